What follows belongs to an exercise in optimizing a design on an open flow for small area; a production flow would make more cautious choices. Where RTL was checked, it was by simulation tests only, not by an equivalence proof against the original. Order is by start time. A run may have started before the one above it ended, and the first run may already hold edits. Not every run is shown, and edits may drop behaviour that the tests do not exercise. Only the layout flow was run in runs 3 to 7, 9 to 11, 15, 19, 41 and 43; the RTL was not checked for function there. No driver is modelled on the clock port, so clocking that relies on it looks cheaper here than on a real chip. Power is estimated from default activity; no workload was simulated.

--- flow/run.sh ---
#!/bin/bash
# synth_recipe.tcl (not shown) runs the flow's synth.tcl, then flattens the netlist and writes it again
# the make line also repeats each setting of config.mk as NAME=value (left out here)
make -C /OpenROAD-flow-scripts/flow DESIGN_CONFIG=/design/flow/config.mk WORK_HOME=/design/flow/orfs CLKGATE_MAP_FILE= SYNTH_SCRIPT=/design/flow/synth_recipe.tcl finish
--- flow/design.v ---
module controller (
    input logic clk,
    input logic reset,
    output logic load_sreg,
    output logic transmit_pixel,
    output logic [5:0] pixel,
    output logic [4:0] frame
);
    localparam TRANSMIT_FRAME       = 1'b0;
    localparam IDLE                 = 1'b1;
    localparam [2:0] READ_CH_VALS   = 3'b001;
    localparam [2:0] LOAD_SREG      = 3'b010;
    localparam [2:0] TRANSMIT_PIXEL = 3'b100;
    localparam [8:0] TRANSMIT_CYCLES    = 9'd360;        
    localparam [22:0] IDLE_CYCLES       = 23'd2400;
    logic state;
    logic next_state;
    logic [2:0] transmit_phase;
    logic [2:0] next_transmit_phase;
    logic [5:0] pixel_counter;
    logic [4:0] frame_counter;
    logic [8:0] transmit_counter;
    logic [22:0] idle_counter;
    logic transmit_pixel_done;
    logic idle_done;
    assign transmit_pixel_done = (transmit_counter == TRANSMIT_CYCLES - 1);
    assign idle_done = (idle_counter == IDLE_CYCLES - 1);
    always_ff @(posedge clk) begin
        if (reset) begin
            state <= TRANSMIT_FRAME;
            transmit_phase <= READ_CH_VALS;
        end
        else begin
            state <= next_state;
            transmit_phase <= next_transmit_phase;
        end
    end
    always_comb begin
        next_state = state;
        case (state)
            TRANSMIT_FRAME:
                if ((pixel_counter == 6'd63) && (transmit_pixel_done))
                    next_state = IDLE;
                else
                    next_state = TRANSMIT_FRAME;
            IDLE:
                if (idle_done)
                    next_state = TRANSMIT_FRAME;
                else
                    next_state = IDLE;
        endcase
    end
    always_comb begin
        next_transmit_phase = READ_CH_VALS;
        if (state == TRANSMIT_FRAME) begin
            case (transmit_phase)
                READ_CH_VALS:
                    next_transmit_phase = LOAD_SREG;
                LOAD_SREG:
                    next_transmit_phase = TRANSMIT_PIXEL;
                TRANSMIT_PIXEL:
                    next_transmit_phase = transmit_pixel_done ? READ_CH_VALS : TRANSMIT_PIXEL;
                default: ;
            endcase
        end
    end
    always_ff @(posedge clk) begin
        if (reset) begin
            pixel_counter <= 6'd0;
        end
        else if ((state == TRANSMIT_FRAME) && transmit_pixel_done) begin
            pixel_counter <= pixel_counter + 1;
        end
    end
    always_ff @(posedge clk) begin
        if (reset) begin
            frame_counter <= 5'd0;
        end
        else if (idle_done) begin
            frame_counter <= frame_counter + 1;
        end
    end
    always_ff @(posedge clk) begin
        if (reset) begin
            transmit_counter <= 9'd0;
        end
        else if (transmit_phase == TRANSMIT_PIXEL) begin
            transmit_counter <= transmit_counter + 1;
        end
        else begin
            transmit_counter <= 9'd0;
        end
    end
    always_ff @(posedge clk) begin
        if (reset) begin
            idle_counter <= 23'd0;
        end
        else if (state == IDLE) begin
            idle_counter <= idle_counter + 1;
        end
        else begin
            idle_counter <= 23'd0;
        end
    end
    assign pixel = pixel_counter;
    assign frame = frame_counter;
    assign load_sreg = (transmit_phase == LOAD_SREG);
    assign transmit_pixel = (transmit_phase == TRANSMIT_PIXEL);
endmodule
module ws2812b(
    input logic clk,
    input logic reset,
    input logic serial_in,
    input logic transmit,
    output logic ws2812b_out,
    output logic shift
);
    localparam IDLE = 1'b0;
    localparam TRANSMITTING = 1'b1;
    localparam T0_CYCLE_COUNT = 4'd5;
    localparam T1_CYCLE_COUNT = 4'd10;
    localparam MAX_CYCLE_COUNT = 4'd15;
    logic state;
    logic [3:0] cycle_count;
    logic bit_being_sent;
    always_ff @(posedge clk) begin
        if (reset) begin
            state <= IDLE;
            cycle_count <= 4'd0;
            bit_being_sent <= 1'b0;
        end
        else begin
            case (state)
                IDLE:
                    if (transmit == 1'b1) begin
                        state <= TRANSMITTING;
                        cycle_count <= 4'd0;
                        bit_being_sent <= serial_in;
                    end
                TRANSMITTING:
                    if (transmit == 1'b0) begin
                        state <= IDLE;
                    end
                    else if (cycle_count == MAX_CYCLE_COUNT - 1) begin
                        cycle_count <= 4'd0;
                        bit_being_sent <= serial_in;
                    end
                    else begin
                        cycle_count <= cycle_count + 1;
                    end
                default:
                    state <= IDLE;
            endcase
        end
    end
    always_comb begin
        if (state == TRANSMITTING)
            if (bit_being_sent == 1'b0)
                ws2812b_out = (cycle_count < T0_CYCLE_COUNT);
            else
                ws2812b_out = (cycle_count < T1_CYCLE_COUNT);
        else
            ws2812b_out = 1'b0;
    end
    assign shift = (state == TRANSMITTING) && (cycle_count == 4'd0);
endmodule
module rules (
    input logic clk,
    input logic reset,
    input logic step,            
    input logic [127:0] initial_pattern,
    output logic [127:0] grid    
);
    logic [127:0] next_grid;
    always_ff @(posedge clk) begin
        if (reset) begin
            grid <= initial_pattern;
        end
        else if (step) begin
            grid <= next_grid;
        end
    end
    function automatic int neighbors(input int row, input int col, input logic [127:0] g);
        int living;
        int r, c, nr, nc, idx;
        living = 0;
            for (nr = -1; nr <= 1; nr++) begin  
                for (nc = -1; nc <= 1; nc++) begin  
                    if (!(nr == 0 && nc == 0)) begin  
                        r = (row + nr + 8) % 8;  
                        c = (col + nc + 8) % 8;  
                        idx = r * 8 + c;  
                        if (g[2*idx +: 2] == 2'b11) living++;  
                    end
                end
            end
        neighbors =  living;  
    endfunction
generate;
    genvar ir, ic;
    for (ir=0; ir<8; ir++) begin  
        for (ic=0; ic<8; ic++) begin  
            localparam int index = ir * 8 + ic;  
            int living_neighbors;
            always_comb begin
                living_neighbors = neighbors(ir, ic, grid); 
                if (grid[2*index +: 2] == 2'b11) begin  
                    if (living_neighbors == 2 || living_neighbors==3) begin
                        next_grid[2*index +: 2] = 2'b11;
                    end
                    else begin
                        next_grid[2*index +: 2] = 2'b01;
                    end
                end
                else if (grid[2*index +: 2] == 2'b01) begin  
                    if (living_neighbors == 3) begin
                        next_grid[2*index +: 2] = 2'b11;
                    end
                    else begin
                        next_grid[2*index +: 2] = 2'b10;
                    end
                end
                else if (grid[2*index +: 2] == 2'b10) begin  
                    if (living_neighbors == 3) begin
                        next_grid[2*index +: 2] = 2'b11;
                    end
                    else begin
                        next_grid[2*index +: 2] = 2'b00;
                    end
                end
                else  begin  
                    if (living_neighbors == 3) begin
                        next_grid[2*index +: 2] = 2'b11;
                    end
                    else begin
                        next_grid[2*index +: 2] = 2'b00;
                    end
                end
            end
        end
    end
endgenerate
endmodule
module top(
    input logic         clk,
    input logic         SW,          
    input logic [63:0]  pattern,     
    output logic        _48b         
);
    logic [127:0] grid;
    logic [127:0] initial_pattern;
    logic step_game;
    logic reset;
    logic [23:0] shift_reg;
    logic shift;
    logic ws2812b_out;
    logic [5:0] pixel;
    logic load_sreg;
    logic transmit_pixel;
    logic [4:0] frame;
    logic [4:0] last_frame;
    localparam [23:0] OFF     = 24'h000000;
    localparam [23:0] RED     = 24'h00FF00;
    localparam [23:0] GREEN   = 24'hFF0000;
    localparam [23:0] BLUE    = 24'h0000FF;
    genvar gi;
    generate
        for (gi = 0; gi < 64; gi++) begin : g_init
            assign initial_pattern[2*gi +: 2] = pattern[gi] ? 2'b11 : 2'b00;
        end
    endgenerate
    assign reset = ~SW;
    rules u3 (
        .clk(clk),
        .reset(reset),
        .step(step_game),
        .initial_pattern(initial_pattern),
        .grid(grid)  
    );
    ws2812b u4 (
        .clk            (clk),
        .reset          (reset),
        .serial_in      (shift_reg[23]),
        .transmit       (transmit_pixel),
        .ws2812b_out    (ws2812b_out),
        .shift          (shift)
    );
    controller u5 (
        .clk            (clk),
        .reset          (reset),
        .load_sreg      (load_sreg),
        .transmit_pixel (transmit_pixel),
        .pixel          (pixel),
        .frame          (frame)
    );
    always_ff @(posedge clk) begin
        if (reset)
            last_frame <= 5'd0;
        else
            last_frame <= frame;
    end
    assign step_game = (frame != last_frame);  
    always_ff @(posedge clk) begin
        if (reset) begin
            shift_reg <= OFF;
        end
        else if (load_sreg) begin
            if (grid[2*pixel +: 2] == 2'b11) begin  
                shift_reg <= GREEN;
            end
            else if (grid[2*pixel +: 2] == 2'b01) begin  
                shift_reg <= BLUE;
            end
            else if (grid[2*pixel +: 2] == 2'b10) begin  
                shift_reg <= RED;
            end
            else begin  
                shift_reg <= OFF;
            end
        end
        else if (shift) begin
            shift_reg <= { shift_reg[22:0], 1'b0 };
        end
    end
    assign _48b = ws2812b_out;
endmodule
--- flow/constraint.sdc ---
create_clock -name core_clock -period 10.0 [get_ports {clk}]
set_input_delay 2.0000 -clock core_clock [delete_from_list [all_inputs] [get_ports {clk}]]
set_output_delay 2.0000 -clock core_clock [all_outputs]
set_load 0.01 [all_outputs]
--- flow/config.mk ---
export PLATFORM = sky130hd
export DESIGN_NAME = top
export DESIGN_NICKNAME = top
export VERILOG_FILES = /design/flow/design.v
export SDC_FILE = /design/flow/constraint.sdc
export NUM_CORES = 4
export LEC_CHECK = 0
export CAP_MARGIN = 20
export CORE_MARGIN = 2
export CORE_UTILIZATION = 40
export SLEW_MARGIN = 20
==> impl_metrics.csv, run 1 <==
group,metric,value,unit
status,status,"timing/DRC/antenna clean",
clock_network,cts-hold-fix-buffers,0,
synth,ys_top_cells_by_count,"nand2_1 (543), xnor2_1 (490), nor2_1 (398), ha_1 (388), nand3_1 (310)",
worst_setup_path,critPathLaunch,"u3.grid[84]",
clock_network,cts_sinks,210,
grt,grt_use_total,26.04,%
synth,syn_nets,5802,
synth,yosysMostFrequentCell,"nand2_1",
worst_setup_path,crit_arrival,6.71,ns
placed_design,hpwl,104200,microns
timing,finClkSkew,0.02641,ns
worst_setup_path,worstSetupPathType,"flip-flop to flip-flop",
die,ioPinCount,67,
clock_network,post-cts-setup-buffers,0,
synth,yosysTopAreaCell,"ha_1",
synth,synth_top_cells_by_area,"ha_1 (11%), xnor2_1 (10%), edfxtp_1 (9.1%)",
die,num_rows,119,
min_path,min_from,"u5.idle_counter[0]",
synth,synth_cells,5348,
synth,synthDistinctLibCells,116,
die,core_region_area,105000,sq um
synth,ys_seq_area_share,12.98,%
finish,largest_reg_flops,128,
grt,grt_pass1_wl,221900,microns
timing,rsz0062_at_grt,"false",
synth,synth_edf_count,128,
timing,setup_viol,0,
finish,area_growth_syn_to_layout,6.398,%
grt,antenna_found_initial,1,
clock_network,clockBufferDepth,3,
die,initial_utilization,40.26,%
timing,drv_slew,0,
worst_setup_path,critical_path.max_stage_delay,0.60,ns
worst_setup_path,crit_slowest_cell,"ha_1",
die,die_y,329.0,microns
synth,synthArstFlopShare,0,%
synth,yosys.area.top_type_share,11.49,%
detailed_routing,drc,0,
timing,slew_headroom,31.22,%
detailed_routing,ant_nets,0,
clock_network,clock_latency,0.60,ns
worst_setup_path,r2r_slack,3.59,ns
worst_setup_path,reg2reg_from,"u3.grid[84]",
clock_network,htree_levels,2,
finish,antenna_cells,0,
clock_network,cts_tree,"yes",
min_path,min_to,"u5.idle_counter[0]",
synth,avgSynthCellArea,7.902,sq um
grt,grt_max_degree,79,
detailed_routing,wl,145300,microns
detailed_routing,drt_iter0_drc,3835,
clock_network,cts-root-buf,"clkbuf_16",
detailed_routing,firstDrtPassIters,8,
die,die_area,108300,sq um
worst_setup_path,critPathLaunchType,"flip-flop",
timing,fin_crit_sh,64.07,%
synth,ys_warn_count,4,
placed_design,port_buffers,66,
synth,synth_area,42260,sq um
worst_setup_path,reg2reg_depth,29,
detailed_routing,routedWlPerCell,21.99,microns
grt,grt_pass1_vias,37840,
synth,ys_ff_latch,210,
timing,hold_viol_final,0,
clock_network,cts_resized,0,
finish,drive_gt1_share,7.246,%
detailed_routing,vias_per_cell,6.152,
min_path,min_path_type,"flip-flop to flip-flop",
worst_setup_path,rr_endpoint,"u3.grid[102]",
worst_setup_path,critPathMostFrequentCell,"ha_1",
synth,synth_flop_cell,"edfxtp_1",
die,die_x,329.0,microns
worst_setup_path,crit_path_end_kind,"flip-flop",
clock_network,path_clk_slew,0.06,ns
placed_design,place_congestion,0.9096,
grt,grt_overflow,0,
timing,worstMarginPinSlew,1.031,ns
clock_network,cts_inserted_buffers,35,
timing,max_freq,156.1,MHz
worst_setup_path,crit_fanout,20,
timing,fin_tns_setup,0,ns
worst_setup_path,cp.required,10.30,ns
run,cap_violations,0,
timing,finalCriticalPeriod,6.407,ns
finish,nNetsFinal,5647,
min_path,worst_hold_path.num_cells,1,
detailed_routing,vias,40650,
[layer usage]
layer / vias to the layer above / global-route usage [%] / wire length, microns / share of wire (%)
li1: 19320 / - / - / -
met1: 19460 / 34.91 / 63330 / 44
met2: 1551 / 42.97 / 65450 / 45
met3: 322 / 2.806 / 10590 / 7.3
met4: 0 / 9.897 / 5950 / 4.1
met5: - / 0 / 0 / 0
[how the worst max path moves through the flow]
stage                   endpoint  slack [ns]
finish              u3.grid[102]        3.59
global route        u3.grid[102]        3.09
CTS                 u3.grid[102]        3.65
detailed placement  u3.grid[102]        3.69
global placement    u3.grid[102]        3.73
floorplan             u3.grid[0]        2.55
[critical path, delay by kind of cell, from the launching register on]
family	cells	cell delay, ns
compound gates	8	1.45
xor+xnor	1	0.22
fa+ha+maj	6	1.97
buf+inv	4	0.98
flops	1	0.52
simple gates	10	0.98
[layout by cell type, fill, tap and decap left out, types with 31 or more instances in the layout]
cell             Yosys  final
nand3_1            310    309
xnor2_1            490    490
a211oi_1            42     42
inv_1              260    260
nand2_1            543    543
and4_1              43     43
o21ai_0            184    184
o31ai_1             58     58
a21oi_1            184    184
a311oi_1            34     34
clkdlybuf4s50_1      0     65
mux2i_1             64     64
nand2b_1            31     31
a31oi_1            132    132
mux2_2              42     42
nor3_1              88     88
mux4_2              41     41
and2_1              87     87
o22ai_1             53     53
nor2_1             398    398
clkbuf_16            0     37
edfxtp_1           128    128
buf_4               25    107
xor2_1             166    166
xnor3_1            105    105
o211ai_1            53     53
nand4_1            117    117
and3_1             115    115
ha_1               388    388
nand3b_1            63     63
dfxtp_1             82     80
[through the flow]
stage | hold WS (ns) | instances | setup slack [ns] | utilization (%) | cell area, sq um
after floorplan | 0.4175 | 5348 | 2.551 | - | 42260
after global placement | 0.4335 | 6547 | 3.727 | 41.77 | 43850
after detailed placement | 0.4413 | 6547 | 3.693 | 41.77 | 43850
after CTS | 0.4503 | 6608 | 3.653 | 42.83 | 44950
after global routing | 0.4659 | 6608 | 3.091 | 42.83 | 44960
final | 0.4508 | 6608 | 3.593 | 42.83 | 44960
[area by class of cell]
type | count | area (sq um)
Fill cell | 10580 | 60010
Multi-Input combinational cell | 4464 | 33980
Timing Repair Buffer | 173 | 1469
Sequential cell | 210 | 5490
Inverter | 309 | 1176
Tap cell | 1391 | 1740
Clock inverter | 17 | 133.9
Clock buffer | 44 | 972.2
[logic make-up (layout without fill, tap and decap cells)]
| logic type | after synthesis | in the layout | share of synthesized area (%) |
|---|---|---|---|
| simple gates | 1996 | 1996 | 23.98 |
| compound gates | 1123 | 1123 | 18.54 |
| xor+xnor | 806 | 806 | 21.43 |
| buf+inv | 674 | 543 | 6.653 |
| fa+ha+maj | 391 | 391 | 11.56 |
| flops | 210 | 210 | 12.98 |
| mux | 148 | 148 | 4.856 |
Power of run 1 is left out: the tool's default activity adds up to more than one toggle a clock period on the data nets, which glitch-free logic cannot reach.
==> run 2, diff against run 1 <==
==> flow/design.v (replaced) <==
module top(
    input  logic        clk,
    input  logic        SW,          
    input  logic [63:0] pattern,     
    output logic        _48b         
);
    logic reset;
    assign reset = ~SW;
    logic [63:0] ra, ry;             
    logic [5:0]  q;                  
    logic        fresh;
    logic        inpass;             
    logic [15:1] L;                  
    logic [7:0]  R0;                 
    function automatic logic alive(input logic a, input logic y, input logic f);
        alive = a & (y | f);
    endfunction
    logic h_alive;                   
    logic t1, t7, t8, t9, t15;       
    assign h_alive = alive(ra[0],  ry[0],  fresh);
    assign t1      = alive(ra[1],  ry[1],  fresh);
    assign t7      = alive(ra[7],  ry[7],  fresh);
    assign t8      = alive(ra[8],  ry[8],  fresh);
    assign t9      = alive(ra[9],  ry[9],  fresh);
    assign t15     = alive(ra[15], ry[15], fresh);
    logic c0, c7, r0, r7;
    assign c0 = (q[2:0] == 3'd0);
    assign c7 = (q[2:0] == 3'd7);
    assign r0 = (q[5:3] == 3'd0);
    assign r7 = (q[5:3] == 3'd7);
    logic nul, nu, nur, nl, nr, ndl, nd, ndr;
    assign nul = c0 ? L[1]  : L[9];
    assign nu  = L[8];
    assign nur = c7 ? L[15] : L[7];
    assign nl  = c0 ? t7    : L[1];
    assign nr  = c7 ? L[7]  : t1;
    assign ndl = r7 ? R0[0] : (c0 ? t15 : t7);
    assign nd  = r7 ? R0[7] : t8;
    assign ndr = r7 ? R0[6] : (c7 ? t1 : t9);
    logic [3:0] n;
    assign n = nul + nu + nur + nl + nr + ndl + nd + ndr;
    logic h_dead1, h_dead2, new_alive, new_a, new_y;
    assign h_dead1   = ~ra[0] & ry[0] & ~fresh;
    assign h_dead2   = ra[0] & ~ry[0] & ~fresh;
    assign new_alive = (n[3:1] == 3'b001) & (n[0] | h_alive);
    assign new_a     = new_alive | h_dead1;
    assign new_y     = new_alive | h_alive;
    always_ff @(posedge clk) begin
        ra <= reset ? pattern : {inpass ? new_a : ra[0], ra[63:1]};
        ry <= {inpass ? new_y : ry[0], ry[63:1]};
        L  <= {L[14:1], h_alive};
        R0 <= {R0[6:0], (inpass & r0) ? h_alive : R0[7]};
        if (reset) q <= 6'd0; else q <= q + 6'd1;
    end
    logic [2:0] m5;
    logic [1:0] s3;
    logic [4:0] w;
    logic [5:0] p;
    logic       idle;
    logic       N, CB;
    logic we, last_win, idle_end, enter_gap, enter_idle, p_zero;
    assign we         = (s3 == 2'd2) & (m5 == 3'd4);
    assign last_win   = ~idle & (w == 5'd23);
    assign idle_end   = idle & (w == 5'd31) & (p == 6'd4);
    assign enter_idle = we & last_win & (p == 6'd63);
    assign enter_gap  = we & ((last_win & (p != 6'd63)) | idle_end);
    assign p_zero     = (p == 6'd0);
    always_ff @(posedge clk) begin
        if (reset) begin
            m5 <= 3'd4; s3 <= 2'd2; w <= 5'd31; p <= 6'd4; idle <= 1'b1;
        end else begin
            m5 <= enter_gap ? 3'd3 : (m5 == 3'd4) ? 3'd0 : m5 + 3'd1;
            if (m5 == 3'd4 && !enter_gap) s3 <= (s3 == 2'd2) ? 2'd0 : s3 + 2'd1;
            if (we) w <= enter_gap ? 5'd31 : enter_idle ? 5'd0 : w + 5'd1;
            if (we && idle_end) p <= 6'd0;
            else if (we && (last_win || (idle && w == 5'd31))) p <= p + 6'd1;
            if (enter_idle) idle <= 1'b1;
            else if (we && idle_end) idle <= 1'b0;
        end
    end
    always_ff @(posedge clk) begin
        if (reset) begin
            inpass <= 1'b0; fresh <= 1'b1;
        end else begin
            if (q == 6'd63) inpass <= idle & p_zero & (w[4:2] == 3'b001);
            if (inpass && q == 6'd63) fresh <= 1'b0;
        end
    end
    logic n_in;
    always_comb begin
        if (idle) n_in = h_alive;
        else case (w[4:3])
            2'd0: n_in = h_dead2;                      
            2'd1: n_in = h_dead1;                       
            2'd2: n_in = t1;                          
            default: n_in = h_alive;
        endcase
    end
    always_ff @(posedge clk) begin
        if (reset) N <= pattern[0];
        else if (q == p && (!idle || p_zero)) N <= n_in;
        if (we && w[2:0] == 3'd7) CB <= N;
    end
    assign _48b = ~idle & ((s3 == 2'd0) | ((s3 == 2'd1) & CB));
endmodule
==> run 2 against run 1 <==
Non-clock buffer count is 106 lower; flip-flop and latch count shrank 32; clock skew fell by 0.020 ns.
==> impl_metrics.csv, run 2 <==
group,metric,value,unit
status,status,"timing/DRC/antenna clean",
clock_network,htree_levels,4,
finish,drive_gt1_share,18.88,%
timing,fin_crit_sh,40.80,%
worst_setup_path,reg2reg_depth,16,
synth,ys_seq_area_share,63.01,%
worst_setup_path,crit_path_end_kind,"flip-flop",
finish,most-common-layout-cells,"dfxtp_1 (176), mux2_2 (65), clkdlybuf4s50_1 (65)",
clock_network,post-cts-setup-buffers,0,
placed_design,port_buffers,66,
finish,area_growth_syn_to_layout,24.33,%
detailed_routing,wl,9653,microns
synth,synth_xor_area_share,1.232,%
finish,antenna_cells,0,
timing,rsz0062_at_grt,"false",
worst_setup_path,cp.required,10.29,ns
synth,synth_top_cells_by_area,"dfxtp_1 (62%), mux2_2 (13%), ha_1 (2.9%)",
clock_network,clockBufferDepth,2,
die,die_area,15190,sq um
clock_network,path_clk_slew,0.07,ns
synth,yosysMostFrequentCell,"dfxtp_1",
detailed_routing,drt_iter0_drc,197,
detailed_routing,routedWlPerCell,13.50,microns
worst_setup_path,critPathLaunchType,"flip-flop",
timing,drv_slew,0,
synth,yosys.area_share.adder,4.268,%
synth,ys_warn_count,1,
run,cap_violations,0,
grt,grt_use_total,14.21,%
synth,synth_flop_cell,"dfxtp_1",
placed_design,place_congestion,0.7905,
synth,yosys.area_share.simple,9.109,%
detailed_routing,vias,3436,
timing,max_freq,245.1,MHz
grt,grt_max_degree,48,
worst_setup_path,crit_fanout,6,
min_path,min_path_type,"flip-flop to flip-flop",
finish,final_common_cell,"dfxtp_1",
timing,worstMarginPinSlew,0.5774,ns
grt,grt_pass1_wl,16420,microns
clock_network,cts_inserted_buffers,17,
detailed_routing,ant_nets,0,
synth,synth_area,5687,sq um
timing,hold_viol_final,0,
clock_network,cts_resized,0,
finish,fillers,1242,
grt,grt_overflow,0,
die,die_y,123.2,microns
synth,ys_ff_latch,178,
clock_network,clock_latency,0.42,ns
synth,synthArstFlopShare,0,%
die,num_rows,43,
grt,grt_pass1_vias,3450,
synth,synth_edf_count,2,
timing,fin_tns_setup,0,ns
placed_design,hpwl,6634,microns
clock_network,cts-root-buf,"clkbuf_16",
timing,finClkSkew,0.006241,ns
finish,nNetsFinal,605,
die,ioPinCount,67,
grt,antenna_found_initial,0,
synth,ys_top_cells_by_count,"dfxtp_1 (176), mux2_2 (65), nand2_1 (19), o21ai_0 (19), inv_1 (15)",
synth,synth_top_family_by_area,"multiplexers",
synth,synth_cells,453,
die,initial_utilization,40.97,%
synth,yosys.area.top_type_share,61.96,%
synth,synth_compound_area_share,6.535,%
detailed_routing,drc,0,
power_and_ir_drop,powerDensity,247.5,nW/um^2
synth,yosysTopAreaCell,"dfxtp_1",
synth,avgSynthCellArea,12.55,sq um
timing,setup_viol,0,
timing,slew_headroom,61.10,%
power_and_ir_drop,leakagePower,2.777,nW
min_path,worst_hold_path.num_cells,0,
worst_setup_path,r2r_slack,5.92,ns
detailed_routing,firstDrtPassIters,4,
detailed_routing,vias_per_cell,4.806,
die,core_region_area,13880,sq um
finish,post-route-util,50.94,%
clock_network,cts_tree,"yes",
synth,syn_nets,536,
synth,synthDistinctLibCells,49,
clock_network,cts-hold-fix-buffers,0,
synth,synthMuxAreaShare,13.58,%
clock_network,cts_sinks,178,
die,die_x,123.2,microns
worst_setup_path,crit_arrival,4.37,ns
worst_setup_path,worstSetupPathType,"flip-flop to flip-flop",
timing,finalCriticalPeriod,4.080,ns
power_and_ir_drop,ir_drop,0.1053,mV
## run 2: power by group
| group | internal [mW] | total (mW) | switching [mW] | leakage, nW |
|---|---|---|---|---|
| Clock | 0.354 | 0.628 | 0.274 | 0.273 |
| Combinational | 0.148 | 0.311 | 0.164 | 1.03 |
| Sequential | 0.769 | 0.811 | 0.0416 | 1.47 |
| Total | 1.27 | 1.75 | 0.479 | 2.78 |
## run 2: per-layer routing
| metal | routed length (microns) | up-vias | share of wire (%) | track usage, % |
|---|---|---|---|---|
| li1 | - | 1717 | - | - |
| met1 | 4537 | 1615 | 47 | 18.27 |
| met2 | 4338 | 89 | 45 | 21.05 |
| met3 | 594 | 15 | 6.2 | 5.351 |
| met4 | 182 | 0 | 1.9 | 6.818 |
| met5 | 0 | - | 0 | 0 |
## run 2: area by class of cell
class                      instances  area [sq um]  area share [%]
tap                              180         225.2           3.185
clock inverter                    13         122.6           1.734
inverter                          15         56.30          0.7963
sequential                       178          3583           50.68
multi-input combinational        243          1974           27.92
timing repair buffer              67         665.6           9.414
clock buffer                      19         442.9           6.264
## run 2: final timing paths
| check | start | to |
|---|---|---|
| worst max-delay path | q[0] | ra[63] |
| worst min-delay path | R0[4] | R0[5] |
| worst max register to register | q[0] | ra[63] |
| worst min register to register | R0[4] | R0[5] |
## run 2: worst max-delay path: stages (launching register included)
cell	delay, ns
dfxtp_1	0.42
inv_1	0.08
ha_1	0.20
nand2b_1	0.20
mux2i_1	0.14
fa_1	0.52
inv_1	0.06
fa_1	0.52
inv_1	0.05
fa_1	0.53
inv_1	0.04
ha_1	0.22
fa_1	0.51
nand4bb_1	0.15
nand2_1	0.06
o221ai_1	0.15
nand3_1	0.10
## run 2: through the flow
stage / hold slack, ns / setup slack, ns / total power, mW / instance area, sq um / cells
6_report: 0.3226 / 5.920 / 1.750 / 7071 / 715
3_5_place_dp: 0.3121 / 5.945 / 1.138 / 6505 / 683
2_1_floorplan: 0.3096 / 6.233 / 1.050 / 5687 / 453
5_1_grt: 0.3306 / 5.597 / 1.851 / 7071 / 715
4_1_cts: 0.3268 / 5.916 / 1.773 / 7071 / 715
3_3_place_gp: 0.3105 / 6.128 / 1.123 / 6505 / 683
## run 2: cell families (layout without fill, tap and decap cells)
| kind of cell | count (synthesis) | after routing |
|---|---|---|
| AOI/OAI and AO/OA | 60 | 60 |
| xor gates and xnor gates | 8 | 8 |
| adders and majority gates | 17 | 17 |
| buffers and inverters | 32 | 114 |
| DFF | 178 | 178 |
| muxes | 69 | 69 |
| and+or+nand+nor | 89 | 89 |
==> run 3, diff against run 2 <==
--- a/flow/design.v
+++ b/flow/design.v
@@ -9,19 +9,28 @@
     logic [63:0] ra, ry;             
     logic [5:0]  q;                  
+    logic        pol;
     logic        fresh;
     logic        inpass;             
-    logic [15:1] L;                  
+    logic [9:1]  L;                  
+    logic        E;                  
     logic [7:0]  R0;                 
-    function automatic logic alive(input logic a, input logic y, input logic f);
-        alive = a & (y | f);
-    endfunction
+    assign pol = ~q[0];
+    logic ld;
+    assign ld = reset & fresh;
+    logic a0, a1, a7, a8, a9, a15;
+    assign a0  = ra[0]  ^ pol;
+    assign a1  = ra[1]  ^ pol;
+    assign a7  = ra[7]  ^ pol;
+    assign a8  = ra[8]  ^ pol;
+    assign a9  = ra[9]  ^ pol;
+    assign a15 = ra[15] ^ pol;
     logic h_alive;                   
     logic t1, t7, t8, t9, t15;       
-    assign h_alive = alive(ra[0],  ry[0],  fresh);
-    assign t1      = alive(ra[1],  ry[1],  fresh);
-    assign t7      = alive(ra[7],  ry[7],  fresh);
-    assign t8      = alive(ra[8],  ry[8],  fresh);
-    assign t9      = alive(ra[9],  ry[9],  fresh);
-    assign t15     = alive(ra[15], ry[15], fresh);
+    assign h_alive = a0  & (ry[0]  | fresh);
+    assign t1      = a1  & (ry[1]  | fresh);
+    assign t7      = a7  & (ry[7]  | fresh);
+    assign t8      = a8  & (ry[8]  | fresh);
+    assign t9      = a9  & (ry[9]  | fresh);
+    assign t15     = a15 & (ry[15] | fresh);
     logic c0, c7, r0, r7;
     assign c0 = (q[2:0] == 3'd0);
@@ -32,5 +41,5 @@
     assign nul = c0 ? L[1]  : L[9];
     assign nu  = L[8];
-    assign nur = c7 ? L[15] : L[7];
+    assign nur = c7 ? E     : L[7];
     assign nl  = c0 ? t7    : L[1];
     assign nr  = c7 ? L[7]  : t1;
@@ -41,13 +50,16 @@
     assign n = nul + nu + nur + nl + nr + ndl + nd + ndr;
     logic h_dead1, h_dead2, new_alive, new_a, new_y;
-    assign h_dead1   = ~ra[0] & ry[0] & ~fresh;
-    assign h_dead2   = ra[0] & ~ry[0] & ~fresh;
+    assign h_dead1   = ~a0 & ry[0] & ~fresh;
+    assign h_dead2   = a0 & ~ry[0] & ~fresh;
     assign new_alive = (n[3:1] == 3'b001) & (n[0] | h_alive);
     assign new_a     = new_alive | h_dead1;
     assign new_y     = new_alive | h_alive;
     always_ff @(posedge clk) begin
-        ra <= reset ? pattern : {inpass ? new_a : ra[0], ra[63:1]};
+        for (int k = 0; k < 63; k++)
+            ra[k] <= ~((ld | ra[k+1]) & (SW | pattern[k]));
+        ra[63] <= ~((ld | (inpass ? new_a ^ pol : ra[0])) & (SW | pattern[63]));
         ry <= {inpass ? new_y : ry[0], ry[63:1]};
-        L  <= {L[14:1], h_alive};
+        L  <= {L[8:1], h_alive};
+        if (c0) E <= L[8];
         R0 <= {R0[6:0], (inpass & r0) ? h_alive : R0[7]};
         if (reset) q <= 6'd0; else q <= q + 6'd1;
@@ -91,7 +103,7 @@
         if (idle) n_in = h_alive;
         else case (w[4:3])
-            2'd0: n_in = h_dead2;                      
-            2'd1: n_in = h_dead1;                       
-            2'd2: n_in = t1;                          
+            2'd0: n_in = h_dead2;        
+            2'd1: n_in = h_dead1;        
+            2'd2: n_in = t1;             
             default: n_in = h_alive;
         endcase
--- a/flow/config.mk
+++ b/flow/config.mk
@@ -9,3 +9,4 @@
 export CORE_MARGIN = 2
 export CORE_UTILIZATION = 40
+export CTS_BUF_LIST = sky130_fd_sc_hd__clkbuf_8
 export SLEW_MARGIN = 20
==> run 3 against run 2 <==
Final cell count shrank 0.84%; highest routed layer unchanged; register-to-register slack worse by 1.0 ns; global-route usage grew 0.51 points; fmax is 20% lower; first-iteration DRC count fell by 47%; still clean; wire length about the same; clock skew increased by 0.0043 ns; count of clock-buffer cells in the layout is 2 lower; via count decreased by 0.47%; design area down 8.2%.
==> impl_metrics.csv, run 3 <==
group,metric,value,unit
status,status,"timing/DRC/antenna clean",
clock_network,htree_levels,4,
synth,synth_xor_area_share,2.810,%
clock_network,clockBufferDepth,2,
worst_setup_path,crit_slowest_cell,"dfxtp_1",
worst_setup_path,reg2reg_depth,17,
power_and_ir_drop,ir_drop,0.1049,mV
worst_setup_path,critPathLaunchType,"flip-flop",
synth,ys_ff_latch,173,
detailed_routing,vias,3420,
timing,setup_viol,0,
power_and_ir_drop,leakagePower,2.536,nW
clock_network,cts-hold-fix-buffers,0,
placed_design,place_congestion,0.8322,
grt,grt_use_total,14.72,%
synth,synth_top_cells_by_area,"dfxtp_1 (64%), o22ai_1 (7.6%), ha_1 (3.1%)",
synth,synth_top_family_by_area,"compound AO/OA/AOI/OAI gates",
clock_network,cts_inserted_buffers,17,
synth,synth_area,5299,sq um
synth,synth_cells,455,
finish,nNetsFinal,603,
synth,yosys.area.top_type_share,64.23,%
timing,worst_slack,4.889,ns
die,ioPinCount,67,
timing,fin_crit_sh,51.11,%
clock_network,path_clk_slew,0.10,ns
finish,most-common-layout-cells,"dfxtp_1 (170), clkdlybuf4s50_1 (65), o22ai_1 (64)",
detailed_routing,ant_nets,0,
grt,grt_pass1_wl,16400,microns
die,die_x,119.1,microns
power_and_ir_drop,power,1.524,mW
finish,seq_area,3493,sq um
clock_network,cts-root-buf,"clkbuf_8",
timing,finClkSkew,0.01051,ns
finish,antenna_cells,0,
timing,hold_viol_final,0,
finish,final_area,6491,sq um
finish,fillers,1202,
finish,final_common_cell,"dfxtp_1",
placed_design,hpwl,6461,microns
worst_setup_path,cp_top_family,"adder cells",
worst_setup_path,crit_path_end_kind,"flip-flop",
grt,grt_pass1_vias,3430,
placed_design,port_buffers,66,
die,die_area,14180,sq um
timing,rsz0062_at_grt,"false",
finish,multi_input_area,1648,sq um
detailed_routing,drt_iter0_drc,105,
synth,yosys.area_share.simple,8.076,%
worst_setup_path,crit_chain,"inv_1 > ha_1 > nand2b_1 > mux2i_1 > fa_1 > inv_1 > fa_1 > inv_1 > fa_1 > inv_1 > ha_1 > fa_1 > and2_1 > a32o_1 > o31ai_1 > a21oi_1 > o32a_1",
synth,ys_warn_count,1,
timing,finalCriticalPeriod,5.111,ns
worst_setup_path,worstSetupPathType,"flip-flop to flip-flop",
timing,slew_headroom,41.54,%
synth,syn_nets,538,
clock_network,clock_latency,0.44,ns
synth,avgSynthCellArea,11.65,sq um
detailed_routing,routedWlPerCell,13.61,microns
worst_setup_path,crit_arrival,5.45,ns
worst_setup_path,critical_path.max_stage_delay,0.72,ns
synth,yosys.area_share.adder,4.581,%
clock_network,post-cts-setup-buffers,0,
synth,synthMuxAreaShare,1.558,%
worst_setup_path,cp.required,10.34,ns
placed_design,preCtsSetupSlack,4.907,ns
synth,synth_edf_count,3,
grt,antenna_found_initial,0,
die,die_y,119.1,microns
synth,synth_compound_area_share,13.93,%
synth,synthDistinctLibCells,50,
die,initial_utilization,40.50,%
synth,yosysMostFrequentCell,"dfxtp_1",
synth,synth_flop_cell,"dfxtp_1",
worst_setup_path,cp_num_buf_inv,4,
clock_network,cts_tree,"yes",
detailed_routing,drc,0,
power_and_ir_drop,powerDensity,234.7,nW/um^2
grt,grt_overflow,0,
min_path,min_path_type,"flip-flop to flip-flop",
synth,synthArstFlopShare,0,%
placed_design,placed_area,6103,sq um
grt,grt_max_degree,79,
synth,ys_seq_area_share,65.93,%
timing,fin_tns_setup,0,ns
synth,ys_top_cells_by_count,"dfxtp_1 (170), o22ai_1 (64), nor2_1 (24), inv_1 (19), clkbuf_1 (18)",
timing,fin_hold_ws,0.3280,ns
timing,max_freq,195.6,MHz
die,num_rows,42,
clock_network,cts_sinks,173,
detailed_routing,wl,9649,microns
finish,drive_gt1_share,8.443,%
min_path,worst_hold_path.num_cells,0,
synth,yosysTopAreaCell,"dfxtp_1",
worst_setup_path,crit_fanout,13,
die,core_region_area,13090,sq um
timing,drv_slew,0,
worst_setup_path,worst-path-stages,17,
worst_setup_path,r2r_slack,4.89,ns
detailed_routing,firstDrtPassIters,4,
detailed_routing,vias_per_cell,4.824,
run,cap_violations,0,
clock_network,cts_resized,0,
finish,area_growth_syn_to_layout,22.50,%
timing,worstMarginPinSlew,0.8731,ns
-- run 3: cell types whose count changed after synthesis, sizes merged, moves of 4 or more --
cell    previous run  this run
xnor2              6        10
clkbuf            14        18
xor2               2         7
inv               15        19
dfxtp            176       170
o22ai              1        64
nor2               8        25
o21ai             20        11
nand4              7         2
nor3b              5         1
mux2              65         2
nor2b              6         2
-- run 3: final cells by class --
class	instances	share of cell area, %
Inverter	19	1.099
Clock inverter	15	2.371
Sequential cell	173	53.82
Timing Repair Buffer	68	10.33
Clock buffer	17	3.604
Multi-Input combinational cell	241	25.39
Tap cell	176	3.392
-- run 3: worst paths after layout --
| path | start | endpoint |
|---|---|---|
| worst max-delay path | q[0] | ra[63] |
| worst max register to register | q[0] | ra[63] |
| worst min-delay path | ry[21] | ry[20] |
| worst min register to register | ry[21] | ry[20] |
-- run 3: stage by stage --
step,cells,utilization [%]
finish,709,49.61
global route,709,49.61
CTS,709,49.61
detailed placement,677,46.64
global placement,677,46.64
floorplan,455,-
-- run 3: cell families (layout without fill, tap and decap cells) --
logic type,count (synthesis),after routing
AO/OA/AOI/OAI,115,115
XOR/XNOR,17,17
adder cells (fa/ha/maj),17,17
buffers and inverters,41,119
flip-flops,173,173
multiplexers,8,8
AND/OR/NAND/NOR,84,84
-- run 3: power breakdown --
part | internal [mW] | switching [mW]
sequential | 0.743 | 0.0335
combinational | 0.135 | 0.156
clock | 0.185 | 0.271
-- run 3: routing by layer --
metal	vias to the layer above	part of all wire, %	GRT usage (%)
met5	-	0	0
met3	10	4.8	5.508
met2	66	46	22.63
met1	1590	48	19.04
li1	1754	-	-
met4	0	1.2	5.134
==> run 4, diff against run 3 <==
==> flow/flow/run.sh (new file) <==
#!/bin/bash
# Standard layout, with the port buffers made of the smallest buffer cell.
set -euo pipefail
export BUFFER_PORTS_ARGS="-buffer_cell sky130_fd_sc_hd__buf_1"
bash standard.sh > standard.log 2>&1
==> flow/standard.sh (new file) <==
#!/bin/bash
# synth_recipe.tcl (not shown) runs the flow's synth.tcl, then flattens the netlist and writes it again
# the make line also repeats each setting of config.mk as NAME=value (left out here)
make -C /OpenROAD-flow-scripts/flow DESIGN_CONFIG=/design/flow/config.mk WORK_HOME=/design/flow/orfs CLKGATE_MAP_FILE= SYNTH_SCRIPT=/design/flow/synth_recipe.tcl "${@:-finish}"
removed: flow/run.sh
==> run 4 against run 3 <==
Wire length fell by 1.5%; die area did not move; worst hold slack got worse by 0.0019 ns; total power rose by 1.5%; flip-flop and latch count did not move; synthesized cell count did not move.
==> impl_metrics.csv, run 4 <==
group,metric,value,unit
detailed_routing,wl,9509,microns
synth,synth_flop_cell,"dfxtp_1",
timing,drv_slew,0,
synth,synth_area,5299,sq um
detailed_routing,firstDrtPassIters,4,
synth,ys_top_cells_by_count,"dfxtp_1 (170), o22ai_1 (64), nor2_1 (24), inv_1 (19), clkbuf_1 (18)",
timing,fin_crit_sh,51.30,%
timing,max_freq,194.9,MHz
worst_setup_path,crit_chain,"inv_1 > ha_1 > nand2b_1 > mux2i_1 > fa_1 > inv_1 > fa_1 > inv_1 > fa_1 > inv_1 > ha_1 > fa_1 > and2_1 > a32o_1 > o31ai_1 > a21oi_1 > o32a_1",
die,ioPinCount,67,
synth,synth_top_cells_by_area,"dfxtp_1 (64%), o22ai_1 (7.6%), ha_1 (3.1%)",
synth,yosysMostFrequentCell,"dfxtp_1",
worst_setup_path,crit_slowest_cell,"dfxtp_1",
die,die_y,119.1,microns
placed_design,dp.cells,677,
status,status,"timing/DRC/antenna clean",
detailed_routing,drt_iter0_drc,89,
finish,post-route-util,46.68,%
worst_setup_path,worstSetupPathType,"flip-flop to flip-flop",
grt,grt_overflow,0,
detailed_routing,ant_nets,0,
power_and_ir_drop,leakagePower,2.377,nW
placed_design,port_buffers,66,
clock_network,clockBufferDepth,2,
clock_network,cts_inserted_buffers,17,
clock_network,htree_levels,4,
finish,final_common_cell,"dfxtp_1",
finish,final_area,6108,sq um
clock_network,cts-hold-fix-buffers,0,
worst_setup_path,critical_path.max_stage_delay,0.71,ns
clock_network,cts_resized,0,
clock_network,cts_sinks,173,
timing,worstMarginPinSlew,0.8942,ns
worst_setup_path,cp_num_buf_inv,4,
synth,syn_nets,538,
synth,synth_edf_count,3,
synth,avgSynthCellArea,11.65,sq um
finish,nNetsFinal,603,
run,cap_violations,0,
power_and_ir_drop,ir_drop,0.1326,mV
grt,grt_pass1_wl,16160,microns
placed_design,preCtsSetupSlack,4.934,ns
synth,yosysTopAreaCell,"dfxtp_1",
clock_network,post-cts-setup-buffers,0,
timing,setup_viol,0,
finish,most-common-layout-cells,"dfxtp_1 (170), buf_1 (65), o22ai_1 (64)",
timing,rsz0062_at_grt,"false",
detailed_routing,vias,3423,
die,die_area,14180,sq um
synth,ys_warn_count,1,
power_and_ir_drop,powerDensity,253.2,nW/um^2
timing,finalCriticalPeriod,5.130,ns
clock_network,cts_tree,"yes",
finish,antenna_cells,0,
timing,slew_headroom,40.13,%
placed_design,place_congestion,0.7994,
worst_setup_path,critPathLaunchType,"flip-flop",
finish,drive_gt1_share,8.068,%
detailed_routing,vias_per_cell,4.828,
grt,grt_pass1_vias,3415,
die,num_rows,42,
grt,grt_use_total,14.53,%
timing,hold_viol_final,0,
synth,synthArstFlopShare,0,%
synth,synth_cells,455,
clock_network,path_clk_slew,0.09,ns
detailed_routing,routedWlPerCell,13.41,microns
worst_setup_path,cp.required,10.34,ns
finish,fin_cells,709,
worst_setup_path,crit_arrival,5.47,ns
die,core_region_area,13090,sq um
clock_network,cts-root-buf,"clkbuf_8",
clock_network,clock_latency,0.44,ns
timing,fin_tns_setup,0,ns
finish,area_growth_syn_to_layout,15.28,%
detailed_routing,drc,0,
grt,grt_max_degree,79,
die,die_x,119.1,microns
worst_setup_path,crit_fanout,13,
power_and_ir_drop,power,1.546,mW
synth,ys_ff_latch,173,
timing,fin_hold_ws,0.3261,ns
timing,worst_slack,4.870,ns
placed_design,hpwl,6198,microns
grt,antenna_found_initial,0,
min_path,min_path_type,"flip-flop to flip-flop",
synth,synthDistinctLibCells,50,
timing,finClkSkew,0.006963,ns
synth,ys_seq_area_share,65.93,%
synth,yosys.area.top_type_share,64.23,%
placed_design,placed_area,5697,sq um
die,initial_utilization,40.50,%
worst_setup_path,crit_path_end_kind,"flip-flop",
worst_setup_path,cp_top_family,"adder cells",
==> run 4: final timing paths <==
check        endpoint  slack (ns)  depth (start not counted)   start
max            ra[63]        4.87                         17    q[0]
max reg2reg    ra[63]        4.87                         17    q[0]
min            ry[46]        0.33                          0  ry[47]
min reg2reg    ry[46]        0.33                          0  ry[47]
==> run 4: layout make-up <==
class | count | area [sq um]
clock buffers | 20 | 275.3
clock inverters | 12 | 136.4
fillers | 1205 | 6977
inverters | 19 | 71.32
multi-input cells | 241 | 1648
flip-flops and latches | 173 | 3493
well taps | 176 | 220.2
repair buffers | 68 | 264.0
==> run 4: kinds of logic after synthesis <==
family	Yosys count	synth area share, %
compound gates	115	13.93
xor+xnor	17	2.810
fa+ha+maj	17	4.581
buf+inv	41	3.117
flops	173	65.93
mux	8	1.558
simple gates	84	8.076
==> run 4: metal layers <==
layer | wire, microns | vias up | track usage [%]
met1 | 4704 | 1588 | 19.54
met3 | 469 | 14 | 5.556
li1 | - | 1749 | -
met2 | 4184 | 72 | 20.58
met5 | 0 | - | 0
met4 | 150 | 0 | 6.771
==> run 4: power by group <==
group,internal (mW),switching [mW]
Clock,0.244,0.243
Combinational,0.120,0.163
Sequential,0.743,0.0329
==> run 5, diff against run 4 <==
==> flow/flow/run.sh (replaced) <==
#!/bin/bash
# Standard layout, with the port buffers made of the smallest buffer cell
# and a clock tree without dummy loads.
set -euo pipefail
export BUFFER_PORTS_ARGS="-buffer_cell sky130_fd_sc_hd__buf_1"
export CTS_ARGS="-sink_clustering_enable -repair_clock_nets -dont_use_dummy_load -buf_list sky130_fd_sc_hd__clkbuf_8"
bash standard.sh > standard.log 2>&1
--- a/flow/config.mk
+++ b/flow/config.mk
@@ -9,4 +9,3 @@
 export CORE_MARGIN = 2
 export CORE_UTILIZATION = 40
-export CTS_BUF_LIST = sky130_fd_sc_hd__clkbuf_8
 export SLEW_MARGIN = 20
==> run 5 against run 4 <==
Wire length shrank 0.90%; core utilization shrank 1.4 points; sequential share of layout area grew 1.7 points; combinational power is essentially flat; die area is the same; total power shrank 9.0%; via count grew 0.18%; count of clock-buffer cells in the layout shrank 3; synthesized cell count is the same; flip-flop and latch count is the same; non-clock buffer count is the same; final cell count shrank 2.1%; largest power group unchanged; highest routed layer unchanged.
==> impl_metrics.csv, run 5 <==
group,metric,value,unit
finish,post-route-util,45.32,%
synth,synth_edf_count,3,
worst_setup_path,worstSetupPathType,"flip-flop to flip-flop",
worst_setup_path,critPathLaunch,"q[0]",
clock_network,cts-hold-fix-buffers,0,
synth,syn_nets,538,
timing,setup_viol,0,
placed_design,hpwl,6198,microns
timing,rsz0062_at_grt,"false",
detailed_routing,ant_nets,0,
placed_design,placed_area,5697,sq um
placed_design,dp.cells,677,
placed_design,port_buffers,66,
finish,nNetsFinal,603,
run,cap_violations,0,
clock_network,path_clk_slew,0.08,ns
synth,ys_ff_latch,173,
synth,synthDistinctLibCells,50,
synth,ys_warn_count,1,
die,die_x,119.1,microns
timing,fin_tns_setup,0,ns
worst_setup_path,reg2reg_from,"q[0]",
finish,final_area,5931,sq um
clock_network,cts_sinks,173,
finish,final_common_cell,"dfxtp_1",
synth,yosysTopAreaCell,"dfxtp_1",
grt,grt_max_degree,79,
worst_setup_path,critPathLaunchType,"flip-flop",
clock_network,cts-root-buf,"clkbuf_8",
detailed_routing,drt_iter0_drc,134,
grt,grt_use_total,14.43,%
detailed_routing,vias,3429,
synth,synthArstFlopShare,0,%
finish,most-common-layout-cells,"dfxtp_1 (170), buf_1 (65), o22ai_1 (64)",
finish,fillers,1224,
finish,antenna_cells,0,
placed_design,place_congestion,0.7994,
die,num_rows,42,
finish,area_growth_syn_to_layout,11.92,%
finish,drive_gt1_share,5.792,%
synth,synth_cells,455,
clock_network,htree_levels,4,
timing,slew_headroom,40.11,%
synth,yosysMostFrequentCell,"dfxtp_1",
grt,grt_overflow,0,
grt,grt_pass1_vias,3380,
synth,synth_area,5299,sq um
detailed_routing,routedWlPerCell,13.58,microns
worst_setup_path,crit_path_end_kind,"flip-flop",
power_and_ir_drop,leakagePower,2.292,nW
die,ioPinCount,67,
status,status,"timing/DRC/antenna clean",
timing,hold_viol_final,0,
timing,drv_slew,0,
synth,synth_top_cells_by_area,"dfxtp_1 (64%), o22ai_1 (7.6%), ha_1 (3.1%)",
timing,max_freq,195.2,MHz
synth,ys_top_cells_by_count,"dfxtp_1 (170), o22ai_1 (64), nor2_1 (24), inv_1 (19), clkbuf_1 (18)",
timing,fin_crit_sh,51.24,%
die,initial_utilization,40.50,%
clock_network,cts_tree,"yes",
timing,fin_hold_ws,0.3114,ns
clock_network,cts_inserted_buffers,17,
synth,synth_flop_cell,"dfxtp_1",
detailed_routing,vias_per_cell,4.941,
min_path,min_from,"ry[19]",
detailed_routing,wl,9423,microns
worst_setup_path,crit_fanout,13,
grt,antenna_found_initial,0,
synth,yosys.area.top_type_share,64.23,%
detailed_routing,drc,0,
synth,avgSynthCellArea,11.65,sq um
power_and_ir_drop,ir_drop,0.1006,mV
worst_setup_path,cp.required,10.32,ns
worst_setup_path,crit_arrival,5.44,ns
grt,grt_pass1_wl,16090,microns
die,die_area,14180,sq um
clock_network,clockBufferDepth,2,
min_path,min_path_type,"flip-flop to flip-flop",
detailed_routing,firstDrtPassIters,4,
clock_network,clock_latency,0.44,ns
power_and_ir_drop,powerDensity,237.3,nW/um^2
timing,finalCriticalPeriod,5.124,ns
clock_network,cts_resized,0,
timing,worstMarginPinSlew,0.8944,ns
clock_network,post-cts-setup-buffers,0,
synth,ys_seq_area_share,65.93,%
die,die_y,119.1,microns
finish,fin_cells,694,
die,core_region_area,13090,sq um
timing,finClkSkew,0.02592,ns
==> run 5: logic make-up after synthesis <==
logic type,after synthesis,synth area share [%]
DFF,173,65.93
xor gates and xnor gates,17,2.810
and+or+nand+nor,84,8.076
buffers and inverters,41,3.117
muxes,8,1.558
AOI/OAI and AO/OA,115,13.93
adders and majority gates,17,4.581
==> run 5: per-stage QoR <==
| stage | total power [mW] | setup slack, ns |
|---|---|---|
| global route | 1.497 | 4.564 |
| global placement | 1.053 | 5.112 |
| detailed placement | 1.072 | 4.934 |
| finish | 1.407 | 4.876 |
| floorplan | 1.003 | 5.411 |
| CTS | 1.421 | 4.913 |
==> run 5: cell type report <==
cell class	count	area, sq um	area share [%]
multi-input cells	241	1648	27.78
repair buffers	68	264.0	4.451
well taps	176	220.2	3.713
flip-flops and latches	173	3493	58.90
inverters	19	71.32	1.203
clock buffers	17	234.0	3.945
==> run 5: metal layers <==
metal | share of wire [%] | global-route usage [%]
met1 | 49 | 19.28
met2 | 44 | 20.73
met3 | 5.7 | 5.651
met4 | 1.3 | 6.176
met5 | 0 | 0
==> run 5: worst paths after layout <==
| kind | end | slack [ns] | cells after the start |
|---|---|---|---|
| worst max-delay path | ra[63] | 4.88 | 17 |
| worst min-delay path | ry[18] | 0.31 | 0 |
| worst max register to register | ra[63] | 4.88 | 17 |
| worst min register to register | ry[18] | 0.31 | 0 |
==> run 5: power breakdown <==
part	leakage, nW	switching [mW]	internal [mW]	total (mW)
clock network	0.122	0.199	0.150	0.349
registers	1.43	0.0330	0.744	0.777
logic	0.740	0.162	0.120	0.282
==> run 5: critical path, stage by stage (launching register included) <==
cell,delay (ns)
dfxtp_1,0.71
inv_1,0.21
ha_1,0.24
nand2b_1,0.19
mux2i_1,0.13
fa_1,0.51
inv_1,0.05
fa_1,0.53
inv_1,0.05
fa_1,0.52
inv_1,0.04
ha_1,0.22
fa_1,0.49
and2_1,0.19
a32o_1,0.29
o31ai_1,0.20
a21oi_1,0.08
o32a_1,0.33
==> run 6, diff against run 5 <==
==> flow/flow/run.sh (replaced) <==
#!/bin/bash
# Standard layout, with the port buffers made of the smallest buffer cell
# and a clock tree without dummy loads.
set -euo pipefail
export BUFFER_PORTS_ARGS="-buffer_cell sky130_fd_sc_hd__buf_1"
export CTS_ARGS="-sink_clustering_enable -repair_clock_nets -dont_use_dummy_load -buf_list {sky130_fd_sc_hd__clkbuf_4 sky130_fd_sc_hd__clkbuf_8}"

bash standard.sh > standard.log 2>&1
==> run 6 against run 5 <==
Largest cell class unchanged; critical path depth is the same; highest routed layer unchanged; via count is the same; core utilization is the same; global-route usage is the same; first-iteration DRC count is the same; setup slack is the same; largest power group unchanged.
==> impl_metrics.csv, run 6 <==
group,metric,value,unit
power_and_ir_drop,ir_drop,0.1006,mV
power_and_ir_drop,leakagePower,2.292,nW
timing,fin_crit_sh,51.24,%
die,die_area,14180,sq um
die,die_y,119.1,microns
timing,drv_slew,0,
placed_design,port_buffers,66,
clock_network,post-cts-setup-buffers,0,
finish,area_growth_syn_to_layout,11.92,%
power_and_ir_drop,powerDensity,237.3,nW/um^2
synth,ys_seq_area_share,65.93,%
min_path,min_path_type,"flip-flop to flip-flop",
timing,fin_tns_setup,0,ns
worst_setup_path,crit_arrival,5.44,ns
synth,synth_xor_area_share,2.810,%
synth,synthMuxAreaShare,1.558,%
clock_network,cts-hold-fix-buffers,0,
timing,max_freq,195.2,MHz
timing,finClkSkew,0.02592,ns
synth,synth_flop_cell,"dfxtp_1",
finish,nNetsFinal,603,
run,cap_violations,0,
min_path,worst_hold_path.num_cells,0,
clock_network,cts_sinks,173,
synth,synthDistinctLibCells,50,
synth,synth_compound_area_share,13.93,%
worst_setup_path,reg2reg_from,"q[0]",
die,num_rows,42,
placed_design,hpwl,6198,microns
clock_network,cts_tree,"yes",
worst_setup_path,rr_endpoint,"ra[63]",
finish,fin_cells,694,
die,core_region_area,13090,sq um
synth,yosys.area_share.simple,8.076,%
detailed_routing,vias,3429,
worst_setup_path,r2r_slack,4.88,ns
placed_design,dp.cells,677,
finish,drive_gt1_share,5.792,%
detailed_routing,wl,9423,microns
synth,synth_edf_count,3,
die,ioPinCount,67,
synth,synthArstFlopShare,0,%
synth,avgSynthCellArea,11.65,sq um
power_and_ir_drop,power,1.407,mW
timing,worst_slack,4.876,ns
synth,yosysTopAreaCell,"dfxtp_1",
synth,ys_top_cells_by_count,"dfxtp_1 (170), o22ai_1 (64), nor2_1 (24), inv_1 (19), clkbuf_1 (18)",
clock_network,clockBufferDepth,2,
synth,syn_nets,538,
grt,grt_overflow,0,
clock_network,cts-root-buf,"clkbuf_8",
detailed_routing,routedWlPerCell,13.58,microns
min_path,min_to,"ry[18]",
worst_setup_path,crit_path_end_kind,"flip-flop",
worst_setup_path,crit_fanout,13,
finish,most-common-layout-cells,"dfxtp_1 (170), buf_1 (65), o22ai_1 (64)",
die,die_x,119.1,microns
grt,antenna_found_initial,0,
finish,final_area,5931,sq um
detailed_routing,vias_per_cell,4.941,
worst_setup_path,reg2reg_depth,17,
synth,synth_top_family_by_area,"compound AO/OA/AOI/OAI gates",
grt,grt_pass1_vias,3380,
grt,grt_pass1_wl,16090,microns
clock_network,cts_inserted_buffers,17,
detailed_routing,drc,0,
placed_design,place_congestion,0.7994,
timing,hold_viol_final,0,
synth,yosysMostFrequentCell,"dfxtp_1",
worst_setup_path,worstSetupPathType,"flip-flop to flip-flop",
placed_design,preCtsSetupSlack,4.934,ns
detailed_routing,ant_nets,0,
clock_network,htree_levels,4,
die,initial_utilization,40.50,%
worst_setup_path,cp.required,10.32,ns
synth,yosys.area_share.adder,4.581,%
timing,fin_hold_ws,0.3114,ns
timing,worstMarginPinSlew,0.8944,ns
synth,ys_ff_latch,173,
timing,rsz0062_at_grt,"false",
synth,synth_cells,455,
finish,fillers,1224,
worst_setup_path,critPathLaunchType,"flip-flop",
grt,grt_max_degree,79,
detailed_routing,drt_iter0_drc,134,
clock_network,cts_resized,0,
timing,slew_headroom,40.11,%
placed_design,placed_area,5697,sq um
detailed_routing,firstDrtPassIters,4,
status,status,"timing/DRC/antenna clean",
finish,final_common_cell,"dfxtp_1",
synth,synth_top_cells_by_area,"dfxtp_1 (64%), o22ai_1 (7.6%), ha_1 (3.1%)",
timing,setup_viol,0,
min_path,min_from,"ry[19]",
synth,ys_warn_count,1,
clock_network,path_clk_slew,0.08,ns
timing,finalCriticalPeriod,5.124,ns
synth,synth_area,5299,sq um
finish,antenna_cells,0,
finish,post-route-util,45.32,%
synth,yosys.area.top_type_share,64.23,%
grt,grt_use_total,14.43,%
clock_network,clock_latency,0.44,ns
-- run 6: cell counts after synthesis --
No cell type changed its count.
-- run 6: worst max-delay path by stage --
stage	start	endpoint	slack, ns	cells after the start
2_1_floorplan	q[0]	ra[63]	5.41	18
3_3_place_gp	q[0]	ra[63]	5.11	17
3_5_place_dp	q[0]	ra[63]	4.93	17
4_1_cts	q[0]	ra[63]	4.91	17
5_1_grt	q[0]	ra[63]	4.56	17
6_report	q[0]	ra[63]	4.88	17
-- run 6: cell type report --
class,instances,area (sq um),share of cell area [%]
clock buffers,17,234.0,3.945
repair buffers,68,264.0,4.451
multi-input cells,241,1648,27.78
inverters,19,71.32,1.203
well taps,176,220.2,3.713
flip-flops and latches,173,3493,58.90
-- run 6: cell families after synthesis --
family	after synthesis
AO/OA/AOI/OAI	115
XOR/XNOR	17
adder cells (fa/ha/maj)	17
buffers and inverters	41
flip-flops	173
multiplexers	8
AND/OR/NAND/NOR	84
-- run 6: worst max-delay path, cell delays in order, from the launching register on --
cell and delay (ns):
dfxtp_1 0.71, inv_1 0.21, ha_1 0.24, nand2b_1 0.19, mux2i_1 0.13, fa_1 0.51, inv_1 0.05, fa_1 0.53
inv_1 0.05, fa_1 0.52, inv_1 0.04, ha_1 0.22, fa_1 0.49, and2_1 0.19, a32o_1 0.29, o31ai_1 0.20
a21oi_1 0.08, o32a_1 0.33
-- run 6: power by group --
part | internal (mW) | switching, mW
registers | 0.744 | 0.0330
logic | 0.120 | 0.162
clock network | 0.150 | 0.199
-- run 6: routing by layer --
layer,vias up,GRT usage (%),part of all wire [%]
li1,1737,-,-
met1,1612,19.28,49
met2,69,20.73,44
met3,11,5.651,5.7
met4,0,6.176,1.3
met5,-,0,0
==> run 7, diff against run 6 <==
==> flow/flow/run.sh (replaced) <==
#!/bin/bash
# Standard layout, with the port buffers made of the smallest buffer cell,
# a clock tree of small buffers without dummy loads, and the clock buffers
# that drive slow edges upsized after clock tree synthesis.
set -euo pipefail
here=$(pwd)
export BUFFER_PORTS_ARGS="-buffer_cell sky130_fd_sc_hd__buf_1"
export CTS_ARGS="-sink_clustering_enable -repair_clock_nets -dont_use_dummy_load -buf_list sky130_fd_sc_hd__clkbuf_4"
export POST_CTS_TCL="$here/flow/post_cts.tcl"
bash standard.sh > standard.log 2>&1
==> flow/flow/post_cts.tcl (new file) <==
# Upsize the clock buffers whose flip-flop loads would see a slow clock edge.
estimate_parasitics -placement
set upsized 0
foreach inst [get_cells clkbuf*] {
  if { [get_property $inst ref_name] != "sky130_fd_sc_hd__clkbuf_4" } { continue }
  set net [get_nets -of_objects [get_pins [get_full_name $inst]/X]]
  set worst 0
  foreach p [get_pins -of_objects $net -filter "direction == input"] {
    foreach prop {slew_max_rise slew_max_fall} {
      set s [get_property $p $prop]
      if { $s > $worst } { set worst $s }
    }
  }
  if { $worst > 0.112 } {
    puts "post_cts: upsizing [get_full_name $inst] (worst load slew $worst ns)"
    replace_cell $inst sky130_fd_sc_hd__clkbuf_8
    incr upsized
  }
}
if { $upsized > 0 } {
  detailed_placement
  check_placement -verbose
  estimate_parasitics -placement
}
==> run 7 against run 6 <==
Critical path depth unchanged; total power decreased by 3.6%; core utilization decreased by 0.48 points; sequential power about the same; sequential share of layout area increased by 0.63 points; non-clock buffer count unchanged; flip-flop and latch count unchanged; first-iteration DRC count decreased by 22%; worst hold slack got worse by 0.013 ns; largest power group unchanged.
==> impl_metrics.csv, run 7 <==
group,metric,value,unit
timing,drv_slew,0,
power_and_ir_drop,powerDensity,231.1,nW/um^2
detailed_routing,firstDrtPassIters,6,
timing,hold_viol_final,0,
worst_setup_path,cp_top_family,"adder cells",
timing,rsz0062_at_grt,"false",
synth,synthDistinctLibCells,50,
synth,synth_top_cells_by_area,"dfxtp_1 (64%), o22ai_1 (7.6%), ha_1 (3.1%)",
synth,synth_cells,455,
die,num_rows,42,
die,ioPinCount,67,
timing,slew_headroom,39.94,%
worst_setup_path,crit_path_end_kind,"flip-flop",
finish,final_common_cell,"dfxtp_1",
worst_setup_path,critPathLaunch,"q[0]",
placed_design,port_buffers,66,
grt,grt_pass1_wl,15980,microns
finish,drive_gt1_share,5.792,%
worst_setup_path,cp_num_buf_inv,4,
timing,finClkSkew,0.02794,ns
timing,setup_viol,0,
grt,grt_max_degree,79,
power_and_ir_drop,power,1.356,mW
synth,ys_seq_area_share,65.93,%
timing,fin_crit_sh,51.32,%
synth,yosys.area.top_type_share,64.23,%
synth,synth_edf_count,3,
worst_setup_path,r2r_slack,4.87,ns
synth,yosysTopAreaCell,"dfxtp_1",
synth,yosysMostFrequentCell,"dfxtp_1",
detailed_routing,vias_per_cell,4.931,
power_and_ir_drop,seqPwrFrac,57.2,%
finish,area_growth_syn_to_layout,10.74,%
power_and_ir_drop,p_int,0.9717,mW
finish,fillers,1233,
timing,fin_tns_setup,0,ns
worst_setup_path,worstSetupPathType,"flip-flop to flip-flop",
detailed_routing,ant_nets,0,
clock_network,path_clk_slew,0.10,ns
die,die_x,119.1,microns
synth,synth_area,5299,sq um
die,die_y,119.1,microns
clock_network,cts_tree,"yes",
placed_design,placed_area,5697,sq um
timing,fin_hold_ws,0.2989,ns
power_and_ir_drop,ir_drop,0.09570,mV
detailed_routing,vias,3422,
worst_setup_path,cp.required,10.32,ns
power_and_ir_drop,leakagePower,2.266,nW
worst_setup_path,rr_endpoint,"ra[63]",
worst_setup_path,critPathLaunchType,"flip-flop",
synth,ys_warn_count,1,
synth,avgSynthCellArea,11.65,sq um
grt,grt_overflow,0,
die,core_region_area,13090,sq um
worst_setup_path,reg2reg_from,"q[0]",
power_and_ir_drop,swShare,28.33,%
finish,final_area,5868,sq um
clock_network,clock_latency,0.43,ns
grt,antenna_found_initial,0,
detailed_routing,drc,0,
power_and_ir_drop,comb_power_share,20.7,%
worst_setup_path,crit_chain,"inv_1 > ha_1 > nand2b_1 > mux2i_1 > fa_1 > inv_1 > fa_1 > inv_1 > fa_1 > inv_1 > ha_1 > fa_1 > and2_1 > a32o_1 > o31ai_1 > a21oi_1 > o32a_1",
status,status,"timing/DRC/antenna clean",
grt,grt_use_total,14.42,%
synth,ys_ff_latch,173,
worst_setup_path,crit_slowest_cell,"dfxtp_1",
min_path,min_path_type,"flip-flop to flip-flop",
finish,antenna_cells,0,
detailed_routing,drt_iter0_drc,104,
synth,syn_nets,538,
placed_design,hpwl,6198,microns
power_and_ir_drop,p_switching,0.3841,mW
placed_design,place_congestion,0.7994,
die,initial_utilization,40.50,%
finish,most-common-layout-cells,"dfxtp_1 (170), buf_1 (65), o22ai_1 (64)",
grt,grt_pass1_vias,3402,
finish,nNetsFinal,603,
timing,worstMarginPinSlew,0.8970,ns
detailed_routing,wl,9352,microns
worst_setup_path,crit_arrival,5.45,ns
worst_setup_path,critical_path.max_stage_delay,0.72,ns
run,cap_violations,0,
power_and_ir_drop,clockPowerShare,22.0,%
worst_setup_path,worst-path-stages,17,
worst_setup_path,crit_fanout,13,
synth,synthArstFlopShare,0,%
synth,synth_flop_cell,"dfxtp_1",
synth,ys_top_cells_by_count,"dfxtp_1 (170), o22ai_1 (64), nor2_1 (24), inv_1 (19), clkbuf_1 (18)",
timing,max_freq,194.9,MHz
die,die_area,14180,sq um
clock_network,cts_sinks,173,
finish,post-route-util,44.85,%
worst_setup_path,reg2reg_depth,17,
detailed_routing,routedWlPerCell,13.48,microns
timing,finalCriticalPeriod,5.132,ns
worst_setup_path,endpoint,"ra[63]",
## run 7: cell counts after synthesis
Identical to the previous run, type by type.
## run 7: per-layer routing
layer	track usage, %	routed length [microns]	up-vias
met2	20.69	4233	75
met3	5.843	512	9
met5	0	0	-
met1	19.07	4497	1600
met4	6.399	108	0
li1	-	-	1738
## run 7: cell families (layout without fill, tap and decap cells)
kind of cell             Yosys count  in the layout  share of synthesized area [%]
XOR/XNOR                          17             17                          2.810
flip-flops                       173            173                          65.93
AND/OR/NAND/NOR                   84             84                          8.076
multiplexers                       8              8                          1.558
adder cells (fa/ha/maj)           17             17                          4.581
buffers and inverters             41            104                          3.117
AO/OA/AOI/OAI                    115            115                          13.93
## run 7: final cells by class
cell class / count / area [sq um] / area share, %
sequential: 173 / 3493 / 59.53
multi-input combinational: 241 / 1648 / 28.08
timing repair buffer: 68 / 264.0 / 4.499
tap: 176 / 220.2 / 3.753
clock buffer: 17 / 171.4 / 2.921
inverter: 19 / 71.32 / 1.215
## run 7: worst min path at each step
stage | from | endpoint | slack, ns | depth (start not counted)
6_report | ry[39] | ry[38] | 0.30 | 0
5_1_grt | ry[39] | ry[38] | 0.30 | 0
3_5_place_dp | ry[51] | ry[50] | 0.31 | 0
3_3_place_gp | L[4] | L[5] | 0.31 | 0
2_1_floorplan | L[2] | L[3] | 0.31 | 0
## run 7: stage by stage
step	cells	setup slack (ns)
floorplan	455	5.411
global placement	677	5.112
detailed placement	677	4.934
global route	694	4.558
finish	694	4.868
## run 7: power groups by stage
stage | Clock (mW) | Combinational, mW | Sequential (mW)
global placement | 0 | 0.262 | 0.791
global route | 0.344 | 0.322 | 0.783
detailed placement | 0 | 0.281 | 0.792
finish | 0.299 | 0.281 | 0.776
floorplan | 0 | 0.225 | 0.778
==> run 8, diff against run 7 <==
--- a/flow/design.v
+++ b/flow/design.v
@@ -68,25 +68,21 @@
     logic [1:0] s3;
     logic [4:0] w;
-    logic [5:0] p;
-    logic       idle;
+    logic [6:0] p;
     logic       N, CB;
-    logic we, last_win, idle_end, enter_gap, enter_idle, p_zero;
+    logic we, last_win, idle_end, enter_gap, enter_idle;
     assign we         = (s3 == 2'd2) & (m5 == 3'd4);
-    assign last_win   = ~idle & (w == 5'd23);
-    assign idle_end   = idle & (w == 5'd31) & (p == 6'd4);
-    assign enter_idle = we & last_win & (p == 6'd63);
-    assign enter_gap  = we & ((last_win & (p != 6'd63)) | idle_end);
-    assign p_zero     = (p == 6'd0);
+    assign last_win   = ~p[6] & (w == 5'd23);
+    assign idle_end   = p[6] & p[2] & (w == 5'd31);
+    assign enter_idle = we & last_win & (p[5:0] == 6'd63);
+    assign enter_gap  = we & ((last_win & (p[5:0] != 6'd63)) | idle_end);
     always_ff @(posedge clk) begin
         if (reset) begin
-            m5 <= 3'd4; s3 <= 2'd2; w <= 5'd31; p <= 6'd4; idle <= 1'b1;
+            m5 <= 3'd4; s3 <= 2'd2; w <= 5'd31; p <= 7'd68;
         end else begin
             m5 <= enter_gap ? 3'd3 : (m5 == 3'd4) ? 3'd0 : m5 + 3'd1;
             if (m5 == 3'd4 && !enter_gap) s3 <= (s3 == 2'd2) ? 2'd0 : s3 + 2'd1;
             if (we) w <= enter_gap ? 5'd31 : enter_idle ? 5'd0 : w + 5'd1;
-            if (we && idle_end) p <= 6'd0;
-            else if (we && (last_win || (idle && w == 5'd31))) p <= p + 6'd1;
-            if (enter_idle) idle <= 1'b1;
-            else if (we && idle_end) idle <= 1'b0;
+            if (we && idle_end) p <= 7'd0;
+            else if (we && (last_win || (p[6] && w == 5'd31))) p <= p + 7'd1;
         end
     end
@@ -94,13 +90,12 @@
         if (reset) begin
             inpass <= 1'b0; fresh <= 1'b1;
-        end else begin
-            if (q == 6'd63) inpass <= idle & p_zero & (w[4:2] == 3'b001);
-            if (inpass && q == 6'd63) fresh <= 1'b0;
+        end else if (q == 6'd63) begin
+            inpass <= ~inpass & (p == 7'd63) & (w[4:3] == 2'd1);
+            if (inpass) fresh <= 1'b0;
         end
     end
     logic n_in;
     always_comb begin
-        if (idle) n_in = h_alive;
-        else case (w[4:3])
+        case (w[4:3])
             2'd0: n_in = h_dead2;        
             2'd1: n_in = h_dead1;        
@@ -111,7 +106,7 @@
     always_ff @(posedge clk) begin
         if (reset) N <= pattern[0];
-        else if (q == p && (!idle || p_zero)) N <= n_in;
+        else if (q == p[5:0] && !p[6]) N <= n_in;
         if (we && w[2:0] == 3'd7) CB <= N;
     end
-    assign _48b = ~idle & ((s3 == 2'd0) | ((s3 == 2'd1) & CB));
+    assign _48b = ~p[6] & ((s3 == 2'd0) | ((s3 == 2'd1) & CB));
 endmodule
--- a/flow/flow/post_cts.tcl
+++ b/flow/flow/post_cts.tcl
@@ -12,5 +12,5 @@
     }
   }
-  if { $worst > 0.112 } {
+  if { $worst > 0.122 } {
     puts "post_cts: upsizing [get_full_name $inst] (worst load slew $worst ns)"
     replace_cell $inst sky130_fd_sc_hd__clkbuf_8
==> run 8 against run 7 <==
Area after synthesis is 0.40% lower; critical path depth unchanged; sequential share of layout area rose by 0.80 points; clock power fell by 8.0%; synthesized cell count shrank 0.44%; first-iteration DRC count shrank 15%; critical path type unchanged; highest routed layer unchanged.
==> impl_metrics.csv, run 8 <==
group,metric,value,unit
detailed_routing,firstDrtPassIters,4,
timing,worst_slack,4.878,ns
grt,grt_overflow,0,
worst_setup_path,critPathLaunchType,"flip-flop",
finish,nNetsFinal,599,
finish,area_growth_syn_to_layout,9.720,%
grt,grt_use_total,14.00,%
timing,drv_slew,0,
synth,ys_top_cells_by_count,"dfxtp_1 (170), o22ai_1 (64), nor2_1 (29), a21oi_1 (20), inv_1 (18)",
worst_setup_path,cp.required,10.29,ns
placed_design,place_congestion,0.8223,
die,initial_utilization,41.32,%
worst_setup_path,cp_num_buf_inv,4,
synth,syn_nets,535,
worst_setup_path,critical_path.max_stage_delay,0.72,ns
die,die_y,118.9,microns
clock_network,clock_latency,0.42,ns
synth,avgSynthCellArea,11.65,sq um
grt,grt_max_degree,84,
synth,ys_seq_area_share,66.19,%
worst_setup_path,crit_path_end_kind,"flip-flop",
timing,hold_viol_final,0,
worst_setup_path,critPathLaunch,"q[0]",
timing,worstMarginPinSlew,0.8311,ns
worst_setup_path,reg2reg_depth,17,
timing,finClkSkew,0.03713,ns
detailed_routing,ant_nets,0,
min_path,min_path_type,"flip-flop to flip-flop",
die,num_rows,41,
timing,max_freq,195.2,MHz
die,die_x,118.9,microns
detailed_routing,vias_per_cell,4.918,
detailed_routing,routedWlPerCell,13.58,microns
grt,antenna_found_initial,0,
worst_setup_path,cp_top_family,"adder cells",
grt,grt_pass1_vias,3267,
detailed_routing,drc,0,
detailed_routing,drt_iter0_drc,88,
synth,yosys.area.top_type_share,64.49,%
worst_setup_path,crit_arrival,5.41,ns
worst_setup_path,r2r_slack,4.88,ns
status,status,"timing/DRC/antenna clean",
synth,synth_cells,453,
synth,synth_edf_count,3,
timing,slew_headroom,44.60,%
die,die_area,14130,sq um
finish,final_common_cell,"dfxtp_1",
synth,synthArstFlopShare,0,%
synth,synth_flop_cell,"dfxtp_1",
worst_setup_path,crit_fanout,15,
synth,yosysMostFrequentCell,"dfxtp_1",
synth,ys_warn_count,1,
die,ioPinCount,67,
worst_setup_path,crit_slowest_cell,"dfxtp_1",
power_and_ir_drop,ir_drop,0.09661,mV
synth,ys_ff_latch,173,
power_and_ir_drop,powerDensity,240.4,nW/um^2
timing,fin_hold_ws,0.2976,ns
timing,rsz0062_at_grt,"false",
timing,fin_crit_sh,51.22,%
finish,antenna_cells,0,
timing,setup_viol,0,
die,core_region_area,12770,sq um
grt,grt_pass1_wl,15630,microns
finish,most-common-layout-cells,"dfxtp_1 (170), buf_1 (65), o22ai_1 (64)",
clock_network,cts_tree,"yes",
clock_network,cts_sinks,173,
detailed_routing,wl,9330,microns
min_path,min_from,"ry[49]",
finish,drive_gt1_share,5.049,%
run,cap_violations,0,
power_and_ir_drop,leakagePower,2.254,nW
timing,finalCriticalPeriod,5.122,ns
synth,yosysTopAreaCell,"dfxtp_1",
worst_setup_path,crit_chain,"inv_1 > ha_1 > nand2b_1 > mux2i_1 > fa_1 > inv_1 > fa_1 > inv_1 > fa_1 > inv_1 > ha_1 > fa_1 > and4b_1 > a22oi_1 > nor3_1 > nor4_1 > a31oi_1",
synth,synthDistinctLibCells,45,
worst_setup_path,rr_endpoint,"ra[63]",
worst_setup_path,worst-path-stages,17,
placed_design,hpwl,6173,microns
placed_design,port_buffers,66,
synth,synth_top_cells_by_area,"dfxtp_1 (64%), o22ai_1 (7.6%), ha_1 (2.8%)",
worst_setup_path,worstSetupPathType,"flip-flop to flip-flop",
worst_setup_path,reg2reg_from,"q[0]",
detailed_routing,vias,3379,
synth,synth_area,5278,sq um
power_and_ir_drop,power,1.392,mW
timing,fin_tns_setup,0,ns
clock_network,path_clk_slew,0.11,ns
placed_design,preCtsSetupSlack,4.947,ns
worst_setup_path,endpoint,"ra[63]",
## run 8: per-stage QoR
step	instance area [sq um]	utilization, %	std cells
6_report	5791	45.33	687
5_1_grt	5791	45.33	687
3_5_place_dp	5650	44.24	670
3_3_place_gp	5650	44.24	670
2_1_floorplan	5278	-	453
## run 8: where the power goes
group	internal, mW	total (mW)	switching, mW
clock	0.0880	0.275	0.187
sequential	0.751	0.797	0.0454
combinational	0.138	0.321	0.183
## run 8: layout make-up
cell class              instances  area, sq um
fillers                      1190         6983
well taps                     172        215.2
inverters                      18        67.56
flip-flops and latches        173         3493
clock buffers                  17        140.1
repair buffers                 68        264.0
multi-input cells             239         1610
## run 8: worst min-delay path by stage
stage	endpoint	cells past startpoint
2_1_floorplan	L[3]	0
3_3_place_gp	L[4]	0
3_5_place_dp	R0[2]	0
5_1_grt	ry[28]	0
6_report	ry[48]	0
## run 8: metal layers
layer	up-vias	routed length (microns)	global-route usage [%]
met5	-	0	0
met1	1570	4628	18.77
li1	1739	-	-
met3	7	424	5.460
met2	63	4196	20.33
met4	0	82	5.432
## run 8: logic make-up after synthesis
logic type / after synthesis / synth area share [%]
AO/OA/AOI/OAI: 121 / 14.60
buffers and inverters: 41 / 3.390
flip-flops: 173 / 66.19
XOR/XNOR: 17 / 2.821
adder cells (fa/ha/maj): 16 / 4.362
AND/OR/NAND/NOR: 78 / 7.231
multiplexers: 7 / 1.399
==> run 9, diff against run 8 <==
==> flow/design.v (replaced) <==
module top(
    input  logic        clk,
    input  logic        SW,          
    input  logic [63:0] pattern,     
    output logic        _48b         
);
    logic reset;
    assign reset = ~SW;
    logic [63:0] ra, ry;             
    logic [5:0]  d;                  
    logic        tpar;               
    logic        pol;
    logic        fresh;
    logic        inpass;             
    logic [9:1]  L;                  
    logic        E;                  
    logic [7:0]  R0;                 
    assign pol = ~tpar;
    logic ld;
    assign ld = reset & fresh;
    logic a0, a1, a7, a8, a9, a15;
    assign a0  = ra[0]  ^ pol;
    assign a1  = ra[1]  ^ pol;
    assign a7  = ra[7]  ^ pol;
    assign a8  = ra[8]  ^ pol;
    assign a9  = ra[9]  ^ pol;
    assign a15 = ra[15] ^ pol;
    logic h_alive;                   
    logic t1, t7, t8, t9, t15;       
    assign h_alive = a0  & (ry[0]  | fresh);
    assign t1      = a1  & (ry[1]  | fresh);
    assign t7      = a7  & (ry[7]  | fresh);
    assign t8      = a8  & (ry[8]  | fresh);
    assign t9      = a9  & (ry[9]  | fresh);
    assign t15     = a15 & (ry[15] | fresh);
    logic c0, c7, r0, r7;
    assign c0 = (d[2:0] == 3'd0);
    assign c7 = (d[2:0] == 3'd7);
    assign r0 = (d[5:3] == 3'd0);
    assign r7 = (d[5:3] == 3'd7);
    logic nul, nu, nur, nl, nr, ndl, nd, ndr;
    assign nul = c0 ? L[1]  : L[9];
    assign nu  = L[8];
    assign nur = c7 ? E     : L[7];
    assign nl  = c0 ? t7    : L[1];
    assign nr  = c7 ? L[7]  : t1;
    assign ndl = r7 ? R0[0] : (c0 ? t15 : t7);
    assign nd  = r7 ? R0[7] : t8;
    assign ndr = r7 ? R0[6] : (c7 ? t1 : t9);
    logic [3:0] n;
    assign n = nul + nu + nur + nl + nr + ndl + nd + ndr;
    logic h_dead1, h_dead2, new_alive, new_a, new_y;
    assign h_dead1   = ~a0 & ry[0] & ~fresh;
    assign h_dead2   = a0 & ~ry[0] & ~fresh;
    assign new_alive = (n[3:1] == 3'b001) & (n[0] | h_alive);
    assign new_a     = new_alive | h_dead1;
    assign new_y     = new_alive | h_alive;
    always_ff @(posedge clk) begin
        for (int k = 0; k < 63; k++)
            ra[k] <= ~((ld | ra[k+1]) & (SW | pattern[k]));
        ra[63] <= ~((ld | (inpass ? new_a ^ pol : ra[0])) & (SW | pattern[63]));
        ry <= {inpass ? new_y : ry[0], ry[63:1]};
        L  <= {L[8:1], h_alive};
        if (c0) E <= L[8];
        R0 <= {R0[6:0], (inpass & r0) ? h_alive : R0[7]};
    end
    logic [3:0] ph;                  
    logic       sh, sd;
    logic [4:0] w;
    logic       idle, fpar;
    logic [2:0] blk;
    logic       N, CB;
    logic we, wlast, slot_end, frame_end, idle_end, enter_gap;
    assign we        = (ph == 4'd1);
    assign sh        = (ph == 4'd2) | (ph == 4'd4) | (ph == 4'd9) | (ph == 4'd3) | (ph == 4'd6);
    assign sd        = (ph == 4'd13) | (ph == 4'd10) | (ph == 4'd5) | (ph == 4'd11) | (ph == 4'd7);
    assign wlast     = we & (w == 5'd31);
    assign slot_end  = wlast & ~idle;
    assign frame_end = slot_end & (d[4:0] == 5'd1) & (d[5] == fpar);
    assign idle_end  = wlast & idle & blk[2];
    assign enter_gap = (slot_end & ~frame_end) | idle_end;
    always_ff @(posedge clk) begin
        if (reset) begin
            ph <= 4'd1; w <= 5'd31;
            idle <= 1'b1; blk <= 3'd4; fpar <= 1'b0; d <= 6'd0; tpar <= 1'b0;
        end else begin
            ph <= enter_gap ? 4'd8 : {ph[2:0], ph[3] ^ ph[2]};
            if (we) w <= enter_gap ? 5'd7 : w + 5'd1;
            if (frame_end) begin
                idle <= 1'b1; fpar <= ~fpar;
            end else if (idle_end) begin
                idle <= 1'b0; blk <= 3'd0;
            end else if (wlast && idle) blk <= blk + 3'd1;
            if (!slot_end) d <= d + 6'd1;
            tpar <= ~tpar;
        end
    end
    always_ff @(posedge clk) begin
        if (reset) begin
            inpass <= 1'b0; fresh <= 1'b1;
        end else if (d == 6'd63) begin
            inpass <= idle & (blk == 3'd0) & (w[4:2] == 3'b001);
            if (inpass) fresh <= 1'b0;
        end
    end
    logic n_in;
    always_comb begin
        if (idle) n_in = h_alive;
        else case (w[4:3])
            2'd1: n_in = h_dead2;        
            2'd2: n_in = h_dead1;        
            2'd3: n_in = t1;             
            default: n_in = h_alive;     
        endcase
    end
    always_ff @(posedge clk) begin
        if (d == 6'd0) N <= n_in;
        if (we && w[2:0] == 3'd7) CB <= N;
    end
    assign _48b = ~idle & (sh | (sd & CB));
endmodule
==> run 9 against run 8 <==
Via count down 3.7%; largest power group unchanged; first-iteration DRC count up 15%; still clean on timing, DRC and antenna; synthesized cell count down 2.6%; sequential share of layout area down 0.21 points; critical path depth unchanged; total power up 2.0%; critical endpoint unchanged.
==> impl_metrics.csv, run 9 <==
group,metric,value,unit
status,status,"timing/DRC/antenna clean",
placed_design,place_congestion,0.7938,
worst_setup_path,r2r_slack,5.39,ns
synth,synthMuxAreaShare,1.200,%
run,cap_violations,0,
finish,area_growth_syn_to_layout,10.15,%
grt,grt_max_degree,86,
power_and_ir_drop,powerDensity,247.0,nW/um^2
grt,grt_overflow,0,
placed_design,port_buffers,66,
grt,grt_pass1_vias,3159,
clock_network,cts_sinks,171,
timing,slew_headroom,47.40,%
finish,drive_gt1_share,5.754,%
timing,fin_tns_setup,0,ns
synth,syn_nets,527,
finish,post-route-util,45.33,%
timing,finalCriticalPeriod,4.609,ns
power_and_ir_drop,clockPowerShare,19.9,%
die,ioPinCount,67,
worst_setup_path,reg2reg_depth,17,
die,die_y,118.2,microns
timing,worst_slack,5.391,ns
worst_setup_path,critPathLaunchType,"flip-flop",
synth,synth_area,5215,sq um
detailed_routing,ant_nets,0,
synth,ys_warn_count,1,
finish,most-common-layout-cells,"dfxtp_1 (168), o22ai_1 (65), buf_1 (65)",
detailed_routing,drc,0,
clock_network,cts_tree,"yes",
synth,ys_top_cells_by_count,"dfxtp_1 (168), o22ai_1 (65), nand2_1 (21), inv_1 (20), ha_1 (16)",
power_and_ir_drop,ir_drop,0.1119,mV
synth,synthArstFlopShare,0,%
detailed_routing,vias,3254,
synth,ys_seq_area_share,66.22,%
grt,grt_pass1_wl,14800,microns
placed_design,preCtsSetupSlack,5.372,ns
worst_setup_path,crit_arrival,4.96,ns
min_path,min_path_type,"flip-flop to flip-flop",
finish,final_common_cell,"dfxtp_1",
worst_setup_path,crit_fanout,7,
synth,ys_ff_latch,171,
timing,hold_viol_final,0,
synth,yosys.area_share.simple,8.445,%
synth,synth_compound_area_share,13.08,%
finish,antenna_cells,0,
die,die_x,118.2,microns
timing,max_freq,216.9,MHz
synth,yosysMostFrequentCell,"dfxtp_1",
synth,synth_top_cells_by_area,"dfxtp_1 (64%), o22ai_1 (7.8%), ha_1 (3.8%)",
timing,rsz0062_at_grt,"false",
detailed_routing,routedWlPerCell,12.88,microns
power_and_ir_drop,p_int,1.005,mW
worst_setup_path,cp.required,10.35,ns
die,num_rows,41,
synth,synth_top_family_by_area,"compound AO/OA/AOI/OAI gates",
timing,fin_crit_sh,46.09,%
detailed_routing,vias_per_cell,4.814,
synth,synth_edf_count,3,
power_and_ir_drop,leakagePower,2.230,nW
timing,worstMarginPinSlew,0.7890,ns
synth,yosys.area.top_type_share,64.49,%
worst_setup_path,crit_path_end_kind,"flip-flop",
power_and_ir_drop,comb_power_share,24.8,%
synth,avgSynthCellArea,11.83,sq um
grt,antenna_found_initial,0,
worst_setup_path,worstSetupPathType,"flip-flop to flip-flop",
power_and_ir_drop,seqPwrFrac,55.3,%
finish,nNetsFinal,592,
synth,synth_xor_area_share,2.015,%
synth,synthDistinctLibCells,51,
detailed_routing,firstDrtPassIters,4,
min_path,worst_hold_path.num_cells,0,
synth,yosys.area_share.adder,5.374,%
timing,drv_slew,0,
detailed_routing,drt_iter0_drc,101,
die,die_area,13970,sq um
die,initial_utilization,41.16,%
synth,synth_flop_cell,"dfxtp_1",
power_and_ir_drop,swShare,29.15,%
synth,synth_cells,441,
synth,yosysTopAreaCell,"dfxtp_1",
timing,finClkSkew,0.03646,ns
power_and_ir_drop,p_switching,0.4137,mW
clock_network,path_clk_slew,0.12,ns
die,core_region_area,12670,sq um
clock_network,clock_latency,0.42,ns
grt,grt_use_total,13.25,%
placed_design,hpwl,5930,microns
detailed_routing,wl,8710,microns
timing,setup_viol,0,
-- run 9: cell types whose count changed after synthesis, moves of 3 or more --
cell,delta
a211oi_1,-3
a21oi_1,-7
and2_1,+4
buf_1,+4
buf_2,-8
clkbuf_1,+3
ha_1,+4
nand2_1,+6
nor2_1,-14
nor2b_1,+5
nor4_1,-3
o211ai_1,-5
xor2_1,-7
-- run 9: path summary, 6_finish.rpt --
kind | to | from
worst max-delay path | ra[63] | d[0]
worst min-delay path | ry[37] | ry[38]
worst max register to register | ra[63] | d[0]
worst min register to register | ry[37] | ry[38]
-- run 9: power groups by stage --
stage | registers (mW) | logic (mW) | clock network (mW)
6_report | 0.785 | 0.352 | 0.283
3_5_place_dp | 0.800 | 0.353 | 0
2_1_floorplan | 0.783 | 0.294 | 0
3_3_place_gp | 0.799 | 0.332 | 0
5_1_grt | 0.792 | 0.402 | 0.326
-- run 9: cell type report --
class | count | area, sq um
well taps | 172 | 215.2
clock buffers | 17 | 158.9
multi-input cells | 228 | 1578
fillers | 1215 | 6927
flip-flops and latches | 171 | 3453
repair buffers | 68 | 264.0
inverters | 20 | 75.07
-- run 9: kinds of logic (layout without fill, tap and decap cells) --
| kind of cell | count (synthesis) | count (layout) |
|---|---|---|
| flip-flops | 171 | 171 |
| AO/OA/AOI/OAI | 106 | 106 |
| AND/OR/NAND/NOR | 84 | 84 |
| buffers and inverters | 42 | 105 |
| adder cells (fa/ha/maj) | 20 | 20 |
| XOR/XNOR | 12 | 12 |
| multiplexers | 6 | 6 |
-- run 9: per-stage QoR --
| stage | instance area, sq um | total power, mW | std cells | hold WS (ns) |
|---|---|---|---|---|
| detailed placement | 5585 | 1.153 | 659 | 0.3121 |
| finish | 5744 | 1.419 | 676 | 0.2926 |
| global route | 5744 | 1.520 | 676 | 0.2990 |
| floorplan | 5215 | 1.077 | 441 | 0.3096 |
| global placement | 5585 | 1.130 | 659 | 0.3099 |
-- run 9: layer usage --
layer	wire length, microns	GRT usage, %
met5	0	0
met3	593	5.598
met1	4140	16.66
met4	115	4.819
met2	3861	20.30
-- run 9: worst max-delay path, cell delays in order, from the launching register on --
cell and delay (ns):
dfxtp_1 0.42, inv_1 0.06, ha_1 0.19, nand2b_1 0.25, mux2i_1 0.16, fa_1 0.52
inv_1 0.05, fa_1 0.53, inv_1 0.06, fa_1 0.53, inv_1 0.04, ha_1 0.22
fa_1 0.50, inv_1 0.07, o32ai_4 0.39, mux2i_1 0.13, a211o_1 0.31, o21ai_1 0.12
==> run 10, diff against run 9 <==
--- a/flow/design.v
+++ b/flow/design.v
@@ -65,5 +65,5 @@
         R0 <= {R0[6:0], (inpass & r0) ? h_alive : R0[7]};
     end
-    logic [3:0] ph;                  
+    logic [2:0] m;
     logic       sh, sd;
     logic [4:0] w;
@@ -71,8 +71,7 @@
     logic [2:0] blk;
     logic       N, CB;
-    logic we, wlast, slot_end, frame_end, idle_end, enter_gap;
-    assign we        = (ph == 4'd1);
-    assign sh        = (ph == 4'd2) | (ph == 4'd4) | (ph == 4'd9) | (ph == 4'd3) | (ph == 4'd6);
-    assign sd        = (ph == 4'd13) | (ph == 4'd10) | (ph == 4'd5) | (ph == 4'd11) | (ph == 4'd7);
+    logic mend, we, wlast, slot_end, frame_end, idle_end, enter_gap;
+    assign mend      = m[2] & ~m[1];
+    assign we        = mend & ~sh & ~sd;
     assign wlast     = we & (w == 5'd31);
     assign slot_end  = wlast & ~idle;
@@ -82,8 +81,12 @@
     always_ff @(posedge clk) begin
         if (reset) begin
-            ph <= 4'd1; w <= 5'd31;
+            m <= 3'b100; sh <= 1'b0; sd <= 1'b0; w <= 5'd31;
             idle <= 1'b1; blk <= 3'd4; fpar <= 1'b0; d <= 6'd0; tpar <= 1'b0;
         end else begin
-            ph <= enter_gap ? 4'd8 : {ph[2:0], ph[3] ^ ph[2]};
+            m <= {m[1] | enter_gap, m[0] | enter_gap, ~(m[2] | m[1] | enter_gap)};
+            if (mend) begin
+                sh <= ~sh & ~sd & ~enter_gap;
+                sd <= sh;
+            end
             if (we) w <= enter_gap ? 5'd7 : w + 5'd1;
             if (frame_end) begin
==> run 10 against run 9 <==
Count of clock-buffer cells in the layout is the same; clock skew shrank 0.0029 ns; final cell count shrank 1.2%; wire length shrank 0.80%; critical path type unchanged; largest cell class unchanged; largest power group unchanged.
==> impl_metrics.csv, run 10 <==
group,metric,value,unit
power_and_ir_drop,p_switching,0.4213,mW
finish,most-common-layout-cells,"dfxtp_1 (169), buf_1 (65), o22ai_1 (64)",
die,initial_utilization,40.99,%
worst_setup_path,crit_path_end_kind,"flip-flop",
power_and_ir_drop,p_int,1.025,mW
timing,drv_slew,0,
worst_setup_path,critPathLaunch,"tpar",
synth,synth_area,5172,sq um
power_and_ir_drop,swShare,29.12,%
grt,grt_max_degree,90,
worst_setup_path,r2r_slack,5.49,ns
synth,ys_warn_count,1,
timing,fin_crit_sh,45.14,%
die,die_area,13860,sq um
placed_design,hpwl,5749,microns
run,cap_violations,0,
synth,syn_nets,515,
timing,finClkSkew,0.03355,ns
timing,finalCriticalPeriod,4.514,ns
worst_setup_path,crit_chain,"xor2_1 > nor3_1 > a21oi_1 > fa_1 > inv_1 > fa_1 > inv_1 > fa_1 > inv_1 > ha_1 > fa_1 > and3_1 > o21a_1 > o311ai_0 > o31ai_1",
timing,rsz0062_at_grt,"false",
synth,synth_flop_cell,"dfxtp_1",
timing,fin_tns_setup,0,ns
detailed_routing,drt_iter0_drc,156,
worst_setup_path,reg2reg_depth,15,
timing,worst_slack,5.486,ns
worst_setup_path,reg2reg_from,"tpar",
clock_network,path_clk_slew,0.11,ns
synth,yosys.area.top_type_share,65.41,%
timing,setup_viol,0,
worst_setup_path,crit_arrival,4.77,ns
detailed_routing,routedWlPerCell,12.93,microns
finish,area_growth_syn_to_layout,10.86,%
grt,grt_pass1_vias,3243,
die,die_y,117.7,microns
power_and_ir_drop,seqPwrFrac,54.8,%
synth,ys_ff_latch,172,
synth,ys_top_cells_by_count,"dfxtp_1 (169), o22ai_1 (64), nor2_1 (18), clkbuf_1 (16), inv_1 (14)",
placed_design,place_congestion,0.7857,
finish,drive_gt1_share,6.452,%
detailed_routing,ant_nets,0,
timing,slew_headroom,44.67,%
power_and_ir_drop,clockPowerShare,19.6,%
detailed_routing,vias_per_cell,4.823,
power_and_ir_drop,leakagePower,2.219,nW
synth,synth_cells,433,
worst_setup_path,critPathLaunchType,"flip-flop",
grt,grt_use_total,13.40,%
timing,worstMarginPinSlew,0.8300,ns
worst_setup_path,crit_slowest_cell,"dfxtp_1",
worst_setup_path,crit_fanout,15,
status,status,"timing/DRC/antenna clean",
die,ioPinCount,67,
die,num_rows,41,
synth,synthDistinctLibCells,46,
worst_setup_path,rr_endpoint,"ra[63]",
worst_setup_path,worstSetupPathType,"flip-flop to flip-flop",
timing,hold_viol_final,0,
clock_network,cts_sinks,172,
worst_setup_path,critical_path.max_stage_delay,0.69,ns
detailed_routing,drc,0,
finish,post-route-util,45.44,%
detailed_routing,wl,8640,microns
power_and_ir_drop,powerDensity,252.3,nW/um^2
power_and_ir_drop,ir_drop,0.1316,mV
placed_design,preCtsSetupSlack,5.608,ns
synth,avgSynthCellArea,11.95,sq um
synth,synthArstFlopShare,0,%
die,core_region_area,12620,sq um
worst_setup_path,endpoint,"ra[63]",
synth,synth_edf_count,3,
clock_network,cts_tree,"yes",
grt,antenna_found_initial,0,
placed_design,port_buffers,66,
finish,fillers,1211,
detailed_routing,firstDrtPassIters,4,
synth,ys_seq_area_share,67.15,%
grt,grt_overflow,0,
finish,final_common_cell,"dfxtp_1",
synth,yosysTopAreaCell,"dfxtp_1",
power_and_ir_drop,comb_power_share,25.6,%
timing,max_freq,221.5,MHz
finish,antenna_cells,0,
die,die_x,117.7,microns
synth,synth_top_cells_by_area,"dfxtp_1 (65%), o22ai_1 (7.7%), ha_1 (2.9%)",
synth,yosysMostFrequentCell,"dfxtp_1",
finish,nNetsFinal,580,
min_path,min_path_type,"flip-flop to flip-flop",
worst_setup_path,cp.required,10.26,ns
clock_network,clock_latency,0.41,ns
detailed_routing,vias,3222,
grt,grt_pass1_wl,15000,microns
worst_setup_path,critPathMostFrequentCell,"fa_1",
==> run 10: routing by layer <==
metal	global-route usage, %	vias to the layer above	share of wire, %
li1	-	1647	-
met1	17.55	1495	48
met2	20.09	69	46
met3	5.039	11	5.2
met4	5.120	0	1.2
met5	0	-	0
==> run 10: cells by family after synthesis <==
kind of cell    after synthesis  synth area share (%)
flops                       172                 67.15
mux                           9                 1.814
fa+ha+maj                    16                 4.451
xor+xnor                     13                 2.201
buf+inv                      36                 2.637
simple gates                 85                 9.337
compound gates              102                 12.41
==> run 10: worst max-delay path, delay by kind of cell (launching register included) <==
| kind | cells | cell delay [ns] |
|---|---|---|
| AOI/OAI and AO/OA | 4 | 0.77 |
| xor gates and xnor gates | 1 | 0.16 |
| adders and majority gates | 5 | 2.19 |
| buffers and inverters | 3 | 0.15 |
| DFF | 1 | 0.69 |
| and+or+nand+nor | 2 | 0.38 |
==> run 10: worst min path at each step <==
stage,from,to,slack (ns),cells after the start
after floorplan,L[2],L[3],0.31,0
after global placement,ry[5],ry[4],0.31,0
after detailed placement,ry[23],ry[22],0.31,0
after global routing,ry[46],ry[45],0.31,0
final,ry[49],ry[48],0.30,0
==> run 10: final cells by class <==
| class | instances | area, sq um | share of cell area (%) |
|---|---|---|---|
| clock buffer | 17 | 158.9 | 2.771 |
| inverter | 14 | 52.55 | 0.9164 |
| multi-input combinational | 225 | 1570 | 27.38 |
| sequential | 172 | 3473 | 60.57 |
| tap | 172 | 215.2 | 3.753 |
| timing repair buffer | 68 | 264.0 | 4.604 |
==> run 10: power by group through the flow <==
| stage | Sequential [mW] | Clock [mW] | Combinational, mW |
|---|---|---|---|
| after floorplan | 0.795 | 0 | 0.300 |
| after global placement | 0.806 | 0 | 0.353 |
| after detailed placement | 0.808 | 0 | 0.366 |
| after global routing | 0.801 | 0.329 | 0.427 |
| final | 0.793 | 0.284 | 0.370 |
==> run 10: stage by stage <==
stage          area, sq um  instances  hold WS [ns]  power, mW
5_1_grt               5734        668        0.3053      1.557
3_5_place_dp          5575        651        0.3121      1.175
6_report              5734        668        0.3015      1.447
2_1_floorplan         5172        433        0.3096      1.095
3_3_place_gp          5575        651        0.3102      1.159
==> run 11, diff against run 10 <==
--- a/flow/design.v
+++ b/flow/design.v
@@ -65,5 +65,5 @@
         R0 <= {R0[6:0], (inpass & r0) ? h_alive : R0[7]};
     end
-    logic [2:0] m;
+    logic [3:0] ph;                  
     logic       sh, sd;
     logic [4:0] w;
@@ -71,7 +71,8 @@
     logic [2:0] blk;
     logic       N, CB;
-    logic mend, we, wlast, slot_end, frame_end, idle_end, enter_gap;
-    assign mend      = m[2] & ~m[1];
-    assign we        = mend & ~sh & ~sd;
+    logic we, wlast, slot_end, frame_end, idle_end, enter_gap;
+    assign we        = (ph == 4'd1);
+    assign sh        = (ph == 4'd2) | (ph == 4'd4) | (ph == 4'd9) | (ph == 4'd3) | (ph == 4'd6);
+    assign sd        = (ph == 4'd13) | (ph == 4'd10) | (ph == 4'd5) | (ph == 4'd11) | (ph == 4'd7);
     assign wlast     = we & (w == 5'd31);
     assign slot_end  = wlast & ~idle;
@@ -79,20 +80,18 @@
     assign idle_end  = wlast & idle & blk[2];
     assign enter_gap = (slot_end & ~frame_end) | idle_end;
+    logic restart;
+    assign restart = idle_end | reset;
     always_ff @(posedge clk) begin
+        ph <= reset ? 4'd12 : enter_gap ? 4'd8 : {ph[2:0], ph[3] ^ ph[2]};
+        if (reset || enter_gap) w <= 5'd7;
+        else if (we) w <= w + 5'd1;
+        if (restart) begin
+            idle <= 1'b0; blk <= 3'd0;
+        end else if (frame_end) idle <= 1'b1;
+        else if (wlast && idle) blk <= blk + 3'd1;
         if (reset) begin
-            m <= 3'b100; sh <= 1'b0; sd <= 1'b0; w <= 5'd31;
-            idle <= 1'b1; blk <= 3'd4; fpar <= 1'b0; d <= 6'd0; tpar <= 1'b0;
+            fpar <= 1'b0; d <= 6'd0; tpar <= 1'b0;
         end else begin
-            m <= {m[1] | enter_gap, m[0] | enter_gap, ~(m[2] | m[1] | enter_gap)};
-            if (mend) begin
-                sh <= ~sh & ~sd & ~enter_gap;
-                sd <= sh;
-            end
-            if (we) w <= enter_gap ? 5'd7 : w + 5'd1;
-            if (frame_end) begin
-                idle <= 1'b1; fpar <= ~fpar;
-            end else if (idle_end) begin
-                idle <= 1'b0; blk <= 3'd0;
-            end else if (wlast && idle) blk <= blk + 3'd1;
+            if (frame_end) fpar <= ~fpar;
             if (!slot_end) d <= d + 6'd1;
             tpar <= ~tpar;
==> run 11 against run 10 <==
Non-clock buffer count unchanged; count of clock-buffer cells in the layout unchanged; register-to-register slack improved by 0.18 ns; combinational power decreased by 48%; worst hold slack about the same; clock power increased by 2%; via count increased by 1.1%; core utilization decreased by 0.085 points; flip-flop and latch count decreased by 1; wire length increased by 4.8%; fmax increased by 4.1%; clock skew increased by 0.0016 ns; critical path type unchanged.
==> impl_metrics.csv, run 11 <==
group,metric,value,unit
die,die_area,13950,sq um
worst_setup_path,crit_path_end_kind,"flip-flop",
synth,synth_cells,440,
clock_network,path_clk_slew,0.11,ns
clock_network,cts_sinks,171,
status,status,"timing/DRC/antenna clean",
detailed_routing,wl,9055,microns
die,num_rows,41,
synth,synth_area,5210,sq um
worst_setup_path,crit_fanout,15,
finish,drive_gt1_share,5.988,%
grt,grt_pass1_vias,3248,
detailed_routing,vias,3258,
timing,slew_headroom,48.59,%
synth,yosysMostFrequentCell,"dfxtp_1",
synth,ys_warn_count,1,
die,die_y,118.1,microns
detailed_routing,vias_per_cell,4.841,
synth,synthDistinctLibCells,48,
worst_setup_path,worstSetupPathType,"flip-flop to flip-flop",
placed_design,hpwl,6079,microns
grt,antenna_found_initial,0,
worst_setup_path,critPathLaunchType,"flip-flop",
synth,avgSynthCellArea,11.84,sq um
timing,finalCriticalPeriod,4.335,ns
synth,synth_top_cells_by_area,"dfxtp_1 (65%), o22ai_1 (7.7%), ha_1 (3.8%)",
grt,grt_pass1_wl,15530,microns
timing,fin_tns_setup,0,ns
synth,ys_seq_area_share,66.28,%
timing,hold_viol_final,0,
worst_setup_path,critPathMostFrequentCell,"fa_1",
timing,fin_crit_sh,43.35,%
synth,yosysTopAreaCell,"dfxtp_1",
clock_network,clock_latency,0.43,ns
power_and_ir_drop,powerDensity,212.5,nW/um^2
finish,final_common_cell,"dfxtp_1",
timing,rsz0062_at_grt,"false",
finish,most-common-layout-cells,"dfxtp_1 (168), buf_1 (65), o22ai_1 (64)",
grt,grt_overflow,0,
die,die_x,118.1,microns
finish,nNetsFinal,589,
placed_design,place_congestion,0.8400,
run,cap_violations,0,
detailed_routing,routedWlPerCell,13.45,microns
placed_design,dp.cells,656,
die,ioPinCount,67,
clock_network,cts_tree,"yes",
detailed_routing,drt_iter0_drc,147,
synth,synth_flop_cell,"dfxtp_1",
worst_setup_path,crit_arrival,4.65,ns
worst_setup_path,crit_chain,"xor2_1 > nor3_1 > a21oi_1 > fa_1 > inv_1 > fa_1 > inv_1 > fa_1 > inv_1 > ha_1 > fa_1 > and3_1 > o21a_1 > mux2i_1 > o31ai_1",
synth,synth_edf_count,3,
power_and_ir_drop,leakagePower,2.254,nW
timing,finClkSkew,0.03511,ns
grt,grt_max_degree,82,
worst_setup_path,cp_num_buf_inv,3,
synth,syn_nets,526,
finish,area_growth_syn_to_layout,10.30,%
finish,fin_cells,673,
min_path,min_path_type,"flip-flop to flip-flop",
power_and_ir_drop,ir_drop,0.09947,mV
detailed_routing,drc,0,
die,initial_utilization,41.12,%
detailed_routing,ant_nets,0,
timing,worstMarginPinSlew,0.7712,ns
timing,setup_viol,0,
synth,synthArstFlopShare,0,%
detailed_routing,firstDrtPassIters,4,
synth,ys_top_cells_by_count,"dfxtp_1 (168), o22ai_1 (64), inv_1 (17), nor2_1 (17)",
worst_setup_path,crit_slowest_cell,"dfxtp_1",
die,core_region_area,12670,sq um
finish,antenna_cells,0,
worst_setup_path,cp.required,10.32,ns
synth,yosys.area.top_type_share,64.55,%
timing,drv_slew,0,
worst_setup_path,cp_top_family,"adder cells",
worst_setup_path,critical_path.max_stage_delay,0.69,ns
grt,grt_use_total,14.01,%
placed_design,port_buffers,66,
synth,ys_ff_latch,171,
timing,max_freq,230.7,MHz
-- run 11: cell types whose count changed after synthesis, sizes merged, moves of 2 or more --
cell / previous run / this run
nand4: 3 / 5
a21boi: 1 / 3
xor2: 5 / 3
nor2b: 11 / 9
o21ai: 12 / 8
nand3: 9 / 4
and3: 4 / 6
nand2: 12 / 16
ha: 12 / 16
and2: 6 / 8
buf: 6 / 8
xnor2: 8 / 10
a21oi: 12 / 15
inv: 14 / 17
-- run 11: final cells by class --
| class | instances | area (sq um) |
|---|---|---|
| fill | 1221 | 6924 |
| sequential | 171 | 3453 |
| multi-input combinational | 228 | 1592 |
| timing repair buffer | 68 | 264.0 |
| tap | 172 | 215.2 |
| clock buffer | 17 | 158.9 |
| inverter | 17 | 63.81 |
-- run 11: per-stage QoR --
stage	total power, mW	util, %	instance area, sq um	hold slack (ns)	worst slack, ns
2_1_floorplan	0.8968	-	5210	0.3096	5.913
3_3_place_gp	0.9351	44.10	5588	0.3105	5.819
3_5_place_dp	0.9467	44.10	5588	0.3121	5.673
5_1_grt	1.293	45.35	5747	0.2999	5.378
6_report	1.221	45.35	5747	0.3015	5.665
-- run 11: power by group --
group / switching (mW) / internal (mW)
Sequential: 0.0179 / 0.721
Clock: 0.189 / 0.101
Combinational: 0.103 / 0.0902
Total: 0.310 / 0.912
-- run 11: metal layers --
| layer | global-route usage [%] | share of wire (%) | vias up |
|---|---|---|---|
| met2 | 20.01 | 43 | 78 |
| met4 | 6.777 | 1.9 | 0 |
| met3 | 5.184 | 5.6 | 16 |
| met1 | 18.64 | 49 | 1499 |
| li1 | - | - | 1665 |
| met5 | 0 | 0 | - |
-- run 11: final timing paths --
kind         startpoint  cells after the start  slack, ns  endpoint
min              ry[60]                      0       0.30    ry[59]
max reg2reg        tpar                     15       5.67    ra[63]
min reg2reg      ry[60]                      0       0.30    ry[59]
max                tpar                     15       5.67    ra[63]
-- run 11: cell families (layout without fill, tap and decap cells) --
logic type	count (synthesis)	count (layout)	synth area share, %
XOR/XNOR	13	13	2.185
flip-flops	171	171	66.28
buffers and inverters	41	102	3.314
adder cells (fa/ha/maj)	20	20	5.379
AO/OA/AOI/OAI	104	104	12.68
AND/OR/NAND/NOR	84	84	8.766
multiplexers	7	7	1.393
==> run 12, diff against run 11 <==
--- a/flow/design.v
+++ b/flow/design.v
@@ -48,10 +48,14 @@
     assign nd  = r7 ? R0[7] : t8;
     assign ndr = r7 ? R0[6] : (c7 ? t1 : t9);
-    logic [3:0] n;
-    assign n = nul + nu + nur + nl + nr + ndl + nd + ndr;
+    logic u0, u1, b0, b1, s0, s1, z0, z1, one;
+    assign {u1, u0} = nul + nu + nur;
+    assign {b1, b0} = ndl + nd + ndr;
+    assign {s1, s0} = nl + nr;
+    assign {z1, z0} = u0 + b0 + s0;
+    assign one = ((z1 ^ u1) & ~(b1 | s1)) | ((b1 ^ s1) & ~(z1 | u1));
     logic h_dead1, h_dead2, new_alive, new_a, new_y;
     assign h_dead1   = ~a0 & ry[0] & ~fresh;
     assign h_dead2   = a0 & ~ry[0] & ~fresh;
-    assign new_alive = (n[3:1] == 3'b001) & (n[0] | h_alive);
+    assign new_alive = one & (z0 | h_alive);
     assign new_a     = new_alive | h_dead1;
     assign new_y     = new_alive | h_alive;
@@ -84,17 +88,10 @@
     always_ff @(posedge clk) begin
         ph <= reset ? 4'd12 : enter_gap ? 4'd8 : {ph[2:0], ph[3] ^ ph[2]};
-        if (reset || enter_gap) w <= 5'd7;
-        else if (we) w <= w + 5'd1;
-        if (restart) begin
-            idle <= 1'b0; blk <= 3'd0;
-        end else if (frame_end) idle <= 1'b1;
-        else if (wlast && idle) blk <= blk + 3'd1;
-        if (reset) begin
-            fpar <= 1'b0; d <= 6'd0; tpar <= 1'b0;
-        end else begin
-            if (frame_end) fpar <= ~fpar;
-            if (!slot_end) d <= d + 6'd1;
-            tpar <= ~tpar;
-        end
+        w <= (reset | enter_gap) ? 5'd7 : w + {4'd0, we};
+        blk <= restart ? 3'd0 : blk + {2'd0, wlast & idle};
+        idle <= ~restart & (idle | frame_end);
+        fpar <= ~reset & (fpar ^ frame_end);
+        d <= reset ? 6'd0 : d + {5'd0, ~slot_end};
+        tpar <= ~(reset | tpar);
     end
     always_ff @(posedge clk) begin
==> run 12 against run 11 <==
Fmax is 13% higher; sequential power is 0.5% lower; clock skew hardly changed; die area is 3.2% lower; via count is 8.3% lower; count of clock-buffer cells in the layout stayed put; sequential share of layout area is 1.8 points higher; largest power group unchanged.
==> impl_metrics.csv, run 12 <==
group,metric,value,unit
worst_setup_path,reg2reg_from,"tpar",
timing,setup_viol,0,
finish,antenna_cells,0,
die,num_rows,40,
timing,fin_tns_setup,0,ns
synth,synth_area,5037,sq um
worst_setup_path,endpoint,"_48b",
synth,avgSynthCellArea,12.50,sq um
power_and_ir_drop,leakagePower,2.195,nW
detailed_routing,vias_per_cell,4.689,
detailed_routing,wl,8269,microns
die,ioPinCount,67,
clock_network,cts_sinks,171,
worst_setup_path,worstSetupPathType,"flip-flop to output pin",
worst_setup_path,crit_arrival,1.83,ns
synth,synth_xor_area_share,2.434,%
worst_setup_path,critPathLaunch,"ph[2]",
worst_setup_path,r2r_slack,6.48,ns
grt,grt_pass1_vias,3001,
die,initial_utilization,41.42,%
finish,multi_input_area,1436,sq um
worst_setup_path,crit_chain,"inv_1 > ha_1 > a21o_1 > a222oi_1 > nor2_1 > buf_1",
timing,worstMarginPinSlew,0.7436,ns
run,cap_violations,0,
clock_network,cts_tree,"yes",
detailed_routing,firstDrtPassIters,4,
placed_design,place_congestion,0.7257,
synth,ys_ff_latch,171,
timing,max_freq,260.9,MHz
synth,synthArstFlopShare,0,%
timing,drv_slew,0,
timing,fin_hold_ws,0.3036,ns
timing,finalCriticalPeriod,3.833,ns
grt,grt_use_total,13.82,%
synth,ys_seq_area_share,68.55,%
synth,synth_top_cells_by_area,"dfxtp_1 (67%), o22ai_1 (7.9%), ha_1 (3.2%)",
placed_design,hpwl,5551,microns
timing,slew_headroom,50.42,%
timing,hold_viol_final,0,
worst_setup_path,crit_slowest_cell,"dfxtp_1",
grt,antenna_found_initial,0,
grt,grt_overflow,0,
finish,fillers,1149,
die,core_region_area,12160,sq um
synth,syn_nets,485,
worst_setup_path,cp_num_buf_inv,2,
detailed_routing,drt_iter0_drc,89,
timing,fin_crit_sh,38.33,%
worst_setup_path,reg2reg_depth,13,
timing,worst_slack,6.167,ns
detailed_routing,ant_nets,0,
synth,synth_cells,403,
placed_design,preCtsSetupSlack,6.364,ns
finish,drive_gt1_share,6.397,%
detailed_routing,drc,0,
worst_setup_path,cp.required,8.00,ns
detailed_routing,routedWlPerCell,12.98,microns
worst_setup_path,crit_fanout,3,
placed_design,placed_area,5428,sq um
worst_setup_path,critPathLaunchType,"flip-flop",
clock_network,clock_latency,0.42,ns
finish,final_common_cell,"dfxtp_1",
worst_setup_path,critical_path.max_stage_delay,0.37,ns
min_path,min_path_type,"flip-flop to flip-flop",
die,die_y,116.2,microns
synth,yosys.area_share.adder,4.421,%
finish,area_growth_syn_to_layout,10.78,%
finish,seq_area,3453,sq um
synth,synthMuxAreaShare,1.192,%
die,die_x,116.2,microns
die,die_area,13510,sq um
synth,yosys.area.top_type_share,66.77,%
synth,ys_warn_count,1,
status,status,"timing/DRC/antenna clean",
worst_setup_path,rr_endpoint,"ra[63]",
synth,yosys.area_share.simple,7.501,%
clock_network,path_clk_slew,0.09,ns
finish,post-route-util,45.88,%
power_and_ir_drop,powerDensity,200.0,nW/um^2
timing,rsz0062_at_grt,"false",
finish,most-common-layout-cells,"dfxtp_1 (168), buf_1 (65), o22ai_1 (64)",
synth,yosysMostFrequentCell,"dfxtp_1",
worst_setup_path,cp_top_family,"compound AO/OA/AOI/OAI gates",
worst_setup_path,worst-path-stages,6,
synth,synth_flop_cell,"dfxtp_1",
detailed_routing,vias,2987,
grt,grt_pass1_wl,14160,microns
power_and_ir_drop,ir_drop,0.1315,mV
worst_setup_path,crit_path_end_kind,"output pin",
timing,finClkSkew,0.03510,ns
synth,synthDistinctLibCells,46,
grt,grt_max_degree,79,
synth,yosysTopAreaCell,"dfxtp_1",
synth,synth_compound_area_share,12.82,%
synth,ys_top_cells_by_count,"dfxtp_1 (168), o22ai_1 (64), inv_1 (17), ha_1 (13), xnor2_1 (12)",
synth,synth_edf_count,3,
finish,final_area,5580,sq um
synth,synth_top_family_by_area,"compound AO/OA/AOI/OAI gates",
finish,nNetsFinal,553,
placed_design,port_buffers,66,
-- run 12: worst min path at each step --
stage | to | from | depth (start not counted) | slack [ns]
2_1_floorplan | L[3] | L[2] | 0 | 0.31
3_3_place_gp | ry[55] | ry[56] | 0 | 0.31
3_5_place_dp | L[7] | L[6] | 0 | 0.31
5_1_grt | ry[51] | ry[52] | 0 | 0.31
6_report | ry[44] | ry[45] | 0 | 0.30
-- run 12: cells by family after synthesis --
family                     Yosys count
and+or+nand+nor                     63
xor gates and xnor gates            14
AOI/OAI and AO/OA                   97
adders and majority gates           16
buffers and inverters               36
muxes                                6
DFF                                171
-- run 12: routing by layer --
layer  routed length (microns)  track usage, %  vias to the layer above
li1                          -               -                     1554
met5                         0               0                        -
met1                      4055           17.85                     1363
met3                       524           6.227                        5
met2                      3602           19.92                       65
met4                        86           6.190                        0
-- run 12: layout make-up --
| cell class | instances | area share (%) |
|---|---|---|
| sequential | 171 | 61.88 |
| clock buffer | 17 | 2.735 |
| tap | 168 | 3.767 |
| inverter | 17 | 1.143 |
| multi-input combinational | 196 | 25.74 |
| timing repair buffer | 68 | 4.731 |
-- run 12: per-stage QoR --
stage	total power [mW]	cells
floorplan	0.8223	403
global placement	0.8496	620
detailed placement	0.8528	620
global route	1.181	637
finish	1.116	637
-- run 12: power by group --
group          switching [mW]  internal (mW)  total, mW
Clock                   0.183         0.0964      0.279
Combinational          0.0520         0.0499      0.102
Sequential             0.0163          0.719      0.735
Total                   0.251          0.865       1.12
==> run 13, diff against run 12 <==
--- a/flow/config.mk
+++ b/flow/config.mk
@@ -6,6 +6,6 @@
 export NUM_CORES = 4
 export LEC_CHECK = 0
-export CAP_MARGIN = 20
+export CAP_MARGIN = 0
 export CORE_MARGIN = 2
 export CORE_UTILIZATION = 40
-export SLEW_MARGIN = 20
+export SLEW_MARGIN = 0
==> run 13 against run 12 <==
Fmax unchanged; flip-flop and latch count stayed put; highest routed layer unchanged; largest power group unchanged; total power unchanged; synthesized cell count unchanged; area after synthesis is the same; sequential share of layout area did not move; critical endpoint unchanged; via count did not move.
==> impl_metrics.csv, run 13 <==
group,metric,value,unit
status,status,"timing/DRC/antenna clean",
finish,seq_area,3453,sq um
power_and_ir_drop,clockPowerShare,25.0,%
worst_setup_path,cp.required,8.00,ns
finish,antenna_cells,0,
power_and_ir_drop,ir_drop,0.1315,mV
finish,fillers,1149,
die,die_y,116.2,microns
power_and_ir_drop,swShare,22.51,%
detailed_routing,drc,0,
clock_network,cts_tree,"yes",
placed_design,preCtsSetupSlack,6.364,ns
power_and_ir_drop,p_int,0.8648,mW
die,num_rows,40,
synth,syn_nets,485,
detailed_routing,routedWlPerCell,12.98,microns
detailed_routing,firstDrtPassIters,4,
timing,finalCriticalPeriod,3.833,ns
finish,area_growth_syn_to_layout,10.78,%
timing,worstMarginPinSlew,0.7436,ns
timing,max_freq,260.9,MHz
clock_network,clock_latency,0.42,ns
detailed_routing,vias,2987,
finish,nNetsFinal,553,
synth,ys_ff_latch,171,
power_and_ir_drop,p_switching,0.2512,mW
synth,synth_flop_cell,"dfxtp_1",
timing,fin_crit_sh,38.33,%
timing,drv_slew,0,
min_path,min_to,"ry[44]",
grt,grt_use_total,13.82,%
power_and_ir_drop,leakagePower,2.195,nW
power_and_ir_drop,comb_power_share,9.1,%
run,cap_violations,0,
worst_setup_path,critPathLaunchType,"flip-flop",
power_and_ir_drop,power,1.116,mW
grt,grt_max_degree,79,
worst_setup_path,r2r_slack,6.48,ns
synth,ys_top_cells_by_count,"dfxtp_1 (168), o22ai_1 (64), inv_1 (17), ha_1 (13), xnor2_1 (12)",
die,ioPinCount,67,
timing,slew_headroom,50.42,%
grt,grt_pass1_wl,14160,microns
synth,synth_top_cells_by_area,"dfxtp_1 (67%), o22ai_1 (7.9%), ha_1 (3.2%)",
synth,avgSynthCellArea,12.50,sq um
grt,grt_pass1_vias,3001,
timing,hold_viol_final,0,
clock_network,path_clk_slew,0.09,ns
min_path,min_from,"ry[45]",
die,core_region_area,12160,sq um
timing,fin_tns_setup,0,ns
worst_setup_path,crit_arrival,1.83,ns
timing,rsz0062_at_grt,"false",
worst_setup_path,crit_fanout,3,
finish,final_common_cell,"dfxtp_1",
die,die_x,116.2,microns
finish,most-common-layout-cells,"dfxtp_1 (168), buf_1 (65), o22ai_1 (64)",
timing,setup_viol,0,
timing,finClkSkew,0.03510,ns
detailed_routing,wl,8269,microns
synth,synthArstFlopShare,0,%
die,die_area,13510,sq um
clock_network,cts_sinks,171,
worst_setup_path,reg2reg_from,"tpar",
grt,grt_overflow,0,
placed_design,port_buffers,66,
detailed_routing,drt_iter0_drc,89,
synth,ys_warn_count,1,
min_path,worst_hold_path.num_cells,0,
finish,drive_gt1_share,6.397,%
synth,yosys.area.top_type_share,66.77,%
synth,synth_area,5037,sq um
synth,yosysTopAreaCell,"dfxtp_1",
placed_design,place_congestion,0.7257,
synth,synth_cells,403,
grt,antenna_found_initial,0,
synth,synthDistinctLibCells,46,
synth,ys_seq_area_share,68.55,%
placed_design,hpwl,5551,microns
power_and_ir_drop,powerDensity,200.0,nW/um^2
finish,post-route-util,45.88,%
detailed_routing,ant_nets,0,
worst_setup_path,reg2reg_depth,13,
synth,synth_edf_count,3,
worst_setup_path,rr_endpoint,"ra[63]",
timing,worst_slack,6.167,ns
worst_setup_path,worstSetupPathType,"flip-flop to output pin",
worst_setup_path,crit_path_end_kind,"output pin",
die,initial_utilization,41.42,%
finish,multi_input_area,1436,sq um
power_and_ir_drop,seqPwrFrac,65.8,%
min_path,min_path_type,"flip-flop to flip-flop",
timing,fin_hold_ws,0.3036,ns
detailed_routing,vias_per_cell,4.689,
synth,yosysMostFrequentCell,"dfxtp_1",
[run 13: power groups by stage]
stage                     Sequential, mW  Combinational (mW)  Clock [mW]
after global placement             0.749               0.100           0
final                              0.735               0.102       0.279
after floorplan                    0.744              0.0785           0
after detailed placement           0.750               0.103           0
after global routing               0.739               0.119       0.324
[run 13: final cells by class]
type	count	area share, %
flip-flops and latches	171	61.88
well taps	168	3.767
repair buffers	68	4.731
clock buffers	17	2.735
multi-input cells	196	25.74
inverters	17	1.143
[run 13: critical path, cell delays in order, from the launching register on]
cell,delay (ns)
dfxtp_1,0.37
inv_1,0.08
ha_1,0.25
a21o_1,0.17
a222oi_1,0.33
nor2_1,0.09
buf_1,0.14
[run 13: per-layer routing]
metal | vias up | GRT usage [%] | wire length, microns
met5 | - | 0 | 0
met4 | 0 | 6.190 | 86
met3 | 5 | 6.227 | 524
met2 | 65 | 19.92 | 3602
met1 | 1363 | 17.85 | 4055
li1 | 1554 | - | -
[run 13: kinds of logic (layout without fill, tap and decap cells)]
kind of cell,count (synthesis),count (layout),share of synthesized area (%)
muxes,6,6,1.192
DFF,171,171,68.55
xor gates and xnor gates,14,14,2.434
buffers and inverters,36,102,3.080
and+or+nand+nor,63,63,7.502
adders and majority gates,16,16,4.421
AOI/OAI and AO/OA,97,97,12.82
[run 13: worst max path at each step]
stage / from / endpoint / slack, ns / cells past startpoint
finish: ph[2] / _48b / 6.17 / 6
global route: ph[2] / _48b / 6.00 / 6
detailed placement: SW / ra[23] / 6.36 / 5
global placement: SW / ra[24] / 6.43 / 5
floorplan: d[2] / ra[63] / 6.72 / 14
[run 13: stage by stage]
stage | instance area (sq um) | instances
2_1_floorplan | 5037 | 403
6_report | 5580 | 637
5_1_grt | 5580 | 637
3_5_place_dp | 5428 | 620
3_3_place_gp | 5428 | 620
==> run 14, diff against run 13 <==
--- a/flow/flow/post_cts.tcl
+++ b/flow/flow/post_cts.tcl
@@ -1,4 +1,6 @@
-# Upsize the clock buffers whose flip-flop loads would see a slow clock edge.
+# After clock tree synthesis: trade the ample setup slack for smaller cells,
+# then upsize the clock buffers whose flip-flop loads would see a slow edge.
 estimate_parasitics -placement
+repair_timing -recover_power 100 -setup_margin 1.0
 set upsized 0
 foreach inst [get_cells clkbuf*] {
@@ -18,7 +20,5 @@
   }
 }
-if { $upsized > 0 } {
-  detailed_placement
-  check_placement -verbose
-  estimate_parasitics -placement
-}
+detailed_placement
+check_placement -verbose
+estimate_parasitics -placement
--- a/flow/config.mk
+++ b/flow/config.mk
@@ -6,6 +6,6 @@
 export NUM_CORES = 4
 export LEC_CHECK = 0
-export CAP_MARGIN = 0
+export CAP_MARGIN = 20
 export CORE_MARGIN = 2
 export CORE_UTILIZATION = 40
-export SLEW_MARGIN = 0
+export SLEW_MARGIN = 20
==> run 14 against run 13 <==
Non-clock buffer count increased by 1; sequential power about the same; flip-flop and latch count unchanged; fmax increased by 0.99%; synthesized cell count unchanged; critical path type unchanged; critical endpoint unchanged; largest cell class unchanged; highest routed layer unchanged.
==> impl_metrics.csv, run 14 <==
group,metric,value,unit
timing,slew_headroom,45.50,%
worst_setup_path,crit_arrival,1.80,ns
worst_setup_path,cp_top_family,"compound AO/OA/AOI/OAI gates",
grt,grt_use_total,13.81,%
worst_setup_path,critPathLaunch,"ph[2]",
worst_setup_path,critPathLaunchType,"flip-flop",
synth,ys_top_cells_by_count,"dfxtp_1 (168), o22ai_1 (64), inv_1 (17), ha_1 (13), xnor2_1 (12)",
finish,final_area,5550,sq um
grt,grt_use_met2,20.04,%
worst_setup_path,critical_path.max_stage_delay,0.37,ns
timing,max_freq,263.5,MHz
timing,finClkSkew,0.03433,ns
finish,fillers,1162,
synth,synth_top_cells_by_area,"dfxtp_1 (67%), o22ai_1 (7.9%), ha_1 (3.2%)",
synth,synthDistinctLibCells,46,
detailed_routing,vias_per_cell,4.679,
synth,synth_edf_count,3,
die,num_rows,40,
clock_network,cts_tree,"yes",
synth,yosysTopAreaCell,"dfxtp_1",
die,die_y,116.2,microns
timing,finalCriticalPeriod,3.796,ns
finish,multi_input_area,1389,sq um
grt,grt_overflow,0,
finish,nNetsFinal,554,
worst_setup_path,crit_path_end_kind,"output pin",
synth,synth_flop_cell,"dfxtp_1",
placed_design,port_buffers,66,
grt,grt_pass1_vias,3007,
synth,syn_nets,485,
timing,fin_tns_setup,0,ns
timing,worstMarginPinSlew,0.8069,ns
die,ioPinCount,67,
grt,antenna_found_initial,0,
grt,grt-busiest-layer,"met2",
timing,setup_viol,0,
timing,drv_slew,0,
placed_design,placed_area,5428,sq um
timing,rsz0062_at_grt,"false",
placed_design,preCtsSetupSlack,6.364,ns
status,status,"timing/DRC/antenna clean",
synth,ys_ff_latch,171,
synth,synthArstFlopShare,0,%
clock_network,clock_latency,0.42,ns
detailed_routing,wl,8233,microns
grt,grt_pass1_wl,14170,microns
grt,grt_max_degree,79,
power_and_ir_drop,leakagePower,2.168,nW
finish,drive_gt1_share,5.532,%
power_and_ir_drop,ir_drop,0.1297,mV
detailed_routing,vias,2985,
timing,worst_slack,6.204,ns
die,core_region_area,12160,sq um
detailed_routing,drt_iter0_drc,107,
clock_network,path_clk_slew,0.09,ns
finish,seq_area,3453,sq um
synth,yosysMostFrequentCell,"dfxtp_1",
placed_design,place_congestion,0.7257,
synth,ys_seq_area_share,68.55,%
timing,hold_viol_final,0,
run,cap_violations,0,
detailed_routing,routedWlPerCell,12.90,microns
grt,grt_util_met3,5.916,%
min_path,min_from,"ry[45]",
worst_setup_path,crit_slowest_cell,"dfxtp_1",
placed_design,hpwl,5551,microns
die,initial_utilization,41.42,%
synth,synth_area,5037,sq um
worst_setup_path,cp_num_buf_inv,2,
detailed_routing,ant_nets,0,
synth,ys_warn_count,1,
min_path,min_path_type,"flip-flop to flip-flop",
worst_setup_path,reg2reg_from,"d[1]",
finish,area_growth_syn_to_layout,10.18,%
worst_setup_path,crit_chain,"inv_1 > ha_1 > a21o_1 > a222oi_1 > nor2_1 > buf_1",
timing,fin_hold_ws,0.3036,ns
finish,antenna_cells,0,
worst_setup_path,worstSetupPathType,"flip-flop to output pin",
worst_setup_path,cp.required,8.00,ns
synth,yosys.area.top_type_share,66.77,%
detailed_routing,drc,0,
synth,avgSynthCellArea,12.50,sq um
finish,most-common-layout-cells,"dfxtp_1 (168), buf_1 (65), o22ai_1 (64)",
clock_network,cts_sinks,171,
worst_setup_path,crit_fanout,3,
worst_setup_path,r2r_slack,6.24,ns
grt,grt.met1_usage,17.89,%
synth,synth_cells,403,
die,die_x,116.2,microns
timing,fin_crit_sh,37.96,%
die,die_area,13510,sq um
detailed_routing,firstDrtPassIters,4,
power_and_ir_drop,powerDensity,200.8,nW/um^2
finish,final_common_cell,"dfxtp_1",
[run 14: cell counts after synthesis]
Identical to the previous run, type by type.
[run 14: logic make-up (layout without fill, tap and decap cells)]
| logic type | after synthesis | after routing | synth area share, % |
|---|---|---|---|
| AO/OA/AOI/OAI | 97 | 97 | 12.82 |
| multiplexers | 6 | 6 | 1.192 |
| adder cells (fa/ha/maj) | 16 | 16 | 4.421 |
| flip-flops | 171 | 171 | 68.55 |
| XOR/XNOR | 14 | 14 | 2.434 |
| buffers and inverters | 36 | 103 | 3.080 |
| AND/OR/NAND/NOR | 63 | 63 | 7.502 |
[run 14: path summary, 6_finish.rpt]
check | to | cells after the start
max | _48b | 6
min | ry[44] | 0
max reg2reg | ra[63] | 13
min reg2reg | ry[44] | 0
[run 14: cell type report]
cell class | count | share of cell area, %
clock buffer | 17 | 2.750
inverter | 17 | 1.150
multi-input combinational | 196 | 25.02
sequential | 171 | 62.22
tap | 168 | 3.787
timing repair buffer | 69 | 5.072
[run 14: worst register-to-register path, cell delays in order, from the launching register on]
cell and delay (ns):
dfxtp_1 0.36, nor3_1 0.67, o211ai_1 0.19, o211ai_1 0.13, o21ai_0 0.14, fa_1 0.56
inv_1 0.05, fa_1 0.35, inv_1 0.06, ha_1 0.22, a22o_1 0.25, a22o_1 0.20
or3_1 0.31, a31o_1 0.17
[run 14: metrics by stage]
| stage | total power [mW] | util (%) | cells |
|---|---|---|---|
| 6_report | 1.115 | 45.64 | 638 |
| 3_3_place_gp | 0.8496 | 44.63 | 620 |
| 3_5_place_dp | 0.8528 | 44.63 | 620 |
| 2_1_floorplan | 0.8223 | - | 403 |
| 5_1_grt | 1.181 | 45.64 | 638 |
[run 14: where the power goes]
part | internal (mW) | total, mW | switching (mW)
Clock | 0.0963 | 0.279 | 0.183
Combinational | 0.0497 | 0.101 | 0.0516
Sequential | 0.719 | 0.734 | 0.0158
[run 14: layer usage]
layer | vias up | routed length [microns]
li1 | 1550 | -
met1 | 1369 | 4008
met2 | 59 | 3607
met3 | 7 | 499
met4 | 0 | 118
met5 | - | 0
==> run 15, diff against run 14 <==
--- a/flow/design.v
+++ b/flow/design.v
@@ -39,17 +39,14 @@
     assign r0 = (d[5:3] == 3'd0);
     assign r7 = (d[5:3] == 3'd7);
-    logic nul, nu, nur, nl, nr, ndl, nd, ndr;
-    assign nul = c0 ? L[1]  : L[9];
-    assign nu  = L[8];
-    assign nur = c7 ? E     : L[7];
-    assign nl  = c0 ? t7    : L[1];
-    assign nr  = c7 ? L[7]  : t1;
-    assign ndl = r7 ? R0[0] : (c0 ? t15 : t7);
-    assign nd  = r7 ? R0[7] : t8;
-    assign ndr = r7 ? R0[6] : (c7 ? t1 : t9);
+    logic cl1, cl2, cr1, cr2, cm;
+    assign cl1 = c0 ? t7 : L[9];
+    assign cl2 = r7 ? R0[0] : (c0 ? t15 : t7);
+    assign cr1 = c7 ? E : t1;
+    assign cr2 = r7 ? R0[6] : (c7 ? t1 : t9);
+    assign cm  = r7 ? R0[7] : t8;
     logic u0, u1, b0, b1, s0, s1, z0, z1, one;
-    assign {u1, u0} = nul + nu + nur;
-    assign {b1, b0} = ndl + nd + ndr;
-    assign {s1, s0} = nl + nr;
+    assign {u1, u0} = L[1] + cl1 + cl2;
+    assign {b1, b0} = L[7] + cr1 + cr2;
+    assign {s1, s0} = L[8] + cm;
     assign {z1, z0} = u0 + b0 + s0;
     assign one = ((z1 ^ u1) & ~(b1 | s1)) | ((b1 ^ s1) & ~(z1 | u1));
==> run 15 against run 14 <==
Largest power group unchanged; total power rose by 0.33%; fmax decreased by 2.1%; critical path depth is the same; sequential share of layout area hardly changed; worst hold slack improved by 0.010 ns; combinational power is 4% higher; first-iteration DRC count grew 68%; wire length increased by 4.7%; sequential power about the same; clock skew down 0.0069 ns; global-route usage up 0.83 points.
==> impl_metrics.csv, run 15 <==
group,metric,value,unit
synth,syn_nets,486,
worst_setup_path,critPathLaunchType,"input port",
synth,synth_cells,404,
worst_setup_path,endpoint,"ra[52]",
worst_setup_path,cp.required,10.27,ns
timing,drv_slew,0,
worst_setup_path,reg2reg_depth,13,
finish,post-route-util,45.80,%
finish,drive_gt1_share,5.945,%
synth,ys_top_cells_by_count,"dfxtp_1 (168), o22ai_1 (63), inv_1 (17), ha_1 (13)",
placed_design,dp.cells,621,
worst_setup_path,worstSetupPathType,"input port to flip-flop",
finish,area_growth_syn_to_layout,10.41,%
power_and_ir_drop,comb_power_share,9.4,%
grt,grt_use_total,14.63,%
detailed_routing,vias_per_cell,4.779,
power_and_ir_drop,clockPowerShare,24.8,%
synth,synthDistinctLibCells,44,
synth,avgSynthCellArea,12.43,sq um
detailed_routing,ant_nets,0,
synth,synth_top_cells_by_area,"dfxtp_1 (67%), o22ai_1 (7.8%), ha_1 (3.2%)",
run,cap_violations,0,
finish,final_common_cell,"dfxtp_1",
placed_design,hpwl,5762,microns
worst_setup_path,r2r_slack,6.18,ns
die,die_x,116.1,microns
finish,antenna_cells,0,
power_and_ir_drop,p_switching,0.2620,mW
placed_design,place_congestion,0.7657,
power_and_ir_drop,powerDensity,201.6,nW/um^2
timing,fin_crit_sh,38.78,%
worst_setup_path,critPathLaunch,"SW",
die,initial_utilization,41.48,%
synth,yosysMostFrequentCell,"dfxtp_1",
placed_design,preCtsSetupSlack,6.324,ns
grt,grt_max_degree,79,
die,core_region_area,12110,sq um
die,die_area,13470,sq um
clock_network,cts_sinks,171,
timing,max_freq,257.9,MHz
worst_setup_path,crit_path_end_kind,"flip-flop",
power_and_ir_drop,ir_drop,0.1011,mV
synth,yosysTopAreaCell,"dfxtp_1",
synth,ys_ff_latch,171,
synth,ys_warn_count,1,
clock_network,cts_tree,"yes",
timing,rsz0062_at_grt,"false",
power_and_ir_drop,swShare,23.42,%
power_and_ir_drop,power,1.118,mW
worst_setup_path,rr_endpoint,"ra[63]",
timing,fin_tns_setup,0,ns
synth,ys_seq_area_share,68.74,%
detailed_routing,wl,8621,microns
detailed_routing,vias,3054,
timing,worst_slack,6.122,ns
power_and_ir_drop,p_int,0.8564,mW
timing,hold_viol_final,0,
finish,nNetsFinal,555,
clock_network,path_clk_slew,0.12,ns
detailed_routing,drt_iter0_drc,180,
min_path,min_path_type,"flip-flop to flip-flop",
synth,yosys.area.top_type_share,66.95,%
synth,synth_flop_cell,"dfxtp_1",
finish,most-common-layout-cells,"dfxtp_1 (168), buf_1 (65), o22ai_1 (63)",
die,ioPinCount,67,
die,die_y,116.1,microns
grt,grt_pass1_vias,3064,
timing,setup_viol,0,
grt,grt_overflow,0,
placed_design,port_buffers,66,
synth,synth_edf_count,3,
detailed_routing,drc,0,
synth,synthArstFlopShare,0,%
detailed_routing,routedWlPerCell,13.49,microns
timing,worstMarginPinSlew,0.8200,ns
status,status,"timing/DRC/antenna clean",
finish,fin_cells,639,
clock_network,clock_latency,0.43,ns
detailed_routing,firstDrtPassIters,4,
power_and_ir_drop,seqPwrFrac,65.8,%
synth,synth_area,5024,sq um
timing,finClkSkew,0.02739,ns
die,num_rows,40,
timing,finalCriticalPeriod,3.878,ns
worst_setup_path,crit_arrival,4.14,ns
timing,slew_headroom,44.91,%
grt,grt_pass1_wl,14820,microns
worst_setup_path,crit_fanout,78,
worst_setup_path,reg2reg_from,"d[1]",
power_and_ir_drop,leakagePower,2.097,nW
grt,antenna_found_initial,0,
## run 15: cell types whose count changed after synthesis, sizes merged, moves of 2 or more
cell    previous run  this run
mux2i              6         2
mux2               0         3
o211ai             4         6
a21oi              4         7
## run 15: how the worst min path moves through the flow
stage,from,to,slack (ns),cells after the start
after global routing,ry[21],ry[20],0.33,0
final,ry[21],ry[20],0.31,0
after floorplan,L[2],L[3],0.31,0
after global placement,L[2],L[3],0.31,0
after detailed placement,R0[4],R0[5],0.31,0
## run 15: cells by family after synthesis
group           after synthesis  synth area share (%)
buf+inv                      36                 2.989
fa+ha+maj                    16                 4.434
simple gates                 64                 7.672
mux                           5                 1.071
compound gates               98                 12.65
xor+xnor                     14                 2.441
flops                       171                 68.74
## run 15: final cells by class
class                   instances  area (sq um)
inverters                      17         63.81
multi-input cells             197          1398
repair buffers                 69         281.5
clock buffers                  17         140.1
fillers                      1195          6565
flip-flops and latches        171          3453
well taps                     168         210.2
## run 15: stage by stage
step	area (sq um)	hold WS, ns
floorplan	5024	0.3096
global placement	5419	0.3100
detailed placement	5419	0.3121
global route	5547	0.3308
finish	5547	0.3141
## run 15: layer usage
layer  share of wire, %  track usage (%)
met5                  0                0
met4                2.2            7.143
met3                5.0            5.230
met2                 43            21.21
met1                 50            19.46
## run 15: worst max-delay path, stage by stage
cell,delay (ns)
clkbuf_2,0.08
clkbuf_4,0.44
nor2b_1,0.78
clkbuf_2,0.42
buf_12,0.24
o22ai_1,0.11
## run 15: power groups by stage
| stage | Sequential, mW | Clock, mW | Combinational [mW] |
|---|---|---|---|
| 2_1_floorplan | 0.745 | 0 | 0.0800 |
| 3_3_place_gp | 0.751 | 0 | 0.102 |
| 3_5_place_dp | 0.751 | 0 | 0.106 |
| 5_1_grt | 0.740 | 0.316 | 0.125 |
| 6_report | 0.735 | 0.278 | 0.105 |
==> run 16, diff against run 15 <==
--- a/flow/design.v
+++ b/flow/design.v
@@ -69,5 +69,5 @@
     logic       sh, sd;
     logic [4:0] w;
-    logic       idle, fpar;
+    logic       idle, fpar;          
     logic [2:0] blk;
     logic       N, CB;
@@ -76,4 +76,5 @@
     assign sh        = (ph == 4'd2) | (ph == 4'd4) | (ph == 4'd9) | (ph == 4'd3) | (ph == 4'd6);
     assign sd        = (ph == 4'd13) | (ph == 4'd10) | (ph == 4'd5) | (ph == 4'd11) | (ph == 4'd7);
+    assign idle      = ~&blk;
     assign wlast     = we & (w == 5'd31);
     assign slot_end  = wlast & ~idle;
@@ -86,6 +87,5 @@
         ph <= reset ? 4'd12 : enter_gap ? 4'd8 : {ph[2:0], ph[3] ^ ph[2]};
         w <= (reset | enter_gap) ? 5'd7 : w + {4'd0, we};
-        blk <= restart ? 3'd0 : blk + {2'd0, wlast & idle};
-        idle <= ~restart & (idle | frame_end);
+        blk <= restart ? 3'd7 : blk + {2'd0, wlast & (idle | frame_end)};
         fpar <= ~reset & (fpar ^ frame_end);
         d <= reset ? 6'd0 : d + {5'd0, ~slot_end};
@@ -96,5 +96,5 @@
             inpass <= 1'b0; fresh <= 1'b1;
         end else if (d == 6'd63) begin
-            inpass <= idle & (blk == 3'd0) & (w[4:2] == 3'b001);
+            inpass <= (blk == 3'd0) & (w[4:2] == 3'b001);
             if (inpass) fresh <= 1'b0;
         end
--- a/flow/flow/run.sh
+++ b/flow/flow/run.sh
@@ -6,5 +6,5 @@
 here=$(pwd)
 export BUFFER_PORTS_ARGS="-buffer_cell sky130_fd_sc_hd__buf_1"
-export CTS_ARGS="-sink_clustering_enable -repair_clock_nets -dont_use_dummy_load -buf_list sky130_fd_sc_hd__clkbuf_4"
+export CTS_ARGS="-sink_clustering_enable -repair_clock_nets -dont_use_dummy_load -buf_list sky130_fd_sc_hd__clkbuf_4 -sink_clustering_size 20 -sink_clustering_max_diameter 100"
 export POST_CTS_TCL="$here/flow/post_cts.tcl"
 bash standard.sh > standard.log 2>&1
==> run 16 against run 15 <==
Area after synthesis down 1.5%; synthesized cell count down 0.50%; final cell count down 0.16%; critical endpoint is now ra[63]; non-clock buffer count unchanged; register-to-register slack better by 0.32 ns; combinational power up 9%; still clean on timing, DRC and antenna.
==> impl_metrics.csv, run 16 <==
group,metric,value,unit
finish,fillers,1132,
worst_setup_path,reg2reg_from,"d[1]",
timing,worstMarginPinSlew,0.7527,ns
power_and_ir_drop,p_int,0.8643,mW
synth,synth_top_cells_by_area,"dfxtp_1 (68%), o22ai_1 (8.1%), ha_1 (3.3%)",
grt,antenna_found_initial,0,
worst_setup_path,critPathLaunch,"SW",
clock_network,clock_latency,0.42,ns
synth,synthDistinctLibCells,46,
finish,area_growth_syn_to_layout,11.45,%
power_and_ir_drop,leakagePower,2.077,nW
finish,drive_gt1_share,6.170,%
worst_setup_path,reg2reg_depth,13,
clock_network,cts_sinks,170,
synth,yosys.area_share.simple,7.636,%
worst_setup_path,critical_path.max_stage_delay,0.71,ns
grt,grt_overflow,0,
synth,synth_edf_count,3,
detailed_routing,drc,0,
timing,fin_tns_setup,0,ns
power_and_ir_drop,swShare,23.06,%
timing,max_freq,261.4,MHz
min_path,worst_hold_path.num_cells,0,
synth,synth_flop_cell,"dfxtp_1",
detailed_routing,drt_iter0_drc,114,
finish,antenna_cells,0,
power_and_ir_drop,p_switching,0.2590,mW
worst_setup_path,worst-path-stages,7,
status,status,"timing/DRC/antenna clean",
synth,yosys.area_share.adder,4.501,%
placed_design,place_congestion,0.7680,
detailed_routing,vias_per_cell,4.749,
die,die_y,115.2,microns
timing,rsz0062_at_grt,"false",
synth,synthMuxAreaShare,0.8597,%
die,initial_utilization,41.03,%
synth,ys_seq_area_share,69.38,%
synth,yosysMostFrequentCell,"dfxtp_1",
die,die_x,115.2,microns
power_and_ir_drop,ir_drop,0.09551,mV
timing,slew_headroom,49.82,%
grt,grt_pass1_vias,3002,
worst_setup_path,crit_chain,"clkbuf_2 > clkbuf_4 > nor2b_1 > clkbuf_2 > buf_12 > o22ai_1 > o31a_1",
synth,synth_cells,402,
synth,synthArstFlopShare,0,%
min_path,min_path_type,"flip-flop to flip-flop",
detailed_routing,wl,8390,microns
synth,ys_ff_latch,170,
power_and_ir_drop,power,1.123,mW
worst_setup_path,crit_fanout,71,
worst_setup_path,cp_top_family,"buffers and inverters",
die,num_rows,40,
finish,multi_input_area,1395,sq um
power_and_ir_drop,clockPowerShare,24.5,%
grt,grt_pass1_wl,14060,microns
timing,finClkSkew,0.02803,ns
synth,yosysTopAreaCell,"dfxtp_1",
timing,hold_viol_final,0,
worst_setup_path,critPathMostFrequentCell,"clkbuf_2",
placed_design,placed_area,5359,sq um
worst_setup_path,crit_slowest_cell,"nor2b_1",
timing,setup_viol,0,
die,die_area,13280,sq um
detailed_routing,firstDrtPassIters,4,
finish,final_common_cell,"dfxtp_1",
power_and_ir_drop,seqPwrFrac,65.3,%
grt,grt_use_total,13.80,%
finish,final_area,5515,sq um
finish,most-common-layout-cells,"dfxtp_1 (167), buf_1 (65), o22ai_1 (64)",
synth,ys_warn_count,1,
timing,finalCriticalPeriod,3.826,ns
die,ioPinCount,67,
timing,drv_slew,0,
timing,fin_crit_sh,38.26,%
run,cap_violations,0,
detailed_routing,vias,3030,
synth,yosys.area.top_type_share,67.56,%
finish,post-route-util,45.73,%
synth,synth_area,4948,sq um
worst_setup_path,crit_arrival,4.15,ns
synth,synth_top_family_by_area,"compound AO/OA/AOI/OAI gates",
finish,seq_area,3433,sq um
placed_design,port_buffers,66,
die,core_region_area,12060,sq um
grt,grt_max_degree,72,
synth,avgSynthCellArea,12.31,sq um
detailed_routing,routedWlPerCell,13.15,microns
min_path,min_from,"R0[3]",
synth,synth_xor_area_share,2.478,%
synth,syn_nets,484,
placed_design,hpwl,5691,microns
power_and_ir_drop,powerDensity,203.7,nW/um^2
worst_setup_path,worstSetupPathType,"input port to flip-flop",
synth,ys_top_cells_by_count,"dfxtp_1 (167), o22ai_1 (64), ha_1 (13), inv_1 (13), nand3_1 (13)",
finish,nNetsFinal,554,
worst_setup_path,critPathLaunchType,"input port",
clock_network,path_clk_slew,0.11,ns
power_and_ir_drop,comb_power_share,10.1,%
detailed_routing,ant_nets,0,
worst_setup_path,cp.required,10.32,ns
synth,synth_compound_area_share,12.72,%
worst_setup_path,crit_path_end_kind,"flip-flop",
clock_network,cts_tree,"yes",
worst_setup_path,cp_num_buf_inv,4,
## run 16: worst reg2reg max path, stage by stage (launching register included)
cell and delay (ns):
dfxtp_1 0.38, nor3_1 0.55, o211ai_1 0.18, o211ai_1 0.12, o21ai_0 0.14, fa_1 0.52, inv_1 0.05, fa_1 0.41
inv_1 0.06, ha_1 0.23, a22o_1 0.27, o211ai_1 0.16, nand3_1 0.10, o31a_1 0.23
## run 16: cell type report
class,instances,share of cell area (%)
Sequential cell,170,62.25
Multi-Input combinational cell,201,25.29
Inverter,13,0.8848
Clock buffer,17,2.654
Tap cell,168,3.811
Timing Repair Buffer,69,5.104
## run 16: path summary, 6_finish.rpt
path,to,slack (ns)
worst max-delay path,ra[63],6.17
worst min-delay path,R0[4],0.31
worst max register to register,ra[63],6.50
worst min register to register,R0[4],0.31
## run 16: per-layer routing
layer	routed length, microns	share of wire (%)	vias up	track usage, %
met5	0	0	-	0
met4	176	2.1	0	6.506
met3	447	5.3	14	5.377
met2	3547	42	60	19.65
met1	4218	50	1393	18.45
li1	-	-	1563	-
## run 16: logic make-up (layout without fill, tap and decap cells)
| logic type | count (synthesis) | in the layout |
|---|---|---|
| xor+xnor | 14 | 14 |
| flops | 170 | 170 |
| buf+inv | 31 | 99 |
| fa+ha+maj | 16 | 16 |
| simple gates | 68 | 68 |
| compound gates | 99 | 99 |
| mux | 4 | 4 |
## run 16: through the flow
step | hold WS [ns] | setup slack [ns] | cells
floorplan | 0.3096 | 6.829 | 402
global route | 0.3065 | 6.001 | 638
detailed placement | 0.3121 | 6.300 | 620
finish | 0.3129 | 6.174 | 638
global placement | 0.3106 | 6.345 | 620
## run 16: power groups by stage
stage                     sequential, mW  clock [mW]  combinational [mW]
after floorplan                    0.743           0              0.0844
after global placement             0.749           0               0.108
after detailed placement           0.749           0               0.113
after global routing               0.738       0.322               0.131
final                              0.734       0.276               0.114
==> run 17, diff against run 16 <==
==> flow/flow/run.sh (replaced) <==
#!/bin/bash
# Standard layout, with the port buffers made of the smallest buffer cell,
# a clock tree of small buffers without dummy loads, and the clock buffers
# that drive slow edges upsized after clock tree synthesis.
set -euo pipefail
here=$(pwd)
export BUFFER_PORTS_ARGS="-buffer_cell sky130_fd_sc_hd__buf_1"
export CTS_ARGS="-sink_clustering_enable -repair_clock_nets -dont_use_dummy_load -buf_list sky130_fd_sc_hd__clkbuf_8 -sink_clustering_size 25 -sink_clustering_max_diameter 100"
export POST_CTS_TCL="$here/flow/post_cts.tcl"
bash standard.sh > standard.log 2>&1
==> run 17 against run 16 <==
Synthesized cell count unchanged; critical endpoint unchanged; setup slack improved by 0.0055 ns; core utilization increased by 0.73 points; first-iteration DRC count decreased by 8.8%; critical path type unchanged; clock skew decreased by 0.0061 ns; critical path depth unchanged.
==> impl_metrics.csv, run 17 <==
group,metric,value,unit
worst_setup_path,rr_endpoint,"ra[63]",
detailed_routing,firstDrtPassIters,4,
worst_setup_path,reg2reg_from,"tpar",
synth,synthArstFlopShare,0,%
power_and_ir_drop,seqPwrFrac,61.7,%
synth,yosysTopAreaCell,"dfxtp_1",
placed_design,port_buffers,66,
timing,fin_crit_sh,38.20,%
worst_setup_path,critPathMostFrequentCell,"clkbuf_2",
placed_design,placed_area,5359,sq um
die,die_area,13280,sq um
timing,worstMarginPinSlew,0.7558,ns
worst_setup_path,critical_path.max_stage_delay,0.71,ns
worst_setup_path,crit_fanout,71,
detailed_routing,drt_iter0_drc,104,
die,num_rows,40,
power_and_ir_drop,power,1.191,mW
placed_design,hpwl,5691,microns
status,status,"timing/DRC/antenna clean",
detailed_routing,ant_nets,0,
power_and_ir_drop,powerDensity,212.6,nW/um^2
synth,syn_nets,484,
finish,antenna_cells,0,
die,ioPinCount,67,
timing,max_freq,261.8,MHz
worst_setup_path,critPathLaunchType,"input port",
synth,ys_warn_count,1,
power_and_ir_drop,p_int,0.9226,mW
grt,grt_max_degree,72,
grt,grt_pass1_vias,3004,
grt,grt_overflow,0,
power_and_ir_drop,clockPowerShare,28.8,%
clock_network,cts_sinks,170,
grt,grt_use_total,13.78,%
finish,multi_input_area,1395,sq um
worst_setup_path,cp_num_buf_inv,4,
worst_setup_path,r2r_slack,6.50,ns
finish,most-common-layout-cells,"dfxtp_1 (167), buf_1 (65), o22ai_1 (64)",
timing,finClkSkew,0.02195,ns
finish,seq_area,3433,sq um
synth,ys_top_cells_by_count,"dfxtp_1 (167), o22ai_1 (64), ha_1 (13), inv_1 (13), nand3_1 (13)",
power_and_ir_drop,swShare,22.54,%
finish,area_growth_syn_to_layout,13.22,%
synth,ys_seq_area_share,69.38,%
power_and_ir_drop,leakagePower,2.114,nW
timing,worst_slack,6.180,ns
run,cap_violations,0,
detailed_routing,wl,8436,microns
die,initial_utilization,41.03,%
timing,rsz0062_at_grt,"false",
timing,finalCriticalPeriod,3.820,ns
min_path,min_from,"ry[31]",
finish,final_common_cell,"dfxtp_1",
die,core_region_area,12060,sq um
synth,yosys.area.top_type_share,67.56,%
finish,fin_cells,638,
synth,ys_ff_latch,170,
finish,final_area,5603,sq um
synth,synth_edf_count,3,
worst_setup_path,cp.required,10.33,ns
detailed_routing,vias,3022,
min_path,worst_hold_path.num_cells,0,
die,die_y,115.2,microns
synth,synthDistinctLibCells,46,
worst_setup_path,reg2reg_depth,13,
worst_setup_path,crit_path_end_kind,"flip-flop",
synth,synth_cells,402,
synth,yosysMostFrequentCell,"dfxtp_1",
finish,fillers,1113,
clock_network,path_clk_slew,0.09,ns
power_and_ir_drop,comb_power_share,9.6,%
finish,nNetsFinal,554,
placed_design,dp.cells,620,
synth,avgSynthCellArea,12.31,sq um
worst_setup_path,crit_chain,"clkbuf_2 > clkbuf_4 > nor2b_1 > clkbuf_2 > buf_12 > o22ai_1 > o31a_1",
finish,drive_gt1_share,6.170,%
timing,slew_headroom,49.61,%
power_and_ir_drop,ir_drop,0.1145,mV
synth,synth_area,4948,sq um
synth,synth_flop_cell,"dfxtp_1",
grt,antenna_found_initial,0,
worst_setup_path,crit_arrival,4.15,ns
timing,setup_viol,0,
die,die_x,115.2,microns
timing,fin_tns_setup,0,ns
min_path,min_to,"ry[30]",
synth,synth_top_cells_by_area,"dfxtp_1 (68%), o22ai_1 (8.1%), ha_1 (3.3%)",
worst_setup_path,worstSetupPathType,"input port to flip-flop",
worst_setup_path,cp_top_family,"buffers and inverters",
worst_setup_path,crit_slowest_cell,"nor2b_1",
min_path,min_path_type,"flip-flop to flip-flop",
grt,grt_pass1_wl,14030,microns
clock_network,cts_tree,"yes",
placed_design,preCtsSetupSlack,6.300,ns
power_and_ir_drop,p_switching,0.2684,mW
detailed_routing,vias_per_cell,4.737,
detailed_routing,routedWlPerCell,13.22,microns
placed_design,place_congestion,0.7680,
detailed_routing,drc,0,
timing,hold_viol_final,0,
clock_network,clock_latency,0.44,ns
timing,drv_slew,0,
[run 17: cell counts after synthesis]
Identical to the previous run, type by type.
[run 17: power groups by stage]
stage | clock (mW) | sequential (mW) | combinational (mW)
2_1_floorplan | 0 | 0.743 | 0.0844
3_3_place_gp | 0 | 0.749 | 0.108
3_5_place_dp | 0 | 0.749 | 0.113
5_1_grt | 0.388 | 0.738 | 0.131
6_report | 0.343 | 0.734 | 0.114
[run 17: layout make-up]
type,count,share of cell area (%)
Timing Repair Buffer,69,5.025
Clock buffer,17,4.176
Inverter,13,0.8709
Tap cell,168,3.752
Sequential cell,170,61.28
Multi-Input combinational cell,201,24.90
[run 17: worst max path at each step]
stage,startpoint,end,slack (ns),cells after the start
after floorplan,ph[2],_48b,6.83,5
after global placement,SW,ra[63],6.35,6
after detailed placement,SW,ra[63],6.30,6
after global routing,SW,ra[63],5.98,7
final,SW,ra[63],6.18,7
[run 17: cells by family (layout without fill, tap and decap cells)]
family          Yosys count  count (layout)  share of synthesized area, %
xor+xnor                 14              14                         2.478
buf+inv                  31              99                         2.427
compound gates           99              99                         12.72
mux                       4               4                        0.8597
simple gates             68              68                         7.636
flops                   170             170                         69.38
fa+ha+maj                16              16                         4.501
[run 17: through the flow]
step	util, %	hold slack, ns
after detailed placement	44.43	0.3121
after global placement	44.43	0.3106
after floorplan	-	0.3096
after global routing	46.45	0.3137
final	46.45	0.3033
[run 17: routing by layer]
| layer | GRT usage, % | vias to the layer above | routed length, microns |
|---|---|---|---|
| met5 | 0 | - | 0 |
| met4 | 6.506 | 0 | 172 |
| met3 | 5.377 | 12 | 493 |
| met2 | 19.65 | 70 | 3586 |
| met1 | 18.38 | 1385 | 4183 |
| li1 | - | 1555 | - |
==> run 18, diff against run 17 <==
==> flow/flow/run.sh (replaced) <==
#!/bin/bash
# Standard layout, with the port buffers made of the smallest buffer cell,
# a clock tree of small buffers without dummy loads, and the clock buffers
# that drive slow edges upsized after clock tree synthesis.
set -euo pipefail
here=$(pwd)
export BUFFER_PORTS_ARGS="-buffer_cell sky130_fd_sc_hd__buf_1"
export CTS_ARGS="-sink_clustering_enable -repair_clock_nets -dont_use_dummy_load -buf_list sky130_fd_sc_hd__clkbuf_4"
export POST_CTS_TCL="$here/flow/post_cts.tcl"
bash standard.sh > standard.log 2>&1
==> run 18 against run 17 <==
Highest routed layer unchanged; core utilization decreased by 0.73 points; critical endpoint unchanged; final cell count unchanged; still clean on timing, DRC and antenna; worst hold slack improved by 0.0096 ns.
==> impl_metrics.csv, run 18 <==
group,metric,value,unit
placed_design,hpwl,5691,microns
worst_setup_path,crit_arrival,4.15,ns
timing,fin_tns_setup,0,ns
synth,syn_nets,484,
synth,synthDistinctLibCells,46,
worst_setup_path,critPathLaunch,"SW",
power_and_ir_drop,leakagePower,2.077,nW
finish,antenna_cells,0,
worst_setup_path,cp_num_buf_inv,4,
synth,ys_warn_count,1,
detailed_routing,met2WireLength,3547,microns
finish,fillers,1132,
timing,finalCriticalPeriod,3.826,ns
detailed_routing,firstDrtPassIters,4,
synth,yosysTopAreaCell,"dfxtp_1",
placed_design,dp.cells,620,
timing,rsz0062_at_grt,"false",
synth,synth_edf_count,3,
synth,avgSynthCellArea,12.31,sq um
finish,nNetsFinal,554,
power_and_ir_drop,swShare,23.06,%
grt,grt_use_total,13.80,%
finish,fin_cells,638,
die,num_rows,40,
clock_network,cts_tree,"yes",
power_and_ir_drop,ir_drop,0.09551,mV
die,core_region_area,12060,sq um
run,cap_violations,0,
worst_setup_path,cp_top_family,"buffers and inverters",
power_and_ir_drop,comb_power_share,10.1,%
synth,yosysMostFrequentCell,"dfxtp_1",
clock_network,clock_latency,0.42,ns
timing,slew_headroom,49.82,%
timing,setup_viol,0,
worst_setup_path,critPathMostFrequentCell,"clkbuf_2",
die,die_area,13280,sq um
detailed_routing,wl,8390,microns
die,initial_utilization,41.03,%
finish,final_common_cell,"dfxtp_1",
synth,synth_flop_cell,"dfxtp_1",
detailed_routing,routedWlPerCell,13.15,microns
power_and_ir_drop,clockPowerShare,24.5,%
synth,synth_area,4948,sq um
detailed_routing,drt_iter0_drc,114,
power_and_ir_drop,p_switching,0.2590,mW
timing,drv_slew,0,
die,ioPinCount,67,
grt,grt_pass1_wl,14060,microns
die,die_x,115.2,microns
finish,multi_input_area,1395,sq um
finish,most-common-layout-cells,"dfxtp_1 (167), buf_1 (65), o22ai_1 (64)",
grt,grt_max_degree,72,
power_and_ir_drop,seqPwrFrac,65.3,%
die,die_y,115.2,microns
detailed_routing,ant_nets,0,
synth,synth_top_cells_by_area,"dfxtp_1 (68%), o22ai_1 (8.1%), ha_1 (3.3%)",
timing,max_freq,261.4,MHz
timing,fin_crit_sh,38.26,%
detailed_routing,vias_per_cell,4.749,
worst_setup_path,worstSetupPathType,"input port to flip-flop",
synth,synth_cells,402,
synth,ys_seq_area_share,69.38,%
worst_setup_path,critical_path.max_stage_delay,0.71,ns
synth,ys_ff_latch,170,
worst_setup_path,crit_fanout,71,
finish,drive_gt1_share,6.170,%
synth,yosys.area.top_type_share,67.56,%
worst_setup_path,crit_chain,"clkbuf_2 > clkbuf_4 > nor2b_1 > clkbuf_2 > buf_12 > o22ai_1 > o31a_1",
worst_setup_path,crit_path_end_kind,"flip-flop",
placed_design,port_buffers,66,
detailed_routing,highest_layer,"met4",
worst_setup_path,critPathLaunchType,"input port",
timing,hold_viol_final,0,
detailed_routing,wirelength_met1,4218,microns
status,status,"timing/DRC/antenna clean",
power_and_ir_drop,p_int,0.8643,mW
clock_network,cts_sinks,170,
synth,ys_top_cells_by_count,"dfxtp_1 (167), o22ai_1 (64), ha_1 (13), inv_1 (13), nand3_1 (13)",
detailed_routing,drc,0,
worst_setup_path,crit_slowest_cell,"nor2b_1",
placed_design,place_congestion,0.7680,
grt,grt_overflow,0,
grt,antenna_found_initial,0,
min_path,min_path_type,"flip-flop to flip-flop",
timing,worstMarginPinSlew,0.7527,ns
detailed_routing,vias,3030,
timing,finClkSkew,0.02803,ns
clock_network,path_clk_slew,0.11,ns
min_path,min_from,"R0[3]",
detailed_routing,wl_met3,447,microns
finish,area_growth_syn_to_layout,11.45,%
worst_setup_path,cp.required,10.32,ns
worst_setup_path,reg2reg_from,"d[1]",
grt,grt_pass1_vias,3002,
synth,synthArstFlopShare,0,%
finish,seq_area,3433,sq um
power_and_ir_drop,powerDensity,203.7,nW/um^2
## run 18: changes by cell type in the layout (fill, tap and decap cells not counted)
cell / previous run / this run
clkbuf_4: 1 / 15
clkbuf_8: 17 / 3
## run 18: metal layers
metal  track usage [%]  vias up
met5                 0        -
met4             6.506        0
met3             5.377       14
met2             19.65       60
met1             18.45     1393
li1                  -     1563
## run 18: through the flow
step | util (%) | worst slack [ns] | power [mW] | area, sq um | hold WS, ns
after floorplan | - | 6.829 | 0.8274 | 4949 | 0.3096
after global placement | 44.43 | 6.345 | 0.8573 | 5359 | 0.3106
after detailed placement | 44.43 | 6.300 | 0.8626 | 5359 | 0.3121
after global routing | 45.73 | 6.001 | 1.191 | 5515 | 0.3065
final | 45.73 | 6.174 | 1.123 | 5515 | 0.3129
## run 18: area by class of cell
class,instances,area share [%]
Sequential cell,170,62.25
Multi-Input combinational cell,201,25.29
Timing Repair Buffer,69,5.104
Tap cell,168,3.811
Clock buffer,17,2.654
Inverter,13,0.8848
## run 18: power groups by stage
stage                     Combinational (mW)  Sequential (mW)  Clock (mW)
after floorplan                       0.0844            0.743           0
after global placement                 0.108            0.749           0
after detailed placement               0.113            0.749           0
after global routing                   0.131            0.738       0.322
final                                  0.114            0.734       0.276
## run 18: worst paths after layout
path / cells after the start / endpoint / slack (ns)
max: 7 / ra[63] / 6.17
min: 0 / R0[4] / 0.31
max reg2reg: 13 / ra[63] / 6.50
min reg2reg: 0 / R0[4] / 0.31
## run 18: cells by family after synthesis
group / Yosys count / share of synthesized area [%]
xor gates and xnor gates: 14 / 2.478
adders and majority gates: 16 / 4.501
DFF: 170 / 69.38
buffers and inverters: 31 / 2.427
AOI/OAI and AO/OA: 99 / 12.72
muxes: 4 / 0.8597
and+or+nand+nor: 68 / 7.636
==> run 19, diff against run 18 <==
--- a/flow/design.v
+++ b/flow/design.v
@@ -66,5 +66,5 @@
         R0 <= {R0[6:0], (inpass & r0) ? h_alive : R0[7]};
     end
-    logic [3:0] ph;                  
+    logic [2:0] m;
     logic       sh, sd;
     logic [4:0] w;
@@ -72,8 +72,7 @@
     logic [2:0] blk;
     logic       N, CB;
-    logic we, wlast, slot_end, frame_end, idle_end, enter_gap;
-    assign we        = (ph == 4'd1);
-    assign sh        = (ph == 4'd2) | (ph == 4'd4) | (ph == 4'd9) | (ph == 4'd3) | (ph == 4'd6);
-    assign sd        = (ph == 4'd13) | (ph == 4'd10) | (ph == 4'd5) | (ph == 4'd11) | (ph == 4'd7);
+    logic mend, we, wlast, slot_end, frame_end, idle_end, enter_gap;
+    assign mend      = m[2] & ~m[1];
+    assign we        = mend & ~sh & ~sd;
     assign idle      = ~&blk;
     assign wlast     = we & (w == 5'd31);
@@ -85,5 +84,11 @@
     assign restart = idle_end | reset;
     always_ff @(posedge clk) begin
-        ph <= reset ? 4'd12 : enter_gap ? 4'd8 : {ph[2:0], ph[3] ^ ph[2]};
+        m <= reset ? 3'b011 : enter_gap ? 3'b110 : {m[1], m[0], ~(m[2] | m[1])};
+        if (reset) begin
+            sh <= 1'b0; sd <= 1'b0;
+        end else if (mend) begin
+            sh <= ~sh & ~sd & ~enter_gap;
+            sd <= sh;
+        end
         w <= (reset | enter_gap) ? 5'd7 : w + {4'd0, we};
         blk <= restart ? 3'd7 : blk + {2'd0, wlast & (idle | frame_end)};
==> run 19 against run 18 <==
Still clean; first-iteration DRC count unchanged; die area decreased by 1.6%; final cell count shrank 4.2%; area after synthesis shrank 1.6%; total power is 0.38% lower; core utilization fell by 0.38 points; global-route usage is 0.63 points higher; via count down 0.46%; wire length grew 1.3%; sequential share of layout area is 1.4 points higher; synthesized cell count is 1.5% lower; register-to-register slack got worse by 0.19 ns; critical path type unchanged.
==> impl_metrics.csv, run 19 <==
group,metric,value,unit
placed_design,place_congestion,0.7824,
finish,most-common-layout-cells,"dfxtp_1 (168), buf_1 (65), o22ai_1 (63)",
synth,synth_edf_count,3,
power_and_ir_drop,p_int,0.8660,mW
worst_setup_path,r2r_slack,6.31,ns
clock_network,cts_sinks,171,
worst_setup_path,rr_endpoint,"ra[63]",
synth,yosysMostFrequentCell,"dfxtp_1",
synth,yosys.area.top_type_share,69.08,%
finish,final_area,5424,sq um
detailed_routing,wl,8502,microns
die,initial_utilization,40.70,%
placed_design,hpwl,5726,microns
detailed_routing,vias_per_cell,4.936,
synth,yosysTopAreaCell,"dfxtp_1",
grt,grt_overflow,0,
timing,finClkSkew,0.02653,ns
die,ioPinCount,67,
detailed_routing,wirelength_met1,4093,microns
timing,max_freq,255.3,MHz
die,die_area,13070,sq um
detailed_routing,met2WireLength,3657,microns
finish,nNetsFinal,544,
synth,avgSynthCellArea,12.29,sq um
clock_network,path_clk_slew,0.10,ns
synth,synth_cells,396,
synth,synth_area,4868,sq um
finish,fillers,1101,
grt,grt_pass1_wl,14270,microns
synth,syn_nets,474,
finish,antenna_cells,0,
timing,worstMarginPinSlew,0.7662,ns
worst_setup_path,reg2reg_from,"d[2]",
min_path,min_path_type,"flip-flop to flip-flop",
die,die_x,114.3,microns
timing,setup_viol,0,
min_path,worst_hold_path.num_cells,0,
worst_setup_path,critPathLaunchType,"input port",
grt,antenna_found_initial,0,
detailed_routing,drc,0,
timing,rsz0062_at_grt,"false",
synth,synth_flop_cell,"dfxtp_1",
timing,fin_tns_setup,0,ns
timing,finalCriticalPeriod,3.918,ns
power_and_ir_drop,seqPwrFrac,65.9,%
die,num_rows,40,
clock_network,cts_tree,"yes",
die,die_y,114.3,microns
grt,grt_max_degree,75,
finish,final_common_cell,"dfxtp_1",
power_and_ir_drop,ir_drop,0.1163,mV
detailed_routing,firstDrtPassIters,6,
grt,grt_pass1_vias,2925,
detailed_routing,drt_iter0_drc,114,
synth,ys_seq_area_share,70.93,%
timing,drv_slew,0,
timing,hold_viol_final,0,
status,status,"timing/DRC/antenna clean",
worst_setup_path,crit_path_end_kind,"flip-flop",
synth,synthArstFlopShare,0,%
placed_design,placed_area,5255,sq um
synth,ys_warn_count,1,
placed_design,dp.cells,593,
grt,grt_use_total,14.43,%
synth,ys_top_cells_by_count,"dfxtp_1 (168), o22ai_1 (63), nor2_1 (18), o21ai_0 (13)",
worst_setup_path,reg2reg_depth,13,
power_and_ir_drop,powerDensity,206.3,nW/um^2
power_and_ir_drop,swShare,22.62,%
synth,ys_ff_latch,171,
power_and_ir_drop,clockPowerShare,25.1,%
timing,fin_crit_sh,39.18,%
finish,post-route-util,45.35,%
detailed_routing,highest_layer,"met4",
synth,synth_top_cells_by_area,"dfxtp_1 (69%), o22ai_1 (8.1%), ha_1 (2.3%)",
worst_setup_path,crit_fanout,74,
detailed_routing,ant_nets,0,
placed_design,port_buffers,66,
min_path,min_to,"ry[1]",
power_and_ir_drop,p_switching,0.2531,mW
finish,fin_cells,611,
detailed_routing,routedWlPerCell,13.91,microns
synth,synthDistinctLibCells,41,
power_and_ir_drop,leakagePower,2.062,nW
worst_setup_path,crit_arrival,4.18,ns
detailed_routing,vias,3016,
power_and_ir_drop,comb_power_share,9.0,%
min_path,min_from,"ry[2]",
worst_setup_path,cp.required,10.27,ns
detailed_routing,wl_met3,570,microns
finish,area_growth_syn_to_layout,11.41,%
die,core_region_area,11960,sq um
timing,slew_headroom,48.92,%
finish,drive_gt1_share,7.328,%
worst_setup_path,worstSetupPathType,"input port to flip-flop",
run,cap_violations,0,
clock_network,clock_latency,0.42,ns
run 19: per-stage QoR:
step / worst slack (ns) / total power, mW / hold WS [ns]
2_1_floorplan: 6.635 / 0.8206 / 0.3096
3_3_place_gp: 6.165 / 0.8485 / 0.3109
3_5_place_dp: 6.110 / 0.8520 / 0.3121
5_1_grt: 5.834 / 1.178 / 0.3215
6_report: 6.082 / 1.119 / 0.3125
run 19: area by class of cell:
type	instances	area, sq um	area share [%]
repair buffers	69	289.0	5.329
flip-flops and latches	171	3453	63.67
clock buffers	17	152.6	2.814
inverters	13	48.80	0.8997
multi-input cells	194	1296	23.90
well taps	147	183.9	3.391
run 19: worst max-delay path by stage:
stage / from / end / slack (ns)
3_5_place_dp: SW / w[0] / 6.11
6_report: SW / ra[2] / 6.08
5_1_grt: SW / ra[41] / 5.83
3_3_place_gp: SW / w[0] / 6.16
2_1_floorplan: d[2] / ra[63] / 6.64
run 19: worst max-delay path, stage by stage:
cell	delay, ns
clkbuf_2	0.08
clkbuf_4	0.44
nor2_2	0.73
clkbuf_2	0.57
buf_16	0.22
o22ai_1	0.10
run 19: cells by family (layout without fill, tap and decap cells):
kind of cell             count (synthesis)  in the layout  share of synthesized area (%)
AND/OR/NAND/NOR                         68             68                          7.479
buffers and inverters                   31             99                          2.416
flip-flops                             171            171                          70.93
AO/OA/AOI/OAI                           98             98                          12.64
XOR/XNOR                                13             13                          2.339
multiplexers                             3              3                         0.6425
adder cells (fa/ha/maj)                 12             12                          3.547
run 19: power by group through the flow:
stage               Sequential [mW]  Clock [mW]  Combinational (mW)
floorplan                     0.746           0              0.0742
detailed placement            0.753           0              0.0990
global route                  0.742       0.321               0.114
global placement              0.752           0              0.0961
finish                        0.737       0.281               0.100
run 19: routing by layer:
layer  vias up  global-route usage [%]
met5         -                       0
met4         0                   7.561
met3        17                   6.511
met2        74                   20.52
met1      1393                   18.40
li1       1532                       -
==> run 20, diff against run 19 <==
--- a/flow/design.v
+++ b/flow/design.v
@@ -64,20 +64,21 @@
         L  <= {L[8:1], h_alive};
         if (c0) E <= L[8];
-        R0 <= {R0[6:0], (inpass & r0) ? h_alive : R0[7]};
+        R0 <= {R0[6:0], r0 ? h_alive : R0[7]};
     end
     logic [2:0] m;
     logic       sh, sd;
     logic [4:0] w;
-    logic       idle, fpar;          
+    logic       idle;                
     logic [2:0] blk;
     logic       N, CB;
-    logic mend, we, wlast, slot_end, frame_end, idle_end, enter_gap;
+    logic mend, we, wlast, slot_end, half_end, frame_end, idle_end, enter_gap;
     assign mend      = m[2] & ~m[1];
     assign we        = mend & ~sh & ~sd;
-    assign idle      = ~&blk;
+    assign idle      = ~(blk[2] & blk[1]);
     assign wlast     = we & (w == 5'd31);
     assign slot_end  = wlast & ~idle;
-    assign frame_end = slot_end & (d[4:0] == 5'd1) & (d[5] == fpar);
-    assign idle_end  = wlast & idle & blk[2];
+    assign half_end  = wlast & (d[4:0] == 5'd1);
+    assign frame_end = slot_end & half_end & blk[0];
+    assign idle_end  = wlast & blk[2] & ~blk[1];
     assign enter_gap = (slot_end & ~frame_end) | idle_end;
     logic restart;
@@ -92,6 +93,5 @@
         end
         w <= (reset | enter_gap) ? 5'd7 : w + {4'd0, we};
-        blk <= restart ? 3'd7 : blk + {2'd0, wlast & (idle | frame_end)};
-        fpar <= ~reset & (fpar ^ frame_end);
+        blk <= restart ? 3'd6 : blk + {2'd0, (wlast & idle) | half_end};
         d <= reset ? 6'd0 : d + {5'd0, ~slot_end};
         tpar <= ~(reset | tpar);
==> flow/flow/run.sh (replaced) <==
#!/bin/bash
# Standard synthesis, then the standard layout with: port buffers made of the
# smallest buffer cell, no very large buffers for repairs, a clock tree of
# small buffers without dummy loads, and, after clock tree synthesis, spare
# setup slack traded for smaller cells and the clock buffers that drive slow
# edges upsized (flow/post_cts.tcl).
set -euo pipefail
here=$(pwd)
bash standard.sh synth > synth.log 2>&1
export DONT_USE_CELLS="sky130_fd_sc_hd__buf_8 sky130_fd_sc_hd__buf_12 sky130_fd_sc_hd__buf_16 sky130_fd_sc_hd__bufinv_8 sky130_fd_sc_hd__bufinv_16"
export BUFFER_PORTS_ARGS="-buffer_cell sky130_fd_sc_hd__buf_1"
export CTS_ARGS="-sink_clustering_enable -repair_clock_nets -dont_use_dummy_load -buf_list sky130_fd_sc_hd__clkbuf_4"
export POST_CTS_TCL="$here/flow/post_cts.tcl"
bash standard.sh > standard.log 2>&1
==> run 20 against run 19 <==
Worst hold slack better by 0.0022 ns; design area unchanged; total power up 0.32%; still clean; fmax up 5.0%; flip-flop and latch count down 1; largest cell class unchanged; non-clock buffer count up 1; combinational power about the same; highest routed layer unchanged; area after synthesis down 0.28%; wire length down 0.22%; clock skew up 0.0064 ns.
==> impl_metrics.csv, run 20 <==
group,metric,value,unit
status,status,"timing/DRC/antenna clean",
clock_network,clock_latency,0.41,ns
timing,worstMarginPinSlew,0.7177,ns
detailed_routing,routedWlPerCell,13.95,microns
detailed_routing,firstDrtPassIters,4,
finish,antenna_cells,0,
synth,avgSynthCellArea,12.35,sq um
placed_design,place_congestion,0.8037,
synth,yosys.area.top_type_share,68.87,%
finish,area_growth_syn_to_layout,11.73,%
timing,finalCriticalPeriod,3.733,ns
detailed_routing,ant_nets,0,
worst_setup_path,critPathLaunch,"tpar",
clock_network,path_clk_slew,0.11,ns
worst_setup_path,rr_endpoint,"ra[63]",
synth,synth_cells,393,
worst_setup_path,crit_chain,"xnor2_1 > o21ai_0 > o211ai_1 > o21ai_0 > fa_1 > inv_1 > fa_1 > inv_1 > ha_1 > a22oi_1 > a2111oi_0 > a311oi_1 > a31oi_1",
die,die_y,114.2,microns
finish,final_common_cell,"dfxtp_1",
timing,rsz0062_at_grt,"false",
finish,most-common-layout-cells,"dfxtp_1 (167), buf_1 (65), o22ai_1 (63)",
power_and_ir_drop,ir_drop,0.1023,mV
timing,setup_viol,0,
detailed_routing,wl,8483,microns
synth,ys_seq_area_share,70.72,%
synth,ys_top_cells_by_count,"dfxtp_1 (167), o22ai_1 (63), o21ai_0 (15), inv_1 (14)",
detailed_routing,wirelength_met1,4062,microns
die,die_area,13030,sq um
synth,yosysMostFrequentCell,"dfxtp_1",
synth,ys_warn_count,1,
timing,max_freq,267.9,MHz
grt,grt_overflow,0,
synth,synthDistinctLibCells,43,
detailed_routing,vias,3009,
grt,grt_pass1_wl,14280,microns
detailed_routing,drc,0,
timing,worst_slack,6.267,ns
detailed_routing,highest_layer,"met4",
worst_setup_path,cp.required,10.27,ns
timing,finClkSkew,0.03289,ns
grt,grt_pass1_vias,2979,
finish,drive_gt1_share,6.291,%
placed_design,port_buffers,66,
placed_design,hpwl,5824,microns
worst_setup_path,crit_arrival,4.00,ns
timing,drv_slew,0,
die,ioPinCount,67,
die,core_region_area,11910,sq um
finish,nNetsFinal,541,
synth,synth_top_cells_by_area,"dfxtp_1 (69%), o22ai_1 (8.1%), ha_1 (2.3%)",
clock_network,cts_tree,"yes",
detailed_routing,vias_per_cell,4.949,
power_and_ir_drop,leakagePower,2.090,nW
synth,synth_edf_count,3,
worst_setup_path,reg2reg_from,"tpar",
die,initial_utilization,40.76,%
power_and_ir_drop,powerDensity,207.0,nW/um^2
worst_setup_path,critical_path.max_stage_delay,0.65,ns
worst_setup_path,worstSetupPathType,"flip-flop to flip-flop",
worst_setup_path,r2r_slack,6.27,ns
placed_design,preCtsSetupSlack,6.178,ns
timing,fin_crit_sh,37.33,%
clock_network,cts_sinks,170,
worst_setup_path,crit_slowest_cell,"dfxtp_1",
synth,synth_area,4855,sq um
finish,fillers,1124,
min_path,min_path_type,"flip-flop to flip-flop",
grt,grt_use_total,14.18,%
worst_setup_path,crit_path_end_kind,"flip-flop",
detailed_routing,met2WireLength,3799,microns
timing,fin_tns_setup,0,ns
timing,slew_headroom,51.93,%
grt,grt_max_degree,85,
detailed_routing,wl_met3,513,microns
worst_setup_path,reg2reg_depth,13,
die,num_rows,40,
synth,synthArstFlopShare,0,%
synth,ys_ff_latch,170,
worst_setup_path,critPathLaunchType,"flip-flop",
worst_setup_path,crit_fanout,13,
synth,syn_nets,471,
power_and_ir_drop,power,1.123,mW
synth,yosysTopAreaCell,"dfxtp_1",
timing,hold_viol_final,0,
grt,antenna_found_initial,0,
synth,synth_flop_cell,"dfxtp_1",
die,die_x,114.2,microns
detailed_routing,drt_iter0_drc,97,
run,cap_violations,0,
worst_setup_path,endpoint,"ra[63]",
run 20: kinds of logic (layout without fill, tap and decap cells):
kind of cell,Yosys count,in the layout,share of synthesized area (%)
xor+xnor,12,12,2.165
simple gates,59,59,6.546
compound gates,103,103,13.58
flops,170,170,70.72
mux,4,4,0.8505
buf+inv,33,101,2.577
fa+ha+maj,12,12,3.557
run 20: metrics by stage:
stage / utilization, % / hold WS [ns] / cells / area [sq um]
after floorplan: - / 0.3096 / 393 / 4855
after global placement: 43.97 / 0.3106 / 589 / 5238
after detailed placement: 43.97 / 0.3121 / 589 / 5238
after global routing: 45.54 / 0.3202 / 608 / 5424
final: 45.54 / 0.3146 / 608 / 5424
run 20: power breakdown:
group          leakage, nW  internal [mW]  total, mW  switching, mW
combinational        0.591         0.0467      0.103         0.0560
clock               0.0886         0.0965      0.280          0.184
sequential            1.41          0.722      0.740         0.0181
total                 2.09          0.865       1.12          0.258
run 20: worst max-delay path, delay by kind of cell, from the launching register on:
kind                     cells  cell delay, ns
buffers and inverters        2            0.12
flip-flops                   1            0.65
AO/OA/AOI/OAI                7            1.53
XOR/XNOR                     1            0.19
adder cells (fa/ha/maj)      3            1.10
run 20: how the worst min path moves through the flow:
stage / from / to / slack, ns / depth (start not counted)
final: ry[61] / ry[60] / 0.31 / 0
after global routing: ry[61] / ry[60] / 0.32 / 0
after detailed placement: ry[31] / ry[30] / 0.31 / 0
after global placement: ry[58] / ry[57] / 0.31 / 0
after floorplan: L[2] / L[3] / 0.31 / 0
run 20: cell type report:
type	instances	area [sq um]	area share, %
inverter	14	52.55	0.9689
clock buffer	17	152.6	2.814
multi-input combinational	190	1292	23.83
timing repair buffer	70	309.0	5.698
sequential	170	3433	63.30
tap	147	183.9	3.391
run 20: per-layer routing:
| metal | vias to the layer above | global-route usage [%] |
|---|---|---|
| met1 | 1394 | 18.41 |
| met4 | 0 | 5.610 |
| li1 | 1531 | - |
| met5 | - | 0 |
| met2 | 77 | 21.47 |
| met3 | 7 | 5.347 |
==> run 21, diff against run 20 <==
--- a/flow/flow/run.sh
+++ b/flow/flow/run.sh
@@ -12,3 +12,4 @@
 export CTS_ARGS="-sink_clustering_enable -repair_clock_nets -dont_use_dummy_load -buf_list sky130_fd_sc_hd__clkbuf_4"
 export POST_CTS_TCL="$here/flow/post_cts.tcl"
+export PRE_GLOBAL_ROUTE_TCL="$here/flow/pre_grt.tcl"
 bash standard.sh > standard.log 2>&1
==> flow/flow/pre_grt.tcl (new file) <==
# Keep the repairs after global routing from using the largest buffers.
set_dont_use {sky130_fd_sc_hd__buf_8 sky130_fd_sc_hd__buf_12 sky130_fd_sc_hd__buf_16 sky130_fd_sc_hd__bufinv_8 sky130_fd_sc_hd__bufinv_16}
==> run 21 against run 20 <==
Design area is essentially flat; area after synthesis unchanged; core utilization is essentially flat; combinational power about the same; critical path depth did not move; first-iteration DRC count shrank 12%; final cell count unchanged; die area is the same; sequential share of layout area hardly changed; sequential power barely moved; largest power group unchanged; largest cell class unchanged; count of clock-buffer cells in the layout unchanged.
==> impl_metrics.csv, run 21 <==
group,metric,value,unit
detailed_routing,vias_per_cell,4.946,
finish,nNetsFinal,541,
die,ioPinCount,67,
placed_design,hpwl,5824,microns
synth,synthArstFlopShare,0,%
die,initial_utilization,40.76,%
timing,hold_viol_final,0,
clock_network,clock_latency,0.41,ns
grt,grt_pass1_wl,14280,microns
synth,synth_xor_area_share,2.165,%
timing,worstMarginPinSlew,0.7222,ns
detailed_routing,drt_iter0_drc,85,
finish,drive_gt1_share,6.291,%
synth,synth_area,4855,sq um
grt,grt_max_degree,85,
timing,fin_tns_setup,0,ns
run,cap_violations,0,
die,die_x,114.2,microns
synth,ys_ff_latch,170,
die,core_region_area,11910,sq um
power_and_ir_drop,p_int,0.8649,mW
finish,antenna_cells,0,
worst_setup_path,cp_top_family,"compound AO/OA/AOI/OAI gates",
min_path,worst_hold_path.num_cells,0,
power_and_ir_drop,comb_power_share,9.1,%
placed_design,place_congestion,0.8037,
synth,synth_top_family_by_area,"compound AO/OA/AOI/OAI gates",
synth,synthMuxAreaShare,0.8505,%
worst_setup_path,worstSetupPathType,"flip-flop to flip-flop",
clock_network,cts_sinks,170,
detailed_routing,drc,0,
synth,yosys.area.top_type_share,68.87,%
synth,syn_nets,471,
worst_setup_path,rr_endpoint,"ra[63]",
grt,antenna_found_initial,0,
detailed_routing,ant_nets,0,
worst_setup_path,critPathLaunchType,"flip-flop",
synth,avgSynthCellArea,12.35,sq um
clock_network,cts_tree,"yes",
synth,yosys.area_share.adder,3.557,%
power_and_ir_drop,swShare,23.06,%
finish,area_growth_syn_to_layout,11.78,%
grt,grt_use_total,14.18,%
die,die_y,114.2,microns
min_path,min_from,"ry[61]",
placed_design,port_buffers,66,
timing,slew_headroom,51.64,%
grt,grt_overflow,0,
timing,fin_hold_ws,0.3159,ns
power_and_ir_drop,seqPwrFrac,65.8,%
worst_setup_path,reg2reg_from,"tpar",
synth,synthDistinctLibCells,43,
timing,setup_viol,0,
power_and_ir_drop,p_switching,0.2593,mW
synth,ys_top_cells_by_count,"dfxtp_1 (167), o22ai_1 (63), o21ai_0 (15), inv_1 (14)",
status,status,"timing/DRC/antenna clean",
synth,yosysMostFrequentCell,"dfxtp_1",
detailed_routing,wl,8574,microns
finish,most-common-layout-cells,"dfxtp_1 (167), buf_1 (65), o22ai_1 (63)",
synth,synth_compound_area_share,13.58,%
worst_setup_path,worst-path-stages,13,
timing,max_freq,267.6,MHz
synth,synth_cells,393,
worst_setup_path,crit_fanout,13,
synth,yosys.area_share.simple,6.546,%
worst_setup_path,critical_path.max_stage_delay,0.66,ns
timing,fin_crit_sh,37.37,%
timing,finalCriticalPeriod,3.737,ns
synth,ys_warn_count,1,
die,die_area,13030,sq um
worst_setup_path,r2r_slack,6.26,ns
timing,rsz0062_at_grt,"false",
finish,fillers,1124,
clock_network,path_clk_slew,0.11,ns
power_and_ir_drop,clockPowerShare,25.1,%
worst_setup_path,cp.required,10.27,ns
detailed_routing,firstDrtPassIters,4,
die,num_rows,40,
detailed_routing,vias,3007,
detailed_routing,routedWlPerCell,14.10,microns
worst_setup_path,reg2reg_depth,13,
timing,drv_slew,0,
min_path,min_path_type,"flip-flop to flip-flop",
timing,finClkSkew,0.03268,ns
worst_setup_path,crit_chain,"xnor2_1 > o21ai_0 > o211ai_1 > o21ai_0 > fa_1 > inv_1 > fa_1 > inv_1 > ha_1 > a22oi_1 > a2111oi_0 > a311oi_1 > a31oi_1",
grt,grt_pass1_vias,2979,
synth,yosysTopAreaCell,"dfxtp_1",
synth,synth_flop_cell,"dfxtp_1",
power_and_ir_drop,leakagePower,2.092,nW
finish,post-route-util,45.56,%
synth,ys_seq_area_share,70.72,%
finish,final_common_cell,"dfxtp_1",
power_and_ir_drop,powerDensity,207.2,nW/um^2
synth,synth_edf_count,3,
worst_setup_path,cp_num_buf_inv,2,
power_and_ir_drop,ir_drop,0.1023,mV
worst_setup_path,crit_path_end_kind,"flip-flop",
synth,synth_top_cells_by_area,"dfxtp_1 (69%), o22ai_1 (8.1%), ha_1 (2.3%)",
worst_setup_path,crit_slowest_cell,"dfxtp_1",
worst_setup_path,crit_arrival,4.00,ns
min_path,min_to,"ry[60]",
-- run 21: stage by stage --
step | setup slack, ns | cell area [sq um] | cells | total power [mW]
6_report | 6.263 | 5426 | 608 | 1.124
3_5_place_dp | 6.178 | 5238 | 589 | 0.8579
3_3_place_gp | 6.266 | 5238 | 589 | 0.8542
5_1_grt | 5.966 | 5426 | 608 | 1.181
2_1_floorplan | 6.691 | 4855 | 393 | 0.8230
-- run 21: cell families after synthesis --
| logic type | Yosys count |
|---|---|
| AOI/OAI and AO/OA | 103 |
| adders and majority gates | 12 |
| buffers and inverters | 33 |
| muxes | 4 |
| DFF | 170 |
| xor gates and xnor gates | 12 |
| and+or+nand+nor | 59 |
-- run 21: final cells by class --
| class | instances | area (sq um) | area share [%] |
|---|---|---|---|
| Timing Repair Buffer | 70 | 311.5 | 5.741 |
| Clock buffer | 17 | 152.6 | 2.813 |
| Inverter | 14 | 52.55 | 0.9684 |
| Sequential cell | 170 | 3433 | 63.27 |
| Multi-Input combinational cell | 190 | 1292 | 23.82 |
| Tap cell | 147 | 183.9 | 3.389 |
-- run 21: power by group through the flow --
stage / registers, mW / logic, mW / clock network [mW]
floorplan: 0.748 / 0.0751 / 0
global placement: 0.755 / 0.0992 / 0
detailed placement: 0.755 / 0.102 / 0
global route: 0.745 / 0.117 / 0.320
finish: 0.740 / 0.103 / 0.282
-- run 21: worst max-delay path by stage --
stage | startpoint | to
floorplan | tpar | ra[63]
global placement | SW | ra[63]
detailed placement | SW | ra[63]
global route | tpar | ra[63]
finish | tpar | ra[63]
-- run 21: worst register-to-register path: cells and delay by family (launching register included) --
kind | cells | cell delay, ns
AO/OA/AOI/OAI | 7 | 1.53
XOR/XNOR | 1 | 0.19
adder cells (fa/ha/maj) | 3 | 1.10
buffers and inverters | 2 | 0.12
flip-flops | 1 | 0.66
-- run 21: routing by layer --
metal	share of wire [%]	global-route usage, %
met1	49	18.41
met5	0	0
met3	5.5	5.347
met4	1.3	5.610
met2	45	21.47
==> run 22, diff against run 21 <==
==> flow/flow/pre_grt.tcl (replaced) <==
# Keep the repairs after global routing from using the largest buffers.
set_dont_use {sky130_fd_sc_hd__buf_6 sky130_fd_sc_hd__buf_8 sky130_fd_sc_hd__buf_12 sky130_fd_sc_hd__buf_16 sky130_fd_sc_hd__bufinv_8 sky130_fd_sc_hd__bufinv_16 sky130_fd_sc_hd__clkbuf_8 sky130_fd_sc_hd__clkbuf_16}
==> run 22 against run 21 <==
Setup slack worse by 0.063 ns; core utilization increased by 0.13 points; flip-flop and latch count stayed put; synthesized cell count did not move; final cell count stayed put; largest cell class unchanged.
==> impl_metrics.csv, run 22 <==
group,metric,value,unit
finish,fin_cells,608,
min_path,min_path_type,"flip-flop to flip-flop",
power_and_ir_drop,power,1.125,mW
synth,synth_area,4855,sq um
synth,yosysMostFrequentCell,"dfxtp_1",
synth,yosys.area.top_type_share,68.87,%
power_and_ir_drop,powerDensity,206.7,nW/um^2
detailed_routing,wl,8548,microns
clock_network,cts_tree,"yes",
die,die_area,13030,sq um
detailed_routing,vias_per_cell,4.974,
detailed_routing,vias,3024,
detailed_routing,routedWlPerCell,14.06,microns
die,die_y,114.2,microns
timing,fin_tns_setup,0,ns
synth,synthDistinctLibCells,43,
detailed_routing,drt_iter0_drc,82,
detailed_routing,drc,0,
power_and_ir_drop,ir_drop,0.1023,mV
die,num_rows,40,
die,die_x,114.2,microns
synth,ys_top_cells_by_count,"dfxtp_1 (167), o22ai_1 (63), o21ai_0 (15), inv_1 (14)",
worst_setup_path,cp.required,10.27,ns
timing,finalCriticalPeriod,3.800,ns
run,cap_violations,0,
finish,antenna_cells,0,
min_path,min_to,"ry[60]",
finish,most-common-layout-cells,"dfxtp_1 (167), buf_1 (65), o22ai_1 (63)",
worst_setup_path,r2r_slack,6.27,ns
worst_setup_path,reg2reg_from,"tpar",
placed_design,port_buffers,66,
placed_design,preCtsSetupSlack,6.178,ns
grt,grt_max_degree,85,
finish,final_common_cell,"dfxtp_1",
worst_setup_path,crit_arrival,4.07,ns
timing,rsz0062_at_grt,"false",
placed_design,placed_area,5238,sq um
timing,worst_slack,6.200,ns
synth,avgSynthCellArea,12.35,sq um
grt,antenna_found_initial,0,
min_path,min_from,"ry[61]",
finish,nNetsFinal,541,
worst_setup_path,reg2reg_depth,13,
placed_design,hpwl,5824,microns
detailed_routing,ant_nets,0,
min_path,worst_hold_path.num_cells,0,
synth,synth_edf_count,3,
synth,ys_warn_count,1,
timing,hold_viol_final,0,
synth,synthArstFlopShare,0,%
grt,grt_pass1_wl,14280,microns
detailed_routing,firstDrtPassIters,8,
worst_setup_path,worstSetupPathType,"input port to flip-flop",
die,core_region_area,11910,sq um
synth,ys_seq_area_share,70.72,%
worst_setup_path,rr_endpoint,"ra[63]",
status,status,"timing/DRC/antenna clean",
synth,synth_cells,393,
grt,grt_use_total,14.18,%
worst_setup_path,critPathLaunchType,"input port",
synth,syn_nets,471,
clock_network,path_clk_slew,0.11,ns
finish,post-route-util,45.68,%
timing,drv_slew,0,
worst_setup_path,crit_fanout,79,
timing,fin_crit_sh,38.00,%
synth,yosysTopAreaCell,"dfxtp_1",
timing,max_freq,263.2,MHz
die,ioPinCount,67,
timing,fin_hold_ws,0.3159,ns
clock_network,clock_latency,0.42,ns
synth,synth_flop_cell,"dfxtp_1",
timing,finClkSkew,0.03309,ns
timing,slew_headroom,51.98,%
placed_design,dp.cells,589,
grt,grt_pass1_vias,2979,
timing,setup_viol,0,
timing,worstMarginPinSlew,0.7171,ns
clock_network,cts_sinks,170,
worst_setup_path,crit_path_end_kind,"flip-flop",
finish,drive_gt1_share,6.291,%
finish,final_area,5441,sq um
grt,grt_overflow,0,
power_and_ir_drop,leakagePower,2.107,nW
finish,area_growth_syn_to_layout,12.09,%
synth,ys_ff_latch,170,
placed_design,place_congestion,0.8037,
die,initial_utilization,40.76,%
synth,synth_top_cells_by_area,"dfxtp_1 (69%), o22ai_1 (8.1%), ha_1 (2.3%)",
## run 22: changes by cell type in the layout (fill, tap and decap cells not counted), sizes merged
| cell | previous run | this run |
|---|---|---|
| bufbuf | 0 | 2 |
| clkbuf | 22 | 20 |
## run 22: worst max-delay path, cell delays in order
cell	delay, ns
clkbuf_2	0.07
clkbuf_4	0.15
bufbuf_16	0.33
nor2b_2	0.61
clkbuf_2	0.32
bufbuf_16	0.36
o22a_1	0.16
a31oi_1	0.04
## run 22: cell families after synthesis
group                    synth area share, %
AND/OR/NAND/NOR                        6.546
flip-flops                             70.72
buffers and inverters                  2.577
AO/OA/AOI/OAI                          13.58
multiplexers                          0.8505
adder cells (fa/ha/maj)                3.557
XOR/XNOR                               2.165
## run 22: final cells by class
cell class,instances,area [sq um]
Clock buffer,17,152.6
Inverter,14,52.55
Sequential cell,170,3433
Multi-Input combinational cell,190,1292
Tap cell,147,183.9
Timing Repair Buffer,70,326.6
Fill cell,1119,6470
## run 22: how the worst max path moves through the flow
stage | start | end | slack, ns | cells past startpoint
after floorplan | tpar | ra[63] | 6.69 | 14
after global routing | tpar | ra[63] | 5.97 | 13
final | SW | ra[63] | 6.20 | 8
after detailed placement | SW | ra[63] | 6.18 | 6
after global placement | SW | ra[63] | 6.27 | 6
## run 22: metal layers
layer | share of wire [%] | routed length, microns | global-route usage, % | up-vias
met2 | 45 | 3840 | 21.47 | 83
met3 | 5.8 | 497 | 5.347 | 7
li1 | - | - | - | 1531
met4 | 1.3 | 108 | 5.610 | 0
met1 | 48 | 4101 | 18.41 | 1403
met5 | 0 | 0 | 0 | -
## run 22: where the power goes
group | internal [mW] | total, mW | switching (mW) | leakage [nW]
clock network | 0.0965 | 0.281 | 0.185 | 0.0886
logic | 0.0479 | 0.104 | 0.0556 | 0.607
registers | 0.722 | 0.740 | 0.0183 | 1.41
==> run 23, diff against run 22 <==
==> flow/flow/run.sh (replaced) <==
#!/bin/bash
# Standard layout, with the port buffers made of the smallest buffer cell,
# a clock tree of small buffers without dummy loads, and the clock buffers
# that drive slow edges upsized after clock tree synthesis.
set -euo pipefail
here=$(pwd)
export BUFFER_PORTS_ARGS="-buffer_cell sky130_fd_sc_hd__buf_1"
export CTS_ARGS="-sink_clustering_enable -repair_clock_nets -dont_use_dummy_load -buf_list sky130_fd_sc_hd__clkbuf_4"
export POST_CTS_TCL="$here/flow/post_cts.tcl"
bash standard.sh > standard.log 2>&1
--- a/flow/flow/post_cts.tcl
+++ b/flow/flow/post_cts.tcl
@@ -2,4 +2,5 @@
 # then upsize the clock buffers whose flip-flop loads would see a slow edge.
 estimate_parasitics -placement
+repair_design -buffer_gain 4.0
 repair_timing -recover_power 100 -setup_margin 1.0
 set upsized 0
removed: flow/flow/pre_grt.tcl
==> run 23 against run 22 <==
The run now fails in 4_1_cts; area after synthesis unchanged; synthesized cell count unchanged.
==> impl_metrics.csv, run 23 <==
group,metric,value,unit
synth,yosysTopAreaCell,"dfxtp_1",
synth,ys_warn_count,1,
die,num_rows,40,
synth,synth_area,4855,sq um
synth,synth_top_cells_by_area,"dfxtp_1 (69%), o22ai_1 (8.1%), ha_1 (2.3%)",
placed_design,dp.cells,589,
placed_design,placed_area,5238,sq um
synth,ys_ff_latch,170,
synth,ys_top_cells_by_count,"dfxtp_1 (167), o22ai_1 (63), o21ai_0 (15), inv_1 (14)",
die,ioPinCount,67,
synth,avgSynthCellArea,12.35,sq um
clock_network,cts_sinks,170,
synth,syn_nets,471,
synth,synth_cells,393,
synth,yosys.area.top_type_share,68.87,%
synth,synth_flop_cell,"dfxtp_1",
die,die_x,114.2,microns
status,stop_stage,"4_1_cts",
synth,synthArstFlopShare,0,%
placed_design,place_congestion,0.8037,
synth,synthDistinctLibCells,43,
die,initial_utilization,40.76,%
synth,yosysMostFrequentCell,"dfxtp_1",
status,stop_error,"[ERROR EST-0104] inconsistent parasitics state",
placed_design,hpwl,5824,microns
synth,synth_edf_count,3,
placed_design,port_buffers,66,
die,die_y,114.2,microns
synth,ys_seq_area_share,70.72,%
status,status,"aborted with a tool error",
## run 23: cell families after synthesis
family          after synthesis  share of synthesized area (%)
simple gates                 59                          6.546
xor+xnor                     12                          2.165
buf+inv                      33                          2.577
fa+ha+maj                    12                          3.557
flops                       170                          70.72
compound gates              103                          13.58
mux                           4                         0.8505
## run 23: worst min-delay path by stage
stage | slack, ns | cells after the start | end
2_1_floorplan | 0.31 | 0 | L[3]
3_3_place_gp | 0.31 | 0 | ry[57]
3_5_place_dp | 0.31 | 0 | ry[30]
## run 23: metrics by stage
stage	hold slack, ns	worst slack (ns)
2_1_floorplan	0.3096	6.691
3_3_place_gp	0.3106	6.266
3_5_place_dp	0.3121	6.178
==> run 24, diff against run 23 <==
--- a/flow/flow/post_cts.tcl
+++ b/flow/flow/post_cts.tcl
@@ -2,5 +2,4 @@
 # then upsize the clock buffers whose flip-flop loads would see a slow edge.
 estimate_parasitics -placement
-repair_design -buffer_gain 4.0
 repair_timing -recover_power 100 -setup_margin 1.0
 set upsized 0
==> run 24 against run 23 <==
The run now finishes clean; synthesized cell count unchanged; area after synthesis unchanged.
==> impl_metrics.csv, run 24 <==
group,metric,value,unit
placed_design,place_congestion,0.8037,
detailed_routing,vias_per_cell,4.949,
die,num_rows,40,
clock_network,cts_sinks,170,
synth,yosysMostFrequentCell,"dfxtp_1",
grt,grt_pass1_vias,2979,
synth,synth_edf_count,3,
finish,post-route-util,45.54,%
synth,synth_flop_cell,"dfxtp_1",
worst_setup_path,cp.required,10.27,ns
grt,antenna_found_initial,0,
timing,max_freq,267.9,MHz
grt,grt_max_degree,85,
synth,synthArstFlopShare,0,%
clock_network,path_clk_slew,0.11,ns
detailed_routing,firstDrtPassIters,4,
synth,yosys.area.top_type_share,68.87,%
timing,finClkSkew,0.03289,ns
worst_setup_path,worstSetupPathType,"flip-flop to flip-flop",
grt,grt_overflow,0,
detailed_routing,wl,8483,microns
worst_setup_path,crit_arrival,4.00,ns
min_path,min_path_type,"flip-flop to flip-flop",
timing,drv_slew,0,
die,die_x,114.2,microns
grt,grt-busiest-layer,"met2",
synth,ys_warn_count,1,
placed_design,preCtsSetupSlack,6.178,ns
power_and_ir_drop,powerDensity,207.0,nW/um^2
finish,most-common-layout-cells,"dfxtp_1 (167), buf_1 (65), o22ai_1 (63)",
worst_setup_path,crit_slowest_cell,"dfxtp_1",
finish,final_common_cell,"dfxtp_1",
status,status,"timing/DRC/antenna clean",
finish,fin_cells,608,
grt,grt_use_total,14.18,%
grt,grt_use_met2,21.47,%
clock_network,clock_latency,0.41,ns
die,die_y,114.2,microns
worst_setup_path,crit_chain,"xnor2_1 > o21ai_0 > o211ai_1 > o21ai_0 > fa_1 > inv_1 > fa_1 > inv_1 > ha_1 > a22oi_1 > a2111oi_0 > a311oi_1 > a31oi_1",
worst_setup_path,crit_fanout,13,
worst_setup_path,critical_path.max_stage_delay,0.65,ns
die,core_region_area,11910,sq um
synth,synth_area,4855,sq um
run,cap_violations,0,
timing,slew_headroom,51.93,%
power_and_ir_drop,leakagePower,2.090,nW
timing,fin_crit_sh,37.33,%
synth,synth_cells,393,
detailed_routing,drc,0,
placed_design,port_buffers,66,
finish,area_growth_syn_to_layout,11.73,%
die,ioPinCount,67,
synth,avgSynthCellArea,12.35,sq um
placed_design,dp.cells,589,
timing,rsz0062_at_grt,"false",
grt,grt.met1_usage,18.41,%
synth,ys_seq_area_share,70.72,%
grt,grt_util_met3,5.347,%
synth,yosysTopAreaCell,"dfxtp_1",
timing,hold_viol_final,0,
worst_setup_path,crit_path_end_kind,"flip-flop",
timing,worstMarginPinSlew,0.7177,ns
grt,grt_pass1_wl,14280,microns
detailed_routing,vias,3009,
die,initial_utilization,40.76,%
finish,multi_input_area,1292,sq um
synth,ys_ff_latch,170,
clock_network,cts_tree,"yes",
timing,setup_viol,0,
synth,synth_top_cells_by_area,"dfxtp_1 (69%), o22ai_1 (8.1%), ha_1 (2.3%)",
placed_design,hpwl,5824,microns
finish,seq_area,3433,sq um
synth,synthDistinctLibCells,43,
worst_setup_path,critPathLaunchType,"flip-flop",
die,die_area,13030,sq um
power_and_ir_drop,ir_drop,0.1023,mV
synth,syn_nets,471,
detailed_routing,ant_nets,0,
timing,worst_slack,6.267,ns
timing,finalCriticalPeriod,3.733,ns
detailed_routing,drt_iter0_drc,97,
timing,fin_tns_setup,0,ns
finish,drive_gt1_share,6.291,%
finish,fillers,1124,
finish,antenna_cells,0,
detailed_routing,routedWlPerCell,13.95,microns
finish,nNetsFinal,541,
synth,ys_top_cells_by_count,"dfxtp_1 (167), o22ai_1 (63), o21ai_0 (15), inv_1 (14)",
==> run 24: cell counts after synthesis <==
No cell type changed its count.
==> run 24: final cells by class <==
type / count / share of cell area, %
Timing Repair Buffer: 70 / 5.698
Tap cell: 147 / 3.391
Multi-Input combinational cell: 190 / 23.83
Clock buffer: 17 / 2.814
Sequential cell: 170 / 63.30
Inverter: 14 / 0.9689
==> run 24: routing by layer <==
| metal | part of all wire [%] | wire [microns] |
|---|---|---|
| met5 | 0 | 0 |
| met4 | 1.3 | 108 |
| met3 | 6.0 | 513 |
| met2 | 45 | 3799 |
| met1 | 48 | 4062 |
==> run 24: logic make-up (layout without fill, tap and decap cells) <==
group	after synthesis	after routing	share of synthesized area, %
flip-flops	170	170	70.72
AO/OA/AOI/OAI	103	103	13.58
AND/OR/NAND/NOR	59	59	6.546
buffers and inverters	33	101	2.577
adder cells (fa/ha/maj)	12	12	3.557
XOR/XNOR	12	12	2.165
multiplexers	4	4	0.8505
==> run 24: through the flow <==
step | hold WS (ns) | power [mW] | area [sq um]
6_report | 0.3146 | 1.123 | 5424
5_1_grt | 0.3202 | 1.181 | 5424
3_5_place_dp | 0.3121 | 0.8579 | 5238
3_3_place_gp | 0.3106 | 0.8542 | 5238
2_1_floorplan | 0.3096 | 0.8230 | 4855
==> run 24: where the power goes <==
group | leakage [nW] | switching, mW | internal [mW]
clock network | 0.0886 | 0.184 | 0.0965
logic | 0.591 | 0.0560 | 0.0467
registers | 1.41 | 0.0181 | 0.722
==> run 24: critical path, delay by kind of cell (launching register included) <==
kind	cells	cell delay (ns)
AO/OA/AOI/OAI	7	1.53
adder cells (fa/ha/maj)	3	1.10
flip-flops	1	0.65
XOR/XNOR	1	0.19
buffers and inverters	2	0.12
==> run 24: final timing paths <==
check	from	endpoint	slack, ns	cells after the start
min reg2reg	ry[61]	ry[60]	0.31	0
max	tpar	ra[63]	6.27	13
min	ry[61]	ry[60]	0.31	0
max reg2reg	tpar	ra[63]	6.27	13
==> run 25, diff against run 24 <==
--- a/flow/design.v
+++ b/flow/design.v
@@ -78,5 +78,5 @@
     assign wlast     = we & (w == 5'd31);
     assign slot_end  = wlast & ~idle;
-    assign half_end  = wlast & (d[4:0] == 5'd1);
+    assign half_end  = wlast & (d[4:0] == 5'd0);
     assign frame_end = slot_end & half_end & blk[0];
     assign idle_end  = wlast & blk[2] & ~blk[1];
@@ -94,5 +94,5 @@
         w <= (reset | enter_gap) ? 5'd7 : w + {4'd0, we};
         blk <= restart ? 3'd6 : blk + {2'd0, (wlast & idle) | half_end};
-        d <= reset ? 6'd0 : d + {5'd0, ~slot_end};
+        d <= reset ? 6'd63 : d + {5'd0, ~enter_gap};
         tpar <= ~(reset | tpar);
     end
@@ -107,6 +107,5 @@
     logic n_in;
     always_comb begin
-        if (idle) n_in = h_alive;
-        else case (w[4:3])
+        case (w[4:3])
             2'd1: n_in = h_dead2;        
             2'd2: n_in = h_dead1;        
@@ -116,5 +115,5 @@
     end
     always_ff @(posedge clk) begin
-        if (d == 6'd0) N <= n_in;
+        if (d == 6'd63) N <= n_in;
         if (we && w[2:0] == 3'd7) CB <= N;
     end
==> run 25 against run 24 <==
Still clean; total power grew 4.1%; die area grew 0.18%; final cell count shrank 0.49%; area after synthesis grew 0.18%; wire length is essentially flat; design area shrank 0.99%; first-iteration DRC count grew 6.2%; sequential power grew 0.9%; critical endpoint is now ra[7].
==> impl_metrics.csv, run 25 <==
group,metric,value,unit
status,status,"timing/DRC/antenna clean",
finish,antenna_cells,0,
detailed_routing,vias,2966,
timing,rsz0062_at_grt,"false",
synth,syn_nets,467,
worst_setup_path,crit_path_end_kind,"flip-flop",
worst_setup_path,crit_chain,"clkbuf_2 > clkbuf_4 > buf_12 > nor2b_2 > buf_6 > clkbuf_2 > o22ai_1",
clock_network,cts_tree,"yes",
synth,yosysTopAreaCell,"dfxtp_1",
placed_design,placed_area,5239,sq um
grt,antenna_found_initial,0,
worst_setup_path,critPathMostFrequentCell,"clkbuf_2",
grt,grt_max_degree,83,
synth,synth_edf_count,3,
finish,final_area,5370,sq um
detailed_routing,wl,8486,microns
clock_network,path_clk_slew,0.11,ns
synth,avgSynthCellArea,12.50,sq um
worst_setup_path,critPathLaunchType,"input port",
power_and_ir_drop,power,1.169,mW
synth,yosys.area.top_type_share,68.74,%
clock_network,cts_sinks,170,
die,core_region_area,11960,sq um
detailed_routing,firstDrtPassIters,4,
placed_design,hpwl,5671,microns
min_path,min_path_type,"flip-flop to flip-flop",
finish,area_growth_syn_to_layout,10.42,%
power_and_ir_drop,seqPwrFrac,63.9,%
power_and_ir_drop,ir_drop,0.1176,mV
worst_setup_path,crit_slowest_cell,"clkbuf_2",
detailed_routing,ant_nets,0,
die,die_x,114.3,microns
placed_design,place_congestion,0.7896,
detailed_routing,routedWlPerCell,14.03,microns
timing,fin_crit_sh,37.05,%
power_and_ir_drop,swShare,24.73,%
worst_setup_path,worstSetupPathType,"input port to flip-flop",
worst_setup_path,r2r_slack,6.35,ns
synth,synth_flop_cell,"dfxtp_1",
finish,fillers,1116,
worst_setup_path,crit_fanout,43,
power_and_ir_drop,clockPowerShare,23.3,%
timing,finClkSkew,0.02874,ns
power_and_ir_drop,powerDensity,217.7,nW/um^2
grt,grt_pass1_wl,14440,microns
detailed_routing,drc,0,
synth,ys_ff_latch,170,
die,die_y,114.3,microns
synth,synth_cells,389,
die,num_rows,40,
synth,synthDistinctLibCells,50,
grt,grt_use_total,14.68,%
power_and_ir_drop,leakagePower,2.047,nW
timing,hold_viol_final,0,
die,initial_utilization,40.66,%
power_and_ir_drop,p_int,0.8799,mW
detailed_routing,drt_iter0_drc,103,
detailed_routing,vias_per_cell,4.902,
grt,grt_overflow,0,
placed_design,port_buffers,66,
finish,most-common-layout-cells,"dfxtp_1 (167), o22ai_1 (65), buf_1 (65)",
power_and_ir_drop,p_switching,0.2891,mW
worst_setup_path,crit_arrival,3.97,ns
die,die_area,13060,sq um
clock_network,clock_latency,0.42,ns
synth,synthArstFlopShare,0,%
synth,synth_top_cells_by_area,"dfxtp_1 (69%), o22ai_1 (8.4%), ha_1 (2.3%)",
finish,nNetsFinal,538,
timing,max_freq,269.9,MHz
grt,grt_pass1_vias,3047,
synth,ys_top_cells_by_count,"dfxtp_1 (167), o22ai_1 (65), nor2_1 (20), nand2_1 (11)",
run,cap_violations,0,
timing,drv_slew,0,
timing,fin_tns_setup,0,ns
finish,final_common_cell,"dfxtp_1",
synth,yosysMostFrequentCell,"dfxtp_1",
timing,finalCriticalPeriod,3.705,ns
synth,synth_area,4863,sq um
timing,fin_hold_ws,0.3138,ns
finish,drive_gt1_share,6.114,%
power_and_ir_drop,comb_power_share,12.8,%
synth,ys_seq_area_share,70.59,%
synth,ys_warn_count,1,
worst_setup_path,critical_path.max_stage_delay,0.66,ns
worst_setup_path,cp.required,10.26,ns
timing,slew_headroom,41.77,%
die,ioPinCount,67,
timing,setup_viol,0,
timing,worstMarginPinSlew,0.8667,ns
## run 25: kinds of logic after synthesis
family          Yosys count  share of synthesized area [%]
xor+xnor                 13                          2.341
buf+inv                  28                          2.418
compound gates           97                          12.79
fa+ha+maj                12                          3.550
flops                   170                          70.59
mux                       3                         0.6432
simple gates             66                          7.667
## run 25: final timing paths
check,from,to,cells after the start
max,SW,ra[7],7
min,ry[35],ry[34],0
max reg2reg,d[1],ra[63],10
min reg2reg,ry[35],ry[34],0
## run 25: worst max-delay path: cells and delay by family
family	cells	cell delay (ns)
buffers and inverters	5	1.51
AOI/OAI and AO/OA	1	0.20
and+or+nand+nor	1	0.20
## run 25: layer usage
metal  vias to the layer above  part of all wire [%]  GRT usage, %  wire length (microns)
li1                       1515                     -             -                      -
met1                      1351                    49         18.52                   4178
met2                        85                    42         21.39                   3606
met3                        15                   5.8         6.564                    488
met4                         0                   2.5         7.236                    213
met5                         -                     0             0                      0
## run 25: power groups by stage
stage	Clock, mW	Sequential (mW)	Combinational, mW
5_1_grt	0.312	0.752	0.173
6_report	0.272	0.747	0.150
3_5_place_dp	0	0.763	0.150
2_1_floorplan	0	0.755	0.115
3_3_place_gp	0	0.763	0.143
## run 25: metrics by stage
stage	instances	setup WS, ns	utilization (%)
global placement	586	6.318	43.80
detailed placement	586	6.253	43.80
finish	605	6.295	44.90
floorplan	389	6.790	-
global route	605	6.030	44.90
## run 25: area by class of cell
cell class / count / area (sq um) / area share (%)
repair buffers: 70 / 292.8 / 5.452
clock buffers: 17 / 140.1 / 2.609
well taps: 147 / 183.9 / 3.425
flip-flops and latches: 170 / 3433 / 63.93
inverters: 10 / 37.54 / 0.6990
multi-input cells: 191 / 1282 / 23.88
==> run 26, diff against run 25 <==
--- a/flow/flow/run.sh
+++ b/flow/flow/run.sh
@@ -6,5 +6,5 @@
 here=$(pwd)
 export BUFFER_PORTS_ARGS="-buffer_cell sky130_fd_sc_hd__buf_1"
-export CTS_ARGS="-sink_clustering_enable -repair_clock_nets -dont_use_dummy_load -buf_list sky130_fd_sc_hd__clkbuf_4"
+export CTS_ARGS="-repair_clock_nets -dont_use_dummy_load -buf_list sky130_fd_sc_hd__clkbuf_4 -sink_clustering_size 30"
 export POST_CTS_TCL="$here/flow/post_cts.tcl"
 bash standard.sh > standard.log 2>&1
==> run 26 against run 25 <==
Largest power group unchanged; critical path type unchanged; total power unchanged; non-clock buffer count unchanged; fmax unchanged; worst hold slack unchanged; register-to-register slack hardly changed; core utilization unchanged; die area is the same.
==> impl_metrics.csv, run 26 <==
group,metric,value,unit
synth,synthArstFlopShare,0,%
finish,drive_gt1_share,6.114,%
timing,max_freq,269.9,MHz
worst_setup_path,cp.required,10.26,ns
timing,slew_headroom,41.77,%
clock_network,clock_latency,0.42,ns
worst_setup_path,critPathMostFrequentCell,"clkbuf_2",
synth,yosys.area.top_type_share,68.74,%
clock_network,cts_sinks,170,
grt,grt_pass1_wl,14440,microns
placed_design,place_congestion,0.7896,
synth,synth_edf_count,3,
synth,syn_nets,467,
timing,rsz0062_at_grt,"false",
placed_design,hpwl,5671,microns
detailed_routing,met2WireLength,3606,microns
timing,setup_viol,0,
finish,multi_input_area,1282,sq um
synth,yosysTopAreaCell,"dfxtp_1",
worst_setup_path,crit_chain,"clkbuf_2 > clkbuf_4 > buf_12 > nor2b_2 > buf_6 > clkbuf_2 > o22ai_1",
detailed_routing,wirelength_met1,4178,microns
timing,drv_slew,0,
worst_setup_path,cp_num_buf_inv,5,
finish,seq_area,3433,sq um
grt,grt_max_degree,83,
power_and_ir_drop,ir_drop,0.1176,mV
timing,hold_viol_final,0,
die,die_area,13060,sq um
detailed_routing,vias_per_cell,4.902,
worst_setup_path,reg2reg_from,"d[1]",
synth,synth_cells,389,
synth,synth_area,4863,sq um
grt,antenna_found_initial,0,
die,die_x,114.3,microns
synth,ys_seq_area_share,70.59,%
detailed_routing,vias,2966,
worst_setup_path,reg2reg_depth,10,
synth,avgSynthCellArea,12.50,sq um
worst_setup_path,rr_endpoint,"ra[63]",
synth,ys_top_cells_by_count,"dfxtp_1 (167), o22ai_1 (65), nor2_1 (20), nand2_1 (11)",
die,core_region_area,11960,sq um
grt,grt_overflow,0,
worst_setup_path,crit_arrival,3.97,ns
placed_design,port_buffers,66,
detailed_routing,drc,0,
worst_setup_path,crit_fanout,43,
finish,final_common_cell,"dfxtp_1",
worst_setup_path,cp_top_family,"buffers and inverters",
power_and_ir_drop,leakagePower,2.047,nW
synth,synthDistinctLibCells,50,
die,ioPinCount,67,
worst_setup_path,critical_path.max_stage_delay,0.66,ns
timing,worstMarginPinSlew,0.8667,ns
finish,area_growth_syn_to_layout,10.42,%
finish,most-common-layout-cells,"dfxtp_1 (167), o22ai_1 (65), buf_1 (65)",
timing,finalCriticalPeriod,3.705,ns
detailed_routing,drt_iter0_drc,103,
worst_setup_path,r2r_slack,6.35,ns
worst_setup_path,crit_slowest_cell,"clkbuf_2",
grt,grt_use_total,14.68,%
timing,fin_tns_setup,0,ns
detailed_routing,wl_met3,488,microns
detailed_routing,firstDrtPassIters,4,
min_path,min_to,"ry[34]",
die,die_y,114.3,microns
detailed_routing,ant_nets,0,
finish,fillers,1116,
grt,grt_pass1_vias,3047,
synth,yosysMostFrequentCell,"dfxtp_1",
worst_setup_path,crit_path_end_kind,"flip-flop",
detailed_routing,wl,8486,microns
detailed_routing,routedWlPerCell,14.03,microns
clock_network,path_clk_slew,0.11,ns
min_path,min_from,"ry[35]",
placed_design,placed_area,5239,sq um
power_and_ir_drop,powerDensity,217.7,nW/um^2
finish,antenna_cells,0,
run,cap_violations,0,
min_path,min_path_type,"flip-flop to flip-flop",
worst_setup_path,critPathLaunchType,"input port",
finish,nNetsFinal,538,
detailed_routing,highest_layer,"met4",
synth,synth_top_cells_by_area,"dfxtp_1 (69%), o22ai_1 (8.4%), ha_1 (2.3%)",
synth,ys_warn_count,1,
status,status,"timing/DRC/antenna clean",
synth,synth_flop_cell,"dfxtp_1",
min_path,worst_hold_path.num_cells,0,
die,initial_utilization,40.66,%
die,num_rows,40,
timing,fin_crit_sh,37.05,%
finish,final_area,5370,sq um
clock_network,cts_tree,"yes",
power_and_ir_drop,power,1.169,mW
worst_setup_path,worstSetupPathType,"input port to flip-flop",
timing,finClkSkew,0.02874,ns
synth,ys_ff_latch,170,
-- run 26: metrics by stage --
stage,util (%),worst slack (ns),hold WS [ns],cells
2_1_floorplan,-,6.790,0.3096,389
3_3_place_gp,43.80,6.318,0.3100,586
3_5_place_dp,43.80,6.253,0.3121,586
5_1_grt,44.90,6.030,0.3109,605
6_report,44.90,6.295,0.3138,605
-- run 26: how the worst max path moves through the flow --
stage / from / end / cells past startpoint
after global placement: SW / ra[15] / 5
final: SW / ra[7] / 7
after detailed placement: SW / ra[34] / 5
after global routing: d[1] / ra[63] / 10
after floorplan: tpar / ra[63] / 11
-- run 26: where the power goes --
| part | total (mW) | switching [mW] | internal [mW] |
|---|---|---|---|
| Combinational | 0.150 | 0.0828 | 0.0674 |
| Sequential | 0.747 | 0.0220 | 0.725 |
| Clock | 0.272 | 0.184 | 0.0879 |
-- run 26: logic make-up after synthesis --
logic type	after synthesis	share of synthesized area, %
buffers and inverters	28	2.418
AND/OR/NAND/NOR	66	7.667
flip-flops	170	70.59
multiplexers	3	0.6432
XOR/XNOR	13	2.341
AO/OA/AOI/OAI	97	12.79
adder cells (fa/ha/maj)	12	3.550
-- run 26: layer usage --
metal	GRT usage [%]	up-vias
met1	18.52	1351
li1	-	1515
met2	21.39	85
met5	0	-
met4	7.236	0
met3	6.564	15
-- run 26: area by class of cell --
class / instances / share of cell area (%)
clock buffers: 17 / 2.609
repair buffers: 70 / 5.452
multi-input cells: 191 / 23.88
inverters: 10 / 0.6990
well taps: 147 / 3.425
flip-flops and latches: 170 / 63.93
==> run 27, diff against run 26 <==
--- a/flow/flow/run.sh
+++ b/flow/flow/run.sh
@@ -6,5 +6,5 @@
 here=$(pwd)
 export BUFFER_PORTS_ARGS="-buffer_cell sky130_fd_sc_hd__buf_1"
-export CTS_ARGS="-repair_clock_nets -dont_use_dummy_load -buf_list sky130_fd_sc_hd__clkbuf_4 -sink_clustering_size 30"
+export CTS_ARGS="-sink_clustering_enable -repair_clock_nets -dont_use_dummy_load -buf_list sky130_fd_sc_hd__clkbuf_4 -sink_clustering_levels 1 -sink_clustering_size 24 -sink_clustering_max_diameter 60"
 export POST_CTS_TCL="$here/flow/post_cts.tcl"
 bash standard.sh > standard.log 2>&1
==> run 27 against run 26 <==
Count of clock-buffer cells in the layout unchanged; clock power is essentially flat; sequential power about the same; combinational power hardly changed; global-route usage is the same; core utilization did not move; largest cell class unchanged; fmax did not move.
==> impl_metrics.csv, run 27 <==
group,metric,value,unit
synth,yosysTopAreaCell,"dfxtp_1",
timing,max_freq,269.9,MHz
synth,synthArstFlopShare,0,%
grt,grt_pass1_wl,14440,microns
power_and_ir_drop,clockPowerShare,23.3,%
synth,yosys.area.top_type_share,68.74,%
worst_setup_path,critPathLaunchType,"input port",
detailed_routing,drt_iter0_drc,103,
timing,slew_headroom,41.77,%
placed_design,preCtsSetupSlack,6.253,ns
finish,drive_gt1_share,6.114,%
detailed_routing,vias,2966,
power_and_ir_drop,ir_drop,0.1176,mV
timing,finClkSkew,0.02874,ns
grt,antenna_found_initial,0,
detailed_routing,wl,8486,microns
finish,nNetsFinal,538,
power_and_ir_drop,powerDensity,217.7,nW/um^2
worst_setup_path,reg2reg_from,"d[1]",
synth,ys_top_cells_by_count,"dfxtp_1 (167), o22ai_1 (65), nor2_1 (20), nand2_1 (11)",
die,ioPinCount,67,
worst_setup_path,crit_fanout,43,
power_and_ir_drop,p_int,0.8799,mW
power_and_ir_drop,p_switching,0.2891,mW
worst_setup_path,crit_arrival,3.97,ns
synth,synth_top_cells_by_area,"dfxtp_1 (69%), o22ai_1 (8.4%), ha_1 (2.3%)",
worst_setup_path,critPathMostFrequentCell,"clkbuf_2",
timing,hold_viol_final,0,
grt,grt_overflow,0,
finish,post-route-util,44.90,%
synth,ys_seq_area_share,70.59,%
grt,grt_max_degree,83,
synth,synth_area,4863,sq um
clock_network,cts_sinks,170,
grt,grt_use_total,14.68,%
timing,worst_slack,6.295,ns
die,die_area,13060,sq um
detailed_routing,firstDrtPassIters,4,
synth,synth_cells,389,
die,initial_utilization,40.66,%
timing,worstMarginPinSlew,0.8667,ns
timing,setup_viol,0,
worst_setup_path,crit_slowest_cell,"clkbuf_2",
worst_setup_path,crit_path_end_kind,"flip-flop",
die,die_y,114.3,microns
finish,most-common-layout-cells,"dfxtp_1 (167), o22ai_1 (65), buf_1 (65)",
power_and_ir_drop,seqPwrFrac,63.9,%
placed_design,place_congestion,0.7896,
detailed_routing,routedWlPerCell,14.03,microns
timing,drv_slew,0,
grt,grt_pass1_vias,3047,
worst_setup_path,critPathLaunch,"SW",
timing,rsz0062_at_grt,"false",
worst_setup_path,critical_path.max_stage_delay,0.66,ns
run,cap_violations,0,
finish,fillers,1116,
worst_setup_path,reg2reg_depth,10,
worst_setup_path,crit_chain,"clkbuf_2 > clkbuf_4 > buf_12 > nor2b_2 > buf_6 > clkbuf_2 > o22ai_1",
synth,synthDistinctLibCells,50,
worst_setup_path,endpoint,"ra[7]",
synth,syn_nets,467,
power_and_ir_drop,swShare,24.73,%
die,core_region_area,11960,sq um
timing,fin_tns_setup,0,ns
synth,yosysMostFrequentCell,"dfxtp_1",
synth,synth_flop_cell,"dfxtp_1",
clock_network,cts_tree,"yes",
detailed_routing,vias_per_cell,4.902,
timing,finalCriticalPeriod,3.705,ns
clock_network,clock_latency,0.42,ns
worst_setup_path,r2r_slack,6.35,ns
placed_design,port_buffers,66,
finish,antenna_cells,0,
synth,avgSynthCellArea,12.50,sq um
timing,fin_crit_sh,37.05,%
synth,ys_ff_latch,170,
worst_setup_path,worstSetupPathType,"input port to flip-flop",
worst_setup_path,cp.required,10.26,ns
detailed_routing,ant_nets,0,
placed_design,hpwl,5671,microns
finish,final_common_cell,"dfxtp_1",
power_and_ir_drop,leakagePower,2.047,nW
status,status,"timing/DRC/antenna clean",
detailed_routing,drc,0,
synth,ys_warn_count,1,
die,num_rows,40,
clock_network,path_clk_slew,0.11,ns
min_path,min_path_type,"flip-flop to flip-flop",
worst_setup_path,rr_endpoint,"ra[63]",
synth,synth_edf_count,3,
power_and_ir_drop,power,1.169,mW
finish,area_growth_syn_to_layout,10.42,%
power_and_ir_drop,comb_power_share,12.8,%
die,die_x,114.3,microns
==> run 27: cell counts in the layout (fill, tap and decap cells not counted) <==
Identical to the previous run, type by type.
==> run 27: cell type report <==
class	count	area, sq um	share of cell area, %
Sequential cell	170	3433	63.93
Tap cell	147	183.9	3.425
Multi-Input combinational cell	191	1282	23.88
Clock buffer	17	140.1	2.609
Timing Repair Buffer	70	292.8	5.452
Inverter	10	37.54	0.6990
==> run 27: logic make-up after synthesis <==
logic type               count (synthesis)  synth area share, %
AO/OA/AOI/OAI                           97                12.79
adder cells (fa/ha/maj)                 12                3.550
buffers and inverters                   28                2.418
multiplexers                             3               0.6432
flip-flops                             170                70.59
AND/OR/NAND/NOR                         66                7.667
XOR/XNOR                                13                2.341
==> run 27: worst min path at each step <==
stage	startpoint	to	slack [ns]	cells after the start
detailed placement	ry[42]	ry[41]	0.31	0
global placement	R0[1]	R0[2]	0.31	0
floorplan	L[2]	L[3]	0.31	0
global route	ry[35]	ry[34]	0.31	0
finish	ry[35]	ry[34]	0.31	0
==> run 27: per-layer routing <==
metal  GRT usage, %  share of wire, %
met5              0                 0
met4          7.236               2.5
met3          6.564               5.8
met2          21.39                42
met1          18.52                49
==> run 27: power by group through the flow <==
| stage | Sequential [mW] | Clock, mW | Combinational (mW) |
|---|---|---|---|
| floorplan | 0.755 | 0 | 0.115 |
| global placement | 0.763 | 0 | 0.143 |
| detailed placement | 0.763 | 0 | 0.150 |
| finish | 0.747 | 0.272 | 0.150 |
| global route | 0.752 | 0.312 | 0.173 |
==> run 27: worst max-delay path, delay by kind of cell <==
kind	cells	cell delay [ns]
compound gates	1	0.20
simple gates	1	0.20
buf+inv	5	1.51
==> run 27: through the flow <==
| stage | hold WS, ns | area (sq um) | std cells |
|---|---|---|---|
| floorplan | 0.3096 | 4863 | 389 |
| global route | 0.3109 | 5370 | 605 |
| finish | 0.3138 | 5370 | 605 |
| global placement | 0.3100 | 5239 | 586 |
| detailed placement | 0.3121 | 5239 | 586 |
==> run 28, diff against run 27 <==
==> flow/flow/run.sh (replaced) <==
#!/bin/bash
# Standard layout, with the port buffers made of the smallest buffer cell,
# a clock tree of small buffers without dummy loads, and the clock buffers
# that drive slow edges upsized after clock tree synthesis.
set -euo pipefail
here=$(pwd)
export BUFFER_PORTS_ARGS="-buffer_cell sky130_fd_sc_hd__buf_1"
export CTS_ARGS="-sink_clustering_enable -repair_clock_nets -dont_use_dummy_load -buf_list sky130_fd_sc_hd__clkbuf_4"
export POST_CTS_TCL="$here/flow/post_cts.tcl"
export POST_GLOBAL_ROUTE_TCL="$here/flow/post_grt.tcl"
bash standard.sh > standard.log 2>&1
==> flow/flow/post_grt.tcl (new file) <==
# After global routing and its repairs: try smaller sizes for the large
# signal buffers the repairs inserted, keeping a size only if no slew or
# capacitance limit is then violated.
proc my_violations {} {
  return [expr {[sta::max_slew_violation_count] + [sta::max_capacitance_violation_count]}]
}
estimate_parasitics -global_routing
set base [my_violations]
foreach inst [get_cells *] {
  set ref [get_property $inst ref_name]
  if { ![regexp {^sky130_fd_sc_hd__(buf|bufbuf)_(6|8|12|16)$} $ref] } { continue }
  set name [get_full_name $inst]
  if { [string match clk* $name] } { continue }
  foreach smaller {sky130_fd_sc_hd__buf_2 sky130_fd_sc_hd__buf_4} {
    replace_cell $inst $smaller
    estimate_parasitics -global_routing
    if { [my_violations] <= $base } {
      puts "post_grt: $name $ref -> $smaller"
      break
    }
    replace_cell $inst $ref
    estimate_parasitics -global_routing
  }
}
==> run 28 against run 27 <==
Final cell count did not move; non-clock buffer count unchanged; clock power about the same; synthesized cell count unchanged; area after synthesis did not move; core utilization fell by 0.18 points; worst hold slack barely moved; total power barely moved; design area decreased by 0.40%; clock skew about the same; first-iteration DRC count is 7.8% lower; critical path type unchanged; highest routed layer unchanged.
==> impl_metrics.csv, run 28 <==
group,metric,value,unit
detailed_routing,ant_nets,0,
worst_setup_path,cp.required,10.26,ns
timing,finClkSkew,0.02904,ns
timing,finalCriticalPeriod,4.081,ns
synth,ys_warn_count,1,
detailed_routing,wl,8477,microns
grt,grt_max_degree,83,
detailed_routing,routedWlPerCell,14.01,microns
synth,synth_cells,389,
finish,antenna_cells,0,
clock_network,cts_sinks,170,
placed_design,place_congestion,0.7896,
worst_setup_path,crit_path_end_kind,"flip-flop",
finish,fin_cells,605,
status,status,"timing/DRC/antenna clean",
clock_network,cts_tree,"yes",
detailed_routing,vias_per_cell,4.861,
detailed_routing,firstDrtPassIters,4,
timing,fin_tns_setup,0,ns
timing,worstMarginPinSlew,0.8683,ns
die,die_x,114.3,microns
grt,grt_pass1_wl,14440,microns
worst_setup_path,crit_fanout,43,
synth,ys_top_cells_by_count,"dfxtp_1 (167), o22ai_1 (65), nor2_1 (20), nand2_1 (11)",
placed_design,preCtsSetupSlack,6.253,ns
detailed_routing,drt_iter0_drc,95,
die,die_y,114.3,microns
timing,drv_slew,0,
synth,synthArstFlopShare,0,%
synth,yosys.area.top_type_share,68.74,%
placed_design,dp.cells,586,
synth,synthDistinctLibCells,50,
synth,ys_ff_latch,170,
detailed_routing,vias,2941,
synth,yosysTopAreaCell,"dfxtp_1",
placed_design,hpwl,5671,microns
power_and_ir_drop,ir_drop,0.1176,mV
detailed_routing,drc,0,
timing,setup_viol,0,
die,core_region_area,11960,sq um
finish,most-common-layout-cells,"dfxtp_1 (167), o22ai_1 (65), buf_1 (65)",
timing,worst_slack,5.919,ns
grt,antenna_found_initial,0,
die,ioPinCount,67,
timing,max_freq,245.0,MHz
power_and_ir_drop,powerDensity,218.4,nW/um^2
placed_design,port_buffers,66,
grt,grt_use_total,14.68,%
clock_network,path_clk_slew,0.11,ns
worst_setup_path,crit_arrival,4.34,ns
synth,ys_seq_area_share,70.59,%
synth,synth_area,4863,sq um
synth,yosysMostFrequentCell,"dfxtp_1",
clock_network,clock_latency,0.42,ns
synth,syn_nets,467,
timing,slew_headroom,41.67,%
synth,synth_edf_count,3,
worst_setup_path,worstSetupPathType,"input port to flip-flop",
run,cap_violations,0,
die,initial_utilization,40.66,%
grt,grt_overflow,0,
finish,drive_gt1_share,6.114,%
power_and_ir_drop,power,1.168,mW
worst_setup_path,critPathLaunchType,"input port",
synth,avgSynthCellArea,12.50,sq um
finish,final_common_cell,"dfxtp_1",
timing,hold_viol_final,0,
power_and_ir_drop,leakagePower,2.039,nW
min_path,min_path_type,"flip-flop to flip-flop",
timing,fin_hold_ws,0.3134,ns
finish,area_growth_syn_to_layout,9.982,%
synth,synth_flop_cell,"dfxtp_1",
die,die_area,13060,sq um
finish,nNetsFinal,538,
die,num_rows,40,
timing,fin_crit_sh,40.81,%
grt,grt_pass1_vias,3047,
synth,synth_top_cells_by_area,"dfxtp_1 (69%), o22ai_1 (8.4%), ha_1 (2.3%)",
run 28: metal layers:
layer | wire length (microns) | vias to the layer above | track usage, % | share of wire, %
li1 | - | 1514 | - | -
met1 | 4199 | 1345 | 18.52 | 50
met2 | 3610 | 69 | 21.39 | 43
met3 | 460 | 13 | 6.564 | 5.4
met4 | 207 | 0 | 7.236 | 2.4
met5 | 0 | - | 0 | 0
run 28: worst max-delay path: stages:
cell	delay, ns
clkbuf_2	0.08
clkbuf_4	0.30
buf_2	0.44
nor2b_2	0.25
buf_2	0.34
clkbuf_2	0.70
o22ai_1	0.20
run 28: cell type report:
class | instances | area [sq um]
clock buffers | 17 | 140.1
fillers | 1118 | 6613
inverters | 10 | 37.54
multi-input cells | 191 | 1282
flip-flops and latches | 170 | 3433
well taps | 147 | 183.9
repair buffers | 70 | 271.5
run 28: worst paths after layout:
kind                            slack, ns    from  endpoint  cells past startpoint
worst min register to register       0.31  ry[35]    ry[34]                      0
worst max-delay path                 5.92      SW     ra[7]                      7
worst max register to register       6.34    d[1]    ra[63]                     10
worst min-delay path                 0.31  ry[35]    ry[34]                      0
run 28: logic make-up (layout without fill, tap and decap cells):
kind of cell               count (synthesis)  after routing  synth area share (%)
DFF                                      170            170                 70.59
AOI/OAI and AO/OA                         97             97                 12.79
and+or+nand+nor                           66             66                 7.667
buffers and inverters                     28             97                 2.418
xor gates and xnor gates                  13             13                 2.341
adders and majority gates                 12             12                 3.550
muxes                                      3              3                0.6432
run 28: through the flow:
step	util (%)	area (sq um)
floorplan	-	4863
global placement	43.80	5239
detailed placement	43.80	5239
finish	44.72	5349
run 28: power by group:
part	internal, mW	total (mW)	leakage, nW	switching (mW)
Combinational	0.0665	0.149	0.550	0.0828
Sequential	0.725	0.747	1.41	0.0221
Clock	0.0879	0.272	0.0834	0.184
==> run 29, diff against run 28 <==
--- a/flow/config.mk
+++ b/flow/config.mk
@@ -8,4 +8,4 @@
 export CAP_MARGIN = 20
 export CORE_MARGIN = 2
-export CORE_UTILIZATION = 40
+export CORE_UTILIZATION = 60
 export SLEW_MARGIN = 20
==> run 29 against run 28 <==
Still clean on timing, DRC and antenna; combinational power down 3%; total power up 0.29%; sequential share of layout area up 0.59 points; via count up 0.44%; largest power group unchanged.
==> impl_metrics.csv, run 29 <==
group,metric,value,unit
grt,grt_pass1_vias,2888,
worst_setup_path,endpoint,"ra[26]",
finish,drive_gt1_share,5.908,%
worst_setup_path,critPathMostFrequentCell,"clkbuf_2",
synth,synth_top_cells_by_area,"dfxtp_1 (69%), o22ai_1 (8.4%), ha_1 (2.3%)",
synth,ys_top_cells_by_count,"dfxtp_1 (167), o22ai_1 (65), nor2_1 (20), nand2_1 (11)",
status,status,"timing/DRC/antenna clean",
worst_setup_path,critPathLaunchType,"input port",
worst_setup_path,worstSetupPathType,"input port to flip-flop",
worst_setup_path,crit_arrival,4.44,ns
synth,ys_ff_latch,170,
synth,synth_area,4863,sq um
grt,grt_pass1_wl,13410,microns
synth,yosysMostFrequentCell,"dfxtp_1",
timing,drv_slew,0,
die,initial_utilization,62.29,%
synth,syn_nets,467,
worst_setup_path,r2r_slack,6.44,ns
die,num_rows,32,
worst_setup_path,critPathLaunch,"SW",
timing,finClkSkew,0.03549,ns
worst_setup_path,crit_path_end_kind,"flip-flop",
synth,synth_flop_cell,"dfxtp_1",
clock_network,cts_sinks,170,
finish,nNetsFinal,537,
die,die_y,94.03,microns
die,ioPinCount,67,
timing,worstMarginPinSlew,0.8313,ns
placed_design,port_buffers,66,
grt,grt_overflow,0,
power_and_ir_drop,powerDensity,221.1,nW/um^2
finish,final_common_cell,"dfxtp_1",
synth,ys_warn_count,1,
run,cap_violations,0,
worst_setup_path,rr_endpoint,"ra[63]",
synth,synth_edf_count,3,
worst_setup_path,reg2reg_from,"d[0]",
detailed_routing,drc,0,
detailed_routing,vias_per_cell,5.284,
timing,max_freq,238.0,MHz
timing,slew_headroom,44.15,%
detailed_routing,drt_iter0_drc,121,
grt,antenna_found_initial,0,
timing,fin_crit_sh,42.02,%
power_and_ir_drop,power,1.172,mW
synth,synthArstFlopShare,0,%
grt,grt_use_total,20.06,%
worst_setup_path,crit_chain,"clkbuf_2 > clkbuf_4 > nor2b_2 > clkbuf_2 > buf_2 > o22ai_1",
finish,antenna_cells,0,
timing,hold_viol_final,0,
detailed_routing,ant_nets,0,
placed_design,place_congestion,0.7936,
worst_setup_path,cp.required,10.24,ns
clock_network,clock_latency,0.42,ns
placed_design,hpwl,5292,microns
power_and_ir_drop,leakagePower,2.040,nW
die,die_x,94.03,microns
die,core_region_area,7807,sq um
timing,fin_hold_ws,0.3086,ns
detailed_routing,wl,8016,microns
timing,setup_viol,0,
power_and_ir_drop,ir_drop,0.1226,mV
worst_setup_path,crit_fanout,82,
min_path,min_path_type,"flip-flop to flip-flop",
finish,area_growth_syn_to_layout,8.979,%
synth,ys_seq_area_share,70.59,%
worst_setup_path,critical_path.max_stage_delay,0.75,ns
clock_network,cts_tree,"yes",
synth,yosys.area.top_type_share,68.74,%
timing,fin_tns_setup,0,ns
detailed_routing,routedWlPerCell,14.34,microns
worst_setup_path,reg2reg_depth,10,
worst_setup_path,crit_slowest_cell,"nor2b_2",
timing,finalCriticalPeriod,4.202,ns
finish,most-common-layout-cells,"dfxtp_1 (167), o22ai_1 (65), buf_1 (65)",
clock_network,path_clk_slew,0.11,ns
detailed_routing,vias,2954,
synth,synthDistinctLibCells,50,
synth,avgSynthCellArea,12.50,sq um
synth,yosysTopAreaCell,"dfxtp_1",
die,die_area,8842,sq um
synth,synth_cells,389,
detailed_routing,firstDrtPassIters,4,
grt,grt_max_degree,83,
## run 29: cell families after synthesis
kind of cell             after synthesis  synth area share, %
adder cells (fa/ha/maj)               12                3.550
multiplexers                           3               0.6432
buffers and inverters                 28                2.418
flip-flops                           170                70.59
AND/OR/NAND/NOR                       66                7.667
XOR/XNOR                              13                2.341
AO/OA/AOI/OAI                         97                12.79
## run 29: layout make-up
class,count,area [sq um]
sequential,170,3433
fill,626,2507
multi-input combinational,191,1282
timing repair buffer,69,266.5
clock buffer,17,152.6
tap,102,127.6
inverter,10,37.54
## run 29: worst min path at each step
stage	from	end	slack, ns	cells after the start
global placement	ry[13]	ry[12]	0.31	0
floorplan	L[2]	L[3]	0.31	0
detailed placement	ry[57]	ry[56]	0.31	0
finish	ry[63]	ry[62]	0.31	0
## run 29: layer usage
layer	track usage, %	wire, microns	up-vias
met1	26.24	3836	1359
met5	0	0	-
li1	-	-	1514
met4	7.126	93	0
met2	29.94	3572	73
met3	8.427	514	8
## run 29: through the flow
stage	setup WS, ns	util [%]	cells	area, sq um
after detailed placement	6.184	66.38	541	5182
after floorplan	6.790	-	389	4863
after global placement	6.244	66.38	541	5182
final	5.798	67.88	559	5300
## run 29: power by group
part / internal [mW] / total (mW) / switching (mW) / leakage (nW)
registers: 0.725 / 0.748 / 0.0229 / 1.41
clock network: 0.0964 / 0.279 / 0.183 / 0.0886
logic: 0.0656 / 0.144 / 0.0788 / 0.546
total: 0.887 / 1.17 / 0.285 / 2.04
## run 29: worst max-delay path: cells and delay by family
kind                   cells  cell delay, ns
buffers and inverters      4            1.50
and+or+nand+nor            1            0.75
AOI/OAI and AO/OA          1            0.16
==> run 30, diff against run 29 <==
--- a/flow/config.mk
+++ b/flow/config.mk
@@ -8,4 +8,4 @@
 export CAP_MARGIN = 20
 export CORE_MARGIN = 2
-export CORE_UTILIZATION = 60
+export CORE_UTILIZATION = 75
 export SLEW_MARGIN = 20
==> run 30 against run 29 <==
Design area down 0.66%; wire length up 9.9%; synthesized cell count unchanged; critical path type unchanged; highest routed layer unchanged; flip-flop and latch count unchanged; combinational power up 9.7%.
==> impl_metrics.csv, run 30 <==
group,metric,value,unit
status,status,"timing/DRC/antenna clean",
finish,area_growth_syn_to_layout,8.258,%
detailed_routing,wl,8807,microns
grt,grt_pass1_wl,14680,microns
synth,synthMuxAreaShare,0.6432,%
die,die_y,84.53,microns
finish,nNetsFinal,537,
run,cap_violations,0,
worst_setup_path,reg2reg_depth,10,
grt,antenna_found_initial,0,
detailed_routing,routedWlPerCell,16.49,microns
synth,yosys.area_share.simple,7.667,%
synth,synth_area,4863,sq um
placed_design,port_buffers,66,
synth,ys_seq_area_share,70.59,%
clock_network,path_clk_slew,0.10,ns
detailed_routing,firstDrtPassIters,4,
worst_setup_path,cp.required,10.24,ns
detailed_routing,drt_iter0_drc,156,
timing,worstMarginPinSlew,0.8082,ns
synth,synthArstFlopShare,0,%
detailed_routing,drc,0,
timing,drv_slew,0,
synth,synth_cells,389,
synth,yosys.area.top_type_share,68.74,%
timing,finClkSkew,0.02956,ns
finish,drive_gt1_share,6.127,%
worst_setup_path,crit_path_end_kind,"flip-flop",
die,num_rows,29,
worst_setup_path,critPathMostFrequentCell,"clkbuf_2",
synth,synth_top_cells_by_area,"dfxtp_1 (69%), o22ai_1 (8.4%), ha_1 (2.3%)",
worst_setup_path,critical_path.max_stage_delay,0.76,ns
synth,synth_edf_count,3,
placed_design,placed_area,5151,sq um
grt,grt_max_degree,83,
synth,synth_compound_area_share,12.79,%
power_and_ir_drop,powerDensity,224.5,nW/um^2
finish,post-route-util,83.39,%
power_and_ir_drop,leakagePower,2.040,nW
synth,ys_warn_count,1,
power_and_ir_drop,ir_drop,0.2447,mV
finish,most-common-layout-cells,"dfxtp_1 (167), o22ai_1 (65), buf_1 (65)",
die,die_area,7144,sq um
finish,fillers,378,
worst_setup_path,crit_chain,"clkbuf_2 > clkbuf_4 > nor2b_2 > clkbuf_2 > buf_2 > o22ai_1",
finish,antenna_cells,0,
timing,max_freq,239.5,MHz
synth,syn_nets,467,
grt,grt_overflow,0,
synth,yosysTopAreaCell,"dfxtp_1",
grt,grt_pass1_vias,3127,
timing,finalCriticalPeriod,4.176,ns
worst_setup_path,critPathLaunchType,"input port",
finish,final_area,5265,sq um
timing,setup_viol,0,
synth,synth_flop_cell,"dfxtp_1",
synth,synthDistinctLibCells,50,
synth,synth_top_family_by_area,"compound AO/OA/AOI/OAI gates",
detailed_routing,vias,3032,
worst_setup_path,r2r_slack,6.35,ns
synth,yosysMostFrequentCell,"dfxtp_1",
worst_setup_path,crit_arrival,4.41,ns
clock_network,clock_latency,0.41,ns
die,initial_utilization,77.03,%
timing,slew_headroom,46.12,%
worst_setup_path,crit_slowest_cell,"nor2b_2",
synth,synth_xor_area_share,2.341,%
die,die_x,84.53,microns
detailed_routing,vias_per_cell,5.678,
die,core_region_area,6314,sq um
min_path,worst_hold_path.num_cells,0,
synth,yosys.area_share.adder,3.550,%
synth,ys_top_cells_by_count,"dfxtp_1 (167), o22ai_1 (65), nor2_1 (20), nand2_1 (11)",
synth,ys_ff_latch,170,
worst_setup_path,worstSetupPathType,"input port to flip-flop",
placed_design,place_congestion,0.8532,
synth,avgSynthCellArea,12.50,sq um
detailed_routing,ant_nets,0,
grt,grt_use_total,26.79,%
clock_network,cts_tree,"yes",
finish,final_common_cell,"dfxtp_1",
placed_design,hpwl,5947,microns
timing,fin_crit_sh,41.76,%
timing,hold_viol_final,0,
timing,fin_tns_setup,0,ns
min_path,min_path_type,"flip-flop to flip-flop",
die,ioPinCount,67,
clock_network,cts_sinks,170,
worst_setup_path,crit_fanout,82,
==> run 30: cell counts after synthesis <==
No cell type changed its count.
==> run 30: path summary, 6_finish.rpt <==
path	from	end
max	SW	ra[46]
min	ry[52]	ry[51]
max reg2reg	d[0]	ra[63]
min reg2reg	ry[52]	ry[51]
==> run 30: area by class of cell <==
cell class | instances | area (sq um) | area share (%)
flip-flops and latches | 170 | 3433 | 65.21
multi-input cells | 191 | 1285 | 24.41
repair buffers | 69 | 266.5 | 5.062
clock buffers | 17 | 146.4 | 2.780
well taps | 77 | 96.34 | 1.830
inverters | 10 | 37.54 | 0.7129
==> run 30: per-layer routing <==
metal	track usage, %	vias to the layer above	routed length [microns]
met2	44.45	71	4498
met1	32.56	1432	3724
li1	-	1517	-
met5	0	-	0
met4	9.957	0	105
met3	9.145	12	479
==> run 30: where the power goes <==
group	total, mW	internal, mW	switching (mW)	leakage [nW]
Sequential	0.748	0.725	0.0235	1.41
Clock	0.276	0.0924	0.184	0.0860
Combinational	0.158	0.0677	0.0898	0.549
Total	1.18	0.885	0.297	2.04
==> run 30: logic make-up after synthesis <==
kind of cell | Yosys count
AOI/OAI and AO/OA | 97
and+or+nand+nor | 66
buffers and inverters | 28
adders and majority gates | 12
xor gates and xnor gates | 13
muxes | 3
DFF | 170
==> run 30: critical path, delay by kind of cell <==
kind	cells	cell delay, ns
simple gates	1	0.76
compound gates	1	0.21
buf+inv	4	1.38
==> run 30: per-stage QoR <==
stage | setup slack (ns) | total power, mW | hold WS (ns) | cells
after floorplan | 6.790 | 0.8700 | 0.3096 | 389
after global placement | 6.287 | 0.9023 | 0.3104 | 516
after detailed placement | 6.211 | 0.9174 | 0.3121 | 516
final | 5.824 | 1.182 | 0.3103 | 534
==> run 31, diff against run 30 <==
--- a/flow/flow/run.sh
+++ b/flow/flow/run.sh
@@ -6,5 +6,5 @@
 here=$(pwd)
 export BUFFER_PORTS_ARGS="-buffer_cell sky130_fd_sc_hd__buf_1"
-export CTS_ARGS="-sink_clustering_enable -repair_clock_nets -dont_use_dummy_load -buf_list sky130_fd_sc_hd__clkbuf_4"
+export CTS_ARGS="-sink_clustering_enable -repair_clock_nets -dont_use_dummy_load -buf_list sky130_fd_sc_hd__clkbuf_2"
 export POST_CTS_TCL="$here/flow/post_cts.tcl"
 export POST_GLOBAL_ROUTE_TCL="$here/flow/post_grt.tcl"
==> flow/flow/post_cts.tcl (replaced) <==
# After clock tree synthesis: trade the ample setup slack for smaller cells,
# then upsize, one size at a time, the clock buffers whose flip-flop loads
# would see a slow clock edge.
estimate_parasitics -placement
repair_timing -recover_power 100 -setup_margin 1.0
proc my_worst_load_slew { inst } {
  set net [get_nets -of_objects [get_pins [get_full_name $inst]/X]]
  set worst 0
  foreach p [get_pins -of_objects $net -filter "direction == input"] {
    foreach prop {slew_max_rise slew_max_fall} {
      set s [get_property $p $prop]
      if { $s > $worst } { set worst $s }
    }
  }
  return $worst
}
set sizes {sky130_fd_sc_hd__clkbuf_1 sky130_fd_sc_hd__clkbuf_2 sky130_fd_sc_hd__clkbuf_4 sky130_fd_sc_hd__clkbuf_8 sky130_fd_sc_hd__clkbuf_16}
for {set pass 0} {$pass < 4} {incr pass} {
  set changed 0
  foreach inst [get_cells clkbuf*] {
    set ref [get_property $inst ref_name]
    set i [lsearch $sizes $ref]
    if { $i < 0 || $i >= [llength $sizes] - 1 } { continue }
    if { [my_worst_load_slew $inst] > 0.122 } {
      set to [lindex $sizes [expr {$i + 1}]]
      puts "post_cts: [get_full_name $inst] $ref -> $to"
      replace_cell $inst $to
      incr changed
    }
  }
  if { $changed == 0 } { break }
  estimate_parasitics -placement
}
detailed_placement
check_placement -verbose
estimate_parasitics -placement
--- a/flow/config.mk
+++ b/flow/config.mk
@@ -8,4 +8,4 @@
 export CAP_MARGIN = 20
 export CORE_MARGIN = 2
-export CORE_UTILIZATION = 75
+export CORE_UTILIZATION = 40
 export SLEW_MARGIN = 20
==> run 31 against run 30 <==
Die area increased by 83%; combinational power down 6%; area after synthesis unchanged; sequential power is essentially flat; sequential share of layout area fell by 1.2 points; wire length is 3.9% lower; global-route usage decreased by 12 points; critical path type unchanged; total power decreased by 0.51%; clock power is 1% higher; first-iteration DRC count is 42% lower.
==> impl_metrics.csv, run 31 <==
group,metric,value,unit
detailed_routing,drt_iter0_drc,90,
die,core_region_area,11960,sq um
power_and_ir_drop,ir_drop,0.1177,mV
worst_setup_path,critPathLaunchType,"input port",
finish,final_common_cell,"dfxtp_1",
synth,synth_area,4863,sq um
run,cap_violations,0,
grt,grt_pass1_vias,3038,
clock_network,clock_latency,0.36,ns
die,ioPinCount,67,
worst_setup_path,crit_arrival,4.34,ns
timing,finalCriticalPeriod,4.140,ns
synth,yosysMostFrequentCell,"dfxtp_1",
die,num_rows,40,
timing,max_freq,241.5,MHz
worst_setup_path,worstSetupPathType,"input port to flip-flop",
timing,slew_headroom,41.74,%
synth,ys_seq_area_share,70.59,%
detailed_routing,drc,0,
finish,multi_input_area,1282,sq um
timing,finClkSkew,0.02828,ns
synth,synthDistinctLibCells,50,
worst_setup_path,r2r_slack,6.34,ns
power_and_ir_drop,powerDensity,219.4,nW/um^2
timing,setup_viol,0,
grt,grt_use_total,14.61,%
timing,worstMarginPinSlew,0.8673,ns
finish,area_growth_syn_to_layout,10.21,%
detailed_routing,routedWlPerCell,13.99,microns
detailed_routing,wl,8466,microns
finish,fillers,1119,
grt,grt_pass1_wl,14410,microns
synth,yosys.area.top_type_share,68.74,%
finish,antenna_cells,0,
finish,drive_gt1_share,6.114,%
status,status,"timing/DRC/antenna clean",
synth,synth_flop_cell,"dfxtp_1",
detailed_routing,ant_nets,0,
synth,synth_cells,389,
clock_network,cts_tree,"yes",
synth,yosysTopAreaCell,"dfxtp_1",
grt,grt_overflow,0,
timing,hold_viol_final,0,
synth,synth_top_cells_by_area,"dfxtp_1 (69%), o22ai_1 (8.4%), ha_1 (2.3%)",
detailed_routing,vias_per_cell,4.868,
clock_network,cts_sinks,170,
synth,synth_edf_count,3,
synth,ys_top_cells_by_count,"dfxtp_1 (167), o22ai_1 (65), nor2_1 (20), nand2_1 (11)",
grt,grt_max_degree,83,
worst_setup_path,crit_fanout,43,
synth,synthArstFlopShare,0,%
finish,most-common-layout-cells,"dfxtp_1 (167), o22ai_1 (65), buf_1 (65)",
clock_network,path_clk_slew,0.11,ns
timing,fin_crit_sh,41.40,%
timing,drv_slew,0,
worst_setup_path,crit_path_end_kind,"flip-flop",
die,initial_utilization,40.66,%
grt,antenna_found_initial,0,
placed_design,port_buffers,66,
detailed_routing,firstDrtPassIters,4,
min_path,min_path_type,"flip-flop to flip-flop",
timing,fin_hold_ws,0.3143,ns
worst_setup_path,cp.required,10.20,ns
synth,avgSynthCellArea,12.50,sq um
placed_design,place_congestion,0.7896,
synth,ys_warn_count,1,
die,die_y,114.3,microns
die,die_area,13060,sq um
detailed_routing,vias,2945,
die,die_x,114.3,microns
synth,syn_nets,467,
placed_design,hpwl,5671,microns
finish,seq_area,3433,sq um
power_and_ir_drop,leakagePower,2.044,nW
synth,ys_ff_latch,170,
finish,nNetsFinal,538,
timing,fin_tns_setup,0,ns
[run 31: changes by cell type in the layout (fill, tap and decap cells not counted), sizes merged]
cell / delta
buf: +1
[run 31: logic make-up after synthesis]
group / Yosys count / share of synthesized area, %
adder cells (fa/ha/maj): 12 / 3.550
AO/OA/AOI/OAI: 97 / 12.79
multiplexers: 3 / 0.6432
AND/OR/NAND/NOR: 66 / 7.667
flip-flops: 170 / 70.59
buffers and inverters: 28 / 2.418
XOR/XNOR: 13 / 2.341
[run 31: power breakdown]
| group | total, mW | switching [mW] | leakage (nW) | internal (mW) |
|---|---|---|---|---|
| combinational | 0.149 | 0.0829 | 0.550 | 0.0665 |
| clock | 0.280 | 0.183 | 0.0885 | 0.0975 |
| sequential | 0.747 | 0.0220 | 1.41 | 0.725 |
[run 31: area by class of cell]
cell class,instances,area share (%)
multi-input cells,191,23.93
well taps,147,3.431
clock buffers,17,2.824
repair buffers,70,5.065
flip-flops and latches,170,64.05
inverters,10,0.7003
[run 31: path summary, 6_finish.rpt]
check | from | end | depth (start not counted)
worst max-delay path | SW | ra[7] | 7
worst min-delay path | ry[35] | ry[34] | 0
worst max register to register | d[1] | ra[63] | 10
worst min register to register | ry[35] | ry[34] | 0
[run 31: stage by stage]
| step | power [mW] | util (%) | worst slack [ns] | area, sq um | cells |
|---|---|---|---|---|---|
| 2_1_floorplan | 0.8700 | - | 6.790 | 4863 | 389 |
| 3_3_place_gp | 0.9064 | 43.80 | 6.318 | 5239 | 586 |
| 3_5_place_dp | 0.9127 | 43.80 | 6.253 | 5239 | 586 |
| 6_report | 1.176 | 44.81 | 5.860 | 5360 | 605 |
[run 31: per-layer routing]
layer / track usage (%) / vias up / wire length, microns / share of wire [%]
met5: 0 / - / 0 / 0
met4: 7.724 / 0 / 235 / 2.8
met3: 5.929 / 14 / 419 / 4.9
met2: 21.39 / 69 / 3619 / 43
met1: 18.52 / 1344 / 4191 / 50
li1: - / 1518 / - / -
[run 31: critical path, stage by stage]
cell	delay [ns]
clkbuf_2	0.08
clkbuf_4	0.30
buf_2	0.44
nor2b_2	0.25
buf_2	0.34
clkbuf_2	0.70
o22ai_1	0.20
==> run 32, diff against run 31 <==
==> flow/flow/run.sh (replaced) <==
#!/bin/bash
# The standard layout (standard.sh) with these changes:
# - synthesis maps the logic with an area-oriented ABC script
#   (flow/abc_area.script in place of ORFS's abc_speed.script);
# - port buffers are the smallest buffer cell;
# - the clock tree uses small buffers and no dummy loads;
# - after clock tree synthesis, spare setup slack is traded for smaller
#   cells and clock buffers that drive slow edges are upsized
#   (flow/post_cts.tcl);
# - after global routing, large repair buffers are downsized where no slew
#   or capacitance limit is then violated (flow/post_grt.tcl).
set -euo pipefail
here=$(pwd)
rm -rf "$here/scripts_area"
cp -r "$FLOW_HOME/scripts" "$here/scripts_area"
cp "$here/flow/abc_area.script" "$here/scripts_area/abc_speed.script"
SCRIPTS_DIR="$here/scripts_area" bash standard.sh synth > synth.log 2>&1
export BUFFER_PORTS_ARGS="-buffer_cell sky130_fd_sc_hd__buf_1"
export CTS_ARGS="-sink_clustering_enable -repair_clock_nets -dont_use_dummy_load -buf_list sky130_fd_sc_hd__clkbuf_4"
export POST_CTS_TCL="$here/flow/post_cts.tcl"
export POST_GLOBAL_ROUTE_TCL="$here/flow/post_grt.tcl"
bash standard.sh > standard.log 2>&1
==> flow/flow/abc_area.script (new file) <==
&get -n
&st
&dch
&nf -R 1000
&put
==> flow/flow/post_cts.tcl (replaced) <==
# After clock tree synthesis: trade the ample setup slack for smaller cells,
# then upsize the clock buffers whose flip-flop loads would see a slow edge.
estimate_parasitics -placement
repair_timing -recover_power 100 -setup_margin 1.0
set upsized 0
foreach inst [get_cells clkbuf*] {
  if { [get_property $inst ref_name] != "sky130_fd_sc_hd__clkbuf_4" } { continue }
  set net [get_nets -of_objects [get_pins [get_full_name $inst]/X]]
  set worst 0
  foreach p [get_pins -of_objects $net -filter "direction == input"] {
    foreach prop {slew_max_rise slew_max_fall} {
      set s [get_property $p $prop]
      if { $s > $worst } { set worst $s }
    }
  }
  if { $worst > 0.122 } {
    puts "post_cts: upsizing [get_full_name $inst] (worst load slew $worst ns)"
    replace_cell $inst sky130_fd_sc_hd__clkbuf_8
    incr upsized
  }
}
detailed_placement
check_placement -verbose
estimate_parasitics -placement
==> run 32 against run 31 <==
Combinational power hardly changed; largest cell class unchanged; die area down 4.4%; critical endpoint is now ra[45]; global-route usage is 1.1 points lower; critical path depth unchanged; final cell count is 2.5% lower; sequential share of layout area rose by 1.3 points; design area fell by 2.0%; clock skew increased by 0.014 ns.
==> impl_metrics.csv, run 32 <==
group,metric,value,unit
synth,synthDistinctLibCells,30,
die,core_region_area,11370,sq um
die,die_y,111.7,microns
finish,area_growth_syn_to_layout,13.24,%
worst_setup_path,rr_endpoint,"ra[63]",
synth,synth_top_cells_by_area,"dfxtp_1 (72%), o22ai_1 (8.6%), ha_1 (2.4%)",
timing,drv_slew,0,
synth,yosysTopAreaCell,"dfxtp_1",
timing,worstMarginPinSlew,0.7536,ns
worst_setup_path,crit_path_end_kind,"flip-flop",
die,initial_utilization,40.82,%
detailed_routing,routedWlPerCell,13.03,microns
die,die_area,12480,sq um
detailed_routing,drt_iter0_drc,88,
clock_network,cts_sinks,170,
synth,synthArstFlopShare,0,%
finish,nNetsFinal,527,
grt,grt_pass1_wl,13240,microns
status,status,"timing/DRC/antenna clean",
grt,grt_use_total,13.52,%
synth,synth_cells,360,
timing,fin_crit_sh,40.69,%
placed_design,place_congestion,0.7804,
worst_setup_path,reg2reg_depth,14,
timing,finalCriticalPeriod,4.069,ns
timing,fin_tns_setup,0,ns
synth,avgSynthCellArea,12.89,sq um
synth,synth_flop_cell,"dfxtp_1",
detailed_routing,vias,2817,
power_and_ir_drop,powerDensity,235.5,nW/um^2
power_and_ir_drop,leakagePower,1.981,nW
min_path,min_from,"ry[51]",
timing,hold_viol_final,0,
finish,final_common_cell,"dfxtp_1",
worst_setup_path,worstSetupPathType,"input port to flip-flop",
placed_design,port_buffers,66,
min_path,min_to,"ry[50]",
die,num_rows,39,
placed_design,hpwl,5129,microns
synth,yosys.area.top_type_share,72.04,%
detailed_routing,firstDrtPassIters,4,
finish,drive_gt1_share,5.145,%
grt,grt_max_degree,83,
worst_setup_path,cp.required,10.25,ns
finish,fin_cells,590,
detailed_routing,ant_nets,0,
min_path,worst_hold_path.num_cells,0,
run,cap_violations,0,
synth,ys_top_cells_by_count,"dfxtp_1 (167), o22ai_1 (64), nand2_1 (14), o21ai_0 (14), nor2_1 (12)",
worst_setup_path,crit_arrival,4.32,ns
timing,finClkSkew,0.04233,ns
placed_design,dp.cells,571,
clock_network,clock_latency,0.42,ns
timing,max_freq,245.7,MHz
worst_setup_path,r2r_slack,6.22,ns
min_path,min_path_type,"flip-flop to flip-flop",
clock_network,cts_tree,"yes",
grt,grt_pass1_vias,2872,
finish,most-common-layout-cells,"dfxtp_1 (167), buf_1 (65), o22ai_1 (64)",
synth,ys_seq_area_share,73.98,%
timing,setup_viol,0,
worst_setup_path,crit_fanout,81,
worst_setup_path,critPathLaunchType,"input port",
detailed_routing,drc,0,
synth,synth_edf_count,3,
power_and_ir_drop,ir_drop,0.1507,mV
detailed_routing,wl,7685,microns
grt,antenna_found_initial,0,
synth,yosysMostFrequentCell,"dfxtp_1",
synth,ys_warn_count,1,
die,die_x,111.7,microns
worst_setup_path,reg2reg_from,"d[1]",
synth,syn_nets,438,
synth,synth_area,4641,sq um
synth,ys_ff_latch,170,
detailed_routing,vias_per_cell,4.775,
die,ioPinCount,67,
finish,antenna_cells,0,
timing,slew_headroom,49.76,%
clock_network,path_clk_slew,0.10,ns
grt,grt_overflow,0,
## run 32: how the worst max path moves through the flow
stage	from	end	depth (start not counted)
floorplan	SW	ra[0]	2
global placement	tpar	ra[63]	15
detailed placement	d[1]	ra[63]	14
finish	SW	ra[45]	7
## run 32: cell families (layout without fill, tap and decap cells)
logic type	after synthesis	count (layout)	share of synthesized area, %
AO/OA/AOI/OAI	97	97	12.75
XOR/XNOR	14	14	2.642
adder cells (fa/ha/maj)	12	12	3.721
buffers and inverters	11	98	0.8897
flip-flops	170	170	73.98
multiplexers	1	1	0.2426
AND/OR/NAND/NOR	55	55	5.770
## run 32: cell type report
class	count	area [sq um]
clock buffer	17	158.9
fill	1053	6115
inverter	11	41.29
multi-input combinational	179	1169
sequential	170	3433
tap	143	178.9
timing repair buffer	70	274.0
## run 32: worst max-delay path, stage by stage
cell and delay (ns):
clkbuf_2 0.08, clkbuf_4 0.12, buf_4 0.32, nor2b_2 0.67, clkbuf_2 0.34, buf_2 0.54, o22ai_1 0.19
## run 32: per-layer routing
metal | vias to the layer above | wire [microns] | global-route usage (%)
met2 | 57 | 3447 | 20.36
met5 | - | 0 | 0
met3 | 8 | 382 | 5.879
met1 | 1290 | 3775 | 17.51
met4 | 0 | 79 | 4.527
li1 | 1462 | - | -
## run 32: power breakdown
part / switching, mW / total (mW) / leakage, nW / internal (mW)
registers: 0.0339 / 0.807 / 1.41 / 0.774
logic: 0.0770 / 0.146 / 0.478 / 0.0695
clock network: 0.183 / 0.284 / 0.0912 / 0.101
total: 0.294 / 1.24 / 1.98 / 0.944
## run 32: metrics by stage
step / instance area, sq um / power [mW] / setup slack (ns) / hold slack, ns / utilization (%)
final: 5255 / 1.238 / 5.931 / 0.3167 / 46.22
after detailed placement: 5091 / 0.9716 / 6.200 / 0.3121 / 44.78
after floorplan: 4641 / 0.9196 / 5.415 / 0.3096 / -
after global placement: 5091 / 0.9641 / 6.246 / 0.3113 / 44.78
==> run 33, diff against run 32 <==
--- a/flow/design.v
+++ b/flow/design.v
@@ -29,9 +29,9 @@
     logic t1, t7, t8, t9, t15;       
     assign h_alive = a0  & (ry[0]  | fresh);
-    assign t1      = a1  & (ry[1]  | fresh);
-    assign t7      = a7  & (ry[7]  | fresh);
-    assign t8      = a8  & (ry[8]  | fresh);
-    assign t9      = a9  & (ry[9]  | fresh);
-    assign t15     = a15 & (ry[15] | fresh);
+    assign t1      = a1  & ry[1];
+    assign t7      = a7  & ry[7];
+    assign t8      = a8  & ry[8];
+    assign t9      = a9  & ry[9];
+    assign t15     = a15 & ry[15];
     logic c0, c7, r0, r7;
     assign c0 = (d[2:0] == 3'd0);
@@ -52,6 +52,6 @@
     assign one = ((z1 ^ u1) & ~(b1 | s1)) | ((b1 ^ s1) & ~(z1 | u1));
     logic h_dead1, h_dead2, new_alive, new_a, new_y;
-    assign h_dead1   = ~a0 & ry[0] & ~fresh;
-    assign h_dead2   = a0 & ~ry[0] & ~fresh;
+    assign h_dead1   = ~a0 & ry[0];
+    assign h_dead2   = a0 & ~ry[0];
     assign new_alive = one & (z0 | h_alive);
     assign new_a     = new_alive | h_dead1;
@@ -61,5 +61,5 @@
             ra[k] <= ~((ld | ra[k+1]) & (SW | pattern[k]));
         ra[63] <= ~((ld | (inpass ? new_a ^ pol : ra[0])) & (SW | pattern[63]));
-        ry <= {inpass ? new_y : ry[0], ry[63:1]};
+        ry <= {inpass ? new_y : fresh ? a0 : ry[0], ry[63:1]};
         L  <= {L[8:1], h_alive};
         if (c0) E <= L[8];
@@ -100,7 +100,7 @@
         if (reset) begin
             inpass <= 1'b0; fresh <= 1'b1;
-        end else if (d == 6'd63) begin
-            inpass <= (blk == 3'd0) & (w[4:2] == 3'b001);
-            if (inpass) fresh <= 1'b0;
+        end else begin
+            if (d == 6'd63) inpass <= (blk == 3'd0) & (w[4:2] == 3'b001);
+            if (wlast) fresh <= 1'b0;
         end
     end
==> run 33 against run 32 <==
Worst hold slack lost 0.0033 ns; critical endpoint is now ra[63]; flip-flop and latch count unchanged; critical path depth increased by 8; sequential power shrank 3.1%; clock skew fell by 0.0048 ns; register-to-register slack improved by 0.29 ns; setup slack improved by 0.58 ns.
==> impl_metrics.csv, run 33 <==
group,metric,value,unit
status,status,"timing/DRC/antenna clean",
synth,ys_top_cells_by_count,"dfxtp_1 (167), o22ai_1 (64), nand2_1 (16), nor2_1 (12), nand3_1 (11)",
timing,finalCriticalPeriod,3.486,ns
synth,yosysTopAreaCell,"dfxtp_1",
synth,synthArstFlopShare,0,%
clock_network,cts_sinks,170,
synth,yosys.area.top_type_share,72.12,%
grt,grt_overflow,0,
worst_setup_path,cp.required,10.32,ns
timing,worstMarginPinSlew,0.7907,ns
worst_setup_path,worstSetupPathType,"flip-flop to flip-flop",
synth,yosys.area_share.simple,5.965,%
finish,final_common_cell,"dfxtp_1",
timing,max_freq,286.9,MHz
synth,synth_xor_area_share,2.645,%
clock_network,cts_tree,"yes",
placed_design,port_buffers,66,
clock_network,path_clk_slew,0.11,ns
timing,setup_viol,0,
detailed_routing,drt_iter0_drc,79,
worst_setup_path,rr_endpoint,"ra[63]",
min_path,min_to,"ry[42]",
die,initial_utilization,40.77,%
synth,synth_flop_cell,"dfxtp_1",
worst_setup_path,crit_fanout,7,
die,core_region_area,11370,sq um
die,ioPinCount,67,
detailed_routing,drc,0,
min_path,worst_hold_path.num_cells,0,
worst_setup_path,crit_arrival,3.81,ns
synth,synth_top_family_by_area,"compound AO/OA/AOI/OAI gates",
finish,nNetsFinal,524,
finish,area_growth_syn_to_layout,13.39,%
worst_setup_path,r2r_slack,6.51,ns
finish,post-route-util,46.23,%
worst_setup_path,reg2reg_depth,15,
grt,grt_pass1_vias,2798,
synth,avgSynthCellArea,12.99,sq um
finish,most-common-layout-cells,"dfxtp_1 (167), buf_1 (65), o22ai_1 (64)",
timing,hold_viol_final,0,
power_and_ir_drop,powerDensity,227.7,nW/um^2
synth,synth_edf_count,3,
synth,synth_area,4636,sq um
grt,grt_pass1_wl,13320,microns
detailed_routing,firstDrtPassIters,4,
die,die_area,12470,sq um
synth,synthMuxAreaShare,0.4858,%
synth,synth_top_cells_by_area,"dfxtp_1 (72%), o22ai_1 (8.6%), ha_1 (2.4%)",
timing,finClkSkew,0.03752,ns
run,cap_violations,0,
finish,fillers,1053,
synth,ys_warn_count,1,
grt,grt_max_degree,82,
die,num_rows,39,
clock_network,clock_latency,0.42,ns
grt,antenna_found_initial,0,
power_and_ir_drop,leakagePower,1.995,nW
placed_design,place_congestion,0.7628,
timing,slew_headroom,47.28,%
synth,synth_cells,357,
die,die_y,111.7,microns
detailed_routing,vias,2836,
finish,drive_gt1_share,4.955,%
worst_setup_path,reg2reg_from,"d[0]",
die,die_x,111.7,microns
synth,yosys.area_share.adder,3.725,%
timing,fin_crit_sh,34.86,%
min_path,min_path_type,"flip-flop to flip-flop",
power_and_ir_drop,ir_drop,0.1214,mV
detailed_routing,vias_per_cell,4.831,
grt,grt_util_met3,6.478,%
detailed_routing,ant_nets,0,
grt,grt_use_total,13.57,%
synth,ys_ff_latch,170,
grt,grt_use_met2,18.71,%
timing,fin_tns_setup,0,ns
min_path,min_from,"ry[43]",
synth,synth_compound_area_share,12.31,%
synth,syn_nets,435,
synth,ys_seq_area_share,74.06,%
synth,synthDistinctLibCells,29,
finish,antenna_cells,0,
grt,grt.met1_usage,18.32,%
timing,drv_slew,0,
power_and_ir_drop,power,1.197,mW
synth,yosysMostFrequentCell,"dfxtp_1",
worst_setup_path,critPathLaunchType,"flip-flop",
placed_design,hpwl,5051,microns
grt,grt-busiest-layer,"met2",
detailed_routing,routedWlPerCell,13.45,microns
detailed_routing,wl,7898,microns
worst_setup_path,crit_path_end_kind,"flip-flop",
run 33: cell types whose count changed in the layout (fill, tap and decap cells not counted), sizes merged, moves of 2 or more:
cell    delta
nor4b      +2
o211ai     -2
nand2      +2
nand4      -2
and3       -2
nand3      +4
o21ai      -4
run 33: stage by stage:
step                area, sq um  std cells  setup WS [ns]  hold slack (ns)
floorplan                  4636        357          5.559           0.3096
global placement           5094        569          6.506           0.3101
finish                     5256        587          6.514           0.3134
detailed placement         5094        569          6.473           0.3121
run 33: cell families (layout without fill, tap and decap cells):
logic type	Yosys count	in the layout
muxes	2	2
and+or+nand+nor	57	57
buffers and inverters	10	97
xor gates and xnor gates	14	14
DFF	170	170
adders and majority gates	12	12
AOI/OAI and AO/OA	92	92
run 33: worst max-delay path by stage:
stage / startpoint / endpoint / slack (ns)
after global placement: SW / ra[21] / 6.51
after detailed placement: SW / ra[17] / 6.47
after floorplan: SW / ra[0] / 5.56
final: d[0] / ra[63] / 6.51
run 33: final cells by class:
class | count | area [sq um] | area share [%]
Inverter | 10 | 37.54 | 0.7141
Tap cell | 143 | 178.9 | 3.404
Timing Repair Buffer | 70 | 275.3 | 5.237
Sequential cell | 170 | 3433 | 65.32
Multi-Input combinational cell | 177 | 1172 | 22.30
Clock buffer | 17 | 158.9 | 3.023
run 33: layer usage:
layer	wire, microns	up-vias	part of all wire (%)
li1	-	1447	-
met2	3336	67	42
met3	602	6	7.6
met5	0	-	0
met4	120	0	1.5
met1	3838	1316	49
run 33: critical path, cell delays in order (launching register included):
cell and delay [ns]:
dfxtp_1 0.34, nor3_1 0.18, clkbuf_1 0.34, nand3_1 0.13, o211ai_1 0.11, o21a_1 0.17
fa_1 0.45, fa_1 0.43, clkinv_1 0.06, ha_1 0.22, a22o_1 0.22, o21ai_0 0.10
nand2b_1 0.11, xnor2_1 0.13, mux2_1 0.30, o22ai_1 0.09
run 33: power breakdown:
group          internal [mW]  switching [mW]  total, mW
Clock                  0.101           0.187      0.288
Sequential             0.754          0.0281      0.782
Combinational         0.0614          0.0663      0.128
==> run 34, diff against run 33 <==
--- a/flow/design.v
+++ b/flow/design.v
@@ -29,9 +29,9 @@
     logic t1, t7, t8, t9, t15;       
     assign h_alive = a0  & (ry[0]  | fresh);
-    assign t1      = a1  & ry[1];
-    assign t7      = a7  & ry[7];
-    assign t8      = a8  & ry[8];
-    assign t9      = a9  & ry[9];
-    assign t15     = a15 & ry[15];
+    assign t1      = a1  & (ry[1]  | fresh);
+    assign t7      = a7  & (ry[7]  | fresh);
+    assign t8      = a8  & (ry[8]  | fresh);
+    assign t9      = a9  & (ry[9]  | fresh);
+    assign t15     = a15 & (ry[15] | fresh);
     logic c0, c7, r0, r7;
     assign c0 = (d[2:0] == 3'd0);
@@ -52,6 +52,6 @@
     assign one = ((z1 ^ u1) & ~(b1 | s1)) | ((b1 ^ s1) & ~(z1 | u1));
     logic h_dead1, h_dead2, new_alive, new_a, new_y;
-    assign h_dead1   = ~a0 & ry[0];
-    assign h_dead2   = a0 & ~ry[0];
+    assign h_dead1   = ~a0 & ry[0] & ~fresh;
+    assign h_dead2   = a0 & ~ry[0] & ~fresh;
     assign new_alive = one & (z0 | h_alive);
     assign new_a     = new_alive | h_dead1;
@@ -61,5 +61,5 @@
             ra[k] <= ~((ld | ra[k+1]) & (SW | pattern[k]));
         ra[63] <= ~((ld | (inpass ? new_a ^ pol : ra[0])) & (SW | pattern[63]));
-        ry <= {inpass ? new_y : fresh ? a0 : ry[0], ry[63:1]};
+        ry <= {inpass ? new_y : ry[0], ry[63:1]};
         L  <= {L[8:1], h_alive};
         if (c0) E <= L[8];
@@ -100,7 +100,7 @@
         if (reset) begin
             inpass <= 1'b0; fresh <= 1'b1;
-        end else begin
-            if (d == 6'd63) inpass <= (blk == 3'd0) & (w[4:2] == 3'b001);
-            if (wlast) fresh <= 1'b0;
+        end else if (d == 6'd63) begin
+            inpass <= (blk == 3'd0) & (w[4:2] == 3'b001);
+            if (inpass) fresh <= 1'b0;
         end
     end
--- a/flow/flow/post_cts.tcl
+++ b/flow/flow/post_cts.tcl
@@ -14,5 +14,5 @@
     }
   }
-  if { $worst > 0.122 } {
+  if { $worst > 0.127 } {
     puts "post_cts: upsizing [get_full_name $inst] (worst load slew $worst ns)"
     replace_cell $inst sky130_fd_sc_hd__clkbuf_8
==> run 34 against run 33 <==
Flip-flop and latch count did not move; total power grew 3.0%; setup slack worse by 0.58 ns; largest power group unchanged; sequential share of layout area is 0.093 points higher; critical path type is now input port to flip-flop; design area shrank 0.14%; sequential power rose by 3.2%; final cell count grew 0.51%.
==> impl_metrics.csv, run 34 <==
group,metric,value,unit
status,status,"timing/DRC/antenna clean",
die,num_rows,39,
finish,post-route-util,46.16,%
worst_setup_path,crit_slowest_cell,"nor2b_2",
detailed_routing,wl,7679,microns
min_path,min_path_type,"flip-flop to flip-flop",
worst_setup_path,r2r_slack,6.22,ns
clock_network,path_clk_slew,0.11,ns
synth,ys_seq_area_share,73.98,%
worst_setup_path,crit_path_end_kind,"flip-flop",
finish,drive_gt1_share,5.145,%
die,core_region_area,11370,sq um
synth,ys_top_cells_by_count,"dfxtp_1 (167), o22ai_1 (64), nand2_1 (14), o21ai_0 (14), nor2_1 (12)",
finish,nNetsFinal,527,
synth,synth_area,4641,sq um
power_and_ir_drop,leakagePower,1.978,nW
finish,final_common_cell,"dfxtp_1",
die,die_y,111.7,microns
synth,yosysTopAreaCell,"dfxtp_1",
synth,avgSynthCellArea,12.89,sq um
finish,multi_input_area,1169,sq um
die,initial_utilization,40.82,%
synth,synth_top_cells_by_area,"dfxtp_1 (72%), o22ai_1 (8.6%), ha_1 (2.4%)",
synth,synth_cells,360,
finish,area_growth_syn_to_layout,13.10,%
timing,fin_tns_setup,0,ns
finish,seq_area,3433,sq um
placed_design,place_congestion,0.7804,
grt,antenna_found_initial,0,
placed_design,port_buffers,66,
min_path,worst_hold_path.num_cells,0,
worst_setup_path,critical_path.max_stage_delay,0.67,ns
clock_network,clock_latency,0.42,ns
finish,fillers,1054,
worst_setup_path,reg2reg_depth,14,
grt,grt_overflow,0,
timing,fin_crit_sh,40.68,%
die,ioPinCount,67,
worst_setup_path,rr_endpoint,"ra[63]",
worst_setup_path,critPathMostFrequentCell,"clkbuf_2",
detailed_routing,routedWlPerCell,13.02,microns
synth,ys_warn_count,1,
min_path,min_to,"ry[27]",
worst_setup_path,crit_arrival,4.31,ns
die,die_x,111.7,microns
worst_setup_path,cp.required,10.25,ns
finish,antenna_cells,0,
worst_setup_path,cp_top_family,"buffers and inverters",
min_path,min_from,"ry[28]",
grt,grt_use_total,13.39,%
worst_setup_path,crit_fanout,81,
detailed_routing,vias,2813,
detailed_routing,drt_iter0_drc,92,
synth,ys_ff_latch,170,
synth,synthArstFlopShare,0,%
clock_network,cts_sinks,170,
worst_setup_path,cp_num_buf_inv,5,
power_and_ir_drop,powerDensity,234.8,nW/um^2
synth,syn_nets,438,
timing,slew_headroom,49.66,%
timing,finClkSkew,0.03315,ns
power_and_ir_drop,ir_drop,0.1507,mV
run,cap_violations,0,
timing,hold_viol_final,0,
finish,most-common-layout-cells,"dfxtp_1 (167), buf_1 (65), o22ai_1 (64)",
clock_network,cts_tree,"yes",
synth,synth_edf_count,3,
timing,drv_slew,0,
worst_setup_path,reg2reg_from,"d[1]",
synth,yosys.area.top_type_share,72.04,%
grt,grt_max_degree,83,
timing,finalCriticalPeriod,4.068,ns
synth,synthDistinctLibCells,30,
timing,max_freq,245.9,MHz
detailed_routing,vias_per_cell,4.768,
placed_design,hpwl,5129,microns
timing,setup_viol,0,
timing,worstMarginPinSlew,0.7552,ns
worst_setup_path,crit_chain,"clkbuf_2 > clkbuf_4 > buf_4 > nor2b_2 > clkbuf_2 > buf_2 > o22ai_1",
die,die_area,12480,sq um
worst_setup_path,worstSetupPathType,"input port to flip-flop",
synth,yosysMostFrequentCell,"dfxtp_1",
worst_setup_path,critPathLaunchType,"input port",
grt,grt_pass1_vias,2865,
detailed_routing,drc,0,
detailed_routing,ant_nets,0,
grt,grt_pass1_wl,13230,microns
synth,synth_flop_cell,"dfxtp_1",
detailed_routing,firstDrtPassIters,4,
## run 34: changes by cell type in the layout (fill, tap and decap cells not counted), sizes merged, moves of 2 or more
cell    change
nor4b       -2
o21ai       +4
nand4       +2
nand3       -4
and3        +2
o211ai      +2
nand2       -2
## run 34: cells by family after synthesis
logic type / synth area share, %
adders and majority gates: 3.721
buffers and inverters: 0.8897
and+or+nand+nor: 5.770
xor gates and xnor gates: 2.642
DFF: 73.98
muxes: 0.2426
AOI/OAI and AO/OA: 12.75
## run 34: stage by stage
stage          hold slack [ns]  area [sq um]  cells  power, mW  worst slack (ns)
6_report                0.3074          5249    590      1.232             5.932
3_3_place_gp            0.3113          5091    571     0.9641             6.246
3_5_place_dp            0.3121          5091    571     0.9716             6.200
2_1_floorplan           0.3096          4641    360     0.9196             5.415
## run 34: area by class of cell
type                    count  share of cell area [%]
well taps                 143                   3.409
repair buffers             70                   5.221
clock buffers              17                   2.908
multi-input cells         179                   22.26
inverters                  11                  0.7867
flip-flops and latches    170                   65.41
## run 34: metal layers
layer,up-vias,routed length [microns],GRT usage (%)
met1,1294,3805,17.54
li1,1461,-,-
met2,50,3444,20.36
met3,8,340,5.226
met5,-,0,0
met4,0,89,4.527
## run 34: worst max-delay path by stage
stage               startpoint     end  slack, ns  cells after the start
floorplan                   SW   ra[0]       5.42                      2
global placement          tpar  ra[63]       6.25                     15
detailed placement        d[1]  ra[63]       6.20                     14
finish                      SW  ra[45]       5.93                      7
## run 34: where the power goes
part           leakage (nW)  switching [mW]  internal [mW]  total, mW
Sequential             1.41          0.0339          0.774      0.807
Combinational         0.478          0.0771         0.0695      0.147
Clock                0.0886           0.182         0.0965      0.278
Total                  1.98           0.293          0.940       1.23
==> run 35, diff against run 34 <==
--- a/flow/flow/run.sh
+++ b/flow/flow/run.sh
@@ -2,5 +2,6 @@
 # The standard layout (standard.sh) with these changes:
 # - synthesis maps the logic with an area-oriented ABC script
-#   (flow/abc_area.script in place of ORFS's abc_speed.script);
+#   (flow/abc_area.script in place of ORFS's abc_speed.script), with no
+#   separate adder mapping (ADDER_MAP_FILE empty);
 # - port buffers are the smallest buffer cell;
 # - the clock tree uses small buffers and no dummy loads;
@@ -15,5 +16,5 @@
 cp -r "$FLOW_HOME/scripts" "$here/scripts_area"
 cp "$here/flow/abc_area.script" "$here/scripts_area/abc_speed.script"
-SCRIPTS_DIR="$here/scripts_area" bash standard.sh synth > synth.log 2>&1
+ADDER_MAP_FILE= SCRIPTS_DIR="$here/scripts_area" bash standard.sh synth > synth.log 2>&1
 export BUFFER_PORTS_ARGS="-buffer_cell sky130_fd_sc_hd__buf_1"
 export CTS_ARGS="-sink_clustering_enable -repair_clock_nets -dont_use_dummy_load -buf_list sky130_fd_sc_hd__clkbuf_4"
==> run 35 against run 34 <==
Sequential power shrank 1%; total power rose by 0.68%; combinational power grew 16%; largest cell class unchanged; first-iteration DRC count grew 14%; largest power group unchanged; critical path type is now flip-flop to flip-flop; via count increased by 3.8%.
==> impl_metrics.csv, run 35 <==
group,metric,value,unit
finish,nNetsFinal,519,
detailed_routing,vias_per_cell,4.914,
detailed_routing,drt_iter0_drc,105,
clock_network,cts_tree,"yes",
clock_network,cts_sinks,170,
grt,antenna_found_initial,0,
detailed_routing,ant_nets,0,
die,initial_utilization,40.67,%
timing,hold_viol_final,0,
synth,synth_flop_cell,"dfxtp_1",
detailed_routing,vias,2919,
synth,syn_nets,432,
placed_design,preCtsSetupSlack,6.270,ns
timing,finClkSkew,0.03070,ns
synth,synth_edf_count,3,
synth,yosysTopAreaCell,"dfxtp_1",
synth,synth_area,4604,sq um
worst_setup_path,crit_arrival,3.84,ns
die,core_region_area,11320,sq um
die,ioPinCount,67,
synth,ys_ff_latch,170,
placed_design,port_buffers,66,
die,num_rows,39,
worst_setup_path,cp.required,10.31,ns
synth,synth_cells,366,
synth,ys_warn_count,1,
power_and_ir_drop,powerDensity,238.5,nW/um^2
worst_setup_path,worstSetupPathType,"flip-flop to flip-flop",
timing,setup_viol,0,
power_and_ir_drop,power,1.241,mW
worst_setup_path,critPathMostFrequentCell,"xnor2_1",
finish,fillers,1103,
run,cap_violations,0,
power_and_ir_drop,leakagePower,1.924,nW
worst_setup_path,critical_path.max_stage_delay,0.61,ns
power_and_ir_drop,ir_drop,0.1279,mV
synth,yosys.area.top_type_share,72.61,%
placed_design,hpwl,5132,microns
worst_setup_path,crit_path_end_kind,"flip-flop",
timing,finalCriticalPeriod,3.534,ns
grt,grt_use_total,13.33,%
placed_design,place_congestion,0.7591,
detailed_routing,routedWlPerCell,13.21,microns
finish,final_common_cell,"dfxtp_1",
grt,grt_pass1_wl,13080,microns
finish,antenna_cells,0,
placed_design,placed_area,5055,sq um
finish,post-route-util,45.94,%
die,die_x,111.3,microns
worst_setup_path,crit_slowest_cell,"dfxtp_1",
clock_network,clock_latency,0.42,ns
worst_setup_path,critPathLaunchType,"flip-flop",
status,status,"timing/DRC/antenna clean",
synth,synthArstFlopShare,0,%
finish,area_growth_syn_to_layout,12.96,%
grt,grt_max_degree,78,
min_path,min_path_type,"flip-flop to flip-flop",
finish,final_area,5201,sq um
clock_network,path_clk_slew,0.10,ns
finish,most-common-layout-cells,"dfxtp_1 (167), o22ai_1 (66), buf_1 (65)",
worst_setup_path,crit_chain,"xnor2_1 > o21ai_0 > o211ai_1 > o21ai_0 > xnor2_1 > xnor2_1 > maj3_1 > xnor2_1 > nor3_1 > o22ai_1 > o21ai_0 > xnor2_1 > mux2_1 > o22ai_1",
synth,synth_top_cells_by_area,"dfxtp_1 (73%), o22ai_1 (9.0%), xnor2_1 (3.4%)",
die,die_area,12390,sq um
detailed_routing,drc,0,
timing,fin_crit_sh,35.34,%
finish,drive_gt1_share,4.656,%
timing,drv_slew,0,
timing,max_freq,282.9,MHz
synth,ys_seq_area_share,74.57,%
die,die_y,111.3,microns
timing,worst_slack,6.466,ns
grt,grt_overflow,0,
worst_setup_path,crit_fanout,8,
synth,avgSynthCellArea,12.58,sq um
timing,worstMarginPinSlew,0.8021,ns
timing,fin_tns_setup,0,ns
detailed_routing,wl,7849,microns
timing,slew_headroom,46.53,%
synth,yosysMostFrequentCell,"dfxtp_1",
detailed_routing,firstDrtPassIters,4,
synth,ys_top_cells_by_count,"dfxtp_1 (167), o22ai_1 (66), xnor2_1 (18), nor2_1 (17), o21ai_0 (16)",
grt,grt_pass1_vias,2880,
synth,synthDistinctLibCells,28,
run 35: cell count changes after synthesis, sizes merged, moves of 3 or more:
cell    before  now
ha           9    0
xnor2       10   18
clkinv      11    6
nor2        12   17
or2          4    0
a21oi        8   11
fa           3    0
nand3        7    4
nor3         4    7
run 35: routing by layer:
layer / global-route usage [%] / vias up / wire [microns]
met1: 17.39 / 1360 / 3856
li1: - / 1488 / -
met3: 5.631 / 5 / 492
met2: 19.80 / 66 / 3449
met5: 0 / - / 0
met4: 4.938 / 0 / 49
run 35: where the power goes:
group	internal (mW)	switching (mW)	total, mW
combinational	0.0806	0.0891	0.170
clock	0.0922	0.180	0.272
sequential	0.767	0.0316	0.799
total	0.940	0.301	1.24
run 35: worst max-delay path, delay by kind of cell (launching register included):
family,cells,cell delay (ns)
compound gates,6,1.21
xor+xnor,5,0.86
flops,1,0.61
fa+ha+maj,1,0.40
mux,1,0.30
simple gates,1,0.06
run 35: worst paths after layout:
check	from	endpoint	slack [ns]	cells past startpoint
max	tpar	ra[63]	6.47	14
min	ry[23]	ry[22]	0.30	0
max reg2reg	tpar	ra[63]	6.47	14
min reg2reg	ry[23]	ry[22]	0.30	0
run 35: cells by family (layout without fill, tap and decap cells):
| kind of cell | count (synthesis) | in the layout | synth area share, % |
|---|---|---|---|
| flip-flops | 170 | 170 | 74.57 |
| AO/OA/AOI/OAI | 106 | 106 | 14.02 |
| AND/OR/NAND/NOR | 59 | 59 | 6.087 |
| XOR/XNOR | 23 | 23 | 4.375 |
| buffers and inverters | 6 | 91 | 0.4891 |
| adder cells (fa/ha/maj) | 1 | 1 | 0.2174 |
| multiplexers | 1 | 1 | 0.2445 |
run 35: area by class of cell:
class / instances / area, sq um / area share [%]
inverters: 6 / 22.52 / 0.4330
multi-input cells: 190 / 1156 / 22.23
repair buffers: 68 / 264.0 / 5.076
well taps: 143 / 178.9 / 3.440
clock buffers: 17 / 146.4 / 2.815
flip-flops and latches: 170 / 3433 / 66.01
run 35: per-stage QoR:
stage,cells,hold slack [ns]
2_1_floorplan,366,0.3096
3_3_place_gp,577,0.3114
3_5_place_dp,577,0.3121
6_report,594,0.3028
==> run 36, diff against run 35 <==
--- a/flow/design.v
+++ b/flow/design.v
@@ -29,9 +29,9 @@
     logic t1, t7, t8, t9, t15;       
     assign h_alive = a0  & (ry[0]  | fresh);
-    assign t1      = a1  & (ry[1]  | fresh);
-    assign t7      = a7  & (ry[7]  | fresh);
-    assign t8      = a8  & (ry[8]  | fresh);
-    assign t9      = a9  & (ry[9]  | fresh);
-    assign t15     = a15 & (ry[15] | fresh);
+    assign t1      = a1  & ry[1];
+    assign t7      = a7  & ry[7];
+    assign t8      = a8  & ry[8];
+    assign t9      = a9  & ry[9];
+    assign t15     = a15 & ry[15];
     logic c0, c7, r0, r7;
     assign c0 = (d[2:0] == 3'd0);
@@ -52,6 +52,6 @@
     assign one = ((z1 ^ u1) & ~(b1 | s1)) | ((b1 ^ s1) & ~(z1 | u1));
     logic h_dead1, h_dead2, new_alive, new_a, new_y;
-    assign h_dead1   = ~a0 & ry[0] & ~fresh;
-    assign h_dead2   = a0 & ~ry[0] & ~fresh;
+    assign h_dead1   = ~a0 & ry[0];
+    assign h_dead2   = a0 & ~ry[0];
     assign new_alive = one & (z0 | h_alive);
     assign new_a     = new_alive | h_dead1;
@@ -61,5 +61,5 @@
             ra[k] <= ~((ld | ra[k+1]) & (SW | pattern[k]));
         ra[63] <= ~((ld | (inpass ? new_a ^ pol : ra[0])) & (SW | pattern[63]));
-        ry <= {inpass ? new_y : ry[0], ry[63:1]};
+        ry <= {inpass ? new_y : fresh ? a0 : ry[0], ry[63:1]};
         L  <= {L[8:1], h_alive};
         if (c0) E <= L[8];
@@ -100,7 +100,7 @@
         if (reset) begin
             inpass <= 1'b0; fresh <= 1'b1;
-        end else if (d == 6'd63) begin
-            inpass <= (blk == 3'd0) & (w[4:2] == 3'b001);
-            if (inpass) fresh <= 1'b0;
+        end else begin
+            if (d == 6'd63) inpass <= (blk == 3'd0) & (w[4:2] == 3'b001);
+            if (wlast) fresh <= 1'b0;
         end
     end
==> run 36 against run 35 <==
Register-to-register slack better by 0.18 ns; first-iteration DRC count up 27%; flip-flop and latch count stayed put; worst hold slack lost 0.0083 ns; largest cell class unchanged; largest power group unchanged.
==> impl_metrics.csv, run 36 <==
group,metric,value,unit
grt,grt_max_degree,78,
synth,syn_nets,428,
synth,avgSynthCellArea,12.68,sq um
synth,synth_edf_count,3,
synth,synth_flop_cell,"dfxtp_1",
synth,ys_ff_latch,170,
worst_setup_path,crit_arrival,3.67,ns
finish,drive_gt1_share,4.698,%
worst_setup_path,crit_fanout,77,
die,num_rows,39,
worst_setup_path,worstSetupPathType,"input port to flip-flop",
grt,antenna_found_initial,0,
detailed_routing,drc,0,
placed_design,port_buffers,66,
detailed_routing,met2WireLength,3268,microns
detailed_routing,wirelength_met1,4047,microns
synth,yosysTopAreaCell,"dfxtp_1",
power_and_ir_drop,powerDensity,242.4,nW/um^2
detailed_routing,wl,7917,microns
timing,drv_slew,0,
status,status,"timing/DRC/antenna clean",
synth,synth_cells,362,
detailed_routing,drt_iter0_drc,133,
worst_setup_path,cp_top_family,"buffers and inverters",
finish,nNetsFinal,515,
grt,grt_use_total,13.73,%
synth,synthDistinctLibCells,26,
grt,grt_pass1_vias,2873,
clock_network,cts_tree,"yes",
timing,worstMarginPinSlew,0.8070,ns
detailed_routing,routedWlPerCell,13.42,microns
die,die_y,111.1,microns
synth,yosysMostFrequentCell,"dfxtp_1",
power_and_ir_drop,leakagePower,1.953,nW
detailed_routing,vias,2845,
detailed_routing,vias_per_cell,4.822,
die,core_region_area,11320,sq um
die,die_area,12350,sq um
detailed_routing,highest_layer,"met4",
finish,area_growth_syn_to_layout,13.27,%
synth,synth_top_cells_by_area,"dfxtp_1 (73%), o22ai_1 (8.9%), xnor2_1 (3.6%)",
placed_design,placed_area,5041,sq um
power_and_ir_drop,ir_drop,0.1141,mV
worst_setup_path,critical_path.max_stage_delay,0.66,ns
die,initial_utilization,40.55,%
placed_design,hpwl,5099,microns
clock_network,clock_latency,0.41,ns
worst_setup_path,cp_num_buf_inv,3,
timing,setup_viol,0,
run,cap_violations,0,
timing,finalCriticalPeriod,3.424,ns
die,die_x,111.1,microns
finish,fillers,1068,
finish,most-common-layout-cells,"dfxtp_1 (167), o22ai_1 (65), buf_1 (65)",
die,ioPinCount,67,
detailed_routing,ant_nets,0,
finish,antenna_cells,0,
worst_setup_path,critPathLaunchType,"input port",
grt,grt_pass1_wl,13570,microns
synth,ys_warn_count,1,
detailed_routing,firstDrtPassIters,4,
clock_network,cts_sinks,170,
timing,max_freq,292.1,MHz
finish,multi_input_area,1146,sq um
worst_setup_path,crit_slowest_cell,"clkbuf_4",
timing,fin_crit_sh,34.24,%
timing,hold_viol_final,0,
placed_design,place_congestion,0.7602,
timing,slew_headroom,46.20,%
detailed_routing,wl_met3,513,microns
synth,synth_area,4591,sq um
synth,ys_top_cells_by_count,"dfxtp_1 (167), o22ai_1 (65), xnor2_1 (19), nor2_1 (17), nand2_1 (16)",
worst_setup_path,crit_path_end_kind,"flip-flop",
timing,finClkSkew,0.03504,ns
finish,seq_area,3433,sq um
worst_setup_path,cp.required,10.25,ns
timing,fin_tns_setup,0,ns
grt,grt_overflow,0,
synth,yosys.area.top_type_share,72.83,%
synth,ys_seq_area_share,74.79,%
clock_network,path_clk_slew,0.12,ns
finish,final_area,5200,sq um
finish,final_common_cell,"dfxtp_1",
worst_setup_path,crit_chain,"clkbuf_2 > clkbuf_4 > clkinv_1 > nor2_1 > o21ai_0",
synth,synthArstFlopShare,0,%
min_path,min_path_type,"flip-flop to flip-flop",
[run 36: cell count changes in the layout (fill, tap and decap cells not counted), sizes merged, moves of 2 or more]
cell / delta
o211ai: -5
nor3b: +3
a211o: +2
a21o: +2
nand3: -2
xor2: -2
[run 36: logic make-up (layout without fill, tap and decap cells)]
kind of cell	after synthesis	after routing	synth area share, %
simple gates	60	60	6.351
xor+xnor	22	22	4.197
compound gates	102	102	13.55
flops	170	170	74.79
mux	2	2	0.4906
fa+ha+maj	1	1	0.2181
buf+inv	5	90	0.4089
[run 36: per-stage QoR]
stage	worst slack [ns]	power [mW]	utilization, %	instances	hold WS [ns]
after floorplan	5.559	0.9404	-	362	0.3096
after detailed placement	6.261	0.9887	44.53	573	0.3121
final	6.576	1.260	45.93	590	0.2945
after global placement	6.383	0.9855	44.53	573	0.3117
[run 36: report_power, final]
part	internal, mW	switching (mW)
Combinational	0.0730	0.0771
Clock	0.101	0.185
Sequential	0.788	0.0369
Total	0.962	0.299
[run 36: layout make-up]
type                            count  area share, %
Inverter                            5         0.3609
Tap cell                          143          3.441
Clock buffer                       17          3.056
Sequential cell                   170          66.02
Multi-Input combinational cell    187          22.04
Timing Repair Buffer               68          5.077
[run 36: final timing paths]
check        slack (ns)      to   start  depth (start not counted)
max                6.58    w[1]      SW                          5
min                0.29  ry[19]  ry[20]                          0
max reg2reg        6.65  ra[63]    d[0]                         14
min reg2reg        0.29  ry[19]  ry[20]                          0
[run 36: worst register-to-register path, cell delays in order, from the launching register on]
cell and delay (ns):
dfxtp_1 0.34, nor3_1 0.61, a31oi_1 0.17, o21ai_0 0.12, o21a_1 0.18, xnor2_1 0.15
xnor2_1 0.13, maj3_1 0.38, xnor2_1 0.16, nor3b_1 0.06, o22ai_1 0.29, nand2b_1 0.12
xnor2_1 0.13, mux2_1 0.30, o22ai_1 0.10
[run 36: layer usage]
metal,vias up,global-route usage [%]
li1,1476,-
met5,-,0
met4,0,4.444
met3,7,6.124
met1,1289,18.51
met2,73,19.80
==> run 37, diff against run 36 <==
--- a/flow/flow/post_cts.tcl
+++ b/flow/flow/post_cts.tcl
@@ -4,4 +4,12 @@
 repair_timing -recover_power 100 -setup_margin 1.0
 set upsized 0
+# A stronger root buffer sharpens the edges at every leaf buffer.
+foreach inst [get_cells clkbuf_0_*] {
+  if { [get_property $inst ref_name] == "sky130_fd_sc_hd__clkbuf_4" } {
+    replace_cell $inst sky130_fd_sc_hd__clkbuf_8
+    incr upsized
+  }
+}
+estimate_parasitics -placement
 foreach inst [get_cells clkbuf*] {
   if { [get_property $inst ref_name] != "sky130_fd_sc_hd__clkbuf_4" } { continue }
==> run 37 against run 36 <==
Setup slack unchanged; flip-flop and latch count unchanged; critical path depth unchanged; largest cell class unchanged; highest routed layer unchanged.
==> impl_metrics.csv, run 37 <==
group,metric,value,unit
synth,ys_seq_area_share,74.79,%
grt,grt_use_total,13.73,%
finish,area_growth_syn_to_layout,13.27,%
clock_network,path_clk_slew,0.12,ns
worst_setup_path,cp_top_family,"buffers and inverters",
min_path,min_path_type,"flip-flop to flip-flop",
clock_network,cts_sinks,170,
placed_design,place_congestion,0.7602,
grt,grt_pass1_vias,2873,
grt,grt_overflow,0,
power_and_ir_drop,ir_drop,0.1141,mV
synth,synth_cells,362,
status,status,"timing/DRC/antenna clean",
grt,grt_max_degree,78,
detailed_routing,drt_iter0_drc,133,
timing,setup_viol,0,
power_and_ir_drop,p_switching,0.2988,mW
power_and_ir_drop,power,1.260,mW
synth,ys_warn_count,1,
finish,fillers,1068,
die,die_y,111.1,microns
grt,antenna_found_initial,0,
worst_setup_path,cp.required,10.25,ns
worst_setup_path,worstSetupPathType,"input port to flip-flop",
timing,finalCriticalPeriod,3.424,ns
timing,worstMarginPinSlew,0.8070,ns
synth,synth_area,4591,sq um
worst_setup_path,critPathLaunchType,"input port",
power_and_ir_drop,leakagePower,1.953,nW
synth,synth_flop_cell,"dfxtp_1",
finish,drive_gt1_share,4.698,%
synth,syn_nets,428,
synth,synth_edf_count,3,
power_and_ir_drop,seqPwrFrac,65.4,%
synth,synthArstFlopShare,0,%
worst_setup_path,crit_path_end_kind,"flip-flop",
detailed_routing,vias,2845,
worst_setup_path,crit_fanout,77,
placed_design,port_buffers,66,
finish,most-common-layout-cells,"dfxtp_1 (167), o22ai_1 (65), buf_1 (65)",
power_and_ir_drop,comb_power_share,11.9,%
detailed_routing,vias_per_cell,4.822,
detailed_routing,wl,7917,microns
synth,synthDistinctLibCells,26,
timing,max_freq,292.1,MHz
timing,fin_crit_sh,34.24,%
timing,slew_headroom,46.20,%
synth,ys_top_cells_by_count,"dfxtp_1 (167), o22ai_1 (65), xnor2_1 (19), nor2_1 (17), nand2_1 (16)",
worst_setup_path,crit_arrival,3.67,ns
finish,post-route-util,45.93,%
die,initial_utilization,40.55,%
synth,yosys.area.top_type_share,72.83,%
power_and_ir_drop,swShare,23.70,%
synth,yosysMostFrequentCell,"dfxtp_1",
finish,final_common_cell,"dfxtp_1",
power_and_ir_drop,p_int,0.9617,mW
finish,antenna_cells,0,
synth,yosysTopAreaCell,"dfxtp_1",
die,die_x,111.1,microns
worst_setup_path,crit_slowest_cell,"clkbuf_4",
synth,synth_top_cells_by_area,"dfxtp_1 (73%), o22ai_1 (8.9%), xnor2_1 (3.6%)",
synth,avgSynthCellArea,12.68,sq um
run,cap_violations,0,
worst_setup_path,critical_path.max_stage_delay,0.66,ns
die,num_rows,39,
detailed_routing,ant_nets,0,
clock_network,cts_tree,"yes",
timing,fin_tns_setup,0,ns
placed_design,hpwl,5099,microns
detailed_routing,routedWlPerCell,13.42,microns
clock_network,clock_latency,0.41,ns
power_and_ir_drop,powerDensity,242.4,nW/um^2
finish,nNetsFinal,515,
die,ioPinCount,67,
worst_setup_path,cp_num_buf_inv,3,
die,die_area,12350,sq um
power_and_ir_drop,clockPowerShare,22.7,%
die,core_region_area,11320,sq um
grt,grt_pass1_wl,13570,microns
timing,drv_slew,0,
synth,ys_ff_latch,170,
detailed_routing,firstDrtPassIters,4,
timing,hold_viol_final,0,
timing,finClkSkew,0.03504,ns
worst_setup_path,crit_chain,"clkbuf_2 > clkbuf_4 > clkinv_1 > nor2_1 > o21ai_0",
detailed_routing,drc,0,
[run 37: kinds of logic (layout without fill, tap and decap cells)]
group                    after synthesis  in the layout  synth area share [%]
AND/OR/NAND/NOR                       60             60                 6.351
adder cells (fa/ha/maj)                1              1                0.2181
multiplexers                           2              2                0.4906
flip-flops                           170            170                 74.79
buffers and inverters                  5             90                0.4089
XOR/XNOR                              22             22                 4.197
AO/OA/AOI/OAI                        102            102                 13.55
[run 37: layout make-up]
| class | instances | area [sq um] | area share, % |
|---|---|---|---|
| Timing Repair Buffer | 68 | 264.0 | 5.077 |
| Clock buffer | 17 | 158.9 | 3.056 |
| Tap cell | 143 | 178.9 | 3.441 |
| Inverter | 5 | 18.77 | 0.3609 |
| Sequential cell | 170 | 3433 | 66.02 |
| Multi-Input combinational cell | 187 | 1146 | 22.04 |
[run 37: through the flow]
stage          worst slack [ns]  hold slack (ns)  cell area (sq um)  cells
2_1_floorplan             5.559           0.3096               4591    362
3_3_place_gp              6.383           0.3117               5041    573
3_5_place_dp              6.261           0.3121               5041    573
6_report                  6.576           0.2945               5200    590
[run 37: worst register-to-register path: stages (launching register included)]
cell and delay (ns):
dfxtp_1 0.34, nor3_1 0.61, a31oi_1 0.17, o21ai_0 0.12, o21a_1 0.18, xnor2_1 0.15
xnor2_1 0.13, maj3_1 0.38, xnor2_1 0.16, nor3b_1 0.06, o22ai_1 0.29, nand2b_1 0.12
xnor2_1 0.13, mux2_1 0.30, o22ai_1 0.10
[run 37: final timing paths]
path               start     end  slack (ns)  depth (start not counted)
setup / recovery      SW    w[1]        6.58                          5
setup reg to reg    d[0]  ra[63]        6.65                         14
hold reg to reg   ry[20]  ry[19]        0.29                          0
hold / removal    ry[20]  ry[19]        0.29                          0
[run 37: power groups by stage]
stage | registers [mW] | logic [mW] | clock network, mW
final | 0.825 | 0.150 | 0.286
after detailed placement | 0.839 | 0.150 | 0
after global placement | 0.839 | 0.146 | 0
after floorplan | 0.826 | 0.115 | 0
[run 37: routing by layer]
metal / GRT usage, % / vias up / share of wire [%]
li1: - / 1476 / -
met3: 6.124 / 7 / 6.5
met5: 0 / - / 0
met1: 18.51 / 1289 / 51
met4: 4.444 / 0 / 1.1
met2: 19.80 / 73 / 41
==> run 38, diff against run 37 <==
--- a/flow/flow/post_cts.tcl
+++ b/flow/flow/post_cts.tcl
@@ -4,12 +4,4 @@
 repair_timing -recover_power 100 -setup_margin 1.0
 set upsized 0
-# A stronger root buffer sharpens the edges at every leaf buffer.
-foreach inst [get_cells clkbuf_0_*] {
-  if { [get_property $inst ref_name] == "sky130_fd_sc_hd__clkbuf_4" } {
-    replace_cell $inst sky130_fd_sc_hd__clkbuf_8
-    incr upsized
-  }
-}
-estimate_parasitics -placement
 foreach inst [get_cells clkbuf*] {
   if { [get_property $inst ref_name] != "sky130_fd_sc_hd__clkbuf_4" } { continue }
--- a/flow/config.mk
+++ b/flow/config.mk
@@ -8,4 +8,4 @@
 export CAP_MARGIN = 20
 export CORE_MARGIN = 2
-export CORE_UTILIZATION = 40
+export CORE_UTILIZATION = 55
 export SLEW_MARGIN = 20
==> run 38 against run 37 <==
Still clean on timing, DRC and antenna; final cell count decreased by 6.4%; clock power shrank 3%; flip-flop and latch count did not move; synthesized cell count unchanged; area after synthesis unchanged; sequential power is essentially flat; wire length is 3.6% lower; die area down 26%; critical path depth did not move; sequential share of layout area rose by 0.69 points; via count up 0.53%; critical endpoint unchanged; largest power group unchanged.
==> impl_metrics.csv, run 38 <==
group,metric,value,unit
timing,finalCriticalPeriod,3.348,ns
worst_setup_path,critPathLaunchType,"input port",
clock_network,cts_tree,"yes",
detailed_routing,firstDrtPassIters,4,
clock_network,clock_latency,0.40,ns
worst_setup_path,crit_arrival,3.63,ns
timing,fin_crit_sh,33.48,%
die,die_y,95.36,microns
grt,grt_overflow,0,
synth,ys_seq_area_share,74.79,%
worst_setup_path,cp.required,10.28,ns
detailed_routing,drc,0,
status,status,"timing/DRC/antenna clean",
power_and_ir_drop,powerDensity,243.1,nW/um^2
placed_design,port_buffers,66,
timing,drv_slew,0,
timing,max_freq,298.6,MHz
die,initial_utilization,56.44,%
synth,syn_nets,428,
worst_setup_path,cp_top_family,"buffers and inverters",
worst_setup_path,crit_path_end_kind,"flip-flop",
synth,synth_flop_cell,"dfxtp_1",
placed_design,hpwl,4979,microns
synth,ys_ff_latch,170,
worst_setup_path,critPathLaunch,"SW",
timing,slew_headroom,46.91,%
timing,worstMarginPinSlew,0.7964,ns
die,die_x,95.36,microns
worst_setup_path,critical_path.max_stage_delay,0.64,ns
die,num_rows,33,
grt,antenna_found_initial,0,
timing,finClkSkew,0.03722,ns
finish,drive_gt1_share,4.698,%
finish,most-common-layout-cells,"dfxtp_1 (167), o22ai_1 (65), buf_1 (65)",
grt,grt_pass1_wl,12650,microns
synth,ys_warn_count,1,
worst_setup_path,worst-path-stages,5,
timing,fin_tns_setup,0,ns
synth,yosysMostFrequentCell,"dfxtp_1",
placed_design,dp.cells,535,
worst_setup_path,worstSetupPathType,"input port to flip-flop",
worst_setup_path,crit_slowest_cell,"clkbuf_4",
worst_setup_path,crit_chain,"clkbuf_2 > clkbuf_4 > clkinv_1 > nor2_1 > o21ai_0",
die,core_region_area,8134,sq um
clock_network,path_clk_slew,0.12,ns
power_and_ir_drop,ir_drop,0.1483,mV
worst_setup_path,r2r_slack,6.71,ns
synth,synthDistinctLibCells,26,
worst_setup_path,rr_endpoint,"ra[63]",
die,ioPinCount,67,
timing,fin_hold_ws,0.3043,ns
worst_setup_path,endpoint,"w[1]",
min_path,min_path_type,"flip-flop to flip-flop",
synth,synth_area,4591,sq um
clock_network,cts_sinks,170,
synth,synth_edf_count,3,
finish,final_common_cell,"dfxtp_1",
grt,grt_max_degree,78,
power_and_ir_drop,power,1.251,mW
synth,yosysTopAreaCell,"dfxtp_1",
synth,synth_top_cells_by_area,"dfxtp_1 (73%), o22ai_1 (8.9%), xnor2_1 (3.6%)",
grt,grt_use_total,18.75,%
finish,fin_cells,552,
finish,antenna_cells,0,
synth,avgSynthCellArea,12.68,sq um
finish,area_growth_syn_to_layout,12.10,%
synth,synth_cells,362,
detailed_routing,vias,2860,
worst_setup_path,reg2reg_depth,14,
detailed_routing,routedWlPerCell,13.83,microns
min_path,worst_hold_path.num_cells,0,
detailed_routing,drt_iter0_drc,69,
grt,grt_pass1_vias,2739,
detailed_routing,wl,7632,microns
finish,nNetsFinal,515,
synth,synthArstFlopShare,0,%
detailed_routing,ant_nets,0,
timing,setup_viol,0,
placed_design,place_congestion,0.7463,
finish,post-route-util,63.27,%
worst_setup_path,crit_fanout,77,
finish,fillers,666,
run,cap_violations,0,
detailed_routing,vias_per_cell,5.181,
synth,yosys.area.top_type_share,72.83,%
worst_setup_path,reg2reg_from,"tpar",
timing,hold_viol_final,0,
die,die_area,9094,sq um
synth,ys_top_cells_by_count,"dfxtp_1 (167), o22ai_1 (65), xnor2_1 (19), nor2_1 (17), nand2_1 (16)",
power_and_ir_drop,leakagePower,1.950,nW
worst_setup_path,cp_num_buf_inv,3,
[run 38: worst reg2reg max path: stages (launching register included)]
cell and delay [ns]:
dfxtp_1 0.62, xnor2_1 0.17, nand2_1 0.13, o21ai_0 0.21, o21a_1 0.19, xnor2_1 0.17
xnor2_1 0.15, maj3_1 0.40, xnor2_1 0.14, nor3b_1 0.06, o22ai_1 0.29, nand2b_1 0.12
xnor2_1 0.13, mux2_1 0.31, o22ai_1 0.11
[run 38: layout make-up]
cell class / count / area [sq um] / area share (%)
timing repair buffer: 68 / 264.0 / 5.130
multi-input combinational: 187 / 1146 / 22.27
inverter: 5 / 18.77 / 0.3647
tap: 105 / 131.4 / 2.553
clock buffer: 17 / 152.6 / 2.966
sequential: 170 / 3433 / 66.72
[run 38: power by group]
part / internal, mW / total [mW] / switching (mW)
sequential: 0.788 / 0.824 / 0.0361
clock: 0.0966 / 0.277 / 0.181
combinational: 0.0730 / 0.150 / 0.0769
[run 38: kinds of logic (layout without fill, tap and decap cells)]
logic type,Yosys count,count (layout),share of synthesized area (%)
DFF,170,170,74.79
and+or+nand+nor,60,60,6.351
xor gates and xnor gates,22,22,4.197
muxes,2,2,0.4906
AOI/OAI and AO/OA,102,102,13.55
buffers and inverters,5,90,0.4089
adders and majority gates,1,1,0.2181
[run 38: how the worst min path moves through the flow]
stage | slack, ns | end | from
after detailed placement | 0.31 | ry[18] | ry[19]
after floorplan | 0.31 | L[3] | L[2]
final | 0.30 | ry[42] | ry[43]
after global placement | 0.31 | L[4] | L[3]
[run 38: per-layer routing]
layer | vias up | part of all wire (%) | track usage (%)
met5 | - | 0 | 0
met3 | 11 | 6.7 | 7.826
met4 | 0 | 1.7 | 8.696
li1 | 1469 | - | -
met1 | 1302 | 50 | 25.52
met2 | 78 | 41 | 25.88
[run 38: through the flow]
step           setup slack, ns  cell area (sq um)
2_1_floorplan            5.559               4591
3_3_place_gp             6.373               4994
6_report                 6.652               5146
3_5_place_dp             6.294               4994
==> run 39, diff against run 38 <==
--- a/flow/config.mk
+++ b/flow/config.mk
@@ -8,4 +8,4 @@
 export CAP_MARGIN = 20
 export CORE_MARGIN = 2
-export CORE_UTILIZATION = 55
+export CORE_UTILIZATION = 88
 export SLEW_MARGIN = 20
==> run 39 against run 38 <==
The flow now stops in 4_1_cts; area after synthesis unchanged; synthesized cell count unchanged.
==> impl_metrics.csv, run 39 <==
group,metric,value,unit
die,initial_utilization,90.46,%
die,num_rows,26,
placed_design,place_congestion,0.8015,
synth,synth_xor_area_share,4.197,%
synth,synth_compound_area_share,13.55,%
synth,syn_nets,428,
synth,synth_top_cells_by_area,"dfxtp_1 (73%), o22ai_1 (8.9%), xnor2_1 (3.6%)",
synth,yosys.area_share.adder,0.2180,%
status,stop_stage,"4_1_cts",
synth,ys_seq_area_share,74.79,%
synth,yosys.area_share.simple,6.351,%
synth,synthMuxAreaShare,0.4906,%
die,die_y,76.23,microns
synth,synth_flop_cell,"dfxtp_1",
status,status,"aborted with a tool error",
synth,synth_area,4591,sq um
synth,avgSynthCellArea,12.68,sq um
placed_design,port_buffers,66,
synth,synth_top_family_by_area,"compound AO/OA/AOI/OAI gates",
placed_design,hpwl,9479,microns
synth,synth_cells,362,
synth,ys_ff_latch,170,
synth,yosysMostFrequentCell,"dfxtp_1",
synth,synthArstFlopShare,0,%
synth,ys_warn_count,1,
clock_network,cts_sinks,170,
placed_design,placed_area,4950,sq um
status,stop_error,"[ERROR DPL-0038] Utilization greater than 100%, impossible to legalize",
die,ioPinCount,67,
synth,ys_top_cells_by_count,"dfxtp_1 (167), o22ai_1 (65), xnor2_1 (19), nor2_1 (17), nand2_1 (16)",
synth,synth_edf_count,3,
synth,synthDistinctLibCells,26,
die,die_x,76.23,microns
synth,yosys.area.top_type_share,72.83,%
synth,yosysTopAreaCell,"dfxtp_1",
run 39: cell counts after synthesis:
No cell type changed its count.
run 39: per-stage QoR:
| step | std cells | worst slack (ns) | hold slack (ns) |
|---|---|---|---|
| 2_1_floorplan | 362 | 5.559 | 0.3096 |
| 3_5_place_dp | 500 | 6.189 | 0.3121 |
| 3_3_place_gp | 500 | 6.452 | 0.3111 |
run 39: cells by family after synthesis:
group,count (synthesis)
simple gates,60
fa+ha+maj,1
flops,170
mux,2
buf+inv,5
xor+xnor,22
compound gates,102
run 39: worst max path at each step:
stage | end | slack [ns] | startpoint | cells past startpoint
floorplan | ra[0] | 5.56 | SW | 2
global placement | w[2] | 6.45 | SW | 5
detailed placement | w[1] | 6.19 | SW | 5
==> run 40, diff against run 39 <==
--- a/flow/config.mk
+++ b/flow/config.mk
@@ -8,4 +8,4 @@
 export CAP_MARGIN = 20
 export CORE_MARGIN = 2
-export CORE_UTILIZATION = 88
+export CORE_UTILIZATION = 70
 export SLEW_MARGIN = 20
==> run 40 against run 39 <==
The run now finishes clean; area after synthesis stayed put; synthesized cell count stayed put.
==> impl_metrics.csv, run 40 <==
group,metric,value,unit
timing,fin_crit_sh,33.73,%
status,status,"timing/DRC/antenna clean",
die,initial_utilization,72.30,%
detailed_routing,routedWlPerCell,15.15,microns
timing,worstMarginPinSlew,0.8040,ns
synth,avgSynthCellArea,12.68,sq um
timing,hold_viol_final,0,
synth,ys_ff_latch,170,
worst_setup_path,worstSetupPathType,"flip-flop to flip-flop",
synth,syn_nets,428,
finish,most-common-layout-cells,"dfxtp_1 (167), o22ai_1 (65), buf_1 (65)",
timing,slew_headroom,46.40,%
timing,finClkSkew,0.04171,ns
timing,setup_viol,0,
power_and_ir_drop,ir_drop,0.2482,mV
detailed_routing,drc,0,
detailed_routing,vias_per_cell,5.571,
die,die_x,84.98,microns
synth,synth_area,4591,sq um
finish,final_area,5099,sq um
timing,fin_tns_setup,0,ns
detailed_routing,wl,7940,microns
synth,synth_flop_cell,"dfxtp_1",
die,die_y,84.98,microns
synth,yosys.area.top_type_share,72.83,%
synth,synth_edf_count,3,
placed_design,port_buffers,66,
worst_setup_path,crit_arrival,3.66,ns
synth,yosysMostFrequentCell,"dfxtp_1",
placed_design,placed_area,4959,sq um
grt,antenna_found_initial,0,
power_and_ir_drop,powerDensity,244.8,nW/um^2
die,ioPinCount,67,
synth,synthArstFlopShare,0,%
finish,nNetsFinal,515,
synth,ys_seq_area_share,74.79,%
detailed_routing,firstDrtPassIters,4,
finish,antenna_cells,0,
worst_setup_path,cp.required,10.29,ns
synth,yosysTopAreaCell,"dfxtp_1",
placed_design,hpwl,5345,microns
min_path,min_from,"ry[16]",
worst_setup_path,crit_path_end_kind,"flip-flop",
finish,area_growth_syn_to_layout,11.07,%
placed_design,place_congestion,0.8300,
run,cap_violations,0,
worst_setup_path,reg2reg_from,"tpar",
synth,synthDistinctLibCells,26,
synth,ys_top_cells_by_count,"dfxtp_1 (167), o22ai_1 (65), xnor2_1 (19), nor2_1 (17), nand2_1 (16)",
detailed_routing,ant_nets,0,
clock_network,cts_tree,"yes",
die,die_area,7222,sq um
detailed_routing,vias,2919,
worst_setup_path,crit_fanout,8,
detailed_routing,drt_iter0_drc,140,
grt,grt_overflow,0,
grt,grt_max_degree,78,
die,core_region_area,6350,sq um
synth,synth_cells,362,
clock_network,cts_sinks,170,
power_and_ir_drop,leakagePower,1.945,nW
timing,finalCriticalPeriod,3.373,ns
die,num_rows,29,
finish,final_common_cell,"dfxtp_1",
synth,synth_top_cells_by_area,"dfxtp_1 (73%), o22ai_1 (8.9%), xnor2_1 (3.6%)",
finish,drive_gt1_share,4.698,%
worst_setup_path,critPathLaunchType,"flip-flop",
grt,grt_pass1_wl,13160,microns
worst_setup_path,critPathLaunch,"tpar",
grt,grt_use_total,23.73,%
timing,drv_slew,0,
clock_network,path_clk_slew,0.12,ns
clock_network,clock_latency,0.41,ns
timing,max_freq,296.4,MHz
min_path,min_path_type,"flip-flop to flip-flop",
synth,ys_warn_count,1,
grt,grt_pass1_vias,2968,
## run 40: cell counts after synthesis
No cell type changed its count.
## run 40: routing by layer
metal	GRT usage, %	up-vias	part of all wire [%]
met5	0	-	0
met4	7.792	0	0.82
met3	9.825	7	5.5
met2	37.43	69	46
met1	29.86	1376	47
li1	-	1467	-
## run 40: power by group
part	total (mW)	switching, mW	internal [mW]	leakage (nW)
combinational	0.155	0.0824	0.0730	0.438
sequential	0.827	0.0388	0.788	1.42
clock	0.266	0.178	0.0880	0.0834
## run 40: metrics by stage
step	setup WS, ns	std cells	power [mW]	utilization, %	hold slack (ns)
global placement	6.422	507	0.9824	78.09	0.3102
detailed placement	6.321	507	0.9943	78.09	0.3121
finish	6.627	524	1.248	80.30	0.2925
floorplan	5.559	362	0.9404	-	0.3096
## run 40: final timing paths
check | to | slack, ns | cells past startpoint
setup reg to reg | ra[63] | 6.63 | 14
setup / recovery | ra[63] | 6.63 | 14
hold reg to reg | ry[15] | 0.29 | 0
hold / removal | ry[15] | 0.29 | 0
## run 40: kinds of logic (layout without fill, tap and decap cells)
logic type / count (synthesis) / after routing / synth area share, %
DFF: 170 / 170 / 74.79
AOI/OAI and AO/OA: 102 / 102 / 13.55
and+or+nand+nor: 60 / 60 / 6.351
xor gates and xnor gates: 22 / 22 / 4.197
buffers and inverters: 5 / 90 / 0.4089
muxes: 2 / 2 / 0.4906
adders and majority gates: 1 / 1 / 0.2181
## run 40: final cells by class
type,instances,area [sq um]
sequential,170,3433
fill,390,1251
multi-input combinational,187,1146
timing repair buffer,68,264.0
clock buffer,17,140.1
tap,77,96.34
inverter,5,18.77
## run 40: worst max-delay path, stage by stage, from the launching register on
cell,delay (ns)
dfxtp_1,0.62
xnor2_1,0.19
nand2_1,0.13
o21ai_0,0.22
o21a_1,0.19
xnor2_1,0.17
xnor2_1,0.16
maj3_1,0.42
xnor2_1,0.18
nor3b_1,0.07
o22ai_1,0.27
nand2b_1,0.12
xnor2_1,0.13
mux2_1,0.31
o22ai_1,0.10
==> run 41, diff against run 40 <==
--- a/flow/design.v
+++ b/flow/design.v
@@ -14,6 +14,6 @@
     logic        inpass;             
     logic [9:1]  L;                  
-    logic        E;                  
     logic [7:0]  R0;                 
+    logic        CB;                 
     assign pol = ~tpar;
     logic ld;
@@ -42,5 +42,5 @@
     assign cl1 = c0 ? t7 : L[9];
     assign cl2 = r7 ? R0[0] : (c0 ? t15 : t7);
-    assign cr1 = c7 ? E : t1;
+    assign cr1 = c7 ? CB : t1;
     assign cr2 = r7 ? R0[6] : (c7 ? t1 : t9);
     assign cm  = r7 ? R0[7] : t8;
@@ -63,5 +63,4 @@
         ry <= {inpass ? new_y : fresh ? a0 : ry[0], ry[63:1]};
         L  <= {L[8:1], h_alive};
-        if (c0) E <= L[8];
         R0 <= {R0[6:0], r0 ? h_alive : R0[7]};
     end
@@ -71,5 +70,5 @@
     logic       idle;                
     logic [2:0] blk;
-    logic       N, CB;
+    logic       N;
     logic mend, we, wlast, slot_end, half_end, frame_end, idle_end, enter_gap;
     assign mend      = m[2] & ~m[1];
@@ -116,5 +115,7 @@
     always_ff @(posedge clk) begin
         if (d == 6'd63) N <= n_in;
-        if (we && w[2:0] == 3'd7) CB <= N;
+        if (inpass) begin
+            if (c0) CB <= L[8];
+        end else if (we && w[2:0] == 3'd7) CB <= N;
     end
     assign _48b = ~idle & (sh | (sd & CB));
==> run 41 against run 40 <==
Combinational power up 3%; clock skew down 0.0014 ns; final cell count up 0.19%; die area about the same; register-to-register slack worse by 0.06 ns; count of clock-buffer cells in the layout unchanged; global-route usage up 1.6 points; wire length up 5.5%; total power up 1.1%; non-clock buffer count unchanged; sequential power about the same; critical endpoint is now ra[31]; largest cell class unchanged; highest routed layer unchanged.
==> impl_metrics.csv, run 41 <==
group,metric,value,unit
clock_network,cts_tree,"yes",
synth,ys_warn_count,1,
power_and_ir_drop,powerDensity,247.6,nW/um^2
timing,max_freq,243.6,MHz
worst_setup_path,cp.required,10.24,ns
power_and_ir_drop,leakagePower,1.957,nW
placed_design,placed_area,4955,sq um
finish,nNetsFinal,516,
timing,fin_crit_sh,41.05,%
synth,yosysMostFrequentCell,"dfxtp_1",
finish,most-common-layout-cells,"dfxtp_1 (167), o22ai_1 (65), buf_1 (65)",
worst_setup_path,worstSetupPathType,"input port to flip-flop",
synth,synthDistinctLibCells,25,
grt,grt_max_degree,82,
synth,avgSynthCellArea,12.64,sq um
min_path,min_to,"ry[55]",
timing,hold_viol_final,0,
synth,ys_ff_latch,169,
detailed_routing,ant_nets,0,
finish,drive_gt1_share,4.688,%
worst_setup_path,crit_arrival,4.35,ns
power_and_ir_drop,seqPwrFrac,65.5,%
finish,final_area,5094,sq um
worst_setup_path,r2r_slack,6.57,ns
grt,grt_pass1_wl,13920,microns
placed_design,hpwl,5562,microns
timing,slew_headroom,41.93,%
synth,ys_top_cells_by_count,"dfxtp_1 (167), o22ai_1 (65), nand2_1 (20), xnor2_1 (20), o21ai_0 (15)",
finish,area_growth_syn_to_layout,11.05,%
grt,grt_use_total,25.35,%
power_and_ir_drop,comb_power_share,12.7,%
synth,synth_edf_count,2,
grt,grt_overflow,0,
synth,synth_cells,363,
timing,setup_viol,0,
power_and_ir_drop,p_switching,0.3086,mW
finish,post-route-util,80.22,%
finish,final_common_cell,"dfxtp_1",
timing,worstMarginPinSlew,0.8702,ns
timing,fin_tns_setup,0,ns
die,ioPinCount,67,
power_and_ir_drop,clockPowerShare,21.8,%
synth,ys_seq_area_share,74.20,%
die,num_rows,29,
min_path,min_path_type,"flip-flop to flip-flop",
detailed_routing,drc,0,
power_and_ir_drop,swShare,24.47,%
clock_network,path_clk_slew,0.12,ns
die,die_x,84.95,microns
clock_network,clock_latency,0.42,ns
die,core_region_area,6350,sq um
power_and_ir_drop,p_int,0.9525,mW
worst_setup_path,reg2reg_from,"m[1]",
grt,grt_pass1_vias,3020,
synth,synth_flop_cell,"dfxtp_1",
die,die_y,84.95,microns
min_path,min_from,"ry[56]",
die,die_area,7217,sq um
status,status,"timing/DRC/antenna clean",
synth,synth_top_cells_by_area,"dfxtp_1 (73%), o22ai_1 (8.9%), xnor2_1 (3.8%)",
detailed_routing,vias,2964,
placed_design,port_buffers,66,
worst_setup_path,crit_path_end_kind,"flip-flop",
synth,yosysTopAreaCell,"dfxtp_1",
worst_setup_path,crit_fanout,81,
min_path,worst_hold_path.num_cells,0,
grt,antenna_found_initial,0,
timing,finClkSkew,0.04031,ns
detailed_routing,firstDrtPassIters,4,
timing,finalCriticalPeriod,4.105,ns
synth,synthArstFlopShare,0,%
worst_setup_path,critPathLaunchType,"input port",
detailed_routing,vias_per_cell,5.646,
worst_setup_path,reg2reg_depth,14,
placed_design,place_congestion,0.7959,
run,cap_violations,0,
synth,synth_area,4587,sq um
timing,drv_slew,0,
finish,antenna_cells,0,
clock_network,cts_sinks,169,
detailed_routing,routedWlPerCell,15.95,microns
power_and_ir_drop,ir_drop,0.2477,mV
synth,yosys.area.top_type_share,72.89,%
detailed_routing,wl,8373,microns
detailed_routing,drt_iter0_drc,171,
synth,syn_nets,429,
die,initial_utilization,72.24,%
worst_setup_path,rr_endpoint,"d[5]",
## run 41: cell count changes after synthesis, sizes merged, moves of 2 or more
cell and change:
mux2 +2, nand2 +4, nor2 -5, nor3b -2
o21a +2
## run 41: routing by layer
layer	part of all wire [%]	vias up	global-route usage, %
met4	1.9	0	9.812
met1	44	1383	31.88
met5	0	-	0
met3	6.9	17	10.99
li1	-	1469	-
met2	47	95	38.92
## run 41: how the worst max path moves through the flow
stage	start	to	slack, ns	cells past startpoint
after floorplan	SW	ra[0]	5.56	2
after detailed placement	SW	ra[31]	6.28	5
final	SW	ra[31]	5.89	5
after global placement	SW	ra[40]	6.37	5
## run 41: worst max-delay path, cell delays in order
cell and delay (ns):
clkbuf_2 0.08, clkbuf_4 0.46, nor2_2 0.83, clkbuf_2 0.75, o22ai_1 0.20
## run 41: metrics by stage
| stage | power, mW | hold slack, ns | std cells | setup slack, ns |
|---|---|---|---|---|
| after detailed placement | 0.9974 | 0.3121 | 508 | 6.280 |
| final | 1.261 | 0.3113 | 525 | 5.895 |
| after global placement | 0.9829 | 0.3096 | 508 | 6.373 |
| after floorplan | 0.9419 | 0.3096 | 363 | 5.559 |
## run 41: logic make-up after synthesis
logic type	share of synthesized area, %
multiplexers	0.9819
flip-flops	74.20
AO/OA/AOI/OAI	13.67
adder cells (fa/ha/maj)	0.2182
XOR/XNOR	4.583
buffers and inverters	0.4092
AND/OR/NAND/NOR	5.947
## run 41: power by group through the flow
| stage | clock network [mW] | logic, mW | registers (mW) |
|---|---|---|---|
| floorplan | 0 | 0.120 | 0.822 |
| global placement | 0 | 0.150 | 0.833 |
| detailed placement | 0 | 0.157 | 0.840 |
| finish | 0.276 | 0.160 | 0.826 |
## run 41: area by class of cell
cell class	instances	area, sq um
multi-input combinational	189	1167
inverter	5	18.77
clock buffer	17	146.4
sequential	169	3403
tap	77	96.34
timing repair buffer	68	261.5
fill	390	1256
==> run 42, diff against run 41 <==
--- a/flow/design.v
+++ b/flow/design.v
@@ -11,6 +11,10 @@
     logic        tpar;               
     logic        pol;
-    logic        fresh;
+    logic        F;                  
+    logic        idle;               
+    logic        fresh;              
     logic        inpass;             
+    assign fresh  = F & ~idle;
+    assign inpass = F & idle;
     logic [9:1]  L;                  
     logic [7:0]  R0;                 
@@ -18,5 +22,5 @@
     assign pol = ~tpar;
     logic ld;
-    assign ld = reset & fresh;
+    assign ld = reset & F;
     logic a0, a1, a7, a8, a9, a15;
     assign a0  = ra[0]  ^ pol;
@@ -68,5 +72,4 @@
     logic       sh, sd;
     logic [4:0] w;
-    logic       idle;                
     logic [2:0] blk;
     logic       N;
@@ -98,9 +101,8 @@
     always_ff @(posedge clk) begin
         if (reset) begin
-            inpass <= 1'b0; fresh <= 1'b1;
-        end else begin
-            if (d == 6'd63) inpass <= (blk == 3'd0) & (w[4:2] == 3'b001);
-            if (wlast) fresh <= 1'b0;
-        end
+            F <= 1'b1;
+        end else if (idle) begin
+            if (d == 6'd63) F <= (blk == 3'd0) & (w[4:2] == 3'b001);
+        end else if (wlast) F <= 1'b0;
     end
     logic n_in;
==> run 42 against run 41 <==
Via count decreased by 0.57%; global-route usage decreased by 1.5 points; non-clock buffer count unchanged; die area decreased by 0.36%; largest power group unchanged; highest routed layer unchanged.
==> impl_metrics.csv, run 42 <==
group,metric,value,unit
grt,grt_overflow,0,
timing,max_freq,295.3,MHz
run,cap_violations,0,
finish,fillers,407,
synth,synth_area,4569,sq um
timing,drv_slew,0,
grt,grt_pass1_wl,12970,microns
worst_setup_path,crit_slowest_cell,"clkbuf_4",
grt,grt_max_degree,81,
timing,slew_headroom,47.08,%
timing,worstMarginPinSlew,0.7938,ns
finish,drive_gt1_share,4.615,%
synth,ys_seq_area_share,74.04,%
synth,synth_edf_count,2,
detailed_routing,vias,2947,
detailed_routing,drc,0,
synth,synth_top_cells_by_area,"dfxtp_1 (73%), o22ai_1 (8.8%), xnor2_1 (4.2%)",
synth,yosys.area_share.simple,6.846,%
die,ioPinCount,67,
timing,fin_crit_sh,33.87,%
synth,ys_top_cells_by_count,"dfxtp_1 (166), o22ai_1 (64), nand2_1 (22), xnor2_1 (22), nor2_1 (16)",
synth,synthMuxAreaShare,0.2464,%
detailed_routing,ant_nets,0,
finish,nNetsFinal,523,
placed_design,place_congestion,0.8250,
timing,fin_hold_ws,0.2878,ns
clock_network,cts_tree,"yes",
timing,fin_tns_setup,0,ns
detailed_routing,vias_per_cell,5.539,
synth,synth_flop_cell,"dfxtp_1",
clock_network,path_clk_slew,0.11,ns
worst_setup_path,crit_path_end_kind,"flip-flop",
synth,yosysTopAreaCell,"dfxtp_1",
synth,yosysMostFrequentCell,"dfxtp_1",
die,die_y,84.80,microns
power_and_ir_drop,leakagePower,1.928,nW
synth,synthArstFlopShare,0,%
die,die_x,84.80,microns
worst_setup_path,cp_top_family,"buffers and inverters",
synth,synth_compound_area_share,13.55,%
synth,synthDistinctLibCells,29,
finish,post-route-util,80.42,%
synth,synth_cells,370,
timing,worst_slack,6.613,ns
timing,hold_viol_final,0,
detailed_routing,firstDrtPassIters,4,
placed_design,dp.cells,515,
die,initial_utilization,72.37,%
synth,ys_ff_latch,168,
worst_setup_path,cp_num_buf_inv,3,
detailed_routing,routedWlPerCell,14.83,microns
grt,grt_pass1_vias,2817,
detailed_routing,drt_iter0_drc,152,
synth,synth_top_family_by_area,"compound AO/OA/AOI/OAI gates",
worst_setup_path,worstSetupPathType,"input port to flip-flop",
worst_setup_path,critPathLaunchType,"input port",
worst_setup_path,critical_path.max_stage_delay,0.58,ns
grt,grt_use_total,23.80,%
min_path,min_path_type,"flip-flop to flip-flop",
grt,antenna_found_initial,0,
die,core_region_area,6314,sq um
placed_design,hpwl,5383,microns
finish,final_common_cell,"dfxtp_1",
timing,setup_viol,0,
finish,area_growth_syn_to_layout,11.12,%
finish,antenna_cells,0,
worst_setup_path,crit_arrival,3.62,ns
timing,finalCriticalPeriod,3.387,ns
power_and_ir_drop,ir_drop,0.2207,mV
finish,fin_cells,532,
finish,most-common-layout-cells,"dfxtp_1 (166), buf_1 (65), o22ai_1 (64)",
timing,finClkSkew,0.04580,ns
die,num_rows,29,
clock_network,cts_sinks,168,
synth,avgSynthCellArea,12.35,sq um
placed_design,preCtsSetupSlack,6.477,ns
clock_network,clock_latency,0.41,ns
power_and_ir_drop,powerDensity,235.8,nW/um^2
finish,final_area,5077,sq um
synth,ys_warn_count,1,
placed_design,port_buffers,66,
synth,yosys.area.top_type_share,72.73,%
placed_design,placed_area,4937,sq um
worst_setup_path,crit_chain,"clkbuf_2 > clkbuf_4 > nor2_4 > clkbuf_4 > a21oi_1 > o21ai_0 > o21ai_0",
worst_setup_path,crit_fanout,80,
worst_setup_path,cp.required,10.23,ns
synth,yosys.area_share.adder,0.2191,%
status,status,"timing/DRC/antenna clean",
synth,synth_xor_area_share,4.600,%
power_and_ir_drop,power,1.197,mW
synth,syn_nets,436,
detailed_routing,wl,7888,microns
die,die_area,7190,sq um
[run 42: cell types whose count changed after synthesis, sizes merged, moves of 3 or more]
cell and delta:
nand2b -3, nor2 +4, mux2 -3, nand3 +6
o21a -3
[run 42: final cells by class]
type	instances	area, sq um	share of cell area (%)
well taps	77	96.34	1.897
clock buffers	17	140.1	2.760
inverters	6	22.52	0.4436
flip-flops and latches	168	3383	66.63
multi-input cells	196	1171	23.07
repair buffers	68	264.0	5.200
[run 42: final timing paths]
path / from / end / slack (ns) / cells after the start
max: SW / ra[63] / 6.61 / 7
min: ry[62] / ry[61] / 0.29 / 0
max reg2reg: m[1] / d[5] / 6.90 / 13
min reg2reg: ry[62] / ry[61] / 0.29 / 0
[run 42: routing by layer]
layer / GRT usage (%) / routed length, microns / vias to the layer above
met2: 36.36 / 3755 / 81
li1: - / - / 1493
met5: 0 / 0 / -
met4: 7.648 / 92 / 0
met3: 10.72 / 483 / 8
met1: 30.58 / 3556 / 1365
[run 42: logic make-up after synthesis]
kind of cell    Yosys count
compound gates          102
flops                   168
xor+xnor                 24
fa+ha+maj                 1
mux                       1
simple gates             68
buf+inv                   6
[run 42: worst register-to-register path: stages (launching register included)]
cell,delay [ns]
dfxtp_1,0.33
clkinv_1,0.05
nand2_1,0.08
nor3_1,0.40
and3_1,0.33
and3_1,0.22
and2_0,0.30
a41o_1,0.31
and2_0,0.25
and3_1,0.24
nand2_1,0.10
nor2_1,0.13
xnor2_1,0.13
nand2_1,0.07
[run 42: power by group]
group / total (mW) / internal, mW / switching, mW
Combinational: 0.158 / 0.0741 / 0.0838
Clock: 0.263 / 0.0879 / 0.175
Sequential: 0.777 / 0.746 / 0.0302
==> run 43, diff against run 42 <==
--- a/flow/design.v
+++ b/flow/design.v
@@ -17,5 +17,6 @@
     assign fresh  = F & ~idle;
     assign inpass = F & idle;
-    logic [9:1]  L;                  
+    logic [8:1]  L;                  
+    logic        N;                  
     logic [7:0]  R0;                 
     logic        CB;                 
@@ -44,5 +45,5 @@
     assign r7 = (d[5:3] == 3'd7);
     logic cl1, cl2, cr1, cr2, cm;
-    assign cl1 = c0 ? t7 : L[9];
+    assign cl1 = c0 ? t7 : N;
     assign cl2 = r7 ? R0[0] : (c0 ? t15 : t7);
     assign cr1 = c7 ? CB : t1;
@@ -66,5 +67,5 @@
         ra[63] <= ~((ld | (inpass ? new_a ^ pol : ra[0])) & (SW | pattern[63]));
         ry <= {inpass ? new_y : fresh ? a0 : ry[0], ry[63:1]};
-        L  <= {L[8:1], h_alive};
+        L  <= {L[7:1], h_alive};
         R0 <= {R0[6:0], r0 ? h_alive : R0[7]};
     end
@@ -73,5 +74,4 @@
     logic [4:0] w;
     logic [2:0] blk;
-    logic       N;
     logic mend, we, wlast, slot_end, half_end, frame_end, idle_end, enter_gap;
     assign mend      = m[2] & ~m[1];
@@ -116,5 +116,6 @@
     end
     always_ff @(posedge clk) begin
-        if (d == 6'd63) N <= n_in;
+        if (inpass) N <= L[8];
+        else if (d == 6'd63) N <= n_in;
         if (inpass) begin
             if (c0) CB <= L[8];
==> run 43 against run 42 <==
Still clean on timing, DRC and antenna; register-to-register slack lost 0.15 ns; sequential share of layout area shrank 0.93 points; total power about the same; worst hold slack gained 0.020 ns; critical path type unchanged.
==> impl_metrics.csv, run 43 <==
group,metric,value,unit
timing,hold_viol_final,0,
worst_setup_path,crit_chain,"clkbuf_2 > clkbuf_4 > nor2b_4 > clkbuf_4 > o22ai_1",
die,die_y,85.11,microns
die,num_rows,29,
die,die_area,7243,sq um
synth,synth_top_cells_by_area,"dfxtp_1 (72%), o22ai_1 (8.7%), xnor2_1 (3.4%)",
synth,synthDistinctLibCells,30,
synth,ys_ff_latch,167,
run,cap_violations,0,
synth,syn_nets,442,
timing,slew_headroom,45.70,%
synth,synthMuxAreaShare,0,%
grt,grt_overflow,0,
worst_setup_path,crit_arrival,3.58,ns
detailed_routing,routedWlPerCell,14.41,microns
status,status,"timing/DRC/antenna clean",
worst_setup_path,crit_slowest_cell,"clkbuf_4",
min_path,min_path_type,"flip-flop to flip-flop",
grt,grt_pass1_vias,2873,
grt,antenna_found_initial,0,
timing,worstMarginPinSlew,0.8144,ns
detailed_routing,firstDrtPassIters,4,
power_and_ir_drop,ir_drop,0.2282,mV
timing,fin_hold_ws,0.3079,ns
placed_design,preCtsSetupSlack,6.448,ns
synth,synth_xor_area_share,5.136,%
synth,synth_cells,376,
worst_setup_path,cp.required,10.23,ns
synth,synth_compound_area_share,13.56,%
detailed_routing,vias,2952,
timing,max_freq,298.1,MHz
synth,yosys.area_share.simple,7.473,%
synth,synth_area,4604,sq um
timing,finalCriticalPeriod,3.354,ns
synth,synth_top_family_by_area,"compound AO/OA/AOI/OAI gates",
synth,yosys.area.top_type_share,71.74,%
synth,ys_seq_area_share,73.04,%
grt,grt_use_total,23.19,%
synth,yosysMostFrequentCell,"dfxtp_1",
die,core_region_area,6350,sq um
finish,fillers,418,
clock_network,cts_tree,"yes",
timing,drv_slew,0,
die,initial_utilization,72.51,%
worst_setup_path,critPathLaunchType,"input port",
grt,grt_max_degree,81,
timing,finClkSkew,0.03946,ns
finish,most-common-layout-cells,"dfxtp_1 (165), buf_1 (65), o22ai_1 (64)",
grt,grt_pass1_wl,12900,microns
timing,fin_crit_sh,33.54,%
synth,avgSynthCellArea,12.25,sq um
power_and_ir_drop,powerDensity,234.0,nW/um^2
worst_setup_path,critical_path.max_stage_delay,0.56,ns
detailed_routing,wl,7754,microns
worst_setup_path,cp_num_buf_inv,3,
finish,final_common_cell,"dfxtp_1",
timing,setup_viol,0,
detailed_routing,drt_iter0_drc,171,
worst_setup_path,critPathMostFrequentCell,"clkbuf_4",
synth,ys_top_cells_by_count,"dfxtp_1 (165), o22ai_1 (64), nand2_1 (30), xnor2_1 (18), nor2_1 (13)",
worst_setup_path,crit_path_end_kind,"flip-flop",
clock_network,clock_latency,0.42,ns
power_and_ir_drop,leakagePower,1.988,nW
worst_setup_path,cp_top_family,"buffers and inverters",
synth,synth_edf_count,2,
synth,ys_warn_count,1,
placed_design,port_buffers,66,
clock_network,cts_sinks,167,
placed_design,hpwl,5207,microns
finish,drive_gt1_share,4.555,%
detailed_routing,drc,0,
finish,antenna_cells,0,
detailed_routing,vias_per_cell,5.487,
worst_setup_path,worstSetupPathType,"input port to flip-flop",
synth,yosysTopAreaCell,"dfxtp_1",
synth,synth_flop_cell,"dfxtp_1",
worst_setup_path,crit_fanout,80,
placed_design,place_congestion,0.8158,
synth,yosys.area_share.adder,0.2174,%
finish,nNetsFinal,529,
die,die_x,85.11,microns
detailed_routing,ant_nets,0,
synth,synthArstFlopShare,0,%
die,ioPinCount,67,
finish,area_growth_syn_to_layout,11.17,%
timing,fin_tns_setup,0,ns
timing,worst_slack,6.646,ns
clock_network,path_clk_slew,0.12,ns
run 43: changes by cell type after synthesis, moves of 3 or more:
cell / previous run / this run
xnor2_1: 22 / 18
xor2_1: 2 / 9
nor2_1: 16 / 13
nand2_1: 22 / 30
o21ai_0: 15 / 12
run 43: final cells by class:
class / count / area, sq um / area share, %
Clock buffer: 17 / 146.4 / 2.860
Inverter: 7 / 26.28 / 0.5133
Multi-Input combinational cell: 202 / 1222 / 23.88
Sequential cell: 167 / 3363 / 65.71
Tap cell: 77 / 96.34 / 1.882
Timing Repair Buffer: 68 / 264.0 / 5.158
run 43: cells by family after synthesis:
kind of cell	after synthesis
buffers and inverters	7
AO/OA/AOI/OAI	100
XOR/XNOR	27
flip-flops	167
adder cells (fa/ha/maj)	1
AND/OR/NAND/NOR	74
run 43: final timing paths:
| check | startpoint | to | slack [ns] | depth (start not counted) |
|---|---|---|---|---|
| worst min register to register | ry[63] | ry[62] | 0.31 | 0 |
| worst min-delay path | ry[63] | ry[62] | 0.31 | 0 |
| worst max register to register | tpar | ra[63] | 6.75 | 15 |
| worst max-delay path | SW | ra[51] | 6.65 | 5 |
run 43: power breakdown:
group	total, mW	switching, mW	internal [mW]
Sequential	0.771	0.0301	0.741
Combinational	0.159	0.0858	0.0729
Clock	0.268	0.176	0.0921
run 43: per-layer routing:
metal	part of all wire [%]	track usage, %	routed length (microns)	vias up
li1	-	-	-	1515
met4	1.4	8.658	111	0
met3	6.3	8.658	488	10
met5	0	0	0	-
met1	46	30.23	3603	1350
met2	46	35.58	3550	77
run 43: through the flow:
stage / total power [mW] / cell area (sq um) / instances / utilization, %
6_report: 1.198 / 5119 / 538 / 80.61
3_5_place_dp: 0.9433 / 4972 / 521 / 78.31
3_3_place_gp: 0.9336 / 4972 / 521 / 78.31
2_1_floorplan: 0.8946 / 4604 / 376 / -

re-timing with driven ports:
The flow's constraints put no driver on any port. The routed layouts listed below were extracted and timed again, unchanged, in two steps. Step 1, drivers: a clkbuf_16 drives clk and a buf_2 each remaining input, both assumed. Step 2, shift: input delay + t, output delay - t, t = (earliest + latest rising clock arrival at the registers) / 2. This alone moves slack from input paths to output paths. a / b / c = ideal ports / drivers / drivers and shift; a / b = the first two.
run	t, ns	slack for setup (ns)	latest minus earliest clock arrival (ns)	pins driven straight from the clock port
run 1	0.656	3.593 / 3.593 / 3.593	0.033 / 0.034	1
run 2	0.455	5.920 / 5.920 / 5.920	0.007 / 0.008	1
run 3	0.469	4.889 / 4.889 / 4.889	0.013 / 0.013	1
run 4	0.473	4.870 / 4.870 / 4.870	0.010 / 0.010	1
run 5	0.462	4.876 / 4.876 / 4.876	0.027 / 0.028	1
run 6	0.462	4.876 / 4.876 / 4.876	0.027 / 0.028	1
run 7	0.447	4.868 / 4.868 / 4.868	0.031 / 0.032	1
run 8	0.431	4.878 / 4.878 / 4.878	0.039 / 0.040	1
run 9	0.433	5.391 / 5.391 / 5.391	0.039 / 0.039	1
run 10	0.427	5.486 / 5.486 / 5.486	0.034 / 0.034	1
run 11	0.442	5.665 / 5.665 / 5.665	0.035 / 0.036	1
run 12	0.432	6.167 / 6.134 / 6.371	0.038 / 0.038	1
run 13	0.432	6.167 / 6.134 / 6.371	0.038 / 0.038	1
run 14	0.434	6.204 / 6.171 / 5.784	0.041 / 0.040	1
run 15	0.449	6.122 / 6.127 / 5.685	0.034 / 0.034	1
run 16	0.441	6.174 / 6.163 / 5.748	0.032 / 0.032	1
run 17	0.463	6.180 / 6.150 / 5.732	0.030 / 0.029	1
run 18	0.441	6.174 / 6.163 / 5.748	0.032 / 0.032	1
run 19	0.438	6.082 / 6.093 / 5.655	0.030 / 0.030	1
run 20	0.431	6.267 / 6.267 / 5.991	0.034 / 0.034	1
run 21	0.431	6.263 / 6.263 / 5.934	0.034 / 0.035	1
run 22	0.433	6.200 / 6.214 / 5.781	0.034 / 0.034	1
run 24	0.431	6.267 / 6.267 / 5.991	0.034 / 0.034	1
run 25	0.439	6.295 / 6.309 / 5.870	0.029 / 0.029	1
run 26	0.439	6.295 / 6.309 / 5.870	0.029 / 0.029	1
run 27	0.439	6.295 / 6.309 / 5.870	0.029 / 0.029	1
run 28	0.439	5.919 / 5.933 / 5.494	0.030 / 0.029	1
run 29	0.430	5.798 / 5.808 / 5.378	0.036 / 0.036	1
run 30	0.423	5.824 / 5.836 / 5.412	0.031 / 0.031	1
run 31	0.387	5.860 / 5.877 / 5.490	0.029 / 0.028	1
run 32	0.429	5.931 / 5.940 / 5.511	0.042 / 0.042	1
run 33	0.429	6.514 / 6.514 / 6.285	0.038 / 0.037	1
run 34	0.430	5.932 / 5.942 / 5.511	0.033 / 0.033	1
run 35	0.426	6.466 / 6.466 / 6.190	0.039 / 0.038	1
run 36	0.428	6.576 / 6.585 / 6.156	0.037 / 0.037	1
run 37	0.428	6.576 / 6.585 / 6.156	0.037 / 0.037	1
run 38	0.422	6.652 / 6.655 / 6.233	0.045 / 0.045	1
run 40	0.418	6.627 / 6.627 / 6.235	0.042 / 0.042	1
run 41	0.427	5.895 / 5.898 / 5.471	0.040 / 0.041	1
run 42	0.414	6.613 / 6.623 / 6.209	0.052 / 0.052	1
run 43	0.428	6.646 / 6.654 / 6.226	0.040 / 0.040	1
After both steps every run listed still meets setup and hold. For run 17, which loses most, drivers alone change the setup slack by -0.030 ns; drivers and shift together by -0.448 ns.
